This design comes from an exercise in tuning for small area on the open sky130 flow, not from production work.
Where RTL was checked, it was by simulation tests only, not by an equivalence proof against the original.
Order is by start time. A run may have started before the one above it ended, and the first run may already hold edits.
Some runs may be left out. An edit can pass the tests and still lose a function that they never use.
No functional check of the RTL was part of runs 9 and 10.
Power and IR drop assume default switching activity.

$ cat run.sh
#!/bin/bash
# synth_recipe.tcl (not shown) runs the flow's synth.tcl, then flattens the netlist and writes it again
# the make line also repeats each setting of config.mk as NAME=value (left out here)
make -C /OpenROAD-flow-scripts/flow DESIGN_CONFIG=/design/flow/config.mk WORK_HOME=/design/flow/orfs CLKGATE_MAP_FILE= SYNTH_SCRIPT=/design/flow/synth_recipe.tcl finish
$ cat config.mk
export PLATFORM = sky130hd
export DESIGN_NAME = cf_hdmi
export DESIGN_NICKNAME = cf_hdmi
export VERILOG_FILES = /design/flow/design.v
export SDC_FILE = /design/flow/constraint.sdc
export NUM_CORES = 4
export LEC_CHECK = 0
export CAP_MARGIN = 20
export CORE_MARGIN = 2
export CORE_UTILIZATION = 40
export PLACE_DENSITY = 0.6
export SLEW_MARGIN = 20
$ cat constraint.sdc
create_clock -name core_clock -period 5.0 [get_ports {hdmi_clk}]
set_input_delay 1.0000 -clock core_clock [delete_from_list [all_inputs] [get_ports {hdmi_clk}]]
set_output_delay 1.0000 -clock core_clock [all_outputs]
set_load 0.01 [all_outputs]
$ cat design.v
`timescale 1ps/1ps
module cf_mul (
  clk,
  data_a,
  data_b,
  data_p,
  ddata_in,
  ddata_out);
  parameter DELAY_DATA_WIDTH = 16;
  parameter DW = DELAY_DATA_WIDTH - 1;
  input           clk;
  input   [16:0]  data_a;
  input   [ 7:0]  data_b;
  output  [24:0]  data_p;
  input   [DW:0]  ddata_in;
  output  [DW:0]  ddata_out;
  reg             p1_sign;
  reg     [DW:0]  p1_ddata;
  reg     [23:0]  p1_data_p_0;
  reg     [23:0]  p1_data_p_1;
  reg     [23:0]  p1_data_p_2;
  reg     [23:0]  p1_data_p_3;
  reg     [23:0]  p1_data_p_4;
  reg             p2_sign;
  reg     [DW:0]  p2_ddata;
  reg     [23:0]  p2_data_p_0;
  reg     [23:0]  p2_data_p_1;
  reg             p3_sign;
  reg     [DW:0]  p3_ddata;
  reg     [23:0]  p3_data_p_0;
  reg     [DW:0]  ddata_out;
  reg     [24:0]  data_p;
  wire    [16:0]  p1_data_a_1p_17_s;
  wire    [16:0]  p1_data_a_1n_17_s;
  wire    [23:0]  p1_data_a_1p_s;
  wire    [23:0]  p1_data_a_1n_s;
  wire    [23:0]  p1_data_a_2p_s;
  wire    [23:0]  p1_data_a_2n_s;
  assign p1_data_a_1p_17_s = {1'b0, data_a[15:0]};
  assign p1_data_a_1n_17_s = ~p1_data_a_1p_17_s + 1'b1;
  assign p1_data_a_1p_s = {{7{p1_data_a_1p_17_s[16]}}, p1_data_a_1p_17_s};
  assign p1_data_a_1n_s = {{7{p1_data_a_1n_17_s[16]}}, p1_data_a_1n_17_s};
  assign p1_data_a_2p_s = {{6{p1_data_a_1p_17_s[16]}}, p1_data_a_1p_17_s, 1'b0};
  assign p1_data_a_2n_s = {{6{p1_data_a_1n_17_s[16]}}, p1_data_a_1n_17_s, 1'b0};
  always @(posedge clk) begin
    p1_sign <= data_a[16];
    p1_ddata <= ddata_in;
    case (data_b[1:0])
      2'b11: p1_data_p_0 <= p1_data_a_1n_s;
      2'b10: p1_data_p_0 <= p1_data_a_2n_s;
      2'b01: p1_data_p_0 <= p1_data_a_1p_s;
      default: p1_data_p_0 <= 24'd0;
    endcase
    case (data_b[3:1])
      3'b011: p1_data_p_1 <= {p1_data_a_2p_s[21:0], 2'd0};
      3'b100: p1_data_p_1 <= {p1_data_a_2n_s[21:0], 2'd0};
      3'b001: p1_data_p_1 <= {p1_data_a_1p_s[21:0], 2'd0};
      3'b010: p1_data_p_1 <= {p1_data_a_1p_s[21:0], 2'd0};
      3'b101: p1_data_p_1 <= {p1_data_a_1n_s[21:0], 2'd0};
      3'b110: p1_data_p_1 <= {p1_data_a_1n_s[21:0], 2'd0};
      default: p1_data_p_1 <= 24'd0;
    endcase
    case (data_b[5:3])
      3'b011: p1_data_p_2 <= {p1_data_a_2p_s[19:0], 4'd0};
      3'b100: p1_data_p_2 <= {p1_data_a_2n_s[19:0], 4'd0};
      3'b001: p1_data_p_2 <= {p1_data_a_1p_s[19:0], 4'd0};
      3'b010: p1_data_p_2 <= {p1_data_a_1p_s[19:0], 4'd0};
      3'b101: p1_data_p_2 <= {p1_data_a_1n_s[19:0], 4'd0};
      3'b110: p1_data_p_2 <= {p1_data_a_1n_s[19:0], 4'd0};
      default: p1_data_p_2 <= 24'd0;
    endcase
    case (data_b[7:5])
      3'b011: p1_data_p_3 <= {p1_data_a_2p_s[17:0], 6'd0};
      3'b100: p1_data_p_3 <= {p1_data_a_2n_s[17:0], 6'd0};
      3'b001: p1_data_p_3 <= {p1_data_a_1p_s[17:0], 6'd0};
      3'b010: p1_data_p_3 <= {p1_data_a_1p_s[17:0], 6'd0};
      3'b101: p1_data_p_3 <= {p1_data_a_1n_s[17:0], 6'd0};
      3'b110: p1_data_p_3 <= {p1_data_a_1n_s[17:0], 6'd0};
      default: p1_data_p_3 <= 24'd0;
    endcase
    case (data_b[7])
      1'b1: p1_data_p_4 <= {p1_data_a_1p_s[15:0], 8'd0};
      default: p1_data_p_4 <= 24'd0;
    endcase
  end
  always @(posedge clk) begin
    p2_sign <= p1_sign;
    p2_ddata <= p1_ddata;
    p2_data_p_0 <= p1_data_p_0 + p1_data_p_1 + p1_data_p_4;
    p2_data_p_1 <= p1_data_p_2 + p1_data_p_3;
  end
  always @(posedge clk) begin
    p3_sign <= p2_sign;
    p3_ddata <= p2_ddata;
    p3_data_p_0 <= p2_data_p_0 + p2_data_p_1;
  end
  always @(posedge clk) begin
    ddata_out <= p3_ddata;
    data_p <= {p3_sign, p3_data_p_0};
  end
endmodule
`timescale 1ps/1ps
module cf_add (
  clk,
  data_1,
  data_2,
  data_3,
  data_4,
  data_p,
  ddata_in,
  ddata_out);
  parameter DELAY_DATA_WIDTH = 16;
  parameter DW = DELAY_DATA_WIDTH - 1;
  input           clk;
  input   [24:0]  data_1;
  input   [24:0]  data_2;
  input   [24:0]  data_3;
  input   [24:0]  data_4;
  output  [ 7:0]  data_p;
  input   [DW:0]  ddata_in;
  output  [DW:0]  ddata_out;
  reg     [DW:0]  p1_ddata;
  reg     [24:0]  p1_data_1;
  reg     [24:0]  p1_data_2;
  reg     [24:0]  p1_data_3;
  reg     [24:0]  p1_data_4;
  reg     [DW:0]  p2_ddata;
  reg     [24:0]  p2_data_0;
  reg     [24:0]  p2_data_1;
  reg     [DW:0]  p3_ddata;
  reg     [24:0]  p3_data;
  reg     [DW:0]  ddata_out;
  reg     [ 7:0]  data_p;
  wire    [24:0]  p1_data_1_p_s;
  wire    [24:0]  p1_data_1_n_s;
  wire    [24:0]  p1_data_1_s;
  wire    [24:0]  p1_data_2_p_s;
  wire    [24:0]  p1_data_2_n_s;
  wire    [24:0]  p1_data_2_s;
  wire    [24:0]  p1_data_3_p_s;
  wire    [24:0]  p1_data_3_n_s;
  wire    [24:0]  p1_data_3_s;
  wire    [24:0]  p1_data_4_p_s;
  wire    [24:0]  p1_data_4_n_s;
  wire    [24:0]  p1_data_4_s;
  assign p1_data_1_p_s = {1'b0, data_1[23:0]};
  assign p1_data_1_n_s = ~p1_data_1_p_s + 1'b1;
  assign p1_data_1_s = (data_1[24] == 1'b1) ? p1_data_1_n_s : p1_data_1_p_s;
  assign p1_data_2_p_s = {1'b0, data_2[23:0]};
  assign p1_data_2_n_s = ~p1_data_2_p_s + 1'b1;
  assign p1_data_2_s = (data_2[24] == 1'b1) ? p1_data_2_n_s : p1_data_2_p_s;
  assign p1_data_3_p_s = {1'b0, data_3[23:0]};
  assign p1_data_3_n_s = ~p1_data_3_p_s + 1'b1;
  assign p1_data_3_s = (data_3[24] == 1'b1) ? p1_data_3_n_s : p1_data_3_p_s;
  assign p1_data_4_p_s = {1'b0, data_4[23:0]};
  assign p1_data_4_n_s = ~p1_data_4_p_s + 1'b1;
  assign p1_data_4_s = (data_4[24] == 1'b1) ? p1_data_4_n_s : p1_data_4_p_s;
  always @(posedge clk) begin
    p1_ddata <= ddata_in;
    p1_data_1 <= p1_data_1_s;
    p1_data_2 <= p1_data_2_s;
    p1_data_3 <= p1_data_3_s;
    p1_data_4 <= p1_data_4_s;
  end
  always @(posedge clk) begin
    p2_ddata <= p1_ddata;
    p2_data_0 <= p1_data_1 + p1_data_2;
    p2_data_1 <= p1_data_3 + p1_data_4;
  end
  always @(posedge clk) begin
    p3_ddata <= p2_ddata;
    p3_data <= p2_data_0 + p2_data_1;
  end
  always @(posedge clk) begin
    ddata_out <= p3_ddata;
    if (p3_data[24] == 1'b1) begin
      data_p <= 8'h00;
    end else if (p3_data[23:20] == 'd0) begin
      data_p <= p3_data[19:12];
    end else begin
      data_p <= 8'hff;
    end
  end
endmodule
module cf_csc_1 (
  clk,
  vs,
  hs,
  de,
  data,
  C1,
  C2,
  C3,
  C4,
  csc_vs,
  csc_hs,
  csc_de,
  csc_data_1);
  input           clk;
  input           vs;
  input           hs;
  input           de;
  input   [23:0]  data;
  input   [16:0]  C1;
  input   [16:0]  C2;
  input   [16:0]  C3;
  input   [24:0]  C4;
  output          csc_vs;
  output          csc_hs;
  output          csc_de;
  output  [ 7:0]  csc_data_1;
  wire    [24:0]  data_1_m_s;
  wire    [ 2:0]  ddata_1_m_s;
  wire    [24:0]  data_2_m_s;
  wire    [ 2:0]  ddata_2_m_s;
  wire    [24:0]  data_3_m_s;
  wire    [ 2:0]  ddata_3_m_s;
  wire    [ 2:0]  ddata_m_s;
  assign ddata_m_s = ddata_1_m_s & ddata_2_m_s & ddata_3_m_s;
  cf_mul #(.DELAY_DATA_WIDTH(3)) i_mul_c1 (
    .clk (clk),
    .data_a (C1),
    .data_b (data[23:16]),
    .data_p (data_1_m_s),
    .ddata_in ({vs, hs, de}),
    .ddata_out (ddata_1_m_s));
  cf_mul #(.DELAY_DATA_WIDTH(3)) i_mul_c2 (
    .clk (clk),
    .data_a (C2),
    .data_b (data[15:8]),
    .data_p (data_2_m_s),
    .ddata_in ({vs, hs, de}),
    .ddata_out (ddata_2_m_s));
  cf_mul #(.DELAY_DATA_WIDTH(3)) i_mul_c3 (
    .clk (clk),
    .data_a (C3),
    .data_b (data[7:0]),
    .data_p (data_3_m_s),
    .ddata_in ({vs, hs, de}),
    .ddata_out (ddata_3_m_s));
  cf_add #(.DELAY_DATA_WIDTH(3)) i_add_c4 (
    .clk (clk),
    .data_1 (data_1_m_s),
    .data_2 (data_2_m_s),
    .data_3 (data_3_m_s),
    .data_4 (C4),
    .data_p (csc_data_1),
    .ddata_in (ddata_m_s),
    .ddata_out ({csc_vs, csc_hs, csc_de}));
endmodule
module cf_csc_RGB2CrYCb (
  clk,
  RGB_vs,
  RGB_hs,
  RGB_de,
  RGB_data,
  CrYCb_vs,
  CrYCb_hs,
  CrYCb_de,
  CrYCb_data);
  input           clk;
  input           RGB_vs;
  input           RGB_hs;
  input           RGB_de;
  input   [23:0]  RGB_data;
  output          CrYCb_vs;
  output          CrYCb_hs;
  output          CrYCb_de;
  output  [23:0]  CrYCb_data;
  reg             CrYCb_vs;
  reg             CrYCb_hs;
  reg             CrYCb_de;
  reg     [23:0]  CrYCb_data;
  wire            Cr_vs_s;
  wire            Cr_hs_s;
  wire            Cr_de_s;
  wire    [ 7:0]  Cr_data_s;
  wire            Y_vs_s;
  wire            Y_hs_s;
  wire            Y_de_s;
  wire    [ 7:0]  Y_data_s;
  wire            Cb_vs_s;
  wire            Cb_hs_s;
  wire            Cb_de_s;
  wire    [ 7:0]  Cb_data_s;
  always @(posedge clk) begin
    CrYCb_vs <= Cr_vs_s & Y_vs_s & Cb_vs_s;
    CrYCb_hs <= Cr_hs_s & Y_hs_s & Cb_hs_s;
    CrYCb_de <= Cr_de_s & Y_de_s & Cb_de_s;
    CrYCb_data <= {Cr_data_s, Y_data_s, Cb_data_s};
  end
  cf_csc_1 i_csc_Cr (
    .clk (clk),
    .vs (RGB_vs),
    .hs (RGB_hs),
    .de (RGB_de),
    .data (RGB_data),
    .C1 (17'h00707),
    .C2 (17'h105e2),
    .C3 (17'h10124),
    .C4 (25'h0080000),
    .csc_vs (Cr_vs_s),
    .csc_hs (Cr_hs_s),
    .csc_de (Cr_de_s),
    .csc_data_1 (Cr_data_s));
  cf_csc_1 i_csc_Y (
    .clk (clk),
    .vs (RGB_vs),
    .hs (RGB_hs),
    .de (RGB_de),
    .data (RGB_data),
    .C1 (17'h0041b),
    .C2 (17'h00810),
    .C3 (17'h00191),
    .C4 (25'h0010000),
    .csc_vs (Y_vs_s),
    .csc_hs (Y_hs_s),
    .csc_de (Y_de_s),
    .csc_data_1 (Y_data_s));
  cf_csc_1 i_csc_Cb (
    .clk (clk),
    .vs (RGB_vs),
    .hs (RGB_hs),
    .de (RGB_de),
    .data (RGB_data),
    .C1 (17'h1025f),
    .C2 (17'h104a7),
    .C3 (17'h00707),
    .C4 (25'h0080000),
    .csc_vs (Cb_vs_s),
    .csc_hs (Cb_hs_s),
    .csc_de (Cb_de_s),
    .csc_data_1 (Cb_data_s));
endmodule
module cf_ss_444to422 (
  clk,
  s444_vs,
  s444_hs,
  s444_de,
  s444_data,
  s422_vs,
  s422_hs,
  s422_de,
  s422_data);
  input           clk;
  input           s444_vs;
  input           s444_hs;
  input           s444_de;
  input   [23:0]  s444_data;
  output          s422_vs;
  output          s422_hs;
  output          s422_de;
  output  [15:0]  s422_data;
  reg             s444_vs_d;
  reg             s444_hs_d;
  reg             s444_de_d;
  reg     [23:0]  s444_data_d;
  reg             s444_vs_2d;
  reg             s444_hs_2d;
  reg             s444_de_2d;
  reg     [23:0]  s444_data_2d;
  reg             s444_vs_3d;
  reg             s444_hs_3d;
  reg             s444_de_3d;
  reg     [23:0]  s444_data_3d;
  reg     [ 7:0]  Cr;
  reg     [ 7:0]  Cb;
  reg             Cr_Cb_sel;
  reg             s422_vs;
  reg             s422_hs;
  reg             s422_de;
  reg     [15:0]  s422_data;
  wire    [23:0]  s444_data_s;
  wire    [ 9:0]  Cr_s;
  wire    [ 9:0]  Cb_s;
  assign s444_data_s = (s444_de == 1'b1) ? s444_data : 24'd0;
  always @(posedge clk) begin
    s444_vs_d <= s444_vs;
    s444_hs_d <= s444_hs;
    s444_de_d <= s444_de;
    s444_data_d <= s444_data_s;
    s444_vs_2d <= s444_vs_d;
    s444_hs_2d <= s444_hs_d;
    s444_de_2d <= s444_de_d;
    s444_data_2d <= s444_data_d;
    s444_vs_3d <= s444_vs_2d;
    s444_hs_3d <= s444_hs_2d;
    s444_de_3d <= s444_de_2d;
    s444_data_3d <= s444_data_2d;
  end
  assign Cr_s = {2'd0, s444_data_d[23:16]} + {2'd0, s444_data_3d[23:16]} +
    {1'd0, s444_data_2d[23:16], 1'd0};
  assign Cb_s = {2'd0, s444_data_d[7:0]} + {2'd0, s444_data_3d[7:0]} +
    {1'd0, s444_data_2d[7:0], 1'd0};
  always @(posedge clk) begin
    Cr <= Cr_s[9:2];
    Cb <= Cb_s[9:2];
    if (s444_de_3d == 1'b1) begin
      Cr_Cb_sel <= ~Cr_Cb_sel;
    end else begin
      Cr_Cb_sel <= 'd0;
    end
  end
  always @(posedge clk) begin
    s422_vs <= s444_vs_3d;
    s422_hs <= s444_hs_3d;
    s422_de <= s444_de_3d;
    if (s444_de_3d == 1'b0) begin
      s422_data <= 'd0;
    end else if (Cr_Cb_sel == 1'b1) begin
      s422_data <= {Cr, s444_data_3d[15:8]};
    end else begin
      s422_data <= {Cb, s444_data_3d[15:8]};
    end
  end
endmodule
module cf_hdmi (
  hdmi_clk,
  rst,
  hdmi_vsync,
  hdmi_hsync,
  hdmi_data_e,
  hdmi_data,
  hdmi_fs_toggle,
  hdmi_raddr_g,
  hdmi_tpm_oos,
  mem_raddr,
  mem_rdata,
  vdma_fs_ret_toggle,
  vdma_fs_waddr,
  up_enable,
  up_tpg_enable,
  up_csc_bypass,
  up_hs_width,
  up_hs_count,
  up_hs_de_min,
  up_hs_de_max,
  up_vs_width,
  up_vs_count,
  up_vs_de_min,
  up_vs_de_max,
  up_cp_en,
  up_cp);
  input           hdmi_clk;
  input           rst;
  output          hdmi_vsync;
  output          hdmi_hsync;
  output          hdmi_data_e;
  output  [15:0]  hdmi_data;
  output          hdmi_fs_toggle;
  output  [ 8:0]  hdmi_raddr_g;
  output          hdmi_tpm_oos;
  output  [ 8:0]  mem_raddr;
  input   [47:0]  mem_rdata;
  input           vdma_fs_ret_toggle;
  input   [ 8:0]  vdma_fs_waddr;
  input           up_enable;
  input           up_tpg_enable;
  input           up_csc_bypass;
  input   [15:0]  up_hs_width;
  input   [15:0]  up_hs_count;
  input   [15:0]  up_hs_de_min;
  input   [15:0]  up_hs_de_max;
  input   [15:0]  up_vs_width;
  input   [15:0]  up_vs_count;
  input   [15:0]  up_vs_de_min;
  input   [15:0]  up_vs_de_max;
  input           up_cp_en;
  input   [23:0]  up_cp;
  reg             hdmi_up_enable_m1;
  reg             hdmi_up_enable_m2;
  reg             hdmi_up_enable_m3;
  reg             hdmi_up_enable;
  reg             hdmi_up_tpg_enable;
  reg             hdmi_up_csc_bypass;
  reg     [15:0]  hdmi_up_hs_width;
  reg     [15:0]  hdmi_up_hs_count;
  reg     [15:0]  hdmi_up_hs_de_min;
  reg     [15:0]  hdmi_up_hs_de_max;
  reg     [15:0]  hdmi_up_vs_width;
  reg     [15:0]  hdmi_up_vs_count;
  reg     [15:0]  hdmi_up_vs_de_min;
  reg     [15:0]  hdmi_up_vs_de_max;
  reg             hdmi_up_cp_en_m1;
  reg             hdmi_up_cp_en_m2;
  reg             hdmi_up_cp_en_m3;
  reg             hdmi_up_cp_en;
  reg     [23:0]  hdmi_up_cp;
  reg     [15:0]  hdmi_hs_count;
  reg     [15:0]  hdmi_vs_count;
  reg             hdmi_fs_ret_toggle_m1;
  reg             hdmi_fs_ret_toggle_m2;
  reg             hdmi_fs_ret_toggle_m3;
  reg             hdmi_fs_ret;
  reg     [ 8:0]  hdmi_fs_waddr;
  reg             hdmi_fs_toggle;
  reg     [ 8:0]  hdmi_raddr_g;
  reg             hdmi_vs;
  reg             hdmi_hs;
  reg             hdmi_de;
  reg     [ 9:0]  hdmi_raddr;
  reg             hdmi_vs_d;
  reg             hdmi_hs_d;
  reg             hdmi_de_d;
  reg             hdmi_data_sel_d;
  reg             hdmi_vs_2d;
  reg             hdmi_hs_2d;
  reg             hdmi_de_2d;
  reg             hdmi_data_sel_2d;
  reg     [47:0]  hdmi_data_2d;
  reg     [23:0]  hdmi_tpm_data;
  reg     [ 4:0]  hdmi_tpm_mismatch_count;
  reg             hdmi_tpm_oos;
  reg             hdmi_vs_444;
  reg             hdmi_hs_444;
  reg             hdmi_de_444;
  reg     [23:0]  hdmi_data_444;
  reg             hdmi_vs_422;
  reg             hdmi_hs_422;
  reg             hdmi_de_422;
  reg     [15:0]  hdmi_data_422;
  reg             hdmi_vsync;
  reg             hdmi_hsync;
  reg             hdmi_data_e;
  reg     [15:0]  hdmi_data;
  wire    [15:0]  hdmi_up_hs_count_s;
  wire    [15:0]  hdmi_up_vs_count_s;
  wire            hdmi_fs_s;
  wire            hdmi_hs_s;
  wire            hdmi_vs_s;
  wire            hdmi_hs_de_s;
  wire            hdmi_vs_de_s;
  wire            hdmi_fs_ret_s;
  wire    [47:0]  hdmi_rdata_s;
  wire    [23:0]  hdmi_data_2d_s;
  wire            hdmi_tpm_mismatch_s;
  wire    [23:0]  hdmi_tpg_data_s;
  wire            csc_vs_s;
  wire            csc_hs_s;
  wire            csc_de_s;
  wire    [23:0]  csc_data_s;
  wire            hdmi_vs_422_s;
  wire            hdmi_hs_422_s;
  wire            hdmi_de_422_s;
  wire    [15:0]  hdmi_data_422_s;
  function [8:0] b2g;
    input [8:0] b;
    reg   [8:0] g;
    begin
      g[8] = b[8];
      g[7] = b[8] ^ b[7];
      g[6] = b[7] ^ b[6];
      g[5] = b[6] ^ b[5];
      g[4] = b[5] ^ b[4];
      g[3] = b[4] ^ b[3];
      g[2] = b[3] ^ b[2];
      g[1] = b[2] ^ b[1];
      g[0] = b[1] ^ b[0];
      b2g = g;
    end
  endfunction
  assign mem_raddr = hdmi_raddr[9:1];
  assign hdmi_rdata_s = mem_rdata;
  assign hdmi_up_hs_count_s = hdmi_up_hs_count - 1'b1;
  assign hdmi_up_vs_count_s = hdmi_up_vs_count - 1'b1;
  always @(posedge hdmi_clk) begin
    if (rst == 1'b1) begin
      hdmi_up_enable_m1 <= 'd0;
      hdmi_up_enable_m2 <= 'd0;
      hdmi_up_enable_m3 <= 'd0;
      hdmi_up_enable <= 'd0;
      hdmi_up_tpg_enable <= 'd0;
      hdmi_up_csc_bypass <= 'd0;
      hdmi_up_hs_width <= 'd0;
      hdmi_up_hs_count <= 'd0;
      hdmi_up_hs_de_min <= 'd0;
      hdmi_up_hs_de_max <= 'd0;
      hdmi_up_vs_width <= 'd0;
      hdmi_up_vs_count <= 'd0;
      hdmi_up_vs_de_min <= 'd0;
      hdmi_up_vs_de_max <= 'd0;
      hdmi_up_cp_en_m1 <= 'd0;
      hdmi_up_cp_en_m2 <= 'd0;
      hdmi_up_cp_en_m3 <= 'd0;
      hdmi_up_cp_en <= 'd0;
      hdmi_up_cp <= 'd0;
    end else begin
      hdmi_up_enable_m1 <= up_enable;
      hdmi_up_enable_m2 <= hdmi_up_enable_m1;
      hdmi_up_enable_m3 <= hdmi_up_enable_m2;
      hdmi_up_enable <= hdmi_up_enable_m3;
      if ((hdmi_up_enable_m2 == 1'b1) && (hdmi_up_enable_m3 == 1'b0)) begin
        hdmi_up_tpg_enable <= up_tpg_enable;
        hdmi_up_csc_bypass <= up_csc_bypass;
        hdmi_up_hs_width <= up_hs_width;
        hdmi_up_hs_count <= up_hs_count;
        hdmi_up_hs_de_min <= up_hs_de_min;
        hdmi_up_hs_de_max <= up_hs_de_max;
        hdmi_up_vs_width <= up_vs_width;
        hdmi_up_vs_count <= up_vs_count;
        hdmi_up_vs_de_min <= up_vs_de_min;
        hdmi_up_vs_de_max <= up_vs_de_max;
      end
      hdmi_up_cp_en_m1 <= up_cp_en;
      hdmi_up_cp_en_m2 <= hdmi_up_cp_en_m1;
      hdmi_up_cp_en_m3 <= hdmi_up_cp_en_m2;
      hdmi_up_cp_en <= hdmi_up_cp_en_m3;
      if ((hdmi_up_cp_en_m2 == 1'b1) && (hdmi_up_cp_en_m3 == 1'b0)) begin
        hdmi_up_cp <= up_cp;
      end
    end
  end
  assign hdmi_fs_s = ((hdmi_hs_count == 1) && (hdmi_vs_count == hdmi_up_vs_width)) ?
    hdmi_up_enable : 1'b0;
  assign hdmi_hs_s = (hdmi_hs_count < hdmi_up_hs_width) ? hdmi_up_enable : 1'b0;
  assign hdmi_vs_s = (hdmi_vs_count < hdmi_up_vs_width) ? hdmi_up_enable : 1'b0;
  assign hdmi_hs_de_s = ((hdmi_hs_count < hdmi_up_hs_de_min) ||
    (hdmi_hs_count >= hdmi_up_hs_de_max)) ? 1'b0 : hdmi_up_enable;
  assign hdmi_vs_de_s = ((hdmi_vs_count < hdmi_up_vs_de_min) ||
    (hdmi_vs_count >= hdmi_up_vs_de_max)) ? 1'b0 : hdmi_up_enable;
  always @(posedge hdmi_clk) begin
    if (rst == 1'b1) begin
      hdmi_hs_count <= 'd0;
      hdmi_vs_count <= 'd0;
    end else begin
      if (hdmi_hs_count >= hdmi_up_hs_count_s) begin
        hdmi_hs_count <= 0;
      end else begin
        hdmi_hs_count <= hdmi_hs_count + 1'b1;
      end
      if (hdmi_hs_count >= hdmi_up_hs_count_s) begin
        if (hdmi_vs_count >= hdmi_up_vs_count_s) begin
          hdmi_vs_count <= 0;
        end else begin
          hdmi_vs_count <= hdmi_vs_count + 1'b1;
        end
      end
    end
  end
  assign hdmi_fs_ret_s = hdmi_fs_ret_toggle_m2 ^ hdmi_fs_ret_toggle_m3;
  always @(posedge hdmi_clk) begin
    if (rst == 1'b1) begin
      hdmi_fs_ret_toggle_m1 <= 'd0;
      hdmi_fs_ret_toggle_m2 <= 'd0;
      hdmi_fs_ret_toggle_m3 <= 'd0;
      hdmi_fs_ret <= 'd0;
      hdmi_fs_waddr <= 'd0;
      hdmi_fs_toggle <= 'd0;
      hdmi_raddr_g <= 'd0;
    end else begin
      hdmi_fs_ret_toggle_m1 <= vdma_fs_ret_toggle;
      hdmi_fs_ret_toggle_m2 <= hdmi_fs_ret_toggle_m1;
      hdmi_fs_ret_toggle_m3 <= hdmi_fs_ret_toggle_m2;
      hdmi_fs_ret <= hdmi_fs_ret_s;
      if (hdmi_fs_ret_s == 1'b1) begin
        hdmi_fs_waddr <= vdma_fs_waddr;
      end
      if (hdmi_fs_s == 1'b1) begin
        hdmi_fs_toggle <= ~hdmi_fs_toggle;
      end
      hdmi_raddr_g <= b2g(hdmi_raddr[9:1]);
    end
  end
  always @(posedge hdmi_clk) begin
    if (rst == 1'b1) begin
      hdmi_vs <= 'd0;
      hdmi_hs <= 'd0;
      hdmi_de <= 'd0;
      hdmi_raddr <= 'd0;
      hdmi_vs_d <= 'd0;
      hdmi_hs_d <= 'd0;
      hdmi_de_d <= 'd0;
      hdmi_data_sel_d <= 'd0;
      hdmi_vs_2d <= 'd0;
      hdmi_hs_2d <= 'd0;
      hdmi_de_2d <= 'd0;
      hdmi_data_sel_2d <= 'd0;
      hdmi_data_2d <= 'd0;
    end else begin
      hdmi_vs <= hdmi_vs_s;
      hdmi_hs <= hdmi_hs_s;
      hdmi_de <= hdmi_hs_de_s & hdmi_vs_de_s;
      if (hdmi_fs_ret == 1'b1) begin
        hdmi_raddr <= {hdmi_fs_waddr, 1'b0};
      end else if (hdmi_de == 1'b1) begin
        hdmi_raddr <= hdmi_raddr + 1;
      end
      hdmi_vs_d <= hdmi_vs;
      hdmi_hs_d <= hdmi_hs;
      hdmi_de_d <= hdmi_de;
      hdmi_data_sel_d <= hdmi_raddr[0];
      hdmi_vs_2d <= hdmi_vs_d;
      hdmi_hs_2d <= hdmi_hs_d;
      hdmi_de_2d <= hdmi_de_d;
      hdmi_data_sel_2d <= hdmi_data_sel_d;
      hdmi_data_2d <= hdmi_rdata_s;
    end
  end
  assign hdmi_data_2d_s = (hdmi_data_sel_2d == 1'b1) ? hdmi_data_2d[47:24] : hdmi_data_2d[23:0];
  assign hdmi_tpm_mismatch_s = (hdmi_data_2d_s == hdmi_tpm_data) ? 1'b0 : hdmi_de_2d;
  assign hdmi_tpg_data_s = hdmi_tpm_data;
  always @(posedge hdmi_clk) begin
    if (rst == 1'b1) begin
      hdmi_tpm_data <= 'd0;
      hdmi_tpm_mismatch_count <= 'd0;
      hdmi_tpm_oos <= 'd0;
    end else begin
      if (hdmi_fs_ret == 1'b1) begin
        hdmi_tpm_data <= 'd0;
      end else if (hdmi_de_2d == 1'b1) begin
        hdmi_tpm_data <= hdmi_tpm_data + 1'b1;
      end
      if (hdmi_tpm_mismatch_s == 1'b1) begin
        hdmi_tpm_mismatch_count <= 5'h10;
      end else if (hdmi_tpm_mismatch_count[4] == 1'b1) begin
        hdmi_tpm_mismatch_count <= hdmi_tpm_mismatch_count + 1'b1;
      end
      hdmi_tpm_oos <= hdmi_tpm_mismatch_count[4];
    end
  end
  always @(posedge hdmi_clk) begin
    if (rst == 1'b1) begin
      hdmi_vs_444 <= 'd0;
      hdmi_hs_444 <= 'd0;
      hdmi_de_444 <= 'd0;
      hdmi_data_444 <= 'd0;
      hdmi_vs_422 <= 'd0;
      hdmi_hs_422 <= 'd0;
      hdmi_de_422 <= 'd0;
      hdmi_data_422 <= 'd0;
      hdmi_vsync <= 'd0;
      hdmi_hsync <= 'd0;
      hdmi_data_e <= 'd0;
      hdmi_data <= 'd0;
    end else begin
      hdmi_vs_444 <= hdmi_vs_2d;
      hdmi_hs_444 <= hdmi_hs_2d;
      hdmi_de_444 <= hdmi_de_2d;
      if (hdmi_up_cp_en == 1'b1) begin
        hdmi_data_444 <= hdmi_up_cp;
      end else if (hdmi_up_tpg_enable == 1'b1) begin
        hdmi_data_444 <= hdmi_tpg_data_s;
      end else begin
        hdmi_data_444 <= hdmi_data_2d_s;
      end
      if (hdmi_up_csc_bypass == 1'b1) begin
        hdmi_vs_422 <= hdmi_vs_444;
        hdmi_hs_422 <= hdmi_hs_444;
        hdmi_de_422 <= hdmi_de_444;
        hdmi_data_422 <= hdmi_data_444[15:0];
      end else begin
        hdmi_vs_422 <= hdmi_vs_422_s;
        hdmi_hs_422 <= hdmi_hs_422_s;
        hdmi_de_422 <= hdmi_de_422_s;
        hdmi_data_422 <= hdmi_data_422_s;
      end
      hdmi_vsync <= hdmi_vs_422;
      hdmi_hsync <= hdmi_hs_422;
      hdmi_data_e <= hdmi_de_422;
      hdmi_data <= hdmi_data_422;
    end
  end
  cf_csc_RGB2CrYCb i_csc (
    .clk (hdmi_clk),
    .RGB_vs (hdmi_vs_444),
    .RGB_hs (hdmi_hs_444),
    .RGB_de (hdmi_de_444),
    .RGB_data (hdmi_data_444),
    .CrYCb_vs (csc_vs_s),
    .CrYCb_hs (csc_hs_s),
    .CrYCb_de (csc_de_s),
    .CrYCb_data (csc_data_s));
  cf_ss_444to422 i_ss (
    .clk (hdmi_clk),
    .s444_vs (csc_vs_s),
    .s444_hs (csc_hs_s),
    .s444_de (csc_de_s),
    .s444_data (csc_data_s),
    .s422_vs (hdmi_vs_422_s),
    .s422_hs (hdmi_hs_422_s),
    .s422_de (hdmi_de_422_s),
    .s422_data (hdmi_data_422_s));
endmodule
==> qor.yml, run 1 <==
status:
  status: "no timing/DRC/antenna violations"
sta:
  fin_skew_ns: 0.0645
  worst_pin_slew_ns: 1.11
  relSlewSlack_pct: 25.7
  period_share_pct: 78.7
  slew_viol_final: 0
  setup-tns-final_ns: 0
  final_hold_viol_count: 0
  max_freq_ghz: 0.254
  setup_violations: 0
  fin_crit_ns: 3.94
  rsz0062_at_grt: "false"
synth:
  yosys_register_bits: 1784
  synth_compound_area_share_pct: 14.1
  synth-xor-area-share_pct: 7.54
  synthSimpleGateAreaFrac_pct: 13.1
  synth_warnings: 5
  synth_area_mm2: 0.0739
  synthAdderAreaFrac_pct: 13.1
  syn-num-nets: 8446
  synth_top_family_by_area: "compound AO/OA/AOI/OAI gates"
  synthCells: 7492
  synth.mux.area_fraction_pct: 0.957
  synth-edff-count: 0
  seq_area_frac_synth_pct: 48.3
  yosysUniqueCellTypes: 80
  synth-main-ff-cell: "dfxtp_1"
  syn_area_per_cell_um2: 9.86
  synthArstFlopShare_pct: 0
clock_tree:
  postCtsSetupRepairBufs: 0
  cts.clk_slew.worst_paths_ns: 0.06
  clkSinkCount: 1784
  hold_buffers: 0
  cts_tree: "built"
  clkLatencyLatePin_ns: 0.85
  root_buffer: "clkbuf_16"
  clockBufferDepth: 3
  cts_buffers: 184
  ctsResizeCount: 0
  htreeDepth: 4
routing:
  first_pass_iters: 5
  wire_per_inst_um: 18.7
  viasPerCell: 5.05
  vias: 52360
  ant_nets: 0
  route.detailed.drc: 0
  routed_wl_um: 194000
  drtIter0Drc: 3117
global_route:
  grt_max_degree: 118
  use_met2_pct: 33.8
  grt_overflow: 0
  grt_pass1_vias: 51043
  grtUsageMet1_pct: 26.8
  grt_pass1_wl_um: 296000
  track_usage_pct: 20.4
  met3_usage_pct: 3.02
  grt_antenna_before_repair: 22
  top_usage_layer: "met2"
cells_and_area:
  final_cell_mix: "dfxtp_1 (1784), ha_1 (680), nand2_1 (637), a21oi_1 (627), nor2_1 (516)"
  largest_register_ff_count: 48
  fin_util_pct: 46.7
  nets: 8687
  regMostFlops: "hdmi_data_2d"
  instances_no_fill: 10364
  reg_top3: "hdmi_data_2d x48, i_csc.i_csc_Cb.i_add_c4.p1_data_1 x25, i_csc.i_csc_Cb.i_add_c4.p2_data_0 x25"
  nFillCells: 17162
  area_delta_synth_final_pct: 15.8
  drive_above_1_share_pct: 5.01
  ff_latch_area_mm2: 0.0357
  layout_commonest_cell: "dfxtp_1"
  multi_input_area_mm2: 0.0360
floorplan:
  fp.dieW_um: 434
  initial_utilization_pct: 40.3
  fp.dieH_um: 434
  design.die.area_mm2: 0.188
  top_level_ports: 255
  core_mm2: 0.183
  rows: 157
power:
  switching_power_uw: 12700
  power_leakage_uw: 0.0370
  ir_drop_uv: 436
  p_int_uw: 29400
  p_clk_share_pct: 34.8
  switching_share_pct: 30.1
  power_density_mw_per_mm2: 491
  pwr-share-seq_pct: 43.7
  combinationalPowerShare_pct: 21.5
setup_path:
  start_kind: "flop"
  cp-end-kind: "flop"
  crit_top_cell: "ha_1"
  critPathBufInv: 1
  slowest_stage: "o311ai_0"
  arrival_ns: 4.62
  crit_path_max_incr_delay_ns: 0.63
  cp_cell_sequence: "inv_1, ha_1, ha_1, nand2b_1, o311ai_0, a221oi_1, o31ai_1, a31o_2, nand2_1, o2bb2ai_1"
  crit_fanout: 12
  cp_top_family: "compound AO/OA/AOI/OAI gates"
  cp.required_ns: 5.68
  worstSetupPathType: "flop to flop"
placed_design:
  placed_cells: 10009
  port_buffers: 254
  dp_hpwl_um: 151000
  routabilityCongestion: 0.868
min_path:
  hp-class: "flop to flop"
flow_run:
  maxCapViolations: 0
## metrics by stage
step	worst slack (ns)	hold WS (ns)	total power (uW)	cell area (um2)
global route	0.602	0.299	44200	85600
finish	1.06	0.293	42100	85600
global placement	1.14	0.310	27500	78800
CTS	1.06	0.291	42400	85500
detailed placement	1.07	0.312	27700	78800
floorplan	1.54	0.310	24400	73900
## per-layer routing
metal,part of all wire [%],vias up
met2,47,1024
met1,46,24670
li1,-,26382
met5,0.010,-
met3,3.9,282
met4,3.3,2
## logic make-up (layout without fill, tap and decap cells)
group	count (synthesis)	in the layout
muxes	70	70
AOI/OAI and AO/OA	1675	1675
adders and majority gates	738	738
DFF	1784	1784
other	0	11
xor gates and xnor gates	636	636
and+or+nand+nor	2027	2027
buffers and inverters	562	959
## path summary, 6_finish.rpt
path	start	end	slack [ns]	cells past startpoint
worst min-delay path	i_csc.i_csc_Y.i_mul_c1.p3_data_p_0[4]$_DFF_P_	i_csc.i_csc_Y.i_mul_c1.data_p[4]$_DFF_P_	0.29	0
worst max register to register	i_csc.i_csc_Cb.i_mul_c1.p1_data_p_1[22]$_SDFF_PN0_	i_csc.i_csc_Cr.i_mul_c1.p2_data_p_0[23]$_DFF_P_	1.06	10
worst min register to register	i_csc.i_csc_Y.i_mul_c1.p3_data_p_0[4]$_DFF_P_	i_csc.i_csc_Y.i_mul_c1.data_p[4]$_DFF_P_	0.29	0
worst max-delay path	i_csc.i_csc_Cb.i_mul_c1.p1_data_p_1[22]$_SDFF_PN0_	i_csc.i_csc_Cr.i_mul_c1.p2_data_p_0[23]$_DFF_P_	1.06	10
## power by group through the flow
stage | sequential, uW | clock [uW] | combinational, uW
2_1_floorplan | 17800 | 0 | 6560
3_3_place_gp | 18700 | 0 | 8820
3_5_place_dp | 18700 | 0 | 8940
4_1_cts | 18400 | 15000 | 9020
5_1_grt | 18600 | 15600 | 10000
6_report | 18400 | 14600 | 9040
## Yosys cell counts, types with 12 or more instances
cell | n | area [um2]
nand2_1 | 637 | 2390
nand3_1 | 110 | 551
dfxtp_1 | 1784 | 35700
o31ai_1 | 31 | 233
a221oi_1 | 16 | 140
nand4_1 | 54 | 338
o211ai_1 | 35 | 263
inv_1 | 344 | 1290
nor3_1 | 120 | 601
or4_1 | 22 | 165
o22ai_1 | 13 | 81.3
xor2_1 | 194 | 1700
a31oi_1 | 49 | 307
o21a_1 | 90 | 676
nand2b_1 | 63 | 394
xnor2_1 | 442 | 3870
o211a_1 | 13 | 130
mux2i_1 | 65 | 651
nor2b_1 | 199 | 1240
a211o_1 | 13 | 114
a21boi_0 | 25 | 188
buf_1 | 20 | 75.1
and2_1 | 67 | 419
nor2_1 | 516 | 1940
o31a_1 | 12 | 105
a21o_1 | 185 | 1390
fa_1 | 58 | 1160
a221o_1 | 12 | 120
and3_1 | 67 | 419
nor4_1 | 49 | 307
ha_1 | 680 | 8510
a21oi_1 | 627 | 3140
clkbuf_1 | 182 | 683
a211oi_1 | 63 | 473
o21bai_1 | 53 | 398
or2_2 | 21 | 131
o21ai_0 | 324 | 1620
or3_1 | 51 | 319
## layout make-up
class,instances,area share (%)
Inverter,347,1.52
Multi-Input combinational cell,5146,42.1
Tap cell,2464,3.60
Clock buffer,248,6.13
Clock inverter,94,1.71
Sequential cell,1784,41.7
Timing Repair Buffer,270,3.16
Antenna cell,11,0.0322
==> inputs of run 2 (changes only) <==
==> design.v (replaced) <==
module cf_hdmi (
  hdmi_clk,
  rst,
  hdmi_vsync,
  hdmi_hsync,
  hdmi_data_e,
  hdmi_data,
  hdmi_fs_toggle,
  hdmi_raddr_g,
  hdmi_tpm_oos,
  mem_raddr,
  mem_rdata,
  vdma_fs_ret_toggle,
  vdma_fs_waddr,
  up_enable,
  up_tpg_enable,
  up_csc_bypass,
  up_hs_width,
  up_hs_count,
  up_hs_de_min,
  up_hs_de_max,
  up_vs_width,
  up_vs_count,
  up_vs_de_min,
  up_vs_de_max,
  up_cp_en,
  up_cp);
  input           hdmi_clk;
  input           rst;
  output          hdmi_vsync;
  output          hdmi_hsync;
  output          hdmi_data_e;
  output  [15:0]  hdmi_data;
  output          hdmi_fs_toggle;
  output  [ 8:0]  hdmi_raddr_g;
  output          hdmi_tpm_oos;
  output  [ 8:0]  mem_raddr;
  input   [47:0]  mem_rdata;
  input           vdma_fs_ret_toggle;
  input   [ 8:0]  vdma_fs_waddr;
  input           up_enable;
  input           up_tpg_enable;
  input           up_csc_bypass;
  input   [15:0]  up_hs_width;
  input   [15:0]  up_hs_count;
  input   [15:0]  up_hs_de_min;
  input   [15:0]  up_hs_de_max;
  input   [15:0]  up_vs_width;
  input   [15:0]  up_vs_count;
  input   [15:0]  up_vs_de_min;
  input   [15:0]  up_vs_de_max;
  input           up_cp_en;
  input   [23:0]  up_cp;
  reg             en_m1, en_m2, en_m3;
  reg             cpen_m1, cpen_m2, cpen_m3;
  reg             fsr_m1, fsr_m2, fsr_m3;
  reg             up_en;
  reg             cp_en;
  reg             fs_ret;
  reg     [ 8:0]  fs_waddr;
  reg             tpg_en;
  reg             bypass;
  reg     [15:0]  hs_width;
  reg     [15:0]  hs_lim;
  reg     [15:0]  hs_de_min;
  reg     [15:0]  hs_de_max;
  reg     [15:0]  vs_width;
  reg     [15:0]  vs_lim;
  reg     [15:0]  vs_de_min;
  reg     [15:0]  vs_de_max;
  reg     [23:0]  cp;
  reg     [15:0]  hs_count;
  reg     [15:0]  vs_count;
  reg             hdmi_fs_toggle;
  reg     [ 9:0]  raddr;
  reg     [ 8:0]  hdmi_raddr_g;
  reg             sel_d;
  reg     [23:0]  tpm_data;
  reg     [ 4:0]  tpm_mc;
  reg             hdmi_tpm_oos;
  reg     [ 2:0]  s0, s1, s2, s3;
  reg     [ 2:0]  sc [4:16];
  reg     [ 2:0]  s17, s18;
  reg     [23:0]  pix_2;
  reg     [23:0]  pix_3;
  reg     [23:0]  csc_4;
  reg     [23:0]  csc_5;
  reg     [ 7:0]  chr_6;
  reg             cr_sel;
  reg     [15:0]  od [6:16];
  reg     [15:0]  d17;
  reg     [15:0]  hdmi_data;
  integer         i;
  wire load = en_m2 & ~en_m3;
  wire cp_load = cpen_m2 & ~cpen_m3;
  always @(posedge hdmi_clk) begin
    if (rst == 1'b1) begin
      en_m1 <= 1'b0;
      en_m2 <= 1'b0;
      en_m3 <= 1'b0;
      cpen_m1 <= 1'b0;
      cpen_m2 <= 1'b0;
      cpen_m3 <= 1'b0;
      fsr_m1 <= 1'b0;
      fsr_m2 <= 1'b0;
      fsr_m3 <= 1'b0;
    end else begin
      en_m1 <= up_enable;
      en_m2 <= en_m1;
      en_m3 <= en_m2;
      cpen_m1 <= up_cp_en;
      cpen_m2 <= cpen_m1;
      cpen_m3 <= cpen_m2;
      fsr_m1 <= vdma_fs_ret_toggle;
      fsr_m2 <= fsr_m1;
      fsr_m3 <= fsr_m2;
    end
  end
  always @(posedge hdmi_clk) begin
    up_en <= en_m3;
    cp_en <= cpen_m3;
    fs_ret <= fsr_m2 ^ fsr_m3;
    fs_waddr <= vdma_fs_waddr;
  end
  always @(posedge hdmi_clk) begin
    if (load == 1'b1) begin
      tpg_en <= up_tpg_enable;
      bypass <= up_csc_bypass;
      hs_width <= up_hs_width;
      hs_de_min <= up_hs_de_min;
      hs_de_max <= up_hs_de_max;
      vs_width <= up_vs_width;
      vs_de_min <= up_vs_de_min;
      vs_de_max <= up_vs_de_max;
    end
    if (cp_load == 1'b1) begin
      cp <= up_cp;
    end
  end
  always @(posedge hdmi_clk) begin
    if (rst == 1'b1) begin
      hs_lim <= 16'hffff;
      vs_lim <= 16'hffff;
    end else if (load == 1'b1) begin
      hs_lim <= up_hs_count - 1'b1;
      vs_lim <= up_vs_count - 1'b1;
    end
  end
  wire hs_wrap = (hs_count >= hs_lim);
  wire vs_wrap = (vs_count >= vs_lim);
  always @(posedge hdmi_clk) begin
    if (rst == 1'b1) begin
      hs_count <= 16'd0;
      vs_count <= 16'd0;
    end else begin
      if (hs_wrap == 1'b1) begin
        hs_count <= 16'd0;
        if (vs_wrap == 1'b1) begin
          vs_count <= 16'd0;
        end else begin
          vs_count <= vs_count + 1'b1;
        end
      end else begin
        hs_count <= hs_count + 1'b1;
      end
    end
  end
  wire fs_s = up_en & (hs_count == 16'd1) & (vs_count == vs_width);
  wire hs_s = up_en & (hs_count < hs_width);
  wire vs_s = up_en & (vs_count < vs_width);
  wire de_s = up_en & (hs_count >= hs_de_min) & (hs_count < hs_de_max) &
    (vs_count >= vs_de_min) & (vs_count < vs_de_max);
  always @(posedge hdmi_clk) begin
    if (rst == 1'b1) begin
      hdmi_fs_toggle <= 1'b0;
      raddr <= 10'd0;
    end else begin
      if (fs_s == 1'b1) begin
        hdmi_fs_toggle <= ~hdmi_fs_toggle;
      end
      if (fs_ret == 1'b1) begin
        raddr <= {fs_waddr, 1'b0};
      end else if (s0[0] == 1'b1) begin
        raddr <= raddr + 1'b1;
      end
    end
  end
  assign mem_raddr = raddr[9:1];
  always @(posedge hdmi_clk) begin
    if (rst == 1'b1) begin
      hdmi_raddr_g <= 9'd0;
    end else begin
      hdmi_raddr_g <= raddr[9:1] ^ {1'b0, raddr[9:2]};
    end
    sel_d <= raddr[0];
  end
  always @(posedge hdmi_clk) begin
    s0 <= {vs_s, hs_s, de_s};
    s1 <= s0;
    s2 <= s1;
    if (rst == 1'b1) begin
      s3 <= 3'd0;
    end else begin
      s3 <= s2;
    end
    sc[4] <= s3;
    for (i = 5; i <= 16; i = i + 1) begin
      sc[i] <= sc[i-1];
    end
    s17 <= (bypass == 1'b1) ? s3 : sc[16];
    if (rst == 1'b1) begin
      s18 <= 3'd0;
    end else begin
      s18 <= s17;
    end
  end
  assign hdmi_vsync = s18[2];
  assign hdmi_hsync = s18[1];
  assign hdmi_data_e = s18[0];
  always @(posedge hdmi_clk) begin
    pix_2 <= (sel_d == 1'b1) ? mem_rdata[47:24] : mem_rdata[23:0];
  end
  wire tpm_mismatch = s2[0] & (pix_2 != tpm_data);
  always @(posedge hdmi_clk) begin
    if (rst == 1'b1) begin
      tpm_data <= 24'd0;
      tpm_mc <= 5'd0;
    end else begin
      if (fs_ret == 1'b1) begin
        tpm_data <= 24'd0;
      end else if (s2[0] == 1'b1) begin
        tpm_data <= tpm_data + 1'b1;
      end
      if (tpm_mismatch == 1'b1) begin
        tpm_mc <= 5'h10;
      end else if (tpm_mc[4] == 1'b1) begin
        tpm_mc <= tpm_mc + 1'b1;
      end
    end
  end
  always @(posedge hdmi_clk) begin
    if (rst == 1'b1) begin
      hdmi_tpm_oos <= 1'b0;
    end else begin
      hdmi_tpm_oos <= tpm_mc[4];
    end
  end
  always @(posedge hdmi_clk) begin
    if (cp_en == 1'b1) begin
      pix_3 <= cp;
    end else if (tpg_en == 1'b1) begin
      pix_3 <= tpm_data;
    end else begin
      pix_3 <= pix_2;
    end
  end
  wire [ 7:0] r = pix_3[23:16];
  wire [ 7:0] g = pix_3[15:8];
  wire [ 7:0] b = pix_3[7:0];
  wire [ 7:0] rn = ~pix_3[23:16];
  wire [ 7:0] gn = ~pix_3[15:8];
  wire [ 7:0] bn = ~pix_3[7:0];
  wire [19:0] cr_sum = 20'd1799 * r + 20'd1506 * gn + 20'd292 * bn + 20'd65798;
  wire [19:0] y_sum  = 20'd1051 * r + 20'd2064 * g + 20'd401 * b + 20'd65536;
  wire [19:0] cb_sum = 20'd607 * rn + 20'd1191 * gn + 20'd1799 * b + 20'd65798;
  always @(posedge hdmi_clk) begin
    csc_4 <= {cr_sum[19:12], y_sum[19:12], cb_sum[19:12]};
    csc_5 <= csc_4;
  end
  wire [ 7:0] chr_5 = (cr_sel == 1'b1) ? csc_5[23:16] : csc_5[7:0];
  wire [ 7:0] chr_4 = (cr_sel == 1'b1) ? csc_4[23:16] : csc_4[7:0];
  wire [ 9:0] chr_sum = {2'd0, chr_6} + {1'd0, chr_5, 1'd0} +
    {2'd0, (sc[4][0] == 1'b1) ? chr_4 : 8'd0};
  always @(posedge hdmi_clk) begin
    if (sc[5][0] == 1'b1) begin
      chr_6 <= (cr_sel == 1'b1) ? csc_5[7:0] : csc_5[23:16];
      cr_sel <= ~cr_sel;
    end else begin
      chr_6 <= 8'd0;
      cr_sel <= 1'b0;
    end
    od[6] <= {chr_sum[9:2], csc_5[15:8]};
    for (i = 7; i <= 16; i = i + 1) begin
      od[i] <= od[i-1];
    end
    d17 <= (bypass == 1'b1) ? pix_3[15:0] : od[16];
    hdmi_data <= d17;
  end
endmodule
==> run 2 against run 1 <==
  * Now fails the layout checks on setup timing
  * Design area fell by 51%
  * Hold slack better by 0.025 ns
  * Setup slack lost 2.4 ns
  * Flip-flop and latch count fell by 1156
  * Non-clock buffer count is 219 higher
  * Sequential power fell by 64%
  * Global-route usage decreased by 1.5 points
  * Maximum frequency fell by 38%
  * Routed wire length fell by 59%
  * Sequential share of layout area fell by 8.9 points
  * Critical endpoint is now csc_4[23]$_DFF_P_
==> qor.yml, run 2 <==
sta:
  final_hold_viol_count: 0
  period_share_pct: 126
  fin_hold_ws_ns: 0.318
  max_freq_ghz: 0.159
  fin_ws_ns: -1.31
  slew_viol_final: 0
  setup_violations: 21
  rsz0062_at_grt: "true"
  relSlewSlack_pct: 47.6
  fin_skew_ns: 0.0208
  fin_crit_ns: 6.31
  worst_pin_slew_ns: 0.785
setup_path:
  worstSetupPathType: "flop to flop"
  cp-end-kind: "flop"
  reg2reg_depth: 25
  regToRegSetupSlack_ns: -1.31
  arrival_ns: 6.84
  crit_top_cell: "fa_1"
  cp.required_ns: 5.53
  slowest_stage: "fa_1"
  r2r-end: "csc_4[23]$_DFF_P_"
  cp_top_family: "adder cells"
  crit_fanout: 3
  startpoint: "pix_3[13]$_DFF_P_"
  start_kind: "flop"
  critPathBufInv: 5
  crit_path_max_incr_delay_ns: 0.56
  timing.rr.start: "pix_3[13]$_DFF_P_"
routing:
  drtIter0Drc: 911
  ant_nets: 0
  vias: 21719
  wire_per_inst_um: 17.0
  first_pass_iters: 5
  route.detailed.drc: 0
  routed_wl_um: 78900
  viasPerCell: 4.68
power:
  pwr-share-seq_pct: 22.4
  power_density_mw_per_mm2: 704
  combinationalPowerShare_pct: 59.3
  p_int_uw: 18500
  ir_drop_uv: 924
  power_leakage_uw: 0.0198
  switching_power_uw: 11100
  switching_share_pct: 37.6
  p_clk_share_pct: 18.3
clock_tree:
  clockBufferDepth: 3
  hold_buffers: 0
  clkSinkCount: 628
  clkLatencyLatePin_ns: 0.61
  root_buffer: "clkbuf_16"
  cts_buffers: 72
  htreeDepth: 3
  cts.clk_slew.worst_paths_ns: 0.06
  cts_tree: "built"
global_route:
  grt_max_degree: 62
  track_usage_pct: 18.9
  grt_antenna_before_repair: 3
  grt_pass1_wl_um: 125000
  grt_pass1_vias: 22701
  grt_overflow: 0
synth:
  synthCells: 2993
  yosys_register_bits: 628
  syn_area_per_cell_um2: 11.2
  synth-edff-count: 122
  seq_area_frac_synth_pct: 41.2
  yosysUniqueCellTypes: 69
  synth-main-ff-cell: "dfxtp_1"
  synth.area.top_cells: "dfxtp_1 (30%), ha_1 (17%), fa_1 (14%), edfxtp_1 (11%), inv_1 (6.3%)"
  synth_warnings: 3
  synth_area_mm2: 0.0335
  yosys.area.top_type: "dfxtp_1"
  synthTopCellsByCount: "inv_1 (565), dfxtp_1 (506), ha_1 (467), fa_1 (231), nor2_1 (143)"
  synth_most_common_cell: "inv_1"
  synthArstFlopShare_pct: 0
  syn-num-nets: 3907
  synth_top_area_share_pct: 30.3
status:
  status: "failed layout checks"
  so_faults: "setup timing"
cells_and_area:
  drive_above_1_share_pct: 15.6
  area_delta_synth_final_pct: 25.8
  final_cell_mix: "inv_1 (537), dfxtp_1 (490), ha_1 (447), clkdlybuf4s50_1 (253), buf_4 (222)"
  largest_register_ff_count: 176
  layout_commonest_cell: "inv_1"
  regMostFlops: "od"
  num_antenna_cells: 0
  reg_top3: "od x176, sc x39"
  nets: 4418
floorplan:
  top_level_ports: 255
  fp.dieH_um: 293
  core_mm2: 0.0833
  fp.dieW_um: 293
  rows: 106
  design.die.area_mm2: 0.0860
  initial_utilization_pct: 40.2
min_path:
  min_path_cells: 0
  min_to: "od[14][12]$_DFF_P_"
  hp-start: "od[13][12]$_DFF_P_"
  hp-class: "flop to flop"
placed_design:
  port_buffers: 254
  dp_hpwl_um: 62400
  routabilityCongestion: 0.896
  dp_slack_ns: -1.33
flow_run:
  maxCapViolations: 0
[run 2: cell count changes in the layout (fill, tap and decap cells not counted), sizes merged, moves of 152 or more]
cell,delta
buf,+219
nor2,-374
ha,-213
xnor2,-354
clkbuf,-152
nand2,-549
o21ai,-252
dfxtp,-1278
a21oi,-555
inv,+226
fa,+173
[run 2: cell families (layout without fill, tap and decap cells)]
kind of cell | after synthesis | in the layout | synth area share [%]
AOI/OAI and AO/OA | 314 | 314 | 6.19
xor gates and xnor gates | 147 | 147 | 3.85
adders and majority gates | 698 | 698 | 31.3
buffers and inverters | 618 | 1187 | 7.06
DFF | 628 | 628 | 41.2
muxes | 94 | 94 | 3.00
and+or+nand+nor | 494 | 494 | 7.44
[run 2: cell type report]
| class | count | area (um2) |
|---|---|---|
| Fill cell | 7461 | 41200 |
| Inverter | 566 | 2150 |
| Sequential cell | 628 | 13800 |
| Clock buffer | 96 | 2080 |
| Multi-Input combinational cell | 1747 | 17900 |
| Clock inverter | 36 | 409 |
| Timing Repair Buffer | 489 | 4360 |
| Tap cell | 1080 | 1350 |
[run 2: repair_timing]
item	in CTS	in global routing
buffers inserted	9	15
gates resized for setup	42	59
pin swaps	39	68
hold endpoints to repair	0	0
setup endpoints to repair	23	24
[run 2: through the flow]
stage	cells	instance area, um2	total power [uW]	utilization, %	TNS, ns
after floorplan	2993	33700	16100	-	-9.60
after global placement	4492	39000	21200	46.8	-16.33
after detailed placement	4492	39000	21300	46.8	-16.89
after CTS	4630	41700	28100	50.1	-13.43
after global routing	4642	42100	32200	50.6	-19.12
final	4642	42100	29600	50.6	-14.45
[run 2: worst max path at each step]
stage,endpoint,slack (ns),cells after the start
2_1_floorplan,csc_4[23]$_DFF_P_,-1.15,25
3_3_place_gp,csc_4[23]$_DFF_P_,-1.35,25
3_5_place_dp,csc_4[23]$_DFF_P_,-1.33,25
4_1_cts,csc_4[23]$_DFF_P_,-1.18,25
5_1_grt,csc_4[23]$_DFF_P_,-1.56,25
6_report,csc_4[23]$_DFF_P_,-1.31,25
[run 2: power by group through the flow]
stage | clock network, uW | registers (uW) | logic, uW
finish | 5420 | 6640 | 17600
floorplan | 0 | 6650 | 9450
CTS | 5610 | 6660 | 15800
global route | 5790 | 6740 | 19700
detailed placement | 0 | 6750 | 14600
global placement | 0 | 6730 | 14500
[run 2: worst reg2reg max path, cell delays in order (launching register included)]
cell	delay [ns]
dfxtp_4	0.36
inv_6	0.03
fa_1	0.56
inv_2	0.05
fa_1	0.49
fa_1	0.43
fa_1	0.52
inv_2	0.05
ha_4	0.15
or3_1	0.32
o21ai_2	0.09
nor2_1	0.08
a21oi_2	0.18
xnor2_1	0.09
ha_1	0.31
fa_1	0.51
inv_1	0.05
fa_1	0.49
inv_2	0.05
ha_4	0.22
a21o_1	0.16
a21o_1	0.19
a31oi_2	0.29
nor3_2	0.09
a2111oi_2	0.31
xnor2_1	0.16
[run 2: routing by layer]
| metal | vias to the layer above | track usage (%) | routed length (um) |
|---|---|---|---|
| met5 | - | 0 | 12 |
| met3 | 114 | 3.01 | 3460 |
| li1 | 10862 | - | - |
| met1 | 10338 | 24.3 | 35000 |
| met2 | 403 | 32.4 | 38000 |
| met4 | 2 | 6.11 | 2430 |
==> inputs of run 3 (changes only) <==
--- a/design.v
+++ b/design.v
@@ -258,12 +258,470 @@
   wire [ 7:0] g = pix_3[15:8];
   wire [ 7:0] b = pix_3[7:0];
-  wire [ 7:0] rn = ~pix_3[23:16];
-  wire [ 7:0] gn = ~pix_3[15:8];
-  wire [ 7:0] bn = ~pix_3[7:0];
-  wire [19:0] cr_sum = 20'd1799 * r + 20'd1506 * gn + 20'd292 * bn + 20'd65798;
-  wire [19:0] y_sum  = 20'd1051 * r + 20'd2064 * g + 20'd401 * b + 20'd65536;
-  wire [19:0] cb_sum = 20'd607 * rn + 20'd1191 * gn + 20'd1799 * b + 20'd65798;
+  wire csc_cr_w1 = ~r[5] ^ r[2];
+  wire csc_cr_w2 = ~r[5] & r[2];
+  wire csc_cr_w3 = ~r[6] ^ r[3];
+  wire csc_cr_w4 = ~r[6] & r[3];
+  wire csc_cr_w5 = ~r[7] ^ r[4];
+  wire csc_cr_w6 = ~r[7] & r[4];
+  wire csc_cr_w7 = r[5] ^ ~r[0] ^ ~g[7];
+  wire csc_cr_w8 = (r[5] & ~r[0]) | (r[5] & ~g[7]) | (~r[0] & ~g[7]);
+  wire csc_cr_w9 = g[3] ^ ~b[6];
+  wire csc_cr_w10 = g[3] & ~b[6];
+  wire csc_cr_w11 = r[6] ^ ~r[1] ^ g[4];
+  wire csc_cr_w12 = (r[6] & ~r[1]) | (r[6] & g[4]) | (~r[1] & g[4]);
+  wire csc_cr_w13 = g[0] ^ ~b[7] ^ ~b[4];
+  wire csc_cr_w14 = (g[0] & ~b[7]) | (g[0] & ~b[4]) | (~b[7] & ~b[4]);
+  wire csc_cr_w15 = r[7] ^ ~r[2] ^ g[5];
+  wire csc_cr_w16 = (r[7] & ~r[2]) | (r[7] & g[5]) | (~r[2] & g[5]);
+  wire csc_cr_w17 = ~r[3] ^ r[0] ^ g[6];
+  wire csc_cr_w18 = (~r[3] & r[0]) | (~r[3] & g[6]) | (r[0] & g[6]);
+  wire csc_cr_w19 = ~r[4] ^ r[1] ^ g[7];
+  wire csc_cr_w20 = (~r[4] & r[1]) | (~r[4] & g[7]) | (r[1] & g[7]);
+  wire csc_cr_w21 = ~r[5] ^ r[2];
+  wire csc_cr_w22 = ~r[5] & r[2];
+  wire csc_cr_w23 = ~r[6] ^ r[3];
+  wire csc_cr_w24 = ~r[6] & r[3];
+  wire csc_cr_w25 = ~r[7] ^ r[4];
+  wire csc_cr_w26 = ~r[7] & r[4];
+  wire csc_cr_w27 = csc_cr_w1 ^ ~g[4] ^ g[0];
+  wire csc_cr_w28 = (csc_cr_w1 & ~g[4]) | (csc_cr_w1 & g[0]) | (~g[4] & g[0]);
+  wire csc_cr_w29 = csc_cr_w2 ^ csc_cr_w3 ^ ~g[5];
+  wire csc_cr_w30 = (csc_cr_w2 & csc_cr_w3) | (csc_cr_w2 & ~g[5]) | (csc_cr_w3 & ~g[5]);
+  wire csc_cr_w31 = g[1] ^ ~b[4];
+  wire csc_cr_w32 = g[1] & ~b[4];
+  wire csc_cr_w33 = csc_cr_w4 ^ csc_cr_w5 ^ ~g[6];
+  wire csc_cr_w34 = (csc_cr_w4 & csc_cr_w5) | (csc_cr_w4 & ~g[6]) | (csc_cr_w5 & ~g[6]);
+  wire csc_cr_w35 = g[2] ^ ~b[5] ^ ~b[2];
+  wire csc_cr_w36 = (g[2] & ~b[5]) | (g[2] & ~b[2]) | (~b[5] & ~b[2]);
+  wire csc_cr_w37 = csc_cr_w6 ^ csc_cr_w7 ^ csc_cr_w9;
+  wire csc_cr_w38 = (csc_cr_w6 & csc_cr_w7) | (csc_cr_w6 & csc_cr_w9) | (csc_cr_w7 & csc_cr_w9);
+  wire csc_cr_w39 = ~b[3] ^ ~b[0] ^ 1'b1;
+  wire csc_cr_w40 = (~b[3] & ~b[0]) | (~b[3] & 1'b1) | (~b[0] & 1'b1);
+  wire csc_cr_w41 = csc_cr_w8 ^ csc_cr_w10 ^ csc_cr_w11;
+  wire csc_cr_w42 = (csc_cr_w8 & csc_cr_w10) | (csc_cr_w8 & csc_cr_w11) | (csc_cr_w10 & csc_cr_w11);
+  wire csc_cr_w43 = csc_cr_w13 ^ ~b[1] ^ 1'b1;
+  wire csc_cr_w44 = (csc_cr_w13 & ~b[1]) | (csc_cr_w13 & 1'b1) | (~b[1] & 1'b1);
+  wire csc_cr_w45 = csc_cr_w12 ^ csc_cr_w14 ^ csc_cr_w15;
+  wire csc_cr_w46 = (csc_cr_w12 & csc_cr_w14) | (csc_cr_w12 & csc_cr_w15) | (csc_cr_w14 & csc_cr_w15);
+  wire csc_cr_w47 = g[1] ^ ~b[5] ^ ~b[2];
+  wire csc_cr_w48 = (g[1] & ~b[5]) | (g[1] & ~b[2]) | (~b[5] & ~b[2]);
+  wire csc_cr_w49 = csc_cr_w16 ^ csc_cr_w17 ^ g[2];
+  wire csc_cr_w50 = (csc_cr_w16 & csc_cr_w17) | (csc_cr_w16 & g[2]) | (csc_cr_w17 & g[2]);
+  wire csc_cr_w51 = ~g[0] ^ ~b[6] ^ ~b[3];
+  wire csc_cr_w52 = (~g[0] & ~b[6]) | (~g[0] & ~b[3]) | (~b[6] & ~b[3]);
+  wire csc_cr_w53 = csc_cr_w18 ^ csc_cr_w19 ^ g[3];
+  wire csc_cr_w54 = (csc_cr_w18 & csc_cr_w19) | (csc_cr_w18 & g[3]) | (csc_cr_w19 & g[3]);
+  wire csc_cr_w55 = ~g[1] ^ ~b[7] ^ ~b[4];
+  wire csc_cr_w56 = (~g[1] & ~b[7]) | (~g[1] & ~b[4]) | (~b[7] & ~b[4]);
+  wire csc_cr_w57 = csc_cr_w20 ^ csc_cr_w21 ^ g[4];
+  wire csc_cr_w58 = (csc_cr_w20 & csc_cr_w21) | (csc_cr_w20 & g[4]) | (csc_cr_w21 & g[4]);
+  wire csc_cr_w59 = ~g[2] ^ ~b[5] ^ 1'b1;
+  wire csc_cr_w60 = (~g[2] & ~b[5]) | (~g[2] & 1'b1) | (~b[5] & 1'b1);
+  wire csc_cr_w61 = csc_cr_w22 ^ csc_cr_w23 ^ g[5];
+  wire csc_cr_w62 = (csc_cr_w22 & csc_cr_w23) | (csc_cr_w22 & g[5]) | (csc_cr_w23 & g[5]);
+  wire csc_cr_w63 = ~g[3] ^ ~b[6] ^ 1'b1;
+  wire csc_cr_w64 = (~g[3] & ~b[6]) | (~g[3] & 1'b1) | (~b[6] & 1'b1);
+  wire csc_cr_w65 = csc_cr_w24 ^ csc_cr_w25 ^ g[6];
+  wire csc_cr_w66 = (csc_cr_w24 & csc_cr_w25) | (csc_cr_w24 & g[6]) | (csc_cr_w25 & g[6]);
+  wire csc_cr_w67 = ~g[4] ^ ~b[7] ^ 1'b1;
+  wire csc_cr_w68 = (~g[4] & ~b[7]) | (~g[4] & 1'b1) | (~b[7] & 1'b1);
+  wire csc_cr_w69 = csc_cr_w26 ^ r[5] ^ g[7];
+  wire csc_cr_w70 = (csc_cr_w26 & r[5]) | (csc_cr_w26 & g[7]) | (r[5] & g[7]);
+  wire csc_cr_w71 = ~g[5] ^ 1'b1;
+  wire csc_cr_w72 = ~g[5] & 1'b1;
+  wire csc_cr_w73 = ~r[2] ^ ~g[1];
+  wire csc_cr_w74 = ~r[2] & ~g[1];
+  wire csc_cr_w75 = ~r[3] ^ r[0] ^ ~g[2];
+  wire csc_cr_w76 = (~r[3] & r[0]) | (~r[3] & ~g[2]) | (r[0] & ~g[2]);
+  wire csc_cr_w77 = ~r[4] ^ r[1] ^ ~g[3];
+  wire csc_cr_w78 = (~r[4] & r[1]) | (~r[4] & ~g[3]) | (r[1] & ~g[3]);
+  wire csc_cr_w79 = csc_cr_w27 ^ ~b[3] ^ ~b[0];
+  wire csc_cr_w80 = (csc_cr_w27 & ~b[3]) | (csc_cr_w27 & ~b[0]) | (~b[3] & ~b[0]);
+  wire csc_cr_w81 = csc_cr_w28 ^ csc_cr_w29 ^ csc_cr_w31;
+  wire csc_cr_w82 = (csc_cr_w28 & csc_cr_w29) | (csc_cr_w28 & csc_cr_w31) | (csc_cr_w29 & csc_cr_w31);
+  wire csc_cr_w83 = csc_cr_w30 ^ csc_cr_w32 ^ csc_cr_w33;
+  wire csc_cr_w84 = (csc_cr_w30 & csc_cr_w32) | (csc_cr_w30 & csc_cr_w33) | (csc_cr_w32 & csc_cr_w33);
+  wire csc_cr_w85 = csc_cr_w34 ^ csc_cr_w36 ^ csc_cr_w37;
+  wire csc_cr_w86 = (csc_cr_w34 & csc_cr_w36) | (csc_cr_w34 & csc_cr_w37) | (csc_cr_w36 & csc_cr_w37);
+  wire csc_cr_w87 = csc_cr_w38 ^ csc_cr_w40 ^ csc_cr_w41;
+  wire csc_cr_w88 = (csc_cr_w38 & csc_cr_w40) | (csc_cr_w38 & csc_cr_w41) | (csc_cr_w40 & csc_cr_w41);
+  wire csc_cr_w89 = csc_cr_w42 ^ csc_cr_w44 ^ csc_cr_w45;
+  wire csc_cr_w90 = (csc_cr_w42 & csc_cr_w44) | (csc_cr_w42 & csc_cr_w45) | (csc_cr_w44 & csc_cr_w45);
+  wire csc_cr_w91 = csc_cr_w46 ^ csc_cr_w48 ^ csc_cr_w49;
+  wire csc_cr_w92 = (csc_cr_w46 & csc_cr_w48) | (csc_cr_w46 & csc_cr_w49) | (csc_cr_w48 & csc_cr_w49);
+  wire csc_cr_w93 = csc_cr_w50 ^ csc_cr_w52 ^ csc_cr_w53;
+  wire csc_cr_w94 = (csc_cr_w50 & csc_cr_w52) | (csc_cr_w50 & csc_cr_w53) | (csc_cr_w52 & csc_cr_w53);
+  wire csc_cr_w95 = csc_cr_w54 ^ csc_cr_w56 ^ csc_cr_w57;
+  wire csc_cr_w96 = (csc_cr_w54 & csc_cr_w56) | (csc_cr_w54 & csc_cr_w57) | (csc_cr_w56 & csc_cr_w57);
+  wire csc_cr_w97 = csc_cr_w58 ^ csc_cr_w60 ^ csc_cr_w61;
+  wire csc_cr_w98 = (csc_cr_w58 & csc_cr_w60) | (csc_cr_w58 & csc_cr_w61) | (csc_cr_w60 & csc_cr_w61);
+  wire csc_cr_w99 = csc_cr_w62 ^ csc_cr_w64 ^ csc_cr_w65;
+  wire csc_cr_w100 = (csc_cr_w62 & csc_cr_w64) | (csc_cr_w62 & csc_cr_w65) | (csc_cr_w64 & csc_cr_w65);
+  wire csc_cr_w101 = csc_cr_w66 ^ csc_cr_w68 ^ csc_cr_w69;
+  wire csc_cr_w102 = (csc_cr_w66 & csc_cr_w68) | (csc_cr_w66 & csc_cr_w69) | (csc_cr_w68 & csc_cr_w69);
+  wire csc_cr_w103 = csc_cr_w70 ^ csc_cr_w72 ^ r[6];
+  wire csc_cr_w104 = (csc_cr_w70 & csc_cr_w72) | (csc_cr_w70 & r[6]) | (csc_cr_w72 & r[6]);
+  wire csc_cr_w105 = r[7] ^ ~g[7];
+  wire csc_cr_w106 = r[7] & ~g[7];
+  wire csc_cr_w107 = ~r[1] ^ ~g[0];
+  wire csc_cr_w108 = ~r[1] & ~g[0];
+  wire csc_cr_w109 = csc_cr_w73 ^ ~b[0] ^ 1'b1;
+  wire csc_cr_w110 = (csc_cr_w73 & ~b[0]) | (csc_cr_w73 & 1'b1) | (~b[0] & 1'b1);
+  wire csc_cr_w111 = csc_cr_w74 ^ csc_cr_w75 ^ ~b[1];
+  wire csc_cr_w112 = (csc_cr_w74 & csc_cr_w75) | (csc_cr_w74 & ~b[1]) | (csc_cr_w75 & ~b[1]);
+  wire csc_cr_w113 = csc_cr_w76 ^ csc_cr_w77 ^ ~b[2];
+  wire csc_cr_w114 = (csc_cr_w76 & csc_cr_w77) | (csc_cr_w76 & ~b[2]) | (csc_cr_w77 & ~b[2]);
+  wire csc_cr_w115 = csc_cr_w78 ^ csc_cr_w79 ^ 1'b1;
+  wire csc_cr_w116 = (csc_cr_w78 & csc_cr_w79) | (csc_cr_w78 & 1'b1) | (csc_cr_w79 & 1'b1);
+  wire csc_cr_w117 = csc_cr_w80 ^ csc_cr_w81 ^ ~b[1];
+  wire csc_cr_w118 = (csc_cr_w80 & csc_cr_w81) | (csc_cr_w80 & ~b[1]) | (csc_cr_w81 & ~b[1]);
+  wire csc_cr_w119 = csc_cr_w82 ^ csc_cr_w83 ^ csc_cr_w35;
+  wire csc_cr_w120 = (csc_cr_w82 & csc_cr_w83) | (csc_cr_w82 & csc_cr_w35) | (csc_cr_w83 & csc_cr_w35);
+  wire csc_cr_w121 = csc_cr_w84 ^ csc_cr_w85 ^ csc_cr_w39;
+  wire csc_cr_w122 = (csc_cr_w84 & csc_cr_w85) | (csc_cr_w84 & csc_cr_w39) | (csc_cr_w85 & csc_cr_w39);
+  wire csc_cr_w123 = csc_cr_w86 ^ csc_cr_w87 ^ csc_cr_w43;
+  wire csc_cr_w124 = (csc_cr_w86 & csc_cr_w87) | (csc_cr_w86 & csc_cr_w43) | (csc_cr_w87 & csc_cr_w43);
+  wire csc_cr_w125 = csc_cr_w88 ^ csc_cr_w89 ^ csc_cr_w47;
+  wire csc_cr_w126 = (csc_cr_w88 & csc_cr_w89) | (csc_cr_w88 & csc_cr_w47) | (csc_cr_w89 & csc_cr_w47);
+  wire csc_cr_w127 = csc_cr_w90 ^ csc_cr_w91 ^ csc_cr_w51;
+  wire csc_cr_w128 = (csc_cr_w90 & csc_cr_w91) | (csc_cr_w90 & csc_cr_w51) | (csc_cr_w91 & csc_cr_w51);
+  wire csc_cr_w129 = csc_cr_w92 ^ csc_cr_w93 ^ csc_cr_w55;
+  wire csc_cr_w130 = (csc_cr_w92 & csc_cr_w93) | (csc_cr_w92 & csc_cr_w55) | (csc_cr_w93 & csc_cr_w55);
+  wire csc_cr_w131 = csc_cr_w94 ^ csc_cr_w95 ^ csc_cr_w59;
+  wire csc_cr_w132 = (csc_cr_w94 & csc_cr_w95) | (csc_cr_w94 & csc_cr_w59) | (csc_cr_w95 & csc_cr_w59);
+  wire csc_cr_w133 = csc_cr_w96 ^ csc_cr_w97 ^ csc_cr_w63;
+  wire csc_cr_w134 = (csc_cr_w96 & csc_cr_w97) | (csc_cr_w96 & csc_cr_w63) | (csc_cr_w97 & csc_cr_w63);
+  wire csc_cr_w135 = csc_cr_w98 ^ csc_cr_w99 ^ csc_cr_w67;
+  wire csc_cr_w136 = (csc_cr_w98 & csc_cr_w99) | (csc_cr_w98 & csc_cr_w67) | (csc_cr_w99 & csc_cr_w67);
+  wire csc_cr_w137 = csc_cr_w100 ^ csc_cr_w101 ^ csc_cr_w71;
+  wire csc_cr_w138 = (csc_cr_w100 & csc_cr_w101) | (csc_cr_w100 & csc_cr_w71) | (csc_cr_w101 & csc_cr_w71);
+  wire csc_cr_w139 = csc_cr_w102 ^ csc_cr_w103 ^ ~g[6];
+  wire csc_cr_w140 = (csc_cr_w102 & csc_cr_w103) | (csc_cr_w102 & ~g[6]) | (csc_cr_w103 & ~g[6]);
+  wire csc_cr_w141 = csc_cr_w104 ^ csc_cr_w105 ^ 1'b1;
+  wire csc_cr_w142 = (csc_cr_w104 & csc_cr_w105) | (csc_cr_w104 & 1'b1) | (csc_cr_w105 & 1'b1);
+  wire csc_cr_w143 = csc_cr_w106 ^ 1'b1;
+  wire csc_cr_w144 = csc_cr_w106 & 1'b1;
+  wire [19:0] csc_cr_a = {csc_cr_w142, csc_cr_w140, csc_cr_w138, csc_cr_w136, csc_cr_w134, csc_cr_w132, csc_cr_w130, csc_cr_w128, csc_cr_w126, csc_cr_w124, csc_cr_w122, csc_cr_w120, csc_cr_w118, csc_cr_w116, csc_cr_w114, csc_cr_w112, csc_cr_w110, csc_cr_w108, csc_cr_w107, ~r[0]};
+  wire [19:0] csc_cr_b = {csc_cr_w143, csc_cr_w141, csc_cr_w139, csc_cr_w137, csc_cr_w135, csc_cr_w133, csc_cr_w131, csc_cr_w129, csc_cr_w127, csc_cr_w125, csc_cr_w123, csc_cr_w121, csc_cr_w119, csc_cr_w117, csc_cr_w115, csc_cr_w113, csc_cr_w111, csc_cr_w109, 1'b1, 1'b1};
+  wire [19:0] csc_cr_s = csc_cr_a + csc_cr_b;
+  wire [7:0] csc_cr = csc_cr_s[19:12];
+  wire csc_y_w1 = ~r[7] ^ ~r[5] ^ r[2];
+  wire csc_y_w2 = (~r[7] & ~r[5]) | (~r[7] & r[2]) | (~r[5] & r[2]);
+  wire csc_y_w3 = ~r[6] ^ r[3];
+  wire csc_y_w4 = ~r[6] & r[3];
+  wire csc_y_w5 = ~r[7] ^ r[4] ^ g[5];
+  wire csc_y_w6 = (~r[7] & r[4]) | (~r[7] & g[5]) | (r[4] & g[5]);
+  wire csc_y_w7 = r[5] ^ r[0];
+  wire csc_y_w8 = r[5] & r[0];
+  wire csc_y_w9 = r[6] ^ r[1] ^ g[7];
+  wire csc_y_w10 = (r[6] & r[1]) | (r[6] & g[7]) | (r[1] & g[7]);
+  wire csc_y_w11 = g[0] ^ b[7];
+  wire csc_y_w12 = g[0] & b[7];
+  wire csc_y_w13 = r[7] ^ r[2] ^ g[1];
+  wire csc_y_w14 = (r[7] & r[2]) | (r[7] & g[1]) | (r[2] & g[1]);
+  wire csc_y_w15 = ~r[4] ^ ~r[2];
+  wire csc_y_w16 = ~r[4] & ~r[2];
+  wire csc_y_w17 = ~r[5] ^ ~r[3] ^ r[0];
+  wire csc_y_w18 = (~r[5] & ~r[3]) | (~r[5] & r[0]) | (~r[3] & r[0]);
+  wire csc_y_w19 = g[1] ^ b[5];
+  wire csc_y_w20 = g[1] & b[5];
+  wire csc_y_w21 = ~r[6] ^ ~r[4] ^ r[1];
+  wire csc_y_w22 = (~r[6] & ~r[4]) | (~r[6] & r[1]) | (~r[4] & r[1]);
+  wire csc_y_w23 = g[2] ^ b[6] ^ b[2];
+  wire csc_y_w24 = (g[2] & b[6]) | (g[2] & b[2]) | (b[6] & b[2]);
+  wire csc_y_w25 = csc_y_w1 ^ g[3] ^ b[7];
+  wire csc_y_w26 = (csc_y_w1 & g[3]) | (csc_y_w1 & b[7]) | (g[3] & b[7]);
+  wire csc_y_w27 = b[3] ^ ~b[0] ^ 1'b1;
+  wire csc_y_w28 = (b[3] & ~b[0]) | (b[3] & 1'b1) | (~b[0] & 1'b1);
+  wire csc_y_w29 = csc_y_w2 ^ csc_y_w3 ^ g[4];
+  wire csc_y_w30 = (csc_y_w2 & csc_y_w3) | (csc_y_w2 & g[4]) | (csc_y_w3 & g[4]);
+  wire csc_y_w31 = b[4] ^ ~b[1] ^ 1'b1;
+  wire csc_y_w32 = (b[4] & ~b[1]) | (b[4] & 1'b1) | (~b[1] & 1'b1);
+  wire csc_y_w33 = csc_y_w4 ^ csc_y_w5 ^ b[5];
+  wire csc_y_w34 = (csc_y_w4 & csc_y_w5) | (csc_y_w4 & b[5]) | (csc_y_w5 & b[5]);
+  wire csc_y_w35 = ~b[2] ^ b[0] ^ 1'b1;
+  wire csc_y_w36 = (~b[2] & b[0]) | (~b[2] & 1'b1) | (b[0] & 1'b1);
+  wire csc_y_w37 = csc_y_w6 ^ csc_y_w7 ^ g[6];
+  wire csc_y_w38 = (csc_y_w6 & csc_y_w7) | (csc_y_w6 & g[6]) | (csc_y_w7 & g[6]);
+  wire csc_y_w39 = b[6] ^ ~b[3] ^ b[1];
+  wire csc_y_w40 = (b[6] & ~b[3]) | (b[6] & b[1]) | (~b[3] & b[1]);
+  wire csc_y_w41 = csc_y_w8 ^ csc_y_w9 ^ csc_y_w11;
+  wire csc_y_w42 = (csc_y_w8 & csc_y_w9) | (csc_y_w8 & csc_y_w11) | (csc_y_w9 & csc_y_w11);
+  wire csc_y_w43 = ~b[4] ^ b[2] ^ 1'b1;
+  wire csc_y_w44 = (~b[4] & b[2]) | (~b[4] & 1'b1) | (b[2] & 1'b1);
+  wire csc_y_w45 = csc_y_w10 ^ csc_y_w12 ^ csc_y_w13;
+  wire csc_y_w46 = (csc_y_w10 & csc_y_w12) | (csc_y_w10 & csc_y_w13) | (csc_y_w12 & csc_y_w13);
+  wire csc_y_w47 = ~b[5] ^ b[3] ^ 1'b1;
+  wire csc_y_w48 = (~b[5] & b[3]) | (~b[5] & 1'b1) | (b[3] & 1'b1);
+  wire csc_y_w49 = csc_y_w14 ^ r[3] ^ g[2];
+  wire csc_y_w50 = (csc_y_w14 & r[3]) | (csc_y_w14 & g[2]) | (r[3] & g[2]);
+  wire csc_y_w51 = ~b[6] ^ b[4] ^ 1'b1;
+  wire csc_y_w52 = (~b[6] & b[4]) | (~b[6] & 1'b1) | (b[4] & 1'b1);
+  wire csc_y_w53 = r[4] ^ g[3] ^ ~b[7];
+  wire csc_y_w54 = (r[4] & g[3]) | (r[4] & ~b[7]) | (g[3] & ~b[7]);
+  wire csc_y_w55 = b[5] ^ 1'b1;
+  wire csc_y_w56 = b[5] & 1'b1;
+  wire csc_y_w57 = r[5] ^ g[4];
+  wire csc_y_w58 = r[5] & g[4];
+  wire csc_y_w59 = ~r[2] ^ ~r[0];
+  wire csc_y_w60 = ~r[2] & ~r[0];
+  wire csc_y_w61 = ~r[3] ^ ~r[1];
+  wire csc_y_w62 = ~r[3] & ~r[1];
+  wire csc_y_w63 = csc_y_w15 ^ g[0] ^ b[4];
+  wire csc_y_w64 = (csc_y_w15 & g[0]) | (csc_y_w15 & b[4]) | (g[0] & b[4]);
+  wire csc_y_w65 = csc_y_w16 ^ csc_y_w17 ^ csc_y_w19;
+  wire csc_y_w66 = (csc_y_w16 & csc_y_w17) | (csc_y_w16 & csc_y_w19) | (csc_y_w17 & csc_y_w19);
+  wire csc_y_w67 = csc_y_w18 ^ csc_y_w20 ^ csc_y_w21;
+  wire csc_y_w68 = (csc_y_w18 & csc_y_w20) | (csc_y_w18 & csc_y_w21) | (csc_y_w20 & csc_y_w21);
+  wire csc_y_w69 = csc_y_w22 ^ csc_y_w24 ^ csc_y_w25;
+  wire csc_y_w70 = (csc_y_w22 & csc_y_w24) | (csc_y_w22 & csc_y_w25) | (csc_y_w24 & csc_y_w25);
+  wire csc_y_w71 = csc_y_w26 ^ csc_y_w28 ^ csc_y_w29;
+  wire csc_y_w72 = (csc_y_w26 & csc_y_w28) | (csc_y_w26 & csc_y_w29) | (csc_y_w28 & csc_y_w29);
+  wire csc_y_w73 = csc_y_w30 ^ csc_y_w32 ^ csc_y_w33;
+  wire csc_y_w74 = (csc_y_w30 & csc_y_w32) | (csc_y_w30 & csc_y_w33) | (csc_y_w32 & csc_y_w33);
+  wire csc_y_w75 = csc_y_w34 ^ csc_y_w36 ^ csc_y_w37;
+  wire csc_y_w76 = (csc_y_w34 & csc_y_w36) | (csc_y_w34 & csc_y_w37) | (csc_y_w36 & csc_y_w37);
+  wire csc_y_w77 = csc_y_w38 ^ csc_y_w40 ^ csc_y_w41;
+  wire csc_y_w78 = (csc_y_w38 & csc_y_w40) | (csc_y_w38 & csc_y_w41) | (csc_y_w40 & csc_y_w41);
+  wire csc_y_w79 = csc_y_w42 ^ csc_y_w44 ^ csc_y_w45;
+  wire csc_y_w80 = (csc_y_w42 & csc_y_w44) | (csc_y_w42 & csc_y_w45) | (csc_y_w44 & csc_y_w45);
+  wire csc_y_w81 = csc_y_w46 ^ csc_y_w48 ^ csc_y_w49;
+  wire csc_y_w82 = (csc_y_w46 & csc_y_w48) | (csc_y_w46 & csc_y_w49) | (csc_y_w48 & csc_y_w49);
+  wire csc_y_w83 = csc_y_w50 ^ csc_y_w52 ^ csc_y_w53;
+  wire csc_y_w84 = (csc_y_w50 & csc_y_w52) | (csc_y_w50 & csc_y_w53) | (csc_y_w52 & csc_y_w53);
+  wire csc_y_w85 = csc_y_w54 ^ csc_y_w56 ^ csc_y_w57;
+  wire csc_y_w86 = (csc_y_w54 & csc_y_w56) | (csc_y_w54 & csc_y_w57) | (csc_y_w56 & csc_y_w57);
+  wire csc_y_w87 = csc_y_w58 ^ r[6] ^ g[5];
+  wire csc_y_w88 = (csc_y_w58 & r[6]) | (csc_y_w58 & g[5]) | (r[6] & g[5]);
+  wire csc_y_w89 = ~r[0] ^ b[0];
+  wire csc_y_w90 = ~r[0] & b[0];
+  wire csc_y_w91 = ~r[1] ^ b[1];
+  wire csc_y_w92 = ~r[1] & b[1];
+  wire csc_y_w93 = csc_y_w59 ^ b[2] ^ 1'b1;
+  wire csc_y_w94 = (csc_y_w59 & b[2]) | (csc_y_w59 & 1'b1) | (b[2] & 1'b1);
+  wire csc_y_w95 = csc_y_w60 ^ csc_y_w61 ^ b[3];
+  wire csc_y_w96 = (csc_y_w60 & csc_y_w61) | (csc_y_w60 & b[3]) | (csc_y_w61 & b[3]);
+  wire csc_y_w97 = csc_y_w62 ^ csc_y_w63 ^ b[0];
+  wire csc_y_w98 = (csc_y_w62 & csc_y_w63) | (csc_y_w62 & b[0]) | (csc_y_w63 & b[0]);
+  wire csc_y_w99 = csc_y_w64 ^ csc_y_w65 ^ b[1];
+  wire csc_y_w100 = (csc_y_w64 & csc_y_w65) | (csc_y_w64 & b[1]) | (csc_y_w65 & b[1]);
+  wire csc_y_w101 = csc_y_w66 ^ csc_y_w67 ^ csc_y_w23;
+  wire csc_y_w102 = (csc_y_w66 & csc_y_w67) | (csc_y_w66 & csc_y_w23) | (csc_y_w67 & csc_y_w23);
+  wire csc_y_w103 = csc_y_w68 ^ csc_y_w69 ^ csc_y_w27;
+  wire csc_y_w104 = (csc_y_w68 & csc_y_w69) | (csc_y_w68 & csc_y_w27) | (csc_y_w69 & csc_y_w27);
+  wire csc_y_w105 = csc_y_w70 ^ csc_y_w71 ^ csc_y_w31;
+  wire csc_y_w106 = (csc_y_w70 & csc_y_w71) | (csc_y_w70 & csc_y_w31) | (csc_y_w71 & csc_y_w31);
+  wire csc_y_w107 = csc_y_w72 ^ csc_y_w73 ^ csc_y_w35;
+  wire csc_y_w108 = (csc_y_w72 & csc_y_w73) | (csc_y_w72 & csc_y_w35) | (csc_y_w73 & csc_y_w35);
+  wire csc_y_w109 = csc_y_w74 ^ csc_y_w75 ^ csc_y_w39;
+  wire csc_y_w110 = (csc_y_w74 & csc_y_w75) | (csc_y_w74 & csc_y_w39) | (csc_y_w75 & csc_y_w39);
+  wire csc_y_w111 = csc_y_w76 ^ csc_y_w77 ^ csc_y_w43;
+  wire csc_y_w112 = (csc_y_w76 & csc_y_w77) | (csc_y_w76 & csc_y_w43) | (csc_y_w77 & csc_y_w43);
+  wire csc_y_w113 = csc_y_w78 ^ csc_y_w79 ^ csc_y_w47;
+  wire csc_y_w114 = (csc_y_w78 & csc_y_w79) | (csc_y_w78 & csc_y_w47) | (csc_y_w79 & csc_y_w47);
+  wire csc_y_w115 = csc_y_w80 ^ csc_y_w81 ^ csc_y_w51;
+  wire csc_y_w116 = (csc_y_w80 & csc_y_w81) | (csc_y_w80 & csc_y_w51) | (csc_y_w81 & csc_y_w51);
+  wire csc_y_w117 = csc_y_w82 ^ csc_y_w83 ^ csc_y_w55;
+  wire csc_y_w118 = (csc_y_w82 & csc_y_w83) | (csc_y_w82 & csc_y_w55) | (csc_y_w83 & csc_y_w55);
+  wire csc_y_w119 = csc_y_w84 ^ csc_y_w85 ^ b[6];
+  wire csc_y_w120 = (csc_y_w84 & csc_y_w85) | (csc_y_w84 & b[6]) | (csc_y_w85 & b[6]);
+  wire csc_y_w121 = csc_y_w86 ^ csc_y_w87 ^ b[7];
+  wire csc_y_w122 = (csc_y_w86 & csc_y_w87) | (csc_y_w86 & b[7]) | (csc_y_w87 & b[7]);
+  wire csc_y_w123 = csc_y_w88 ^ r[7] ^ g[6];
+  wire csc_y_w124 = (csc_y_w88 & r[7]) | (csc_y_w88 & g[6]) | (r[7] & g[6]);
+  wire [19:0] csc_y_a = {1'b0, csc_y_w124, csc_y_w122, csc_y_w120, csc_y_w118, csc_y_w116, csc_y_w114, csc_y_w112, csc_y_w110, csc_y_w108, csc_y_w106, csc_y_w104, csc_y_w102, csc_y_w100, csc_y_w98, csc_y_w96, csc_y_w94, csc_y_w92, csc_y_w90, csc_y_w89};
+  wire [19:0] csc_y_b = {1'b0, g[7], csc_y_w123, csc_y_w121, csc_y_w119, csc_y_w117, csc_y_w115, csc_y_w113, csc_y_w111, csc_y_w109, csc_y_w107, csc_y_w105, csc_y_w103, csc_y_w101, csc_y_w99, csc_y_w97, csc_y_w95, csc_y_w93, csc_y_w91, 1'b1};
+  wire [19:0] csc_y_s = csc_y_a + csc_y_b;
+  wire [7:0] csc_y = csc_y_s[19:12];
+  wire csc_cb_w1 = r[5] ^ ~r[3];
+  wire csc_cb_w2 = r[5] & ~r[3];
+  wire csc_cb_w3 = r[6] ^ ~r[4];
+  wire csc_cb_w4 = r[6] & ~r[4];
+  wire csc_cb_w5 = r[7] ^ ~r[5];
+  wire csc_cb_w6 = r[7] & ~r[5];
+  wire csc_cb_w7 = r[5] ^ r[0] ^ g[5];
+  wire csc_cb_w8 = (r[5] & r[0]) | (r[5] & g[5]) | (r[0] & g[5]);
+  wire csc_cb_w9 = r[6] ^ r[1] ^ g[6];
+  wire csc_cb_w10 = (r[6] & r[1]) | (r[6] & g[6]) | (r[1] & g[6]);
+  wire csc_cb_w11 = r[7] ^ r[2] ^ ~r[0];
+  wire csc_cb_w12 = (r[7] & r[2]) | (r[7] & ~r[0]) | (r[2] & ~r[0]);
+  wire csc_cb_w13 = g[7] ^ ~g[4] ^ ~g[2];
+  wire csc_cb_w14 = (g[7] & ~g[4]) | (g[7] & ~g[2]) | (~g[4] & ~g[2]);
+  wire csc_cb_w15 = r[3] ^ ~r[1] ^ ~g[5];
+  wire csc_cb_w16 = (r[3] & ~r[1]) | (r[3] & ~g[5]) | (~r[1] & ~g[5]);
+  wire csc_cb_w17 = ~g[3] ^ ~g[1] ^ b[5];
+  wire csc_cb_w18 = (~g[3] & ~g[1]) | (~g[3] & b[5]) | (~g[1] & b[5]);
+  wire csc_cb_w19 = r[4] ^ ~r[2] ^ ~r[0];
+  wire csc_cb_w20 = (r[4] & ~r[2]) | (r[4] & ~r[0]) | (~r[2] & ~r[0]);
+  wire csc_cb_w21 = ~g[6] ^ ~g[4] ^ ~g[2];
+  wire csc_cb_w22 = (~g[6] & ~g[4]) | (~g[6] & ~g[2]) | (~g[4] & ~g[2]);
+  wire csc_cb_w23 = b[6] ^ ~b[1];
+  wire csc_cb_w24 = b[6] & ~b[1];
+  wire csc_cb_w25 = csc_cb_w1 ^ ~r[1] ^ ~g[7];
+  wire csc_cb_w26 = (csc_cb_w1 & ~r[1]) | (csc_cb_w1 & ~g[7]) | (~r[1] & ~g[7]);
+  wire csc_cb_w27 = ~g[5] ^ ~g[3] ^ ~g[0];
+  wire csc_cb_w28 = (~g[5] & ~g[3]) | (~g[5] & ~g[0]) | (~g[3] & ~g[0]);
+  wire csc_cb_w29 = b[7] ^ ~b[2] ^ 1'b1;
+  wire csc_cb_w30 = (b[7] & ~b[2]) | (b[7] & 1'b1) | (~b[2] & 1'b1);
+  wire csc_cb_w31 = csc_cb_w2 ^ csc_cb_w3 ^ ~r[2];
+  wire csc_cb_w32 = (csc_cb_w2 & csc_cb_w3) | (csc_cb_w2 & ~r[2]) | (csc_cb_w3 & ~r[2]);
+  wire csc_cb_w33 = ~g[6] ^ ~g[4] ^ ~g[1];
+  wire csc_cb_w34 = (~g[6] & ~g[4]) | (~g[6] & ~g[1]) | (~g[4] & ~g[1]);
+  wire csc_cb_w35 = ~b[3] ^ b[0] ^ 1'b1;
+  wire csc_cb_w36 = (~b[3] & b[0]) | (~b[3] & 1'b1) | (b[0] & 1'b1);
+  wire csc_cb_w37 = csc_cb_w4 ^ csc_cb_w5 ^ ~r[3];
+  wire csc_cb_w38 = (csc_cb_w4 & csc_cb_w5) | (csc_cb_w4 & ~r[3]) | (csc_cb_w5 & ~r[3]);
+  wire csc_cb_w39 = ~g[7] ^ ~g[5] ^ ~g[2];
+  wire csc_cb_w40 = (~g[7] & ~g[5]) | (~g[7] & ~g[2]) | (~g[5] & ~g[2]);
+  wire csc_cb_w41 = ~b[4] ^ b[1] ^ 1'b1;
+  wire csc_cb_w42 = (~b[4] & b[1]) | (~b[4] & 1'b1) | (b[1] & 1'b1);
+  wire csc_cb_w43 = csc_cb_w6 ^ ~r[6] ^ ~r[4];
+  wire csc_cb_w44 = (csc_cb_w6 & ~r[6]) | (csc_cb_w6 & ~r[4]) | (~r[6] & ~r[4]);
+  wire csc_cb_w45 = ~g[6] ^ ~g[3] ^ ~b[5];
+  wire csc_cb_w46 = (~g[6] & ~g[3]) | (~g[6] & ~b[5]) | (~g[3] & ~b[5]);
+  wire csc_cb_w47 = ~r[7] ^ ~r[5] ^ ~g[7];
+  wire csc_cb_w48 = (~r[7] & ~r[5]) | (~r[7] & ~g[7]) | (~r[5] & ~g[7]);
+  wire csc_cb_w49 = ~g[4] ^ ~b[6];
+  wire csc_cb_w50 = ~g[4] & ~b[6];
+  wire csc_cb_w51 = ~r[6] ^ ~g[5];
+  wire csc_cb_w52 = ~r[6] & ~g[5];
+  wire csc_cb_w53 = r[3] ^ g[3] ^ ~g[0];
+  wire csc_cb_w54 = (r[3] & g[3]) | (r[3] & ~g[0]) | (g[3] & ~g[0]);
+  wire csc_cb_w55 = r[4] ^ g[4] ^ ~g[1];
+  wire csc_cb_w56 = (r[4] & g[4]) | (r[4] & ~g[1]) | (g[4] & ~g[1]);
+  wire csc_cb_w57 = csc_cb_w7 ^ ~g[2] ^ ~g[0];
+  wire csc_cb_w58 = (csc_cb_w7 & ~g[2]) | (csc_cb_w7 & ~g[0]) | (~g[2] & ~g[0]);
+  wire csc_cb_w59 = ~b[5] ^ b[2];
+  wire csc_cb_w60 = ~b[5] & b[2];
+  wire csc_cb_w61 = csc_cb_w8 ^ csc_cb_w9 ^ ~g[3];
+  wire csc_cb_w62 = (csc_cb_w8 & csc_cb_w9) | (csc_cb_w8 & ~g[3]) | (csc_cb_w9 & ~g[3]);
+  wire csc_cb_w63 = ~g[1] ^ ~b[6] ^ b[3];
+  wire csc_cb_w64 = (~g[1] & ~b[6]) | (~g[1] & b[3]) | (~b[6] & b[3]);
+  wire csc_cb_w65 = csc_cb_w10 ^ csc_cb_w11 ^ csc_cb_w13;
+  wire csc_cb_w66 = (csc_cb_w10 & csc_cb_w11) | (csc_cb_w10 & csc_cb_w13) | (csc_cb_w11 & csc_cb_w13);
+  wire csc_cb_w67 = ~g[0] ^ ~b[7] ^ b[4];
+  wire csc_cb_w68 = (~g[0] & ~b[7]) | (~g[0] & b[4]) | (~b[7] & b[4]);
+  wire csc_cb_w69 = csc_cb_w12 ^ csc_cb_w14 ^ csc_cb_w15;
+  wire csc_cb_w70 = (csc_cb_w12 & csc_cb_w14) | (csc_cb_w12 & csc_cb_w15) | (csc_cb_w14 & csc_cb_w15);
+  wire csc_cb_w71 = csc_cb_w17 ^ ~b[0] ^ 1'b1;
+  wire csc_cb_w72 = (csc_cb_w17 & ~b[0]) | (csc_cb_w17 & 1'b1) | (~b[0] & 1'b1);
+  wire csc_cb_w73 = csc_cb_w16 ^ csc_cb_w18 ^ csc_cb_w19;
+  wire csc_cb_w74 = (csc_cb_w16 & csc_cb_w18) | (csc_cb_w16 & csc_cb_w19) | (csc_cb_w18 & csc_cb_w19);
+  wire csc_cb_w75 = csc_cb_w21 ^ csc_cb_w23 ^ 1'b1;
+  wire csc_cb_w76 = (csc_cb_w21 & csc_cb_w23) | (csc_cb_w21 & 1'b1) | (csc_cb_w23 & 1'b1);
+  wire csc_cb_w77 = csc_cb_w20 ^ csc_cb_w22 ^ csc_cb_w24;
+  wire csc_cb_w78 = (csc_cb_w20 & csc_cb_w22) | (csc_cb_w20 & csc_cb_w24) | (csc_cb_w22 & csc_cb_w24);
+  wire csc_cb_w79 = csc_cb_w25 ^ csc_cb_w27 ^ csc_cb_w29;
+  wire csc_cb_w80 = (csc_cb_w25 & csc_cb_w27) | (csc_cb_w25 & csc_cb_w29) | (csc_cb_w27 & csc_cb_w29);
+  wire csc_cb_w81 = csc_cb_w26 ^ csc_cb_w28 ^ csc_cb_w30;
+  wire csc_cb_w82 = (csc_cb_w26 & csc_cb_w28) | (csc_cb_w26 & csc_cb_w30) | (csc_cb_w28 & csc_cb_w30);
+  wire csc_cb_w83 = csc_cb_w31 ^ csc_cb_w33 ^ csc_cb_w35;
+  wire csc_cb_w84 = (csc_cb_w31 & csc_cb_w33) | (csc_cb_w31 & csc_cb_w35) | (csc_cb_w33 & csc_cb_w35);
+  wire csc_cb_w85 = csc_cb_w32 ^ csc_cb_w34 ^ csc_cb_w36;
+  wire csc_cb_w86 = (csc_cb_w32 & csc_cb_w34) | (csc_cb_w32 & csc_cb_w36) | (csc_cb_w34 & csc_cb_w36);
+  wire csc_cb_w87 = csc_cb_w37 ^ csc_cb_w39 ^ csc_cb_w41;
+  wire csc_cb_w88 = (csc_cb_w37 & csc_cb_w39) | (csc_cb_w37 & csc_cb_w41) | (csc_cb_w39 & csc_cb_w41);
+  wire csc_cb_w89 = csc_cb_w38 ^ csc_cb_w40 ^ csc_cb_w42;
+  wire csc_cb_w90 = (csc_cb_w38 & csc_cb_w40) | (csc_cb_w38 & csc_cb_w42) | (csc_cb_w40 & csc_cb_w42);
+  wire csc_cb_w91 = csc_cb_w43 ^ csc_cb_w45 ^ b[2];
+  wire csc_cb_w92 = (csc_cb_w43 & csc_cb_w45) | (csc_cb_w43 & b[2]) | (csc_cb_w45 & b[2]);
+  wire csc_cb_w93 = csc_cb_w44 ^ csc_cb_w46 ^ csc_cb_w47;
+  wire csc_cb_w94 = (csc_cb_w44 & csc_cb_w46) | (csc_cb_w44 & csc_cb_w47) | (csc_cb_w46 & csc_cb_w47);
+  wire csc_cb_w95 = csc_cb_w49 ^ b[3] ^ 1'b1;
+  wire csc_cb_w96 = (csc_cb_w49 & b[3]) | (csc_cb_w49 & 1'b1) | (b[3] & 1'b1);
+  wire csc_cb_w97 = csc_cb_w48 ^ csc_cb_w50 ^ csc_cb_w51;
+  wire csc_cb_w98 = (csc_cb_w48 & csc_cb_w50) | (csc_cb_w48 & csc_cb_w51) | (csc_cb_w50 & csc_cb_w51);
+  wire csc_cb_w99 = ~b[7] ^ b[4] ^ 1'b1;
+  wire csc_cb_w100 = (~b[7] & b[4]) | (~b[7] & 1'b1) | (b[4] & 1'b1);
+  wire csc_cb_w101 = csc_cb_w52 ^ ~r[7] ^ ~g[6];
+  wire csc_cb_w102 = (csc_cb_w52 & ~r[7]) | (csc_cb_w52 & ~g[6]) | (~r[7] & ~g[6]);
+  wire csc_cb_w103 = b[5] ^ 1'b1;
+  wire csc_cb_w104 = b[5] & 1'b1;
+  wire csc_cb_w105 = ~g[7] ^ b[6];
+  wire csc_cb_w106 = ~g[7] & b[6];
+  wire csc_cb_w107 = r[0] ^ g[0];
+  wire csc_cb_w108 = r[0] & g[0];
+  wire csc_cb_w109 = r[1] ^ g[1];
+  wire csc_cb_w110 = r[1] & g[1];
+  wire csc_cb_w111 = r[2] ^ g[2];
+  wire csc_cb_w112 = r[2] & g[2];
+  wire csc_cb_w113 = csc_cb_w53 ^ ~b[3] ^ b[0];
+  wire csc_cb_w114 = (csc_cb_w53 & ~b[3]) | (csc_cb_w53 & b[0]) | (~b[3] & b[0]);
+  wire csc_cb_w115 = csc_cb_w54 ^ csc_cb_w55 ^ ~b[4];
+  wire csc_cb_w116 = (csc_cb_w54 & csc_cb_w55) | (csc_cb_w54 & ~b[4]) | (csc_cb_w55 & ~b[4]);
+  wire csc_cb_w117 = csc_cb_w56 ^ csc_cb_w57 ^ csc_cb_w59;
+  wire csc_cb_w118 = (csc_cb_w56 & csc_cb_w57) | (csc_cb_w56 & csc_cb_w59) | (csc_cb_w57 & csc_cb_w59);
+  wire csc_cb_w119 = csc_cb_w58 ^ csc_cb_w60 ^ csc_cb_w61;
+  wire csc_cb_w120 = (csc_cb_w58 & csc_cb_w60) | (csc_cb_w58 & csc_cb_w61) | (csc_cb_w60 & csc_cb_w61);
+  wire csc_cb_w121 = csc_cb_w62 ^ csc_cb_w64 ^ csc_cb_w65;
+  wire csc_cb_w122 = (csc_cb_w62 & csc_cb_w64) | (csc_cb_w62 & csc_cb_w65) | (csc_cb_w64 & csc_cb_w65);
+  wire csc_cb_w123 = csc_cb_w66 ^ csc_cb_w68 ^ csc_cb_w69;
+  wire csc_cb_w124 = (csc_cb_w66 & csc_cb_w68) | (csc_cb_w66 & csc_cb_w69) | (csc_cb_w68 & csc_cb_w69);
+  wire csc_cb_w125 = csc_cb_w70 ^ csc_cb_w72 ^ csc_cb_w73;
+  wire csc_cb_w126 = (csc_cb_w70 & csc_cb_w72) | (csc_cb_w70 & csc_cb_w73) | (csc_cb_w72 & csc_cb_w73);
+  wire csc_cb_w127 = csc_cb_w74 ^ csc_cb_w76 ^ csc_cb_w77;
+  wire csc_cb_w128 = (csc_cb_w74 & csc_cb_w76) | (csc_cb_w74 & csc_cb_w77) | (csc_cb_w76 & csc_cb_w77);
+  wire csc_cb_w129 = csc_cb_w78 ^ csc_cb_w80 ^ csc_cb_w81;
+  wire csc_cb_w130 = (csc_cb_w78 & csc_cb_w80) | (csc_cb_w78 & csc_cb_w81) | (csc_cb_w80 & csc_cb_w81);
+  wire csc_cb_w131 = csc_cb_w82 ^ csc_cb_w84 ^ csc_cb_w85;
+  wire csc_cb_w132 = (csc_cb_w82 & csc_cb_w84) | (csc_cb_w82 & csc_cb_w85) | (csc_cb_w84 & csc_cb_w85);
+  wire csc_cb_w133 = csc_cb_w86 ^ csc_cb_w88 ^ csc_cb_w89;
+  wire csc_cb_w134 = (csc_cb_w86 & csc_cb_w88) | (csc_cb_w86 & csc_cb_w89) | (csc_cb_w88 & csc_cb_w89);
+  wire csc_cb_w135 = csc_cb_w90 ^ csc_cb_w92 ^ csc_cb_w93;
+  wire csc_cb_w136 = (csc_cb_w90 & csc_cb_w92) | (csc_cb_w90 & csc_cb_w93) | (csc_cb_w92 & csc_cb_w93);
+  wire csc_cb_w137 = csc_cb_w94 ^ csc_cb_w96 ^ csc_cb_w97;
+  wire csc_cb_w138 = (csc_cb_w94 & csc_cb_w96) | (csc_cb_w94 & csc_cb_w97) | (csc_cb_w96 & csc_cb_w97);
+  wire csc_cb_w139 = csc_cb_w98 ^ csc_cb_w100 ^ csc_cb_w101;
+  wire csc_cb_w140 = (csc_cb_w98 & csc_cb_w100) | (csc_cb_w98 & csc_cb_w101) | (csc_cb_w100 & csc_cb_w101);
+  wire csc_cb_w141 = csc_cb_w102 ^ csc_cb_w104 ^ csc_cb_w105;
+  wire csc_cb_w142 = (csc_cb_w102 & csc_cb_w104) | (csc_cb_w102 & csc_cb_w105) | (csc_cb_w104 & csc_cb_w105);
+  wire csc_cb_w143 = csc_cb_w106 ^ b[7];
+  wire csc_cb_w144 = csc_cb_w106 & b[7];
+  wire csc_cb_w145 = csc_cb_w107 ^ ~b[0];
+  wire csc_cb_w146 = csc_cb_w107 & ~b[0];
+  wire csc_cb_w147 = csc_cb_w108 ^ csc_cb_w109 ^ ~b[1];
+  wire csc_cb_w148 = (csc_cb_w108 & csc_cb_w109) | (csc_cb_w108 & ~b[1]) | (csc_cb_w109 & ~b[1]);
+  wire csc_cb_w149 = csc_cb_w110 ^ csc_cb_w111 ^ ~b[2];
+  wire csc_cb_w150 = (csc_cb_w110 & csc_cb_w111) | (csc_cb_w110 & ~b[2]) | (csc_cb_w111 & ~b[2]);
+  wire csc_cb_w151 = csc_cb_w112 ^ csc_cb_w113 ^ 1'b1;
+  wire csc_cb_w152 = (csc_cb_w112 & csc_cb_w113) | (csc_cb_w112 & 1'b1) | (csc_cb_w113 & 1'b1);
+  wire csc_cb_w153 = csc_cb_w114 ^ csc_cb_w115 ^ b[1];
+  wire csc_cb_w154 = (csc_cb_w114 & csc_cb_w115) | (csc_cb_w114 & b[1]) | (csc_cb_w115 & b[1]);
+  wire csc_cb_w155 = csc_cb_w116 ^ csc_cb_w117 ^ 1'b1;
+  wire csc_cb_w156 = (csc_cb_w116 & csc_cb_w117) | (csc_cb_w116 & 1'b1) | (csc_cb_w117 & 1'b1);
+  wire csc_cb_w157 = csc_cb_w118 ^ csc_cb_w119 ^ csc_cb_w63;
+  wire csc_cb_w158 = (csc_cb_w118 & csc_cb_w119) | (csc_cb_w118 & csc_cb_w63) | (csc_cb_w119 & csc_cb_w63);
+  wire csc_cb_w159 = csc_cb_w120 ^ csc_cb_w121 ^ csc_cb_w67;
+  wire csc_cb_w160 = (csc_cb_w120 & csc_cb_w121) | (csc_cb_w120 & csc_cb_w67) | (csc_cb_w121 & csc_cb_w67);
+  wire csc_cb_w161 = csc_cb_w122 ^ csc_cb_w123 ^ csc_cb_w71;
+  wire csc_cb_w162 = (csc_cb_w122 & csc_cb_w123) | (csc_cb_w122 & csc_cb_w71) | (csc_cb_w123 & csc_cb_w71);
+  wire csc_cb_w163 = csc_cb_w124 ^ csc_cb_w125 ^ csc_cb_w75;
+  wire csc_cb_w164 = (csc_cb_w124 & csc_cb_w125) | (csc_cb_w124 & csc_cb_w75) | (csc_cb_w125 & csc_cb_w75);
+  wire csc_cb_w165 = csc_cb_w126 ^ csc_cb_w127 ^ csc_cb_w79;
+  wire csc_cb_w166 = (csc_cb_w126 & csc_cb_w127) | (csc_cb_w126 & csc_cb_w79) | (csc_cb_w127 & csc_cb_w79);
+  wire csc_cb_w167 = csc_cb_w128 ^ csc_cb_w129 ^ csc_cb_w83;
+  wire csc_cb_w168 = (csc_cb_w128 & csc_cb_w129) | (csc_cb_w128 & csc_cb_w83) | (csc_cb_w129 & csc_cb_w83);
+  wire csc_cb_w169 = csc_cb_w130 ^ csc_cb_w131 ^ csc_cb_w87;
+  wire csc_cb_w170 = (csc_cb_w130 & csc_cb_w131) | (csc_cb_w130 & csc_cb_w87) | (csc_cb_w131 & csc_cb_w87);
+  wire csc_cb_w171 = csc_cb_w132 ^ csc_cb_w133 ^ csc_cb_w91;
+  wire csc_cb_w172 = (csc_cb_w132 & csc_cb_w133) | (csc_cb_w132 & csc_cb_w91) | (csc_cb_w133 & csc_cb_w91);
+  wire csc_cb_w173 = csc_cb_w134 ^ csc_cb_w135 ^ csc_cb_w95;
+  wire csc_cb_w174 = (csc_cb_w134 & csc_cb_w135) | (csc_cb_w134 & csc_cb_w95) | (csc_cb_w135 & csc_cb_w95);
+  wire csc_cb_w175 = csc_cb_w136 ^ csc_cb_w137 ^ csc_cb_w99;
+  wire csc_cb_w176 = (csc_cb_w136 & csc_cb_w137) | (csc_cb_w136 & csc_cb_w99) | (csc_cb_w137 & csc_cb_w99);
+  wire csc_cb_w177 = csc_cb_w138 ^ csc_cb_w139 ^ csc_cb_w103;
+  wire csc_cb_w178 = (csc_cb_w138 & csc_cb_w139) | (csc_cb_w138 & csc_cb_w103) | (csc_cb_w139 & csc_cb_w103);
+  wire csc_cb_w179 = csc_cb_w140 ^ csc_cb_w141 ^ 1'b1;
+  wire csc_cb_w180 = (csc_cb_w140 & csc_cb_w141) | (csc_cb_w140 & 1'b1) | (csc_cb_w141 & 1'b1);
+  wire csc_cb_w181 = csc_cb_w142 ^ csc_cb_w143 ^ 1'b1;
+  wire csc_cb_w182 = (csc_cb_w142 & csc_cb_w143) | (csc_cb_w142 & 1'b1) | (csc_cb_w143 & 1'b1);
+  wire csc_cb_w183 = csc_cb_w144 ^ 1'b1;
+  wire csc_cb_w184 = csc_cb_w144 & 1'b1;
+  wire [19:0] csc_cb_a = {csc_cb_w182, csc_cb_w180, csc_cb_w178, csc_cb_w176, csc_cb_w174, csc_cb_w172, csc_cb_w170, csc_cb_w168, csc_cb_w166, csc_cb_w164, csc_cb_w162, csc_cb_w160, csc_cb_w158, csc_cb_w156, csc_cb_w154, csc_cb_w152, csc_cb_w150, csc_cb_w148, csc_cb_w146, csc_cb_w145};
+  wire [19:0] csc_cb_b = {csc_cb_w183, csc_cb_w181, csc_cb_w179, csc_cb_w177, csc_cb_w175, csc_cb_w173, csc_cb_w171, csc_cb_w169, csc_cb_w167, csc_cb_w165, csc_cb_w163, csc_cb_w161, csc_cb_w159, csc_cb_w157, csc_cb_w155, csc_cb_w153, csc_cb_w151, csc_cb_w149, csc_cb_w147, 1'b1};
+  wire [19:0] csc_cb_s = csc_cb_a + csc_cb_b;
+  wire [7:0] csc_cb = csc_cb_s[19:12];
   always @(posedge hdmi_clk) begin
-    csc_4 <= {cr_sum[19:12], y_sum[19:12], cb_sum[19:12]};
+    csc_4 <= {csc_cr, csc_y, csc_cb};
     csc_5 <= csc_4;
   end
==> run 3 against run 2 <==
  * The run now finishes clean
  * Critical path depth shrank 11
  * Clock power shrank 5.2%
  * Flip-flop and latch count is the same
  * Non-clock buffer count shrank 168
  * Area after synthesis shrank 14%
  * Clock skew grew 0.012 ns
  * Total power shrank 47%
  * Routed wire length shrank 9.6%
  * Count of clock-buffer cells in the layout shrank 5
  * Sequential share of layout area grew 6.4 points
==> qor.yml, run 3 <==
placed_design:
  placed_cells: 3736
  dp_hpwl_um: 54700
  routabilityCongestion: 0.921
  port_buffers: 254
  placedInstanceArea_mm2: 0.0328
setup_path:
  crit_path_max_incr_delay_ns: 0.54
  slowest_stage: "fa_1"
  cp_cell_sequence: "inv_1, fa_1, fa_1, fa_1, inv_1, fa_1, inv_1, ha_1, a21o_1, a21o_1, a31o_2, a21o_1, or4_1, o311ai_0"
  crit_fanout: 7
  arrival_ns: 5.10
  start_kind: "flop"
  cp-end-kind: "flop"
  crit_top_cell: "fa_1"
  cp.required_ns: 5.48
  worstSetupPathType: "flop to flop"
status:
  status: "no timing/DRC/antenna violations"
synth:
  synthSimpleGateAreaFrac_pct: 8.60
  synth_area_mm2: 0.0288
  synth.area.top_cells: "dfxtp_1 (35%), edfxtp_1 (13%), fa_1 (12%), ha_1 (12%), inv_1 (5.0%)"
  syn_area_per_cell_um2: 11.5
  yosysUniqueCellTypes: 79
  synthArstFlopShare_pct: 0
  seq_area_frac_synth_pct: 47.8
  synth.mux.area_fraction_pct: 3.56
  synth-xor-area-share_pct: 3.74
  synth-edff-count: 122
  synth_top_family_by_area: "adder cells"
  synth_compound_area_share_pct: 7.01
  synth-main-ff-cell: "dfxtp_1"
  synthCells: 2518
  synthTopCellsByCount: "dfxtp_1 (506), inv_1 (388), ha_1 (268), fa_1 (169), edfxtp_1 (122)"
  synthAdderAreaFrac_pct: 23.4
  syn-num-nets: 3171
  yosys.area.top_type: "dfxtp_1"
  synth_top_area_share_pct: 35.1
  synth_warnings: 3
  synth_most_common_cell: "dfxtp_1"
  yosys_register_bits: 628
sta:
  relSlewSlack_pct: 35.3
  period_share_pct: 92.4
  fin_hold_ws_ns: 0.314
  fin_skew_ns: 0.0329
  slew_viol_final: 0
  setup-tns-final_ns: 0
  final_hold_viol_count: 0
  setup_violations: 0
  rsz0062_at_grt: "false"
  fin_crit_ns: 4.62
  worst_pin_slew_ns: 0.971
  max_freq_ghz: 0.216
routing:
  wire_per_inst_um: 18.5
  vias: 18624
  ant_nets: 0
  first_pass_iters: 5
  viasPerCell: 4.82
  drtIter0Drc: 947
  routed_wl_um: 71400
  route.detailed.drc: 0
clock_tree:
  cts_tree: "built"
  cts_buffers: 68
  hold_buffers: 0
  ctsResizeCount: 0
  htreeDepth: 3
  clkLatencyLatePin_ns: 0.61
  clockBufferDepth: 3
  root_buffer: "clkbuf_16"
  clkSinkCount: 628
  postCtsSetupRepairBufs: 0
  cts.clk_slew.worst_paths_ns: 0.06
global_route:
  grt_pass1_wl_um: 112000
  grt_pass1_vias: 20031
  grt_max_degree: 50
  track_usage_pct: 19.9
  grt_overflow: 0
  grt_antenna_before_repair: 5
floorplan:
  core_mm2: 0.0715
  initial_utilization_pct: 40.3
  top_level_ports: 255
  rows: 98
  fp.dieW_um: 273
  design.die.area_mm2: 0.0743
  fp.dieH_um: 273
cells_and_area:
  nets: 3509
  largest_register_ff_count: 176
  final_cell_mix: "dfxtp_1 (506), inv_1 (387), ha_1 (268), clkdlybuf4s50_1 (253), fa_1 (169)"
  area_delta_synth_final_pct: 22.0
  instances_no_fill: 3861
  drive_above_1_share_pct: 9.21
  fin_area_mm2: 0.0352
  regMostFlops: "od"
  num_antenna_cells: 0
  layout_commonest_cell: "dfxtp_1"
  reg_top3: "od x176, sc x39"
min_path:
  hp-class: "flop to flop"
power:
  ir_drop_uv: 303
  finalPower_uw: 15800
  power_leakage_uw: 0.0156
  power_density_mw_per_mm2: 450
flow_run:
  maxCapViolations: 0
-- run 3: cells by family after synthesis --
| kind of cell | after synthesis |
|---|---|
| flops | 628 |
| simple gates | 482 |
| buf+inv | 442 |
| fa+ha+maj | 437 |
| compound gates | 310 |
| xor+xnor | 123 |
| mux | 96 |
-- run 3: layer usage --
metal,part of all wire [%],global-route usage [%]
met1,43,25.1
met2,47,33.0
met3,6.3,4.67
met4,3.8,7.66
met5,0.099,0
-- run 3: worst max-delay path: cells and delay by family, from the launching register on --
family / cells / cell delay (ns)
AND/OR/NAND/NOR: 1 / 0.40
flip-flops: 1 / 0.31
AO/OA/AOI/OAI: 5 / 0.98
buffers and inverters: 3 / 0.49
adder cells (fa/ha/maj): 5 / 2.32
-- run 3: layout make-up --
cell class / count / area [um2]
Timing Repair Buffer: 321 / 3050
Tap cell: 950 / 1190
Clock buffer: 91 / 1950
Multi-Input combinational cell: 1448 / 13400
Fill cell: 6342 / 36300
Sequential cell: 628 / 13800
Inverter: 389 / 1460
Clock inverter: 34 / 378
-- run 3: power by group --
| part | internal (uW) | total [uW] | switching [uW] |
|---|---|---|---|
| combinational | 1920 | 4070 | 2150 |
| sequential | 6250 | 6620 | 367 |
| clock | 3080 | 5140 | 2060 |
| total | 11300 | 15800 | 4580 |
-- run 3: per-stage QoR --
stage          utilization [%]  setup WS (ns)
2_1_floorplan                -          0.404
3_3_place_gp              45.9          0.489
3_5_place_dp              45.9          0.442
4_1_cts                   49.2          0.387
5_1_grt                   49.2          0.132
6_report                  49.2          0.380
-- run 3: final timing paths --
path                      from  cells after the start                 to  slack (ns)
min reg2reg   od[8][6]$_DFF_P_                      0   od[9][6]$_DFF_P_        0.31
min           od[8][6]$_DFF_P_                      0   od[9][6]$_DFF_P_        0.31
max          pix_3[19]$_DFF_P_                     14  csc_4[22]$_DFF_P_        0.38
max reg2reg  pix_3[19]$_DFF_P_                     14  csc_4[22]$_DFF_P_        0.38
==> inputs of run 4 (changes only) <==
--- a/design.v
+++ b/design.v
@@ -62,9 +62,9 @@
   reg             bypass;
   reg     [15:0]  hs_width;
-  reg     [15:0]  hs_lim;
+  reg     [15:0]  hs_cnt;
   reg     [15:0]  hs_de_min;
   reg     [15:0]  hs_de_max;
   reg     [15:0]  vs_width;
-  reg     [15:0]  vs_lim;
+  reg     [15:0]  vs_cnt;
   reg     [15:0]  vs_de_min;
   reg     [15:0]  vs_de_max;
@@ -92,4 +92,17 @@
   reg     [15:0]  hdmi_data;
   integer         i;
+  function lt16;
+    input [15:0] a;
+    input [15:0] b;
+    integer k;
+    reg c;
+    begin
+      c = 1'b0;
+      for (k = 0; k < 16; k = k + 1) begin
+        c = (~a[k] & b[k]) | (~a[k] & c) | (b[k] & c);
+      end
+      lt16 = c;
+    end
+  endfunction
   wire load = en_m2 & ~en_m3;
   wire cp_load = cpen_m2 & ~cpen_m3;
@@ -140,13 +153,15 @@
   always @(posedge hdmi_clk) begin
     if (rst == 1'b1) begin
-      hs_lim <= 16'hffff;
-      vs_lim <= 16'hffff;
+      hs_cnt <= 16'd0;
+      vs_cnt <= 16'd0;
     end else if (load == 1'b1) begin
-      hs_lim <= up_hs_count - 1'b1;
-      vs_lim <= up_vs_count - 1'b1;
+      hs_cnt <= up_hs_count;
+      vs_cnt <= up_vs_count;
     end
   end
-  wire hs_wrap = (hs_count >= hs_lim);
-  wire vs_wrap = (vs_count >= vs_lim);
+  wire [16:0] hs_inc = {1'b0, hs_count} + 1'b1;
+  wire [16:0] vs_inc = {1'b0, vs_count} + 1'b1;
+  wire hs_wrap = hs_inc[16] | ((|hs_cnt) & ~lt16(hs_inc[15:0], hs_cnt));
+  wire vs_wrap = vs_inc[16] | ((|vs_cnt) & ~lt16(vs_inc[15:0], vs_cnt));
   always @(posedge hdmi_clk) begin
     if (rst == 1'b1) begin
@@ -159,16 +174,16 @@
           vs_count <= 16'd0;
         end else begin
-          vs_count <= vs_count + 1'b1;
+          vs_count <= vs_inc[15:0];
         end
       end else begin
-        hs_count <= hs_count + 1'b1;
+        hs_count <= hs_inc[15:0];
       end
     end
   end
   wire fs_s = up_en & (hs_count == 16'd1) & (vs_count == vs_width);
-  wire hs_s = up_en & (hs_count < hs_width);
-  wire vs_s = up_en & (vs_count < vs_width);
-  wire de_s = up_en & (hs_count >= hs_de_min) & (hs_count < hs_de_max) &
-    (vs_count >= vs_de_min) & (vs_count < vs_de_max);
+  wire hs_s = up_en & lt16(hs_count, hs_width);
+  wire vs_s = up_en & lt16(vs_count, vs_width);
+  wire de_s = up_en & ~lt16(hs_count, hs_de_min) & lt16(hs_count, hs_de_max) &
+    ~lt16(vs_count, vs_de_min) & lt16(vs_count, vs_de_max);
   always @(posedge hdmi_clk) begin
     if (rst == 1'b1) begin
@@ -404,6 +419,22 @@
   wire [19:0] csc_cr_a = {csc_cr_w142, csc_cr_w140, csc_cr_w138, csc_cr_w136, csc_cr_w134, csc_cr_w132, csc_cr_w130, csc_cr_w128, csc_cr_w126, csc_cr_w124, csc_cr_w122, csc_cr_w120, csc_cr_w118, csc_cr_w116, csc_cr_w114, csc_cr_w112, csc_cr_w110, csc_cr_w108, csc_cr_w107, ~r[0]};
   wire [19:0] csc_cr_b = {csc_cr_w143, csc_cr_w141, csc_cr_w139, csc_cr_w137, csc_cr_w135, csc_cr_w133, csc_cr_w131, csc_cr_w129, csc_cr_w127, csc_cr_w125, csc_cr_w123, csc_cr_w121, csc_cr_w119, csc_cr_w117, csc_cr_w115, csc_cr_w113, csc_cr_w111, csc_cr_w109, 1'b1, 1'b1};
-  wire [19:0] csc_cr_s = csc_cr_a + csc_cr_b;
-  wire [7:0] csc_cr = csc_cr_s[19:12];
+  wire csc_cr_w145 = ~r[0] ^ 1'b1 ^ 1'b0;
+  wire csc_cr_w146 = (~r[0] & 1'b1) | (~r[0] & 1'b0) | (1'b1 & 1'b0);
+  wire csc_cr_w147 = csc_cr_w107 ^ 1'b1 ^ csc_cr_w146;
+  wire csc_cr_w148 = (csc_cr_w107 & 1'b1) | (csc_cr_w107 & csc_cr_w146) | (1'b1 & csc_cr_w146);
+  wire csc_cr_w149 = csc_cr_w108 ^ csc_cr_w109 ^ csc_cr_w148;
+  wire csc_cr_w150 = (csc_cr_w108 & csc_cr_w109) | (csc_cr_w108 & csc_cr_w148) | (csc_cr_w109 & csc_cr_w148);
+  wire csc_cr_w151 = csc_cr_w110 ^ csc_cr_w111 ^ csc_cr_w150;
+  wire csc_cr_w152 = (csc_cr_w110 & csc_cr_w111) | (csc_cr_w110 & csc_cr_w150) | (csc_cr_w111 & csc_cr_w150);
+  wire csc_cr_w153 = csc_cr_w112 ^ csc_cr_w113 ^ csc_cr_w152;
+  wire csc_cr_w154 = (csc_cr_w112 & csc_cr_w113) | (csc_cr_w112 & csc_cr_w152) | (csc_cr_w113 & csc_cr_w152);
+  wire csc_cr_w155 = csc_cr_w114 ^ csc_cr_w115 ^ csc_cr_w154;
+  wire csc_cr_w156 = (csc_cr_w114 & csc_cr_w115) | (csc_cr_w114 & csc_cr_w154) | (csc_cr_w115 & csc_cr_w154);
+  wire csc_cr_w157 = csc_cr_w116 ^ csc_cr_w117 ^ csc_cr_w156;
+  wire csc_cr_w158 = (csc_cr_w116 & csc_cr_w117) | (csc_cr_w116 & csc_cr_w156) | (csc_cr_w117 & csc_cr_w156);
+  wire csc_cr_w159 = csc_cr_w118 ^ csc_cr_w119 ^ csc_cr_w158;
+  wire csc_cr_w160 = (csc_cr_w118 & csc_cr_w119) | (csc_cr_w118 & csc_cr_w158) | (csc_cr_w119 & csc_cr_w158);
+  wire [11:0] csc_cr_hs = csc_cr_a[19:8] + csc_cr_b[19:8] + csc_cr_w160;
+  wire [7:0] csc_cr = {csc_cr_hs[11:4]};
   wire csc_y_w1 = ~r[7] ^ ~r[5] ^ r[2];
   wire csc_y_w2 = (~r[7] & ~r[5]) | (~r[7] & r[2]) | (~r[5] & r[2]);
@@ -532,6 +563,22 @@
   wire [19:0] csc_y_a = {1'b0, csc_y_w124, csc_y_w122, csc_y_w120, csc_y_w118, csc_y_w116, csc_y_w114, csc_y_w112, csc_y_w110, csc_y_w108, csc_y_w106, csc_y_w104, csc_y_w102, csc_y_w100, csc_y_w98, csc_y_w96, csc_y_w94, csc_y_w92, csc_y_w90, csc_y_w89};
   wire [19:0] csc_y_b = {1'b0, g[7], csc_y_w123, csc_y_w121, csc_y_w119, csc_y_w117, csc_y_w115, csc_y_w113, csc_y_w111, csc_y_w109, csc_y_w107, csc_y_w105, csc_y_w103, csc_y_w101, csc_y_w99, csc_y_w97, csc_y_w95, csc_y_w93, csc_y_w91, 1'b1};
-  wire [19:0] csc_y_s = csc_y_a + csc_y_b;
-  wire [7:0] csc_y = csc_y_s[19:12];
+  wire csc_y_w125 = csc_y_w89 ^ 1'b1 ^ 1'b0;
+  wire csc_y_w126 = (csc_y_w89 & 1'b1) | (csc_y_w89 & 1'b0) | (1'b1 & 1'b0);
+  wire csc_y_w127 = csc_y_w90 ^ csc_y_w91 ^ csc_y_w126;
+  wire csc_y_w128 = (csc_y_w90 & csc_y_w91) | (csc_y_w90 & csc_y_w126) | (csc_y_w91 & csc_y_w126);
+  wire csc_y_w129 = csc_y_w92 ^ csc_y_w93 ^ csc_y_w128;
+  wire csc_y_w130 = (csc_y_w92 & csc_y_w93) | (csc_y_w92 & csc_y_w128) | (csc_y_w93 & csc_y_w128);
+  wire csc_y_w131 = csc_y_w94 ^ csc_y_w95 ^ csc_y_w130;
+  wire csc_y_w132 = (csc_y_w94 & csc_y_w95) | (csc_y_w94 & csc_y_w130) | (csc_y_w95 & csc_y_w130);
+  wire csc_y_w133 = csc_y_w96 ^ csc_y_w97 ^ csc_y_w132;
+  wire csc_y_w134 = (csc_y_w96 & csc_y_w97) | (csc_y_w96 & csc_y_w132) | (csc_y_w97 & csc_y_w132);
+  wire csc_y_w135 = csc_y_w98 ^ csc_y_w99 ^ csc_y_w134;
+  wire csc_y_w136 = (csc_y_w98 & csc_y_w99) | (csc_y_w98 & csc_y_w134) | (csc_y_w99 & csc_y_w134);
+  wire csc_y_w137 = csc_y_w100 ^ csc_y_w101 ^ csc_y_w136;
+  wire csc_y_w138 = (csc_y_w100 & csc_y_w101) | (csc_y_w100 & csc_y_w136) | (csc_y_w101 & csc_y_w136);
+  wire csc_y_w139 = csc_y_w102 ^ csc_y_w103 ^ csc_y_w138;
+  wire csc_y_w140 = (csc_y_w102 & csc_y_w103) | (csc_y_w102 & csc_y_w138) | (csc_y_w103 & csc_y_w138);
+  wire [11:0] csc_y_hs = csc_y_a[19:8] + csc_y_b[19:8] + csc_y_w140;
+  wire [7:0] csc_y = {csc_y_hs[11:4]};
   wire csc_cb_w1 = r[5] ^ ~r[3];
   wire csc_cb_w2 = r[5] & ~r[3];
@@ -720,6 +767,22 @@
   wire [19:0] csc_cb_a = {csc_cb_w182, csc_cb_w180, csc_cb_w178, csc_cb_w176, csc_cb_w174, csc_cb_w172, csc_cb_w170, csc_cb_w168, csc_cb_w166, csc_cb_w164, csc_cb_w162, csc_cb_w160, csc_cb_w158, csc_cb_w156, csc_cb_w154, csc_cb_w152, csc_cb_w150, csc_cb_w148, csc_cb_w146, csc_cb_w145};
   wire [19:0] csc_cb_b = {csc_cb_w183, csc_cb_w181, csc_cb_w179, csc_cb_w177, csc_cb_w175, csc_cb_w173, csc_cb_w171, csc_cb_w169, csc_cb_w167, csc_cb_w165, csc_cb_w163, csc_cb_w161, csc_cb_w159, csc_cb_w157, csc_cb_w155, csc_cb_w153, csc_cb_w151, csc_cb_w149, csc_cb_w147, 1'b1};
-  wire [19:0] csc_cb_s = csc_cb_a + csc_cb_b;
-  wire [7:0] csc_cb = csc_cb_s[19:12];
+  wire csc_cb_w185 = csc_cb_w145 ^ 1'b1 ^ 1'b0;
+  wire csc_cb_w186 = (csc_cb_w145 & 1'b1) | (csc_cb_w145 & 1'b0) | (1'b1 & 1'b0);
+  wire csc_cb_w187 = csc_cb_w146 ^ csc_cb_w147 ^ csc_cb_w186;
+  wire csc_cb_w188 = (csc_cb_w146 & csc_cb_w147) | (csc_cb_w146 & csc_cb_w186) | (csc_cb_w147 & csc_cb_w186);
+  wire csc_cb_w189 = csc_cb_w148 ^ csc_cb_w149 ^ csc_cb_w188;
+  wire csc_cb_w190 = (csc_cb_w148 & csc_cb_w149) | (csc_cb_w148 & csc_cb_w188) | (csc_cb_w149 & csc_cb_w188);
+  wire csc_cb_w191 = csc_cb_w150 ^ csc_cb_w151 ^ csc_cb_w190;
+  wire csc_cb_w192 = (csc_cb_w150 & csc_cb_w151) | (csc_cb_w150 & csc_cb_w190) | (csc_cb_w151 & csc_cb_w190);
+  wire csc_cb_w193 = csc_cb_w152 ^ csc_cb_w153 ^ csc_cb_w192;
+  wire csc_cb_w194 = (csc_cb_w152 & csc_cb_w153) | (csc_cb_w152 & csc_cb_w192) | (csc_cb_w153 & csc_cb_w192);
+  wire csc_cb_w195 = csc_cb_w154 ^ csc_cb_w155 ^ csc_cb_w194;
+  wire csc_cb_w196 = (csc_cb_w154 & csc_cb_w155) | (csc_cb_w154 & csc_cb_w194) | (csc_cb_w155 & csc_cb_w194);
+  wire csc_cb_w197 = csc_cb_w156 ^ csc_cb_w157 ^ csc_cb_w196;
+  wire csc_cb_w198 = (csc_cb_w156 & csc_cb_w157) | (csc_cb_w156 & csc_cb_w196) | (csc_cb_w157 & csc_cb_w196);
+  wire csc_cb_w199 = csc_cb_w158 ^ csc_cb_w159 ^ csc_cb_w198;
+  wire csc_cb_w200 = (csc_cb_w158 & csc_cb_w159) | (csc_cb_w158 & csc_cb_w198) | (csc_cb_w159 & csc_cb_w198);
+  wire [11:0] csc_cb_hs = csc_cb_a[19:8] + csc_cb_b[19:8] + csc_cb_w200;
+  wire [7:0] csc_cb = {csc_cb_hs[11:4]};
   always @(posedge hdmi_clk) begin
     csc_4 <= {csc_cr, csc_y, csc_cb};
==> run 4 against run 3 <==
  * Synthesized cell count down 7.8%
  * First-iteration DRC count down 1.4%
  * Highest routed layer unchanged
  * Critical endpoint is now csc_4[23]$_DFF_P_
  * Setup slack worse by 0.12 ns
  * Clock power down 3%
==> qor.yml, run 4 <==
global_route:
  grt_antenna_before_repair: 3
  grt_overflow: 0
  grt_pass1_wl_um: 105000
  track_usage_pct: 19.7
  grt_max_degree: 89
  grt_pass1_vias: 18654
synth:
  yosys.area.top_type: "dfxtp_1"
  synth_warnings: 3
  synthCells: 2321
  synth-main-ff-cell: "dfxtp_1"
  syn-num-nets: 2843
  synth.area.top_cells: "dfxtp_1 (38%), edfxtp_1 (14%), fa_1 (13%), ha_1 (6.4%), inv_1 (3.8%)"
  synthTopCellsByCount: "dfxtp_1 (506), inv_1 (274), fa_1 (169), nand2_1 (142), ha_1 (137)"
  synthArstFlopShare_pct: 0
  synth-edff-count: 122
  seq_area_frac_synth_pct: 51.2
  syn_area_per_cell_um2: 11.6
  synth_most_common_cell: "dfxtp_1"
  synth_top_area_share_pct: 37.6
  yosys_register_bits: 628
  synth_area_mm2: 0.0269
  yosysUniqueCellTypes: 71
cells_and_area:
  layout_commonest_cell: "dfxtp_1"
  regMostFlops: "od"
  nets: 3169
  final_cell_mix: "dfxtp_1 (504), inv_1 (273), clkdlybuf4s50_1 (253), fa_1 (169), nand2_1 (142)"
  ff_latch_area_mm2: 0.0138
  nFillCells: 5970
  multi_input_area_mm2: 0.0118
  num_antenna_cells: 0
  largest_register_ff_count: 176
  drive_above_1_share_pct: 9.20
  reg_top3: "od x176, sc x39"
  area_delta_synth_final_pct: 22.7
sta:
  final_hold_viol_count: 0
  max_freq_ghz: 0.211
  slew_viol_final: 0
  rsz0062_at_grt: "false"
  period_share_pct: 94.7
  worst_pin_slew_ns: 1.00
  setup-tns-final_ns: 0
  relSlewSlack_pct: 33.2
  fin_crit_ns: 4.74
  fin_hold_ws_ns: 0.310
  fin_skew_ns: 0.0275
  setup_violations: 0
setup_path:
  crit_path_max_incr_delay_ns: 0.55
  critPathBufInv: 3
  arrival_ns: 5.28
  worstSetupPathType: "flop to flop"
  start_kind: "flop"
  cp_cell_sequence: "inv_1, fa_1, inv_1, fa_1, fa_1, fa_1, inv_1, ha_1, or4_1, or3_4, a41o_1, a41o_1, o22a_1, a21oi_2, xnor2_1"
  cp.required_ns: 5.54
  cp-end-kind: "flop"
  crit_top_cell: "fa_1"
  cp_top_family: "adder cells"
  crit_fanout: 3
  slowest_stage: "fa_1"
clock_tree:
  hold_buffers: 0
  htreeDepth: 3
  clockBufferDepth: 3
  cts_tree: "built"
  clkSinkCount: 628
  cts_buffers: 69
  clkLatencyLatePin_ns: 0.61
  cts.clk_slew.worst_paths_ns: 0.06
  root_buffer: "clkbuf_16"
floorplan:
  fp.dieW_um: 263
  rows: 95
  initial_utilization_pct: 40.2
  top_level_ports: 255
  fp.dieH_um: 263
  core_mm2: 0.0669
  design.die.area_mm2: 0.0694
power:
  power_density_mw_per_mm2: 458
  ir_drop_uv: 266
  finalPower_uw: 15100
  power_leakage_uw: 0.0133
routing:
  drtIter0Drc: 934
  route.detailed.drc: 0
  vias: 17359
  wire_per_inst_um: 18.6
  first_pass_iters: 5
  viasPerCell: 4.86
  ant_nets: 0
  routed_wl_um: 66600
flow_run:
  maxCapViolations: 0
placed_design:
  port_buffers: 254
  dp_hpwl_um: 51000
  routabilityCongestion: 0.922
min_path:
  hp-class: "flop to flop"
status:
  status: "no timing/DRC/antenna violations"
[run 4: final cells by class]
class	count	share of cell area, %
flip-flops and latches	628	41.8
multi-input cells	1346	35.7
repair buffers	321	9.24
clock buffers	93	5.78
well taps	873	3.31
inverters	281	3.20
clock inverters	27	0.962
[run 4: metrics by stage]
stage,setup slack (ns),util [%],instances,area [um2]
6_report,0.264,49.4,3569,33000
5_1_grt,0.00214,49.4,3569,33000
4_1_cts,0.0815,49.3,3567,33000
3_5_place_dp,0.0894,46.0,3447,30800
3_3_place_gp,0.176,46.0,3447,30800
2_1_floorplan,0.150,-,2321,26900
[run 4: kinds of logic after synthesis]
logic type / share of synthesized area (%)
xor gates and xnor gates: 3.45
AOI/OAI and AO/OA: 6.89
DFF: 51.2
buffers and inverters: 5.05
and+or+nand+nor: 9.22
muxes: 3.77
adders and majority gates: 20.4
[run 4: path summary, 6_finish.rpt]
path	slack [ns]	cells past startpoint	from	to
min	0.31	0	csc_4[10]$_DFF_P_	csc_5[10]$_DFF_P_
max	0.26	15	pix_3[16]$_DFF_P_	csc_4[23]$_DFF_P_
min reg2reg	0.31	0	csc_4[10]$_DFF_P_	csc_5[10]$_DFF_P_
max reg2reg	0.26	15	pix_3[16]$_DFF_P_	csc_4[23]$_DFF_P_
[run 4: per-layer routing]
| layer | routed length (um) | track usage (%) | vias to the layer above | share of wire, % |
|---|---|---|---|---|
| met5 | 47 | 0 | - | 0.071 |
| met4 | 2290 | 7.07 | 6 | 3.4 |
| met3 | 3370 | 4.03 | 135 | 5.1 |
| met2 | 31800 | 33.2 | 465 | 48 |
| met1 | 29000 | 25.0 | 8372 | 44 |
| li1 | - | - | 8381 | - |
[run 4: worst reg2reg max path: stages, from the launching register on]
cell and delay [ns]:
dfxtp_1 0.34, inv_1 0.08, fa_1 0.54, inv_1 0.07, fa_1 0.55, fa_1 0.44
fa_1 0.52, inv_1 0.05, ha_1 0.18, or4_1 0.54, or3_4 0.35, a41o_1 0.27
a41o_1 0.28, o22a_1 0.21, a21oi_2 0.16, xnor2_1 0.12
[run 4: timing repair]
item | in CTS | in global routing
buffers inserted | 0 | 2
setup endpoints to repair | 0 | 6
resized for setup | 0 | 8
[run 4: power breakdown]
group | internal [uW] | total, uW | switching, uW | leakage [uW]
clock network | 2960 | 5000 | 2040 | 0.00108
logic | 1750 | 3560 | 1810 | 0.00695
registers | 6240 | 6570 | 323 | 0.00531
total | 11000 | 15100 | 4170 | 0.0133
==> inputs of run 5 (changes only) <==
--- a/config.mk
+++ b/config.mk
@@ -9,4 +9,6 @@
 export CORE_MARGIN = 2
 export CORE_UTILIZATION = 40
+export CTS_BUF_LIST = sky130_fd_sc_hd__clkbuf_2 sky130_fd_sc_hd__clkbuf_4 sky130_fd_sc_hd__clkbuf_8
+export CTS_CLUSTER_SIZE = 20
 export PLACE_DENSITY = 0.6
 export SLEW_MARGIN = 20
==> run 5 against run 4 <==
  * Sequential share of layout area shrank 0.25 points
  * Largest power group unchanged
  * Largest cell class unchanged
  * Still clean on timing, DRC and antenna
  * Highest routed layer unchanged
  * Clock power is 1% higher
  * Flip-flop and latch count unchanged
==> qor.yml, run 5 <==
power:
  power_leakage_uw: 0.0135
  combinationalPowerShare_pct: 24.0
  switching_share_pct: 28.1
  p_clk_share_pct: 33.1
  finalPower_uw: 15300
  ir_drop_uv: 257
  switching_power_uw: 4310
  p_int_uw: 11000
  power_density_mw_per_mm2: 460
  pwr-share-seq_pct: 42.9
synth:
  synth_top_area_share_pct: 37.6
  synth.mux.area_fraction_pct: 3.77
  yosys.area.top_type: "dfxtp_1"
  synthArstFlopShare_pct: 0
  synthSimpleGateAreaFrac_pct: 9.22
  synth_compound_area_share_pct: 6.89
  synth-xor-area-share_pct: 3.45
  synth.area.top_cells: "dfxtp_1 (38%), edfxtp_1 (14%), fa_1 (13%), ha_1 (6.4%), inv_1 (3.8%)"
  synth-edff-count: 122
  synthTopCellsByCount: "dfxtp_1 (506), inv_1 (274), fa_1 (169), nand2_1 (142), ha_1 (137)"
  synth_warnings: 3
  synth_area_mm2: 0.0269
  syn-num-nets: 2843
  seq_area_frac_synth_pct: 51.2
  synthCells: 2321
  yosys_register_bits: 628
  yosysUniqueCellTypes: 71
  syn_area_per_cell_um2: 11.6
  synthAdderAreaFrac_pct: 20.4
  synth_most_common_cell: "dfxtp_1"
  synth-main-ff-cell: "dfxtp_1"
  synth_top_family_by_area: "adder cells"
clock_tree:
  clockBufferDepth: 3
  root_buffer: "clkbuf_8"
  htreeDepth: 3
  cts_tree: "built"
  cts.clk_slew.worst_paths_ns: 0.07
  clkLatencyLatePin_ns: 0.76
  cts_buffers: 103
  clkSinkCount: 628
sta:
  fin_skew_ns: 0.0800
  final_hold_viol_count: 0
  relSlewSlack_pct: 33.1
  slew_viol_final: 0
  worst_pin_slew_ns: 1.00
  fin_hold_ws_ns: 0.266
  max_freq_ghz: 0.209
  setup_violations: 0
  fin_crit_ns: 4.79
  period_share_pct: 95.8
setup_path:
  cp.required_ns: 5.57
  r2r-end: "csc_4[5]$_DFF_P_"
  worstSetupPathType: "flop to flop"
  timing.rr.start: "pix_3[13]$_DFF_P_"
  slowest_stage: "fa_1"
  arrival_ns: 5.36
  crit_path_max_incr_delay_ns: 0.54
  cp_cell_sequence: "buf_4, fa_1, fa_1, fa_1, fa_1, inv_1, ha_1, o2111ai_2, a311o_1, a21oi_2, o31a_1, o21a_1, o22ai_4, nor2b_2, o21a_1, nor2_1, xnor2_1"
  cp-end-kind: "flop"
  crit_fanout: 9
  crit_top_cell: "fa_1"
  critPathBufInv: 2
  start_kind: "flop"
  reg2reg_depth: 17
  cp_top_family: "adder cells"
  regToRegSetupSlack_ns: 0.21
global_route:
  grt_max_degree: 89
  grt_pass1_wl_um: 106000
  track_usage_pct: 19.9
  grt_pass1_vias: 19053
  grt_antenna_before_repair: 4
  grt_overflow: 0
routing:
  vias: 17585
  drtIter0Drc: 977
  wire_per_inst_um: 18.5
  route.detailed.drc: 0
  viasPerCell: 4.83
  ant_nets: 0
  first_pass_iters: 5
  routed_wl_um: 67200
placed_design:
  placedInstanceArea_mm2: 0.0308
  port_buffers: 254
  routabilityCongestion: 0.922
  dp_hpwl_um: 51000
cells_and_area:
  drive_above_1_share_pct: 12.3
  reg_top3: "od x176, sc x39"
  layout_commonest_cell: "dfxtp_1"
  nets: 3204
  largest_register_ff_count: 176
  area_delta_synth_final_pct: 23.4
  fin_area_mm2: 0.0332
  fin_util_pct: 49.7
  final_cell_mix: "dfxtp_1 (504), inv_1 (273), clkdlybuf4s50_1 (253), fa_1 (168), nand2_1 (142)"
  regMostFlops: "od"
min_path:
  hp-class: "flop to flop"
  min_to: "csc_5[9]$_DFF_P_"
  min_path_cells: 0
  hp-start: "csc_4[9]$_DFF_P_"
floorplan:
  fp.dieW_um: 263
  design.die.area_mm2: 0.0694
  initial_utilization_pct: 40.2
  fp.dieH_um: 263
  core_mm2: 0.0669
  rows: 95
  top_level_ports: 255
status:
  status: "no timing/DRC/antenna violations"
flow_run:
  maxCapViolations: 0
## run 5: per-stage QoR
stage | setup slack [ns] | TNS [ns] | cells
floorplan | 0.150 | 0 | 2321
global placement | 0.176 | 0 | 3447
detailed placement | 0.0894 | 0 | 3447
CTS | 0.0152 | 0 | 3634
global route | -0.0126 | -0.0126 | 3639
finish | 0.208 | 0 | 3639
## run 5: layout make-up
cell class	count	area [um2]
tap	873	1090
antenna	2	5.00
inverter	281	1060
timing repair buffer	322	3060
clock inverter	35	437
clock buffer	152	1940
fill	5970	33700
sequential	628	13800
multi-input combinational	1346	11800
## run 5: cells by family (layout without fill, tap and decap cells)
family                     after synthesis  in the layout
AOI/OAI and AO/OA                      292            292
muxes                                   95             95
and+or+nand+nor                        508            508
DFF                                    628            628
adders and majority gates              345            345
buffers and inverters                  347            790
xor gates and xnor gates               106            106
other                                    0              2
## run 5: routing by layer
metal  part of all wire (%)  global-route usage [%]
met1                     43                    25.0
met3                    5.2                    4.00
met4                    3.5                    7.95
met5                  0.060                       0
met2                     48                    33.5
## run 5: timing repair
action / 4_1_cts / 5_1_grt
pin swaps: 1 / 5
setup buffers: 0 / 3
hold buffers: 0 / 0
setup endpoints to repair: 2 / 6
resized for setup: 0 / 15
## run 5: worst max-delay path by stage
stage / start / end / cells past startpoint
floorplan: pix_3[16]$_DFF_P_ / csc_4[23]$_DFF_P_ / 15
global placement: pix_3[21]$_DFF_P_ / csc_4[7]$_DFF_P_ / 19
detailed placement: pix_3[21]$_DFF_P_ / csc_4[7]$_DFF_P_ / 19
CTS: pix_3[21]$_DFF_P_ / csc_4[6]$_DFF_P_ / 19
global route: pix_3[19]$_DFF_P_ / csc_4[5]$_DFF_P_ / 18
finish: pix_3[13]$_DFF_P_ / csc_4[5]$_DFF_P_ / 17
## run 5: power groups by stage
stage	logic [uW]	registers [uW]	clock network, uW
finish	3670	6560	5060
global route	4170	6680	5450
global placement	3430	6670	0
floorplan	2280	6580	0
CTS	3530	6590	5230
detailed placement	3500	6690	0
==> inputs of run 6 (changes only) <==
==> flow/run.sh (new file) <==
#!/bin/bash
# Own layout flow: the standard synthesis and layout, with the port
# buffers made from the smallest buffer cell instead of the default choice.
# Each step's full output goes to its own log file in the work folder.
set -euo pipefail
bash standard.sh synth > flow_synth.log 2>&1
bash standard.sh "BUFFER_PORTS_ARGS=-buffer_cell sky130_fd_sc_hd__buf_1" finish > flow_layout.log 2>&1
==> standard.sh (new file) <==
#!/bin/bash
# synth_recipe.tcl (not shown) runs the flow's synth.tcl, then flattens the netlist and writes it again
# the make line also repeats each setting of config.mk as NAME=value (left out here)
make -C /OpenROAD-flow-scripts/flow DESIGN_CONFIG=/design/flow/config.mk WORK_HOME=/design/flow/orfs CLKGATE_MAP_FILE= SYNTH_SCRIPT=/design/flow/synth_recipe.tcl "${@:-finish}"
--- a/config.mk
+++ b/config.mk
@@ -9,6 +9,4 @@
 export CORE_MARGIN = 2
 export CORE_UTILIZATION = 40
-export CTS_BUF_LIST = sky130_fd_sc_hd__clkbuf_2 sky130_fd_sc_hd__clkbuf_4 sky130_fd_sc_hd__clkbuf_8
-export CTS_CLUSTER_SIZE = 20
 export PLACE_DENSITY = 0.6
 export SLEW_MARGIN = 20
removed: run.sh
==> run 6 against run 5 <==
  * Routed wire length fell by 2.8%
  * Utilization fell by 2.4 points
  * Global-route usage fell by 0.63 points
  * Register-to-register slack improved by 0.06 ns
  * First-iteration DRC count fell by 13%
  * Die area did not move
  * Critical path depth rose by 2
==> qor.yml, run 6 <==
synth:
  synth_warnings: 3
  synthTopCellsByCount: "dfxtp_1 (506), inv_1 (274), fa_1 (169), nand2_1 (142), ha_1 (137)"
  yosysUniqueCellTypes: 71
  synthSimpleGateAreaFrac_pct: 9.22
  synth_most_common_cell: "dfxtp_1"
  synth-edff-count: 122
  synth.mux.area_fraction_pct: 3.77
  syn_area_per_cell_um2: 11.6
  synth-xor-area-share_pct: 3.45
  yosys_register_bits: 628
  synth-main-ff-cell: "dfxtp_1"
  synth_compound_area_share_pct: 6.89
  synth_top_family_by_area: "adder cells"
  synth_area_mm2: 0.0269
  synth.area.top_cells: "dfxtp_1 (38%), edfxtp_1 (14%), fa_1 (13%), ha_1 (6.4%), inv_1 (3.8%)"
  yosys.area.top_type: "dfxtp_1"
  synth_top_area_share_pct: 37.6
  seq_area_frac_synth_pct: 51.2
  syn-num-nets: 2843
  synthAdderAreaFrac_pct: 20.4
  synthCells: 2321
  synthArstFlopShare_pct: 0
clock_tree:
  clkSinkCount: 628
  cts_buffers: 68
  clockBufferDepth: 3
  htreeDepth: 3
  hold_buffers: 0
  clkLatencyLatePin_ns: 0.60
  cts.clk_slew.worst_paths_ns: 0.06
  cts_tree: "built"
  root_buffer: "clkbuf_16"
cells_and_area:
  fin_util_pct: 47.2
  drive_above_1_share_pct: 9.69
  largest_register_ff_count: 176
  reg_top3: "od x176, sc x39"
  regMostFlops: "od"
  final_cell_mix: "dfxtp_1 (501), inv_1 (271), buf_1 (253), fa_1 (168), nand2_1 (142)"
  instances_no_fill: 3570
  area_delta_synth_final_pct: 17.4
  layout_commonest_cell: "dfxtp_1"
  nets: 3164
sta:
  final_hold_viol_count: 0
  setup_violations: 0
  worst_pin_slew_ns: 1.03
  fin_crit_ns: 4.74
  slew_viol_final: 0
  rsz0062_at_grt: "true"
  relSlewSlack_pct: 31.3
  fin_skew_ns: 0.0215
  fin_hold_ws_ns: 0.321
  period_share_pct: 94.7
  max_freq_ghz: 0.211
setup_path:
  crit_fanout: 5
  cp_cell_sequence: "inv_1, buf_4, fa_1, fa_1, inv_1, fa_1, fa_1, inv_1, ha_1, o21ai_0, nand2b_1, a21oi_1, nor2b_1, and3_1, a32oi_2, a21oi_1, a41o_1, o21ai_0, nor2b_1"
  cp.required_ns: 5.53
  cp_top_family: "adder cells"
  start_kind: "flop"
  arrival_ns: 5.27
  slowest_stage: "fa_1"
  crit_path_max_incr_delay_ns: 0.51
  crit_top_cell: "fa_1"
  cp-end-kind: "flop"
  critPathBufInv: 4
  worstSetupPathType: "flop to flop"
global_route:
  grt_pass1_vias: 18660
  grt_pass1_wl_um: 103000
  track_usage_pct: 19.2
  grt_max_degree: 72
  grt_antenna_before_repair: 2
  grt_overflow: 0
routing:
  ant_nets: 0
  drtIter0Drc: 850
  wire_per_inst_um: 18.3
  first_pass_iters: 5
  viasPerCell: 4.88
  route.detailed.drc: 0
  vias: 17438
  routed_wl_um: 65400
power:
  ir_drop_uv: 256
  finalPower_uw: 15200
  power_leakage_uw: 0.0127
  power_density_mw_per_mm2: 481
floorplan:
  top_level_ports: 255
  design.die.area_mm2: 0.0694
  rows: 95
  fp.dieH_um: 263
  fp.dieW_um: 263
  core_mm2: 0.0669
  initial_utilization_pct: 40.2
placed_design:
  port_buffers: 254
  dp_hpwl_um: 50200
  placed_cells: 3445
  routabilityCongestion: 0.916
status:
  status: "no timing/DRC/antenna violations"
flow_run:
  maxCapViolations: 0
min_path:
  hp-class: "flop to flop"
## run 6: cell counts after synthesis
Identical to the previous run, type by type.
## run 6: layout make-up
type,instances,area [um2]
Clock buffer,98,2030
Timing Repair Buffer,317,1430
Fill cell,6107,35300
Tap cell,873,1090
Clock inverter,24,394
Sequential cell,628,13800
Inverter,281,1060
Multi-Input combinational cell,1346,11800
Antenna cell,3,7.51
## run 6: repair_timing
item	in CTS	in global routing
endpoints found under the setup margin	0	8
gates resized for setup	0	13
buffers inserted	0	0
endpoints found under the hold margin	0	0
## run 6: final timing paths
kind,start,to,slack (ns),cells past startpoint
min reg2reg,od[9][5]$_DFF_P_,od[10][5]$_DFF_P_,0.32,0
min,od[9][5]$_DFF_P_,od[10][5]$_DFF_P_,0.32,0
max reg2reg,pix_3[23]$_DFF_P_,csc_4[14]$_DFF_P_,0.26,19
max,pix_3[23]$_DFF_P_,csc_4[14]$_DFF_P_,0.26,19
## run 6: cell families (layout without fill, tap and decap cells)
logic type | count (synthesis) | count (layout)
AND/OR/NAND/NOR | 508 | 508
adder cells (fa/ha/maj) | 345 | 345
other | 0 | 3
AO/OA/AOI/OAI | 292 | 292
buffers and inverters | 347 | 720
multiplexers | 95 | 95
flip-flops | 628 | 628
XOR/XNOR | 106 | 106
## run 6: power breakdown
group / leakage (uW) / switching (uW) / total [uW] / internal, uW
Sequential: 0.00531 / 329 / 6570 / 6240
Combinational: 0.00625 / 1780 / 3320 / 1540
Clock: 0.00118 / 2050 / 5310 / 3270
## run 6: per-stage QoR
| stage | setup WS (ns) | cell area [um2] | setup TNS [ns] |
|---|---|---|---|
| global route | -0.0246 | 31600 | -0.0378 |
| CTS | 0.0928 | 31600 | 0 |
| finish | 0.265 | 31600 | 0 |
| detailed placement | 0.134 | 29200 | 0 |
| global placement | 0.198 | 29200 | 0 |
| floorplan | 0.150 | 26900 | 0 |
## run 6: layer usage
| metal | track usage, % | vias up | share of wire [%] |
|---|---|---|---|
| li1 | - | 8392 | - |
| met1 | 24.0 | 8478 | 43 |
| met2 | 33.8 | 461 | 50 |
| met3 | 3.23 | 105 | 4.9 |
| met4 | 6.25 | 2 | 2.8 |
| met5 | 0 | - | 0.017 |
==> inputs of run 7 (changes only) <==
==> flow/run.sh (replaced) <==
#!/bin/bash
# Own layout flow: the standard synthesis and layout, with the port
# buffers made from the smallest buffer cell, and a clock tree with larger
# sink clusters and no dummy loads. Each step's full output goes to its own
# log file in the work folder.
set -euo pipefail
bash standard.sh synth > flow_synth.log 2>&1
bash standard.sh "BUFFER_PORTS_ARGS=-buffer_cell sky130_fd_sc_hd__buf_1" \
  "CTS_ARGS=-sink_clustering_enable -repair_clock_nets -dont_use_dummy_load -sink_clustering_size 18 -sink_clustering_max_diameter 60 -buf_list sky130_fd_sc_hd__clkbuf_16" \
  finish > flow_layout.log 2>&1
==> run 7 against run 6 <==
  * Synthesized cell count did not move
  * Critical endpoint is now csc_4[23]$_DFF_P_
  * Highest routed layer unchanged
  * Sequential power is essentially flat
  * Hold slack worse by 0.031 ns
  * Clock power fell by 36%
  * Cell count decreased by 2.0%
  * Die area unchanged
  * Total power shrank 12%
  * Global-route usage down 0.24 points
  * Area after synthesis stayed put
==> qor.yml, run 7 <==
sta:
  setup_violations: 0
  relSlewSlack_pct: 31.8
  fin_ws_ns: 0.255
  worst_pin_slew_ns: 1.02
  rsz0062_at_grt: "true"
  period_share_pct: 94.9
  fin_skew_ns: 0.0466
  slew_viol_final: 0
  fin_crit_ns: 4.75
  fin_hold_ws_ns: 0.290
  final_hold_viol_count: 0
  setup-tns-final_ns: 0
  max_freq_ghz: 0.211
global_route:
  met3_usage_pct: 2.84
  use_met2_pct: 33.4
  track_usage_pct: 19.0
  grt_pass1_vias: 18325
  grt_pass1_wl_um: 102000
  grt_max_degree: 72
  grt_antenna_before_repair: 2
  grt_overflow: 0
  top_usage_layer: "met2"
  grtUsageMet1_pct: 24.1
setup_path:
  timing.rr.start: "pix_3[16]$_DFF_P_"
  slowest_stage: "fa_1"
  crit_fanout: 5
  cp.required_ns: 5.52
  worstSetupPathType: "flop to flop"
  arrival_ns: 5.27
  crit_top_cell: "fa_1"
  regToRegSetupSlack_ns: 0.25
  start_kind: "flop"
  cp-end-kind: "flop"
  reg2reg_depth: 15
  crit_path_max_incr_delay_ns: 0.55
  cp_cell_sequence: "inv_2, fa_1, inv_1, fa_1, fa_1, fa_1, inv_1, ha_1, or4_1, or3_1, a41o_1, a41o_1, o22a_1, a21oi_2, xnor2_1"
  r2r-end: "csc_4[23]$_DFF_P_"
synth:
  synthSimpleGateAreaFrac_pct: 9.22
  synth-edff-count: 122
  synth_compound_area_share_pct: 6.89
  synth_area_mm2: 0.0269
  syn_area_per_cell_um2: 11.6
  yosys.area.top_type: "dfxtp_1"
  synth.area.top_cells: "dfxtp_1 (38%), edfxtp_1 (14%), fa_1 (13%), ha_1 (6.4%), inv_1 (3.8%)"
  yosys_register_bits: 628
  synth.mux.area_fraction_pct: 3.77
  synth_most_common_cell: "dfxtp_1"
  synthCells: 2321
  synth-xor-area-share_pct: 3.45
  synth_warnings: 3
  syn-num-nets: 2843
  synth-main-ff-cell: "dfxtp_1"
  seq_area_frac_synth_pct: 51.2
  synthAdderAreaFrac_pct: 20.4
  yosysUniqueCellTypes: 71
  synth_top_family_by_area: "adder cells"
  synthArstFlopShare_pct: 0
  synthTopCellsByCount: "dfxtp_1 (506), inv_1 (274), fa_1 (169), nand2_1 (142), ha_1 (137)"
  synth_top_area_share_pct: 37.6
routing:
  first_pass_iters: 7
  ant_nets: 0
  vias: 17233
  drtIter0Drc: 779
  route.detailed.drc: 0
  viasPerCell: 4.93
  routed_wl_um: 64700
  wire_per_inst_um: 18.5
power:
  power_density_mw_per_mm2: 437
  power_leakage_uw: 0.0122
  ir_drop_uv: 247
cells_and_area:
  nets: 3146
  drive_above_1_share_pct: 7.59
  largest_register_ff_count: 176
  layout_commonest_cell: "dfxtp_1"
  regMostFlops: "od"
  reg_top3: "od x176, sc x39"
  ff_latch_area_mm2: 0.0138
  multi_input_area_mm2: 0.0118
  fin_area_mm2: 0.0304
  final_cell_mix: "dfxtp_1 (502), inv_1 (271), buf_1 (253), fa_1 (169), nand2_1 (142)"
  area_delta_synth_final_pct: 13.0
  nFillCells: 6209
floorplan:
  initial_utilization_pct: 40.2
  design.die.area_mm2: 0.0694
  core_mm2: 0.0669
  fp.dieW_um: 263
  rows: 95
  fp.dieH_um: 263
  top_level_ports: 255
status:
  status: "no timing/DRC/antenna violations"
min_path:
  min_path_cells: 0
  min_to: "od[9][2]$_DFF_P_"
  hp-start: "od[8][2]$_DFF_P_"
  hp-class: "flop to flop"
clock_tree:
  clkLatencyLatePin_ns: 0.59
  root_buffer: "clkbuf_16"
  cts.clk_slew.worst_paths_ns: 0.07
  cts_tree: "built"
  hold_buffers: 0
  clockBufferDepth: 3
  cts_buffers: 50
  clkSinkCount: 628
  htreeDepth: 2
placed_design:
  placedInstanceArea_mm2: 0.0292
  dp_slack_ns: 0.134
  dp_hpwl_um: 50200
  routabilityCongestion: 0.916
  port_buffers: 254
flow_run:
  maxCapViolations: 0
[run 7: area by class of cell]
| type | count | share of cell area, % |
|---|---|---|
| tap | 873 | 3.59 |
| clock buffer | 50 | 4.11 |
| multi-input combinational | 1346 | 38.8 |
| timing repair buffer | 317 | 4.69 |
| sequential | 628 | 45.3 |
| antenna | 2 | 0.0164 |
| inverter | 281 | 3.47 |
[run 7: cell families after synthesis]
group	after synthesis
fa+ha+maj	345
mux	95
buf+inv	347
compound gates	292
simple gates	508
xor+xnor	106
flops	628
[run 7: stage by stage]
stage	total power [uW]	instances	utilization [%]
2_1_floorplan	8860	2321	-
3_3_place_gp	9890	3445	43.6
3_5_place_dp	9990	3445	43.6
6_report	13300	3497	45.5
4_1_cts	13500	3495	45.4
5_1_grt	14200	3495	45.5
[run 7: worst max-delay path: cells and delay by family (launching register included)]
kind,cells,cell delay [ns]
flops,1,0.34
compound gates,4,0.94
fa+ha+maj,5,2.19
buf+inv,3,0.20
xor+xnor,1,0.12
simple gates,2,0.87
[run 7: layer usage]
metal,up-vias,part of all wire [%]
met1,8433,43
li1,8279,-
met4,2,2.7
met3,93,4.6
met2,426,49
met5,-,0.019
[run 7: worst max path at each step]
| stage | startpoint | endpoint | cells past startpoint |
|---|---|---|---|
| after CTS | pix_3[23]$_DFF_P_ | csc_4[14]$_DFF_P_ | 19 |
| after global routing | pix_3[19]$_DFF_P_ | csc_4[6]$_DFF_P_ | 20 |
| after detailed placement | pix_3[23]$_DFF_P_ | csc_4[14]$_DFF_P_ | 19 |
| after floorplan | pix_3[16]$_DFF_P_ | csc_4[23]$_DFF_P_ | 15 |
| final | pix_3[16]$_DFF_P_ | csc_4[23]$_DFF_P_ | 15 |
| after global placement | pix_3[16]$_DFF_P_ | csc_4[23]$_DFF_P_ | 15 |
[run 7: report_power, final]
part / switching [uW] / total (uW) / internal, uW
sequential: 326 / 6560 / 6240
combinational: 1790 / 3320 / 1540
clock: 1660 / 3420 / 1750
total: 3780 / 13300 / 9530
[run 7: timing repair]
item,4_1_cts,5_1_grt
endpoints found under the setup margin,0,6
buffers inserted,0,0
gates resized for setup,0,11
==> inputs of run 8 (changes only) <==
--- a/flow/run.sh
+++ b/flow/run.sh
@@ -7,4 +7,4 @@
 bash standard.sh synth > flow_synth.log 2>&1
 bash standard.sh "BUFFER_PORTS_ARGS=-buffer_cell sky130_fd_sc_hd__buf_1" \
-  "CTS_ARGS=-sink_clustering_enable -repair_clock_nets -dont_use_dummy_load -sink_clustering_size 18 -sink_clustering_max_diameter 60 -buf_list sky130_fd_sc_hd__clkbuf_16" \
+  "CTS_ARGS=-sink_clustering_enable -repair_clock_nets -dont_use_dummy_load -sink_clustering_size 14 -sink_clustering_max_diameter 60 -buf_list sky130_fd_sc_hd__clkbuf_8" \
   finish > flow_layout.log 2>&1
==> run 8 against run 7 <==
  * Flip-flop and latch count did not move
  * Critical path type unchanged
  * Routed wire length rose by 0.35%
  * Hold slack got worse by 0.0069 ns
  * Critical path depth rose by 4
  * Clock power fell by 24%
  * Combinational power barely moved
  * Still clean
  * Sequential power barely moved
==> qor.yml, run 8 <==
clock_tree:
  cts_tree: "built"
  clkLatencyLatePin_ns: 0.69
  cts_buffers: 57
  clockBufferDepth: 3
  htreeDepth: 2
  clkSinkCount: 628
  cts.clk_slew.worst_paths_ns: 0.09
  root_buffer: "clkbuf_8"
  postCtsSetupRepairBufs: 0
setup_path:
  startpoint: "pix_3[23]$_DFF_P_"
  cp-end-kind: "flop"
  cp.required_ns: 5.53
  worstSetupPathType: "flop to flop"
  endpoint: "csc_4[15]$_DFF_P_"
  slowest_stage: "fa_1"
  start_kind: "flop"
  crit_fanout: 5
  arrival_ns: 5.29
  r2r-end: "csc_4[15]$_DFF_P_"
  timing.rr.start: "pix_3[23]$_DFF_P_"
  crit_path_max_incr_delay_ns: 0.50
  regToRegSetupSlack_ns: 0.24
  reg2reg_depth: 19
  crit_top_cell: "fa_1"
  cp_cell_sequence: "inv_1, buf_4, fa_1, fa_1, inv_1, fa_1, fa_1, inv_1, ha_1, o21ai_0, nand2b_1, a21oi_1, nor2b_1, and3_1, a32oi_2, a21oi_1, a41o_1, o21ai_0, nand2b_1"
synth:
  synth.area.top_cells: "dfxtp_1 (38%), edfxtp_1 (14%), fa_1 (13%), ha_1 (6.4%), inv_1 (3.8%)"
  synth_area_mm2: 0.0269
  synthTopCellsByCount: "dfxtp_1 (506), inv_1 (274), fa_1 (169), nand2_1 (142), ha_1 (137)"
  synth-main-ff-cell: "dfxtp_1"
  syn_area_per_cell_um2: 11.6
  yosys_register_bits: 628
  yosys.area.top_type: "dfxtp_1"
  seq_area_frac_synth_pct: 51.2
  syn-num-nets: 2843
  yosysUniqueCellTypes: 71
  synth-edff-count: 122
  synthArstFlopShare_pct: 0
  synth_top_area_share_pct: 37.6
  synthCells: 2321
  synth_warnings: 3
  synth_most_common_cell: "dfxtp_1"
cells_and_area:
  nets: 3153
  fin_util_pct: 44.8
  nFillCells: 6275
  drive_above_1_share_pct: 7.87
  fin_area_mm2: 0.0300
  final_cell_mix: "dfxtp_1 (501), inv_1 (271), buf_1 (253), fa_1 (169), nand2_1 (142)"
  reg_top3: "od x176, sc x39"
  regMostFlops: "od"
  ff_latch_area_mm2: 0.0138
  largest_register_ff_count: 176
  multi_input_area_mm2: 0.0118
  layout_commonest_cell: "dfxtp_1"
  area_delta_synth_final_pct: 11.3
floorplan:
  fp.dieW_um: 263
  core_mm2: 0.0669
  initial_utilization_pct: 40.2
  rows: 95
  top_level_ports: 255
  design.die.area_mm2: 0.0694
  fp.dieH_um: 263
power:
  power_leakage_uw: 0.0120
  ir_drop_uv: 214
  power_density_mw_per_mm2: 416
global_route:
  track_usage_pct: 19.0
  grt_pass1_vias: 18399
  grt_antenna_before_repair: 4
  grt_overflow: 0
  grt_pass1_wl_um: 102000
  grt_max_degree: 72
routing:
  wire_per_inst_um: 18.5
  vias: 17260
  viasPerCell: 4.93
  route.detailed.drc: 0
  drtIter0Drc: 828
  ant_nets: 0
  routed_wl_um: 65000
  first_pass_iters: 5
sta:
  setup-tns-final_ns: 0
  slew_viol_final: 0
  fin_crit_ns: 4.76
  worst_pin_slew_ns: 1.02
  setup_violations: 0
  period_share_pct: 95.2
  fin_skew_ns: 0.0913
  final_hold_viol_count: 0
  max_freq_ghz: 0.210
  relSlewSlack_pct: 32.0
placed_design:
  port_buffers: 254
  dp_hpwl_um: 50200
  placedInstanceArea_mm2: 0.0292
  routabilityCongestion: 0.916
flow_run:
  maxCapViolations: 0
status:
  status: "no timing/DRC/antenna violations"
min_path:
  hp-class: "flop to flop"
run 8: cells by family (layout without fill, tap and decap cells):
logic type	after synthesis	after routing	synth area share (%)
compound gates	292	292	6.89
xor+xnor	106	106	3.45
flops	628	628	51.2
simple gates	508	508	9.22
buf+inv	347	655	5.05
mux	95	95	3.77
other cells	0	2	0
fa+ha+maj	345	345	20.4
run 8: worst min path at each step:
stage,start,end,slack (ns),cells past startpoint
finish,sc[9][1]$_DFF_P_,sc[10][1]$_DFF_P_,0.28,0
global route,csc_4[17]$_DFF_P_,csc_5[17]$_DFF_P_,0.28,0
CTS,sc[9][1]$_DFF_P_,sc[10][1]$_DFF_P_,0.29,0
detailed placement,sc[13][2]$_DFF_P_,sc[14][2]$_DFF_P_,0.31,0
global placement,od[9][9]$_DFF_P_,od[10][9]$_DFF_P_,0.31,0
floorplan,csc_4[10]$_DFF_P_,csc_5[10]$_DFF_P_,0.31,0
run 8: layout make-up:
type / instances / area share, %
multi-input cells: 1346 / 39.4
flip-flops and latches: 628 / 46.0
repair buffers: 317 / 4.76
clock buffers: 57 / 2.62
well taps: 873 / 3.64
diodes: 2 / 0.0167
inverters: 281 / 3.53
run 8: layer usage:
layer	vias up	part of all wire [%]	track usage [%]
li1	8287	-	-
met1	8401	43	24.0
met2	470	49	33.4
met3	100	5.0	2.87
met4	2	2.9	5.85
met5	-	0.018	0
run 8: worst max-delay path: cells and delay by family, from the launching register on:
family,cells,cell delay [ns]
compound gates,6,1.17
fa+ha+maj,5,2.16
buf+inv,4,0.40
flops,1,0.43
simple gates,4,0.43
run 8: repair_timing:
item / 4_1_cts / 5_1_grt
gates resized for setup: 0 / 12
endpoints found under the setup margin: 0 / 8
hold buffers: 0 / 0
run 8: power by group:
group	leakage [uW]	internal, uW	switching, uW	total (uW)
clock	0.000410	1010	1580	2590
combinational	0.00625	1540	1790	3320
sequential	0.00531	6230	325	6560
run 8: through the flow:
| step | hold WS [ns] | std cells | setup WS [ns] | total power [uW] |
|---|---|---|---|---|
| after floorplan | 0.310 | 2321 | 0.150 | 8860 |
| after global placement | 0.310 | 3445 | 0.198 | 9890 |
| after detailed placement | 0.312 | 3445 | 0.134 | 9990 |
| after CTS | 0.286 | 3502 | 0.0788 | 12600 |
| after global routing | 0.276 | 3503 | -0.00186 | 13400 |
| final | 0.283 | 3504 | 0.239 | 12500 |
==> inputs of run 9 (changes only) <==
--- a/design.v
+++ b/design.v
@@ -63,4 +63,5 @@
   reg     [15:0]  hs_width;
   reg     [15:0]  hs_cnt;
+  reg             cnt_valid;
   reg     [15:0]  hs_de_min;
   reg     [15:0]  hs_de_max;
@@ -152,16 +153,18 @@
   end
   always @(posedge hdmi_clk) begin
-    if (rst == 1'b1) begin
-      hs_cnt <= 16'd0;
-      vs_cnt <= 16'd0;
-    end else if (load == 1'b1) begin
+    if (load == 1'b1) begin
       hs_cnt <= up_hs_count;
       vs_cnt <= up_vs_count;
     end
+    if (rst == 1'b1) begin
+      cnt_valid <= 1'b0;
+    end else if (load == 1'b1) begin
+      cnt_valid <= 1'b1;
+    end
   end
   wire [16:0] hs_inc = {1'b0, hs_count} + 1'b1;
   wire [16:0] vs_inc = {1'b0, vs_count} + 1'b1;
-  wire hs_wrap = hs_inc[16] | ((|hs_cnt) & ~lt16(hs_inc[15:0], hs_cnt));
-  wire vs_wrap = vs_inc[16] | ((|vs_cnt) & ~lt16(vs_inc[15:0], vs_cnt));
+  wire hs_wrap = hs_inc[16] | (cnt_valid & (|hs_cnt) & ~lt16(hs_inc[15:0], hs_cnt));
+  wire vs_wrap = vs_inc[16] | (cnt_valid & (|vs_cnt) & ~lt16(vs_inc[15:0], vs_cnt));
   always @(posedge hdmi_clk) begin
     if (rst == 1'b1) begin
--- a/config.mk
+++ b/config.mk
@@ -9,4 +9,5 @@
 export CORE_MARGIN = 2
 export CORE_UTILIZATION = 40
+export GPL_TIMING_DRIVEN = 0
 export PLACE_DENSITY = 0.6
 export SLEW_MARGIN = 20
==> run 9 against run 8 <==
  * Synthesized cell count fell by 4.7%
  * Die area shrank 0.17%
  * Setup slack worse by 0.058 ns
  * Total power rose by 2.6%
  * Global-route usage is 0.38 points lower
  * Critical path depth shrank 3
  * Sequential power rose by 1%
  * Clock power is essentially flat
  * Sequential share of layout area grew 0.72 points
  * Hold slack worse by 0.0071 ns
  * Critical path type unchanged
  * Largest cell class unchanged
  * Highest routed layer unchanged
==> qor.yml, run 9 <==
routing:
  drt-met1-wl_um: 27600
  wire_per_inst_um: 18.5
  viasPerCell: 4.94
  ant_nets: 0
  vias: 17042
  drtIter0Drc: 977
  first_pass_iters: 5
  wl_met2_um: 31000
  route.detailed.drc: 0
  top_layer_used: "met5"
  routed_wl_um: 63800
  wl_met3_um: 3380
power:
  pwr-share-seq_pct: 51.9
  finalPower_uw: 12800
  p_clk_share_pct: 20.1
  ir_drop_uv: 200
  power_leakage_uw: 0.0121
  combinationalPowerShare_pct: 27.9
  switching_power_uw: 3880
  p_int_uw: 8920
  switching_share_pct: 30.3
  power_density_mw_per_mm2: 421
min_path:
  hp-start: "od[9][3]$_DFF_P_"
  min_to: "od[10][3]$_DFF_P_"
  min_path_cells: 0
  hp-class: "flop to flop"
global_route:
  grt_max_degree: 31
  grt_pass1_wl_um: 100000
  grt_pass1_vias: 18048
  grt_antenna_before_repair: 2
  grt_overflow: 0
  track_usage_pct: 18.6
cells_and_area:
  fin_util_pct: 45.5
  regMostFlops: "od"
  instances_no_fill: 3447
  final_cell_mix: "dfxtp_1 (451), inv_1 (265), buf_1 (256), fa_1 (169), edfxtp_1 (154)"
  area_delta_synth_final_pct: 13.0
  largest_register_ff_count: 176
  nets: 3097
  reg_top3: "od x176, sc x39"
  layout_commonest_cell: "dfxtp_1"
  drive_above_1_share_pct: 9.99
sta:
  worst_pin_slew_ns: 1.08
  fin_skew_ns: 0.0568
  fin_hold_ws_ns: 0.276
  setup_violations: 0
  period_share_pct: 96.4
  final_hold_viol_count: 0
  relSlewSlack_pct: 27.7
  slew_viol_final: 0
  max_freq_ghz: 0.208
  fin_crit_ns: 4.82
synth:
  synth_top_area_share_pct: 35.4
  synthTopCellsByCount: "dfxtp_1 (475), inv_1 (277), fa_1 (169), edfxtp_1 (154), ha_1 (137)"
  synth.area.top_cells: "dfxtp_1 (35%), edfxtp_1 (17%), fa_1 (13%), ha_1 (6.4%), inv_1 (3.9%)"
  synth_warnings: 3
  synthCells: 2211
  synth-edff-count: 154
  synthArstFlopShare_pct: 0
  yosys.area.top_type: "dfxtp_1"
  synth_area_mm2: 0.0269
  seq_area_frac_synth_pct: 52.6
  yosys_register_bits: 629
  syn-num-nets: 2733
  synth-main-ff-cell: "dfxtp_1"
  syn_area_per_cell_um2: 12.2
  synth_most_common_cell: "dfxtp_1"
  yosysUniqueCellTypes: 82
clock_tree:
  root_buffer: "clkbuf_8"
  htreeDepth: 2
  cts.clk_slew.worst_paths_ns: 0.09
  clkSinkCount: 629
  clockBufferDepth: 3
  cts_tree: "built"
  cts_buffers: 57
  clkLatencyLatePin_ns: 0.66
flow_run:
  maxCapViolations: 0
setup_path:
  crit_top_cell: "fa_1"
  cp_cell_sequence: "clkinvlp_4, buf_4, fa_1, fa_1, inv_1, fa_1, fa_1, inv_1, ha_1, or4_1, a221oi_2, o21bai_2, a41o_1, o211a_1, nor2_1, xnor2_1"
  reg2reg_depth: 16
  crit_fanout: 6
  start_kind: "flop"
  regToRegSetupSlack_ns: 0.18
  worstSetupPathType: "flop to flop"
  r2r-end: "csc_4[14]$_DFF_P_"
  cp.required_ns: 5.57
  cp-end-kind: "flop"
  crit_path_max_incr_delay_ns: 0.57
  slowest_stage: "or4_1"
  arrival_ns: 5.39
  timing.rr.start: "pix_3[21]$_DFF_P_"
floorplan:
  design.die.area_mm2: 0.0693
  initial_utilization_pct: 40.2
  fp.dieH_um: 263
  top_level_ports: 255
  rows: 95
  core_mm2: 0.0668
  fp.dieW_um: 263
placed_design:
  placed_cells: 3343
  routabilityCongestion: 0.890
  dp_hpwl_um: 48100
  port_buffers: 254
status:
  status: "no timing/DRC/antenna violations"
run 9: cell count changes in the layout (fill, tap and decap cells not counted), moves of 8 or more:
cell,previous run,this run
nand2_1,142,85
a21oi_1,83,47
dfxtp_1,501,451
edfxtp_1,122,154
o21ai_0,73,63
dfxtp_4,0,16
nand4_1,19,27
nor2_1,116,107
nor2b_1,70,60
clkinvlp_4,0,12
clkbuf_1,0,36
run 9: cells by family (layout without fill, tap and decap cells):
| family | Yosys count | after routing | share of synthesized area (%) |
|---|---|---|---|
| flops | 629 | 629 | 52.6 |
| simple gates | 431 | 431 | 8.18 |
| fa+ha+maj | 345 | 345 | 20.5 |
| buf+inv | 341 | 703 | 5.01 |
| compound gates | 263 | 263 | 6.50 |
| xor+xnor | 105 | 105 | 3.42 |
| mux | 97 | 97 | 3.86 |
| other cells | 0 | 1 | 0 |
run 9: timing repair:
action / 4_1_cts / 5_1_grt
resized for setup: 50 / 19
pin swaps: 1 / 9
hold buffers: 0 / 0
buffers inserted: 21 / 25
setup endpoints to repair: 23 / 11
run 9: worst max-delay path by stage:
stage               slack [ns]  cells past startpoint         startpoint                end
floorplan                 0.08                     20  pix_3[21]$_DFF_P_   csc_4[7]$_DFF_P_
global placement         -1.00                     20  pix_3[21]$_DFF_P_   csc_4[7]$_DFF_P_
detailed placement       -1.13                     20  pix_3[21]$_DFF_P_   csc_4[7]$_DFF_P_
CTS                      0.001                     18  pix_3[23]$_DFF_P_  csc_4[23]$_DFF_P_
global route             -0.03                     20  pix_3[21]$_DFF_P_   csc_4[7]$_DFF_P_
finish                    0.18                     16  pix_3[21]$_DFF_P_  csc_4[14]$_DFF_P_
run 9: area by class of cell:
| cell class | count | area (um2) |
|---|---|---|
| timing repair buffer | 305 | 1410 |
| buffer | 57 | 280 |
| fill | 6144 | 36400 |
| inverter | 284 | 1110 |
| multi-input combinational | 1241 | 11500 |
| tap | 873 | 1090 |
| antenna | 1 | 2.50 |
| sequential | 629 | 14200 |
| clock buffer | 57 | 785 |
run 9: worst max-delay path: cells and delay by family (launching register included):
family	cells	cell delay (ns)
xor+xnor	1	0.17
buf+inv	4	0.40
simple gates	2	0.70
flops	1	0.42
compound gates	4	0.98
fa+ha+maj	5	2.08
run 9: metal layers:
| metal | up-vias | GRT usage (%) |
|---|---|---|
| met5 | - | 0 |
| met1 | 8315 | 24.1 |
| met4 | 2 | 5.88 |
| li1 | 8072 | - |
| met3 | 114 | 2.69 |
| met2 | 539 | 32.1 |
run 9: metrics by stage:
step | setup WS, ns | cell area, um2 | TNS (ns)
global placement | -1.00 | 28900 | -85.22
floorplan | 0.0845 | 26900 | 0
CTS | 0.00133 | 30100 | 0
global route | -0.0304 | 30400 | -0.0434
finish | 0.181 | 30400 | 0
detailed placement | -1.13 | 29100 | -11.73
run 9: power groups by stage:
stage | combinational, uW | clock (uW) | sequential [uW]
6_report | 3570 | 2580 | 6640
5_1_grt | 4070 | 2890 | 6760
4_1_cts | 3420 | 2700 | 6670
3_5_place_dp | 3280 | 0 | 6800
3_3_place_gp | 3200 | 0 | 6780
2_1_floorplan | 2410 | 0 | 6650
==> inputs of run 10 (changes only) <==
--- a/flow/run.sh
+++ b/flow/run.sh
@@ -7,4 +7,4 @@
 bash standard.sh synth > flow_synth.log 2>&1
 bash standard.sh "BUFFER_PORTS_ARGS=-buffer_cell sky130_fd_sc_hd__buf_1" \
-  "CTS_ARGS=-sink_clustering_enable -repair_clock_nets -dont_use_dummy_load -sink_clustering_size 14 -sink_clustering_max_diameter 60 -buf_list sky130_fd_sc_hd__clkbuf_8" \
+  "CTS_ARGS=-sink_clustering_enable -repair_clock_nets -dont_use_dummy_load -sink_clustering_size 20 -sink_clustering_max_diameter 80 -buf_list sky130_fd_sc_hd__clkbuf_8" \
   finish > flow_layout.log 2>&1
--- a/config.mk
+++ b/config.mk
@@ -9,5 +9,4 @@
 export CORE_MARGIN = 2
 export CORE_UTILIZATION = 40
-export GPL_TIMING_DRIVEN = 0
 export PLACE_DENSITY = 0.6
 export SLEW_MARGIN = 20
==> run 10 against run 9 <==
  * Still clean on timing, DRC and antenna
  * Flip-flop and latch count did not move
  * Routed wire length fell by 0.58%
  * Cell count fell by 1.1%
  * Count of clock-buffer cells in the layout fell by 13
  * Register-to-register slack improved by 0.07 ns
==> qor.yml, run 10 <==
status:
  status: "no timing/DRC/antenna violations"
floorplan:
  rows: 95
  fp.dieH_um: 263
  initial_utilization_pct: 40.2
  top_level_ports: 255
  design.die.area_mm2: 0.0693
  core_mm2: 0.0668
  fp.dieW_um: 263
cells_and_area:
  reg_top3: "od x176, sc x39"
  ff_latch_area_mm2: 0.0141
  area_delta_synth_final_pct: 11.3
  layout_commonest_cell: "dfxtp_1"
  fin_util_pct: 44.8
  regMostFlops: "od"
  instances_no_fill: 3409
  drive_above_1_share_pct: 8.57
  largest_register_ff_count: 176
  final_cell_mix: "dfxtp_1 (472), inv_1 (277), buf_1 (253), fa_1 (169), edfxtp_1 (154)"
  multi_input_area_mm2: 0.0114
  nFillCells: 6255
  nets: 3057
  fin_area_mm2: 0.0299
clock_tree:
  cts_tree: "built"
  root_buffer: "clkbuf_8"
  cts.clk_slew.worst_paths_ns: 0.12
  clockBufferDepth: 3
  clkSinkCount: 629
  clkLatencyLatePin_ns: 0.67
  hold_buffers: 0
  cts_buffers: 44
  htreeDepth: 2
sta:
  relSlewSlack_pct: 33.5
  setup_violations: 0
  worst_pin_slew_ns: 0.996
  final_hold_viol_count: 0
  slew_viol_final: 0
  period_share_pct: 94.9
  fin_skew_ns: 0.0827
  max_freq_ghz: 0.211
  fin_crit_ns: 4.75
synth:
  synthArstFlopShare_pct: 0
  synth_top_area_share_pct: 35.4
  synth-main-ff-cell: "dfxtp_1"
  yosysUniqueCellTypes: 82
  synth.area.top_cells: "dfxtp_1 (35%), edfxtp_1 (17%), fa_1 (13%), ha_1 (6.4%), inv_1 (3.9%)"
  synth_area_mm2: 0.0269
  synthCells: 2211
  synth_warnings: 3
  synth_most_common_cell: "dfxtp_1"
  synth-edff-count: 154
  seq_area_frac_synth_pct: 52.6
  syn-num-nets: 2733
  yosys.area.top_type: "dfxtp_1"
  synthTopCellsByCount: "dfxtp_1 (475), inv_1 (277), fa_1 (169), edfxtp_1 (154), ha_1 (137)"
  yosys_register_bits: 629
  syn_area_per_cell_um2: 12.2
placed_design:
  placedInstanceArea_mm2: 0.0293
  placed_cells: 3361
  routabilityCongestion: 0.919
  port_buffers: 254
  dp_hpwl_um: 49200
routing:
  vias: 16628
  route.detailed.drc: 0
  wire_per_inst_um: 18.6
  drtIter0Drc: 992
  first_pass_iters: 8
  ant_nets: 0
  routed_wl_um: 63400
  viasPerCell: 4.88
global_route:
  grt_pass1_vias: 17724
  grt_overflow: 0
  track_usage_pct: 18.7
  grt_antenna_before_repair: 5
  grt_max_degree: 66
  grt_pass1_wl_um: 100000
min_path:
  hp-start: "sc[13][2]$_DFF_P_"
  hp-class: "flop to flop"
  min_path_cells: 0
  min_to: "sc[14][2]$_DFF_P_"
flow_run:
  maxCapViolations: 0
power:
  p_int_uw: 8740
  pwr-share-seq_pct: 53.2
  p_clk_share_pct: 18.5
  switching_share_pct: 30.0
  ir_drop_uv: 229
  combinationalPowerShare_pct: 28.3
  power_density_mw_per_mm2: 417
  switching_power_uw: 3750
  finalPower_uw: 12500
  power_leakage_uw: 0.0120
setup_path:
  reg2reg_depth: 21
  start_kind: "flop"
  timing.rr.start: "pix_3[19]$_DFF_P_"
  cp-end-kind: "flop"
  crit_fanout: 4
  arrival_ns: 5.30
  worstSetupPathType: "flop to flop"
  r2r-end: "csc_4[7]$_DFF_P_"
  regToRegSetupSlack_ns: 0.25
  cp.required_ns: 5.55
==> run 10: cell counts after synthesis <==
Identical to the previous run, type by type.
==> run 10: final cells by class <==
type                       instances  share of cell area, %
tap                              873                   3.65
clock buffer                      44                   2.02
sequential                       629                   47.2
antenna                            3                 0.0251
multi-input combinational       1241                   38.2
inverter                         284                   3.56
timing repair buffer             335                   5.26
==> run 10: kinds of logic after synthesis <==
kind of cell             synth area share [%]
flip-flops                               52.6
AND/OR/NAND/NOR                          8.18
adder cells (fa/ha/maj)                  20.5
buffers and inverters                    5.01
AO/OA/AOI/OAI                            6.50
XOR/XNOR                                 3.42
multiplexers                             3.86
==> run 10: how the worst max path moves through the flow <==
stage                            from           endpoint  slack [ns]  cells past startpoint
global route        pix_3[19]$_DFF_P_   csc_4[7]$_DFF_P_       -0.02                     22
floorplan           pix_3[21]$_DFF_P_   csc_4[7]$_DFF_P_        0.08                     20
global placement    pix_3[11]$_DFF_P_  csc_4[23]$_DFF_P_        0.07                     17
CTS                 pix_3[11]$_DFF_P_  csc_4[23]$_DFF_P_        0.03                     17
finish              pix_3[19]$_DFF_P_   csc_4[7]$_DFF_P_        0.25                     21
detailed placement  pix_3[11]$_DFF_P_  csc_4[23]$_DFF_P_        0.02                     17
==> run 10: power by group through the flow <==
stage                     combinational (uW)  sequential (uW)  clock (uW)
after floorplan                         2410             6650           0
after global placement                  3430             6770           0
after detailed placement                3460             6780           0
after CTS                               3490             6670        2450
after global routing                    4070             6760        2610
final                                   3530             6650        2310
==> run 10: worst max-delay path, cell delays in order (launching register included) <==
cell and delay [ns]:
dfxtp_1 0.36, inv_1 0.06, ha_1 0.28, inv_1 0.08, fa_1 0.44, fa_1 0.43
inv_1 0.09, fa_1 0.41, inv_1 0.09, fa_1 0.42, ha_1 0.30, nand3_1 0.10
a21oi_2 0.05, a221oi_2 0.30, buf_4 0.16, o2111a_1 0.20, nor3_1 0.06, buf_4 0.15
o31a_1 0.25, o21a_1 0.18, nor2_1 0.11, xnor2_1 0.12
==> run 10: routing by layer <==
layer | part of all wire [%] | wire, um | global-route usage (%)
met1 | 44 | 27600 | 24.0
met2 | 49 | 31300 | 32.7
met3 | 4.9 | 3100 | 3.14
met4 | 2.2 | 1430 | 4.71
met5 | 0.050 | 32 | 0
==> run 10: stage by stage <==
step	setup TNS, ns	hold WS (ns)	worst slack, ns
final	0	0.282	0.253
after global routing	-0.0226	0.288	-0.0226
after CTS	0	0.289	0.0269
after detailed placement	0	0.312	0.0230
after global placement	0	0.310	0.0688
after floorplan	0	0.310	0.0845
==> run 10: repair_timing <==
action                     in CTS  in global routing
buffers inserted                0                  1
resized for setup               0                 10
setup endpoints to repair       0                 11
==> inputs of run 11 (changes only) <==
--- a/design.v
+++ b/design.v
@@ -81,5 +81,7 @@
   reg             hdmi_tpm_oos;
   reg     [ 2:0]  s0, s1, s2, s3;
-  reg     [ 2:0]  sc [4:16];
+  reg     [ 1:0]  sc [4:16];
+  reg             de_4, de_5;
+  wire            de_16;
   reg     [ 2:0]  s17, s18;
   reg     [23:0]  pix_2;
@@ -213,4 +215,5 @@
     sel_d <= raddr[0];
   end
+  assign de_16 = |od[16][7:4];
   always @(posedge hdmi_clk) begin
     s0 <= {vs_s, hs_s, de_s};
@@ -222,9 +225,11 @@
       s3 <= s2;
     end
-    sc[4] <= s3;
+    sc[4] <= s3[2:1];
     for (i = 5; i <= 16; i = i + 1) begin
       sc[i] <= sc[i-1];
     end
-    s17 <= (bypass == 1'b1) ? s3 : sc[16];
+    de_4 <= s3[0];
+    de_5 <= de_4;
+    s17 <= (bypass == 1'b1) ? s3 : {sc[16], de_16};
     if (rst == 1'b1) begin
       s18 <= 3'd0;
@@ -795,7 +800,7 @@
   wire [ 7:0] chr_4 = (cr_sel == 1'b1) ? csc_4[23:16] : csc_4[7:0];
   wire [ 9:0] chr_sum = {2'd0, chr_6} + {1'd0, chr_5, 1'd0} +
-    {2'd0, (sc[4][0] == 1'b1) ? chr_4 : 8'd0};
+    {2'd0, (de_4 == 1'b1) ? chr_4 : 8'd0};
   always @(posedge hdmi_clk) begin
-    if (sc[5][0] == 1'b1) begin
+    if (de_5 == 1'b1) begin
       chr_6 <= (cr_sel == 1'b1) ? csc_5[7:0] : csc_5[23:16];
       cr_sel <= ~cr_sel;
@@ -804,5 +809,5 @@
       cr_sel <= 1'b0;
     end
-    od[6] <= {chr_sum[9:2], csc_5[15:8]};
+    od[6] <= {chr_sum[9:2], csc_5[15:12] & {4{de_5}}, csc_5[11:8]};
     for (i = 7; i <= 16; i = i + 1) begin
       od[i] <= od[i-1];
--- a/flow/run.sh
+++ b/flow/run.sh
@@ -7,4 +7,4 @@
 bash standard.sh synth > flow_synth.log 2>&1
 bash standard.sh "BUFFER_PORTS_ARGS=-buffer_cell sky130_fd_sc_hd__buf_1" \
-  "CTS_ARGS=-sink_clustering_enable -repair_clock_nets -dont_use_dummy_load -sink_clustering_size 20 -sink_clustering_max_diameter 80 -buf_list sky130_fd_sc_hd__clkbuf_8" \
+  "CTS_ARGS=-sink_clustering_enable -repair_clock_nets -dont_use_dummy_load -sink_clustering_size 14 -sink_clustering_max_diameter 60 -buf_list sky130_fd_sc_hd__clkbuf_8" \
   finish > flow_layout.log 2>&1
==> run 11 against run 10 <==
  * Highest routed layer unchanged
  * Largest cell class unchanged
  * Critical path depth shrank 4
  * Design area shrank 0.21%
  * Still clean on timing, DRC and antenna
  * Cell count grew 0.12%
  * Critical endpoint unchanged
  * Utilization shrank 0.17 points
  * Critical path type unchanged
  * Total power shrank 4.8%
==> qor.yml, run 11 <==
synth:
  synth-main-ff-cell: "dfxtp_1"
  synth_top_area_share_pct: 34.5
  synth_most_common_cell: "dfxtp_1"
  synth.area.top_cells: "dfxtp_1 (35%), edfxtp_1 (17%), fa_1 (13%), ha_1 (6.4%), inv_1 (3.8%)"
  seq_area_frac_synth_pct: 51.7
  yosysUniqueCellTypes: 82
  synthTopCellsByCount: "dfxtp_1 (464), inv_1 (274), fa_1 (169), edfxtp_1 (154), ha_1 (137)"
  syn_area_per_cell_um2: 12.0
  synthCells: 2234
  yosys.area.top_type: "dfxtp_1"
  yosys_register_bits: 618
  synth-edff-count: 154
  syn-num-nets: 2756
  synth_area_mm2: 0.0269
  synthArstFlopShare_pct: 0
  synth_warnings: 3
clock_tree:
  clkLatencyLatePin_ns: 0.69
  clockBufferDepth: 3
  root_buffer: "clkbuf_8"
  clkSinkCount: 618
  cts.clk_slew.worst_paths_ns: 0.09
  cts_buffers: 56
  htreeDepth: 2
  cts_tree: "built"
global_route:
  track_usage_pct: 18.1
  grt_max_degree: 59
  grt_pass1_wl_um: 98800
  grt_antenna_before_repair: 5
  grt_overflow: 0
  grt_pass1_vias: 18029
cells_and_area:
  final_cell_mix: "dfxtp_1 (463), inv_1 (274), buf_1 (253), fa_1 (169), edfxtp_1 (154)"
  drive_above_1_share_pct: 7.13
  multi_input_area_mm2: 0.0117
  largest_register_ff_count: 176
  layout_commonest_cell: "dfxtp_1"
  area_delta_synth_final_pct: 11.0
  nFillCells: 6228
  regMostFlops: "od"
  reg_top3: "od x176, sc x26"
  fin_area_mm2: 0.0299
  nets: 3064
  num_antenna_cells: 0
  ff_latch_area_mm2: 0.0139
  instances_no_fill: 3413
  fin_util_pct: 44.6
sta:
  fin_skew_ns: 0.107
  rsz0062_at_grt: "false"
  slew_viol_final: 0
  period_share_pct: 95.0
  final_hold_viol_count: 0
  fin_hold_ws_ns: 0.307
  fin_crit_ns: 4.75
  worst_pin_slew_ns: 1.07
  setup-tns-final_ns: 0
  relSlewSlack_pct: 28.4
  setup_violations: 0
  max_freq_ghz: 0.211
setup_path:
  crit_fanout: 4
  cp_top_family: "adder cells"
  cp-end-kind: "flop"
  worstSetupPathType: "flop to flop"
  path_depth: 17
  cp.required_ns: 5.58
  critPathBufInv: 4
  reg2reg_depth: 17
  crit_top_cell: "fa_1"
  crit_path_max_incr_delay_ns: 0.57
  cp_cell_sequence: "inv_1, fa_1, inv_1, fa_1, fa_1, inv_1, fa_1, and2_1, o21bai_1, a311oi_1, a21oi_1, o31a_1, o31a_1, o41ai_2, buf_4, nor2_1, a211oi_1"
  slowest_stage: "fa_1"
  arrival_ns: 5.32
  start_kind: "flop"
floorplan:
  fp.dieW_um: 263
  top_level_ports: 255
  fp.dieH_um: 263
  design.die.area_mm2: 0.0693
  core_mm2: 0.0669
  initial_utilization_pct: 40.2
  rows: 95
routing:
  first_pass_iters: 5
  vias: 16667
  routed_wl_um: 61700
  viasPerCell: 4.88
  route.detailed.drc: 0
  ant_nets: 0
  wire_per_inst_um: 18.1
  drtIter0Drc: 787
power:
  switching_share_pct: 29.4
  pwr-share-seq_pct: 52.9
  p_int_uw: 8400
  switching_power_uw: 3490
  power_density_mw_per_mm2: 398
  ir_drop_uv: 217
  p_clk_share_pct: 21.2
  combinationalPowerShare_pct: 25.9
  power_leakage_uw: 0.0119
flow_run:
  maxCapViolations: 0
placed_design:
  dp_hpwl_um: 47500
  placedInstanceArea_mm2: 0.0291
  placed_cells: 3357
  port_buffers: 254
  routabilityCongestion: 0.918
min_path:
  hp-class: "flop to flop"
  min_path_cells: 0
status:
  status: "no timing/DRC/antenna violations"
==> run 11: repair_timing <==
| action | 4_1_cts | 5_1_grt |
|---|---|---|
| hold buffers | 0 | 0 |
| resized for setup | 0 | 3 |
| endpoints found under the setup margin | 0 | 5 |
| setup buffers | 0 | 0 |
==> run 11: power by group through the flow <==
stage	registers (uW)	clock network [uW]	logic, uW
floorplan	6330	0	2200
global placement	6400	0	3010
detailed placement	6410	0	3080
CTS	6310	2670	3120
global route	6380	2830	3580
finish	6290	2520	3080
==> run 11: final cells by class <==
| cell class | count | area share [%] |
|---|---|---|
| flip-flops and latches | 618 | 46.6 |
| repair buffers | 308 | 4.55 |
| well taps | 873 | 3.66 |
| multi-input cells | 1278 | 39.1 |
| inverters | 280 | 3.52 |
| clock buffers | 56 | 2.58 |
==> run 11: per-stage QoR <==
stage               power (uW)  setup WS (ns)
floorplan                 8520         0.0236
CTS                      12100          0.217
finish                   11900          0.252
global route             12800        0.00924
global placement          9410          0.289
detailed placement        9500          0.185
==> run 11: final timing paths <==
kind | endpoint | slack [ns] | start
worst min register to register | od[10][11]$_DFF_P_ | 0.31 | od[9][11]$_DFF_P_
worst max register to register | csc_4[7]$_DFF_P_ | 0.25 | pix_3[10]$_DFF_P_
worst max-delay path | csc_4[7]$_DFF_P_ | 0.25 | pix_3[10]$_DFF_P_
worst min-delay path | od[10][11]$_DFF_P_ | 0.31 | od[9][11]$_DFF_P_
==> run 11: cells by family after synthesis <==
family | share of synthesized area, %
AO/OA/AOI/OAI | 7.15
multiplexers | 3.74
flip-flops | 51.7
XOR/XNOR | 3.42
adder cells (fa/ha/maj) | 20.1
AND/OR/NAND/NOR | 8.92
buffers and inverters | 4.94
==> run 11: metal layers <==
layer  vias to the layer above  wire length [um]  track usage, %
met5                         -                55               0
met4                         8              1880            6.25
met3                       117              3060            3.69
met2                       389             30000            31.1
met1                      8063             26800            22.6
li1                       8090                 -               -
==> run 11: worst register-to-register path: cells and delay by family, from the launching register on <==
kind,cells,cell delay [ns]
DFF,1,0.40
AOI/OAI and AO/OA,7,1.66
buffers and inverters,4,0.45
and+or+nand+nor,2,0.21
adders and majority gates,4,1.96
==> inputs of run 12 (changes only) <==
==> flow/run.sh (replaced) <==
#!/bin/bash
# Own layout flow: the standard synthesis, then an inverter polarity
# clean-up of its netlist around the full adders (flow/polopt.py, registers
# untouched), then the standard layout with the port buffers made from
# the smallest buffer cell and a clock tree with larger sink clusters and no
# dummy loads. Each step's full output goes to its own log file in the work
# folder.
set -euo pipefail
R=orfs/results/sky130hd/cf_hdmi/base
bash standard.sh synth > flow_synth.log 2>&1
cp $R/1_2_yosys.v flow_1_2_yosys_standard.v
python3 flow/polopt.py flow_1_2_yosys_standard.v $R/1_2_yosys.v > flow_polopt.log 2>&1
rm -f $R/1_synth.odb $R/1_synth.sdc
bash standard.sh synth > flow_synth_odb.log 2>&1
bash standard.sh "BUFFER_PORTS_ARGS=-buffer_cell sky130_fd_sc_hd__buf_1" \
  "CTS_ARGS=-sink_clustering_enable -repair_clock_nets -dont_use_dummy_load -sink_clustering_size 14 -sink_clustering_max_diameter 60 -buf_list sky130_fd_sc_hd__clkbuf_8" \
  finish > flow_layout.log 2>&1
==> flow/polopt.py (new file) <==
#!/usr/bin/env python3
"""Inverter polarity optimisation of a mapped sky130hd netlist (yosys output).

A full adder computes the same sums and carries, all inverted, from all-inverted
inputs: FA(~a,~b,~c) = ~FA(a,b,c). The netlist's inverters are taken out,
every signal becomes a (net, polarity) pair, and a polarity flip is chosen
for each full adder so that as few nets as possible are needed in both
polarities; then one inverter is put back for each such net. Flip-flops,
ports and all other cells are left as they are.

usage: polopt.py IN.v OUT.v

The flips are chosen by simulated annealing (fixed seed) and a final greedy pass.
"""
import re, sys, collections

OUT_PINS = {"X", "Y", "Q", "Q_N", "COUT", "SUM", "HI", "LO"}
INV_RE = re.compile(r"^sky130_fd_sc_hd__(inv|clkinv)_\d+$")
FA = "sky130_fd_sc_hd__fa_1"

src = open(sys.argv[1]).read()
m = re.search(r"^\s*sky130_fd_sc_hd__", src, re.M)
head = src[:m.start()]
body = src[m.start():src.rindex("endmodule")]
cell_re = re.compile(r"(sky130_fd_sc_hd__\w+)\s+(\S+)\s*\((.*?)\);", re.S)
pin_re = re.compile(r"\.(\w+)\(([^()]*)\)")
cells = []
for cm in cell_re.finditer(body):
    typ, name, pins = cm.group(1), cm.group(2), cm.group(3)
    cells.append([typ, name, [(p, n.strip()) for p, n in pin_re.findall(pins)]])
# nothing but cells in the body
rest = cell_re.sub("", body).strip()
assert rest == "", rest[:200]

# ports
outputs = set()
for d, rng, names in re.findall(r"^\s*(input|output)\s+(\[\d+:\d+\]\s+)?([^;]+);", head, re.M):
    for nm in names.split(","):
        nm = nm.strip()
        if d == "output":
            if rng:
                hi, lo = map(int, re.findall(r"\d+", rng))
                for i in range(lo, hi + 1):
                    outputs.add(f"{nm}[{i}]")
            else:
                outputs.add(nm)

driver = {}
for c in cells:
    for p, n in c[2]:
        if p in OUT_PINS:
            driver[n] = c
# removable inverters: those not driving a port
removable = set()
for c in cells:
    if INV_RE.match(c[0]):
        y = dict(c[2])["Y"]
        if y not in outputs:
            removable.add(c[1])

def resolve(n):
    p = 0
    while True:
        c = driver.get(n)
        if c is None or c[1] not in removable:
            return n, p
        n = dict(c[2])["A"]
        p ^= 1

# consumers: (cell index or None for port, pin) -> (base, pol)
cons = []          # list of [cellidx, pin, base, pol]
for i, c in enumerate(cells):
    if c[1] in removable:
        continue
    for j, (p, n) in enumerate(c[2]):
        if p in OUT_PINS:
            continue
        if not n or n.startswith("1'") or n.startswith("1 '"):
            continue
        b, pol = resolve(n)
        cons.append([i, j, b, pol])
fa_idx = [i for i, c in enumerate(cells) if c[0] == FA]
flip = collections.defaultdict(int)
fa_of_base = {}
for i in fa_idx:
    for p, n in cells[i][2]:
        if p in OUT_PINS:
            fa_of_base[n] = i
by_base = collections.defaultdict(list)
for k, (i, j, b, pol) in enumerate(cons):
    by_base[b].append(k)
fa_inputs = collections.defaultdict(list)
for k, (i, j, b, pol) in enumerate(cons):
    if cells[i][0] == FA:
        fa_inputs[i].append(k)

def need(b):
    s = flip[fa_of_base[b]] if b in fa_of_base else 0
    for k in by_base[b]:
        i, j, _, pol = cons[k]
        x = flip[i] if cells[i][0] == FA else 0
        if pol ^ x ^ s:
            return 1
    return 0

def affected(f):
    bs = set()
    for p, n in cells[f][2]:
        if p in OUT_PINS:
            bs.add(n)
    for k in fa_inputs[f]:
        bs.add(cons[k][2])
    return bs

import random, math
random.seed(1)
aff = {f: affected(f) for f in fa_idx}
def delta(f):
    bs = aff[f]
    old = sum(need(b) for b in bs)
    flip[f] ^= 1
    new = sum(need(b) for b in bs)
    flip[f] ^= 1
    return new - old
cur = sum(need(b) for b in by_base)
best = cur; bestflip = dict(flip)
T = 2.0
for it in range(200000):
    f = random.choice(fa_idx)
    d = delta(f)
    if d <= 0 or random.random() < math.exp(-d / T):
        flip[f] ^= 1
        cur += d
        if cur < best:
            best = cur; bestflip = dict(flip)
    T = max(0.05, T * 0.99997)
flip.clear(); flip.update(bestflip)
# final greedy
improved = True
while improved:
    improved = False
    for f in fa_idx:
        if delta(f) < 0:
            flip[f] ^= 1; improved = True
ninv_orig = len(removable)

# rewrite
newwires = []
invnet = {}
def inv_of(b):
    if b not in invnet:
        nn = f"_polinv{len(invnet)}_"
        invnet[b] = nn
        newwires.append(nn)
    return invnet[b]
for k, (i, j, b, pol) in enumerate(cons):
    s = flip[fa_of_base[b]] if b in fa_of_base else 0
    x = flip[i] if cells[i][0] == FA else 0
    p, _ = cells[i][2][j]
    cells[i][2][j] = (p, inv_of(b) if (pol ^ x ^ s) else b)
out = [head.rstrip("\n") + "\n"]
for w in newwires:
    out.append(f"  wire {w};\n")
for c in cells:
    if c[1] in removable:
        continue
    pins = ",\n".join(f"    .{p}({n + ' ' if n.startswith(chr(92)) else n})" for p, n in c[2])
    out.append(f"  {c[0]} {c[1]} (\n{pins}\n  );\n")
for k, (b, nn) in enumerate(invnet.items()):
    bb = b + " " if b.startswith(chr(92)) else b
    out.append(f"  sky130_fd_sc_hd__inv_1 _polinvcell{k}_ (\n    .A({bb}),\n    .Y({nn})\n  );\n")
out.append("endmodule\n")
open(sys.argv[2], "w").write("".join(out))
print(f"inverters: {ninv_orig} removable, {len(invnet)} after; full adders flipped: {sum(flip[f] for f in fa_idx)} of {len(fa_idx)}")
==> run 12 against run 11 <==
  * Still clean on timing, DRC and antenna
  * Maximum frequency up 2.2%
  * Critical path depth up 1
  * Routed wire length down 1.0%
  * Largest power group unchanged
  * Highest routed layer unchanged
==> qor.yml, run 12 <==
min_path:
  hp-class: "flop to flop"
  hp-start: "od[11][12]$_DFF_P_"
  min_path_cells: 0
global_route:
  grtUsageMet1_pct: 22.9
  grt_max_degree: 116
  met3_usage_pct: 3.16
  grt_antenna_before_repair: 1
  grt_overflow: 0
  top_usage_layer: "met2"
  track_usage_pct: 18.3
  grt_pass1_wl_um: 96600
  use_met2_pct: 31.8
  grt_pass1_vias: 17486
setup_path:
  startpoint: "pix_3[19]$_DFF_P_"
  arrival_ns: 5.25
  cp.required_ns: 5.60
  timing.rr.start: "pix_3[19]$_DFF_P_"
  cp_cell_sequence: "inv_1, ha_1, inv_1, fa_1, fa_1, fa_1, fa_1, ha_1, nand4_1, nor2_1, o21ai_0, a21oi_1, o31a_1, o31a_1, o41ai_1, buf_4, o21bai_1, xor2_1"
  slowest_stage: "fa_1"
  crit_top_cell: "fa_1"
  crit_path_max_incr_delay_ns: 0.54
  reg2reg_depth: 18
  path_depth: 18
  start_kind: "flop"
  worstSetupPathType: "flop to flop"
  cp_top_family: "adder cells"
  cp-end-kind: "flop"
  critPathBufInv: 3
  crit_fanout: 4
clock_tree:
  root_buffer: "clkbuf_8"
  postCtsSetupRepairBufs: 0
  cts_buffers: 56
  cts_tree: "built"
  htreeDepth: 2
  clkSinkCount: 618
  ctsResizeCount: 0
  clkLatencyLatePin_ns: 0.71
  hold_buffers: 0
  cts.clk_slew.worst_paths_ns: 0.09
  clockBufferDepth: 3
routing:
  route.detailed.drc: 0
  ant_nets: 0
  first_pass_iters: 5
  vias: 16265
  drtIter0Drc: 846
  viasPerCell: 4.95
  wire_per_inst_um: 18.6
  routed_wl_um: 61100
flow_run:
  maxCapViolations: 0
sta:
  max_freq_ghz: 0.215
  fin_skew_ns: 0.0748
  fin_crit_ns: 4.65
  final_hold_viol_count: 0
  relSlewSlack_pct: 20.9
  setup_violations: 0
  setup-tns-final_ns: 0
  worst_pin_slew_ns: 1.18
  rsz0062_at_grt: "false"
  slew_viol_final: 0
  period_share_pct: 92.9
power:
  switching_power_uw: 3420
  combinationalPowerShare_pct: 25.1
  p_clk_share_pct: 21.6
  switching_share_pct: 29.0
  power_leakage_uw: 0.0112
  p_int_uw: 8370
  ir_drop_uv: 198
  pwr-share-seq_pct: 53.3
  power_density_mw_per_mm2: 401
cells_and_area:
  nets: 2942
  instances_no_fill: 3283
  drive_above_1_share_pct: 7.44
  largest_register_ff_count: 176
  fin_area_mm2: 0.0294
  area_delta_synth_final_pct: 11.3
  final_cell_mix: "dfxtp_1 (464), buf_1 (253), fa_1 (169), inv_1 (156), edfxtp_1 (154)"
  layout_commonest_cell: "dfxtp_1"
  reg_top3: "od x176, sc x26"
  regMostFlops: "od"
floorplan:
  fp.dieH_um: 261
  rows: 94
  core_mm2: 0.0656
  fp.dieW_um: 261
  initial_utilization_pct: 40.3
  design.die.area_mm2: 0.0682
  top_level_ports: 255
synth:
  synthCells: 2110
  syn_area_per_cell_um2: 12.5
  syn-num-nets: 2632
  synth_area_mm2: 0.0264
  synth_warnings: 3
placed_design:
  routabilityCongestion: 0.917
  port_buffers: 254
  placedInstanceArea_mm2: 0.0286
  dp_hpwl_um: 47100
  placed_cells: 3226
status:
  status: "no timing/DRC/antenna violations"
run 12: power groups by stage:
stage               Combinational, uW  Sequential, uW  Clock [uW]
finish                           2960            6280        2550
global route                     3430            6380        2830
CTS                              3020            6300        2670
detailed placement               3000            6400           0
global placement                 2910            6390           0
floorplan                        2140            6320           0
run 12: cell type report:
cell class	count	area, um2
Fill cell	6176	36200
Sequential cell	618	13900
Multi-Input combinational cell	1278	11700
Timing Repair Buffer	310	1390
Tap cell	864	1080
Clock buffer	56	771
Inverter	156	586
Antenna cell	1	2.50
run 12: worst paths after layout:
kind                                      endpoint  slack, ns
worst max-delay path              csc_4[6]$_DFF_P_       0.35
worst min-delay path            od[12][12]$_DFF_P_       0.27
worst max register to register    csc_4[6]$_DFF_P_       0.35
worst min register to register  od[12][12]$_DFF_P_       0.27
run 12: per-stage QoR:
stage | util, % | power (uW) | hold slack [ns] | setup slack [ns]
3_5_place_dp | 43.6 | 9400 | 0.312 | 0.289
2_1_floorplan | - | 8460 | 0.310 | 0.0398
5_1_grt | 44.8 | 12600 | 0.284 | 0.0314
3_3_place_gp | 43.6 | 9310 | 0.310 | 0.278
6_report | 44.8 | 11800 | 0.272 | 0.353
4_1_cts | 44.8 | 12000 | 0.281 | 0.332
run 12: metal layers:
layer / wire (um) / up-vias
met3: 2980 / 126
met5: 13 / -
met2: 29700 / 401
met4: 2170 / 2
met1: 26300 / 7879
li1: - / 7857
==> inputs of run 13 (changes only) <==
--- a/config.mk
+++ b/config.mk
@@ -6,7 +6,7 @@
 export NUM_CORES = 4
 export LEC_CHECK = 0
-export CAP_MARGIN = 20
+export CAP_MARGIN = 5
 export CORE_MARGIN = 2
 export CORE_UTILIZATION = 40
 export PLACE_DENSITY = 0.6
-export SLEW_MARGIN = 20
+export SLEW_MARGIN = 5
==> run 13 against run 12 <==
  * Non-clock buffer count did not move
  * Still clean on timing, DRC and antenna
  * Sequential share of layout area unchanged
  * Area after synthesis did not move
  * Maximum frequency unchanged
  * Largest cell class unchanged
  * Critical path type unchanged
  * Largest power group unchanged
  * First-iteration DRC count stayed put
  * Setup slack stayed put
  * Total power unchanged
==> qor.yml, run 13 <==
sta:
  setup-tns-final_ns: 0
  fin_skew_ns: 0.0748
  slew_viol_final: 0
  rsz0062_at_grt: "false"
  worst_pin_slew_ns: 1.18
  period_share_pct: 92.9
  fin_crit_ns: 4.65
  setup_violations: 0
  final_hold_viol_count: 0
  max_freq_ghz: 0.215
  relSlewSlack_pct: 20.9
cells_and_area:
  reg_top3: "od x176, sc x26"
  layout_commonest_cell: "dfxtp_1"
  fin_util_pct: 44.8
  nets: 2942
  regMostFlops: "od"
  area_delta_synth_final_pct: 11.3
  largest_register_ff_count: 176
  nFillCells: 6176
  drive_above_1_share_pct: 7.44
  final_cell_mix: "dfxtp_1 (464), buf_1 (253), fa_1 (169), inv_1 (156), edfxtp_1 (154)"
clock_tree:
  clkSinkCount: 618
  cts_tree: "built"
  ctsResizeCount: 0
  root_buffer: "clkbuf_8"
  clkLatencyLatePin_ns: 0.71
  hold_buffers: 0
  postCtsSetupRepairBufs: 0
  clockBufferDepth: 3
  htreeDepth: 2
  cts_buffers: 56
  cts.clk_slew.worst_paths_ns: 0.09
floorplan:
  fp.dieW_um: 261
  rows: 94
  core_mm2: 0.0656
  design.die.area_mm2: 0.0682
  initial_utilization_pct: 40.3
  fp.dieH_um: 261
  top_level_ports: 255
global_route:
  grt_overflow: 0
  grt_pass1_vias: 17486
  grt_max_degree: 116
  track_usage_pct: 18.3
  grt_antenna_before_repair: 1
  grt_pass1_wl_um: 96600
synth:
  synth_area_mm2: 0.0264
  syn-num-nets: 2632
  synth_warnings: 3
  synthCells: 2110
  syn_area_per_cell_um2: 12.5
setup_path:
  crit_fanout: 4
  cp-end-kind: "flop"
  worstSetupPathType: "flop to flop"
  start_kind: "flop"
  timing.rr.start: "pix_3[19]$_DFF_P_"
  regToRegSetupSlack_ns: 0.35
  startpoint: "pix_3[19]$_DFF_P_"
  reg2reg_depth: 18
  arrival_ns: 5.25
  r2r-end: "csc_4[6]$_DFF_P_"
  endpoint: "csc_4[6]$_DFF_P_"
  cp.required_ns: 5.60
routing:
  ant_nets: 0
  drtIter0Drc: 846
  routed_wl_um: 61100
  vias: 16265
  wire_per_inst_um: 18.6
  first_pass_iters: 5
  route.detailed.drc: 0
  viasPerCell: 4.95
placed_design:
  routabilityCongestion: 0.917
  dp_hpwl_um: 47100
  port_buffers: 254
power:
  power_leakage_uw: 0.0112
  power_density_mw_per_mm2: 401
  ir_drop_uv: 198
min_path:
  min_path_cells: 0
  hp-class: "flop to flop"
status:
  status: "no timing/DRC/antenna violations"
flow_run:
  maxCapViolations: 0
==> run 13: where the power goes <==
group | leakage (uW) | switching [uW] | internal, uW
logic | 0.00557 | 1600 | 1370
registers | 0.00525 | 265 | 6010
clock network | 0.000403 | 1560 | 991
total | 0.0112 | 3420 | 8370
==> run 13: final cells by class <==
cell class	count	area [um2]	area share [%]
clock buffer	56	771	2.62
timing repair buffer	310	1390	4.72
multi-input combinational	1278	11700	39.7
inverter	156	586	1.99
sequential	618	13900	47.3
tap	864	1080	3.68
antenna	1	2.50	0.00851
==> run 13: worst min path at each step <==
stage               slack, ns                from            endpoint
floorplan                0.31   csc_4[10]$_DFF_P_   csc_5[10]$_DFF_P_
CTS                      0.28  od[11][12]$_DFF_P_  od[12][12]$_DFF_P_
global route             0.28  od[11][12]$_DFF_P_  od[12][12]$_DFF_P_
finish                   0.27  od[11][12]$_DFF_P_  od[12][12]$_DFF_P_
detailed placement       0.31    sc[4][1]$_DFF_P_    sc[5][1]$_DFF_P_
global placement         0.31   od[13][9]$_DFF_P_   od[14][9]$_DFF_P_
==> run 13: worst max-delay path, stage by stage, from the launching register on <==
cell      delay [ns]
dfxtp_1         0.34
inv_1           0.06
ha_1            0.28
inv_1           0.07
fa_1            0.44
fa_1            0.45
fa_1            0.54
fa_1            0.43
ha_1            0.31
nand4_1         0.12
nor2_1          0.05
o21ai_0         0.06
a21oi_1         0.10
o31a_1          0.38
o31a_1          0.31
o41ai_1         0.26
buf_4           0.19
o21bai_1        0.07
xor2_1          0.14
==> run 13: layer usage <==
metal / part of all wire [%] / GRT usage [%] / wire, um / up-vias
li1: - / - / - / 7857
met1: 43 / 22.9 / 26300 / 7879
met2: 49 / 31.8 / 29700 / 401
met3: 4.9 / 3.16 / 2980 / 126
met4: 3.5 / 6.83 / 2170 / 2
met5: 0.021 / 0 / 13 / -
==> run 13: metrics by stage <==
step / cell area (um2) / setup slack (ns) / power [uW] / hold WS [ns] / cells
floorplan: 26400 / 0.0398 / 8460 / 0.310 / 2110
global placement: 28600 / 0.278 / 9310 / 0.310 / 3226
detailed placement: 28600 / 0.289 / 9400 / 0.312 / 3226
CTS: 29400 / 0.332 / 12000 / 0.281 / 3282
global route: 29400 / 0.0314 / 12600 / 0.284 / 3282
finish: 29400 / 0.353 / 11800 / 0.272 / 3283
==> inputs of run 14 (changes only) <==
--- a/config.mk
+++ b/config.mk
@@ -6,7 +6,7 @@
 export NUM_CORES = 4
 export LEC_CHECK = 0
-export CAP_MARGIN = 5
+export CAP_MARGIN = 20
 export CORE_MARGIN = 2
-export CORE_UTILIZATION = 40
-export PLACE_DENSITY = 0.6
-export SLEW_MARGIN = 5
+export CORE_UTILIZATION = 60
+export PLACE_DENSITY = 0.75
+export SLEW_MARGIN = 20
==> run 14 against run 13 <==
  * Via count increased by 1.3%
  * Hold slack better by 0.031 ns
  * Maximum frequency shrank 2.1%
  * Sequential share of layout area up 0.66 points
  * Flip-flop and latch count stayed put
  * Non-clock buffer count shrank 2
  * Synthesized cell count did not move
  * Register-to-register slack worse by 0.10 ns
  * Count of clock-buffer cells in the layout is 3 lower
  * Largest cell class unchanged
==> qor.yml, run 14 <==
cells_and_area:
  layout_commonest_cell: "dfxtp_1"
  ff_latch_area_mm2: 0.0139
  final_cell_mix: "dfxtp_1 (463), buf_1 (253), fa_1 (169), inv_1 (154), edfxtp_1 (154)"
  fin_area_mm2: 0.0290
  regMostFlops: "od"
  largest_register_ff_count: 176
  area_delta_synth_final_pct: 9.74
  drive_above_1_share_pct: 7.38
  instances_no_fill: 2998
  num_antenna_cells: 0
  multi_input_area_mm2: 0.0117
  nFillCells: 3262
  reg_top3: "od x176, sc x26"
  nets: 2937
power:
  switching_power_uw: 3330
  switching_share_pct: 28.6
  p_int_uw: 8320
  combinationalPowerShare_pct: 25.2
  power_leakage_uw: 0.0112
  pwr-share-seq_pct: 54.1
  p_clk_share_pct: 20.7
  power_density_mw_per_mm2: 401
  ir_drop_uv: 269
setup_path:
  worstSetupPathType: "flop to flop"
  reg2reg_depth: 15
  cp-end-kind: "flop"
  cp.required_ns: 5.56
  arrival_ns: 5.31
  start_kind: "flop"
  crit_fanout: 6
placed_design:
  placed_cells: 2940
  placedInstanceArea_mm2: 0.0282
  routabilityCongestion: 0.951
  port_buffers: 254
  dp_hpwl_um: 42800
floorplan:
  fp.dieH_um: 214
  core_mm2: 0.0433
  rows: 76
  fp.dieW_um: 214
  design.die.area_mm2: 0.0457
  top_level_ports: 255
  initial_utilization_pct: 61.1
global_route:
  grt_pass1_wl_um: 89900
  grt_max_degree: 108
  track_usage_pct: 25.8
  grt_overflow: 0
  grt_antenna_before_repair: 0
  grt_pass1_vias: 16955
clock_tree:
  cts_tree: "built"
  clkLatencyLatePin_ns: 0.67
  clkSinkCount: 618
  root_buffer: "clkbuf_8"
  clockBufferDepth: 3
  cts.clk_slew.worst_paths_ns: 0.09
  cts_buffers: 53
  hold_buffers: 0
  htreeDepth: 2
routing:
  first_pass_iters: 5
  routed_wl_um: 56500
  vias: 16471
  wl_met3_um: 2960
  viasPerCell: 5.49
  route.detailed.drc: 0
  top_layer_used: "met4"
  drt-met1-wl_um: 24000
  wire_per_inst_um: 18.8
  wl_met2_um: 27800
  ant_nets: 0
  drtIter0Drc: 1165
sta:
  relSlewSlack_pct: 31.9
  setup_violations: 0
  fin_skew_ns: 0.0774
  worst_pin_slew_ns: 1.02
  fin_crit_ns: 4.75
  final_hold_viol_count: 0
  period_share_pct: 95.0
  max_freq_ghz: 0.211
  slew_viol_final: 0
synth:
  synth_warnings: 3
  synthCells: 2110
  syn-num-nets: 2632
  syn_area_per_cell_um2: 12.5
  synth_area_mm2: 0.0264
min_path:
  min_path_cells: 0
  hp-class: "flop to flop"
status:
  status: "no timing/DRC/antenna violations"
flow_run:
  maxCapViolations: 0
-- run 14: cell count changes in the layout (fill, tap and decap cells not counted), sizes merged --
| cell | delta |
|---|---|
| diode | -1 |
| clkinvlp | +2 |
| inv | -2 |
| buf | -2 |
| clkbuf | -3 |
-- run 14: routing by layer --
metal,GRT usage (%),up-vias
li1,-,7847
met1,33.3,8070
met2,44.3,450
met3,4.53,104
met4,8.41,0
met5,0,-
-- run 14: area by class of cell --
cell class / instances / share of cell area, %
Clock buffer: 53 / 2.51
Inverter: 156 / 2.04
Multi-Input combinational cell: 1278 / 40.2
Sequential cell: 618 / 48.0
Tap cell: 585 / 2.52
Timing Repair Buffer: 308 / 4.73
-- run 14: path summary, 6_finish.rpt --
kind                           from               end  slack (ns)
setup / recovery  pix_3[18]$_DFF_P_  csc_4[6]$_DFF_P_        0.25
hold / removal     sc[4][1]$_DFF_P_  sc[5][1]$_DFF_P_        0.30
setup reg to reg  pix_3[18]$_DFF_P_  csc_4[6]$_DFF_P_        0.25
hold reg to reg    sc[4][1]$_DFF_P_  sc[5][1]$_DFF_P_        0.30
-- run 14: power by group through the flow --
| stage | clock network (uW) | logic, uW | registers (uW) |
|---|---|---|---|
| floorplan | 0 | 2140 | 6320 |
| global placement | 0 | 2820 | 6400 |
| detailed placement | 0 | 2930 | 6420 |
| CTS | 2510 | 2960 | 6320 |
| global route | 2670 | 3390 | 6380 |
| finish | 2410 | 2930 | 6300 |
-- run 14: what timing repair did --
| item | 4_1_cts | 5_1_grt |
|---|---|---|
| setup endpoints to repair | 0 | 3 |
| buffers inserted | 0 | 5 |
| resized for setup | 0 | 3 |
| hold endpoints to repair | 0 | 0 |
-- run 14: through the flow --
stage | power, uW | worst slack (ns) | utilization (%) | hold WS (ns) | setup TNS, ns
floorplan | 8460 | 0.0398 | - | 0.310 | 0
global placement | 9220 | 0.131 | 65.3 | 0.310 | 0
detailed placement | 9350 | 0.0793 | 65.3 | 0.312 | 0
CTS | 11800 | 0.0758 | 66.9 | 0.313 | 0
global route | 12400 | -0.00951 | 67.0 | 0.307 | -0.00951
finish | 11600 | 0.252 | 67.0 | 0.304 | 0
-- run 14: worst max-delay path, cell delays in order, from the launching register on --
cell and delay (ns):
dfxtp_2 0.46, clkinvlp_4 0.22, fa_1 0.59, fa_1 0.43, fa_1 0.52, fa_1 0.42
ha_1 0.30, a21o_1 0.18, a21oi_1 0.18, nor2b_1 0.09, o31a_1 0.31, o31a_1 0.30
o41ai_1 0.26, buf_4 0.19, o21bai_1 0.09, xor2_1 0.16
==> inputs of run 15 (changes only) <==
--- a/flow/run.sh
+++ b/flow/run.sh
@@ -14,4 +14,4 @@
 bash standard.sh synth > flow_synth_odb.log 2>&1
 bash standard.sh "BUFFER_PORTS_ARGS=-buffer_cell sky130_fd_sc_hd__buf_1" \
-  "CTS_ARGS=-sink_clustering_enable -repair_clock_nets -dont_use_dummy_load -sink_clustering_size 14 -sink_clustering_max_diameter 60 -buf_list sky130_fd_sc_hd__clkbuf_8" \
+  "CTS_ARGS=-sink_clustering_enable -repair_clock_nets -dont_use_dummy_load -sink_clustering_size 24 -sink_clustering_max_diameter 80 -buf_list sky130_fd_sc_hd__clkbuf_16" \
   finish > flow_layout.log 2>&1
--- a/config.mk
+++ b/config.mk
@@ -8,5 +8,5 @@
 export CAP_MARGIN = 20
 export CORE_MARGIN = 2
-export CORE_UTILIZATION = 60
-export PLACE_DENSITY = 0.75
+export CORE_UTILIZATION = 40
+export PLACE_DENSITY = 0.6
 export SLEW_MARGIN = 20
==> run 15 against run 14 <==
  * Still clean
  * Total power grew 4.0%
  * Design area grew 1.9%
  * First-iteration DRC count shrank 25%
  * Sequential share of layout area shrank 0.90 points
  * Largest power group unchanged
  * Highest routed layer is now met5
==> qor.yml, run 15 <==
status:
  status: "no timing/DRC/antenna violations"
clock_tree:
  clkSinkCount: 618
  postCtsSetupRepairBufs: 0
  clockBufferDepth: 3
  root_buffer: "clkbuf_16"
  ctsResizeCount: 0
  hold_buffers: 0
  htreeDepth: 2
  clkLatencyLatePin_ns: 0.59
  cts_tree: "built"
  cts_buffers: 37
  cts.clk_slew.worst_paths_ns: 0.09
cells_and_area:
  reg_top3: "od x176, sc x26"
  nFillCells: 6153
  area_delta_synth_final_pct: 11.8
  layout_commonest_cell: "dfxtp_1"
  drive_above_1_share_pct: 6.71
  ff_latch_area_mm2: 0.0139
  multi_input_area_mm2: 0.0117
  instances_no_fill: 3264
  final_cell_mix: "dfxtp_1 (464), buf_1 (253), fa_1 (169), inv_1 (156), edfxtp_1 (154)"
  nets: 2923
  regMostFlops: "od"
  largest_register_ff_count: 176
global_route:
  grt_pass1_vias: 17368
  grt_max_degree: 116
  grt_pass1_wl_um: 96000
  grt_overflow: 0
  track_usage_pct: 18.2
  grt_antenna_before_repair: 1
setup_path:
  start_kind: "flop"
  cp-end-kind: "flop"
  worstSetupPathType: "flop to flop"
  cp.required_ns: 5.48
  crit_fanout: 4
  regToRegSetupSlack_ns: 0.33
  arrival_ns: 5.15
placed_design:
  placed_cells: 3226
  dp_hpwl_um: 47100
  port_buffers: 254
  routabilityCongestion: 0.917
routing:
  first_pass_iters: 5
  drtIter0Drc: 875
  vias: 16192
  viasPerCell: 4.96
  route.detailed.drc: 0
  ant_nets: 0
  routed_wl_um: 60700
  wire_per_inst_um: 18.6
min_path:
  hp-class: "flop to flop"
synth:
  syn-num-nets: 2632
  synth_warnings: 3
  synthCells: 2110
  synth_area_mm2: 0.0264
  syn_area_per_cell_um2: 12.5
sta:
  setup_violations: 0
  slew_viol_final: 0
  fin_skew_ns: 0.0706
  worst_pin_slew_ns: 1.14
  fin_hold_ws_ns: 0.281
  max_freq_ghz: 0.214
  period_share_pct: 93.4
  fin_crit_ns: 4.67
  relSlewSlack_pct: 23.3
  setup-tns-final_ns: 0
  rsz0062_at_grt: "false"
  final_hold_viol_count: 0
floorplan:
  fp.dieH_um: 261
  rows: 94
  core_mm2: 0.0656
  initial_utilization_pct: 40.3
  design.die.area_mm2: 0.0682
  fp.dieW_um: 261
  top_level_ports: 255
power:
  ir_drop_uv: 243
  power_leakage_uw: 0.0113
  finalPower_uw: 12100
  power_density_mw_per_mm2: 410
flow_run:
  maxCapViolations: 0
==> run 15: layer usage <==
| metal | vias to the layer above | GRT usage (%) | wire, um |
|---|---|---|---|
| met5 | - | 0 | 13 |
| met4 | 2 | 7.02 | 2230 |
| met3 | 114 | 3.51 | 2990 |
| met2 | 375 | 31.4 | 29400 |
| met1 | 7885 | 22.7 | 26100 |
| li1 | 7816 | - | - |
==> run 15: final timing paths <==
| path | startpoint | to | cells past startpoint |
|---|---|---|---|
| worst max-delay path | pix_3[19]$_DFF_P_ | csc_4[6]$_DFF_P_ | 18 |
| worst min-delay path | od[13][10]$_DFF_P_ | od[14][10]$_DFF_P_ | 0 |
| worst max register to register | pix_3[19]$_DFF_P_ | csc_4[6]$_DFF_P_ | 18 |
| worst min register to register | od[13][10]$_DFF_P_ | od[14][10]$_DFF_P_ | 0 |
==> run 15: through the flow <==
stage	utilization, %	setup slack, ns	cell area, um2
floorplan	-	0.0398	26400
global placement	43.6	0.278	28600
detailed placement	43.6	0.289	28600
CTS	45.0	0.303	29600
global route	45.0	0.00121	29600
finish	45.0	0.328	29600
==> run 15: report_power, final <==
group          switching [uW]  internal (uW)
clock network            1550           1320
logic                    1600           1370
registers                 263           6010
total                    3410           8700
==> run 15: critical path, stage by stage, from the launching register on <==
cell and delay, ns:
dfxtp_1 0.34, inv_1 0.06, ha_1 0.28, inv_1 0.07
fa_1 0.44, fa_1 0.45, fa_1 0.54, fa_1 0.43
ha_1 0.32, nand4_1 0.12, nor2_1 0.05, o21ai_0 0.06
a21oi_1 0.10, o31a_1 0.38, o31a_1 0.30, o41ai_1 0.26
buf_4 0.19, o21bai_1 0.07, xor2_1 0.14
==> run 15: layout make-up <==
type	count	area share (%)
diodes	1	0.00846
multi-input cells	1278	39.5
repair buffers	310	4.69
flip-flops and latches	618	47.1
clock buffers	37	3.13
well taps	864	3.66
inverters	156	1.98
==> inputs of run 16 (changes only) <==
--- a/flow/run.sh
+++ b/flow/run.sh
@@ -14,4 +14,4 @@
 bash standard.sh synth > flow_synth_odb.log 2>&1
 bash standard.sh "BUFFER_PORTS_ARGS=-buffer_cell sky130_fd_sc_hd__buf_1" \
-  "CTS_ARGS=-sink_clustering_enable -repair_clock_nets -dont_use_dummy_load -sink_clustering_size 24 -sink_clustering_max_diameter 80 -buf_list sky130_fd_sc_hd__clkbuf_16" \
+  "CTS_ARGS=-sink_clustering_enable -repair_clock_nets -dont_use_dummy_load -sink_clustering_size 9 -sink_clustering_max_diameter 45 -buf_list sky130_fd_sc_hd__clkbuf_4" \
   finish > flow_layout.log 2>&1
==> run 16 against run 15 <==
  * Utilization is 0.32 points lower
  * Highest routed layer unchanged
  * Hold slack worse by 0.054 ns
  * Critical endpoint is now csc_4[7]$_DFF_P_
  * Critical path type unchanged
  * Clock power down 16%
  * Synthesized cell count unchanged
  * Sequential share of layout area increased by 0.34 points
  * Global-route usage increased by 0.25 points
  * Maximum frequency is 0.61% lower
  * Cell count rose by 1.8%
  * Design area decreased by 0.72%
  * Register-to-register slack got worse by 0.03 ns
  * Routed wire length increased by 0.62%
==> qor.yml, run 16 <==
status:
  status: "no timing/DRC/antenna violations"
cells_and_area:
  regMostFlops: "od"
  layout_commonest_cell: "dfxtp_1"
  reg_top3: "od x176, sc x26"
  nets: 2980
  nFillCells: 6217
  largest_register_ff_count: 176
  final_cell_mix: "dfxtp_1 (464), buf_1 (253), fa_1 (169), inv_1 (156), edfxtp_1 (154)"
  instances_no_fill: 3324
  drive_above_1_share_pct: 8.88
  area_delta_synth_final_pct: 11.0
setup_path:
  crit_fanout: 6
  startpoint: "pix_3[18]$_DFF_P_"
  regToRegSetupSlack_ns: 0.30
  cp-end-kind: "flop"
  timing.rr.start: "pix_3[18]$_DFF_P_"
  cp.required_ns: 5.72
  arrival_ns: 5.42
  worstSetupPathType: "flop to flop"
  start_kind: "flop"
clock_tree:
  ctsResizeCount: 0
  hold_buffers: 0
  clkLatencyLatePin_ns: 0.83
  root_buffer: "clkbuf_4"
  cts_tree: "built"
  postCtsSetupRepairBufs: 0
  clkSinkCount: 618
  cts.clk_slew.worst_paths_ns: 0.09
  htreeDepth: 3
  cts_buffers: 94
  clockBufferDepth: 3
sta:
  fin_skew_ns: 0.0764
  setup-tns-final_ns: 0
  final_hold_viol_count: 0
  relSlewSlack_pct: 23.3
  worst_pin_slew_ns: 1.14
  rsz0062_at_grt: "false"
  slew_viol_final: 0
  period_share_pct: 94.0
  fin_crit_ns: 4.70
  setup_violations: 0
  max_freq_ghz: 0.213
routing:
  routed_wl_um: 61100
  first_pass_iters: 5
  wl_met2_um: 29600
  ant_nets: 0
  wire_per_inst_um: 18.4
  viasPerCell: 4.97
  route.detailed.drc: 0
  vias: 16517
  drtIter0Drc: 760
  top_layer_used: "met5"
  drt-met1-wl_um: 25900
  wl_met3_um: 3020
power:
  ir_drop_uv: 179
  power_leakage_uw: 0.0113
  power_density_mw_per_mm2: 397
placed_design:
  placed_cells: 3226
  port_buffers: 254
  routabilityCongestion: 0.917
  dp_hpwl_um: 47100
floorplan:
  initial_utilization_pct: 40.3
  top_level_ports: 255
  core_mm2: 0.0656
  design.die.area_mm2: 0.0682
  rows: 94
  fp.dieW_um: 261
  fp.dieH_um: 261
global_route:
  grt_antenna_before_repair: 2
  grt_overflow: 0
  grt_max_degree: 116
  grt_pass1_wl_um: 97000
  track_usage_pct: 18.5
  grt_pass1_vias: 17838
synth:
  synth_warnings: 3
  syn_area_per_cell_um2: 12.5
  syn-num-nets: 2632
  synthCells: 2110
  synth_area_mm2: 0.0264
min_path:
  hp-class: "input pin to flop"
  hp-start: "vdma_fs_waddr[1]"
flow_run:
  maxCapViolations: 0
## run 16: cell count changes in the layout (fill, tap and decap cells not counted)
cell and delta:
diode_2 +3, clkbuf_4 +94, clkbuf_16 -37
## run 16: metal layers
layer / track usage [%] / up-vias
met5: 0 / -
met4: 8.22 / 2
met3: 4.08 / 154
met2: 31.6 / 409
met1: 22.4 / 7985
li1: - / 7967
## run 16: critical path, cell delays in order, from the launching register on
cell	delay (ns)
dfxtp_1	0.36
inv_1	0.20
fa_1	0.63
fa_1	0.44
fa_1	0.53
fa_1	0.43
ha_1	0.31
a21o_1	0.18
a21oi_1	0.15
nor2b_1	0.08
o31a_1	0.32
o31a_1	0.31
o41ai_1	0.26
buf_4	0.19
nor2_1	0.04
a211oi_1	0.19
## run 16: where the power goes
part	internal (uW)	switching (uW)	total [uW]
combinational	1370	1600	2970
clock	858	1540	2400
sequential	6010	264	6280
total	8240	3410	11600
## run 16: through the flow
step / power, uW / utilization, % / cell area, um2 / worst slack, ns / hold WS [ns]
after floorplan: 8460 / - / 26400 / 0.0398 / 0.310
after global placement: 9310 / 43.6 / 28600 / 0.278 / 0.310
after detailed placement: 9400 / 43.6 / 28600 / 0.289 / 0.312
after CTS: 11900 / 44.7 / 29300 / 0.302 / 0.0784
after global routing: 12600 / 44.7 / 29300 / 0.00856 / 0.148
final: 11600 / 44.7 / 29300 / 0.299 / 0.227
## run 16: layout make-up
type	count	area, um2	share of cell area, %
inverters	156	586	2.00
repair buffers	310	1390	4.73
clock buffers	94	706	2.40
well taps	864	1080	3.68
flip-flops and latches	618	13900	47.4
diodes	4	10.0	0.0341
multi-input cells	1278	11700	39.7
## run 16: final timing paths
check,endpoint,depth (start not counted)
hold reg to reg,od[9][0]$_DFF_P_,0
setup reg to reg,csc_4[7]$_DFF_P_,15
setup / recovery,csc_4[7]$_DFF_P_,15
hold / removal,fs_waddr[1]$_DFF_P_,1
==> inputs of run 17 (changes only) <==
==> flow/run.sh (replaced) <==
#!/bin/bash
# Own layout flow: the standard synthesis, then an inverter polarity
# clean-up of its netlist around the full adders (flow/polopt.py, registers
# untouched), then the standard layout with the port buffers made from
# the smallest buffer cell, a clock tree with larger sink clusters and no
# dummy loads, and downsizing of gates off the critical paths after global
# routing. Each step's full output goes to its own log file in the work
# folder.
set -euo pipefail
R=orfs/results/sky130hd/cf_hdmi/base
bash standard.sh synth > flow_synth.log 2>&1
cp $R/1_2_yosys.v flow_1_2_yosys_standard.v
python3 flow/polopt.py flow_1_2_yosys_standard.v $R/1_2_yosys.v > flow_polopt.log 2>&1
rm -f $R/1_synth.odb $R/1_synth.sdc
bash standard.sh synth > flow_synth_odb.log 2>&1
bash standard.sh "BUFFER_PORTS_ARGS=-buffer_cell sky130_fd_sc_hd__buf_1" \
  "CTS_ARGS=-sink_clustering_enable -repair_clock_nets -dont_use_dummy_load -sink_clustering_size 14 -sink_clustering_max_diameter 60 -buf_list sky130_fd_sc_hd__clkbuf_8" \
  RECOVER_POWER=100 \
  finish > flow_layout.log 2>&1
==> run 17 against run 16 <==
  * Now fails the layout checks on capacitance limit, slew limit
  * Count of clock-buffer cells in the layout shrank 38
  * Critical path depth shrank 1
  * Area after synthesis is the same
  * Utilization is essentially flat
  * Combinational power is essentially flat
  * First-iteration DRC count grew 14%
==> qor.yml, run 17 <==
floorplan:
  top_level_ports: 255
  fp.dieW_um: 261
  rows: 94
  initial_utilization_pct: 40.3
  design.die.area_mm2: 0.0682
  fp.dieH_um: 261
  core_mm2: 0.0656
power:
  power_leakage_uw: 0.0112
  power_density_mw_per_mm2: 402
  finalPower_uw: 11800
  ir_drop_uv: 198
clock_tree:
  postCtsSetupRepairBufs: 0
  clkLatencyLatePin_ns: 0.70
  htreeDepth: 2
  cts_buffers: 56
  hold_buffers: 0
  clkSinkCount: 618
  root_buffer: "clkbuf_8"
  cts_tree: "built"
  clockBufferDepth: 3
  ctsResizeCount: 0
  cts.clk_slew.worst_paths_ns: 0.09
placed_design:
  dp_slack_ns: 0.289
  routabilityCongestion: 0.917
  port_buffers: 254
  dp_hpwl_um: 47100
global_route:
  top_usage_layer: "met2"
  grt_overflow: 0
  grt_max_degree: 116
  grtUsageMet1_pct: 22.9
  met3_usage_pct: 3.16
  use_met2_pct: 31.8
  grt_pass1_vias: 17486
  grt_antenna_before_repair: 1
  grt_pass1_wl_um: 96600
  track_usage_pct: 18.3
sta:
  max_freq_ghz: 0.214
  fin_ws_ns: 0.333
  final_hold_viol_count: 0
  fin_crit_ns: 4.67
  fin_hold_ws_ns: 0.272
  period_share_pct: 93.3
  setup-tns-final_ns: 0
  setup_violations: 0
  relSlewSlack_pct: -85.6
  rsz0062_at_grt: "false"
  slew_viol_final: 206
  fin_skew_ns: 0.0742
  worst_pin_slew_ns: 2.78
routing:
  routed_wl_um: 61000
  first_pass_iters: 5
  viasPerCell: 4.95
  drtIter0Drc: 864
  route.detailed.drc: 0
  ant_nets: 0
  vias: 16256
  wire_per_inst_um: 18.6
setup_path:
  crit_fanout: 6
  cp.required_ns: 5.54
  cp_cell_sequence: "inv_1, clkbuf_1, fa_1, fa_1, fa_1, fa_1, ha_1, a211oi_1, nand2_1, o211ai_1, o21bai_1, a211oi_1, o21bai_1, xor2_1"
  cp-end-kind: "flop"
  arrival_ns: 5.20
  slowest_stage: "fa_1"
  regToRegSetupSlack_ns: 0.33
  crit_path_max_incr_delay_ns: 0.59
  worstSetupPathType: "flop to flop"
  critPathBufInv: 2
  crit_top_cell: "fa_1"
  start_kind: "flop"
  cp_top_family: "adder cells"
status:
  so_faults: "capacitance limit, slew limit"
  status: "failed layout checks"
synth:
  synth_warnings: 3
  synth_area_mm2: 0.0264
  syn-num-nets: 2632
  synthCells: 2110
  syn_area_per_cell_um2: 12.5
cells_and_area:
  largest_register_ff_count: 176
  final_cell_mix: "dfxtp_1 (464), buf_1 (253), fa_1 (169), inv_1 (156), edfxtp_1 (154)"
  regMostFlops: "od"
  nets: 2942
  drive_above_1_share_pct: 6.49
  reg_top3: "od x176, sc x26"
  nFillCells: 6195
  layout_commonest_cell: "dfxtp_1"
  area_delta_synth_final_pct: 10.9
  ff_latch_area_mm2: 0.0139
  multi_input_area_mm2: 0.0116
flow_run:
  maxCapViolations: 5
min_path:
  hp-class: "flop to flop"
run 17: area by class of cell:
cell class | instances | share of cell area [%]
sequential | 618 | 47.4
multi-input combinational | 1278 | 39.7
timing repair buffer | 310 | 4.57
tap | 864 | 3.69
clock buffer | 56 | 2.63
inverter | 156 | 2.00
antenna | 1 | 0.00853
run 17: worst register-to-register path, cell delays in order, from the launching register on:
cell,delay [ns]
dfxtp_1,0.35
inv_1,0.11
clkbuf_1,0.40
fa_1,0.56
fa_1,0.46
fa_1,0.59
fa_1,0.44
ha_1,0.21
a211oi_1,0.27
nand2_1,0.09
o211ai_1,0.24
o21bai_1,0.19
a211oi_1,0.37
o21bai_1,0.12
xor2_1,0.15
run 17: stage by stage:
step	cells	util, %	area, um2
5_1_grt	3282	44.7	29300
2_1_floorplan	2110	-	26400
3_5_place_dp	3226	43.6	28600
3_3_place_gp	3226	43.6	28600
4_1_cts	3282	44.8	29400
6_report	3283	44.7	29300
run 17: final timing paths:
| kind | from | to | cells past startpoint |
|---|---|---|---|
| setup reg to reg | pix_3[15]$_DFF_P_ | csc_4[21]$_DFF_P_ | 14 |
| hold / removal | od[11][12]$_DFF_P_ | od[12][12]$_DFF_P_ | 0 |
| hold reg to reg | od[11][12]$_DFF_P_ | od[12][12]$_DFF_P_ | 0 |
| setup / recovery | pix_3[15]$_DFF_P_ | csc_4[21]$_DFF_P_ | 14 |
run 17: where the power goes:
group          internal [uW]  switching [uW]
Combinational           1360            1600
Sequential              6020             264
Clock                    991            1550
run 17: metal layers:
layer | part of all wire [%] | vias to the layer above
met2 | 49 | 378
met3 | 4.7 | 124
met4 | 3.6 | 2
met1 | 43 | 7885
met5 | 0.021 | -
li1 | - | 7867
==> inputs of run 18 (changes only) <==
==> flow/run.sh (replaced) <==
#!/bin/bash
# Own layout flow: the standard synthesis, then an inverter polarity
# clean-up of its netlist around the full and half adders (flow/polopt.py, registers
# untouched), then the standard layout with the port buffers made from
# the smallest buffer cell and a clock tree with larger sink clusters and no
# dummy loads. Each step's full output goes to its own log file in the work
# folder.
set -euo pipefail
R=orfs/results/sky130hd/cf_hdmi/base
bash standard.sh synth > flow_synth.log 2>&1
cp $R/1_2_yosys.v flow_1_2_yosys_standard.v
python3 flow/polopt.py flow_1_2_yosys_standard.v $R/1_2_yosys.v > flow_polopt.log 2>&1
rm -f $R/1_synth.odb $R/1_synth.sdc
bash standard.sh synth > flow_synth_odb.log 2>&1
bash standard.sh "BUFFER_PORTS_ARGS=-buffer_cell sky130_fd_sc_hd__buf_1" \
  "CTS_ARGS=-sink_clustering_enable -repair_clock_nets -dont_use_dummy_load -sink_clustering_size 9 -sink_clustering_max_diameter 45 -buf_list sky130_fd_sc_hd__clkbuf_4" \
  finish > flow_layout.log 2>&1
--- a/flow/polopt.py
+++ b/flow/polopt.py
@@ -6,10 +6,10 @@
 every signal becomes a (net, polarity) pair, and a polarity flip is chosen
 for each full adder so that as few nets as possible are needed in both
-polarities; then one inverter is put back for each such net. Flip-flops,
-ports and all other cells are left as they are.
+polarities; then one inverter is put back for each such net. A half adder
+may also be rebuilt from an XOR/XNOR and an AND/NAND gate when that lets one
+of its outputs be used inverted. Flip-flops, ports and all other cells are
+left as they are.
 
 usage: polopt.py IN.v OUT.v
-
-The flips are chosen by simulated annealing (fixed seed) and a final greedy pass.
 """
 import re, sys, collections
@@ -81,4 +81,6 @@
         cons.append([i, j, b, pol])
 fa_idx = [i for i, c in enumerate(cells) if c[0] == FA]
+HA = "sky130_fd_sc_hd__ha_1"
+ha_idx = [i for i, c in enumerate(cells) if c[0] == HA]
 flip = collections.defaultdict(int)
 fa_of_base = {}
@@ -87,4 +89,18 @@
         if p in OUT_PINS:
             fa_of_base[n] = i
+hflip = collections.defaultdict(int)
+ha_of_base = {}
+for i in ha_idx:
+    for p, n in cells[i][2]:
+        if p in ("SUM", "COUT"):
+            ha_of_base[n] = (i, p)
+INV_AREA = 3.7536
+def ha_cost(i):
+    ps, pc = hflip[(i, "SUM")], hflip[(i, "COUT")]
+    if ps == 0 and pc == 0:
+        return 0.0
+    if pc == 1:
+        return 0.0          # xor2/xnor2 + nand2 = ha_1's area
+    return 2.5024 / INV_AREA  # xnor2 + and2
 by_base = collections.defaultdict(list)
 for k, (i, j, b, pol) in enumerate(cons):
@@ -95,6 +111,13 @@
         fa_inputs[i].append(k)
 
+def shift(b):
+    if b in fa_of_base:
+        return flip[fa_of_base[b]]
+    if b in ha_of_base:
+        return hflip[ha_of_base[b]]
+    return 0
+
 def need(b):
-    s = flip[fa_of_base[b]] if b in fa_of_base else 0
+    s = shift(b)
     for k in by_base[b]:
         i, j, _, pol = cons[k]
@@ -116,31 +139,43 @@
 random.seed(1)
 aff = {f: affected(f) for f in fa_idx}
-def delta(f):
-    bs = aff[f]
-    old = sum(need(b) for b in bs)
-    flip[f] ^= 1
-    new = sum(need(b) for b in bs)
-    flip[f] ^= 1
+moves = [("fa", f) for f in fa_idx] + [("ha", (i, p)) for i in ha_idx for p in ("SUM", "COUT")]
+def toggle(mv):
+    if mv[0] == "fa":
+        flip[mv[1]] ^= 1
+    else:
+        hflip[mv[1]] ^= 1
+def delta(mv):
+    if mv[0] == "fa":
+        bs = aff[mv[1]]; extra = lambda: 0.0
+    else:
+        i, p = mv[1]
+        bs = [dict(cells[i][2])[p]]; extra = lambda: ha_cost(i)
+    old = sum(need(b) for b in bs) + extra()
+    toggle(mv)
+    new = sum(need(b) for b in bs) + extra()
+    toggle(mv)
     return new - old
-cur = sum(need(b) for b in by_base)
-best = cur; bestflip = dict(flip)
+def total():
+    return sum(need(b) for b in by_base) + sum(ha_cost(i) for i in ha_idx)
+cur = total()
+best = cur; bestflip = (dict(flip), dict(hflip))
 T = 2.0
-for it in range(200000):
-    f = random.choice(fa_idx)
-    d = delta(f)
+for it in range(300000):
+    mv = random.choice(moves)
+    d = delta(mv)
     if d <= 0 or random.random() < math.exp(-d / T):
-        flip[f] ^= 1
+        toggle(mv)
         cur += d
-        if cur < best:
-            best = cur; bestflip = dict(flip)
-    T = max(0.05, T * 0.99997)
-flip.clear(); flip.update(bestflip)
+        if cur < best - 1e-9:
+            best = cur; bestflip = (dict(flip), dict(hflip))
+    T = max(0.05, T * 0.99998)
+flip.clear(); flip.update(bestflip[0]); hflip.clear(); hflip.update(bestflip[1])
 # final greedy
 improved = True
 while improved:
     improved = False
-    for f in fa_idx:
-        if delta(f) < 0:
-            flip[f] ^= 1; improved = True
+    for mv in moves:
+        if delta(mv) < -1e-9:
+            toggle(mv); improved = True
 ninv_orig = len(removable)
 
@@ -155,5 +190,5 @@
     return invnet[b]
 for k, (i, j, b, pol) in enumerate(cons):
-    s = flip[fa_of_base[b]] if b in fa_of_base else 0
+    s = shift(b)
     x = flip[i] if cells[i][0] == FA else 0
     p, _ = cells[i][2][j]
@@ -162,6 +197,25 @@
 for w in newwires:
     out.append(f"  wire {w};\n")
+def q(n):
+    return n + " " if n.startswith(chr(92)) else n
+nha = 0
+for i in ha_idx:
+    ps, pc = hflip[(i, "SUM")], hflip[(i, "COUT")]
+    if ps == 0 and pc == 0:
+        continue
+    c = cells[i]; pd = dict(c[2])
+    a, b2 = q(pd["A"]), q(pd["B"])
+    if ps:
+        out.append(f"  sky130_fd_sc_hd__xnor2_1 {c[1][:-1] if c[1].endswith('_') else c[1]}_s_ (\n    .A({a}),\n    .B({b2}),\n    .Y({q(pd['SUM'])})\n  );\n")
+    else:
+        out.append(f"  sky130_fd_sc_hd__xor2_1 {c[1][:-1] if c[1].endswith('_') else c[1]}_s_ (\n    .A({a}),\n    .B({b2}),\n    .X({q(pd['SUM'])})\n  );\n")
+    if pc:
+        out.append(f"  sky130_fd_sc_hd__nand2_1 {c[1][:-1] if c[1].endswith('_') else c[1]}_c_ (\n    .A({a}),\n    .B({b2}),\n    .Y({q(pd['COUT'])})\n  );\n")
+    else:
+        out.append(f"  sky130_fd_sc_hd__and2_1 {c[1][:-1] if c[1].endswith('_') else c[1]}_c_ (\n    .A({a}),\n    .B({b2}),\n    .X({q(pd['COUT'])})\n  );\n")
+    c[1] = None
+    nha += 1
 for c in cells:
-    if c[1] in removable:
+    if c[1] is None or c[1] in removable:
         continue
     pins = ",\n".join(f"    .{p}({n + ' ' if n.startswith(chr(92)) else n})" for p, n in c[2])
@@ -172,3 +226,3 @@
 out.append("endmodule\n")
 open(sys.argv[2], "w").write("".join(out))
-print(f"inverters: {ninv_orig} removable, {len(invnet)} after; full adders flipped: {sum(flip[f] for f in fa_idx)} of {len(fa_idx)}")
+print(f"inverters: {ninv_orig} removable, {len(invnet)} after; full adders flipped: {sum(flip[f] for f in fa_idx)} of {len(fa_idx)}; half adders rebuilt: {nha} of {len(ha_idx)}")
==> run 18 against run 17 <==
  * Now clean on timing, DRC and antenna
  * Hold slack worse by 0.051 ns
  * Non-clock buffer count up 1
  * Routed wire length up 2.1%
  * Sequential power about the same
  * Clock power down 6%
  * Maximum frequency down 1.0%
  * Register-to-register slack worse by 0.05 ns
  * Count of clock-buffer cells in the layout up 35
  * Setup slack worse by 0.047 ns
  * Critical path type unchanged
  * Largest power group unchanged
==> qor.yml, run 18 <==
power:
  combinationalPowerShare_pct: 25.8
  pwr-share-seq_pct: 53.9
  switching_share_pct: 29.3
  p_int_uw: 8250
  ir_drop_uv: 188
  power_density_mw_per_mm2: 402
  power_leakage_uw: 0.0108
  switching_power_uw: 3420
  p_clk_share_pct: 20.4
clock_tree:
  root_buffer: "clkbuf_4"
  cts_tree: "built"
  clockBufferDepth: 3
  clkLatencyLatePin_ns: 0.86
  cts_buffers: 91
  cts.clk_slew.worst_paths_ns: 0.10
  htreeDepth: 3
  clkSinkCount: 618
setup_path:
  cp.required_ns: 5.76
  arrival_ns: 5.48
  crit_fanout: 6
  cp-end-kind: "flop"
  worstSetupPathType: "flop to flop"
  regToRegSetupSlack_ns: 0.29
  start_kind: "flop"
sta:
  setup-tns-final_ns: 0
  fin_ws_ns: 0.286
  worst_pin_slew_ns: 1.03
  relSlewSlack_pct: 30.7
  fin_skew_ns: 0.123
  slew_viol_final: 0
  period_share_pct: 94.3
  final_hold_viol_count: 0
  setup_violations: 0
  fin_crit_ns: 4.71
  rsz0062_at_grt: "false"
  max_freq_ghz: 0.212
floorplan:
  design.die.area_mm2: 0.0674
  fp.dieW_um: 260
  fp.dieH_um: 260
  core_mm2: 0.0646
  top_level_ports: 255
  rows: 93
  initial_utilization_pct: 40.5
global_route:
  grt_antenna_before_repair: 1
  track_usage_pct: 18.9
  grt_max_degree: 123
  grt_pass1_wl_um: 97900
  grt_overflow: 0
  grt_pass1_vias: 17672
status:
  status: "no timing/DRC/antenna violations"
routing:
  vias: 16556
  route.detailed.drc: 0
  wire_per_inst_um: 19.0
  viasPerCell: 5.04
  drtIter0Drc: 914
  ant_nets: 0
  first_pass_iters: 5
  routed_wl_um: 62400
cells_and_area:
  multi_input_area_mm2: 0.0116
  nFillCells: 6057
  area_delta_synth_final_pct: 11.1
  layout_commonest_cell: "dfxtp_1"
  instances_no_fill: 3283
  largest_register_ff_count: 176
  regMostFlops: "od"
  final_cell_mix: "dfxtp_1 (463), buf_1 (253), fa_1 (169), edfxtp_1 (154), nor2_1 (122)"
  nets: 2902
  reg_top3: "od x176, sc x26"
  ff_latch_area_mm2: 0.0139
  drive_above_1_share_pct: 8.99
synth:
  syn_area_per_cell_um2: 12.6
  synth_area_mm2: 0.0261
  syn-num-nets: 2556
  synthCells: 2082
  synth_warnings: 3
flow_run:
  maxCapViolations: 0
placed_design:
  placed_cells: 3188
  routabilityCongestion: 0.882
  dp_hpwl_um: 47300
  port_buffers: 254
  dp_slack_ns: 0.231
min_path:
  hp-class: "input pin to flop"
-- run 18: area by class of cell --
type                       instances  area share, %
antenna                            2         0.0172
clock buffer                      91           2.35
inverter                          98           1.28
multi-input combinational       1308           39.9
sequential                       618           47.9
tap                              855           3.69
timing repair buffer             311           4.81
-- run 18: worst max-delay path, stage by stage, from the launching register on --
cell and delay, ns:
dfxtp_1 0.31, inv_1 0.26, fa_1 0.51, fa_1 0.55
fa_1 0.44, fa_1 0.47, and2_1 0.16, o21bai_1 0.16
a311oi_1 0.24, a21oi_1 0.17, o31a_1 0.35, o31a_1 0.30
o41ai_1 0.30, buf_4 0.20, nor2_1 0.05, a211oi_1 0.20
-- run 18: timing repair --
action	4_1_cts	5_1_grt
gates resized for setup	0	2
hold buffers	0	0
hold endpoints to repair	0	0
setup endpoints to repair	0	2
setup buffers	0	2
-- run 18: power groups by stage --
| stage | clock [uW] | combinational, uW | sequential [uW] |
|---|---|---|---|
| finish | 2380 | 3010 | 6280 |
| global route | 2720 | 3430 | 6370 |
| CTS | 2530 | 3050 | 6300 |
| detailed placement | 0 | 3030 | 6410 |
| global placement | 0 | 2950 | 6400 |
| floorplan | 0 | 2170 | 6330 |
-- run 18: path summary, 6_finish.rpt --
check | start | end | cells after the start
max | pix_3[16]$_DFF_P_ | csc_4[7]$_DFF_P_ | 15
min reg2reg | od[8][14]$_DFF_P_ | od[9][14]$_DFF_P_ | 0
max reg2reg | pix_3[16]$_DFF_P_ | csc_4[7]$_DFF_P_ | 15
min | vdma_fs_waddr[4] | fs_waddr[4]$_DFF_P_ | 1
-- run 18: layer usage --
layer  up-vias  GRT usage (%)  wire (um)
li1       7925              -          -
met1      8056           23.8      26800
met2       462           32.5      30900
met3       113           3.16       2730
met4         0           6.90       1960
met5         -              0          0
-- run 18: through the flow --
step | power, uW | util [%] | hold WS, ns | area (um2)
floorplan | 8490 | - | 0.310 | 26100
global placement | 9350 | 43.9 | 0.310 | 28300
detailed placement | 9430 | 43.9 | 0.312 | 28300
CTS | 11900 | 44.9 | 0.104 | 29000
global route | 12500 | 44.9 | 0.129 | 29000
finish | 11700 | 44.9 | 0.221 | 29000
==> inputs of run 19 (changes only) <==
==> flow/run.sh (replaced) <==
#!/bin/bash
# Own layout flow: the standard synthesis; an inverter polarity clean-up
# of its netlist around the full and half adders (flow/polopt.py); an
# area-oriented re-mapping of the other gates with ABC (flow/remap.ys,
# flip-flops and adders kept with their names and cells); then the standard flow's
# standard layout with the port buffers made from the smallest buffer cell
# and a clock tree with larger sink clusters and no dummy loads. Each step's
# full output goes to its own log file in the work folder.
set -euo pipefail
R=orfs/results/sky130hd/cf_hdmi/base
YOSYS=${YOSYS_EXE:-$FLOW_HOME/../tools/install/yosys/bin/yosys}
LIB=$FLOW_HOME/platforms/sky130hd/lib/sky130_fd_sc_hd__tt_025C_1v80.lib
bash standard.sh synth > flow_synth.log 2>&1
cp $R/1_2_yosys.v flow_1_2_yosys_standard.v
python3 flow/polopt.py flow_1_2_yosys_standard.v flow_1_2_yosys_pol.v > flow_polopt.log 2>&1
sed "s#LIBFILE#$LIB#g" flow/remap.ys > flow_remap.ys
$YOSYS -s flow_remap.ys > flow_remap.log 2>&1
python3 flow/fixnet.py flow_remap_all.v $R/1_2_yosys.v > flow_fixnet.log 2>&1
rm -f $R/1_synth.odb $R/1_synth.sdc
bash standard.sh synth > flow_synth_odb.log 2>&1
bash standard.sh "BUFFER_PORTS_ARGS=-buffer_cell sky130_fd_sc_hd__buf_1" \
  "CTS_ARGS=-sink_clustering_enable -repair_clock_nets -dont_use_dummy_load -sink_clustering_size 9 -sink_clustering_max_diameter 45 -buf_list sky130_fd_sc_hd__clkbuf_4" \
  finish > flow_layout.log 2>&1
==> flow/abc_area_map.script (new file) <==
strash
dch
amap
topo
stime -c
==> flow/fixnet.py (new file) <==
#!/usr/bin/env python3
"""Take module cf_hdmi out of a yosys netlist and fold the
'assign PORT = {nets};' aliases into the port names."""
import re, sys
t = open(sys.argv[1]).read()
m = re.search(r'^module cf_hdmi\(.*?^endmodule\n', t, re.S | re.M)
mod = m.group(0)
# port bit widths
ports = {}
for d, rng, names in re.findall(r'^\s*(input|output)\s+(\[\d+:\d+\]\s+)?([^;]+);', mod, re.M):
    for nm in names.split(','):
        nm = nm.strip()
        if rng:
            hi, lo = map(int, re.findall(r'\d+', rng))
            ports[nm] = (hi, lo)
        else:
            ports[nm] = None
alias = {}
def parts(rhs):
    rhs = rhs.strip()
    if rhs.startswith('{'):
        rhs = rhs[1:-1]
    out = []
    for p in re.findall(r'\\\S+|[\w$]+(?:\s*\[\d+\])?', rhs):
        out.append(p.strip())
    return out
for lhs, rhs in re.findall(r'^\s*assign\s+(\S+)\s*=\s*(.*?);\s*$', mod, re.M):
    ps = parts(rhs)
    if ports.get(lhs) is not None:
        hi, lo = ports[lhs]
        bits = [f"{lhs}[{i}]" for i in range(hi, lo - 1, -1)]
    else:
        bits = [lhs]
    assert len(bits) == len(ps), (lhs, rhs)
    for b, p in zip(bits, ps):
        alias[p] = b
mod = re.sub(r'^\s*assign\s+.*?;\s*\n', '', mod, flags=re.M)
# drop wire declarations of aliased nets
lines = []
for ln in mod.split('\n'):
    mm = re.match(r'^\s*wire\s+(?:\[\d+:\d+\]\s+)?(\\\S+|\S+)\s*;\s*$', ln)
    if mm and mm.group(1) in alias:
        continue
    lines.append(ln)
mod = '\n'.join(lines)
# rename: token pattern for escaped ids (terminated by whitespace) and plain ids
cnt = [0]
names = {}
def ren(mo):
    tok = mo.group(0)
    key = tok.strip()
    if key in alias:
        return alias[key] + (' ' if tok.endswith(' ') else '')
    return tok
mod = re.sub(r'\\\S+ ', ren, mod)
mod = re.sub(r'(?<![\w\\$.])[A-Za-z_][\w$]*(?:\[\d+\])?', ren, mod)
open(sys.argv[2], 'w').write(mod)
==> flow/remap.ys (new file) <==
# Re-map the netlist's gates other than flip-flops, full and half adders for
# area (ABC's amap); those cells are kept as they are, with their names.
read_liberty -ignore_miss_func LIBFILE
read_verilog flow_1_2_yosys_pol.v
hierarchy -top cf_hdmi
setattr -mod -set keep_hierarchy 1 sky130_fd_sc_hd__fa_1 sky130_fd_sc_hd__ha_1 sky130_fd_sc_hd__dfxtp_1 sky130_fd_sc_hd__edfxtp_1
flatten
opt_clean -purge
abc -liberty LIBFILE -dont_use sky130_fd_sc_hd__lpflow_bleeder_1 -dont_use sky130_fd_sc_hd__lpflow_clkbufkapwr_1 -dont_use sky130_fd_sc_hd__lpflow_clkbufkapwr_16 -dont_use sky130_fd_sc_hd__lpflow_clkbufkapwr_2 -dont_use sky130_fd_sc_hd__lpflow_clkbufkapwr_4 -dont_use sky130_fd_sc_hd__lpflow_clkbufkapwr_8 -dont_use sky130_fd_sc_hd__lpflow_clkinvkapwr_1 -dont_use sky130_fd_sc_hd__lpflow_clkinvkapwr_16 -dont_use sky130_fd_sc_hd__lpflow_clkinvkapwr_2 -dont_use sky130_fd_sc_hd__lpflow_clkinvkapwr_4 -dont_use sky130_fd_sc_hd__lpflow_clkinvkapwr_8 -dont_use sky130_fd_sc_hd__lpflow_decapkapwr_12 -dont_use sky130_fd_sc_hd__lpflow_decapkapwr_3 -dont_use sky130_fd_sc_hd__lpflow_decapkapwr_4 -dont_use sky130_fd_sc_hd__lpflow_decapkapwr_6 -dont_use sky130_fd_sc_hd__lpflow_decapkapwr_8 -dont_use sky130_fd_sc_hd__lpflow_inputiso0n_1 -dont_use sky130_fd_sc_hd__lpflow_inputiso0p_1 -dont_use sky130_fd_sc_hd__lpflow_inputiso1n_1 -dont_use sky130_fd_sc_hd__lpflow_inputiso1p_1 -dont_use sky130_fd_sc_hd__lpflow_inputisolatch_1 -dont_use sky130_fd_sc_hd__lpflow_isobufsrc_1 -dont_use sky130_fd_sc_hd__lpflow_isobufsrc_16 -dont_use sky130_fd_sc_hd__lpflow_isobufsrc_2 -dont_use sky130_fd_sc_hd__lpflow_isobufsrc_4 -dont_use sky130_fd_sc_hd__lpflow_isobufsrc_8 -dont_use sky130_fd_sc_hd__lpflow_isobufsrckapwr_16 -dont_use sky130_fd_sc_hd__lpflow_lsbuf_lh_hl_isowell_tap_1 -dont_use sky130_fd_sc_hd__lpflow_lsbuf_lh_hl_isowell_tap_2 -dont_use sky130_fd_sc_hd__lpflow_lsbuf_lh_hl_isowell_tap_4 -dont_use sky130_fd_sc_hd__lpflow_lsbuf_lh_isowell_4 -dont_use sky130_fd_sc_hd__lpflow_lsbuf_lh_isowell_tap_1 -dont_use sky130_fd_sc_hd__lpflow_lsbuf_lh_isowell_tap_2 -dont_use sky130_fd_sc_hd__lpflow_lsbuf_lh_isowell_tap_4 -dont_use sky130_fd_sc_hd__probe_p_8 -dont_use sky130_fd_sc_hd__probec_p_8  -script flow/abc_area_map.script -D 5000
opt_clean -purge
splitnets
opt_clean -purge
write_verilog -noattr -noexpr -selected flow_remap_all.v
==> run 19 against run 18 <==
  * The layout now fails its checks (setup timing)
  * Clock skew decreased by 0.018 ns
  * Sequential power barely moved
  * Flip-flop and latch count is the same
  * Register-to-register slack lost 0.34 ns
  * Sequential share of layout area up 0.82 points
  * Global-route usage about the same
  * Critical endpoint unchanged
==> qor.yml, run 19 <==
status:
  status: "failed layout checks"
  so_faults: "setup timing"
global_route:
  grt_pass1_vias: 17622
  track_usage_pct: 18.9
  grt_antenna_before_repair: 5
  grt_pass1_wl_um: 93700
  grt_max_degree: 63
  grt_overflow: 0
sta:
  worst_pin_slew_ns: 0.790
  fin_crit_ns: 5.06
  final_hold_viol_count: 0
  rsz0062_at_grt: "true"
  fin_skew_ns: 0.105
  fin_ws_ns: -0.0553
  slew_viol_final: 0
  fin_hold_ws_ns: 0.193
  relSlewSlack_pct: 47.3
  setup_violations: 2
  period_share_pct: 101
  max_freq_ghz: 0.198
cells_and_area:
  final_cell_mix: "dfxtp_1 (448), buf_1 (253), nor2_1 (221), fa_1 (162), clkinv_1 (155)"
  regMostFlops: "od"
  largest_register_ff_count: 176
  area_delta_synth_final_pct: 15.8
  layout_commonest_cell: "dfxtp_1"
  reg_top3: "od x176, sc x26"
  fin_area_mm2: 0.0286
  multi_input_area_mm2: 0.0103
  nets: 3023
  drive_above_1_share_pct: 11.1
  ff_latch_area_mm2: 0.0140
  nFillCells: 5638
placed_design:
  placedInstanceArea_mm2: 0.0275
  routabilityCongestion: 0.887
  port_buffers: 254
  dp_hpwl_um: 45600
flow_run:
  maxCapViolations: 0
setup_path:
  cp-end-kind: "flop"
  cp.required_ns: 5.73
  arrival_ns: 5.79
  crit_fanout: 3
  worstSetupPathType: "flop to flop"
  start_kind: "flop"
floorplan:
  top_level_ports: 255
  fp.dieW_um: 253
  design.die.area_mm2: 0.0638
  core_mm2: 0.0614
  fp.dieH_um: 253
  rows: 91
  initial_utilization_pct: 40.3
power:
  power_density_mw_per_mm2: 432
  ir_drop_uv: 216
  power_leakage_uw: 0.0106
clock_tree:
  clkSinkCount: 618
  cts_tree: "built"
  root_buffer: "clkbuf_4"
  clkLatencyLatePin_ns: 0.86
  htreeDepth: 3
  cts_buffers: 93
  clockBufferDepth: 3
  hold_buffers: 0
  cts.clk_slew.worst_paths_ns: 0.10
routing:
  routed_wl_um: 59500
  wire_per_inst_um: 17.8
  viasPerCell: 5.13
  ant_nets: 0
  vias: 17159
  drtIter0Drc: 957
  route.detailed.drc: 0
  first_pass_iters: 5
synth:
  synth_area_mm2: 0.0247
  synth_warnings: 3
  syn-num-nets: 2553
  syn_area_per_cell_um2: 11.9
  synthCells: 2079
min_path:
  hp-class: "input pin to flop"
[run 19: per-layer routing]
metal | vias to the layer above | track usage, % | routed length, um
met2 | 485 | 32.6 | 29100
li1 | 8380 | - | -
met4 | 6 | 6.90 | 1960
met1 | 8160 | 23.4 | 25200
met5 | - | 0 | 44
met3 | 128 | 3.82 | 3190
[run 19: critical path: stages (launching register included)]
cell and delay (ns):
dfxtp_4 0.37, fa_1 0.52, fa_1 0.56, fa_1 0.45
fa_1 0.54, a211oi_1 0.25, nor2_1 0.09, a21oi_1 0.13
nor3_1 0.06, nor2_1 0.11, o21ai_2 0.10, and2_4 0.16
nor2_4 0.11, nor2_2 0.04, or2_1 0.22, and2_4 0.14
or2_1 0.22, and2_4 0.16, nor2_4 0.10, nor2_2 0.05
or2_1 0.22, and2_4 0.16, a32oi_1 0.19, a31oi_1 0.06
[run 19: path summary, 6_finish.rpt]
kind,startpoint,endpoint,slack [ns],cells past startpoint
setup / recovery,pix_3[17]$_DFF_P_,csc_4[7]$_DFF_P_,-0.06,23
hold / removal,vdma_fs_waddr[7],fs_waddr[7]$_DFF_P_,0.19,1
setup reg to reg,pix_3[17]$_DFF_P_,csc_4[7]$_DFF_P_,-0.06,23
hold reg to reg,od[6][14]$_DFF_P_,od[7][14]$_DFF_P_,0.24,0
[run 19: layout make-up]
class | instances | share of cell area, %
flip-flops and latches | 618 | 48.8
multi-input cells | 1289 | 36.1
repair buffers | 375 | 6.72
well taps | 790 | 3.45
inverters | 172 | 2.47
clock buffers | 93 | 2.44
diodes | 5 | 0.0437
[run 19: metrics by stage]
stage          setup TNS (ns)  utilization (%)  worst slack [ns]  instances  power, uW
2_1_floorplan         -0.0106                -           -0.0106       2079       8270
3_3_place_gp           -0.973             44.9            -0.367       3226       9440
3_5_place_dp            -1.49             44.9            -0.385       3226       9520
4_1_cts                -0.181             46.3            -0.130       3328      12300
5_1_grt                 -1.09             46.6            -0.315       3342      13300
6_report               -0.110             46.6           -0.0553       3342      12400
[run 19: what timing repair did]
action,4_1_cts,5_1_grt
pin swaps,22,29
setup endpoints to repair,10,19
gates resized for setup,30,35
buffers inserted,9,9
[run 19: power by group]
part	switching, uW	total [uW]	internal [uW]	leakage (uW)
registers	275	6280	6000	0.00526
clock network	1540	2390	848	0.000428
logic	1860	3700	1840	0.00488
==> inputs of run 20 (changes only) <==
--- a/flow/remap.ys
+++ b/flow/remap.ys
@@ -1,8 +1,14 @@
 # Re-map the netlist's gates other than flip-flops, full and half adders for
-# area (ABC's amap); those cells are kept as they are, with their names.
+# area (ABC's amap); those cells are kept as they are, with their names, and
+# so are the gates of the colour conversion (the input cone of csc_4), whose
+# timing is tight.
 read_liberty -ignore_miss_func LIBFILE
 read_verilog flow_1_2_yosys_pol.v
 hierarchy -top cf_hdmi
 setattr -mod -set keep_hierarchy 1 sky130_fd_sc_hd__fa_1 sky130_fd_sc_hd__ha_1 sky130_fd_sc_hd__dfxtp_1 sky130_fd_sc_hd__edfxtp_1
+select -set ffcsc c:csc_4*
+select -set cone @ffcsc %ci1 %ci*:-sky130_fd_sc_hd__dfxtp_1,sky130_fd_sc_hd__edfxtp_1 @ffcsc %d
+setattr -set keep_hierarchy 1 @cone
+select -clear
 flatten
 opt_clean -purge
==> run 20 against run 19 <==
  * The run now finishes clean
  * Die area is 1.3% higher
  * Synthesized cell count is 1.1% lower
  * Largest cell class unchanged
  * Critical endpoint is now csc_4[6]$_DFF_P_
  * Clock power hardly changed
==> qor.yml, run 20 <==
power:
  power_density_mw_per_mm2: 420
  ir_drop_uv: 287
  combinationalPowerShare_pct: 26.5
  p_int_uw: 8280
  switching_power_uw: 3580
  pwr-share-seq_pct: 53.2
  switching_share_pct: 30.2
  power_leakage_uw: 0.0103
  p_clk_share_pct: 20.3
global_route:
  grt_pass1_wl_um: 99800
  grt_overflow: 0
  track_usage_pct: 20.4
  grt_pass1_vias: 17687
  grt_antenna_before_repair: 14
  grt_max_degree: 54
routing:
  ant_nets: 0
  wire_per_inst_um: 19.3
  drtIter0Drc: 945
  vias: 16968
  first_pass_iters: 5
  routed_wl_um: 64000
  route.detailed.drc: 0
  viasPerCell: 5.13
placed_design:
  port_buffers: 254
  routabilityCongestion: 0.901
  placed_cells: 3208
  placedInstanceArea_mm2: 0.0275
  dp_hpwl_um: 48900
clock_tree:
  clkLatencyLatePin_ns: 0.87
  postCtsSetupRepairBufs: 0
  cts_buffers: 92
  htreeDepth: 3
  hold_buffers: 0
  clockBufferDepth: 3
  clkSinkCount: 618
  cts_tree: "built"
  root_buffer: "clkbuf_4"
  cts.clk_slew.worst_paths_ns: 0.09
cells_and_area:
  final_cell_mix: "dfxtp_1 (464), buf_1 (253), nor2_1 (193), fa_1 (169), edfxtp_1 (154)"
  reg_top3: "od x176, sc x26"
  regMostFlops: "od"
  drive_above_1_share_pct: 6.46
  instances_no_fill: 3308
  layout_commonest_cell: "dfxtp_1"
  ff_latch_area_mm2: 0.0139
  largest_register_ff_count: 176
  nets: 2939
  fin_area_mm2: 0.0282
  nFillCells: 5766
  area_delta_synth_final_pct: 12.7
  multi_input_area_mm2: 0.0105
floorplan:
  initial_utilization_pct: 40.5
  design.die.area_mm2: 0.0646
  core_mm2: 0.0618
  rows: 91
  fp.dieH_um: 254
  top_level_ports: 255
  fp.dieW_um: 254
setup_path:
  arrival_ns: 5.37
  start_kind: "flop"
  crit_fanout: 5
  worstSetupPathType: "flop to flop"
  critPathBufInv: 2
  cp_cell_sequence: "inv_1, fa_1, fa_1, fa_1, fa_1, and2_1, o21bai_1, a311oi_1, a21oi_1, o31a_1, o31a_1, o41ai_1, buf_4, o21bai_1, xor2_1"
  slowest_stage: "fa_1"
  cp_top_family: "adder cells"
  cp.required_ns: 5.76
  cp-end-kind: "flop"
  crit_path_max_incr_delay_ns: 0.52
  crit_top_cell: "fa_1"
synth:
  syn_area_per_cell_um2: 12.2
  syn-num-nets: 2530
  synthCells: 2056
  synth_warnings: 3
  synth_area_mm2: 0.0250
sta:
  fin_crit_ns: 4.61
  slew_viol_final: 0
  relSlewSlack_pct: 34.2
  period_share_pct: 92.3
  worst_pin_slew_ns: 0.984
  fin_skew_ns: 0.121
  final_hold_viol_count: 0
  setup_violations: 0
  max_freq_ghz: 0.217
min_path:
  hp-class: "input pin to flop"
status:
  status: "no timing/DRC/antenna violations"
flow_run:
  maxCapViolations: 0
==> run 20: cell types whose count changed in the layout (fill, tap and decap cells not counted), moves of 28 or more <==
cell and delta:
nand2_1 -35, buf_4 -51, xnor2_1 +45, o21ai_0 -31, inv_1 +44, a21oi_1 -30
nor2_1 -28
==> run 20: worst paths after layout <==
| path | cells after the start | startpoint | endpoint | slack [ns] |
|---|---|---|---|---|
| worst min-delay path | 1 | vdma_fs_waddr[4] | fs_waddr[4]$_DFF_P_ | 0.20 |
| worst min register to register | 0 | od[8][14]$_DFF_P_ | od[9][14]$_DFF_P_ | 0.27 |
| worst max register to register | 15 | pix_3[10]$_DFF_P_ | csc_4[6]$_DFF_P_ | 0.39 |
| worst max-delay path | 15 | pix_3[10]$_DFF_P_ | csc_4[6]$_DFF_P_ | 0.39 |
==> run 20: what timing repair did <==
item | 4_1_cts | 5_1_grt
endpoints found under the hold margin | 0 | 0
endpoints found under the setup margin | 0 | 20
resized for setup | 0 | 2
==> run 20: worst register-to-register path: stages (launching register included) <==
cell and delay, ns:
dfxtp_1 0.32, inv_1 0.32, fa_1 0.49, fa_1 0.52
fa_1 0.44, fa_1 0.47, and2_1 0.16, o21bai_1 0.14
a311oi_1 0.20, a21oi_1 0.17, o31a_1 0.35, o31a_1 0.29
o41ai_1 0.26, buf_4 0.19, o21bai_1 0.07, xor2_1 0.15
==> run 20: power by group through the flow <==
stage / Clock, uW / Sequential (uW) / Combinational [uW]
3_3_place_gp: 0 / 6430 / 3100
3_5_place_dp: 0 / 6430 / 3150
4_1_cts: 2520 / 6330 / 3180
6_report: 2400 / 6310 / 3150
2_1_floorplan: 0 / 6340 / 2240
5_1_grt: 2740 / 6390 / 3600
==> run 20: metal layers <==
| layer | vias up | part of all wire, % | global-route usage, % |
|---|---|---|---|
| li1 | 8123 | - | - |
| met1 | 8199 | 42 | 25.4 |
| met2 | 503 | 49 | 34.7 |
| met3 | 131 | 6.0 | 4.88 |
| met4 | 12 | 3.0 | 7.03 |
| met5 | - | 0.11 | 0 |
==> run 20: final cells by class <==
cell class                 count  area share (%)
clock buffer                  92            2.45
inverter                     172            2.29
multi-input combinational   1266            37.2
timing repair buffer         315            5.00
tap                          837            3.71
sequential                   618            49.3
antenna                        8          0.0709
==> run 20: stage by stage <==
step	setup WS, ns	total power (uW)	hold WS [ns]	TNS (ns)	util, %
floorplan	0.171	8580	0.310	0	-
global placement	0.397	9530	0.310	0	44.5
detailed placement	0.377	9590	0.312	0	44.5
CTS	0.359	12000	0.121	0	45.6
global route	-0.00798	12700	0.128	-0.00798	45.7
finish	0.386	11900	0.203	0	45.7
==> inputs of run 21 (changes only) <==
--- a/flow/run.sh
+++ b/flow/run.sh
@@ -20,4 +20,4 @@
 bash standard.sh synth > flow_synth_odb.log 2>&1
 bash standard.sh "BUFFER_PORTS_ARGS=-buffer_cell sky130_fd_sc_hd__buf_1" \
-  "CTS_ARGS=-sink_clustering_enable -repair_clock_nets -dont_use_dummy_load -sink_clustering_size 9 -sink_clustering_max_diameter 45 -buf_list sky130_fd_sc_hd__clkbuf_4" \
+  "CTS_ARGS=-sink_clustering_enable -repair_clock_nets -dont_use_dummy_load -sink_clustering_size 12 -sink_clustering_max_diameter 50 -buf_list sky130_fd_sc_hd__clkbuf_4" \
   finish > flow_layout.log 2>&1
==> run 21 against run 20 <==
  * Cell count is 0.45% lower
  * Die area did not move
  * Clock skew rose by 0.039 ns
  * Largest cell class unchanged
  * Hold slack worse by 0.00051 ns
  * Utilization decreased by 0.20 points
  * Synthesized cell count is the same
  * Setup slack better by 0.0053 ns
  * Non-clock buffer count unchanged
  * First-iteration DRC count decreased by 0.11%
  * Maximum frequency increased by 0.12%
==> qor.yml, run 21 <==
sta:
  slew_viol_final: 0
  setup-tns-final_ns: 0
  final_hold_viol_count: 0
  relSlewSlack_pct: 33.2
  max_freq_ghz: 0.217
  fin_crit_ns: 4.61
  setup_violations: 0
  period_share_pct: 92.2
  fin_skew_ns: 0.160
  worst_pin_slew_ns: 0.999
floorplan:
  design.die.area_mm2: 0.0646
  top_level_ports: 255
  core_mm2: 0.0618
  fp.dieH_um: 254
  rows: 91
  initial_utilization_pct: 40.5
  fp.dieW_um: 254
cells_and_area:
  drive_above_1_share_pct: 5.81
  final_cell_mix: "dfxtp_1 (464), buf_1 (253), nor2_1 (193), fa_1 (169), edfxtp_1 (154)"
  layout_commonest_cell: "dfxtp_1"
  largest_register_ff_count: 176
  reg_top3: "od x176, sc x26"
  area_delta_synth_final_pct: 12.2
  nets: 2922
  regMostFlops: "od"
routing:
  vias: 16919
  viasPerCell: 5.14
  drtIter0Drc: 944
  wire_per_inst_um: 19.4
  route.detailed.drc: 0
  routed_wl_um: 63800
  first_pass_iters: 5
  ant_nets: 0
global_route:
  grt_pass1_vias: 17513
  grt_max_degree: 54
  track_usage_pct: 20.3
  grt_overflow: 0
  grt_pass1_wl_um: 99100
  grt_antenna_before_repair: 13
setup_path:
  start_kind: "flop"
  cp-end-kind: "flop"
  crit_fanout: 9
  arrival_ns: 5.42
  worstSetupPathType: "flop to flop"
  cp.required_ns: 5.81
clock_tree:
  postCtsSetupRepairBufs: 0
  htreeDepth: 3
  cts.clk_slew.worst_paths_ns: 0.12
  cts_tree: "built"
  hold_buffers: 0
  root_buffer: "clkbuf_4"
  clkLatencyLatePin_ns: 0.86
  cts_buffers: 75
  clockBufferDepth: 3
  clkSinkCount: 618
flow_run:
  maxCapViolations: 0
synth:
  synthCells: 2056
  synth_warnings: 3
  syn-num-nets: 2530
  syn_area_per_cell_um2: 12.2
  synth_area_mm2: 0.0250
power:
  finalPower_uw: 11700
  ir_drop_uv: 280
  power_leakage_uw: 0.0103
  power_density_mw_per_mm2: 415
placed_design:
  routabilityCongestion: 0.901
  dp_hpwl_um: 48900
  port_buffers: 254
min_path:
  hp-class: "input pin to flop"
status:
  status: "no timing/DRC/antenna violations"
[run 21: worst paths after layout]
path / from / to / slack [ns] / depth (start not counted)
setup reg to reg: vs_count[4]$_SDFFE_PP0P_ / vs_count[3]$_SDFFE_PP0P_ / 0.39 / 21
hold / removal: vdma_fs_waddr[2] / fs_waddr[2]$_DFF_P_ / 0.20 / 1
hold reg to reg: csc_4[8]$_DFF_P_ / csc_5[8]$_DFF_P_ / 0.27 / 0
setup / recovery: vs_count[4]$_SDFFE_PP0P_ / vs_count[3]$_SDFFE_PP0P_ / 0.39 / 21
[run 21: cell type report]
| cell class | count | area (um2) |
|---|---|---|
| multi-input combinational | 1266 | 10500 |
| tap | 837 | 1050 |
| antenna | 10 | 25.0 |
| inverter | 172 | 646 |
| fill | 5758 | 33700 |
| timing repair buffer | 315 | 1410 |
| sequential | 618 | 13900 |
| clock buffer | 75 | 563 |
[run 21: critical path, stage by stage (launching register included)]
cell and delay [ns]:
dfxtp_1 0.41, clkinv_1 0.22, nor4_2 0.43, clkinv_1 0.16, nor2_1 0.24, clkinv_1 0.12
or3_1 0.41, nor2_1 0.15, nor2_1 0.05, a21oi_1 0.24, and2_0 0.20, a21o_1 0.12
nor3_1 0.06, nor3_1 0.16, nor2_1 0.07, a2111oi_1 0.32, buf_4 0.22, clkinv_1 0.08
nor2_1 0.14, clkinv_1 0.28, o32a_1 0.36, o21ai_0 0.08
[run 21: power breakdown]
| group | switching, uW | internal (uW) | total (uW) |
|---|---|---|---|
| Combinational | 1720 | 1420 | 3140 |
| Sequential | 288 | 6010 | 6300 |
| Clock | 1520 | 690 | 2210 |
| Total | 3530 | 8130 | 11700 |
[run 21: metrics by stage]
step | util (%) | cell area [um2] | hold WS [ns] | setup WS (ns) | std cells
final | 45.5 | 28100 | 0.202 | 0.391 | 3293
after global routing | 45.5 | 28100 | 0.117 | -0.00945 | 3290
after CTS | 45.4 | 28100 | 0.123 | 0.353 | 3283
after detailed placement | 44.5 | 27500 | 0.312 | 0.377 | 3208
after global placement | 44.5 | 27500 | 0.310 | 0.397 | 3208
after floorplan | - | 25100 | 0.310 | 0.171 | 2056
[run 21: what timing repair did]
item,in CTS,in global routing
resized for setup,0,2
endpoints found under the hold margin,0,0
setup endpoints to repair,0,20
[run 21: routing by layer]
layer	vias to the layer above	track usage, %	part of all wire (%)
li1	8092	-	-
met1	8201	25.2	43
met2	489	35.0	49
met3	125	4.65	5.6
met4	12	6.34	2.7
met5	-	0	0.12
==> inputs of run 22 (changes only) <==
--- a/flow/run.sh
+++ b/flow/run.sh
@@ -6,5 +6,6 @@
 # standard layout with the port buffers made from the smallest buffer cell
 # and a clock tree with larger sink clusters and no dummy loads. Each step's
-# full output goes to its own log file in the work folder.
+# full output goes to its own log file in the work folder. The polarity
+# clean-up runs once more on the re-mapped netlist.
 set -euo pipefail
 R=orfs/results/sky130hd/cf_hdmi/base
@@ -16,8 +17,9 @@
 sed "s#LIBFILE#$LIB#g" flow/remap.ys > flow_remap.ys
 $YOSYS -s flow_remap.ys > flow_remap.log 2>&1
-python3 flow/fixnet.py flow_remap_all.v $R/1_2_yosys.v > flow_fixnet.log 2>&1
+python3 flow/fixnet.py flow_remap_all.v flow_remap.v > flow_fixnet.log 2>&1
+python3 flow/polopt.py flow_remap.v $R/1_2_yosys.v > flow_polopt2.log 2>&1
 rm -f $R/1_synth.odb $R/1_synth.sdc
 bash standard.sh synth > flow_synth_odb.log 2>&1
 bash standard.sh "BUFFER_PORTS_ARGS=-buffer_cell sky130_fd_sc_hd__buf_1" \
-  "CTS_ARGS=-sink_clustering_enable -repair_clock_nets -dont_use_dummy_load -sink_clustering_size 12 -sink_clustering_max_diameter 50 -buf_list sky130_fd_sc_hd__clkbuf_4" \
+  "CTS_ARGS=-sink_clustering_enable -repair_clock_nets -dont_use_dummy_load -sink_clustering_size 9 -sink_clustering_max_diameter 45 -buf_list sky130_fd_sc_hd__clkbuf_4" \
   finish > flow_layout.log 2>&1
==> flow/abc_area_map.script (replaced) <==
strash
dch -f
amap -F 2 -A 4
topo
--- a/config.mk
+++ b/config.mk
@@ -6,4 +6,5 @@
 export NUM_CORES = 4
 export LEC_CHECK = 0
+export ABC_AREA = 1
 export CAP_MARGIN = 20
 export CORE_MARGIN = 2
==> run 22 against run 21 <==
  * Via count fell by 2.8%
  * Register-to-register slack better by 0.18 ns
  * Hold slack improved by 0.048 ns
  * First-iteration DRC count grew 9.5%
  * Combinational power down 5%
  * Clock skew shrank 0.013 ns
  * Total power fell by 0.38%
  * Count of clock-buffer cells in the layout increased by 13
  * Sequential power about the same
  * Clock power grew 5%
  * Sequential share of layout area rose by 0.99 points
  * Global-route usage shrank 1.9 points
  * Largest cell class unchanged
==> qor.yml, run 22 <==
routing:
  vias: 16441
  viasPerCell: 5.14
  first_pass_iters: 6
  routed_wl_um: 56800
  drtIter0Drc: 1034
  route.detailed.drc: 0
  ant_nets: 0
  wire_per_inst_um: 17.7
cells_and_area:
  nets: 2860
  fin_util_pct: 45.5
  layout_commonest_cell: "dfxtp_1"
  largest_register_ff_count: 176
  drive_above_1_share_pct: 6.09
  reg_top3: "od x176, sc x26"
  regMostFlops: "od"
  final_cell_mix: "dfxtp_1 (464), buf_1 (253), nand2_1 (190), fa_1 (169), inv_1 (162)"
  area_delta_synth_final_pct: 12.2
sta:
  relSlewSlack_pct: 33.0
  final_hold_viol_count: 0
  period_share_pct: 88.7
  slew_viol_final: 0
  rsz0062_at_grt: "false"
  fin_crit_ns: 4.43
  max_freq_ghz: 0.226
  worst_pin_slew_ns: 1.00
  setup-tns-final_ns: 0
  fin_skew_ns: 0.147
  setup_violations: 0
synth:
  synth_area_mm2: 0.0246
  synthCells: 2025
  syn-num-nets: 2468
  syn_area_per_cell_um2: 12.1
  synth_warnings: 3
placed_design:
  routabilityCongestion: 0.917
  port_buffers: 254
  dp_hpwl_um: 42800
setup_path:
  cp-end-kind: "flop"
  arrival_ns: 5.10
  start_kind: "flop"
  crit_fanout: 15
  worstSetupPathType: "flop to flop"
  cp.required_ns: 5.66
  reg2reg_depth: 22
clock_tree:
  htreeDepth: 3
  clockBufferDepth: 3
  root_buffer: "clkbuf_4"
  cts_buffers: 88
  clkSinkCount: 618
  clkLatencyLatePin_ns: 0.88
  postCtsSetupRepairBufs: 0
  cts.clk_slew.worst_paths_ns: 0.09
  cts_tree: "built"
  hold_buffers: 0
floorplan:
  design.die.area_mm2: 0.0634
  initial_utilization_pct: 40.6
  rows: 90
  fp.dieH_um: 252
  fp.dieW_um: 252
  core_mm2: 0.0606
  top_level_ports: 255
global_route:
  grt_pass1_vias: 17211
  grt_pass1_wl_um: 90700
  grt_overflow: 0
  grt_max_degree: 113
  track_usage_pct: 18.4
  grt_antenna_before_repair: 4
flow_run:
  maxCapViolations: 0
min_path:
  hp-class: "input pin to flop"
  min_path_cells: 1
status:
  status: "no timing/DRC/antenna violations"
power:
  power_density_mw_per_mm2: 421
  power_leakage_uw: 0.0101
  ir_drop_uv: 248
## run 22: what timing repair did
action                                  CTS  global route
resized for setup                         0             3
endpoints found under the setup margin    0            15
endpoints found under the hold margin     0             0
## run 22: layout make-up
| class | instances | area [um2] |
|---|---|---|
| Fill cell | 5657 | 33000 |
| Sequential cell | 618 | 13900 |
| Multi-Input combinational cell | 1245 | 10100 |
| Timing Repair Buffer | 302 | 1330 |
| Tap cell | 782 | 978 |
| Clock buffer | 88 | 661 |
| Inverter | 162 | 608 |
| Antenna cell | 2 | 5.00 |
## run 22: where the power goes
part	leakage, uW	switching [uW]	internal (uW)
clock	0.000405	1520	806
sequential	0.00525	277	6010
combinational	0.00440	1680	1320
## run 22: worst paths after layout
check / from / end / slack [ns]
min: vdma_fs_waddr[0] / fs_waddr[0]$_DFF_P_ / 0.25
max reg2reg: vs_count[1]$_SDFFE_PP0P_ / vs_count[7]$_SDFFE_PP0P_ / 0.57
min reg2reg: od[10][7]$_DFF_P_ / od[11][7]$_DFF_P_ / 0.27
max: vs_count[1]$_SDFFE_PP0P_ / vs_count[7]$_SDFFE_PP0P_ / 0.57
## run 22: metrics by stage
stage / instance area [um2] / total power, uW / instances / hold slack, ns / setup WS (ns)
final: 27600 / 11600 / 3199 / 0.250 / 0.567
after CTS: 27500 / 11800 / 3197 / 0.144 / 0.326
after detailed placement: 26900 / 9430 / 3109 / 0.312 / 0.400
after floorplan: 24600 / 8580 / 2025 / 0.310 / 0.817
after global routing: 27600 / 12500 / 3198 / 0.161 / 0.0241
after global placement: 26900 / 9330 / 3109 / 0.310 / 0.459
## run 22: worst max-delay path: stages (launching register included)
cell and delay, ns:
dfxtp_1 0.39, inv_1 0.17, nor3_2 0.25, inv_1 0.07, nor3_1 0.23, inv_1 0.09, nor3_1 0.23, inv_1 0.08
nor3_1 0.28, inv_1 0.10, nor3_1 0.21, o21ai_0 0.18, a221oi_1 0.30, o21bai_1 0.13, a21boi_0 0.18, nor2_1 0.07
a21o_1 0.16, o21a_1 0.10, a221oi_1 0.21, o21ai_0 0.11, a41oi_1 0.31, a31o_4 0.28, o32ai_1 0.12
## run 22: metal layers
metal	wire length [um]	vias up	global-route usage (%)
met3	3610	122	4.60
met4	1700	6	6.59
met1	23900	7850	22.8
met5	37	-	0
met2	27600	500	31.2
li1	-	7963	-
==> inputs of run 23 (changes only) <==
--- a/flow/run.sh
+++ b/flow/run.sh
@@ -6,6 +6,5 @@
 # standard layout with the port buffers made from the smallest buffer cell
 # and a clock tree with larger sink clusters and no dummy loads. Each step's
-# full output goes to its own log file in the work folder. The polarity
-# clean-up runs once more on the re-mapped netlist.
+# full output goes to its own log file in the work folder.
 set -euo pipefail
 R=orfs/results/sky130hd/cf_hdmi/base
@@ -17,6 +16,5 @@
 sed "s#LIBFILE#$LIB#g" flow/remap.ys > flow_remap.ys
 $YOSYS -s flow_remap.ys > flow_remap.log 2>&1
-python3 flow/fixnet.py flow_remap_all.v flow_remap.v > flow_fixnet.log 2>&1
-python3 flow/polopt.py flow_remap.v $R/1_2_yosys.v > flow_polopt2.log 2>&1
+python3 flow/fixnet.py flow_remap_all.v $R/1_2_yosys.v > flow_fixnet.log 2>&1
 rm -f $R/1_synth.odb $R/1_synth.sdc
 bash standard.sh synth > flow_synth_odb.log 2>&1
==> flow/abc_area_map.script (replaced) <==
strash
dch
amap
topo
stime -c
==> run 23 against run 22 <==
  * Still clean
  * Via count is 0.94% higher
  * Hold slack got worse by 0.021 ns
  * Critical path depth increased by 8
  * Clock power about the same
  * Design area grew 0.81%
  * First-iteration DRC count fell by 5.1%
  * Area after synthesis is 0.26% higher
  * Flip-flop and latch count unchanged
  * Combinational power increased by 11%
  * Clock skew shrank 0.012 ns
  * Register-to-register slack lost 0.20 ns
  * Critical endpoint is now vs_count[8]$_SDFFE_PP0P_
  * Largest power group unchanged
==> qor.yml, run 23 <==
placed_design:
  port_buffers: 254
  routabilityCongestion: 0.907
  dp_hpwl_um: 42900
sta:
  setup_violations: 0
  fin_crit_ns: 4.64
  fin_hold_ws_ns: 0.229
  final_hold_viol_count: 0
  relSlewSlack_pct: 31.1
  fin_skew_ns: 0.135
  slew_viol_final: 0
  worst_pin_slew_ns: 1.03
  rsz0062_at_grt: "true"
  setup-tns-final_ns: 0
  max_freq_ghz: 0.216
  period_share_pct: 92.7
cells_and_area:
  drive_above_1_share_pct: 7.11
  nets: 2897
  final_cell_mix: "dfxtp_1 (462), buf_1 (253), nor2_1 (192), fa_1 (169), edfxtp_1 (154)"
  layout_commonest_cell: "dfxtp_1"
  regMostFlops: "od"
  reg_top3: "od x176, sc x26"
  largest_register_ff_count: 176
  area_delta_synth_final_pct: 12.8
  fin_util_pct: 45.9
floorplan:
  rows: 90
  fp.dieH_um: 252
  top_level_ports: 255
  design.die.area_mm2: 0.0636
  initial_utilization_pct: 40.7
  fp.dieW_um: 252
  core_mm2: 0.0606
power:
  finalPower_uw: 11900
  power_density_mw_per_mm2: 429
  ir_drop_uv: 249
  power_leakage_uw: 0.0102
setup_path:
  crit_fanout: 8
  timing.rr.start: "hs_count[1]$_SDFF_PP0_"
  cp-end-kind: "flop"
  arrival_ns: 5.39
  endpoint: "vs_count[8]$_SDFFE_PP0P_"
  crit_path_max_incr_delay_ns: 0.48
  slowest_stage: "a311o_2"
  cp_top_family: "compound AO/OA/AOI/OAI gates"
  worstSetupPathType: "flop to flop"
  critPathBufInv: 2
  crit_top_cell: "o21ai_0"
  reg2reg_depth: 30
  regToRegSetupSlack_ns: 0.36
  cp.required_ns: 5.75
  path_depth: 30
  startpoint: "hs_count[1]$_SDFF_PP0_"
  r2r-end: "vs_count[8]$_SDFFE_PP0P_"
  start_kind: "flop"
min_path:
  hp-class: "input pin to flop"
  min_path_cells: 1
  hp-start: "vdma_fs_waddr[7]"
routing:
  routed_wl_um: 57200
  wire_per_inst_um: 17.7
  viasPerCell: 5.13
  ant_nets: 0
  route.detailed.drc: 0
  vias: 16596
  first_pass_iters: 7
  drtIter0Drc: 981
global_route:
  grt_overflow: 0
  grt_antenna_before_repair: 5
  grt_pass1_wl_um: 90100
  grt_max_degree: 100
  track_usage_pct: 18.3
  grt_pass1_vias: 16933
clock_tree:
  cts_tree: "built"
  htreeDepth: 3
  clkSinkCount: 618
  cts.clk_slew.worst_paths_ns: 0.10
  clockBufferDepth: 3
  clkLatencyLatePin_ns: 0.90
  hold_buffers: 0
  root_buffer: "clkbuf_4"
  cts_buffers: 90
synth:
  synth_warnings: 3
  syn_area_per_cell_um2: 12.0
  synthCells: 2049
  syn-num-nets: 2496
  synth_area_mm2: 0.0246
status:
  status: "no timing/DRC/antenna violations"
flow_run:
  maxCapViolations: 0
==> run 23: layout make-up <==
cell class                 instances  area, um2
antenna                            8       20.0
tap                              782        978
fill                            5544      32800
sequential                       618      13900
multi-input combinational       1224      10000
inverter                         208        792
timing repair buffer             308       1370
clock buffer                      90        676
==> run 23: stage by stage <==
stage	worst slack, ns	instances	cell area (um2)
floorplan	0.682	2049	24600
global placement	0.154	3138	27000
detailed placement	0.0296	3138	27000
CTS	0.0978	3228	27700
global route	-0.0411	3235	27800
finish	0.364	3238	27800
==> run 23: power breakdown <==
part / internal (uW) / switching [uW] / total, uW
Clock: 823 / 1530 / 2360
Combinational: 1430 / 1880 / 3310
Sequential: 6010 / 259 / 6270
Total: 8260 / 3670 / 11900
==> run 23: worst min path at each step <==
stage | endpoint | slack [ns]
after floorplan | csc_5[10]$_DFF_P_ | 0.31
after global placement | hdmi_data[2]$_DFF_P_ | 0.31
after global routing | fs_waddr[7]$_DFF_P_ | 0.11
after CTS | fs_waddr[7]$_DFF_P_ | 0.13
after detailed placement | od[15][2]$_DFF_P_ | 0.31
final | fs_waddr[7]$_DFF_P_ | 0.23
==> run 23: layer usage <==
layer  track usage, %  routed length, um  up-vias
li1                 -                  -     8030
met1             23.4              24700     7966
met2             30.6              27300      486
met3             4.56               3620      112
met4             5.80               1530        2
met5                0                 10        -
==> run 23: timing repair <==
item | CTS | global route
gates cloned | 0 | 1
gates resized for setup | 2 | 25
endpoints found under the setup margin | 14 | 28
setup buffers | 0 | 1
pin swaps | 0 | 4
==> inputs of run 24 (changes only) <==
==> flow/abc_area_map.script (replaced) <==
strash
dch -f
amap -F 2 -A 4
topo
==> run 24 against run 23 <==
  * Still clean
  * Routed wire length fell by 1.7%
  * Total power fell by 2.8%
  * Setup slack improved by 0.19 ns
  * Flip-flop and latch count did not move
  * Design area fell by 0.62%
  * Hold slack improved by 0.036 ns
  * Utilization fell by 0.28 points
  * Clock power fell by 3%
  * Register-to-register slack improved by 0.19 ns
  * Non-clock buffer count fell by 2
  * Critical path type unchanged
  * Critical endpoint is now vs_count[5]$_SDFFE_PP0P_
==> qor.yml, run 24 <==
status:
  status: "no timing/DRC/antenna violations"
floorplan:
  design.die.area_mm2: 0.0634
  top_level_ports: 255
  fp.dieH_um: 252
  fp.dieW_um: 252
  initial_utilization_pct: 40.6
  core_mm2: 0.0606
  rows: 90
cells_and_area:
  final_cell_mix: "dfxtp_1 (464), buf_1 (253), nand2_1 (187), fa_1 (169), edfxtp_1 (154)"
  regMostFlops: "od"
  instances_no_fill: 3205
  layout_commonest_cell: "dfxtp_1"
  nets: 2865
  area_delta_synth_final_pct: 12.4
  largest_register_ff_count: 176
  drive_above_1_share_pct: 6.21
  reg_top3: "od x176, sc x26"
sta:
  fin_skew_ns: 0.0849
  worst_pin_slew_ns: 0.898
  rsz0062_at_grt: "false"
  fin_crit_ns: 4.45
  relSlewSlack_pct: 39.8
  period_share_pct: 89.0
  setup-tns-final_ns: 0
  final_hold_viol_count: 0
  max_freq_ghz: 0.225
  slew_viol_final: 0
  setup_violations: 0
  fin_ws_ns: 0.552
placed_design:
  dp_slack_ns: 0.515
  placed_cells: 3110
  dp_hpwl_um: 42600
  routabilityCongestion: 0.905
  port_buffers: 254
global_route:
  track_usage_pct: 18.4
  grt_max_degree: 70
  grt_pass1_wl_um: 90300
  grt_overflow: 0
  grt_pass1_vias: 17197
  grt_antenna_before_repair: 6
routing:
  first_pass_iters: 5
  drtIter0Drc: 856
  vias: 16365
  routed_wl_um: 56200
  viasPerCell: 5.11
  route.detailed.drc: 0
  top_layer_used: "met5"
  drt-met1-wl_um: 23500
  wire_per_inst_um: 17.5
  wl_met2_um: 27400
  ant_nets: 0
  wl_met3_um: 3430
power:
  power_leakage_uw: 0.00997
  power_density_mw_per_mm2: 420
  ir_drop_uv: 271
setup_path:
  worstSetupPathType: "flop to flop"
  cp-end-kind: "flop"
  start_kind: "flop"
  crit_fanout: 15
  reg2reg_depth: 22
  arrival_ns: 5.19
  cp.required_ns: 5.74
clock_tree:
  cts_buffers: 87
  clockBufferDepth: 3
  clkSinkCount: 618
  hold_buffers: 0
  cts_tree: "built"
  htreeDepth: 3
  clkLatencyLatePin_ns: 0.83
  root_buffer: "clkbuf_4"
  cts.clk_slew.worst_paths_ns: 0.09
synth:
  synth_area_mm2: 0.0246
  syn-num-nets: 2470
  synth_warnings: 3
  syn_area_per_cell_um2: 12.1
  synthCells: 2023
min_path:
  min_path_cells: 1
  hp-class: "input pin to flop"
flow_run:
  maxCapViolations: 0
run 24: where the power goes:
| group | switching (uW) | leakage, uW | internal, uW |
|---|---|---|---|
| Combinational | 1700 | 0.00432 | 1320 |
| Sequential | 266 | 0.00525 | 6010 |
| Clock | 1510 | 0.000400 | 797 |
| Total | 3470 | 0.00997 | 8130 |
run 24: layer usage:
metal  vias up  GRT usage (%)
met4         6           6.66
met3       132           4.52
met2       450           31.5
met5         -              0
li1       7961              -
met1      7816           22.5
run 24: timing repair:
| item | in CTS | in global routing |
|---|---|---|
| endpoints found under the setup margin | 0 | 15 |
| gates resized for setup | 0 | 2 |
| setup buffers | 0 | 0 |
run 24: cell type report:
cell class                 instances  area [um2]
antenna                            7        17.5
sequential                       618       13900
inverter                         163         612
clock buffer                      87         653
timing repair buffer             306        1370
tap                              782         978
fill                            5686       33000
multi-input combinational       1242       10100
run 24: critical path, stage by stage (launching register included):
cell and delay [ns]:
dfxtp_1 0.34, clkinv_1 0.25, nor3_1 0.32, clkinv_1 0.15, nor3_1 0.29, clkinv_1 0.14
nor3_1 0.24, nand2_1 0.10, nor2_1 0.16, clkinv_1 0.11, nor3_1 0.37, clkinv_1 0.17
o22ai_1 0.23, a21boi_0 0.13, nor2_1 0.11, a21o_1 0.11, o21a_1 0.11, a221oi_1 0.04
o21ai_0 0.18, a41oi_1 0.08, a31o_1 0.23, buf_4 0.19, o32ai_1 0.26
run 24: stage by stage:
step / hold WS (ns) / total power, uW / util [%] / area (um2)
after floorplan: 0.310 / 8580 / - / 24600
after global placement: 0.310 / 9340 / 44.4 / 26900
after detailed placement: 0.312 / 9450 / 44.4 / 26900
after CTS: 0.145 / 11800 / 45.5 / 27600
after global routing: 0.160 / 12500 / 45.6 / 27600
final: 0.265 / 11600 / 45.6 / 27600
run 24: path summary, 6_finish.rpt:
kind | start | slack, ns | end
setup / recovery | vs_count[3]$_SDFFE_PP0P_ | 0.55 | vs_count[5]$_SDFFE_PP0P_
hold / removal | vdma_fs_waddr[6] | 0.27 | fs_waddr[6]$_DFF_P_
setup reg to reg | vs_count[3]$_SDFFE_PP0P_ | 0.55 | vs_count[5]$_SDFFE_PP0P_
hold reg to reg | od[9][14]$_DFF_P_ | 0.28 | od[10][14]$_DFF_P_
==> inputs of run 25 (changes only) <==
--- a/flow/run.sh
+++ b/flow/run.sh
@@ -6,5 +6,6 @@
 # standard layout with the port buffers made from the smallest buffer cell
 # and a clock tree with larger sink clusters and no dummy loads. Each step's
-# full output goes to its own log file in the work folder.
+# full output goes to its own log file in the work folder. The polarity
+# clean-up runs once more on the re-mapped netlist.
 set -euo pipefail
 R=orfs/results/sky130hd/cf_hdmi/base
@@ -16,5 +17,6 @@
 sed "s#LIBFILE#$LIB#g" flow/remap.ys > flow_remap.ys
 $YOSYS -s flow_remap.ys > flow_remap.log 2>&1
-python3 flow/fixnet.py flow_remap_all.v $R/1_2_yosys.v > flow_fixnet.log 2>&1
+python3 flow/fixnet.py flow_remap_all.v flow_remap.v > flow_fixnet.log 2>&1
+python3 flow/polopt.py flow_remap.v $R/1_2_yosys.v > flow_polopt2.log 2>&1
 rm -f $R/1_synth.odb $R/1_synth.sdc
 bash standard.sh synth > flow_synth_odb.log 2>&1
--- a/flow/polopt.py
+++ b/flow/polopt.py
@@ -6,8 +6,6 @@
 every signal becomes a (net, polarity) pair, and a polarity flip is chosen
 for each full adder so that as few nets as possible are needed in both
-polarities; then one inverter is put back for each such net. A half adder
-may also be rebuilt from an XOR/XNOR and an AND/NAND gate when that lets one
-of its outputs be used inverted. Flip-flops, ports and all other cells are
-left as they are.
+polarities; then one inverter is put back for each such net. Flip-flops,
+ports and all other cells are left as they are.
 
 usage: polopt.py IN.v OUT.v
@@ -181,9 +179,13 @@
 
 # rewrite
+# a prefix for the new nets and cells that the netlist does not use yet
+pfx = "_pol"
+while pfx in src:
+    pfx += "x"
 newwires = []
 invnet = {}
 def inv_of(b):
     if b not in invnet:
-        nn = f"_polinv{len(invnet)}_"
+        nn = f"{pfx}inv{len(invnet)}_"
         invnet[b] = nn
         newwires.append(nn)
@@ -207,11 +209,11 @@
     a, b2 = q(pd["A"]), q(pd["B"])
     if ps:
-        out.append(f"  sky130_fd_sc_hd__xnor2_1 {c[1][:-1] if c[1].endswith('_') else c[1]}_s_ (\n    .A({a}),\n    .B({b2}),\n    .Y({q(pd['SUM'])})\n  );\n")
-    else:
-        out.append(f"  sky130_fd_sc_hd__xor2_1 {c[1][:-1] if c[1].endswith('_') else c[1]}_s_ (\n    .A({a}),\n    .B({b2}),\n    .X({q(pd['SUM'])})\n  );\n")
+        out.append(f"  sky130_fd_sc_hd__xnor2_1 {pfx}ha{i}s_ (\n    .A({a}),\n    .B({b2}),\n    .Y({q(pd['SUM'])})\n  );\n")
+    else:
+        out.append(f"  sky130_fd_sc_hd__xor2_1 {pfx}ha{i}s_ (\n    .A({a}),\n    .B({b2}),\n    .X({q(pd['SUM'])})\n  );\n")
     if pc:
-        out.append(f"  sky130_fd_sc_hd__nand2_1 {c[1][:-1] if c[1].endswith('_') else c[1]}_c_ (\n    .A({a}),\n    .B({b2}),\n    .Y({q(pd['COUT'])})\n  );\n")
-    else:
-        out.append(f"  sky130_fd_sc_hd__and2_1 {c[1][:-1] if c[1].endswith('_') else c[1]}_c_ (\n    .A({a}),\n    .B({b2}),\n    .X({q(pd['COUT'])})\n  );\n")
+        out.append(f"  sky130_fd_sc_hd__nand2_1 {pfx}ha{i}c_ (\n    .A({a}),\n    .B({b2}),\n    .Y({q(pd['COUT'])})\n  );\n")
+    else:
+        out.append(f"  sky130_fd_sc_hd__and2_1 {pfx}ha{i}c_ (\n    .A({a}),\n    .B({b2}),\n    .X({q(pd['COUT'])})\n  );\n")
     c[1] = None
     nha += 1
@@ -223,5 +225,5 @@
 for k, (b, nn) in enumerate(invnet.items()):
     bb = b + " " if b.startswith(chr(92)) else b
-    out.append(f"  sky130_fd_sc_hd__inv_1 _polinvcell{k}_ (\n    .A({bb}),\n    .Y({nn})\n  );\n")
+    out.append(f"  sky130_fd_sc_hd__inv_1 {pfx}invcell{k}_ (\n    .A({bb}),\n    .Y({nn})\n  );\n")
 out.append("endmodule\n")
 open(sys.argv[2], "w").write("".join(out))
==> run 25 against run 24 <==
  * Clock power about the same
  * Non-clock buffer count decreased by 1
  * Maximum frequency about the same
  * Cell count about the same
  * Sequential share of layout area unchanged
  * Clock skew increased by 0.032 ns
  * Global-route usage decreased by 0.068 points
==> qor.yml, run 25 <==
floorplan:
  core_mm2: 0.0606
  fp.dieW_um: 252
  rows: 90
  design.die.area_mm2: 0.0634
  top_level_ports: 255
  initial_utilization_pct: 40.6
  fp.dieH_um: 252
global_route:
  grt_pass1_vias: 17274
  grt_max_degree: 113
  track_usage_pct: 18.3
  grt_pass1_wl_um: 89700
  met3_usage_pct: 4.74
  grt_antenna_before_repair: 7
  grt_overflow: 0
  use_met2_pct: 31.2
  top_usage_layer: "met2"
  grtUsageMet1_pct: 22.5
flow_run:
  maxCapViolations: 0
sta:
  fin_skew_ns: 0.117
  fin_crit_ns: 4.45
  setup_violations: 0
  max_freq_ghz: 0.225
  slew_viol_final: 0
  relSlewSlack_pct: 35.8
  worst_pin_slew_ns: 0.962
  period_share_pct: 88.9
  final_hold_viol_count: 0
  setup-tns-final_ns: 0
clock_tree:
  cts.clk_slew.worst_paths_ns: 0.10
  clkSinkCount: 618
  htreeDepth: 3
  hold_buffers: 0
  root_buffer: "clkbuf_4"
  clockBufferDepth: 3
  cts_buffers: 89
  cts_tree: "built"
  clkLatencyLatePin_ns: 0.83
synth:
  synthCells: 2025
  synth_warnings: 3
  synth_area_mm2: 0.0246
  syn-num-nets: 2468
  syn_area_per_cell_um2: 12.1
cells_and_area:
  final_cell_mix: "dfxtp_1 (464), buf_1 (253), nand2_1 (190), fa_1 (169), inv_1 (162)"
  fin_util_pct: 45.6
  nets: 2865
  layout_commonest_cell: "dfxtp_1"
  reg_top3: "od x176, sc x26"
  ff_latch_area_mm2: 0.0139
  area_delta_synth_final_pct: 12.4
  nFillCells: 5671
  instances_no_fill: 3206
  drive_above_1_share_pct: 6.32
  multi_input_area_mm2: 0.0101
  largest_register_ff_count: 176
  regMostFlops: "od"
setup_path:
  regToRegSetupSlack_ns: 0.55
  cp-end-kind: "flop"
  timing.rr.start: "vs_count[1]$_SDFFE_PP0P_"
  crit_fanout: 8
  reg2reg_depth: 22
  r2r-end: "vs_count[5]$_SDFFE_PP0P_"
  start_kind: "flop"
  worstSetupPathType: "flop to flop"
  arrival_ns: 5.15
  cp.required_ns: 5.71
routing:
  drtIter0Drc: 922
  ant_nets: 0
  first_pass_iters: 5
  viasPerCell: 5.17
  route.detailed.drc: 0
  routed_wl_um: 57100
  wire_per_inst_um: 17.8
  vias: 16573
placed_design:
  dp_hpwl_um: 43300
  routabilityCongestion: 0.913
  placed_cells: 3112
  port_buffers: 254
power:
  power_leakage_uw: 0.0101
  ir_drop_uv: 254
  power_density_mw_per_mm2: 422
min_path:
  hp-start: "vdma_fs_waddr[0]"
  min_path_cells: 1
  min_to: "fs_waddr[0]$_DFF_P_"
  hp-class: "input pin to flop"
status:
  status: "no timing/DRC/antenna violations"
-- run 25: changes by cell type in the layout (fill, tap and decap cells not counted), sizes merged --
| cell | before | now |
|---|---|---|
| ha | 62 | 58 |
| buf | 305 | 304 |
| clkbuf | 88 | 90 |
| inv | 57 | 162 |
| xnor2 | 39 | 40 |
| a31o | 6 | 7 |
| diode | 7 | 4 |
| nand2 | 187 | 190 |
| xor2 | 25 | 28 |
| clkinv | 106 | 0 |
-- run 25: how the worst max path moves through the flow --
| stage | slack [ns] | endpoint | startpoint | cells past startpoint |
|---|---|---|---|---|
| 2_1_floorplan | 0.82 | bypass$_DFFE_PP_ | en_m2$_SDFF_PP0_ | 2 |
| 3_3_place_gp | 0.47 | vs_count[11]$_SDFFE_PP0P_ | vs_count[1]$_SDFFE_PP0P_ | 24 |
| 3_5_place_dp | 0.37 | vs_count[0]$_SDFFE_PP0P_ | vs_count[1]$_SDFFE_PP0P_ | 22 |
| 4_1_cts | 0.32 | vs_count[10]$_SDFFE_PP0P_ | vs_count[1]$_SDFFE_PP0P_ | 22 |
| 5_1_grt | -0.02 | vs_count[5]$_SDFFE_PP0P_ | vs_count[1]$_SDFFE_PP0P_ | 22 |
| 6_report | 0.55 | vs_count[5]$_SDFFE_PP0P_ | vs_count[1]$_SDFFE_PP0P_ | 22 |
-- run 25: critical path: stages, from the launching register on --
cell and delay (ns):
dfxtp_1 0.41, inv_1 0.17, nor3_2 0.25, inv_1 0.09
nor3_1 0.24, inv_1 0.10, nor3_1 0.25, inv_1 0.09
nor3_1 0.24, inv_1 0.10, nor3_1 0.25, o21ai_0 0.20
a221oi_1 0.32, o21bai_1 0.14, a21boi_0 0.18, nor2_1 0.07
a21o_1 0.15, o21a_1 0.10, a221oi_1 0.19, o21ai_0 0.13
a41oi_2 0.29, a31o_2 0.28, o32ai_1 0.11
-- run 25: stage by stage --
stage	hold slack (ns)	setup slack (ns)	power, uW	cell area, um2
6_report	0.256	0.555	11600	27600
4_1_cts	0.140	0.318	11800	27600
5_1_grt	0.126	-0.0217	12500	27600
3_5_place_dp	0.312	0.368	9480	26900
3_3_place_gp	0.310	0.468	9350	26900
2_1_floorplan	0.310	0.817	8580	24600
-- run 25: layer usage --
metal / vias to the layer above / wire length, um
met2: 517 / 27700
li1: 7963 / -
met1: 7953 / 23800
met4: 6 / 1750
met5: - / 35
met3: 134 / 3840
-- run 25: layout make-up --
type,instances,area share (%)
well taps,782,3.54
inverters,162,2.20
diodes,4,0.0362
repair buffers,305,4.89
clock buffers,89,2.42
flip-flops and latches,618,50.4
multi-input cells,1246,36.5
-- run 25: what timing repair did --
item | 4_1_cts | 5_1_grt
resized for setup | 0 | 4
endpoints found under the setup margin | 0 | 15
setup buffers | 0 | 0
-- run 25: power by group --
part	total, uW	switching (uW)	leakage, uW	internal (uW)
registers	6290	273	0.00525	6010
clock network	2320	1510	0.000409	815
logic	3040	1720	0.00442	1320
==> inputs of run 26 (changes only) <==
--- a/flow/run.sh
+++ b/flow/run.sh
@@ -6,6 +6,5 @@
 # standard layout with the port buffers made from the smallest buffer cell
 # and a clock tree with larger sink clusters and no dummy loads. Each step's
-# full output goes to its own log file in the work folder. The polarity
-# clean-up runs once more on the re-mapped netlist.
+# full output goes to its own log file in the work folder.
 set -euo pipefail
 R=orfs/results/sky130hd/cf_hdmi/base
@@ -17,6 +16,5 @@
 sed "s#LIBFILE#$LIB#g" flow/remap.ys > flow_remap.ys
 $YOSYS -s flow_remap.ys > flow_remap.log 2>&1
-python3 flow/fixnet.py flow_remap_all.v flow_remap.v > flow_fixnet.log 2>&1
-python3 flow/polopt.py flow_remap.v $R/1_2_yosys.v > flow_polopt2.log 2>&1
+python3 flow/fixnet.py flow_remap_all.v $R/1_2_yosys.v > flow_fixnet.log 2>&1
 rm -f $R/1_synth.odb $R/1_synth.sdc
 bash standard.sh synth > flow_synth_odb.log 2>&1
==> flow/polopt.py: back to that of run 18 <==
--- a/flow/remap.ys
+++ b/flow/remap.ys
@@ -1,14 +1,8 @@
 # Re-map the netlist's gates other than flip-flops, full and half adders for
-# area (ABC's amap); those cells are kept as they are, with their names, and
-# so are the gates of the colour conversion (the input cone of csc_4), whose
-# timing is tight.
+# area (ABC's amap); those cells are kept as they are, with their names.
 read_liberty -ignore_miss_func LIBFILE
 read_verilog flow_1_2_yosys_pol.v
 hierarchy -top cf_hdmi
 setattr -mod -set keep_hierarchy 1 sky130_fd_sc_hd__fa_1 sky130_fd_sc_hd__ha_1 sky130_fd_sc_hd__dfxtp_1 sky130_fd_sc_hd__edfxtp_1
-select -set ffcsc c:csc_4*
-select -set cone @ffcsc %ci1 %ci*:-sky130_fd_sc_hd__dfxtp_1,sky130_fd_sc_hd__edfxtp_1 @ffcsc %d
-setattr -set keep_hierarchy 1 @cone
-select -clear
 flatten
 opt_clean -purge
==> run 26 against run 25 <==
  * Now fails the layout checks on setup timing
  * Global-route usage increased by 0.72 points
  * Non-clock buffer count increased by 47
  * Critical path depth increased by 3
  * Area after synthesis decreased by 1.1%
  * Design area increased by 0.88%
  * Hold slack got worse by 0.0025 ns
  * Clock skew increased by 0.025 ns
  * Die area decreased by 1.1%
  * Sequential power about the same
  * Setup slack got worse by 0.70 ns
==> qor.yml, run 26 <==
status:
  status: "failed layout checks"
  so_faults: "setup timing"
routing:
  viasPerCell: 5.11
  first_pass_iters: 5
  wire_per_inst_um: 17.9
  route.detailed.drc: 0
  vias: 16588
  routed_wl_um: 58100
  ant_nets: 0
  drtIter0Drc: 1029
clock_tree:
  cts_tree: "built"
  clockBufferDepth: 3
  htreeDepth: 3
  clkLatencyLatePin_ns: 0.90
  cts.clk_slew.worst_paths_ns: 0.10
  cts_buffers: 92
  hold_buffers: 0
  root_buffer: "clkbuf_4"
  clkSinkCount: 618
setup_path:
  path_depth: 25
  cp_top_family: "adder cells"
  cp-end-kind: "flop"
  worstSetupPathType: "flop to flop"
  slowest_stage: "fa_1"
  arrival_ns: 5.98
  start_kind: "flop"
  critPathBufInv: 1
  cp.required_ns: 5.84
  reg2reg_depth: 25
  crit_fanout: 3
  crit_path_max_incr_delay_ns: 0.54
global_route:
  grt_pass1_wl_um: 92200
  grt_antenna_before_repair: 3
  grt_overflow: 0
  track_usage_pct: 19.0
  grt_pass1_vias: 17109
  grt_max_degree: 132
sta:
  fin_ws_ns: -0.143
  worst_pin_slew_ns: 0.949
  max_freq_ghz: 0.194
  setup_violations: 1
  fin_hold_ws_ns: 0.254
  fin_skew_ns: 0.141
  relSlewSlack_pct: 36.5
  fin_crit_ns: 5.14
  slew_viol_final: 0
  period_share_pct: 103
  final_hold_viol_count: 0
  rsz0062_at_grt: "true"
placed_design:
  routabilityCongestion: 0.913
  placed_cells: 3140
  port_buffers: 254
  dp_hpwl_um: 44100
synth:
  synthCells: 2012
  syn_area_per_cell_um2: 12.1
  syn-num-nets: 2459
  synth_warnings: 3
  synth_area_mm2: 0.0243
min_path:
  min_path_cells: 1
  hp-class: "input pin to flop"
power:
  power_density_mw_per_mm2: 418
  ir_drop_uv: 223
  power_leakage_uw: 0.00994
floorplan:
  fp.dieW_um: 250
  fp.dieH_um: 250
  rows: 90
  core_mm2: 0.0602
  top_level_ports: 255
  initial_utilization_pct: 40.3
  design.die.area_mm2: 0.0627
cells_and_area:
  final_cell_mix: "dfxtp_1 (457), buf_1 (253), nor2_1 (181), fa_1 (169), clkinv_1 (159)"
  reg_top3: "od x176, sc x26"
  largest_register_ff_count: 176
  area_delta_synth_final_pct: 14.7
  instances_no_fill: 3245
  nets: 2905
  drive_above_1_share_pct: 9.41
  regMostFlops: "od"
  layout_commonest_cell: "dfxtp_1"
flow_run:
  maxCapViolations: 0
==> run 26: layout make-up <==
| type | count | area [um2] |
|---|---|---|
| Antenna cell | 7 | 17.5 |
| Clock buffer | 92 | 691 |
| Fill cell | 5519 | 32400 |
| Inverter | 167 | 648 |
| Multi-Input combinational cell | 1227 | 9880 |
| Sequential cell | 618 | 13900 |
| Tap cell | 782 | 978 |
| Timing Repair Buffer | 352 | 1720 |
==> run 26: layer usage <==
metal | GRT usage [%] | vias up | wire length (um)
met5 | 0 | - | 16
met4 | 6.78 | 2 | 1750
met3 | 4.33 | 111 | 3230
met2 | 31.8 | 464 | 28000
met1 | 24.2 | 7897 | 25100
li1 | - | 8114 | -
==> run 26: through the flow <==
step	power, uW	TNS, ns	util [%]	area [um2]	worst slack, ns
finish	11600	-0.143	46.2	27900	-0.143
global route	12500	-0.783	46.2	27900	-0.454
CTS	11700	-0.130	46.0	27700	-0.130
detailed placement	9260	-0.365	44.8	27000	-0.237
global placement	9190	-0.263	44.8	27000	-0.239
floorplan	8290	0	-	24400	0.000996
==> run 26: where the power goes <==
group / internal (uW) / switching, uW / leakage, uW
Clock: 840 / 1530 / 0.000423
Sequential: 5990 / 268 / 0.00525
Combinational: 1330 / 1670 / 0.00427
==> run 26: path summary, 6_finish.rpt <==
kind                          to               from  slack, ns
max            csc_4[23]$_DFF_P_  pix_3[15]$_DFF_P_      -0.14
min          fs_waddr[0]$_DFF_P_   vdma_fs_waddr[0]       0.25
max reg2reg    csc_4[23]$_DFF_P_  pix_3[15]$_DFF_P_      -0.14
min reg2reg    od[10][6]$_DFF_P_   od[9][6]$_DFF_P_       0.26
==> run 26: timing repair <==
action | in CTS | in global routing
gates resized for setup | 4 | 24
setup buffers | 0 | 6
pin swaps | 0 | 15
hold endpoints to repair | 0 | 0
endpoints found under the setup margin | 2 | 37
gates cloned | 0 | 0

## separate check: timing with driven ports
The flow's constraints put no driver on any port. The routed layouts listed below were extracted and timed again, unchanged, in two steps.
Step 1 assumes that a clkbuf_16 drives the clock port and a buf_2 every other input.
Step 2 also shifts input and output timing later by t, the mid clock arrival at the registers, as if the neighbouring blocks saw the same clock.
a / b / c = ideal ports / drivers / drivers and shift; a / b = the first two.
run	shift t [ns]	slack for setup (ns)	hold slack, ns	worst setup path after step 2
run 1	0.897	1.064 / 1.064 / 1.064	0.293 / 0.293 / 0.293	register to register
run 2	0.666	-1.307 / -1.307 / -1.307	0.318 / 0.318 / 0.318	register to register
run 3	0.653	0.380 / 0.380 / 0.380	0.314 / 0.314 / 0.314	register to register
run 4	0.655	0.264 / 0.264 / 0.264	0.310 / 0.310 / 0.310	register to register
run 5	0.773	0.208 / 0.208 / 0.208	0.266 / 0.266 / 0.266	register to register
run 6	0.649	0.265 / 0.265 / 0.265	0.321 / 0.321 / 0.321	register to register
run 7	0.629	0.255 / 0.255 / 0.255	0.290 / 0.290 / 0.290	register to register
run 8	0.698	0.239 / 0.239 / 0.239	0.283 / 0.283 / 0.283	register to register
run 9	0.692	0.181 / 0.181 / 0.181	0.276 / 0.276 / 0.276	register to register
run 10	0.695	0.253 / 0.253 / 0.253	0.282 / 0.282 / 0.282	register to register
run 11	0.693	0.252 / 0.252 / 0.252	0.307 / 0.307 / 0.307	register to register
run 12	0.708	0.353 / 0.353 / 0.353	0.272 / 0.272 / 0.272	register to register
run 13	0.708	0.353 / 0.353 / 0.353	0.272 / 0.272 / 0.272	register to register
run 14	0.693	0.252 / 0.252 / 0.252	0.304 / 0.304 / 0.304	register to register
run 15	0.613	0.328 / 0.328 / 0.328	0.281 / 0.281 / 0.281	register to register
run 16	0.860	0.299 / 0.299 / 0.299	0.227 / 0.197 / 0.294	register to register
run 17	0.704	0.333 / 0.333 / 0.333	0.272 / 0.272 / 0.272	register to register
run 18	0.851	0.286 / 0.286 / 0.286	0.221 / 0.190 / 0.266	register to register
run 19	0.881	-0.055 / -0.055 / -0.055	0.193 / 0.185 / 0.235	register to register
run 20	0.873	0.386 / 0.386 / 0.386	0.203 / 0.176 / 0.273	register to register
run 21	0.847	0.391 / 0.391 / 0.391	0.202 / 0.193 / 0.272	register to register
run 22	0.863	0.567 / 0.567 / 0.567	0.250 / 0.221 / 0.274	register to register
run 23	0.883	0.364 / 0.364 / 0.364	0.229 / 0.197 / 0.245	register to register
run 24	0.855	0.552 / 0.552 / 0.552	0.265 / 0.243 / 0.282	register to register
run 25	0.835	0.555 / 0.555 / 0.555	0.256 / 0.223 / 0.256	register to register
run 26	0.880	-0.143 / -0.143 / -0.143	0.254 / 0.220 / 0.258	register to register
